This design comes from an exercise in tuning for small area and a short achievable clock period on the open sky130 flow, not from production work.
At most, simulation tests tie the RTL to the original design; equivalence was not proved.
Runs are listed by start time; runs that overlapped did not see each other's results, and the first one shown may already differ from the original design.
The series may have gaps, and a smaller design here may also do less where the tests do not look.
No functional check of the RTL was part of runs 4 to 7, 14, 17 to 19, 21, 25, 26 and 33.
Power figures rest on the tool's default switching activity, not on a simulated workload.

==> flow/design.v <==
module Register_simple #(
     parameter WIDTH=8)
    (
	  input  clk, reset,
	  input	[WIDTH-1:0] DATA,
	  output reg [WIDTH-1:0] OUT
    );
always@(posedge clk) begin
	if(reset == 1'b1)
		OUT<={WIDTH{1'b0}};
	else	
		OUT<=DATA;
end
endmodule	 
module Register_sync_rw #(
     parameter WIDTH=8)
    (
	  input  clk, reset,we,
	  input	[WIDTH-1:0] DATA,
	  output reg [WIDTH-1:0] OUT
    );
always@(negedge clk) begin
	if (reset == 1'b1)
		OUT<={WIDTH{1'b0}};
	else if(we==1'b1)	
		OUT<=DATA;
end
endmodule	 
module Register_file #(parameter WIDTH=32)
    (
	  input clk, write_enable, reset,
	  input [3:0] Source_select_0, Source_select_1, Destination_select,
	  input	[WIDTH-1:0] DATA, Reg_15,
	  output wire [WIDTH-1:0] out_0, out_1
    );
wire [WIDTH-1:0] Reg_Out [14:0];
wire [15:0] Reg_enable;
genvar i;
generate
    for (i = 0 ; i < 15 ; i = i + 1) begin : registers
        Register_sync_rw #(WIDTH) Reg (.clk(clk),.reset(reset),.we(Reg_enable[i]& write_enable),.DATA(DATA),.OUT(Reg_Out[i]));
    end
endgenerate
Decoder_4to16 dec (.IN(Destination_select),.OUT(Reg_enable));
Mux_16to1 #(WIDTH) mux_0 (.select(Source_select_0),
	.input_0 (Reg_Out[0]),
	.input_1 (Reg_Out[1]),
	.input_2 (Reg_Out[2]),
	.input_3 (Reg_Out[3]),
	.input_4 (Reg_Out[4]),
	.input_5 (Reg_Out[5]),
	.input_6 (Reg_Out[6]),
	.input_7 (Reg_Out[7]),
	.input_8 (Reg_Out[8]),
	.input_9 (Reg_Out[9]),
	.input_10(Reg_Out[10]),
	.input_11(Reg_Out[11]),
	.input_12(Reg_Out[12]),
	.input_13(Reg_Out[13]),
	.input_14(Reg_Out[14]),
	.input_15(Reg_15),
	.output_value(out_0)
    );
Mux_16to1 #(WIDTH) mux_1 (.select(Source_select_1),
	.input_0 (Reg_Out[0]),
	.input_1 (Reg_Out[1]),
	.input_2 (Reg_Out[2]),
	.input_3 (Reg_Out[3]),
	.input_4 (Reg_Out[4]),
	.input_5 (Reg_Out[5]),
	.input_6 (Reg_Out[6]),
	.input_7 (Reg_Out[7]),
	.input_8 (Reg_Out[8]),
	.input_9 (Reg_Out[9]),
	.input_10(Reg_Out[10]),
	.input_11(Reg_Out[11]),
	.input_12(Reg_Out[12]),
	.input_13(Reg_Out[13]),
	.input_14(Reg_Out[14]),
	.input_15(Reg_15),
	.output_value(out_1)
    );
endmodule
module Decoder_4to16
    (
	  input [3:0] IN,
      output reg [15:0] OUT
    );
always @(*) begin
	case(IN)
		4'h0:OUT=16'h0001;
		4'h1:OUT=16'h0002;
		4'h2:OUT=16'h0004;
		4'h3:OUT=16'h0008;
		4'h4:OUT=16'h0010;
		4'h5:OUT=16'h0020;
		4'h6:OUT=16'h0040;
		4'h7:OUT=16'h0080;
		4'h8:OUT=16'h0100;
		4'h9:OUT=16'h0200;
		4'ha:OUT=16'h0400;
		4'hb:OUT=16'h0800;
		4'hc:OUT=16'h1000;
		4'hd:OUT=16'h2000;
		4'he:OUT=16'h4000;
		4'hf:OUT=16'h8000;
	endcase
end
endmodule
module Mux_16to1 #(parameter WIDTH=4)
    (
	  input [3:0] select,
	  input [WIDTH-1:0] input_0, input_1, input_2, input_3, input_4, input_5, input_6, input_7, input_8, input_9, input_10, input_11, input_12, input_13, input_14, input_15,
      output reg [WIDTH-1:0] output_value
    );
always@(*) begin
	case(select)
		4'b0000:output_value = input_0;
		4'b0001:output_value = input_1;
		4'b0010:output_value = input_2;
		4'b0011:output_value = input_3;
		4'b0100:output_value = input_4;
		4'b0101:output_value = input_5;
		4'b0110:output_value = input_6;
		4'b0111:output_value = input_7;
		4'b1000:output_value = input_8;
		4'b1001:output_value = input_9;
		4'b1010:output_value = input_10;
		4'b1011:output_value = input_11;
		4'b1100:output_value = input_12;
		4'b1101:output_value = input_13;
		4'b1110:output_value = input_14;
		4'b1111:output_value = input_15;
		default: output_value = {WIDTH{1'b0}};
	endcase
end
endmodule
module Mux_2to1 #(parameter WIDTH=4)
    (
	  input select,
	  input [WIDTH-1:0] input_0, input_1,
      output [WIDTH-1:0] output_value
    );
assign output_value = select ? input_1 : input_0;
endmodule
module ConstGen  #(parameter W=8, value=4) (output wire [(W -1) : 0] out);
	assign out = value;
endmodule 
module Adder #(parameter WIDTH=32)
    (
	  input	[WIDTH-1:0] DATA_A,
	  input	[WIDTH-1:0] DATA_B,
	  output [WIDTH-1:0] OUT
    );
assign OUT = DATA_A + DATA_B;
endmodule	 
module Extender(
input [23:0] A,
input [1:0] select,
output reg [31:0] Q
);
always @(*)
begin
	case(select)
	0: Q = {24'b0,A[7:0]};
	1: Q = {20'b0,A[11:0]};
	2: Q = {{6{A[23]}}, A, 2'b0};
	default: Q = 0;
	endcase
end
endmodule
module shifter #(
     parameter WIDTH=8)
    (
	  input [1:0]  control,
	  input [4:0]  shamt,
	  input signed [WIDTH-1:0] DATA,
	  output reg signed [WIDTH-1:0] OUT
    );
parameter LSL=2'b00,
		  LSR=2'b01,
		  ASR=2'b10,
		  RR=2'b11;
always@(*) begin
	case(control)
	LSL: OUT = DATA << shamt;
	LSR: OUT = DATA >> shamt;
	ASR: OUT = DATA >>> shamt;
	RR: OUT = {DATA, DATA} >> shamt;
	endcase
end
endmodule	 
module ALU #(parameter WIDTH=8)
    (
	  input [3:0] control,
	  input CI,
	  input [WIDTH-1:0] DATA_A,
	  input [WIDTH-1:0] DATA_B,
      output reg [WIDTH-1:0] OUT,
	  output reg CO,
	  output reg OVF,
	  output N, Z
    );
parameter AND=4'b0000,
		  EXOR=4'b0001,
		  SubtractionAB=4'b0010,
		  SubtractionBA=4'b0011,
		  Addition=4'b0100,
		  Addition_Carry=4'b0101,
		  SubtractionAB_Carry=4'b0110,
		  SubtractionBA_Carry=4'b0111,
		  ORR=4'b1100,
		  Move=4'b1101,
		  Bit_Clear=4'b1110,
		  Move_Not=4'b1111;
assign N = OUT[WIDTH-1];
assign Z = ~(|OUT);
always@(*) begin
	case(control)
		AND:begin
			OUT = DATA_A & DATA_B;
			CO = 1'b0;
			OVF = 1'b0;
		end
		EXOR:begin
			OUT = DATA_A ^ DATA_B;
			CO = 1'b0;
			OVF = 1'b0;
		end
		SubtractionAB:begin
			OUT = DATA_A - DATA_B;
			CO = ~N;  
			OVF = (DATA_A[WIDTH-1] & ~DATA_B[WIDTH-1] & ~OUT[WIDTH-1]) | (~DATA_A[WIDTH-1] & DATA_B[WIDTH-1] & OUT[WIDTH-1]);
		end
		SubtractionBA:begin
			OUT = DATA_B - DATA_A;
			CO = ~N;  
			OVF = (DATA_B[WIDTH-1] & ~DATA_A[WIDTH-1] & ~OUT[WIDTH-1]) | (~DATA_B[WIDTH-1] & DATA_A[WIDTH-1] & OUT[WIDTH-1]);
		end
		Addition:begin
			{CO,OUT} = DATA_A + DATA_B;
			OVF = (DATA_A[WIDTH-1] & DATA_B[WIDTH-1] & ~OUT[WIDTH-1]) | (~DATA_A[WIDTH-1] & ~DATA_B[WIDTH-1] & OUT[WIDTH-1]);
		end
		Addition_Carry:begin
			{CO,OUT} = DATA_A + DATA_B + CI;
			OVF = (DATA_A[WIDTH-1] & DATA_B[WIDTH-1] & ~OUT[WIDTH-1]) | (~DATA_A[WIDTH-1] & ~DATA_B[WIDTH-1] & OUT[WIDTH-1]);
		end
		SubtractionAB_Carry:begin
			OUT = DATA_A - DATA_B + CI - 1;
			CO = ~N;  
			OVF = (DATA_A[WIDTH-1] & ~DATA_B[WIDTH-1] & ~OUT[WIDTH-1]) | (~DATA_A[WIDTH-1] & DATA_B[WIDTH-1] & OUT[WIDTH-1]);
		end
		SubtractionBA_Carry:begin
			OUT = DATA_B - DATA_A + CI - 1;
			CO = ~N;  
			OVF = (DATA_B[WIDTH-1] & ~DATA_A[WIDTH-1] & ~OUT[WIDTH-1]) | (~DATA_B[WIDTH-1] & DATA_A[WIDTH-1] & OUT[WIDTH-1]);
		end
		ORR:begin
			OUT = DATA_A | DATA_B;
			CO = 1'b0;
			OVF = 1'b0;
		end
		Move:begin
			OUT = DATA_B;
			CO = 1'b0;
			OVF = 1'b0;
		end
		Bit_Clear:begin
			OUT = DATA_A ^ ~DATA_B;
			CO = 1'b0;
			OVF = 1'b0;
		end
		Move_Not:begin
			OUT = ~DATA_B;
			CO = 1'b0;
			OVF = 1'b0;
		end
		default:begin
		OUT = {WIDTH{1'b0}};
		CO = 1'b0;
		OVF = 1'b0;
		end
	endcase
end
endmodule	 
module ConditionCheck(
	input [3:0] Cond,
	input [3:0] Flags,			 
	output reg CondEx);
always @(*)
begin
	case(Cond)
	4'b0000: 
	begin
		CondEx = Flags[2];
	end
	4'b0001: 
	begin
		CondEx = ~Flags[2];
	end
	4'b0010: 
	begin
		CondEx = Flags[1];
	end
	4'b0011: 
	begin
		CondEx = ~Flags[1];
	end
	4'b0100: 
	begin
		CondEx = Flags[3];
	end
	4'b0101: 
	begin
		CondEx = ~Flags[3];
	end
	4'b0110: 
	begin
		CondEx = Flags[0];
	end
	4'b0111: 
	begin
		CondEx = ~Flags[0];
	end
	4'b1000: 
	begin
		CondEx = (~Flags[2]) & Flags[1];
	end
	4'b1001: 
	begin
		CondEx = Flags[2] | (~Flags[1]);
	end
	4'b1010: 
	begin
		CondEx = ~(Flags[3] ^ Flags[0]);
	end
	4'b1011: 
	begin
		CondEx = Flags[3] ^ Flags[0];
	end
	4'b1100: 
	begin
		CondEx = (~Flags[2]) & (~(Flags[3] ^ Flags[0]));
	end
	4'b1101: 
	begin
		CondEx = Flags[2] | (Flags[3] ^ Flags[0]);
	end
	default: CondEx = 1'b1;			 
	endcase
end	
endmodule 
module ConditionalLogic(
	input [3:0] Cond,
	input [3:0] ALUFlags,
	input [1:0] FlagW,
	input PCS, Branch,
	input RegW, MemW,
	input clk, reset,
	output PCWrite, RegWrite, MemWrite,
	output ALU_CI);
wire [1:0] FlagWrite;
reg [3:0] Flags;
wire CondEx;
ConditionCheck conditionCheck(
	.Cond(Cond),
	.Flags(Flags),			
	.CondEx(CondEx));
assign FlagWrite[1] = FlagW[1] & CondEx;
assign FlagWrite[0] = FlagW[0] & CondEx;
assign PCWrite = (PCS & CondEx) | (Branch & CondEx);
assign RegWrite = RegW & CondEx;
assign MemWrite = MemW & CondEx;
assign ALU_CI = Flags[1];			 
always @ (posedge clk)
begin
	if(reset)
	begin
		Flags <= 4'b0000;
	end
	else
	begin
	if(FlagWrite[1])
	begin
		Flags[3:2] <= ALUFlags[3:2];
	end
	if(FlagWrite[0])
	begin
		Flags[1:0] <= ALUFlags[1:0];
	end
	end
end		
endmodule 
module PCLogic( 
	input [3:0] Rd, 
	input Branch, RegW, 
	output PCSrc);
	assign PCSrc = ((Rd == 15) & RegW);
endmodule 
module ALUDecoder(
	input [4:0] Funct,
	input ALUOp, Branch,
	output reg [1:0] FlagW,
	output reg [3:0] ALUControl);
parameter AND=4'b0000,
		  EXOR=4'b0001,
		  SubtractionAB=4'b0010,
		  SubtractionBA=4'b0011,
		  Addition=4'b0100,
		  Addition_Carry=4'b0101,
		  SubtractionAB_Carry=4'b0110,
		  SubtractionBA_Carry=4'b0111,
		  ORR=4'b1100,
		  Move=4'b1101,
		  Bit_Clear=4'b1110,
		  Move_Not=4'b1111;
always @(Funct, ALUOp, Branch)	
begin
	case(ALUOp)
	0:
	begin
		FlagW = 2'b00;
		case(Branch)
		0: ALUControl = Addition;
		1: ALUControl = Move;
		endcase			
	end
	1:
	begin
		case(Funct[4:1])
		4'b0100:
		begin
			FlagW = Funct[0] ? 2'b11 : 2'b00;
			ALUControl = Addition;
		end
		4'b0010:
		begin
			FlagW = Funct[0] ? 2'b11 : 2'b00;
			ALUControl = SubtractionAB;
		end
		4'b0000:
		begin
			FlagW = Funct[0] ? 2'b10 : 2'b00;
			ALUControl = AND;
		end
		4'b1100:
		begin
			FlagW = Funct[0] ? 2'b10 : 2'b00;
			ALUControl = ORR;
		end
		4'b1101:
		begin
			FlagW = Funct[0] ? 2'b10 : 2'b00;
			ALUControl = Move;
		end
		4'b1010:
		begin
			FlagW = 2'b11;
			ALUControl = SubtractionAB;
		end
		default:
		begin
			FlagW = 2'b00;
			ALUControl = Move;
		end
		endcase
	end
	endcase
end
endmodule 
module MainDecoder(
	input [1:0] Op, 
	input [5:0] Funct,			
	input [4:0] shamt5,
	input [1:0] sh,
	input L,
	input [23:0] bx_inst,
	output reg RegW, MemtoReg, ALUSrc, WriteSrc, 
	output wire ALUOp, Branch, MemW,
	output reg [1:0] ImmSrc, 
	output reg [2:0] RegSrc,     
	output reg [4:0] shamt,
	output reg [1:0] shiftControl);
assign ALUOp = (Op == 2'b00) & (~( bx_inst == 24'b000100101111111111110001));
assign Branch = (Op == 2'b10) | (( bx_inst == 24'b000100101111111111110001) & (Op == 2'b00));
assign MemW = (Op == 2'b01) & (Funct[0] == 1'b0);			 
always @(*)
begin
	case(Op)
	2'b00:
	begin
		if( bx_inst == 24'b000100101111111111110001)
		begin
			RegSrc[1] =1'b0;		 
			RegSrc[2] = 1'b0;
			RegSrc[0] = 1'b0;
			RegW = 1'b0;
			WriteSrc = 1'b0;
			MemtoReg = 1'b0;		 
			ALUSrc = 1'b0;
			shamt = 0;				 
			shiftControl = 0;		 
			ImmSrc = 2'b00;
		end
		else
		begin
			RegSrc = 3'b000;		 
			WriteSrc = 1'b0;		 
			shamt = shamt5;
			shiftControl = sh;
			MemtoReg = 1'b0;
			if(Funct[4:1] == 4'b1010)
			begin
				RegW = 1'b0;
			end
			else
			begin
				RegW = 1'b1;
			end
			case(Funct[5])
			0:
			begin
				ImmSrc = 2'b00;
				ALUSrc = 1'b0; 		 
			end
			1:
			begin
				ImmSrc = 2'b00;		 
				ALUSrc = 1'b1;			 
			end
			endcase
		end
	end
	2'b01:
	begin
		ALUSrc = 1'b1; 		 
		ImmSrc = 2'b01;		 
		shamt = 0;				 
		shiftControl = 0;		 
		RegSrc[0] = 1'b0;		 
		WriteSrc = 1'b0;		 
		case(Funct[0])
		0:
		begin
			RegSrc[1] =1'b1;		 
			RegSrc[2] = 1'b0;
			RegW = 1'b0;
			MemtoReg = 1'b0;
		end
		1:
		begin
			RegSrc[2] =1'b0;		 
			RegSrc[1] = 1'b0;
			RegW = 1'b1;
			MemtoReg = 1'b1;
		end
		endcase
	end
	2'b10:
	begin
		ImmSrc = 2'b10;				 
		case(L)
		0:
		begin
			RegSrc = 3'b000;
			RegW = 1'b0;
			WriteSrc = 1'b0;
			ALUSrc = 1'b1;
			shamt = 0;				 
			shiftControl = 0;		 
			MemtoReg = 1'b0;		 
		end
		1:
		begin
			RegSrc[2] =1'b1;		 
			RegSrc[1:0] = 2'b00;
			WriteSrc = 1'b1;		 
			ALUSrc = 1'b1;			 
			shamt = 0;				 
			shiftControl = 0;		 
			RegW = 1'b1;			
			MemtoReg = 1'b0;		 
		end
		endcase
	end
	default:
	begin
		RegSrc =3'b000;
		RegW = 1'b0;
		WriteSrc = 1'b0;
		MemtoReg = 1'b0;		
		ALUSrc = 1'b0;
		shamt = 0;				
		shiftControl = 0;		
		ImmSrc = 2'b00;
	end
	endcase
end	
endmodule 
module Decoder_control(
	input [1:0] Op, 
	input [5:0] Funct, 
	input [3:0] Rd,
	input [4:0] shamt5,
	input [1:0] sh,
	input L, 
	input [23:0] bx_inst, 
	output wire [1:0] FlagW,
	output PCSrc, RegW, MemW,
	output MemtoReg, ALUSrc, WriteSrc,
	output [1:0] ImmSrc,
	output [2:0] RegSrc,	
	output [3:0] ALUControl,
	output [4:0] shamt,
	output [1:0] shiftControl,
	output BranchD);
wire ALUOp, Branch;
assign BranchD = Branch;
ALUDecoder ALUdecoder(
	.Funct(Funct[4:0]),
	.ALUOp(ALUOp), .Branch(Branch),
	.FlagW(FlagW),
	.ALUControl(ALUControl));
PCLogic pclogic( 
	.Rd(Rd), 
	.Branch(Branch), .RegW(RegW), 
	.PCSrc(PCSrc));
MainDecoder mainDecoder(
	.Op(Op), 
	.Funct(Funct),			
	.shamt5(shamt5),
	.sh(sh),
	.L(L),
	.bx_inst(bx_inst),
	.RegW(RegW), .MemtoReg(MemtoReg), .ALUSrc(ALUSrc), .WriteSrc(WriteSrc), 
	.ALUOp(ALUOp), .Branch(Branch), .MemW(MemW),
	.ImmSrc(ImmSrc), 
	.RegSrc(RegSrc),    
	.shamt(shamt),
	.shiftControl(shiftControl));
endmodule 
module datapath(
	clk,
	ALU_CI,
	PCSrcW,
	WriteSrcW,
	RegSrcW,
	RESET,
	MemWriteM,
	RegWriteW,
	ALUSrcE,
	MemtoRegW,
	ALUControlE,
	ImmSrcD,
	RegSrc,
	shamt,
	ShiftCont,
	ALU_CO,
	ALU_OVF,
	ALU_N,
	ALU_Z,
	ALUOutW,
	Instruction,
	PC_out,
	RD1_out,
	RD2_out,
	ReadDataW,
	InstrF,
	ReadDataM,
	DataAdrM,
	WriteDataM
);
input wire	clk;
input wire	ALU_CI;
input wire	PCSrcW;
input wire	WriteSrcW;
input wire	RegSrcW;
input wire	RESET;
input wire	MemWriteM;
input wire	RegWriteW;
input wire	ALUSrcE;
input wire	MemtoRegW;
input wire	[3:0] ALUControlE;
input wire	[1:0] ImmSrcD;
input wire	[1:0] RegSrc;
input wire	[4:0] shamt;
input wire	[1:0] ShiftCont;
output wire	ALU_CO;
output wire	ALU_OVF;
output wire	ALU_N;
output wire	ALU_Z;
output wire	[31:0] ALUOutW;
output wire	[31:0] Instruction;
output wire	[31:0] PC_out;
output wire	[31:0] RD1_out;
output wire	[31:0] RD2_out;
output wire	[31:0] ReadDataW;
input wire	[31:0] InstrF;
input wire	[31:0] ReadDataM;
output wire	[31:0] DataAdrM;
output wire	[31:0] WriteDataM;
wire	[31:0] Instr;
wire	[31:0] SYNTHESIZED_WIRE_0;
wire	[31:0] SYNTHESIZED_WIRE_1;
wire	[31:0] SYNTHESIZED_WIRE_2;
wire	[31:0] SYNTHESIZED_WIRE_3;
wire	[31:0] SYNTHESIZED_WIRE_4;
wire	[31:0] SYNTHESIZED_WIRE_36;
wire	[31:0] SYNTHESIZED_WIRE_37;
wire	SYNTHESIZED_WIRE_7;
wire	[31:0] SYNTHESIZED_WIRE_8;
wire	[3:0] SYNTHESIZED_WIRE_9;
wire	[3:0] SYNTHESIZED_WIRE_11;
wire	[3:0] SYNTHESIZED_WIRE_12;
wire	[31:0] SYNTHESIZED_WIRE_38;
wire	[31:0] SYNTHESIZED_WIRE_39;
wire	[31:0] SYNTHESIZED_WIRE_16;
wire	[31:0] SYNTHESIZED_WIRE_17;
wire	[31:0] SYNTHESIZED_WIRE_18;
wire	[31:0] SYNTHESIZED_WIRE_19;
wire	[31:0] SYNTHESIZED_WIRE_40;
wire	[31:0] SYNTHESIZED_WIRE_21;
wire	[31:0] SYNTHESIZED_WIRE_22;
wire	[31:0] SYNTHESIZED_WIRE_23;
wire	[3:0] SYNTHESIZED_WIRE_24;
wire	[3:0] SYNTHESIZED_WIRE_26;
wire	[3:0] SYNTHESIZED_WIRE_27;
wire	[31:0] SYNTHESIZED_WIRE_28;
wire	[3:0] SYNTHESIZED_WIRE_29;
wire	[31:0] SYNTHESIZED_WIRE_32;
wire	[31:0] SYNTHESIZED_WIRE_34;
wire	[3:0] SYNTHESIZED_WIRE_35;
assign	ALUOutW = SYNTHESIZED_WIRE_22;
assign	PC_out = SYNTHESIZED_WIRE_38;
assign	RD1_out = SYNTHESIZED_WIRE_18;
assign	RD2_out = SYNTHESIZED_WIRE_39;
assign	ReadDataW = SYNTHESIZED_WIRE_23;
Register_simple	b2v_decode_regInst(
	.clk(clk),
	.reset(RESET),
	.DATA(SYNTHESIZED_WIRE_0),
	.OUT(Instr));
	defparam	b2v_decode_regInst.WIDTH = 32;
Register_simple	b2v_execute_regExtImm(
	.clk(clk),
	.reset(RESET),
	.DATA(SYNTHESIZED_WIRE_1),
	.OUT(SYNTHESIZED_WIRE_16));
	defparam	b2v_execute_regExtImm.WIDTH = 32;
Register_simple	b2v_execute_regRD1(
	.clk(clk),
	.reset(RESET),
	.DATA(SYNTHESIZED_WIRE_2),
	.OUT(SYNTHESIZED_WIRE_18));
	defparam	b2v_execute_regRD1.WIDTH = 32;
Register_simple	b2v_execute_regRD2(
	.clk(clk),
	.reset(RESET),
	.DATA(SYNTHESIZED_WIRE_3),
	.OUT(SYNTHESIZED_WIRE_39));
	defparam	b2v_execute_regRD2.WIDTH = 32;
Register_simple	b2v_execute_regWA3E(
	.clk(clk),
	.reset(RESET),
	.DATA(Instr[15:12]),
	.OUT(SYNTHESIZED_WIRE_29));
	defparam	b2v_execute_regWA3E.WIDTH = 4;
Register_simple	b2v_FetchReg(
	.clk(clk),
	.reset(RESET),
	.DATA(SYNTHESIZED_WIRE_4),
	.OUT(SYNTHESIZED_WIRE_38));
	defparam	b2v_FetchReg.WIDTH = 32;
Mux_2to1	b2v_inst(
	.select(PCSrcW),
	.input_0(SYNTHESIZED_WIRE_36),
	.input_1(SYNTHESIZED_WIRE_37),
	.output_value(SYNTHESIZED_WIRE_4));
	defparam	b2v_inst.WIDTH = 32;
Register_file	b2v_inst1(
	.clk(clk),
	.write_enable(RegWriteW),
	.reset(RESET),
	.DATA(SYNTHESIZED_WIRE_8),
	.Destination_select(SYNTHESIZED_WIRE_9),
	.Reg_15(SYNTHESIZED_WIRE_36),
	.Source_select_0(SYNTHESIZED_WIRE_11),
	.Source_select_1(SYNTHESIZED_WIRE_12),
	.out_0(SYNTHESIZED_WIRE_2),
	.out_1(SYNTHESIZED_WIRE_3));
	defparam	b2v_inst1.WIDTH = 32;
ConstGen	b2v_inst10(
	.out(SYNTHESIZED_WIRE_32));
	defparam	b2v_inst10.value = 4;
	defparam	b2v_inst10.W = 32;
Mux_2to1	b2v_inst11(
	.select(WriteSrcW),
	.input_0(SYNTHESIZED_WIRE_37),
	.input_1(SYNTHESIZED_WIRE_38),
	.output_value(SYNTHESIZED_WIRE_8));
	defparam	b2v_inst11.WIDTH = 32;
Mux_2to1	b2v_inst13(
	.select(ALUSrcE),
	.input_0(SYNTHESIZED_WIRE_39),
	.input_1(SYNTHESIZED_WIRE_16),
	.output_value(SYNTHESIZED_WIRE_17));
	defparam	b2v_inst13.WIDTH = 32;
shifter	b2v_inst14(
	.control(ShiftCont),
	.DATA(SYNTHESIZED_WIRE_17),
	.shamt(shamt),
	.OUT(SYNTHESIZED_WIRE_19));
	defparam	b2v_inst14.WIDTH = 32;
ALU	b2v_inst15(
	.CI(ALU_CI),
	.control(ALUControlE),
	.DATA_A(SYNTHESIZED_WIRE_18),
	.DATA_B(SYNTHESIZED_WIRE_19),
	.CO(ALU_CO),
	.OVF(ALU_OVF),
	.N(ALU_N),
	.Z(ALU_Z),
	.OUT(SYNTHESIZED_WIRE_28));
	defparam	b2v_inst15.WIDTH = 32;
assign	DataAdrM = SYNTHESIZED_WIRE_40;
assign	WriteDataM = SYNTHESIZED_WIRE_21;
assign	SYNTHESIZED_WIRE_34 = ReadDataM;
Mux_2to1	b2v_inst18(
	.select(MemtoRegW),
	.input_0(SYNTHESIZED_WIRE_22),
	.input_1(SYNTHESIZED_WIRE_23),
	.output_value(SYNTHESIZED_WIRE_37));
	defparam	b2v_inst18.WIDTH = 32;
Mux_2to1	b2v_inst2(
	.select(RegSrc[0]),
	.input_0(Instr[19:16]),
	.input_1(SYNTHESIZED_WIRE_24),
	.output_value(SYNTHESIZED_WIRE_11));
	defparam	b2v_inst2.WIDTH = 4;
ConstGen	b2v_inst3(
	.out(SYNTHESIZED_WIRE_24));
	defparam	b2v_inst3.value = 15;
	defparam	b2v_inst3.W = 4;
Mux_2to1	b2v_inst4(
	.select(RegSrc[1]),
	.input_0(Instr[3:0]),
	.input_1(Instr[15:12]),
	.output_value(SYNTHESIZED_WIRE_12));
	defparam	b2v_inst4.WIDTH = 4;
assign	SYNTHESIZED_WIRE_0 = InstrF;
Mux_2to1	b2v_inst6(
	.select(RegSrcW),
	.input_0(SYNTHESIZED_WIRE_26),
	.input_1(SYNTHESIZED_WIRE_27),
	.output_value(SYNTHESIZED_WIRE_9));
	defparam	b2v_inst6.WIDTH = 4;
ConstGen	b2v_inst7(
	.out(SYNTHESIZED_WIRE_27));
	defparam	b2v_inst7.value = 14;
	defparam	b2v_inst7.W = 4;
Extender	b2v_inst8(
	.A(Instr[23:0]),
	.select(ImmSrcD),
	.Q(SYNTHESIZED_WIRE_1));
assign	SYNTHESIZED_WIRE_7 =  ~clk;
Register_simple	b2v_memory_regALUResultE(
	.clk(clk),
	.reset(RESET),
	.DATA(SYNTHESIZED_WIRE_28),
	.OUT(SYNTHESIZED_WIRE_40));
	defparam	b2v_memory_regALUResultE.WIDTH = 32;
Register_simple	b2v_memory_regWAEM(
	.clk(clk),
	.reset(RESET),
	.DATA(SYNTHESIZED_WIRE_29),
	.OUT(SYNTHESIZED_WIRE_35));
	defparam	b2v_memory_regWAEM.WIDTH = 4;
Register_simple	b2v_memory_regWriteDataE(
	.clk(clk),
	.reset(RESET),
	.DATA(SYNTHESIZED_WIRE_39),
	.OUT(SYNTHESIZED_WIRE_21));
	defparam	b2v_memory_regWriteDataE.WIDTH = 32;
Adder	b2v_PCPlus4(
	.DATA_A(SYNTHESIZED_WIRE_38),
	.DATA_B(SYNTHESIZED_WIRE_32),
	.OUT(SYNTHESIZED_WIRE_36));
	defparam	b2v_PCPlus4.WIDTH = 32;
Register_simple	b2v_writeback_regALUOutM(
	.clk(clk),
	.reset(RESET),
	.DATA(SYNTHESIZED_WIRE_40),
	.OUT(SYNTHESIZED_WIRE_22));
	defparam	b2v_writeback_regALUOutM.WIDTH = 32;
Register_simple	b2v_writeback_regReadDataW(
	.clk(clk),
	.reset(RESET),
	.DATA(SYNTHESIZED_WIRE_34),
	.OUT(SYNTHESIZED_WIRE_23));
	defparam	b2v_writeback_regReadDataW.WIDTH = 32;
Register_simple	b2v_writeback_regWA3W(
	.clk(clk),
	.reset(RESET),
	.DATA(SYNTHESIZED_WIRE_35),
	.OUT(SYNTHESIZED_WIRE_26));
	defparam	b2v_writeback_regWA3W.WIDTH = 4;
assign	Instruction = Instr;
endmodule
module topmodule (
	input clk, rst,
	output [31:0] PC_out, RD1, RD2,
	output wire [31:0] Inst,
	output REGWr,
	output [3:0] ALUCnt,
	output [31:0] ALUOutW, ReadDataW,
	input [31:0] InstrF,
	output [31:0] DataAdrM, WriteDataM,
	output MemWriteM,
	input [31:0] ReadDataM);
wire [31:0] Instruction;
assign Inst = Instruction;
assign REGWr = RegWriteW;
assign ALUCnt = ALUControlE;
wire ALU_CI;	
wire WriteSrcD, WriteSrcE, WriteSrcM, WriteSrcW;
wire [1:0] ImmSrcD;
wire [2:0] RegSrc;
wire [1:0] RegSrcD;	
wire [3:0] ALUControlD, ALUControlE;
wire [4:0] shamtD, shamtE;
wire [1:0] shiftControlD, shiftControlE;
wire RegSrcD2;
wire ALU_N, ALU_Z, ALU_CO, ALU_OVF;
wire [3:0] ALUFlags;
wire [1:0] FlagWriteD, FlagWriteE; 
wire PCSrcD, BranchD, RegWriteD, MemWriteD, ALUSrcD, MemtoRegD;
wire ALUSrcE, PCSrcE, BranchE, RegWriteE, MemWriteE, MemtoRegE, RegSrcE;
wire RegWriteE_cond, MemWriteE_cond, PCSrcE_cond;
wire [3:0] Cond, CondE;
wire PCSrcM, RegWriteM, MemtoRegM, RegSrcM;
wire PCSrcW, RegWriteW, MemtoRegW, RegSrcW;
assign ALUFlags = {ALU_N, ALU_Z, ALU_CO, ALU_OVF};
assign Cond = Instruction[31:28];
assign RegSrcD = RegSrc[1:0];
assign RegSrcD2 = RegSrc[2];
datapath datapath(
	.clk(clk),
	.RESET(rst),
	.MemWriteM(MemWriteM),
	.PCSrcW(PCSrcW),
	.ALUSrcE(ALUSrcE),
	.MemtoRegW(MemtoRegW),
	.RegWriteW(RegWriteW),
	.WriteSrcW(WriteSrcW),
	.RegSrcW(RegSrcW),
	.ALU_CI(ALU_CI),
	.ALUControlE(ALUControlE),
	.ImmSrcD(ImmSrcD),
	.RegSrc(RegSrcD),
	.shamt(shamtE),
	.ShiftCont(shiftControlE),
	.ALU_CO(ALU_CO),
	.ALU_OVF(ALU_OVF),
	.ALU_N(ALU_N),
	.ALU_Z(ALU_Z),
	.Instruction(Instruction),
	.PC_out(PC_out), 
	.RD1_out(RD1), 
	.RD2_out(RD2),
	.ALUOutW(ALUOutW),
	.ReadDataW(ReadDataW),
	.InstrF(InstrF),
	.ReadDataM(ReadDataM),
	.DataAdrM(DataAdrM),
	.WriteDataM(WriteDataM));
ConditionalLogic conditionalLogic(
	.Cond(CondE),
	.ALUFlags(ALUFlags),
	.FlagW(FlagWriteE),
	.PCS(PCSrcE), .Branch(BranchE), 		
	.RegW(RegWriteE), .MemW(MemWriteE),
	.clk(clk), .reset(rst),
	.RegWrite(RegWriteE_cond), .MemWrite(MemWriteE_cond),
	.PCWrite(PCSrcE_cond),
	.ALU_CI(ALU_CI));
Decoder_control decoder_control(
	.Op(Instruction[27:26]), 
	.Funct(Instruction[25:20]), 
	.Rd(Instruction[15:12]),
	.shamt5(Instruction[11:7]),
	.sh(Instruction[6:5]),
	.L(Instruction[24]), 
	.bx_inst(Instruction[27:4]), 
	.FlagW(FlagWriteD),
	.PCSrc(PCSrcD), .RegW(RegWriteD), .MemW(MemWriteD),
	.MemtoReg(MemtoRegD), .ALUSrc(ALUSrcD), .WriteSrc(WriteSrcD),
	.ImmSrc(ImmSrcD),
	.RegSrc(RegSrc),	
	.ALUControl(ALUControlD),
	.shamt(shamtD),
	.shiftControl(shiftControlD),
	.BranchD(BranchD));
Register_simple #(.WIDTH(1)) execute_PCSrc
    (
	  .clk(clk), .reset(rst),
	  .DATA(PCSrcD),
	  .OUT(PCSrcE)
    );
Register_simple  #(.WIDTH(1)) execute_BranchD
    (
	  .clk(clk), .reset(rst),
	  .DATA(BranchD),
	  .OUT(BranchE)
    );
Register_simple  #(.WIDTH(1)) execute_RegWriteD
    (
	  .clk(clk), .reset(rst),
	  .DATA(RegWriteD),
	  .OUT(RegWriteE)
    );
Register_simple  #(.WIDTH(1)) execute_MemWriteD
    (
	  .clk(clk), .reset(rst),
	  .DATA(MemWriteD),
	  .OUT(MemWriteE)
    );
Register_simple  #(.WIDTH(1)) execute_MemtoRegD
    (
	  .clk(clk), .reset(rst),
	  .DATA(MemtoRegD),
	  .OUT(MemtoRegE)
    );
Register_simple  #(.WIDTH(4)) execute_ALUControlD
    (
	  .clk(clk), .reset(rst),
	  .DATA(ALUControlD),
	  .OUT(ALUControlE)
    );	 
Register_simple  #(.WIDTH(1)) execute_ALUSrcD
    (
	  .clk(clk), .reset(rst),
	  .DATA(ALUSrcD),
	  .OUT(ALUSrcE)
    );	
Register_simple  #(.WIDTH(2)) execute_FlagWriteD
    (
	  .clk(clk), .reset(rst),
	  .DATA(FlagWriteD),
	  .OUT(FlagWriteE)
    );	
Register_simple  #(.WIDTH(4)) execute_Cond   
    (
	  .clk(clk), .reset(rst),
	  .DATA(Cond),
	  .OUT(CondE)
    ); 
Register_simple  #(.WIDTH(1)) execute_RegSrcD2
    (
	  .clk(clk), .reset(rst),
	  .DATA(RegSrcD2),
	  .OUT(RegSrcE)
    );	 
Register_simple  #(.WIDTH(5)) execute_shamtD
    (
	  .clk(clk), .reset(rst),
	  .DATA(shamtD),
	  .OUT(shamtE)
    );	
Register_simple  #(.WIDTH(2)) execute_shiftControlD
    (
	  .clk(clk), .reset(rst),
	  .DATA(shiftControlD),
	  .OUT(shiftControlE)
    );	
Register_simple  #(.WIDTH(1)) execute_WriteSrcD
    (
	  .clk(clk), .reset(rst),
	  .DATA(WriteSrcD),
	  .OUT(WriteSrcE)
    );		 
Register_simple  #(.WIDTH(1)) memory_PCSrcE_cond
    (
	  .clk(clk), .reset(rst),
	  .DATA(PCSrcE_cond),
	  .OUT(PCSrcM)
    );	
Register_simple  #(.WIDTH(1)) memory_RegWriteE_cond
    (
	  .clk(clk), .reset(rst),
	  .DATA(RegWriteE_cond),
	  .OUT(RegWriteM)
    );	
Register_simple  #(.WIDTH(1)) memory_MemWriteE_cond
    (
	  .clk(clk), .reset(rst),
	  .DATA(MemWriteE_cond),
	  .OUT(MemWriteM)
    );		 
Register_simple  #(.WIDTH(1)) memory_MemtoRegE
    (
	  .clk(clk), .reset(rst),
	  .DATA(MemtoRegE),
	  .OUT(MemtoRegM)
    );
Register_simple  #(.WIDTH(1)) memory_WriteSrcE
    (
	  .clk(clk), .reset(rst),
	  .DATA(WriteSrcE),
	  .OUT(WriteSrcM)
    );
Register_simple  #(.WIDTH(1)) memory_RegSrcE
    (
	  .clk(clk), .reset(rst),
	  .DATA(RegSrcE),
	  .OUT(RegSrcM)
    );
Register_simple  #(.WIDTH(1)) writeback_PCSrcM
    (
	  .clk(clk), .reset(rst),
	  .DATA(PCSrcM),
	  .OUT(PCSrcW)
    );
Register_simple  #(.WIDTH(1)) writeback_RegWriteM
    (
	  .clk(clk), .reset(rst),
	  .DATA(RegWriteM),
	  .OUT(RegWriteW)
    );
Register_simple  #(.WIDTH(1)) writeback_MemtoRegM
    (
	  .clk(clk), .reset(rst),
	  .DATA(MemtoRegM),
	  .OUT(MemtoRegW)
    );	
Register_simple  #(.WIDTH(1)) writeback_WriteSrcM
    (
	  .clk(clk), .reset(rst),
	  .DATA(WriteSrcM),
	  .OUT(WriteSrcW)
    );
Register_simple  #(.WIDTH(1)) writeback_RegSrcM   
    (
	  .clk(clk), .reset(rst),
	  .DATA(RegSrcM),
	  .OUT(RegSrcW)
    );
endmodule 
==> flow/run.sh <==
#!/bin/bash
# synth_recipe.tcl (not shown) runs the flow's synth.tcl, then flattens the netlist and writes it again
# the make line also repeats each setting of config.mk as NAME=value (left out here)
make -C /OpenROAD-flow-scripts/flow DESIGN_CONFIG=/design/flow/config.mk WORK_HOME=/design/flow/orfs CLKGATE_MAP_FILE= SYNTH_SCRIPT=/design/flow/synth_recipe.tcl finish
==> flow/config.mk <==
export PLATFORM = sky130hd
export DESIGN_NAME = topmodule
export DESIGN_NICKNAME = topmodule
export VERILOG_FILES = /design/flow/design.v
export SDC_FILE = /design/flow/constraint.sdc
export NUM_CORES = 8
export LEC_CHECK = 0
export CAP_MARGIN = 20
export CORE_MARGIN = 2
export CORE_UTILIZATION = 40
export SLEW_MARGIN = 20
==> flow/constraint.sdc <==
create_clock -name core_clock -period 10.0 [get_ports {clk}]
set_input_delay 2.0000 -clock core_clock [delete_from_list [all_inputs] [get_ports {clk}]]
set_output_delay 2.0000 -clock core_clock [all_outputs]
set_load 0.01 [all_outputs]
==> flow_metrics.tcl, run 1 <==
set metrics [dict create \
    syn_inst 6966 \
    via_count 63903 \
    portBuffers 327 \
    synth_area_leader_cell "dfxtp_1" \
    ys_ff_latch 814 \
    gp_congestion 1.08 \
    io_pins 328 \
    drtIter0Drc 11205 \
    rows 134 \
    slew_headroom_pct 14.4 \
    synth-async-reset-ratio_pct 0 \
    numClockSinks 814 \
    viasPerCell 6.74 \
    crit_arrival_ns 9.64 \
    route.detailed.drc 0 \
    syn_area_um2 53600 \
    first_global_vias 59357 \
    syn_area_per_cell_um2 7.70 \
    root_buffer "clkbuf_16" \
    critPathCaptureType "flip-flop" \
    start_util_pct 40.2 \
    max_cap_viol_count 0 \
    ant_nets 0 \
    tightest_slew_ns 1.28 \
    fmax_mhz 111 \
    cp_num_buf_inv 2 \
    peakVddDrop_mv 0.134 \
    cts_htree_levels 3 \
    worstSetupPathType "flip-flop to flip-flop" \
    fin_crit_sh_pct 90.1 \
    antenna_found_initial 28 \
    status "finished clean" \
    synth_area_leaders "dfxtp_1, nand2_1, a21oi_1, a22oi_1, mux4_2" \
    setup.worst_path.start_class "flip-flop" \
    tns_ns 0 \
    postCtsHoldBufs 0 \
    yosysWarnings 16 \
    cts_resized 0 \
    crit_slowest_cell "ha_1" \
    clock_path_buffers 3 \
    synth_top_area_share_pct 30.4 \
    path_cells "buf_12, mux2_2, mux4_2, o221ai_1, nor2_1, o211ai_1, and3_1, inv_1, ha_1, nor2b_1, nor4_1, nand3_1, a2111oi_4, nor2_1, o22ai_1, xnor2_1, nor4b_2, nand2_1, xnor2_1, a2111oi_2, nand4_1, o41ai_2" \
    final_cell_mix "nand2_1, dfxtp_1, a21oi_1" \
    fin_total_pwr_mw 11.3 \
    core_area_um2 133000 \
    insertion_delay_ns 0.76 \
    drive_gt1_share_pct 11.2 \
    power.density_nw_per_um2 175 \
    drv_slew 0 \
    final_common_cell "nand2_1" \
    fin_skew_ns 0.0568 \
    wire_per_inst_um 34.1 \
    cts.clk_slew.worst_paths_ns 0.06 \
    post-cts-setup-buffers 0 \
    nets 7837 \
    cts_buffers 92 \
    syn-num-nets 7175 \
    ys.flop_type "dfxtp_1" \
    hold_viol 0 \
    syn_to_final_growth_pct 20.8 \
    cpPeakStageDelay_ns 0.85 \
    die_w_um 370 \
    setup_viol 0 \
    grt_max_degree 131 \
    critPathRequiredTime_ns 10.63 \
    rsz0062_at_grt "no" \
    wirelength_mm 323 \
    critPathMaxFanout 81 \
    gr-total-overflow 0 \
    fillCellCount 13205 \
    dr.pass1.iters 10 \
    critPathTopFamily "compound AO/OA/AOI/OAI gates" \
    hold_path_class "flip-flop to flip-flop" \
    cts_tree "done" \
    layout_min_cycle_time_ns 9.01 \
    die_height_um 370 \
    seq_area_frac_synth_pct 30.4 \
    synth_cell_types 121 \
    grt_pass1_wl_mm 448 \
    p_leak_nw 24.3 \
    grt_usage_pct 45.3 \
    dieArea_um2 137000 \
    hpwl_mm 223 \
    holdWs_ns 0.433 \
    synth_edf_count 0 \
]
final timing paths:
path                                                        from                                     end  slack [ns]  cells after the start
worst max-delay path            execute_shamtD.OUT[2]$_SDFF_PP0_  conditionalLogic.Flags[2]$_SDFFE_PP0P_        0.99                     22
worst min-delay path            execute_RegWriteD.OUT$_SDFF_PP0_    memory_RegWriteE_cond.OUT$_SDFF_PP0_        0.43                      1
worst max register to register  execute_shamtD.OUT[2]$_SDFF_PP0_  conditionalLogic.Flags[2]$_SDFFE_PP0P_        0.99                     22
worst min register to register  execute_RegWriteD.OUT$_SDFF_PP0_    memory_RegWriteE_cond.OUT$_SDFF_PP0_        0.43                      1
logic make-up after synthesis:
group	Yosys count	share of synthesized area [%]
adders and majority gates	143	3.38
DFF	814	30.4
buffers and inverters	694	5.45
and+or+nand+nor	2831	24.5
xor gates and xnor gates	159	2.61
muxes	312	8.08
AOI/OAI and AO/OA	2013	25.6
worst reg2reg max path, cell delays in order (launching register included):
cell and delay (ns):
dfxtp_4 0.72, buf_12 0.51, mux2_2 0.41, mux4_2 0.46
o221ai_1 0.56, nor2_1 0.09, o211ai_1 0.18, and3_1 0.42
inv_1 0.13, ha_1 0.85, nor2b_1 0.21, nor4_1 0.56
nand3_1 0.29, a2111oi_4 0.59, nor2_1 0.18, o22ai_1 0.72
xnor2_1 0.36, nor4b_2 0.37, nand2_1 0.10, xnor2_1 0.16
a2111oi_2 0.46, nand4_1 0.22, o41ai_2 0.36
power breakdown:
group          internal (mW)  switching [mW]
clock network           2.34            2.10
logic                   1.12            2.23
registers               3.34           0.179
total                   6.79            4.51
Yosys cell counts, types with 110 or more instances:
cell      number
ha_1         140
xnor2_1      128
nand2_1     1252
clkbuf_1     454
nor2_1       499
nor3_1       221
nand3_1      175
a211oi_1     116
dfxtp_1      814
inv_1        120
mux2i_1      110
nor2b_1      204
a21oi_1      731
mux2_2       117
a22oi_1      355
nand4_1      116
o21ai_0      144
per-layer routing:
metal	routed length, um	track usage [%]
met2	131000	64.9
met5	174	0.140
met3	45100	16.2
met4	27300	31.1
met1	120000	56.5
layout make-up:
cell class | count | area (um2) | area share (%)
sequential | 814 | 16300 | 25.2
clock inverter | 540 | 2500 | 3.85
multi-input combinational | 5458 | 34800 | 53.8
clock buffer | 112 | 2530 | 3.91
inverter | 123 | 462 | 0.713
antenna | 5 | 12.5 | 0.0193
timing repair buffer | 659 | 5900 | 9.11
tap | 1768 | 2210 | 3.42
registers in the layout, summed over array words and instances (netlist names), 5 cells and up:
signal and flops:
datapath.b2v_inst1.registers.Reg.OUT 480, datapath.b2v_memory_regALUResultE.OUT 32, datapath.b2v_writeback_regReadDataW.OUT 32, datapath.b2v_execute_regExtImm.OUT 26, datapath.b2v_execute_regRD2.OUT 32, execute_shamtD.OUT 5
datapath.b2v_execute_regRD1.OUT 32, datapath.b2v_FetchReg.OUT 32, datapath.b2v_memory_regWriteDataE.OUT 32, datapath.b2v_writeback_regALUOutM.OUT 32, datapath.b2v_decode_regInst.OUT 32
stage by stage:
| stage | util [%] | cells | instance area, um2 | setup WS (ns) |
|---|---|---|---|---|
| 2_1_floorplan | - | 6966 | 53600 | 2.01 |
| 3_3_place_gp | 44.8 | 8821 | 59700 | 1.18 |
| 3_5_place_dp | 44.8 | 8822 | 59700 | 1.08 |
| 4_1_cts | 48.6 | 9473 | 64700 | 1.06 |
| 5_1_grt | 48.6 | 9474 | 64800 | 0.610 |
| 6_report | 48.6 | 9479 | 64800 | 0.991 |
==> run 2: changes to the inputs <==
==> flow/design.v (replaced) <==
module topmodule (
	input clk, rst,
	output [31:0] PC_out, RD1, RD2,
	output wire [31:0] Inst,
	output REGWr,
	output [3:0] ALUCnt,
	output [31:0] ALUOutW, ReadDataW,
	input [31:0] InstrF,
	output [31:0] DataAdrM, WriteDataM,
	output MemWriteM,
	input [31:0] ReadDataM);
reg [31:0] pcF;                        
reg [31:0] instD;                      
reg [31:0] rd1E, rd2E, srcbE;          
reg [3:0]  alucE, condE, waE;          
reg [1:0]  flagwE;
reg        regwE, memwE, memtoregE, pcsE, blE;
reg [31:0] aluM, wdataM;               
reg [3:0]  waM;
reg        regwM, memwM, memtoregM, pcsM, blM;
reg [31:0] aluW, rdataW;               
reg        regwW, memtoregW, pcsW;
reg [3:0]  flags;                      
wire [479:0] rf;                       
assign PC_out     = pcF;
assign Inst       = instD;
assign RD1        = rd1E;
assign RD2        = rd2E;
assign ALUCnt     = alucE;
assign DataAdrM   = aluM;
assign WriteDataM = wdataM;
assign MemWriteM  = memwM;
assign ALUOutW    = aluW;
assign ReadDataW  = rdataW;
assign REGWr      = regwW;
wire [31:0] pc4     = {pcF[31:2] + 30'd1, pcF[1:0]};
wire [31:0] resultW = memtoregW ? rdataW : aluW;
wire [31:0] pcnext  = pcsW ? resultW : pc4;
always @(posedge clk) begin
	pcF   <= rst ? 32'd0 : pcnext;
	instD <= rst ? 32'd0 : InstrF;
end
wire [1:0] op    = instD[27:26];
wire [3:0] cmd   = instD[24:21];
wire       sbit  = instD[20];
wire [3:0] rn    = instD[19:16];
wire [3:0] rd    = instD[15:12];
wire [3:0] rm    = instD[3:0];
wire isBX  = (instD[27:4] == 24'h12FFF1);
wire isDP  = (op == 2'b00) & ~isBX;
wire isMem = (op == 2'b01);
wire isSTR = isMem & ~instD[20];
wire isLDR = isMem &  instD[20];
wire isBr  = (op == 2'b10);
wire isBL  = isBr & instD[24];
wire isCMP = (cmd == 4'b1010);
wire regwD = (isDP & ~isCMP) | isLDR | isBL;
wire pcsD  = ((rd == 4'd15) & regwD) | isBr | isBX;
reg [3:0] alucD;
reg [1:0] flagwD;
always @* begin
	if (isDP) begin
		case (cmd)
		4'b0100: begin alucD = 4'b0100; flagwD = sbit ? 2'b11 : 2'b00; end
		4'b0010: begin alucD = 4'b0010; flagwD = sbit ? 2'b11 : 2'b00; end
		4'b0000: begin alucD = 4'b0000; flagwD = sbit ? 2'b10 : 2'b00; end
		4'b1100: begin alucD = 4'b1100; flagwD = sbit ? 2'b10 : 2'b00; end
		4'b1101: begin alucD = 4'b1101; flagwD = sbit ? 2'b10 : 2'b00; end
		4'b1010: begin alucD = 4'b0010; flagwD = 2'b11; end
		default: begin alucD = 4'b1101; flagwD = 2'b00; end
		endcase
	end else begin
		alucD  = (isBr | isBX) ? 4'b1101 : 4'b0100;
		flagwD = 2'b00;
	end
end
wire [3:0] ra2 = isSTR ? rd : rm;
wire [15:0] sel1, sel2;
genvar gi;
generate
	for (gi = 0; gi < 16; gi = gi + 1) begin : g_sel
		assign sel1[gi] = ~rst & (rn  == gi);
		assign sel2[gi] = ~rst & (ra2 == gi);
	end
endgenerate
reg [31:0] rv1, rv2;
integer i;
always @* begin
	rv1 = {32{sel1[15]}} & pc4;
	rv2 = {32{sel2[15]}} & pc4;
	for (i = 0; i < 15; i = i + 1) begin
		rv1 = rv1 | ({32{sel1[i]}} & rf[i*32 +: 32]);
		rv2 = rv2 | ({32{sel2[i]}} & rf[i*32 +: 32]);
	end
end
reg [31:0] extimm;
always @* begin
	if (isMem)     extimm = {20'd0, instD[11:0]};
	else if (isBr) extimm = {{6{instD[23]}}, instD[23:0], 2'b00};
	else           extimm = {24'd0, instD[7:0]};
end
wire        alusrcD = isDP ? instD[25] : (isMem | isBr);
wire [4:0]  shamt   = isDP ? instD[11:7] : 5'd0;
wire [1:0]  sh      = isDP ? instD[6:5]  : 2'd0;
wire [31:0] srcb    = alusrcD ? extimm : rv2;
wire signed [31:0] srcb_s = srcb;
reg [31:0] shifted;
always @* begin
	case (sh)
	2'b00: shifted = srcb << shamt;
	2'b01: shifted = srcb >> shamt;
	2'b10: shifted = srcb_s >>> shamt;
	default: shifted = ({srcb, srcb} >> shamt);
	endcase
end
always @(posedge clk) begin
	rd1E  <= rv1;
	rd2E  <= rv2;
	srcbE <= shifted;
	waE   <= isBL ? 4'd14 : rd;
	blE   <= isBL;
	memtoregE <= isLDR;
	if (rst) begin
		alucE <= 4'd0; condE <= 4'd0; flagwE <= 2'd0;
		regwE <= 1'b0; memwE <= 1'b0; pcsE <= 1'b0;
	end else begin
		alucE <= alucD; condE <= instD[31:28]; flagwE <= flagwD;
		regwE <= regwD; memwE <= isSTR; pcsE <= pcsD;
	end
end
wire        isSub = alucE[1];
wire [31:0] bx    = isSub ? ~srcbE : srcbE;
wire [32:0] sum   = {1'b0, rd1E} + {1'b0, bx} + {32'd0, isSub};
reg  [31:0] aluout;
always @* begin
	case (alucE)
	4'b0100, 4'b0010: aluout = sum[31:0];
	4'b1100:          aluout = rd1E | srcbE;
	4'b1101:          aluout = srcbE;
	default:          aluout = rd1E & srcbE;
	endcase
end
wire fN = aluout[31];
wire fZ = (aluout == 32'd0);
wire fC = isSub ? ~sum[31] : sum[32];
wire fV = (rd1E[31] == bx[31]) & (sum[31] != rd1E[31]);
reg condex;
always @* begin
	case (condE)
	4'b0000: condex = flags[2];
	4'b0001: condex = ~flags[2];
	4'b0010: condex = flags[1];
	4'b0011: condex = ~flags[1];
	4'b0100: condex = flags[3];
	4'b0101: condex = ~flags[3];
	4'b0110: condex = flags[0];
	4'b0111: condex = ~flags[0];
	4'b1000: condex = ~flags[2] & flags[1];
	4'b1001: condex = flags[2] | ~flags[1];
	4'b1010: condex = ~(flags[3] ^ flags[0]);
	4'b1011: condex = flags[3] ^ flags[0];
	4'b1100: condex = ~flags[2] & ~(flags[3] ^ flags[0]);
	4'b1101: condex = flags[2] | (flags[3] ^ flags[0]);
	default: condex = 1'b1;
	endcase
end
always @(posedge clk) begin
	if (rst) flags <= 4'd0;
	else begin
		if (flagwE[1] & condex) flags[3:2] <= {fN, fZ};
		if (flagwE[0] & condex) flags[1:0] <= {fC, fV};
	end
end
always @(posedge clk) begin
	wdataM    <= rd2E;
	waM       <= waE;
	blM       <= blE;
	memtoregM <= memtoregE;
	if (rst) begin
		aluM <= 32'd0; regwM <= 1'b0; memwM <= 1'b0; pcsM <= 1'b0;
	end else begin
		aluM  <= aluout;
		regwM <= regwE & condex;
		memwM <= memwE & condex;
		pcsM  <= pcsE & condex;
	end
end
wire [31:0] wd   = blM ? pcnext : (memtoregM ? ReadDataM : aluM);
wire [31:0] wdr  = wd & {32{~rst}};
generate
	for (gi = 0; gi < 15; gi = gi + 1) begin : g_rf
		wire wen = rst | (regwM & (waM == gi));
		reg [31:0] r;
		always @(posedge clk)
			if (wen) r <= wdr;
		assign rf[gi*32 +: 32] = r;
	end
endgenerate
always @(posedge clk) begin
	memtoregW <= memtoregM;
	if (rst) begin
		aluW <= 32'd0; rdataW <= 32'd0; regwW <= 1'b0; pcsW <= 1'b0;
	end else begin
		aluW <= aluM; rdataW <= ReadDataM; regwW <= regwM; pcsW <= pcsM;
	end
end
endmodule
==> run 2 against run 1 <==
  * Still clean on timing, DRC and antenna
  * Setup slack better by 2.2 ns
  * Worst hold slack worse by 0.11 ns
  * Global-route usage down 8.1 points
  * Core utilization up 0.56 points
  * Critical path type unchanged
  * Largest cell class is now flip-flops and latches
  * Largest power group is now registers
==> flow_metrics.tcl, run 2 <==
set metrics [dict create \
    die_height_um 320 \
    ys_top_cells_by_count "edfxtp_1, dfxtp_1, nand2_1, a22oi_1, nor2_1" \
    use_met1_pct 48.6 \
    peakVddDrop_mv 0.130 \
    setup_viol 0 \
    synth_area_leader_cell "edfxtp_1" \
    worstSetupPathType "flip-flop to flip-flop" \
    rows 115 \
    clkPwrFrac_pct 37.2 \
    cts_buffers 88 \
    ys.flop_type "edfxtp_1" \
    synth_cell_types 105 \
    syn-num-nets 3870 \
    numClockSinks 803 \
    tightest_slew_ns 1.22 \
    start_util_pct 40.5 \
    stdcell_count 5417 \
    pwr-share-seq_pct 42.9 \
    crit_slowest_cell "a221oi_1" \
    gr-total-overflow 0 \
    core_area_um2 98600 \
    dpl.cell_count 5247 \
    cpPeakStageDelay_ns 0.85 \
    drive_gt1_share_pct 11.0 \
    pre_cts_slack_ns 3.12 \
    syn_area_um2 39900 \
    setup.worst_path.start_class "flip-flop" \
    fin_total_pwr_mw 9.57 \
    p_int_mw 6.62 \
    top_register "g_rf.r" \
    post-cts-setup-buffers 0 \
    yosysWarnings 1 \
    dieArea_um2 102000 \
    die_w_um 320 \
    r2r_slack_ns 3.23 \
    yosysMostFrequentCell "edfxtp_1" \
    hpwl_mm 133 \
    fmax_mhz 148 \
    status "finished clean" \
    cts_htree_levels 3 \
    ant_nets 0 \
    clock_path_buffers 3 \
    root_buffer "clkbuf_16" \
    fin_crit_sh_pct 67.8 \
    cts.clk_slew.worst_paths_ns 0.07 \
    synth_area_leaders "edfxtp_1, dfxtp_1, mux2i_1, a22oi_1, nand2_1" \
    final_cell_mix "edfxtp_1, clkdlybuf4s50_1, dfxtp_1" \
    wire_per_inst_um 36.2 \
    hold_path_class "flip-flop to flip-flop" \
    syn_inst 3768 \
    slew_headroom_pct 18.4 \
    cts_resized 0 \
    final_common_cell "edfxtp_1" \
    comb_power_share_pct 19.9 \
    synth_top_area_share_pct 36.1 \
    cts_tree "done" \
    antenna_found_initial 18 \
    fin_util_pct 49.1 \
    critPathRequiredTime_ns 10.60 \
    postCtsHoldBufs 0 \
    ys_ff_latch 803 \
    critPathCaptureType "flip-flop" \
    crit_arrival_ns 7.37 \
    viasPerCell 6.86 \
    layout_min_cycle_time_ns 6.78 \
    via_count 37155 \
    largest_register_ffs 480 \
    fillCellCount 8921 \
    syn_to_final_growth_pct 21.5 \
    rsz0062_at_grt "no" \
    first_global_vias 34885 \
    path_cells "inv_1, ha_1, nand2b_1, buf_4, mux2_4, nand2_2, nor2_2, buf_4, nand2_1, a31oi_2, o22ai_1, a221oi_1, mux2i_1, o22ai_1, a21oi_1, a21oi_1" \
    grtUsageMet3_pct 11.2 \
    insertion_delay_ns 0.69 \
    max_cap_viol_count 0 \
    switching_share_pct 30.8 \
    p_leak_nw 17.7 \
    grt_pass1_wl_mm 271 \
    grt_usage_pct 37.2 \
    dr.pass1.iters 9 \
    io_pins 328 \
    switchingPower_mw 2.94 \
    critPathMaxFanout 45 \
    portBuffers 327 \
    tns_ns 0 \
    synth_edf_count 480 \
    cp_num_buf_inv 3 \
    gp_congestion 1.03 \
    drv_slew 0 \
    fin_skew_ns 0.0448 \
    use_met2_pct 53.8 \
    seq_area_frac_synth_pct 52.4 \
    critPathTopFamily "compound AO/OA/AOI/OAI gates" \
    busiest_layer "met2" \
    syn_area_per_cell_um2 10.6 \
    grt_max_degree 71 \
    nets 4156 \
    power.density_nw_per_um2 198 \
    fin_ws_ns 3.23 \
    wirelength_mm 196 \
    hold_viol 0 \
    drtIter0Drc 6539 \
    synth-async-reset-ratio_pct 0 \
    route.detailed.drc 0 \
]
==> run 2: cell types whose count changed after synthesis, moves of 104 or more <==
| cell | before | now |
|---|---|---|
| nand2_1 | 1252 | 319 |
| clkbuf_1 | 454 | 185 |
| nor3_1 | 221 | 55 |
| a21oi_1 | 731 | 184 |
| ha_1 | 140 | 35 |
| edfxtp_1 | 0 | 480 |
| mux2_2 | 117 | 13 |
| a22oi_1 | 355 | 226 |
| nor2_1 | 499 | 222 |
| dfxtp_1 | 814 | 323 |
==> run 2: routing by layer <==
metal	up-vias	routed length, um
met3	739	27900
li1	15285	-
met1	17974	72800
met5	-	71
met2	3147	80900
met4	10	14400
==> run 2: logic make-up (layout without fill, tap and decap cells) <==
family	after synthesis	count (layout)	share of synthesized area [%]
XOR/XNOR	84	84	1.84
AO/OA/AOI/OAI	1230	1230	22.4
other	0	3	0
adder cells (fa/ha/maj)	36	36	1.15
flip-flops	803	803	52.4
buffers and inverters	323	682	3.51
AND/OR/NAND/NOR	1095	1095	13.6
multiplexers	197	197	5.14
==> run 2: worst paths after layout <==
check                                           from  cells past startpoint                to
worst max-delay path            instD[27]$_SDFF_PP0_                     16  srcbE[3]$_DFF_P_
worst min-delay path               waE[2]$_SDFF_PP1_                      0    waM[2]$_DFF_P_
worst min register to register     waE[2]$_SDFF_PP1_                      0    waM[2]$_DFF_P_
worst max register to register  instD[27]$_SDFF_PP0_                     16  srcbE[3]$_DFF_P_
==> run 2: metrics by stage <==
stage                     hold WS [ns]  instance area [um2]
after floorplan                  0.310                39900
after global placement           0.310                45200
after detailed placement         0.312                45200
after CTS                        0.325                48300
after global routing             0.329                48400
final                            0.324                48400
==> run 2: power groups by stage <==
stage	combinational (mW)	sequential, mW	clock, mW
after floorplan	0.983	4.07	0
after global placement	1.82	4.16	0
after detailed placement	1.82	4.16	0
after CTS	1.82	4.10	3.58
after global routing	1.98	4.12	3.72
final	1.90	4.11	3.56
==> run 2: final cells by class <==
type,count,area [um2],area share (%)
flip-flops and latches,803,20900,43.1
multi-input cells,2642,18100,37.3
repair buffers,488,4550,9.39
clock buffers,118,2490,5.14
well taps,1287,1610,3.32
clock inverters,45,688,1.42
inverters,31,116,0.240
diodes,3,7.51,0.0155
==> run 3: changes to the inputs <==
--- a/flow/design.v
+++ b/flow/design.v
@@ -23,2 +23,3 @@
 reg [3:0]  flags;                      
+reg [15:0] sel1, sel2;                 
 wire [479:0] rf;                       
@@ -38,2 +39,5 @@
 wire [31:0] pcnext  = pcsW ? resultW : pc4;
+wire        strF = (InstrF[27:26] == 2'b01) & ~InstrF[20];
+wire [3:0]  ra1F = InstrF[19:16];
+wire [3:0]  ra2F = strF ? InstrF[15:12] : InstrF[3:0];
 always @(posedge clk) begin
@@ -41,2 +45,4 @@
 	instD <= rst ? 32'd0 : InstrF;
+	sel1  <= rst ? 16'd1 : (16'd1 << ra1F);
+	sel2  <= rst ? 16'd1 : (16'd1 << ra2F);
 end
@@ -76,11 +82,3 @@
 end
-wire [3:0] ra2 = isSTR ? rd : rm;
-wire [15:0] sel1, sel2;
 genvar gi;
-generate
-	for (gi = 0; gi < 16; gi = gi + 1) begin : g_sel
-		assign sel1[gi] = ~rst & (rn  == gi);
-		assign sel2[gi] = ~rst & (ra2 == gi);
-	end
-endgenerate
 reg [31:0] rv1, rv2;
@@ -105,15 +103,17 @@
 wire [31:0] srcb    = alusrcD ? extimm : rv2;
-wire signed [31:0] srcb_s = srcb;
-reg [31:0] shifted;
-always @* begin
-	case (sh)
-	2'b00: shifted = srcb << shamt;
-	2'b01: shifted = srcb >> shamt;
-	2'b10: shifted = srcb_s >>> shamt;
-	default: shifted = ({srcb, srcb} >> shamt);
-	endcase
-end
-always @(posedge clk) begin
-	rd1E  <= rv1;
-	rd2E  <= rv2;
+wire        lsl  = (sh == 2'b00);
+wire [4:0]  amt  = lsl ? (5'd0 - shamt) : shamt;
+wire [31:0] r0   = amt[0] ? {srcb[0],    srcb[31:1]} : srcb;
+wire [31:0] r1   = amt[1] ? {r0[1:0],   r0[31:2]}   : r0;
+wire [31:0] r2   = amt[2] ? {r1[3:0],   r1[31:4]}   : r1;
+wire [31:0] r3   = amt[3] ? {r2[7:0],   r2[31:8]}   : r2;
+wire [31:0] r4   = amt[4] ? {r3[15:0],  r3[31:16]}  : r3;
+wire [31:0] mr   = {32{1'b1}} >> shamt;    
+wire [31:0] ml   = {32{1'b1}} << shamt;    
+wire [31:0] keep = (sh == 2'b11) ? {32{1'b1}} : (lsl ? ml : mr);
+wire        fill = (sh == 2'b10) & srcb[31];
+wire [31:0] shifted = (r4 & keep) | ({32{fill}} & ~keep);
+always @(posedge clk) begin
+	rd1E  <= rst ? 32'd0 : rv1;
+	rd2E  <= rst ? 32'd0 : rv2;
 	srcbE <= shifted;
==> run 3 against run 2 <==
  * Still clean
  * Routed wire length is 17% lower
  * Final cell count is 6.8% lower
  * Die area is 4.6% lower
  * Synthesized area is 4.7% lower
  * First-iteration DRC count is 28% lower
  * Core utilization is 0.42 points lower
  * Critical path type unchanged
  * Largest cell class unchanged
  * Largest power group unchanged
==> flow_metrics.tcl, run 3 <==
set metrics [dict create \
    status "finished clean" \
    setup_viol 0 \
    layout_min_cycle_time_ns 5.21 \
    hold_path_class "flip-flop to flip-flop" \
    gr-total-overflow 0 \
    via_count 32782 \
    numClockSinks 835 \
    comb_power_share_pct 18.7 \
    clkPwrFrac_pct 36.0 \
    grt_max_degree 80 \
    crit_arrival_ns 5.82 \
    clock_path_buffers 3 \
    start_util_pct 40.2 \
    p_int_mw 6.67 \
    yosysMostFrequentCell "edfxtp_1" \
    critPathMaxFanout 44 \
    rsz0062_at_grt "no" \
    tightest_slew_ns 1.14 \
    syn-num-nets 3527 \
    tns_ns 0 \
    ff2ff_path_depth 17 \
    p_leak_nw 16.5 \
    gp_congestion 1.00 \
    critPathRequiredTime_ns 10.61 \
    hpwl_mm 106 \
    viasPerCell 6.50 \
    power.density_nw_per_um2 205 \
    syn_area_per_cell_um2 11.1 \
    syn_inst 3421 \
    cts_htree_levels 3 \
    synth_edf_count 480 \
    final_cell_mix "edfxtp_1, dfxtp_1, a22oi_1" \
    synthAdderAreaFrac_pct 1.34 \
    die_w_um 312 \
    cts_buffers 84 \
    pre_cts_slack_ns 4.95 \
    root_buffer "clkbuf_16" \
    path_cells "inv_1, ha_1, and4b_1, nand3_1, nor2_1, nor2b_1, nand2_1, ha_1, mux2_2, mux2i_1, nor3_1, nor2_1, a22oi_1, mux2i_1, a21oi_1, mux2i_1, mux2i_1" \
    synth_area_leader_cell "edfxtp_1" \
    max_cap_viol_count 0 \
    switchingPower_mw 2.80 \
    fin_util_pct 48.7 \
    dr.pass1.iters 10 \
    insertion_delay_ns 0.67 \
    top_register "g_rf.r" \
    synthSimpleGateAreaFrac_pct 12.9 \
    peakVddDrop_mv 0.136 \
    synth_area_leaders "edfxtp_1, dfxtp_1, a22oi_1, mux2i_1, nor2b_1" \
    fmax_mhz 192 \
    die_height_um 312 \
    final_common_cell "edfxtp_1" \
    postCtsHoldBufs 0 \
    first_global_vias 31107 \
    portBuffers 327 \
    cpMostUsedCell "mux2i_1" \
    post-cts-setup-buffers 0 \
    ant_nets 0 \
    ys_top_cells_by_count "edfxtp_1, dfxtp_1, a22oi_1, nor2_1, nand2_1" \
    hold_viol 0 \
    rows 113 \
    fillCellCount 8494 \
    drive_gt1_share_pct 8.63 \
    route.detailed.drc 0 \
    fin_ws_ns 4.79 \
    worstSetupPathType "flip-flop to flip-flop" \
    pwr-share-seq_pct 45.3 \
    largest_register_ffs 480 \
    nets 3815 \
    critPathCaptureType "flip-flop" \
    setup.worst_path.start_class "flip-flop" \
    yosys-mux-area-fraction_pct 3.98 \
    holdWs_ns 0.329 \
    crit_slowest_cell "mux2_2" \
    synth_xor_area_share_pct 1.94 \
    syn_area_um2 38000 \
    ys.flop_type "edfxtp_1" \
    wirelength_mm 163 \
    slew_headroom_pct 23.2 \
    fin_skew_ns 0.0261 \
    cts_tree "done" \
    yosysWarnings 1 \
    fin_crit_sh_pct 52.1 \
    drtIter0Drc 4700 \
    antenna_found_initial 4 \
    io_pins 328 \
    dieArea_um2 97500 \
    worstHoldPathCells 0 \
    synth_cell_types 97 \
    synth-async-reset-ratio_pct 0 \
    seq_area_frac_synth_pct 56.6 \
    grt_pass1_wl_mm 228 \
    cts.clk_slew.worst_paths_ns 0.06 \
    cpPeakStageDelay_ns 0.87 \
    drv_slew 0 \
    grt_usage_pct 32.3 \
    syn_to_final_growth_pct 21.2 \
    wire_per_inst_um 32.3 \
    core_area_um2 94600 \
    ys_ff_latch 835 \
    synth_compound_area_share_pct 20.3 \
    synth_top_area_share_pct 37.9 \
    synth_top_family_by_area "compound AO/OA/AOI/OAI gates" \
    switching_share_pct 29.6 \
    cts_resized 0 \
]
## run 3: cell types whose count changed in the layout (fill, tap and decap cells not counted), sizes merged, moves of 39 or more
cell,delta
a22oi,+103
a21oi,-69
o22ai,-45
nand2,-98
o21ai,-41
mux2i,-39
## run 3: path summary, 6_finish.rpt
| path | end | slack, ns | startpoint |
|---|---|---|---|
| min | blM$_DFF_P_ | 0.33 | blE$_DFF_P_ |
| max reg2reg | srcbE[11]$_DFF_P_ | 4.79 | instD[26]$_SDFF_PP0_ |
| max | srcbE[11]$_DFF_P_ | 4.79 | instD[26]$_SDFF_PP0_ |
| min reg2reg | blM$_DFF_P_ | 0.33 | blE$_DFF_P_ |
## run 3: kinds of logic after synthesis
kind of cell               after synthesis
AOI/OAI and AO/OA                     1050
xor gates and xnor gates                84
adders and majority gates               40
buffers and inverters                  285
DFF                                    835
muxes                                  148
and+or+nand+nor                        979
## run 3: per-stage QoR
stage | cells | cell area, um2 | power [mW]
after floorplan | 3421 | 38000 | 5.24
after global placement | 4886 | 43000 | 6.07
after detailed placement | 4887 | 43000 | 6.07
after CTS | 5041 | 46000 | 9.44
after global routing | 5043 | 46100 | 9.76
final | 5046 | 46100 | 9.47
## run 3: power groups by stage
stage          sequential (mW)  combinational, mW  clock [mW]
2_1_floorplan             4.26              0.984           0
3_3_place_gp              4.35               1.71           0
3_5_place_dp              4.35               1.71           0
4_1_cts                   4.28               1.72        3.44
5_1_grt                   4.31               1.88        3.58
6_report                  4.29               1.77        3.41
## run 3: worst max-delay path, delay by kind of cell, from the launching register on
| kind | cells | cell delay [ns] |
|---|---|---|
| flops | 1 | 0.37 |
| buf+inv | 1 | 0.08 |
| simple gates | 7 | 1.71 |
| compound gates | 2 | 0.72 |
| fa+ha+maj | 2 | 0.75 |
| mux | 5 | 1.51 |
## run 3: layer usage
metal | share of wire [%] | up-vias | track usage, %
li1 | - | 13899 | -
met1 | 37 | 15875 | 40.8
met2 | 44 | 2446 | 49.8
met3 | 12 | 560 | 8.94
met4 | 6.5 | 2 | 18.3
met5 | 0.0080 | - | 0
## run 3: final cells by class
class / instances / area (um2) / share of cell area (%)
diodes: 4 / 10.0 / 0.0217
flip-flops and latches: 835 / 21500 / 46.7
clock inverters: 51 / 653 / 1.42
inverters: 35 / 131 / 0.285
well taps: 1265 / 1580 / 3.43
clock buffers: 103 / 2340 / 5.07
repair buffers: 452 / 4240 / 9.20
multi-input cells: 2301 / 15600 / 33.9
==> run 4: changes to the inputs <==
--- a/flow/design.v
+++ b/flow/design.v
@@ -24,2 +24,5 @@
 reg [15:0] sel1, sel2;                 
+reg [4:0]  amtD, shamtD;               
+reg [1:0]  shD;                        
+reg        alusrcD, subD;              
 wire [479:0] rf;                       
@@ -39,10 +42,21 @@
 wire [31:0] pcnext  = pcsW ? resultW : pc4;
-wire        strF = (InstrF[27:26] == 2'b01) & ~InstrF[20];
-wire [3:0]  ra1F = InstrF[19:16];
-wire [3:0]  ra2F = strF ? InstrF[15:12] : InstrF[3:0];
-always @(posedge clk) begin
-	pcF   <= rst ? 32'd0 : pcnext;
-	instD <= rst ? 32'd0 : InstrF;
-	sel1  <= rst ? 16'd1 : (16'd1 << ra1F);
-	sel2  <= rst ? 16'd1 : (16'd1 << ra2F);
+wire [31:0] instF = rst ? 32'd0 : InstrF;
+wire        strF  = (instF[27:26] == 2'b01) & ~instF[20];
+wire [3:0]  ra1F  = instF[19:16];
+wire [3:0]  ra2F  = strF ? instF[15:12] : instF[3:0];
+wire        bxF   = (instF[27:4] == 24'h12FFF1);
+wire        dpF   = (instF[27:26] == 2'b00) & ~bxF;
+wire [4:0]  shamtF = dpF ? instF[11:7] : 5'd0;
+wire [1:0]  shF    = dpF ? instF[6:5]  : 2'd0;
+wire        subF   = dpF & (instF[23:21] == 3'b010);    
+always @(posedge clk) begin
+	pcF     <= rst ? 32'd0 : pcnext;
+	instD   <= instF;
+	sel1    <= 16'd1 << ra1F;
+	sel2    <= 16'd1 << ra2F;
+	shamtD  <= shamtF;
+	shD     <= shF;
+	amtD    <= (shF == 2'b00) ? (5'd0 - shamtF) : shamtF;
+	alusrcD <= dpF ? instF[25] : (instF[27:26] == 2'b01) | (instF[27:26] == 2'b10);
+	subD    <= subF;
 end
@@ -99,9 +113,9 @@
 end
-wire        alusrcD = isDP ? instD[25] : (isMem | isBr);
-wire [4:0]  shamt   = isDP ? instD[11:7] : 5'd0;
-wire [1:0]  sh      = isDP ? instD[6:5]  : 2'd0;
 wire [31:0] srcb    = alusrcD ? extimm : rv2;
+wire [31:0] srcx = srcb ^ {32{subD}};
+wire [4:0]  amt  = amtD;
+wire [4:0]  shamt = shamtD;
+wire [1:0]  sh   = shD;
 wire        lsl  = (sh == 2'b00);
-wire [4:0]  amt  = lsl ? (5'd0 - shamt) : shamt;
-wire [31:0] r0   = amt[0] ? {srcb[0],    srcb[31:1]} : srcb;
+wire [31:0] r0   = amt[0] ? {srcx[0],    srcx[31:1]} : srcx;
 wire [31:0] r1   = amt[1] ? {r0[1:0],   r0[31:2]}   : r0;
@@ -113,3 +127,3 @@
 wire [31:0] keep = (sh == 2'b11) ? {32{1'b1}} : (lsl ? ml : mr);
-wire        fill = (sh == 2'b10) & srcb[31];
+wire        fill = ((sh == 2'b10) & srcb[31]) ^ subD;
 wire [31:0] shifted = (r4 & keep) | ({32{fill}} & ~keep);
@@ -131,3 +145,3 @@
 wire        isSub = alucE[1];
-wire [31:0] bx    = isSub ? ~srcbE : srcbE;
+wire [31:0] bx    = srcbE;                  
 wire [32:0] sum   = {1'b0, rd1E} + {1'b0, bx} + {32'd0, isSub};
==> run 4 against run 3 <==
  * Largest cell class unchanged
  * Highest routed layer unchanged
  * Still clean on timing, DRC and antenna
  * Sequential share of layout area decreased by 0.87 points
  * Synthesized cell count is 4.6% higher
  * Routed wire length increased by 5.0%
  * Via count increased by 3.1%
==> flow_metrics.tcl, run 4 <==
set metrics [dict create \
    wire_per_inst_um 32.7 \
    die_w_um 318 \
    final_cell_mix "edfxtp_1, dfxtp_1, a22oi_1" \
    switchingPower_mw 3.06 \
    dr.pass1.iters 10 \
    clock_path_buffers 3 \
    power-top-group "registers" \
    fin_ws_ns 4.94 \
    clkPwrFrac_pct 35.6 \
    grt_max_degree 196 \
    cp_num_buf_inv 1 \
    synth-async-reset-ratio_pct 0 \
    cts_buffers 92 \
    cts.clk_slew.worst_paths_ns 0.07 \
    largest_register_ffs 480 \
    crit_slowest_cell "a221oi_1" \
    root_buffer "clkbuf_16" \
    fin_total_pwr_mw 9.95 \
    pwr-share-seq_pct 43.8 \
    critPathTopFamily "compound AO/OA/AOI/OAI gates" \
    syn_inst 3578 \
    critPathRequiredTime_ns 10.48 \
    worstReg2RegEnd "srcbE[14]$_DFF_P_" \
    final_common_cell "edfxtp_1" \
    hold_path_class "flip-flop to flip-flop" \
    antenna_found_initial 9 \
    crit_arrival_ns 5.54 \
    ys_top_cells_by_count "edfxtp_1, dfxtp_1, a22oi_1, nor2_1, nand2_1" \
    hold_start "waE[3]$_SDFF_PP1_" \
    critPathMaxFanout 32 \
    gr-total-overflow 0 \
    rsz0062_at_grt "no" \
    syn-num-nets 3714 \
    first_global_vias 32023 \
    io_pins 328 \
    crit-reg2reg-launch "sel2[11]$_SDFF_PN0_" \
    worstSetupPathType "flip-flop to flip-flop" \
    setup.worst_path.start_class "flip-flop" \
    r2r_slack_ns 4.94 \
    grt_usage_pct 32.6 \
    ys.flop_type "edfxtp_1" \
    ant_nets 0 \
    fin_crit_sh_pct 50.6 \
    synth_edf_count 480 \
    pre_cts_slack_ns 5.27 \
    hpwl_mm 112 \
    synth_area_leaders "edfxtp_1, dfxtp_1, a22oi_1, mux2i_1, nor2b_1" \
    synth_top_area_share_pct 36.5 \
    gp_congestion 0.985 \
    powerClk_mw 3.54 \
    p_leak_nw 17.1 \
    yosysWarnings 1 \
    core_area_um2 98100 \
    critPathCaptureType "flip-flop" \
    syn_area_um2 39500 \
    portBuffers 327 \
    viasPerCell 6.46 \
    min_to "waM[3]$_DFF_P_" \
    ff2ff_path_depth 12 \
    comb_power_share_pct 20.7 \
    pg_comb_mw 2.06 \
    max_cap_viol_count 0 \
    post-cts-setup-buffers 0 \
    fillCellCount 8869 \
    wirelength_mm 171 \
    p_int_mw 6.89 \
    path_cells "buf_4, a222oi_1, nand3_1, o21ai_0, o211ai_1, mux2i_1, mux2i_1, xnor2_1, nor2_1, a21oi_1, mux2_2, a221oi_1" \
    ys_ff_latch 848 \
    cts_htree_levels 3 \
    rows 115 \
    worstHoldPathCells 0 \
    power.density_nw_per_um2 209 \
    insertion_delay_ns 0.70 \
    synth_area_leader_cell "edfxtp_1" \
    drtIter0Drc 5340 \
    switching_share_pct 30.8 \
    postCtsHoldBufs 0 \
    fmax_mhz 198 \
    start_util_pct 40.3 \
    cpMostUsedCell "mux2i_1" \
    setup_viol 0 \
    via_count 33787 \
    nets 4003 \
    layout_min_cycle_time_ns 5.06 \
    hold_viol 0 \
    holdWs_ns 0.326 \
    status "finished clean" \
    dieArea_um2 101000 \
    cpPeakStageDelay_ns 1.02 \
    numClockSinks 848 \
    peakVddDrop_mv 0.150 \
    synth_cell_types 92 \
    route.detailed.drc 0 \
    syn_area_per_cell_um2 11.0 \
    syn_to_final_growth_pct 20.3 \
    top_register "g_rf.r" \
    slew_headroom_pct 14.7 \
    yosysMostFrequentCell "edfxtp_1" \
    drv_slew 0 \
    die_height_um 318 \
    pg_seq_mw 4.35 \
    cts_resized 0 \
    seq_area_frac_synth_pct 55.1 \
    fin_util_pct 48.4 \
    fin_skew_ns 0.0330 \
    drive_gt1_share_pct 9.06 \
    tns_ns 0 \
    grt_pass1_wl_mm 239 \
    cts_tree "done" \
    tightest_slew_ns 1.27 \
]
## run 4: cell types whose count changed in the layout (fill, tap and decap cells not counted), sizes merged, moves of 23 or more
cell / previous run / this run
inv: 35 / 107
xnor2: 26 / 68
mux2: 5 / 30
ha: 39 / 68
xor2: 58 / 30
a22oi: 329 / 352
## run 4: how the worst max path moves through the flow
stage,slack [ns],start,cells after the start,to
final,4.94,sel2[11]$_SDFF_PN0_,12,srcbE[14]$_DFF_P_
after global routing,5.09,alucE[1]$_SDFF_PP0_,14,flags[2]$_SDFFE_PP0P_
after CTS,5.25,sel2[6]$_SDFF_PP0_,12,srcbE[14]$_DFF_P_
after detailed placement,5.27,sel2[11]$_SDFF_PN0_,12,srcbE[14]$_DFF_P_
after global placement,5.25,sel2[11]$_SDFF_PN0_,12,srcbE[14]$_DFF_P_
after floorplan,5.50,rst,6,g_rf[0].r[0]$_DFFE_PP_
## run 4: cell families (layout without fill, tap and decap cells)
| family | Yosys count | in the layout | synth area share (%) |
|---|---|---|---|
| adders and majority gates | 77 | 77 | 2.43 |
| xor gates and xnor gates | 98 | 98 | 2.17 |
| other | 0 | 3 | 0 |
| and+or+nand+nor | 973 | 973 | 12.4 |
| AOI/OAI and AO/OA | 1045 | 1045 | 19.3 |
| muxes | 181 | 181 | 5.16 |
| DFF | 848 | 848 | 55.1 |
| buffers and inverters | 356 | 719 | 3.42 |
## run 4: final cells by class
type	count	area, um2	area share (%)
Clock inverter	44	533	1.12
Inverter	104	390	0.821
Timing Repair Buffer	447	4190	8.82
Sequential cell	848	21800	45.8
Antenna cell	3	7.51	0.0158
Clock buffer	124	2600	5.47
Tap cell	1287	1610	3.39
Multi-Input combinational cell	2374	16400	34.5
## run 4: routing by layer
metal	global-route usage [%]	part of all wire (%)	vias up
met3	9.65	12	548
met4	16.6	5.9	8
met5	0	0.029	-
met1	41.3	38	16307
li1	-	-	14356
met2	50.6	44	2568
## run 4: worst register-to-register path, delay by kind of cell (launching register included)
family,cells,cell delay (ns)
AND/OR/NAND/NOR,2,0.24
multiplexers,3,0.88
XOR/XNOR,1,0.20
AO/OA/AOI/OAI,5,2.91
flip-flops,1,0.30
buffers and inverters,1,0.33
## run 4: stage by stage
stage / instances / instance area [um2]
3_3_place_gp: 5060 / 44400
6_report: 5231 / 47500
2_1_floorplan: 3578 / 39500
4_1_cts: 5228 / 47500
5_1_grt: 5228 / 47500
3_5_place_dp: 5060 / 44400
==> run 5: changes to the inputs <==
--- a/flow/config.mk
+++ b/flow/config.mk
@@ -10,2 +10,3 @@
 export CORE_UTILIZATION = 40
+export SETUP_SLACK_MARGIN = 5
 export SLEW_MARGIN = 20
==> run 5 against run 4 <==
  * Critical endpoint unchanged
  * Die area stayed put
  * Power stayed put
  * Critical path depth unchanged
  * Core utilization stayed put
  * Sequential cell count unchanged
  * Worst hold slack unchanged
  * Still clean on timing, DRC and antenna
  * Non-clock buffer count unchanged
  * Highest routed layer unchanged
  * Synthesized cell count unchanged
  * Global-route usage did not move
  * Clock power about the same
==> flow_metrics.tcl, run 5 <==
set metrics [dict create \
    status "finished clean" \
    tns_ns 0 \
    hold_viol 0 \
    synth_top_area_share_pct 36.5 \
    nets 4003 \
    clkPwrFrac_pct 35.6 \
    clock_path_buffers 3 \
    layout_min_cycle_time_ns 5.06 \
    yosysWarnings 1 \
    synth_compound_area_share_pct 19.3 \
    dpl.cell_count 5060 \
    rows 115 \
    synthAdderAreaFrac_pct 2.43 \
    ys_ff_latch 848 \
    switchingPower_mw 3.06 \
    hold_path_class "flip-flop to flip-flop" \
    synth_edf_count 480 \
    post-cts-setup-buffers 0 \
    fillCellCount 8869 \
    ys_top_cells_by_count "edfxtp_1, dfxtp_1, a22oi_1, nor2_1, nand2_1" \
    cts_tree "done" \
    top_register "g_rf.r" \
    tightest_slew_ns 1.27 \
    crit_arrival_ns 5.54 \
    p_leak_nw 17.1 \
    syn-num-nets 3714 \
    drtIter0Drc 5340 \
    setup_viol 0 \
    cts_buffers 92 \
    largest_register_ffs 480 \
    drive_gt1_share_pct 9.06 \
    holdWs_ns 0.326 \
    cts_htree_levels 3 \
    syn_area_per_cell_um2 11.0 \
    pwr-share-seq_pct 43.8 \
    grt_max_degree 196 \
    fin_skew_ns 0.0330 \
    ys.flop_type "edfxtp_1" \
    drv_slew 0 \
    cts_resized 0 \
    fin_crit_sh_pct 50.6 \
    die_height_um 318 \
    synthSimpleGateAreaFrac_pct 12.4 \
    start_util_pct 40.3 \
    slew_headroom_pct 14.7 \
    critPathMaxFanout 32 \
    dr.pass1.iters 10 \
    synth_top_family_by_area "compound AO/OA/AOI/OAI gates" \
    seq_area_frac_synth_pct 55.1 \
    route.detailed.drc 0 \
    io_pins 328 \
    dieArea_um2 101000 \
    wire_per_inst_um 32.7 \
    final_cell_mix "edfxtp_1, dfxtp_1, a22oi_1" \
    fin_util_pct 48.4 \
    power.density_nw_per_um2 209 \
    max_cap_viol_count 0 \
    crit_slowest_cell "a221oi_1" \
    core_area_um2 98100 \
    worstSetupPathType "flip-flop to flip-flop" \
    hpwl_mm 112 \
    first_global_vias 32023 \
    gp_congestion 0.985 \
    root_buffer "clkbuf_16" \
    postCtsHoldBufs 0 \
    critPathRequiredTime_ns 10.48 \
    synth_area_leader_cell "edfxtp_1" \
    comb_power_share_pct 20.7 \
    numClockSinks 848 \
    cpPeakStageDelay_ns 1.02 \
    via_count 33787 \
    stdcell_count 5231 \
    die_w_um 318 \
    syn_to_final_growth_pct 20.3 \
    p_int_mw 6.89 \
    grt_pass1_wl_mm 239 \
    synth_cell_types 92 \
    final_common_cell "edfxtp_1" \
    gr-total-overflow 0 \
    rsz0062_at_grt "no" \
    viasPerCell 6.46 \
    fmax_mhz 198 \
    synth-async-reset-ratio_pct 0 \
    yosys-mux-area-fraction_pct 5.16 \
    portBuffers 327 \
    critPathCaptureType "flip-flop" \
    path_cells "buf_4, a222oi_1, nand3_1, o21ai_0, o211ai_1, mux2i_1, mux2i_1, xnor2_1, nor2_1, a21oi_1, mux2_2, a221oi_1" \
    fin_total_pwr_mw 9.95 \
    synth_xor_area_share_pct 2.17 \
    cpMostUsedCell "mux2i_1" \
    yosysMostFrequentCell "edfxtp_1" \
    setup.worst_path.start_class "flip-flop" \
    cts.clk_slew.worst_paths_ns 0.07 \
    syn_area_um2 39500 \
    ant_nets 0 \
    switching_share_pct 30.8 \
    peakVddDrop_mv 0.150 \
    antenna_found_initial 9 \
    wirelength_mm 171 \
    syn_inst 3578 \
    grt_usage_pct 32.6 \
    insertion_delay_ns 0.70 \
    synth_area_leaders "edfxtp_1, dfxtp_1, a22oi_1, mux2i_1, nor2b_1" \
]
[run 5: cell counts after synthesis]
Identical to the previous run, type by type.
[run 5: metrics by stage]
stage / cell area, um2 / worst slack, ns
6_report: 47500 / 4.94
5_1_grt: 47500 / 5.09
4_1_cts: 47500 / 5.25
3_5_place_dp: 44400 / 5.27
3_3_place_gp: 44400 / 5.25
2_1_floorplan: 39500 / 5.50
[run 5: worst max-delay path: cells and delay by family, from the launching register on]
kind	cells	cell delay, ns
and+or+nand+nor	2	0.24
buffers and inverters	1	0.33
DFF	1	0.30
muxes	3	0.88
xor gates and xnor gates	1	0.20
AOI/OAI and AO/OA	5	2.86
[run 5: power by group through the flow]
stage               Sequential, mW  Combinational (mW)  Clock (mW)
finish                        4.35                2.06        3.54
CTS                           4.35                2.01        3.57
floorplan                     4.32                1.13           0
global route                  4.38                2.17        3.71
global placement              4.42                2.00           0
detailed placement            4.42                2.00           0
[run 5: cell families after synthesis]
family | Yosys count
muxes | 181
buffers and inverters | 356
and+or+nand+nor | 973
DFF | 848
AOI/OAI and AO/OA | 1045
adders and majority gates | 77
xor gates and xnor gates | 98
[run 5: per-layer routing]
metal  wire [um]  track usage (%)  up-vias
li1            -                -    14356
met4       10100             16.6        8
met1       64200             41.3    16307
met5          50                0        -
met2       75600             50.6     2568
met3       21000             9.65      548
[run 5: area by class of cell]
class | count | area [um2] | share of cell area [%]
sequential | 848 | 21800 | 45.8
timing repair buffer | 447 | 4190 | 8.82
inverter | 104 | 390 | 0.821
clock buffer | 124 | 2600 | 5.47
tap | 1287 | 1610 | 3.39
antenna | 3 | 7.51 | 0.0158
clock inverter | 44 | 533 | 1.12
multi-input combinational | 2374 | 16400 | 34.5
[run 5: worst paths after layout]
kind                             from                end  slack [ns]  depth (start not counted)
setup / recovery  sel2[11]$_SDFF_PN0_  srcbE[14]$_DFF_P_        4.94                         12
setup reg to reg  sel2[11]$_SDFF_PN0_  srcbE[14]$_DFF_P_        4.94                         12
hold reg to reg     waE[3]$_SDFF_PP1_     waM[3]$_DFF_P_        0.33                          0
hold / removal      waE[3]$_SDFF_PP1_     waM[3]$_DFF_P_        0.33                          0
==> run 6: changes to the inputs <==
--- a/flow/config.mk
+++ b/flow/config.mk
@@ -9,4 +9,4 @@
 export CORE_MARGIN = 2
-export CORE_UTILIZATION = 40
-export SETUP_SLACK_MARGIN = 5
+export CORE_UTILIZATION = 50
+export CTS_BUF_LIST = sky130_fd_sc_hd__clkbuf_4 sky130_fd_sc_hd__clkbuf_8
 export SLEW_MARGIN = 20
==> run 6 against run 5 <==
  * Still clean
  * Core utilization up 11 points
  * Count of clock-buffer cells in the layout up 74
  * Clock skew up 0.021 ns
  * Global-route usage up 9.3 points
  * Setup slack better by 0.27 ns
  * First-iteration DRC count up 15%
  * Critical path depth down 1
  * Worst hold slack better by 0.0050 ns
  * Register-to-register slack better by 0.27 ns
  * Power down 3.5%
  * Final cell count down 3.3%
==> flow_metrics.tcl, run 6 <==
set metrics [dict create \
    status "finished clean" \
    insertion_delay_ns 0.84 \
    hpwl_mm 117 \
    ys_ff_latch 848 \
    synth_area_leader_cell "edfxtp_1" \
    rsz0062_at_grt "no" \
    pre_cts_slack_ns 5.24 \
    route.detailed.drc 0 \
    p_leak_nw 17.0 \
    yosysMostFrequentCell "edfxtp_1" \
    final_common_cell "edfxtp_1" \
    cts_tree "done" \
    start_util_pct 50.3 \
    power.density_nw_per_um2 204 \
    cts.clk_slew.worst_paths_ns 0.06 \
    syn_area_um2 39500 \
    synth_top_family_by_area "compound AO/OA/AOI/OAI gates" \
    synth_top_area_share_pct 36.5 \
    drtIter0Drc 6116 \
    hold_viol 0 \
    syn_to_final_growth_pct 18.9 \
    fin_crit_sh_pct 47.9 \
    largest_register_ffs 480 \
    wirelength_mm 176 \
    io_pins 328 \
    ys_top_cells_by_count "edfxtp_1, dfxtp_1, a22oi_1, nor2_1, nand2_1" \
    viasPerCell 6.91 \
    synth-async-reset-ratio_pct 0 \
    synth_compound_area_share_pct 19.3 \
    fmax_mhz 209 \
    critPathCaptureType "flip-flop" \
    fin_area_um2 47000 \
    cpPeakStageDelay_ns 0.94 \
    gp_congestion 1.01 \
    tightest_slew_ns 1.21 \
    die_w_um 285 \
    yosysWarnings 1 \
    path_cells "ha_1, and4_1, nand2_1, xnor2_1, a211oi_2, mux4_2, xnor2_1, mux2_2, mux4_2, or3_1, o311ai_1" \
    grt_usage_pct 41.9 \
    syn_inst 3578 \
    cts_htree_levels 4 \
    hold_path_class "flip-flop to flip-flop" \
    layout_min_cycle_time_ns 4.79 \
    max_cap_viol_count 0 \
    holdWs_ns 0.331 \
    fin_skew_ns 0.0541 \
    setup.worst_path.start_class "flip-flop" \
    peakVddDrop_mv 0.138 \
    postCtsHoldBufs 0 \
    ys.flop_type "edfxtp_1" \
    syn-num-nets 3714 \
    critPathRequiredTime_ns 10.72 \
    synth_edf_count 480 \
    cts_buffers 142 \
    drv_slew 0 \
    tns_ns 0 \
    numClockSinks 848 \
    place_area_um2 44000 \
    synthSimpleGateAreaFrac_pct 12.4 \
    die_height_um 285 \
    fin_ws_ns 5.21 \
    final_cell_mix "edfxtp_1, dfxtp_1, a22oi_1" \
    critPathMaxFanout 8 \
    first_global_vias 33404 \
    dieArea_um2 81300 \
    drive_gt1_share_pct 11.0 \
    dr.pass1.iters 9 \
    wire_per_inst_um 34.8 \
    syn_area_per_cell_um2 11.0 \
    crit_slowest_cell "xnor2_1" \
    grt_pass1_wl_mm 244 \
    root_buffer "clkbuf_8" \
    portBuffers 327 \
    top_register "g_rf.r" \
    synth_cell_types 92 \
    seq_area_frac_synth_pct 55.1 \
    slew_headroom_pct 19.1 \
    antenna_found_initial 12 \
    worstSetupPathType "flip-flop to flip-flop" \
    synth_xor_area_share_pct 2.17 \
    setup_viol 0 \
    core_area_um2 78600 \
    fin_total_pwr_mw 9.60 \
    cts_resized 0 \
    yosys-mux-area-fraction_pct 5.16 \
    via_count 34969 \
    nets 4033 \
    ant_nets 0 \
    synth_area_leaders "edfxtp_1, dfxtp_1, a22oi_1, mux2i_1, nor2b_1" \
    clock_path_buffers 3 \
    post-cts-setup-buffers 0 \
    rows 103 \
    gr-total-overflow 0 \
    grt_max_degree 96 \
    crit_arrival_ns 5.51 \
    synthAdderAreaFrac_pct 2.43 \
]
-- run 6: cell counts after synthesis --
Identical to the previous run, type by type.
-- run 6: per-layer routing --
layer | vias up | routed length [um] | track usage, %
li1 | 14442 | - | -
met1 | 16846 | 64300 | 54.6
met2 | 2987 | 74800 | 61.7
met3 | 684 | 25600 | 14.0
met4 | 10 | 11100 | 22.7
met5 | - | 72 | 0
-- run 6: critical path, delay by kind of cell (launching register included) --
family / cells / cell delay, ns
multiplexers: 3 / 1.50
adder cells (fa/ha/maj): 1 / 0.30
AND/OR/NAND/NOR: 3 / 0.73
XOR/XNOR: 2 / 1.14
flip-flops: 1 / 0.49
AO/OA/AOI/OAI: 2 / 0.53
-- run 6: logic make-up after synthesis --
| group | Yosys count |
|---|---|
| compound gates | 1045 |
| simple gates | 973 |
| mux | 181 |
| xor+xnor | 98 |
| fa+ha+maj | 77 |
| flops | 848 |
| buf+inv | 356 |
-- run 6: power by group --
part	internal [mW]	leakage [nW]	switching, mW
logic	0.774	7.53	1.28
clock network	1.67	1.53	1.48
registers	4.06	7.98	0.334
total	6.51	17.0	3.10
-- run 6: layout make-up --
type | count | area [um2]
Fill cell | 6504 | 31600
Sequential cell | 848 | 21800
Multi-Input combinational cell | 2374 | 16600
Timing Repair Buffer | 427 | 4040
Clock buffer | 198 | 2420
Tap cell | 1050 | 1310
Clock inverter | 53 | 449
Inverter | 104 | 390
Antenna cell | 6 | 15.0
-- run 6: final timing paths --
path                                   startpoint                end  slack (ns)  cells after the start
worst min-delay path                  blE$_DFF_P_        blM$_DFF_P_        0.33                      0
worst max-delay path            pcF[2]$_SDFF_PP0_  srcbE[30]$_DFF_P_        5.21                     11
worst max register to register  pcF[2]$_SDFF_PP0_  srcbE[30]$_DFF_P_        5.21                     11
worst min register to register        blE$_DFF_P_        blM$_DFF_P_        0.33                      0
-- run 6: through the flow --
stage	cells	util (%)
finish	5060	59.8
global route	5055	59.8
CTS	5054	59.7
detailed placement	4803	56.0
global placement	4797	55.9
floorplan	3578	-
==> run 7: changes to the inputs <==
==> flow/flow/run.sh (new file) <==
#!/bin/bash
set -euo pipefail
cd "$(dirname "$0")/.."
bash standard.sh \
  "BUFFER_PORTS_ARGS=-buffer_cell sky130_fd_sc_hd__buf_2" \
  MATCH_CELL_FOOTPRINT=0 \
  SETUP_SLACK_MARGIN=${MARGIN:-6} \
  finish > flow_make.log 2>&1
==> flow/standard.sh (new file) <==
#!/bin/bash
# synth_recipe.tcl (not shown) runs the flow's synth.tcl, then flattens the netlist and writes it again
# the make line also repeats each setting of config.mk as NAME=value (left out here)
make -C /OpenROAD-flow-scripts/flow DESIGN_CONFIG=/design/flow/config.mk WORK_HOME=/design/flow/orfs CLKGATE_MAP_FILE= SYNTH_SCRIPT=/design/flow/synth_recipe.tcl "${@:-finish}"
--- a/flow/config.mk
+++ b/flow/config.mk
@@ -10,3 +10,2 @@
 export CORE_UTILIZATION = 50
-export CTS_BUF_LIST = sky130_fd_sc_hd__clkbuf_4 sky130_fd_sc_hd__clkbuf_8
 export SLEW_MARGIN = 20
removed: flow/run.sh
==> run 7 against run 6 <==
  * Still clean
  * Final cell count shrank 1.2%
  * Combinational power is essentially flat
  * Sequential cell count is the same
  * Critical endpoint is now srcbE[16]$_DFF_P_
==> flow_metrics.tcl, run 7 <==
set metrics [dict create \
    numClockSinks 848 \
    pg_comb_mw 2.07 \
    max_cap_viol_count 0 \
    wire_per_inst_um 35.0 \
    setup_viol 0 \
    drv_slew 0 \
    fin_area_um2 46200 \
    gr-total-overflow 0 \
    portBuffers 327 \
    top_register "g_rf.r" \
    via_count 34717 \
    peakVddDrop_mv 0.201 \
    yosys-mux-area-fraction_pct 5.16 \
    worstReg2RegEnd "srcbE[16]$_DFF_P_" \
    synth_area_leader_cell "edfxtp_1" \
    switching_share_pct 31.4 \
    insertion_delay_ns 0.69 \
    r2r_slack_ns 5.89 \
    fillCellCount 6661 \
    root_buffer "clkbuf_16" \
    ant_nets 0 \
    dr.pass1.iters 9 \
    stdcell_count 4997 \
    drive_gt1_share_pct 19.5 \
    pg_seq_mw 4.35 \
    io_pins 328 \
    drtIter0Drc 5641 \
    tightest_slew_ns 1.19 \
    core_area_um2 78600 \
    critPathLaunch "sel2[7]$_SDFF_PP0_" \
    critPathMaxFanout 32 \
    crit-reg2reg-launch "sel2[7]$_SDFF_PP0_" \
    hpwl_mm 116 \
    gp_congestion 0.981 \
    syn_area_per_cell_um2 11.0 \
    worstSetupPathType "flip-flop to flip-flop" \
    synth_area_leaders "edfxtp_1, dfxtp_1, a22oi_1, mux2i_1, nor2b_1" \
    clock_path_buffers 3 \
    syn_inst 3578 \
    ff2ff_path_depth 12 \
    cts_buffers 89 \
    holdWs_ns 0.328 \
    p_int_mw 6.79 \
    cts_htree_levels 3 \
    switchingPower_mw 3.11 \
    yosysWarnings 1 \
    synthAdderAreaFrac_pct 2.43 \
    p_leak_nw 17.7 \
    synthSimpleGateAreaFrac_pct 12.4 \
    start_util_pct 50.3 \
    largest_register_ffs 480 \
    seq_area_frac_synth_pct 55.1 \
    critPathCaptureType "flip-flop" \
    clkPwrFrac_pct 35.1 \
    hold_path_class "flip-flop to flip-flop" \
    dieArea_um2 81300 \
    final_common_cell "edfxtp_1" \
    pwr-share-seq_pct 44.0 \
    first_global_vias 32631 \
    rows 103 \
    rsz0062_at_grt "yes" \
    yosysMostFrequentCell "edfxtp_1" \
    synth_top_area_share_pct 36.5 \
    nets 4001 \
    hold_start "waE[1]$_SDFF_PP1_" \
    worstHoldPathCells 0 \
    tns_ns 0 \
    ys_ff_latch 848 \
    comb_power_share_pct 20.9 \
    synth_edf_count 480 \
    synth_top_family_by_area "compound AO/OA/AOI/OAI gates" \
    fin_skew_ns 0.0388 \
    synth-async-reset-ratio_pct 0 \
    route.detailed.drc 0 \
    place_area_um2 42400 \
    power.density_nw_per_um2 214 \
    die_w_um 285 \
    status "finished clean" \
    fin_crit_sh_pct 41.1 \
    syn_to_final_growth_pct 17.0 \
    antenna_found_initial 8 \
    fmax_mhz 243 \
    power-top-group "registers" \
    syn_area_um2 39500 \
    critPathRequiredTime_ns 10.53 \
    slew_headroom_pct 20.5 \
    viasPerCell 6.95 \
    synth_cell_types 92 \
    cts.clk_slew.worst_paths_ns 0.06 \
    powerClk_mw 3.48 \
    min_to "waM[1]$_DFF_P_" \
    ys.flop_type "edfxtp_1" \
    wirelength_mm 175 \
    crit_arrival_ns 4.65 \
    hold_viol 0 \
    layout_min_cycle_time_ns 4.11 \
    cts_tree "done" \
    synth_compound_area_share_pct 19.3 \
    grt_max_degree 86 \
    synth_xor_area_share_pct 2.17 \
    fin_total_pwr_mw 9.90 \
    syn-num-nets 3714 \
    final_cell_mix "edfxtp_1, a22oi_1, dfxtp_1" \
    grt_pass1_wl_mm 243 \
    dpl.cell_count 4803 \
    die_height_um 285 \
    setup.worst_path.start_class "flip-flop" \
    ys_top_cells_by_count "edfxtp_1, dfxtp_1, a22oi_1, nor2_1, nand2_1" \
    grt_usage_pct 41.7 \
]
[run 7: cell count changes in the layout (fill, tap and decap cells not counted), sizes merged]
cell,previous run,this run
clkbuf,198,127
buf,101,447
clkinv,38,24
diode,6,10
bufinv,3,8
inv,114,107
clkdlybuf4s50,326,0
[run 7: through the flow]
step / utilization (%) / setup WS, ns
6_report: 58.8 / 5.89
5_1_grt: 58.8 / 5.93
4_1_cts: 58.3 / 5.99
3_5_place_dp: 53.9 / 4.87
3_3_place_gp: 53.9 / 4.90
2_1_floorplan: - / 6.01
[run 7: worst max path at each step]
stage	endpoint	cells past startpoint
2_1_floorplan	amtD[3]$_DFF_P_	13
3_3_place_gp	srcbE[14]$_DFF_P_	10
3_5_place_dp	srcbE[14]$_DFF_P_	10
4_1_cts	srcbE[14]$_DFF_P_	11
5_1_grt	srcbE[7]$_DFF_P_	13
6_report	srcbE[16]$_DFF_P_	12
[run 7: worst max-delay path, stage by stage (launching register included)]
cell       delay [ns]
dfxtp_1          0.30
buf_4            0.36
a222oi_1         0.46
nand3_1          0.12
nor2_1           0.73
a2bb2oi_1        0.24
nand3_1          0.09
o21ai_0          0.37
xnor2_1          0.21
a211o_1          0.37
a21oi_2          0.19
mux2i_1          0.13
mux2i_2          0.36
[run 7: final cells by class]
class	count	area [um2]	area share, %
Sequential cell	848	21800	47.2
Multi-Input combinational cell	2374	17000	36.7
Timing Repair Buffer	448	2590	5.61
Clock buffer	126	2560	5.55
Tap cell	1050	1310	2.84
Clock inverter	37	537	1.16
Inverter	104	390	0.844
Antenna cell	10	25.0	0.0541
[run 7: per-layer routing]
| metal | vias to the layer above | routed length (um) | share of wire (%) | GRT usage [%] |
|---|---|---|---|---|
| li1 | 14347 | - | - | - |
| met4 | 6 | 10500 | 6.0 | 20.8 |
| met5 | - | 35 | 0.020 | 0 |
| met3 | 623 | 23400 | 13 | 11.2 |
| met2 | 2826 | 74900 | 43 | 61.9 |
| met1 | 16915 | 66100 | 38 | 56.5 |
[run 7: logic make-up (layout without fill, tap and decap cells)]
family / Yosys count / count (layout)
and+or+nand+nor: 973 / 973
adders and majority gates: 77 / 77
DFF: 848 / 848
muxes: 181 / 181
buffers and inverters: 356 / 715
AOI/OAI and AO/OA: 1045 / 1045
other: 0 / 10
xor gates and xnor gates: 98 / 98
[run 7: what timing repair did]
item | 4_1_cts | 5_1_grt
buffers inserted | 10 | 10
setup endpoints to repair | 37 | 91
endpoints found under the hold margin | 0 | 0
hold buffers | 0 | 0
resized for setup | 67 | 60
pin swaps | 10 | 17
==> run 8: changes to the inputs <==
--- a/flow/design.v
+++ b/flow/design.v
@@ -22,3 +22,5 @@
 reg        regwW, memtoregW, pcsW;
-reg [3:0]  flags;                      
+reg [3:0]  flagr;                      
+reg        nzp, cvp;                   
+reg        cM, vM;                     
 reg [15:0] sel1, sel2;                 
@@ -42,3 +44,3 @@
 wire [31:0] pcnext  = pcsW ? resultW : pc4;
-wire [31:0] instF = rst ? 32'd0 : InstrF;
+wire [31:0] instF = InstrF;
 wire        strF  = (instF[27:26] == 2'b01) & ~instF[20];
@@ -53,10 +55,10 @@
 	pcF     <= rst ? 32'd0 : pcnext;
-	instD   <= instF;
-	sel1    <= 16'd1 << ra1F;
-	sel2    <= 16'd1 << ra2F;
-	shamtD  <= shamtF;
-	shD     <= shF;
-	amtD    <= (shF == 2'b00) ? (5'd0 - shamtF) : shamtF;
-	alusrcD <= dpF ? instF[25] : (instF[27:26] == 2'b01) | (instF[27:26] == 2'b10);
-	subD    <= subF;
+	instD   <= rst ? 32'd0 : instF;
+	sel1    <= rst ? 16'd1 : (16'd1 << ra1F);
+	sel2    <= rst ? 16'd1 : (16'd1 << ra2F);
+	shamtD  <= rst ? 5'd0 : shamtF;
+	shD     <= rst ? 2'd0 : shF;
+	amtD    <= rst ? 5'd0 : ((shF == 2'b00) ? (5'd0 - shamtF) : shamtF);
+	alusrcD <= ~rst & (dpF ? instF[25] : (instF[27:26] == 2'b01) | (instF[27:26] == 2'b10));
+	subD    <= ~rst & subF;
 end
@@ -156,6 +158,8 @@
 end
-wire fN = aluout[31];
-wire fZ = (aluout == 32'd0);
 wire fC = isSub ? ~sum[31] : sum[32];
 wire fV = (rd1E[31] == bx[31]) & (sum[31] != rd1E[31]);
+wire [3:0] flags = {nzp ? aluM[31] : flagr[3],
+                    nzp ? (aluM == 32'd0) : flagr[2],
+                    cvp ? cM : flagr[1],
+                    cvp ? vM : flagr[0]};
 reg condex;
@@ -181,6 +185,10 @@
 always @(posedge clk) begin
-	if (rst) flags <= 4'd0;
-	else begin
-		if (flagwE[1] & condex) flags[3:2] <= {fN, fZ};
-		if (flagwE[0] & condex) flags[1:0] <= {fC, fV};
+	cM <= fC;
+	vM <= fV;
+	if (rst) begin
+		flagr <= 4'd0; nzp <= 1'b0; cvp <= 1'b0;
+	end else begin
+		flagr <= flags;
+		nzp   <= flagwE[1] & condex;
+		cvp   <= flagwE[0] & condex;
 	end
--- a/flow/flow/run.sh
+++ b/flow/flow/run.sh
@@ -6,3 +6,4 @@
   MATCH_CELL_FOOTPRINT=0 \
-  SETUP_SLACK_MARGIN=${MARGIN:-6} \
+  SETUP_SLACK_MARGIN=7 \
+  "CTS_ARGS=-sink_clustering_enable -repair_clock_nets -dont_use_dummy_load -sink_clustering_size 30 -sink_clustering_max_diameter 100" \
   finish > flow_make.log 2>&1
==> run 8 against run 7 <==
  * Still clean on timing, DRC and antenna
  * Fmax grew 13%
  * Setup slack gained 0.49 ns
  * Sequential share of layout area shrank 3.3 points
  * Highest routed layer is now met4
==> flow_metrics.tcl, run 8 <==
set metrics [dict create \
    wirelength_mm 189 \
    ys_top_cells_by_count "edfxtp_1, dfxtp_1, a22oi_1, nor2_1, nand2_1" \
    root_buffer "clkbuf_16" \
    max_cap_viol_count 0 \
    switchingPower_mw 2.47 \
    nets 4292 \
    final_cell_mix "edfxtp_1, a22oi_1, buf_4" \
    rows 103 \
    cpPeakStageDelay_ns 0.45 \
    hold_viol 0 \
    synth_top_area_share_pct 36.0 \
    wire_per_inst_um 36.3 \
    cp_num_buf_inv 1 \
    ant_nets 0 \
    hpwl_mm 119 \
    critPathLaunch "sel2[7]$_SDFF_PP0_" \
    fin_area_um2 51300 \
    stdcell_count 5208 \
    cts_buffers 38 \
    drv_slew 0 \
    first_global_vias 34736 \
    dieArea_um2 82300 \
    use_met1_pct 57.2 \
    synth_cell_types 89 \
    comb_power_share_pct 24.1 \
    holdWs_ns 0.334 \
    start_util_pct 50.5 \
    grtUsageMet3_pct 13.1 \
    rsz0062_at_grt "yes" \
    switching_share_pct 31.0 \
    cts_htree_levels 2 \
    io_pins 328 \
    setup_viol 0 \
    status "finished clean" \
    critPathTopFamily "compound AO/OA/AOI/OAI gates" \
    syn_to_final_growth_pct 28.2 \
    via_count 37342 \
    dpl.cell_count 4861 \
    top_register "g_rf.r" \
    syn_area_um2 40000 \
    crit-reg2reg-launch "sel2[7]$_SDFF_PP0_" \
    numClockSinks 852 \
    setup.worst_path.start_class "flip-flop" \
    drtIter0Drc 6200 \
    insertion_delay_ns 0.66 \
    p_leak_nw 19.0 \
    r2r_slack_ns 6.37 \
    crit_slowest_cell "a311oi_2" \
    critPathCaptureType "flip-flop" \
    worstReg2RegEnd "srcbE[12]$_DFF_P_" \
    final_common_cell "edfxtp_1" \
    slew_headroom_pct 19.8 \
    route.detailed.drc 0 \
    fin_util_pct 64.8 \
    syn-num-nets 3791 \
    peakVddDrop_mv 0.190 \
    critPathCapture "srcbE[12]$_DFF_P_" \
    clkPwrFrac_pct 22.3 \
    critPathMaxFanout 16 \
    layout_min_cycle_time_ns 3.63 \
    crit_arrival_ns 4.09 \
    die_w_um 287 \
    fin_total_pwr_mw 7.96 \
    synth_area_leader_cell "edfxtp_1" \
    hold_path_class "flip-flop to flip-flop" \
    seq_area_frac_synth_pct 54.7 \
    ff2ff_path_depth 11 \
    syn_area_per_cell_um2 10.9 \
    portBuffers 327 \
    core_area_um2 79100 \
    yosysMostFrequentCell "edfxtp_1" \
    p_int_mw 5.49 \
    antenna_found_initial 5 \
    ys.flop_type "edfxtp_1" \
    grt_pass1_wl_mm 258 \
    pwr-share-seq_pct 53.6 \
    syn_inst 3655 \
    grt_usage_pct 43.9 \
    multi_input_area_um2 19100 \
    use_met2_pct 66.3 \
    synth_area_leaders "edfxtp_1, dfxtp_1, a22oi_1, mux2i_1, nor2_1" \
    viasPerCell 7.17 \
    cts.clk_slew.worst_paths_ns 0.11 \
    grt_max_degree 87 \
    worstHoldPathCells 0 \
    seq_area_um2 22500 \
    tightest_slew_ns 1.20 \
    fin_ws_ns 6.37 \
    worstSetupPathType "flip-flop to flip-flop" \
    cts_tree "done" \
    gr-total-overflow 0 \
    path_cells "clkbuf_16, a22oi_1, nand4_1, a311oi_2, o211ai_1, o21ai_2, o22ai_2, xnor2_2, mux2_4, mux4_2, mux2_2" \
    fin_skew_ns 0.126 \
    fin_crit_sh_pct 36.3 \
    gp_congestion 1.08 \
    drive_gt1_share_pct 33.0 \
    clock_path_buffers 3 \
    synth-async-reset-ratio_pct 0 \
    busiest_layer "met2" \
    largest_register_ffs 480 \
    place_area_um2 43500 \
    fillCellCount 6014 \
    fmax_mhz 276 \
    dr.pass1.iters 9 \
    yosysWarnings 1 \
    synth_edf_count 480 \
    cp.depth 11 \
    power.density_nw_per_um2 155 \
    critPathRequiredTime_ns 10.46 \
    pre_cts_slack_ns 5.45 \
    tns_ns 0 \
    ys_ff_latch 852 \
    die_height_um 287 \
]
run 8: cell count changes in the layout (fill, tap and decap cells not counted), moves of 31 or more:
cell,change
buf_12,+51
clkbuf_16,-45
a211oi_1,-42
buf_2,-239
dfxtp_2,+108
o21ai_0,-31
a211oi_4,+35
buf_6,+259
dfxtp_1,-229
buf_4,+187
dfxtp_4,+125
run 8: cells by family after synthesis:
kind of cell | count (synthesis) | share of synthesized area [%]
buffers and inverters | 358 | 3.39
AOI/OAI and AO/OA | 1093 | 20.0
and+or+nand+nor | 1043 | 13.1
xor gates and xnor gates | 83 | 1.82
adders and majority gates | 74 | 2.33
muxes | 152 | 4.64
DFF | 852 | 54.7
run 8: worst min-delay path by stage:
stage                         from            endpoint
2_1_floorplan          blE$_DFF_P_         blM$_DFF_P_
3_3_place_gp     waE[1]$_SDFF_PP1_      waM[1]$_DFF_P_
3_5_place_dp     waE[3]$_SDFF_PP1_      waM[3]$_DFF_P_
4_1_cts                blE$_DFF_P_         blM$_DFF_P_
5_1_grt        rd2E[30]$_SDFF_PP0_  wdataM[30]$_DFF_P_
6_report       rd2E[30]$_SDFF_PP0_  wdataM[30]$_DFF_P_
run 8: cell type report:
type                            instances  area share [%]
Antenna cell                            4          0.0195
Timing Repair Buffer                  719            13.7
Clock buffer                           38            1.85
Sequential cell                       852            43.9
Multi-Input combinational cell       2445            37.2
Inverter                              100           0.761
Tap cell                             1050            2.56
run 8: per-layer routing:
layer / routed length [um] / share of wire [%]
met4: 13000 / 6.9
met5: 0 / 0
met3: 27400 / 15
met1: 66500 / 35
met2: 82200 / 43
run 8: timing repair:
| action | 4_1_cts | 5_1_grt |
|---|---|---|
| pin swaps | 90 | 84 |
| setup endpoints to repair | 1275 | 598 |
| gates resized for setup | 908 | 165 |
| hold buffers | 0 | 0 |
| gates cloned | 7 | 4 |
| setup buffers | 219 | 74 |
run 8: power groups by stage:
stage | combinational [mW] | clock, mW | sequential [mW]
after CTS | 1.74 | 1.77 | 4.25
after global placement | 1.42 | 0 | 4.33
final | 1.92 | 1.77 | 4.27
after global routing | 2.00 | 1.90 | 4.28
after detailed placement | 1.44 | 0 | 4.33
after floorplan | 0.869 | 0 | 4.25
==> run 9: changes to the inputs <==
==> flow/flow/run.sh (replaced) <==
#!/bin/bash
set -euo pipefail
cd "$(dirname "$0")/.."
bash standard.sh \
  "BUFFER_PORTS_ARGS=-buffer_cell sky130_fd_sc_hd__buf_2" \
  MATCH_CELL_FOOTPRINT=0 \
  SETUP_SLACK_MARGIN=6 \
  finish > flow_make.log 2>&1
==> run 9 against run 8 <==
  * Synthesized area unchanged
  * Clock skew is 0.080 ns lower
  * Final cell count shrank 2.7%
  * Die area unchanged
  * Largest power group unchanged
  * Largest cell class unchanged
  * Worst hold slack improved by 0.0016 ns
  * Cell area decreased by 9.2%
  * Highest routed layer is now met5
  * Synthesized cell count is the same
==> flow_metrics.tcl, run 9 <==
set metrics [dict create \
    status "finished clean" \
    drv_slew 0 \
    root_buffer "clkbuf_16" \
    dieArea_um2 82300 \
    hold_path_class "flip-flop to flip-flop" \
    synth_area_leader_cell "edfxtp_1" \
    ff2ff_path_depth 12 \
    start_util_pct 50.5 \
    top_register "g_rf.r" \
    ys.flop_type "edfxtp_1" \
    synth_area_leaders "edfxtp_1, dfxtp_1, a22oi_1, mux2i_1, nor2_1" \
    largest_register_ffs 480 \
    synthAdderAreaFrac_pct 2.33 \
    path_cells "buf_4, buf_4, a222oi_1, nand3_1, a311oi_1, o211ai_1, o21ai_2, a211oi_2, xnor2_1, mux2_2, mux4_2, mux2_2" \
    crit_slowest_cell "mux4_2" \
    synth_compound_area_share_pct 20.0 \
    drtIter0Drc 5723 \
    wire_per_inst_um 35.4 \
    setup.worst_path.start_class "flip-flop" \
    syn_area_um2 40000 \
    fin_skew_ns 0.0463 \
    worstReg2RegEnd "srcbE[28]$_DFF_P_" \
    setup_viol 0 \
    dr.pass1.iters 9 \
    fin_area_um2 46600 \
    hpwl_mm 119 \
    grt_pass1_wl_mm 247 \
    yosys-mux-area-fraction_pct 4.64 \
    layout_min_cycle_time_ns 3.97 \
    antenna_found_initial 10 \
    tns_ns 0 \
    die_height_um 287 \
    gp_congestion 1.06 \
    critPathMaxFanout 18 \
    fillCellCount 6560 \
    viasPerCell 7.07 \
    min_to "memtoregM$_DFF_P_" \
    fin_total_pwr_mw 9.16 \
    synth_xor_area_share_pct 1.82 \
    hold_viol 0 \
    synth_cell_types 89 \
    yosysMostFrequentCell "edfxtp_1" \
    cts_tree "done" \
    synth-async-reset-ratio_pct 0 \
    power.density_nw_per_um2 197 \
    syn-num-nets 3791 \
    pre_cts_slack_ns 5.58 \
    stdcell_count 5067 \
    final_cell_mix "edfxtp_1, dfxtp_1, a22oi_1" \
    crit_arrival_ns 4.52 \
    critPathCaptureType "flip-flop" \
    peakVddDrop_mv 0.181 \
    cts_htree_levels 3 \
    r2r_slack_ns 6.03 \
    grt_usage_pct 42.0 \
    route.detailed.drc 0 \
    rsz0062_at_grt "yes" \
    synth_top_area_share_pct 36.0 \
    insertion_delay_ns 0.68 \
    die_w_um 287 \
    slew_headroom_pct 19.8 \
    syn_area_per_cell_um2 10.9 \
    drive_gt1_share_pct 19.1 \
    yosysWarnings 1 \
    critPathRequiredTime_ns 10.55 \
    cpPeakStageDelay_ns 0.49 \
    fin_crit_sh_pct 39.7 \
    cts.clk_slew.worst_paths_ns 0.07 \
    io_pins 328 \
    portBuffers 327 \
    numClockSinks 852 \
    nets 4080 \
    clock_path_buffers 3 \
    synth_edf_count 480 \
    ys_top_cells_by_count "edfxtp_1, dfxtp_1, a22oi_1, nor2_1, nand2_1" \
    worstHoldPathCells 0 \
    fin_ws_ns 6.03 \
    synth_top_family_by_area "compound AO/OA/AOI/OAI gates" \
    wirelength_mm 179 \
    holdWs_ns 0.336 \
    seq_area_um2 21900 \
    fin_util_pct 58.9 \
    hold_start "memtoregE$_DFF_P_" \
    core_area_um2 79100 \
    syn_inst 3655 \
    fmax_mhz 252 \
    max_cap_viol_count 0 \
    multi_input_area_um2 17400 \
    worstSetupPathType "flip-flop to flip-flop" \
    synthSimpleGateAreaFrac_pct 13.1 \
    final_common_cell "edfxtp_1" \
    ant_nets 0 \
    ys_ff_latch 852 \
    tightest_slew_ns 1.20 \
    syn_to_final_growth_pct 16.4 \
    dpl.cell_count 4889 \
    p_leak_nw 17.6 \
    place_area_um2 43100 \
    via_count 35832 \
    rows 103 \
    grt_max_degree 198 \
    seq_area_frac_synth_pct 54.7 \
    first_global_vias 33210 \
    postCtsHoldBufs 0 \
    crit-reg2reg-launch "sel2[1]$_SDFF_PP0_" \
    gr-total-overflow 0 \
    cts_buffers 88 \
]
## run 9: changes by cell type in the layout (fill, tap and decap cells not counted), moves of 16 or more
cell / before / now
a211oi_1: 63 / 89
a211oi_4: 37 / 7
buf_12: 51 / 1
buf_2: 87 / 326
buf_4: 298 / 123
buf_6: 268 / 3
clkbuf_1: 0 / 18
clkbuf_16: 49 / 90
clkbuf_8: 0 / 16
dfxtp_1: 113 / 354
dfxtp_2: 129 / 18
dfxtp_4: 130 / 0
o21ai_0: 86 / 107
## run 9: how the worst max path moves through the flow
stage	from	end	slack, ns	cells past startpoint
after CTS	pcF[2]$_SDFF_PP0_	srcbE[22]$_DFF_P_	6.00	10
after detailed placement	pcF[5]$_SDFF_PP0_	srcbE[3]$_DFF_P_	5.58	11
after floorplan	rst	g_rf[3].r[0]$_DFFE_PP_	5.96	4
after global placement	pcF[5]$_SDFF_PP0_	g_rf[0].r[21]$_DFFE_PP_	5.23	6
after global routing	sel2[1]$_SDFF_PP0_	srcbE[12]$_DFF_P_	5.96	12
final	sel2[1]$_SDFF_PP0_	srcbE[28]$_DFF_P_	6.03	12
## run 9: worst max-delay path, delay by kind of cell (launching register included)
family,cells,cell delay (ns)
xor gates and xnor gates,1,0.18
AOI/OAI and AO/OA,5,1.55
and+or+nand+nor,1,0.16
DFF,1,0.30
buffers and inverters,2,0.55
muxes,3,1.08
## run 9: final cells by class
| type | instances | area share [%] |
|---|---|---|
| sequential | 852 | 47.0 |
| multi-input combinational | 2445 | 37.3 |
| timing repair buffer | 457 | 5.73 |
| clock buffer | 122 | 5.39 |
| tap | 1050 | 2.82 |
| clock inverter | 40 | 0.981 |
| inverter | 100 | 0.806 |
| antenna | 1 | 0.00537 |
## run 9: logic make-up (layout without fill, tap and decap cells)
family | after synthesis | count (layout)
multiplexers | 152 | 152
XOR/XNOR | 83 | 83
AO/OA/AOI/OAI | 1093 | 1093
other | 0 | 1
flip-flops | 852 | 852
adder cells (fa/ha/maj) | 74 | 74
AND/OR/NAND/NOR | 1043 | 1043
buffers and inverters | 358 | 719
## run 9: layer usage
metal	track usage [%]	wire, um
met5	0	38
met3	12.7	25200
met2	61.4	75900
met4	22.2	11100
met1	56.3	66800
## run 9: power by group
part	internal (mW)	switching, mW	leakage [nW]
combinational	0.521	0.974	8.14
clock	1.93	1.46	1.44
sequential	4.02	0.263	8.01
## run 9: what timing repair did
item                                    4_1_cts  5_1_grt
gates resized for setup                      29       50
endpoints found under the setup margin       53       47
pin swaps                                     2        4
setup buffers                                 5       10
==> run 10: changes to the inputs <==
--- a/flow/flow/run.sh
+++ b/flow/flow/run.sh
@@ -6,3 +6,4 @@
   MATCH_CELL_FOOTPRINT=0 \
-  SETUP_SLACK_MARGIN=6 \
+  SETUP_SLACK_MARGIN=6.2 \
+  "CTS_ARGS=-sink_clustering_enable -repair_clock_nets -dont_use_dummy_load -sink_clustering_size 20 -sink_clustering_max_diameter 60" \
   finish > flow_make.log 2>&1
==> run 10 against run 9 <==
  * Still clean on timing, DRC and antenna
  * Cell area shrank 1.4%
  * Die area unchanged
  * Count of clock-buffer cells in the layout shrank 55
  * Critical path depth up 1
  * Fmax grew 2.9%
  * Register-to-register slack better by 0.11 ns
  * Critical endpoint is now srcbE[5]$_DFF_P_
  * Largest power group unchanged
==> flow_metrics.tcl, run 10 <==
set metrics [dict create \
    tightest_slew_ns 1.26 \
    fillCellCount 6682 \
    ys.flop_type "edfxtp_1" \
    root_buffer "clkbuf_16" \
    worstHoldPathCells 0 \
    cts_htree_levels 3 \
    synth_top_area_share_pct 36.0 \
    stdcell_count 5008 \
    peakVddDrop_mv 0.179 \
    seq_area_frac_synth_pct 54.7 \
    cts_tree "done" \
    via_count 35660 \
    fin_crit_sh_pct 38.6 \
    synth-async-reset-ratio_pct 0 \
    io_pins 328 \
    worstSetupPathType "flip-flop to flip-flop" \
    p_int_mw 5.75 \
    synth_area_leader_cell "edfxtp_1" \
    drv_slew 0 \
    slew_headroom_pct 15.3 \
    switchingPower_mw 2.43 \
    insertion_delay_ns 0.65 \
    first_global_vias 33532 \
    setup.worst_path.start_class "flip-flop" \
    clkPwrFrac_pct 28.9 \
    route.detailed.drc 0 \
    dr.pass1.iters 9 \
    numClockSinks 852 \
    ff2ff_path_depth 13 \
    ys_top_cells_by_count "edfxtp_1, dfxtp_1, a22oi_1, nor2_1, nand2_1" \
    hpwl_mm 120 \
    die_w_um 287 \
    rsz0062_at_grt "yes" \
    antenna_found_initial 11 \
    synth_edf_count 480 \
    grt_usage_pct 42.1 \
    dieArea_um2 82300 \
    drtIter0Drc 5836 \
    holdWs_ns 0.332 \
    hold_start "blE$_DFF_P_" \
    layout_min_cycle_time_ns 3.86 \
    hold_path_class "flip-flop to flip-flop" \
    final_cell_mix "edfxtp_1, dfxtp_1, a22oi_1" \
    synth_cell_types 89 \
    tns_ns 0 \
    rows 103 \
    start_util_pct 50.5 \
    setup_viol 0 \
    grt_pass1_wl_mm 247 \
    synth_area_leaders "edfxtp_1, dfxtp_1, a22oi_1, mux2i_1, nor2_1" \
    hold_viol 0 \
    p_leak_nw 17.3 \
    fin_util_pct 58.1 \
    critPathRequiredTime_ns 10.39 \
    viasPerCell 7.12 \
    syn_inst 3655 \
    top_register "g_rf.r" \
    switching_share_pct 29.7 \
    nets 4093 \
    critPathCaptureType "flip-flop" \
    max_cap_viol_count 0 \
    dpl.cell_count 4894 \
    gp_congestion 1.04 \
    syn-num-nets 3791 \
    largest_register_ffs 480 \
    crit-reg2reg-launch "sel2[14]$_SDFF_PP0_" \
    cts_buffers 67 \
    crit_arrival_ns 4.25 \
    cts.clk_slew.worst_paths_ns 0.08 \
    gr-total-overflow 0 \
    power.density_nw_per_um2 178 \
    die_height_um 287 \
    fmax_mhz 259 \
    wire_per_inst_um 35.7 \
    fin_skew_ns 0.0955 \
    syn_area_per_cell_um2 10.9 \
    pwr-share-seq_pct 52.4 \
    clock_path_buffers 3 \
    postCtsHoldBufs 0 \
    ant_nets 0 \
    drive_gt1_share_pct 19.6 \
    final_common_cell "edfxtp_1" \
    yosysWarnings 1 \
    grt_max_degree 186 \
    syn_area_um2 40000 \
    status "finished clean" \
    ys_ff_latch 852 \
    critPathLaunch "sel2[14]$_SDFF_PP0_" \
    fin_total_pwr_mw 8.17 \
    yosysMostFrequentCell "edfxtp_1" \
    wirelength_mm 179 \
    comb_power_share_pct 18.7 \
    syn_to_final_growth_pct 14.8 \
    portBuffers 327 \
    critPathMaxFanout 19 \
    core_area_um2 79100 \
]
run 10: routing by layer:
layer  share of wire (%)  vias to the layer above  track usage (%)
met5               0.020                        -                0
met4                 6.3                        6             22.9
met3                  14                      649             13.8
met2                  43                     2916             61.8
met1                  37                    17376             55.1
li1                    -                    14713                -
run 10: timing repair:
action,CTS,global route
gates resized for setup,73,91
pin swaps,12,18
setup endpoints to repair,93,62
endpoints found under the hold margin,0,0
buffers inserted,28,16
run 10: per-stage QoR:
| stage | area (um2) | setup WS [ns] |
|---|---|---|
| 3_5_place_dp | 43200 | 5.48 |
| 3_3_place_gp | 43000 | 4.88 |
| 2_1_floorplan | 40000 | 5.96 |
| 5_1_grt | 45900 | 6.07 |
| 4_1_cts | 45400 | 6.16 |
| 6_report | 45900 | 6.14 |
run 10: logic make-up (layout without fill, tap and decap cells):
kind of cell / count (synthesis) / in the layout / share of synthesized area [%]
multiplexers: 152 / 152 / 4.64
AND/OR/NAND/NOR: 1043 / 1043 / 13.1
AO/OA/AOI/OAI: 1093 / 1093 / 20.0
other: 0 / 3 / 0
buffers and inverters: 358 / 658 / 3.39
flip-flops: 852 / 852 / 54.7
XOR/XNOR: 83 / 83 / 1.82
adder cells (fa/ha/maj): 74 / 74 / 2.33
run 10: final timing paths:
path	endpoint	slack, ns
min	blM$_DFF_P_	0.33
max reg2reg	srcbE[5]$_DFF_P_	6.14
min reg2reg	blM$_DFF_P_	0.33
max	srcbE[5]$_DFF_P_	6.14
run 10: power groups by stage:
stage	Sequential, mW	Clock [mW]	Combinational (mW)
finish	4.28	2.37	1.53
global route	4.29	2.49	1.60
floorplan	4.25	0	0.818
global placement	4.34	0	1.38
detailed placement	4.34	0	1.41
CTS	4.27	2.38	1.44
run 10: area by class of cell:
cell class | instances | area (um2) | area share, %
sequential | 852 | 21900 | 47.7
clock buffer | 67 | 1680 | 3.65
tap | 1050 | 1310 | 2.86
timing repair buffer | 491 | 3020 | 6.57
multi-input combinational | 2445 | 17700 | 38.4
antenna | 3 | 7.51 | 0.0163
inverter | 100 | 375 | 0.817
run 10: critical path: stages, from the launching register on:
cell	delay, ns
dfxtp_1	0.31
buf_4	0.22
buf_6	0.26
a222oi_1	0.32
nand3_1	0.29
o21ai_2	0.28
nand3_1	0.27
mux2i_1	0.39
a211oi_4	0.18
buf_4	0.18
xnor2_1	0.11
mux4_2	0.50
nand2_1	0.10
a31oi_1	0.14
==> run 11: changes to the inputs <==
==> flow/flow/run.sh (replaced) <==
#!/bin/bash
set -euo pipefail
cd "$(dirname "$0")/.."
bash standard.sh \
  "BUFFER_PORTS_ARGS=-buffer_cell sky130_fd_sc_hd__buf_2" \
  MATCH_CELL_FOOTPRINT=0 \
  SETUP_SLACK_MARGIN=6.3 \
  "CTS_ARGS=-sink_clustering_enable -repair_clock_nets -dont_use_dummy_load -sink_clustering_size 25 -sink_clustering_max_diameter 70" \
  finish > flow_make.log 2>&1
==> run 11 against run 10 <==
  * Critical path depth down 3
  * Routed wire length is 2.2% higher
  * First-iteration DRC count rose by 3.1%
  * Sequential cell count is the same
  * Die area did not move
==> flow_metrics.tcl, run 11 <==
set metrics [dict create \
    antenna_found_initial 10 \
    tns_ns 0 \
    ys.flop_type "edfxtp_1" \
    hpwl_mm 122 \
    via_count 35760 \
    io_pins 328 \
    p_int_mw 5.44 \
    crit-reg2reg-launch "sel2[1]$_SDFF_PP0_" \
    clock_path_buffers 3 \
    hold_viol 0 \
    die_w_um 287 \
    cp.depth 10 \
    final_common_cell "edfxtp_1" \
    fin_crit_sh_pct 38.1 \
    crit_slowest_cell "a222oi_1" \
    setup_viol 0 \
    p_leak_nw 17.2 \
    use_met1_pct 55.9 \
    setup.worst_path.start_class "flip-flop" \
    seq_area_frac_synth_pct 54.7 \
    switchingPower_mw 2.39 \
    dr.pass1.iters 9 \
    cpPeakStageDelay_ns 0.93 \
    syn_area_per_cell_um2 10.9 \
    synth_area_leaders "edfxtp_1, dfxtp_1, a22oi_1, mux2i_1, nor2_1" \
    critPathCaptureType "flip-flop" \
    top_register "g_rf.r" \
    largest_register_ffs 480 \
    busiest_layer "met2" \
    root_buffer "clkbuf_16" \
    pwr-share-seq_pct 54.7 \
    synth_area_leader_cell "edfxtp_1" \
    first_global_vias 33352 \
    cts_htree_levels 2 \
    ys_top_cells_by_count "edfxtp_1, dfxtp_1, a22oi_1, nor2_1, nand2_1" \
    critPathTopFamily "compound AO/OA/AOI/OAI gates" \
    syn_area_um2 40000 \
    path_cells "buf_12, a222oi_1, o2111a_2, nand3_4, o32ai_4, a211oi_4, xnor2_1, mux2_2, mux4_2, mux2_2" \
    comb_power_share_pct 20.0 \
    hold_start "memtoregE$_DFF_P_" \
    numClockSinks 852 \
    drv_slew 0 \
    syn_inst 3655 \
    rows 103 \
    wire_per_inst_um 36.4 \
    fin_ws_ns 6.19 \
    power.density_nw_per_um2 170 \
    synth_top_area_share_pct 36.0 \
    slew_headroom_pct 20.0 \
    dpl.cell_count 4883 \
    grt_usage_pct 42.9 \
    max_cap_viol_count 0 \
    final_cell_mix "edfxtp_1, dfxtp_1, a22oi_1" \
    ff2ff_path_depth 10 \
    switching_share_pct 30.5 \
    die_height_um 287 \
    postCtsHoldBufs 0 \
    route.detailed.drc 0 \
    cpMostUsedCell "mux2_2" \
    drtIter0Drc 6014 \
    cts_tree "done" \
    insertion_delay_ns 0.68 \
    syn-num-nets 3791 \
    yosysWarnings 1 \
    cp_num_buf_inv 1 \
    start_util_pct 50.5 \
    r2r_slack_ns 6.19 \
    wirelength_mm 183 \
    tightest_slew_ns 1.19 \
    holdWs_ns 0.329 \
    crit_arrival_ns 4.27 \
    clkPwrFrac_pct 25.3 \
    hold_path_class "flip-flop to flip-flop" \
    synth_edf_count 480 \
    worstSetupPathType "flip-flop to flip-flop" \
    fmax_mhz 262 \
    use_met2_pct 63.6 \
    worstReg2RegEnd "srcbE[12]$_DFF_P_" \
    critPathRequiredTime_ns 10.46 \
    grt_pass1_wl_mm 251 \
    grtUsageMet3_pct 13.4 \
    portBuffers 327 \
    yosysMostFrequentCell "edfxtp_1" \
    status "finished clean" \
    viasPerCell 7.14 \
    layout_min_cycle_time_ns 3.81 \
    syn_to_final_growth_pct 15.0 \
    critPathMaxFanout 32 \
    synth-async-reset-ratio_pct 0 \
    peakVddDrop_mv 0.199 \
    grt_max_degree 92 \
    cts_buffers 49 \
    dieArea_um2 82300 \
    stdcell_count 5010 \
    fin_skew_ns 0.119 \
    gp_congestion 1.03 \
    cts.clk_slew.worst_paths_ns 0.10 \
    ys_ff_latch 852 \
    rsz0062_at_grt "yes" \
    fin_total_pwr_mw 7.83 \
    synth_cell_types 89 \
    ant_nets 0 \
    critPathLaunch "sel2[1]$_SDFF_PP0_" \
    drive_gt1_share_pct 20.3 \
    core_area_um2 79100 \
    critPathCapture "srcbE[12]$_DFF_P_" \
    pre_cts_slack_ns 5.09 \
    gr-total-overflow 0 \
    nets 4092 \
]
==> run 11: per-stage QoR <==
step | area (um2) | util [%]
2_1_floorplan | 40000 | -
3_3_place_gp | 43000 | 54.3
3_5_place_dp | 43000 | 54.3
4_1_cts | 45300 | 57.2
5_1_grt | 46000 | 58.1
6_report | 46000 | 58.1
==> run 11: cell families after synthesis <==
family                   Yosys count  synth area share [%]
adder cells (fa/ha/maj)           74                  2.33
flip-flops                       852                  54.7
XOR/XNOR                          83                  1.82
multiplexers                     152                  4.64
buffers and inverters            358                  3.39
AND/OR/NAND/NOR                 1043                  13.1
AO/OA/AOI/OAI                   1093                  20.0
==> run 11: worst register-to-register path: stages, from the launching register on <==
cell and delay [ns]:
dfxtp_1 0.34, buf_12 0.20, a222oi_1 0.99, o2111a_2 0.40, nand3_4 0.16, o32ai_4 0.21
a211oi_4 0.10, xnor2_1 0.16, mux2_2 0.30, mux4_2 0.48, mux2_2 0.27
==> run 11: final cells by class <==
type | count | area, um2
Inverter | 100 | 375
Clock buffer | 49 | 1230
Timing Repair Buffer | 508 | 3310
Sequential cell | 852 | 21900
Multi-Input combinational cell | 2445 | 17800
Antenna cell | 6 | 15.0
Tap cell | 1050 | 1310
Fill cell | 6713 | 33100
==> run 11: how the worst min path moves through the flow <==
stage | slack (ns) | cells past startpoint | to
after floorplan | 0.31 | 0 | blM$_DFF_P_
after global placement | 0.32 | 0 | memtoregM$_DFF_P_
after detailed placement | 0.31 | 0 | waM[3]$_DFF_P_
after CTS | 0.33 | 0 | memtoregM$_DFF_P_
after global routing | 0.33 | 0 | memtoregM$_DFF_P_
final | 0.33 | 0 | memtoregM$_DFF_P_
==> run 11: timing repair <==
action,4_1_cts,5_1_grt
gates resized for setup,153,108
gates cloned,1,2
pin swaps,32,41
hold endpoints to repair,0,0
setup endpoints to repair,233,103
setup buffers,44,24
==> run 11: routing by layer <==
metal,part of all wire [%],vias up
met5,0.042,-
met4,6.9,12
met3,14,683
met2,43,2877
met1,37,17484
li1,-,14704
==> run 11: power by group through the flow <==
| stage | Sequential [mW] | Clock [mW] | Combinational, mW |
|---|---|---|---|
| 2_1_floorplan | 4.25 | 0 | 0.818 |
| 3_3_place_gp | 4.34 | 0 | 1.38 |
| 3_5_place_dp | 4.35 | 0 | 1.41 |
| 4_1_cts | 4.27 | 1.99 | 1.47 |
| 5_1_grt | 4.30 | 2.11 | 1.64 |
| 6_report | 4.28 | 1.98 | 1.57 |
==> run 12: changes to the inputs <==
--- a/flow/design.v
+++ b/flow/design.v
@@ -26,2 +26,3 @@
 reg [15:0] sel1, sel2;                 
+reg [14:0] valid;                      
 reg [4:0]  amtD, shamtD;               
@@ -45,2 +46,4 @@
 wire [31:0] instF = InstrF;
+wire [14:0] wevec;
+wire [14:0] vnext = valid | wevec;
 wire        strF  = (instF[27:26] == 2'b01) & ~instF[20];
@@ -56,4 +59,5 @@
 	instD   <= rst ? 32'd0 : instF;
-	sel1    <= rst ? 16'd1 : (16'd1 << ra1F);
-	sel2    <= rst ? 16'd1 : (16'd1 << ra2F);
+	sel1    <= rst ? 16'd0 : ((16'd1 << ra1F) & {1'b1, vnext});
+	sel2    <= rst ? 16'd0 : ((16'd1 << ra2F) & {1'b1, vnext});
+	valid   <= rst ? 15'd0 : vnext;
 	shamtD  <= rst ? 5'd0 : shamtF;
@@ -210,9 +214,9 @@
 wire [31:0] wd   = blM ? pcnext : (memtoregM ? ReadDataM : aluM);
-wire [31:0] wdr  = wd & {32{~rst}};
 generate
 	for (gi = 0; gi < 15; gi = gi + 1) begin : g_rf
-		wire wen = rst | (regwM & (waM == gi));
+		wire wen = regwM & (waM == gi);
+		assign wevec[gi] = wen;
 		reg [31:0] r;
 		always @(posedge clk)
-			if (wen) r <= wdr;
+			if (wen) r <= wd;
 		assign rf[gi*32 +: 32] = r;
==> flow/flow/run.sh (replaced) <==
#!/bin/bash
set -euo pipefail
cd "$(dirname "$0")/.."
bash standard.sh \
  "BUFFER_PORTS_ARGS=-buffer_cell sky130_fd_sc_hd__buf_2" \
  MATCH_CELL_FOOTPRINT=0 \
  SETUP_SLACK_MARGIN=6.2 \
  "CTS_ARGS=-sink_clustering_enable -repair_clock_nets -dont_use_dummy_load -sink_clustering_size 20 -sink_clustering_max_diameter 60" \
  finish > flow_make.log 2>&1
==> run 12 against run 11 <==
  * Highest routed layer unchanged
  * Via count is 0.35% higher
  * Largest cell class unchanged
  * Global-route usage fell by 2.5 points
  * Sequential cell count increased by 15
  * Setup slack lost 0.013 ns
==> flow_metrics.tcl, run 12 <==
set metrics [dict create \
    status "finished clean" \
    route.detailed.drc 0 \
    fin_crit_sh_pct 38.2 \
    synth_cell_types 109 \
    power.density_nw_per_um2 151 \
    powerClk_mw 2.51 \
    r2r_slack_ns 6.18 \
    synth_top_area_share_pct 35.0 \
    largest_register_ffs 480 \
    grt_usage_pct 40.4 \
    hold_viol 0 \
    yosysMostFrequentCell "edfxtp_1" \
    start_util_pct 50.3 \
    dr.pass1.iters 10 \
    wirelength_mm 177 \
    fin_skew_ns 0.0971 \
    worstReg2RegEnd "srcbE[16]$_DFF_P_" \
    grt_pass1_wl_mm 246 \
    switching_share_pct 24.4 \
    setup.worst_path.start_class "flip-flop" \
    synth_edf_count 480 \
    tightest_slew_ns 1.24 \
    critPathCapture "srcbE[16]$_DFF_P_" \
    crit-reg2reg-launch "sel2[8]$_SDFF_PP0_" \
    top_register "g_rf.r" \
    peakVddDrop_mv 0.152 \
    ff2ff_path_depth 11 \
    fin_ws_ns 6.18 \
    core_area_um2 81800 \
    critPathMaxFanout 32 \
    seq_area_frac_synth_pct 53.8 \
    cts_htree_levels 3 \
    drv_slew 0 \
    critPathLaunch "sel2[8]$_SDFF_PP0_" \
    p_leak_nw 16.9 \
    switchingPower_mw 1.71 \
    crit_arrival_ns 4.34 \
    dieArea_um2 84700 \
    numClockSinks 867 \
    nets 4176 \
    cts.clk_slew.worst_paths_ns 0.08 \
    final_cell_mix "edfxtp_1, dfxtp_1, a22oi_1" \
    viasPerCell 7.02 \
    cts_buffers 73 \
    cts_tree "done" \
    ys.flop_type "edfxtp_1" \
    worstSetupPathType "flip-flop to flip-flop" \
    io_pins 328 \
    hold_path_class "flip-flop to flip-flop" \
    gr-total-overflow 0 \
    ant_nets 0 \
    pg_comb_mw 0.612 \
    synth_area_leaders "edfxtp_1, dfxtp_1, a22oi_1, mux2i_1, nor2_1" \
    layout_min_cycle_time_ns 3.82 \
    slew_headroom_pct 17.1 \
    yosysWarnings 1 \
    critPathCaptureType "flip-flop" \
    hpwl_mm 116 \
    final_common_cell "edfxtp_1" \
    drive_gt1_share_pct 17.5 \
    rows 105 \
    antenna_found_initial 11 \
    clkPwrFrac_pct 35.7 \
    wire_per_inst_um 34.6 \
    synth_area_leader_cell "edfxtp_1" \
    root_buffer "clkbuf_16" \
    first_global_vias 32806 \
    gp_congestion 0.985 \
    die_height_um 291 \
    pwr-share-seq_pct 55.6 \
    holdWs_ns 0.281 \
    setup_viol 0 \
    clock_path_buffers 3 \
    ys_ff_latch 867 \
    pre_cts_slack_ns 5.45 \
    syn_area_per_cell_um2 10.9 \
    grt_max_degree 181 \
    syn_inst 3787 \
    max_cap_viol_count 0 \
    via_count 35885 \
    die_w_um 291 \
    comb_power_share_pct 8.7 \
    fmax_mhz 262 \
    syn_area_um2 41200 \
    rsz0062_at_grt "yes" \
    postCtsHoldBufs 0 \
    power-top-group "registers" \
    ys_top_cells_by_count "edfxtp_1, dfxtp_1, a22oi_1, nor2_1, nand2_1" \
    portBuffers 327 \
    drtIter0Drc 5655 \
    fillCellCount 7184 \
    pg_seq_mw 3.91 \
    insertion_delay_ns 0.66 \
    p_int_mw 5.32 \
    syn_to_final_growth_pct 12.8 \
    synth-async-reset-ratio_pct 0 \
    critPathRequiredTime_ns 10.51 \
    syn-num-nets 3923 \
    tns_ns 0 \
]
run 12: stage by stage:
| stage | area (um2) | total power [mW] | std cells | utilization (%) |
|---|---|---|---|---|
| floorplan | 41200 | 4.31 | 3787 | - |
| global placement | 43900 | 4.57 | 5013 | 53.7 |
| detailed placement | 43900 | 4.57 | 5013 | 53.7 |
| CTS | 45900 | 7.03 | 5088 | 56.1 |
| global route | 46500 | 7.22 | 5110 | 56.8 |
| finish | 46500 | 7.03 | 5114 | 56.8 |
run 12: how the worst min path moves through the flow:
| stage | startpoint | to | slack [ns] | cells after the start |
|---|---|---|---|---|
| 2_1_floorplan | blE$_DFF_P_ | blM$_DFF_P_ | 0.31 | 0 |
| 3_3_place_gp | waE[2]$_SDFF_PP1_ | waM[2]$_DFF_P_ | 0.31 | 0 |
| 3_5_place_dp | waE[0]$_SDFF_PP0_ | waM[0]$_DFF_P_ | 0.31 | 0 |
| 4_1_cts | waE[2]$_SDFF_PP1_ | waM[2]$_DFF_P_ | 0.28 | 0 |
| 5_1_grt | waE[2]$_SDFF_PP1_ | waM[2]$_DFF_P_ | 0.30 | 0 |
| 6_report | waE[2]$_SDFF_PP1_ | waM[2]$_DFF_P_ | 0.28 | 0 |
run 12: cell type report:
type,instances,area (um2),area share (%)
tap,1070,1340,2.88
antenna,6,15.0,0.0323
timing repair buffer,440,2560,5.50
multi-input combinational,2562,18200,39.1
inverter,96,364,0.784
sequential,867,22200,47.7
clock buffer,73,1830,3.93
run 12: kinds of logic (layout without fill, tap and decap cells):
group	count (synthesis)	after routing	share of synthesized area [%]
simple gates	1157	1157	14.5
compound gates	1084	1084	19.3
flops	867	867	53.8
buf+inv	358	609	3.49
mux	171	171	4.96
fa+ha+maj	76	76	2.31
xor+xnor	74	74	1.59
other cells	0	6	0
run 12: repair_timing:
| action | CTS | global route |
|---|---|---|
| buffers inserted | 2 | 20 |
| pin swaps | 1 | 16 |
| resized for setup | 33 | 65 |
| setup endpoints to repair | 32 | 36 |
run 12: per-layer routing:
metal,track usage [%],wire length [um],vias to the layer above
li1,-,-,15053
met1,54.3,67600,17536
met2,60.6,76500,2710
met3,10.7,22300,576
met4,19.6,10600,10
met5,0,57,-
run 12: critical path: stages (launching register included):
cell and delay (ns):
dfxtp_1 0.31, buf_4 0.34, a222oi_1 0.47, nand3_1 0.27
a311oi_1 0.45, nand3_2 0.24, a221oi_4 0.39, mux2i_4 0.18
mux2i_4 0.21, mux2_1 0.36, a221oi_1 0.25, mux2_2 0.21
==> run 13: changes to the inputs <==
==> flow/flow/run.sh (replaced) <==
#!/bin/bash
set -euo pipefail
cd "$(dirname "$0")/.."
bash standard.sh \
  "BUFFER_PORTS_ARGS=-buffer_cell sky130_fd_sc_hd__buf_2" \
  MATCH_CELL_FOOTPRINT=0 \
  SETUP_SLACK_MARGIN=6.6 \
  "CTS_ARGS=-sink_clustering_enable -repair_clock_nets -dont_use_dummy_load -sink_clustering_size 25 -sink_clustering_max_diameter 70" \
  finish > flow_make.log 2>&1
==> run 13 against run 12 <==
  * Critical path type unchanged
  * Sequential share of layout area fell by 1.5 points
  * Synthesized cell count did not move
  * Setup slack improved by 0.28 ns
  * Largest cell class unchanged
  * First-iteration DRC count rose by 17%
  * Still clean
  * Clock power fell by about 20%
  * Critical path depth rose by 1
  * Non-clock buffer count rose by 120
==> flow_metrics.tcl, run 13 <==
set metrics [dict create \
    fin_skew_ns 0.0987 \
    cts_htree_levels 2 \
    path_cells "buf_6, a22oi_1, nand4_1, o21ai_1, o41a_1, buf_12, a31oi_1, xnor2_1, mux2i_2, mux2_4, mux4_2, mux2_2" \
    die_w_um 291 \
    die_height_um 291 \
    tns_ns 0 \
    wirelength_mm 184 \
    via_count 36736 \
    wire_per_inst_um 35.3 \
    status "finished clean" \
    fin_crit_sh_pct 35.4 \
    max_cap_viol_count 0 \
    ys_top_cells_by_count "edfxtp_1, dfxtp_1, a22oi_1, nor2_1, nand2_1" \
    syn-num-nets 3923 \
    route.detailed.drc 0 \
    cts_tree "done" \
    synth_top_area_share_pct 35.0 \
    yosysWarnings 1 \
    layout_min_cycle_time_ns 3.54 \
    antenna_found_initial 9 \
    p_leak_nw 17.6 \
    drv_slew 0 \
    postCtsHoldBufs 0 \
    yosysMostFrequentCell "edfxtp_1" \
    portBuffers 327 \
    rsz0062_at_grt "yes" \
    hold_path_class "flip-flop to flip-flop" \
    critPathTopFamily "multiplexers" \
    ant_nets 0 \
    final_common_cell "edfxtp_1" \
    synth_edf_count 480 \
    cpPeakStageDelay_ns 0.48 \
    seq_area_frac_synth_pct 53.8 \
    stdcell_count 5205 \
    cts_buffers 48 \
    cts.clk_slew.worst_paths_ns 0.09 \
    hpwl_mm 115 \
    numClockSinks 867 \
    gr-total-overflow 0 \
    root_buffer "clkbuf_16" \
    critPathMaxFanout 32 \
    syn_inst 3787 \
    fin_total_pwr_mw 6.56 \
    crit_arrival_ns 4.01 \
    hold_viol 0 \
    dr.pass1.iters 8 \
    io_pins 328 \
    syn_area_um2 41200 \
    tightest_slew_ns 1.23 \
    top_register "g_rf.r" \
    rows 105 \
    gp_congestion 1.02 \
    largest_register_ffs 480 \
    worstSetupPathType "flip-flop to flip-flop" \
    ys.flop_type "edfxtp_1" \
    grt_max_degree 182 \
    syn_area_per_cell_um2 10.9 \
    clock_path_buffers 3 \
    peakVddDrop_mv 0.139 \
    critPathCaptureType "flip-flop" \
    insertion_delay_ns 0.66 \
    syn_to_final_growth_pct 17.0 \
    viasPerCell 7.06 \
    fmax_mhz 283 \
    cp_num_buf_inv 2 \
    synth_cell_types 109 \
    critPathRequiredTime_ns 10.47 \
    setup_viol 0 \
    slew_headroom_pct 17.4 \
    setup.worst_path.start_class "flip-flop" \
    first_global_vias 33396 \
    ys_ff_latch 867 \
    power.density_nw_per_um2 136 \
    core_area_um2 81800 \
    synth_area_leader_cell "edfxtp_1" \
    crit_slowest_cell "mux4_2" \
    dieArea_um2 84700 \
    drive_gt1_share_pct 23.5 \
    dpl.cell_count 5016 \
    drtIter0Drc 6618 \
    final_cell_mix "edfxtp_1, a22oi_1, buf_2" \
    grt_usage_pct 40.4 \
    grt_pass1_wl_mm 246 \
    start_util_pct 50.3 \
    synth_area_leaders "edfxtp_1, dfxtp_1, a22oi_1, mux2i_1, nor2_1" \
    synth-async-reset-ratio_pct 0 \
    nets 4271 \
]
run 13: cell counts after synthesis:
Identical to the previous run, type by type.
run 13: repair_timing:
| action | in CTS | in global routing |
|---|---|---|
| resized for setup | 231 | 183 |
| endpoints found under the setup margin | 140 | 66 |
| pin swaps | 45 | 97 |
| cloned | 2 | 11 |
| setup buffers | 47 | 79 |
run 13: worst paths after layout:
kind / start / endpoint / slack (ns) / cells past startpoint
worst min register to register: waE[0]$_SDFF_PP0_ / waM[0]$_DFF_P_ / 0.26 / 0
worst max-delay path: sel2[3]$_SDFF_PP0_ / srcbE[7]$_DFF_P_ / 6.46 / 12
worst max register to register: sel2[3]$_SDFF_PP0_ / srcbE[7]$_DFF_P_ / 6.46 / 12
worst min-delay path: waE[0]$_SDFF_PP0_ / waM[0]$_DFF_P_ / 0.26 / 0
run 13: routing by layer:
layer  vias up  share of wire, %  global-route usage, %  routed length (um)
met5         -             0.015                      0                  27
li1      15254                 -                      -                   -
met3       643                14                   11.3               25400
met1     17844                36                   53.2               66800
met4         4               6.4                   19.3               11700
met2      2991                43                   61.5               79700
run 13: kinds of logic after synthesis:
| logic type | count (synthesis) | share of synthesized area [%] |
|---|---|---|
| AOI/OAI and AO/OA | 1084 | 19.3 |
| xor gates and xnor gates | 74 | 1.59 |
| adders and majority gates | 76 | 2.31 |
| buffers and inverters | 358 | 3.49 |
| DFF | 867 | 53.8 |
| muxes | 171 | 4.96 |
| and+or+nand+nor | 1157 | 14.5 |
run 13: through the flow:
stage	util (%)	cell area, um2	hold slack [ns]	setup WS [ns]
2_1_floorplan	-	41200	0.310	6.56
3_3_place_gp	53.7	43900	0.311	5.76
3_5_place_dp	53.7	44000	0.312	5.69
4_1_cts	56.7	46400	0.260	6.55
5_1_grt	58.9	48200	0.248	6.43
6_report	58.9	48200	0.258	6.46
run 13: where the power goes:
group	switching, mW	internal, mW	total (mW)
clock	1.14	0.853	2.00
combinational	0.423	0.236	0.659
sequential	0.0838	3.82	3.90
total	1.65	4.91	6.56
run 13: layout make-up:
class	instances	area [um2]
sequential	867	22300
timing repair buffer	560	4020
clock buffer	48	1200
tap	1070	1340
multi-input combinational	2562	19000
inverter	96	367
fill	6920	33700
antenna	2	5.00
==> run 14: changes to the inputs <==
--- a/flow/design.v
+++ b/flow/design.v
@@ -21,3 +21,3 @@
 reg [31:0] aluW, rdataW;               
-reg        regwW, memtoregW, pcsW;
+reg        regwW, memtoregW, pcsW, blW;
 reg [3:0]  flagr;                      
@@ -25,3 +25,5 @@
 reg        cM, vM;                     
-reg [15:0] sel1, sel2;                 
+reg [15:0] sel1;                       
+reg [31:0] pre2;                       
+reg        hit2, r15s2;                
 reg [14:0] valid;                      
@@ -45,2 +47,3 @@
 wire [31:0] pcnext  = pcsW ? resultW : pc4;
+wire [31:0] wdW     = blW ? pcF : resultW;    
 wire [31:0] instF = InstrF;
@@ -60,3 +63,5 @@
 	sel1    <= rst ? 16'd0 : ((16'd1 << ra1F) & {1'b1, vnext});
-	sel2    <= rst ? 16'd0 : ((16'd1 << ra2F) & {1'b1, vnext});
+	pre2    <= rst ? 32'd0 : pre2F;
+	hit2    <= ~rst & (|(oh2F[14:0] & wevec));
+	r15s2   <= ~rst & oh2F[15];
 	valid   <= rst ? 15'd0 : vnext;
@@ -67,2 +72,10 @@
 	subD    <= ~rst & subF;
+end
+wire [15:0] oh2F = 16'd1 << ra2F;
+reg  [31:0] pre2F;
+integer k;
+always @* begin
+	pre2F = 32'd0;
+	for (k = 0; k < 15; k = k + 1)
+		pre2F = pre2F | ({32{oh2F[k] & valid[k] & ~wevec[k]}} & rf[k*32 +: 32]);
 end
@@ -107,6 +120,5 @@
 	rv1 = {32{sel1[15]}} & pc4;
-	rv2 = {32{sel2[15]}} & pc4;
+	rv2 = ({32{r15s2}} & pc4) | ({32{hit2}} & wdW) | pre2;
 	for (i = 0; i < 15; i = i + 1) begin
 		rv1 = rv1 | ({32{sel1[i]}} & rf[i*32 +: 32]);
-		rv2 = rv2 | ({32{sel2[i]}} & rf[i*32 +: 32]);
 	end
@@ -228,4 +240,6 @@
 		aluW <= 32'd0; rdataW <= 32'd0; regwW <= 1'b0; pcsW <= 1'b0;
+		blW  <= 1'b0;
 	end else begin
 		aluW <= aluM; rdataW <= ReadDataM; regwW <= regwM; pcsW <= pcsM;
+		blW  <= blM;
 	end
--- a/flow/flow/run.sh
+++ b/flow/flow/run.sh
@@ -6,3 +6,3 @@
   MATCH_CELL_FOOTPRINT=0 \
-  SETUP_SLACK_MARGIN=6.6 \
+  SETUP_SLACK_MARGIN=6.4 \
   "CTS_ARGS=-sink_clustering_enable -repair_clock_nets -dont_use_dummy_load -sink_clustering_size 25 -sink_clustering_max_diameter 70" \
==> run 14 against run 13 <==
  * Still clean on timing, DRC and antenna
  * Global-route usage is 0.093 points higher
  * Routed wire length up 0.95%
  * Non-clock buffer count grew 41
  * Clock skew is 0.015 ns lower
  * Power increased by 2.5%
  * Final cell count rose by 0.31%
  * Fmax is 6.2% lower
  * Sequential share of layout area down 0.51 points
  * Sequential power increased by 2%
  * Die area up 0.81%
  * Count of clock-buffer cells in the layout increased by 2
  * Synthesized cell count is 0.24% lower
  * Critical path type is now input pin to flip-flop
  * Highest routed layer unchanged
==> flow_metrics.tcl, run 14 <==
set metrics [dict create \
    via_count 36711 \
    syn_area_per_cell_um2 11.0 \
    tns_ns 0 \
    grt_max_degree 146 \
    seq_area_frac_synth_pct 54.3 \
    synth_edf_count 480 \
    cts_htree_levels 2 \
    fin_ws_ns 6.23 \
    use_met2_pct 60.4 \
    setup.worst_path.start_class "input pin" \
    critPathRequiredTime_ns 10.56 \
    route.detailed.drc 0 \
    nets 4286 \
    critPathMaxFanout 8 \
    syn_area_um2 41500 \
    grt_pass1_wl_mm 248 \
    worstSetupPathType "input pin to flip-flop" \
    synth_area_leaders "edfxtp_1, dfxtp_1, a22oi_1, mux2i_1, nor2_1" \
    final_cell_mix "edfxtp_1, dfxtp_1, buf_2" \
    synth_xor_area_share_pct 2.04 \
    status "finished clean" \
    syn_inst 3778 \
    ys_ff_latch 886 \
    hpwl_mm 113 \
    synthAdderAreaFrac_pct 2.34 \
    grt_usage_pct 40.5 \
    synthSimpleGateAreaFrac_pct 12.9 \
    synth_top_family_by_area "compound AO/OA/AOI/OAI gates" \
    gr-total-overflow 0 \
    peakVddDrop_mv 0.131 \
    drtIter0Drc 6089 \
    critPathTopFamily "buffers and inverters" \
    crit_slowest_cell "mux2i_4" \
    cp_num_buf_inv 6 \
    clkPwrFrac_pct 30.5 \
    drv_slew 0 \
    switching_share_pct 25.1 \
    ys_top_cells_by_count "edfxtp_1, dfxtp_1, nor2_1, a22oi_1, clkbuf_1" \
    yosysMostFrequentCell "edfxtp_1" \
    syn-num-nets 3914 \
    die_height_um 292 \
    wire_per_inst_um 35.5 \
    critPathCaptureType "flip-flop" \
    ant_nets 0 \
    path_cells "buf_8, inv_8, ha_4, nand2b_4, mux2i_4, buf_6, nand2b_4, nor4b_4, buf_4, buf_12, buf_12, a22o_1, a221oi_2, a31oi_1" \
    fmax_mhz 265 \
    portBuffers 327 \
    switchingPower_mw 1.68 \
    synth-async-reset-ratio_pct 0 \
    post-cts-setup-buffers 49 \
    top_register "g_rf.r" \
    pwr-share-seq_pct 59.0 \
    syn_to_final_growth_pct 19.2 \
    rsz0062_at_grt "yes" \
    dieArea_um2 85400 \
    p_int_mw 5.04 \
    io_pins 328 \
    die_w_um 292 \
    cts_buffers 50 \
    slew_headroom_pct 20.6 \
    antenna_found_initial 7 \
    largest_register_ffs 480 \
    clock_path_buffers 3 \
    cpPeakStageDelay_ns 0.35 \
    synth_compound_area_share_pct 20.2 \
    synth_area_leader_cell "edfxtp_1" \
    crit_arrival_ns 4.33 \
    p_leak_nw 17.9 \
    comb_power_share_pct 10.5 \
    gp_congestion 1.03 \
    cts.clk_slew.worst_paths_ns 0.09 \
    yosys-mux-area-fraction_pct 4.66 \
    busiest_layer "met2" \
    yosysWarnings 1 \
    pre_cts_slack_ns 4.99 \
    grtUsageMet3_pct 10.3 \
    synth_top_area_share_pct 34.7 \
    start_util_pct 50.6 \
    wirelength_mm 185 \
    insertion_delay_ns 0.66 \
    first_global_vias 33195 \
    hold_viol 0 \
    dr.pass1.iters 9 \
    power.density_nw_per_um2 136 \
    viasPerCell 7.03 \
    use_met1_pct 53.8 \
    hold_path_class "flip-flop to flip-flop" \
    cts_tree "done" \
    drive_gt1_share_pct 24.0 \
    rows 105 \
    core_area_um2 82100 \
    numClockSinks 886 \
    final_common_cell "edfxtp_1" \
    cts_resized 272 \
    max_cap_viol_count 0 \
    tightest_slew_ns 1.18 \
    setup_viol 0 \
    layout_min_cycle_time_ns 3.77 \
    ys.flop_type "edfxtp_1" \
    synth_cell_types 97 \
    postCtsHoldBufs 0 \
    fin_crit_sh_pct 37.7 \
    fin_skew_ns 0.0832 \
    root_buffer "clkbuf_16" \
]
-- run 14: changes by cell type after synthesis, moves of 19 or more --
| cell | before | now |
|---|---|---|
| a22oi_1 | 344 | 257 |
| clkbuf_1 | 182 | 234 |
| a22o_1 | 42 | 85 |
| nand3_1 | 107 | 69 |
| a221oi_1 | 55 | 91 |
| nand2_1 | 223 | 187 |
| a31oi_1 | 38 | 68 |
| xnor2_1 | 47 | 75 |
| nor2_1 | 304 | 279 |
| nand4_1 | 73 | 51 |
| buf_2 | 37 | 16 |
| a211oi_1 | 78 | 97 |
| dfxtp_1 | 387 | 406 |
-- run 14: layer usage --
metal / wire, um / vias to the layer above
met1: 68100 / 17736
li1: - / 15281
met4: 14100 / 6
met2: 78100 / 2975
met5: 28 / -
met3: 25000 / 713
-- run 14: layout make-up --
class	count	area (um2)
inverter	110	429
clock buffer	50	1250
multi-input combinational	2501	19300
timing repair buffer	601	4510
antenna	3	7.51
sequential	886	22700
fill	6848	32600
tap	1070	1340
-- run 14: worst paths after layout --
| kind | startpoint | to | slack, ns | depth (start not counted) |
|---|---|---|---|---|
| max | InstrF[27] | pre2[26]$_SDFF_PP0_ | 6.23 | 14 |
| min | blE$_DFF_P_ | blM$_DFF_P_ | 0.33 | 0 |
| max reg2reg | pcF[9]$_SDFF_PP0_ | srcbE[24]$_DFF_P_ | 6.29 | 12 |
| min reg2reg | blE$_DFF_P_ | blM$_DFF_P_ | 0.33 | 0 |
-- run 14: stage by stage --
step / area, um2 / instances / util (%) / power (mW) / hold slack [ns]
2_1_floorplan: 41800 / 3778 / - / 4.40 / 0.310
3_3_place_gp: 44500 / 4991 / 54.2 / 4.66 / 0.311
3_5_place_dp: 44500 / 4993 / 54.3 / 4.66 / 0.312
4_1_cts: 47700 / 5103 / 58.0 / 6.67 / 0.332
5_1_grt: 49500 / 5219 / 60.3 / 6.90 / 0.338
6_report: 49500 / 5221 / 60.3 / 6.72 / 0.331
-- run 14: power by group through the flow --
stage / Clock, mW / Sequential [mW] / Combinational [mW]
2_1_floorplan: 0 / 4.02 / 0.380
3_3_place_gp: 0 / 4.05 / 0.611
3_5_place_dp: 0 / 4.05 / 0.616
4_1_cts: 2.06 / 3.96 / 0.646
5_1_grt: 2.19 / 3.97 / 0.746
6_report: 2.05 / 3.96 / 0.708
-- run 14: cell families (layout without fill, tap and decap cells) --
kind of cell | after synthesis | after routing
compound gates | 1127 | 1127
simple gates | 1037 | 1038
flops | 886 | 886
buf+inv | 392 | 761
mux | 162 | 162
xor+xnor | 96 | 96
fa+ha+maj | 78 | 78
other cells | 0 | 3
==> run 15: changes to the inputs <==
--- a/flow/design.v
+++ b/flow/design.v
@@ -21,3 +21,3 @@
 reg [31:0] aluW, rdataW;               
-reg        regwW, memtoregW, pcsW, blW;
+reg        regwW, memtoregW, pcsW;
 reg [3:0]  flagr;                      
@@ -25,5 +25,3 @@
 reg        cM, vM;                     
-reg [15:0] sel1;                       
-reg [31:0] pre2;                       
-reg        hit2, r15s2;                
+reg [15:0] sel1, sel2;                 
 reg [14:0] valid;                      
@@ -47,3 +45,2 @@
 wire [31:0] pcnext  = pcsW ? resultW : pc4;
-wire [31:0] wdW     = blW ? pcF : resultW;    
 wire [31:0] instF = InstrF;
@@ -63,5 +60,3 @@
 	sel1    <= rst ? 16'd0 : ((16'd1 << ra1F) & {1'b1, vnext});
-	pre2    <= rst ? 32'd0 : pre2F;
-	hit2    <= ~rst & (|(oh2F[14:0] & wevec));
-	r15s2   <= ~rst & oh2F[15];
+	sel2    <= rst ? 16'd0 : ((16'd1 << ra2F) & {1'b1, vnext});
 	valid   <= rst ? 15'd0 : vnext;
@@ -72,10 +67,2 @@
 	subD    <= ~rst & subF;
-end
-wire [15:0] oh2F = 16'd1 << ra2F;
-reg  [31:0] pre2F;
-integer k;
-always @* begin
-	pre2F = 32'd0;
-	for (k = 0; k < 15; k = k + 1)
-		pre2F = pre2F | ({32{oh2F[k] & valid[k] & ~wevec[k]}} & rf[k*32 +: 32]);
 end
@@ -120,5 +107,6 @@
 	rv1 = {32{sel1[15]}} & pc4;
-	rv2 = ({32{r15s2}} & pc4) | ({32{hit2}} & wdW) | pre2;
+	rv2 = {32{sel2[15]}} & pc4;
 	for (i = 0; i < 15; i = i + 1) begin
 		rv1 = rv1 | ({32{sel1[i]}} & rf[i*32 +: 32]);
+		rv2 = rv2 | ({32{sel2[i]}} & rf[i*32 +: 32]);
 	end
@@ -240,6 +228,4 @@
 		aluW <= 32'd0; rdataW <= 32'd0; regwW <= 1'b0; pcsW <= 1'b0;
-		blW  <= 1'b0;
 	end else begin
 		aluW <= aluM; rdataW <= ReadDataM; regwW <= regwM; pcsW <= pcsM;
-		blW  <= blM;
 	end
==> run 15 against run 14 <==
  * Critical endpoint is now srcbE[0]$_DFF_P_
  * Global-route usage decreased by 0.29 points
  * Die area decreased by 0.80%
  * Clock skew increased by 0.016 ns
==> flow_metrics.tcl, run 15 <==
set metrics [dict create \
    status "finished clean" \
    critPathMaxFanout 32 \
    synth_area_leaders "edfxtp_1, dfxtp_1, a22oi_1, mux2i_1, nor2_1" \
    rsz0062_at_grt "yes" \
    first_global_vias 32897 \
    switching_share_pct 25.1 \
    drive_gt1_share_pct 20.1 \
    core_area_um2 81800 \
    gr-total-overflow 0 \
    power.density_nw_per_um2 140 \
    start_util_pct 50.3 \
    setup.worst_path.start_class "flip-flop" \
    dr.pass1.iters 9 \
    syn_inst 3787 \
    fin_util_pct 57.3 \
    numClockSinks 867 \
    hold_path_class "flip-flop to flip-flop" \
    drtIter0Drc 5532 \
    fin_ws_ns 6.39 \
    postCtsHoldBufs 0 \
    synth_area_leader_cell "edfxtp_1" \
    pre_cts_slack_ns 5.61 \
    syn-num-nets 3923 \
    critPathCaptureType "flip-flop" \
    yosysMostFrequentCell "edfxtp_1" \
    dieArea_um2 84700 \
    fin_crit_sh_pct 36.1 \
    cts.clk_slew.worst_paths_ns 0.08 \
    comb_power_share_pct 9.6 \
    stdcell_count 5138 \
    syn_to_final_growth_pct 13.9 \
    peakVddDrop_mv 0.166 \
    synth_top_area_share_pct 35.0 \
    hold_viol 0 \
    slew_headroom_pct 23.2 \
    ys_ff_latch 867 \
    die_height_um 291 \
    largest_register_ffs 480 \
    gp_congestion 1.00 \
    ff2ff_path_depth 11 \
    min_to "wdataM[10]$_DFF_P_" \
    final_common_cell "edfxtp_1" \
    worstSetupPathType "flip-flop to flip-flop" \
    met3_length_mm 22.8 \
    worstReg2RegEnd "srcbE[0]$_DFF_P_" \
    tightest_slew_ns 1.15 \
    max_cap_viol_count 0 \
    viasPerCell 6.99 \
    syn_area_per_cell_um2 10.9 \
    insertion_delay_ns 0.68 \
    nets 4204 \
    die_w_um 291 \
    holdWs_ns 0.321 \
    clock_path_buffers 3 \
    hpwl_mm 118 \
    grt_pass1_wl_mm 245 \
    p_int_mw 4.93 \
    switchingPower_mw 1.65 \
    grt_max_degree 73 \
    met1Wirelength_mm 68.1 \
    critPathRequiredTime_ns 10.56 \
    crit_arrival_ns 4.17 \
    final_cell_mix "edfxtp_1, dfxtp_1, a22oi_1" \
    cts_buffers 50 \
    root_buffer "clkbuf_16" \
    p_leak_nw 17.1 \
    dpl.cell_count 5016 \
    r2r_slack_ns 6.39 \
    ant_nets 0 \
    route.detailed.drc 0 \
    ys.flop_type "edfxtp_1" \
    topRoutingLayerUsed "met5" \
    synth_edf_count 480 \
    ys_top_cells_by_count "edfxtp_1, dfxtp_1, a22oi_1, nor2_1, nand2_1" \
    via_count 35906 \
    cts_tree "done" \
    tns_ns 0 \
    clkPwrFrac_pct 31.0 \
    fin_skew_ns 0.0994 \
    wirelength_mm 179 \
    yosysWarnings 1 \
    drv_slew 0 \
    worstHoldPathCells 0 \
    pwr-share-seq_pct 59.4 \
    top_register "g_rf.r" \
    antenna_found_initial 7 \
    syn_area_um2 41200 \
    portBuffers 327 \
    rows 105 \
    grt_usage_pct 40.2 \
    crit-reg2reg-launch "sel2[3]$_SDFF_PP0_" \
    wire_per_inst_um 34.8 \
    synth-async-reset-ratio_pct 0 \
    fmax_mhz 277 \
    synth_cell_types 109 \
    setup_viol 0 \
    cts_htree_levels 2 \
    seq_area_frac_synth_pct 53.8 \
    layout_min_cycle_time_ns 3.61 \
    wl_met2_mm 77.5 \
    io_pins 328 \
    hold_start "rd2E[10]$_SDFF_PP0_" \
]
[run 15: cell count changes in the layout (fill, tap and decap cells not counted), sizes merged, moves of 18 or more]
cell    delta
o21ai     +18
a22oi     +88
a31oi     -30
nand4     +22
a22o      -43
nand2     +36
a221oi    -38
nand3     +41
buf       -90
a211oi    -20
nor2      +25
dfxtp     -19
xnor2     -28
[run 15: cell families after synthesis]
family,synth area share [%]
XOR/XNOR,1.59
flip-flops,53.8
adder cells (fa/ha/maj),2.31
buffers and inverters,3.49
AND/OR/NAND/NOR,14.5
multiplexers,4.96
AO/OA/AOI/OAI,19.3
[run 15: how the worst max path moves through the flow]
stage,startpoint,to,slack (ns),cells after the start
final,sel2[3]$_SDFF_PP0_,srcbE[0]$_DFF_P_,6.39,11
after global routing,amtD[0]$_SDFF_PP0_,srcbE[0]$_DFF_P_,6.27,12
after CTS,amtD[0]$_SDFF_PP0_,srcbE[0]$_DFF_P_,6.29,12
after detailed placement,pcF[11]$_SDFF_PP0_,srcbE[4]$_DFF_P_,5.61,10
after global placement,pcF[11]$_SDFF_PP0_,srcbE[4]$_DFF_P_,5.64,10
after floorplan,InstrF[20],amtD[4]$_SDFF_PP0_,6.48,11
[run 15: layer usage]
layer / GRT usage, % / vias up
met2: 60.4 / 2702
met3: 11.0 / 526
met4: 19.3 / 8
met5: 0 / -
met1: 53.7 / 17549
li1: - / 15121
[run 15: power groups by stage]
stage	Combinational (mW)	Sequential, mW	Clock (mW)
finish	0.633	3.90	2.04
detailed placement	0.586	3.98	0
global placement	0.582	3.98	0
floorplan	0.369	3.95	0
CTS	0.598	3.90	2.05
global route	0.673	3.91	2.16
[run 15: what timing repair did]
item	4_1_cts	5_1_grt
gates cloned	0	3
pin swaps	14	43
endpoints found under the setup margin	45	114
setup buffers	29	38
resized for setup	110	143
[run 15: critical path, stage by stage, from the launching register on]
cell      delay (ns)
dfxtp_1         0.32
buf_6           0.24
a222oi_1        0.40
nand3_1         0.16
nor2_2          0.52
nand3_1         0.15
o211ai_1        0.26
a221oi_1        0.18
o32a_1          0.37
mux2_2          0.29
a221oi_1        0.35
mux2_2          0.22
[run 15: through the flow]
step,instance area [um2],total power [mW]
final,46900,6.58
after global routing,46900,6.74
after CTS,45900,6.55
after detailed placement,43900,4.57
after global placement,43900,4.57
after floorplan,41200,4.31
[run 15: cell type report]
class | count | area [um2]
sequential | 867 | 22200
fill | 7131 | 35000
tap | 1070 | 1340
antenna | 2 | 5.00
timing repair buffer | 491 | 3120
multi-input combinational | 2562 | 18600
inverter | 96 | 372
clock buffer | 50 | 1250
==> run 16: changes to the inputs <==
--- a/flow/flow/run.sh
+++ b/flow/flow/run.sh
@@ -4,3 +4,3 @@
 bash standard.sh \
-  "BUFFER_PORTS_ARGS=-buffer_cell sky130_fd_sc_hd__buf_2" \
+  "BUFFER_PORTS_ARGS=-buffer_cell sky130_fd_sc_hd__buf_1" \
   MATCH_CELL_FOOTPRINT=0 \
--- a/flow/config.mk
+++ b/flow/config.mk
@@ -7,5 +7,5 @@
 export LEC_CHECK = 0
-export CAP_MARGIN = 20
+export CAP_MARGIN = 25
 export CORE_MARGIN = 2
 export CORE_UTILIZATION = 50
-export SLEW_MARGIN = 20
+export SLEW_MARGIN = 25
==> run 16 against run 15 <==
  * Core utilization down 1.1 points
  * Routed wire length down 1.5%
  * Die area unchanged
  * Fmax down 1.6%
  * Still clean on timing, DRC and antenna
  * Register-to-register slack worse by 0.06 ns
  * Via count about the same
  * Final cell count down 0.68%
  * Global-route usage down 0.15 points
  * Largest cell class unchanged
  * Setup slack worse by 0.057 ns
  * Sequential cell count unchanged
==> flow_metrics.tcl, run 16 <==
set metrics [dict create \
    synth_top_area_share_pct 35.0 \
    cts_buffers 50 \
    fin_crit_sh_pct 36.7 \
    portBuffers 327 \
    ys_ff_latch 867 \
    largest_register_ffs 480 \
    tightest_slew_ns 1.15 \
    synth_area_leader_cell "edfxtp_1" \
    gp_congestion 1.04 \
    status "finished clean" \
    critPathMaxFanout 32 \
    syn-num-nets 3923 \
    fin_skew_ns 0.0965 \
    worstReg2RegEnd "srcbE[23]$_DFF_P_" \
    top_register "g_rf.r" \
    die_w_um 291 \
    yosysWarnings 1 \
    synth_top_family_by_area "compound AO/OA/AOI/OAI gates" \
    hpwl_mm 115 \
    grt_max_degree 153 \
    gr-total-overflow 0 \
    viasPerCell 7.04 \
    synth_edf_count 480 \
    drive_gt1_share_pct 11.2 \
    setup.worst_path.start_class "flip-flop" \
    root_buffer "clkbuf_16" \
    wirelength_mm 176 \
    synthSimpleGateAreaFrac_pct 14.5 \
    critPathRequiredTime_ns 10.52 \
    ff2ff_path_depth 11 \
    insertion_delay_ns 0.68 \
    r2r_slack_ns 6.33 \
    seq_share_pct 48.3 \
    synth_xor_area_share_pct 1.59 \
    peakVddDrop_mv 0.123 \
    synth_compound_area_share_pct 19.3 \
    seq_area_um2 22200 \
    start_util_pct 50.3 \
    synthAdderAreaFrac_pct 2.31 \
    rsz0062_at_grt "yes" \
    hold_viol 0 \
    largest_class "flip-flops and latches" \
    syn_area_per_cell_um2 10.9 \
    taps 1070 \
    ys_top_cells_by_count "edfxtp_1, dfxtp_1, a22oi_1, nor2_1, nand2_1" \
    syn_area_um2 41200 \
    syn_inst 3787 \
    grt_pass1_wl_mm 244 \
    rows 105 \
    dieArea_um2 84700 \
    hold_path_class "flip-flop to flip-flop" \
    synth_cell_types 109 \
    buffers_excl_clock 456 \
    slew_headroom_pct 23.1 \
    yosysMostFrequentCell "edfxtp_1" \
    via_count 35902 \
    inverters 96 \
    seq_area_frac_synth_pct 53.8 \
    wire_per_inst_um 34.5 \
    fin_util_pct 56.2 \
    core_area_um2 81800 \
    crit_arrival_ns 4.19 \
    multi_input_area_um2 18500 \
    multi_input_cells 2562 \
    critPathLaunch "sel2[4]$_SDFF_PP0_" \
    crit-reg2reg-launch "sel2[4]$_SDFF_PP0_" \
    drtIter0Drc 6242 \
    numClockSinks 867 \
    critPathCapture "srcbE[23]$_DFF_P_" \
    max_cap_viol_count 0 \
    clock_area_share_pct 2.72 \
    antenna_found_initial 5 \
    drv_slew 0 \
    ant_nets 0 \
    nets 4169 \
    layout_min_cycle_time_ns 3.67 \
    synth-async-reset-ratio_pct 0 \
    final_common_cell "edfxtp_1" \
    yosys-mux-area-fraction_pct 4.96 \
    p_leak_nw 15.5 \
    setup_viol 0 \
    fmax_mhz 272 \
    cts_tree "done" \
    route.detailed.drc 0 \
    tns_ns 0 \
    seq_cell_count 867 \
    nClkBuffers 50 \
    buffer_area_share_pct 5.14 \
    synth_area_leaders "edfxtp_1, dfxtp_1, a22oi_1, mux2i_1, nor2_1" \
    postCtsHoldBufs 0 \
    clock_path_buffers 3 \
    worstSetupPathType "flip-flop to flip-flop" \
    die_height_um 291 \
    io_pins 328 \
    grt_usage_pct 40.0 \
    ys.flop_type "edfxtp_1" \
    multi_input_area_share_pct 40.2 \
    cts.clk_slew.worst_paths_ns 0.10 \
    dr.pass1.iters 9 \
    cts_htree_levels 2 \
    critPathCaptureType "flip-flop" \
    power.density_nw_per_um2 142 \
    diodes 2 \
    fillCellCount 7223 \
    final_cell_mix "edfxtp_1, dfxtp_1, a22oi_1" \
    first_global_vias 32694 \
    syn_to_final_growth_pct 11.8 \
]
run 16: worst min path at each step:
| stage | startpoint | end | depth (start not counted) |
|---|---|---|---|
| floorplan | blE$_DFF_P_ | blM$_DFF_P_ | 0 |
| global placement | waE[1]$_SDFF_PP1_ | waM[1]$_DFF_P_ | 0 |
| detailed placement | waE[0]$_SDFF_PP0_ | waM[0]$_DFF_P_ | 0 |
| CTS | waE[1]$_SDFF_PP1_ | waM[1]$_DFF_P_ | 0 |
| global route | waE[1]$_SDFF_PP1_ | waM[1]$_DFF_P_ | 0 |
| finish | waE[1]$_SDFF_PP1_ | waM[1]$_DFF_P_ | 0 |
run 16: timing repair:
| action | 4_1_cts | 5_1_grt |
|---|---|---|
| resized for setup | 84 | 133 |
| pin swaps | 14 | 32 |
| setup buffers | 21 | 14 |
| setup endpoints to repair | 55 | 60 |
run 16: power by group:
part	total [mW]	internal (mW)	switching [mW]
Sequential	3.91	3.82	0.0868
Clock	2.02	0.885	1.13
Combinational	0.611	0.205	0.405
run 16: cells by family after synthesis:
| kind of cell | after synthesis |
|---|---|
| DFF | 867 |
| and+or+nand+nor | 1157 |
| AOI/OAI and AO/OA | 1084 |
| adders and majority gates | 76 |
| muxes | 171 |
| xor gates and xnor gates | 74 |
| buffers and inverters | 358 |
run 16: metal layers:
metal | up-vias | global-route usage (%) | share of wire (%)
met5 | - | 0 | 0.041
met4 | 6 | 20.6 | 6.3
met1 | 17567 | 53.5 | 38
met3 | 603 | 10.3 | 13
met2 | 2678 | 60.2 | 43
li1 | 15048 | - | -
run 16: critical path, cell delays in order, from the launching register on:
cell,delay (ns)
dfxtp_1,0.32
buf_6,0.26
a222oi_1,0.37
nand3_1,0.27
o21ai_0,0.26
o41a_1,0.40
a31oi_1,0.15
xnor2_1,0.25
mux2i_1,0.15
mux2_2,0.34
mux4_2,0.48
mux2_2,0.27
run 16: per-stage QoR:
| step | setup slack (ns) | cell area (um2) | hold slack, ns | total power, mW | std cells |
|---|---|---|---|---|---|
| 6_report | 6.33 | 46000 | 0.330 | 6.53 | 5103 |
| 5_1_grt | 6.33 | 46000 | 0.335 | 6.71 | 5101 |
| 4_1_cts | 6.36 | 45400 | 0.331 | 6.52 | 5087 |
| 3_5_place_dp | 5.74 | 43600 | 0.312 | 4.56 | 5016 |
| 3_3_place_gp | 5.50 | 43500 | 0.311 | 4.56 | 5016 |
| 2_1_floorplan | 6.48 | 41200 | 0.310 | 4.31 | 3787 |
==> run 17: changes to the inputs <==
--- a/flow/design.v
+++ b/flow/design.v
@@ -29,3 +29,3 @@
 reg [1:0]  shD;                        
-reg        alusrcD, subD;              
+reg        immD, subD;                 
 wire [479:0] rf;                       
@@ -65,3 +65,3 @@
 	amtD    <= rst ? 5'd0 : ((shF == 2'b00) ? (5'd0 - shamtF) : shamtF);
-	alusrcD <= ~rst & (dpF ? instF[25] : (instF[27:26] == 2'b01) | (instF[27:26] == 2'b10));
+	immD    <= ~rst & dpF & instF[25];
 	subD    <= ~rst & subF;
@@ -113,9 +113,5 @@
 end
-reg [31:0] extimm;
-always @* begin
-	if (isMem)     extimm = {20'd0, instD[11:0]};
-	else if (isBr) extimm = {{6{instD[23]}}, instD[23:0], 2'b00};
-	else           extimm = {24'd0, instD[7:0]};
-end
-wire [31:0] srcb    = alusrcD ? extimm : rv2;
+wire        memBr  = isMem | isBr;
+wire [31:0] extMB  = isMem ? {20'd0, instD[11:0]} : {{6{instD[23]}}, instD[23:0], 2'b00};
+wire [31:0] srcb = immD ? {24'd0, instD[7:0]} : rv2;
 wire [31:0] srcx = srcb ^ {32{subD}};
@@ -130,7 +126,13 @@
 wire [31:0] r4   = amt[4] ? {r3[15:0],  r3[31:16]}  : r3;
-wire [31:0] mr   = {32{1'b1}} >> shamt;    
-wire [31:0] ml   = {32{1'b1}} << shamt;    
-wire [31:0] keep = (sh == 2'b11) ? {32{1'b1}} : (lsl ? ml : mr);
-wire        fill = ((sh == 2'b10) & srcb[31]) ^ subD;
-wire [31:0] shifted = (r4 & keep) | ({32{fill}} & ~keep);
+wire [31:0] ml   = {32{1'b1}} << shamt;
+wire [31:0] mr;
+generate
+	for (gi = 0; gi < 32; gi = gi + 1) begin : g_mr
+		assign mr[gi] = ml[31 - gi];
+	end
+endgenerate
+wire [31:0] keep = memBr ? 32'd0 : ((sh == 2'b11) ? {32{1'b1}} : (lsl ? ml : mr));
+wire        fill = (sh == 2'b10) ? srcx[31] : subD;    
+wire [31:0] fillv = memBr ? extMB : {32{fill}};
+wire [31:0] shifted = (r4 & keep) | (fillv & ~keep);
 always @(posedge clk) begin
@@ -152,13 +154,23 @@
 wire [31:0] bx    = srcbE;                  
-wire [32:0] sum   = {1'b0, rd1E} + {1'b0, bx} + {32'd0, isSub};
-reg  [31:0] aluout;
-always @* begin
-	case (alucE)
-	4'b0100, 4'b0010: aluout = sum[31:0];
-	4'b1100:          aluout = rd1E | srcbE;
-	4'b1101:          aluout = srcbE;
-	default:          aluout = rd1E & srcbE;
-	endcase
-end
-wire fC = isSub ? ~sum[31] : sum[32];
+wire [31:0] ag = rd1E & bx, ap = rd1E ^ bx;
+reg  [31:0] G, P;
+integer d, j, b;
+always @* begin
+	G = {ag[31:1], ag[0] | (ap[0] & isSub)};
+	P = ap;
+	for (d = 1; d < 32; d = d * 2)
+		for (b = 0; b < 32; b = b + 1)
+			if (b & d) begin
+				j = (b & ~(d - 1)) - 1;        
+				G[b] = G[b] | (P[b] & G[j]);
+				P[b] = P[b] & P[j];
+			end
+end
+wire [32:0] carry = {G, isSub};
+wire [31:0] sum   = ap ^ carry[31:0];
+wire opArith = ~alucE[3] & (alucE[2] | alucE[1]);
+wire opOrr   = alucE[3] & ~alucE[0];
+wire opMov   = alucE[3] &  alucE[0];
+wire [31:0] aluout = opArith ? sum : ((ag & {32{~opMov}}) | (ap & {32{opOrr}}) | (bx & {32{opMov}}));
+wire fC = isSub ? ~sum[31] : carry[32];
 wire fV = (rd1E[31] == bx[31]) & (sum[31] != rd1E[31]);
--- a/flow/flow/run.sh
+++ b/flow/flow/run.sh
@@ -4,3 +4,3 @@
 bash standard.sh \
-  "BUFFER_PORTS_ARGS=-buffer_cell sky130_fd_sc_hd__buf_1" \
+  "BUFFER_PORTS_ARGS=-buffer_cell sky130_fd_sc_hd__buf_2" \
   MATCH_CELL_FOOTPRINT=0 \
--- a/flow/config.mk
+++ b/flow/config.mk
@@ -7,5 +7,5 @@
 export LEC_CHECK = 0
-export CAP_MARGIN = 25
+export CAP_MARGIN = 20
 export CORE_MARGIN = 2
 export CORE_UTILIZATION = 50
-export SLEW_MARGIN = 25
+export SLEW_MARGIN = 20
==> run 17 against run 16 <==
  * Setup slack got worse by 0.057 ns
  * Count of clock-buffer cells in the layout is the same
  * Clock power is essentially flat
  * Cell area fell by 1.3%
  * Clock skew up 0.034 ns
  * Global-route usage rose by 2.1 points
  * Die area decreased by 4.1%
  * Non-clock buffer count is 50 higher
  * Sequential cell count unchanged
  * Worst hold slack better by 0.0058 ns
  * Power is 0.60% higher
  * Synthesized cell count fell by 5.7%
  * Critical path type unchanged
==> flow_metrics.tcl, run 17 <==
set metrics [dict create \
    status "finished clean" \
    antenna_found_initial 13 \
    dieArea_um2 81200 \
    final_common_cell "edfxtp_1" \
    grtUsageMet3_pct 14.5 \
    wire_per_inst_um 36.3 \
    pwr-share-seq_pct 59.8 \
    fin_crit_sh_pct 37.3 \
    via_count 35015 \
    gp_congestion 1.03 \
    worstReg2RegEnd "srcbE[28]$_DFF_P_" \
    hold_viol 0 \
    cts_tree "done" \
    crit-reg2reg-launch "sel2[2]$_SDFF_PP0_" \
    drive_gt1_share_pct 21.5 \
    setup_viol 0 \
    route.detailed.drc 0 \
    cpPeakStageDelay_ns 0.49 \
    crit_arrival_ns 4.23 \
    stdcell_count 4917 \
    top_register "g_rf.r" \
    use_met1_pct 55.2 \
    grt_pass1_wl_mm 244 \
    final_cell_mix "edfxtp_1, dfxtp_1, a22oi_1" \
    critPathCaptureType "flip-flop" \
    largest_register_ffs 480 \
    worstSetupPathType "flip-flop to flip-flop" \
    worstHoldPathCells 0 \
    hold_start "memtoregE$_DFF_P_" \
    peakVddDrop_mv 0.196 \
    insertion_delay_ns 0.68 \
    io_pins 328 \
    grt_usage_pct 42.1 \
    layout_min_cycle_time_ns 3.73 \
    max_cap_viol_count 0 \
    cpMostUsedCell "mux2i_1" \
    comb_power_share_pct 9.6 \
    yosysWarnings 1 \
    grt_max_degree 119 \
    cts_buffers 50 \
    core_area_um2 78600 \
    dr.pass1.iters 10 \
    crit_slowest_cell "mux4_2" \
    fmax_mhz 268 \
    critPathTopFamily "multiplexers" \
    die_w_um 285 \
    setup.worst_path.start_class "flip-flop" \
    ys_top_cells_by_count "edfxtp_1, dfxtp_1, a22oi_1, nor2_1, clkbuf_1" \
    power.density_nw_per_um2 145 \
    r2r_slack_ns 6.27 \
    fillCellCount 6641 \
    synth_cell_types 87 \
    p_leak_nw 16.5 \
    rows 103 \
    tns_ns 0 \
    syn-num-nets 3681 \
    synth_top_area_share_pct 36.5 \
    start_util_pct 50.2 \
    viasPerCell 7.12 \
    use_met2_pct 62.3 \
    drv_slew 0 \
    path_cells "buf_8, a22o_1, a221oi_1, nand4_1, nor3b_4, mux2i_1, o2111a_1, and2_4, mux4_2, mux2_4, mux2i_1" \
    clock_path_buffers 3 \
    yosysMostFrequentCell "edfxtp_1" \
    ys_ff_latch 867 \
    switchingPower_mw 1.64 \
    switching_share_pct 25.0 \
    hold_path_class "flip-flop to flip-flop" \
    ff2ff_path_depth 11 \
    syn_area_um2 39500 \
    rsz0062_at_grt "yes" \
    slew_headroom_pct 19.8 \
    ant_nets 0 \
    busiest_layer "met2" \
    p_int_mw 4.93 \
    dpl.cell_count 4787 \
    nets 3976 \
    cts.clk_slew.worst_paths_ns 0.09 \
    seq_area_frac_synth_pct 56.1 \
    critPathMaxFanout 25 \
    gr-total-overflow 0 \
    synth_area_leaders "edfxtp_1, dfxtp_1, a22oi_1, nor2_1, nor2b_1" \
    critPathRequiredTime_ns 10.50 \
    ys.flop_type "edfxtp_1" \
    drtIter0Drc 5802 \
    syn_to_final_growth_pct 15.0 \
    critPathLaunch "sel2[2]$_SDFF_PP0_" \
    first_global_vias 32534 \
    cp_num_buf_inv 1 \
    numClockSinks 867 \
    root_buffer "clkbuf_16" \
    die_height_um 285 \
    fin_skew_ns 0.130 \
    portBuffers 327 \
    synth_area_leader_cell "edfxtp_1" \
    hpwl_mm 117 \
    syn_area_per_cell_um2 11.1 \
    clkPwrFrac_pct 30.5 \
    wirelength_mm 178 \
    synth_edf_count 480 \
    min_to "memtoregM$_DFF_P_" \
    syn_inst 3572 \
    tightest_slew_ns 1.20 \
    cts_htree_levels 2 \
    synth-async-reset-ratio_pct 0 \
]
## run 17: metal layers
layer  vias to the layer above  part of all wire [%]
li1                      14392                     -
met4                        12                   6.4
met2                      2987                    42
met5                         -                 0.045
met3                       674                    15
met1                     16950                    36
## run 17: area by class of cell
| type | instances | area (um2) | share of cell area [%] |
|---|---|---|---|
| Timing Repair Buffer | 506 | 3200 | 7.06 |
| Antenna cell | 2 | 5.00 | 0.0110 |
| Tap cell | 1050 | 1310 | 2.89 |
| Inverter | 42 | 158 | 0.347 |
| Multi-Input combinational cell | 2400 | 17200 | 37.9 |
| Clock buffer | 50 | 1250 | 2.76 |
| Sequential cell | 867 | 22300 | 49.1 |
## run 17: how the worst max path moves through the flow
| stage | end | cells after the start |
|---|---|---|
| 2_1_floorplan | srcbE[26]$_DFF_P_ | 13 |
| 3_3_place_gp | srcbE[25]$_DFF_P_ | 11 |
| 3_5_place_dp | srcbE[25]$_DFF_P_ | 11 |
| 4_1_cts | srcbE[26]$_DFF_P_ | 11 |
| 5_1_grt | srcbE[26]$_DFF_P_ | 12 |
| 6_report | srcbE[28]$_DFF_P_ | 11 |
## run 17: what timing repair did
| item | CTS | global route |
|---|---|---|
| pin swaps | 21 | 54 |
| hold buffers | 0 | 0 |
| setup endpoints to repair | 133 | 61 |
| buffers inserted | 37 | 39 |
| gates resized for setup | 122 | 140 |
| endpoints found under the hold margin | 0 | 0 |
| cloned | 0 | 2 |
## run 17: cells by family after synthesis
logic type               synth area share [%]
multiplexers                             4.07
adder cells (fa/ha/maj)                  1.50
flip-flops                               56.1
XOR/XNOR                                 1.82
AND/OR/NAND/NOR                          13.9
buffers and inverters                    2.99
AO/OA/AOI/OAI                            19.6
## run 17: metrics by stage
stage	power, mW	hold slack (ns)	instance area [um2]	worst slack [ns]	util (%)
6_report	6.57	0.336	45400	6.27	57.8
5_1_grt	6.73	0.342	45400	6.24	57.8
4_1_cts	6.54	0.333	44400	6.29	56.5
3_5_place_dp	4.60	0.314	42400	5.56	53.9
3_3_place_gp	4.59	0.315	42400	5.56	53.9
2_1_floorplan	4.31	0.310	39500	6.38	-
## run 17: power by group through the flow
| stage | clock network (mW) | registers [mW] | logic, mW |
|---|---|---|---|
| 2_1_floorplan | 0 | 3.98 | 0.334 |
| 3_3_place_gp | 0 | 4.02 | 0.571 |
| 3_5_place_dp | 0 | 4.02 | 0.581 |
| 4_1_cts | 2.01 | 3.93 | 0.592 |
| 5_1_grt | 2.13 | 3.94 | 0.664 |
| 6_report | 2.01 | 3.93 | 0.632 |
==> run 18: changes to the inputs <==
--- a/flow/flow/run.sh
+++ b/flow/flow/run.sh
@@ -4,3 +4,3 @@
 bash standard.sh \
-  "BUFFER_PORTS_ARGS=-buffer_cell sky130_fd_sc_hd__buf_2" \
+  "BUFFER_PORTS_ARGS=-buffer_cell sky130_fd_sc_hd__buf_1" \
   MATCH_CELL_FOOTPRINT=0 \
--- a/flow/config.mk
+++ b/flow/config.mk
@@ -7,5 +7,5 @@
 export LEC_CHECK = 0
-export CAP_MARGIN = 20
+export CAP_MARGIN = 25
 export CORE_MARGIN = 2
 export CORE_UTILIZATION = 50
-export SLEW_MARGIN = 20
+export SLEW_MARGIN = 25
==> run 18 against run 17 <==
  * Sequential cell count unchanged
  * Highest routed layer unchanged
  * Die area unchanged
  * First-iteration DRC count decreased by 3.4%
  * Count of clock-buffer cells in the layout decreased by 1
  * Sequential power about the same
  * Cell area decreased by 0.92%
  * Core utilization decreased by 0.53 points
  * Synthesized area unchanged
  * Critical path type unchanged
  * Final cell count unchanged
  * Routed wire length increased by 1.8%
==> flow_metrics.tcl, run 18 <==
set metrics [dict create \
    synth-async-reset-ratio_pct 0 \
    synth_area_leaders "edfxtp_1, dfxtp_1, a22oi_1, nor2_1, nor2b_1" \
    io_pins 328 \
    holdWs_ns 0.333 \
    yosysMostFrequentCell "edfxtp_1" \
    fin_skew_ns 0.0987 \
    cpPeakStageDelay_ns 0.66 \
    via_count 35450 \
    worstReg2RegEnd "srcbE[28]$_DFF_P_" \
    peakVddDrop_mv 0.198 \
    wirelength_mm 181 \
    critPathCaptureType "flip-flop" \
    largest_register_ffs 480 \
    max_cap_viol_count 0 \
    portBuffers 327 \
    drv_slew 0 \
    ys.flop_type "edfxtp_1" \
    tightest_slew_ns 1.14 \
    rsz0062_at_grt "yes" \
    fillCellCount 6714 \
    fin_util_pct 57.2 \
    crit-reg2reg-launch "sel2[2]$_SDFF_PP0_" \
    fin_area_um2 45000 \
    worstHoldPathCells 0 \
    final_cell_mix "edfxtp_1, dfxtp_1, a22oi_1" \
    ff2ff_path_depth 10 \
    r2r_slack_ns 6.24 \
    syn_area_per_cell_um2 11.1 \
    place_area_um2 42000 \
    seq_area_frac_synth_pct 56.1 \
    dpl.cell_count 4782 \
    die_w_um 285 \
    hold_viol 0 \
    min_to "blM$_DFF_P_" \
    layout_min_cycle_time_ns 3.76 \
    crit_arrival_ns 4.26 \
    route.detailed.drc 0 \
    ant_nets 0 \
    cts_htree_levels 2 \
    power.density_nw_per_um2 146 \
    critPathMaxFanout 32 \
    syn_to_final_growth_pct 13.9 \
    final_common_cell "edfxtp_1" \
    p_leak_nw 15.2 \
    tns_ns 0 \
    synth_cell_types 87 \
    grt_pass1_wl_mm 249 \
    cts_tree "done" \
    fin_total_pwr_mw 6.56 \
    syn_inst 3572 \
    synth_area_leader_cell "edfxtp_1" \
    numClockSinks 867 \
    die_height_um 285 \
    worstSetupPathType "flip-flop to flip-flop" \
    status "finished clean" \
    gr-total-overflow 0 \
    stdcell_count 4917 \
    core_area_um2 78600 \
    clock_path_buffers 3 \
    fin_crit_sh_pct 37.6 \
    drive_gt1_share_pct 12.8 \
    hold_start "blE$_DFF_P_" \
    yosysWarnings 1 \
    crit_slowest_cell "nor2_1" \
    rows 103 \
    synth_edf_count 480 \
    pwr-share-seq_pct 60.0 \
    syn_area_um2 39500 \
    insertion_delay_ns 0.67 \
    slew_headroom_pct 23.8 \
    switchingPower_mw 1.67 \
    antenna_found_initial 16 \
    syn-num-nets 3681 \
    hpwl_mm 119 \
    dieArea_um2 81200 \
    nets 3973 \
    ys_top_cells_by_count "edfxtp_1, dfxtp_1, a22oi_1, nor2_1, clkbuf_1" \
    grt_max_degree 173 \
    synth_top_area_share_pct 36.5 \
    ys_ff_latch 867 \
    p_int_mw 4.90 \
    wire_per_inst_um 36.9 \
    comb_power_share_pct 9.5 \
    fin_ws_ns 6.24 \
    critPathRequiredTime_ns 10.50 \
    cts_buffers 49 \
    setup_viol 0 \
    dr.pass1.iters 10 \
    setup.worst_path.start_class "flip-flop" \
    first_global_vias 32837 \
    viasPerCell 7.21 \
    cts.clk_slew.worst_paths_ns 0.10 \
    path_cells "buf_4, a222oi_1, nand3_1, nor2_1, nand4_1, a32oi_1, xnor2_1, mux4_2, mux2_4, mux2i_1" \
    drtIter0Drc 5603 \
    start_util_pct 50.2 \
    hold_path_class "flip-flop to flip-flop" \
    gp_congestion 1.03 \
    grt_usage_pct 42.8 \
    fmax_mhz 266 \
    root_buffer "clkbuf_16" \
    pre_cts_slack_ns 5.44 \
    switching_share_pct 25.4 \
    clkPwrFrac_pct 30.5 \
    top_register "g_rf.r" \
]
-- run 18: metal layers --
metal	global-route usage (%)	vias to the layer above	routed length, um
met4	21.1	10	11500
li1	-	14390	-
met3	15.0	701	26400
met5	0	-	197
met1	56.0	17343	66400
met2	63.3	3006	77000
-- run 18: worst max-delay path by stage --
stage | startpoint | end | slack, ns
6_report | sel2[2]$_SDFF_PP0_ | srcbE[28]$_DFF_P_ | 6.24
5_1_grt | pcF[6]$_SDFF_PP0_ | srcbE[26]$_DFF_P_ | 6.26
4_1_cts | pcF[3]$_SDFF_PP0_ | srcbE[26]$_DFF_P_ | 6.34
3_5_place_dp | pcF[10]$_SDFF_PP0_ | srcbE[11]$_DFF_P_ | 5.44
3_3_place_gp | pcF[10]$_SDFF_PP0_ | srcbE[27]$_DFF_P_ | 5.52
2_1_floorplan | pcF[2]$_SDFF_PP0_ | srcbE[26]$_DFF_P_ | 6.38
-- run 18: what timing repair did --
| item | CTS | global route |
|---|---|---|
| gates cloned | 4 | 2 |
| hold buffers | 0 | 0 |
| resized for setup | 149 | 99 |
| pin swaps | 32 | 34 |
| buffers inserted | 54 | 20 |
| setup endpoints to repair | 139 | 39 |
-- run 18: critical path: cells and delay by family (launching register included) --
family                    cells  cell delay [ns]
and+or+nand+nor               3             1.01
xor gates and xnor gates      1             0.17
AOI/OAI and AO/OA             2             0.85
DFF                           1             0.31
muxes                         3             0.91
buffers and inverters         1             0.29
-- run 18: kinds of logic after synthesis --
group	synth area share, %
adders and majority gates	1.50
buffers and inverters	2.99
DFF	56.1
muxes	4.07
and+or+nand+nor	13.9
AOI/OAI and AO/OA	19.6
xor gates and xnor gates	1.82
-- run 18: power by group through the flow --
stage | Sequential, mW | Combinational, mW | Clock [mW]
floorplan | 3.98 | 0.334 | 0
global placement | 4.02 | 0.565 | 0
detailed placement | 4.02 | 0.574 | 0
CTS | 3.94 | 0.587 | 2.00
global route | 3.94 | 0.651 | 2.13
finish | 3.94 | 0.621 | 2.01
-- run 18: cell type report --
class	instances	area, um2	share of cell area (%)
Antenna cell	5	12.5	0.0278
Clock buffer	49	1230	2.73
Inverter	42	161	0.359
Multi-Input combinational cell	2400	17100	38.1
Sequential cell	867	22300	49.5
Tap cell	1050	1310	2.92
Timing Repair Buffer	503	2860	6.35
Timing Repair inverter	1	5.00	0.0111
==> run 19: changes to the inputs <==
--- a/flow/config.mk
+++ b/flow/config.mk
@@ -10,2 +10,3 @@
 export CORE_UTILIZATION = 50
+export PLACE_DENSITY = 0.7
 export SLEW_MARGIN = 25
==> run 19 against run 18 <==
  * Count of clock-buffer cells in the layout increased by 1
  * Sequential cell count unchanged
  * Still clean
  * Worst hold slack got worse by 0.021 ns
  * Sequential power about the same
  * Combinational power decreased by 2%
  * First-iteration DRC count increased by 11%
  * Global-route usage decreased by 3.4 points
  * Critical path type unchanged
  * Critical path depth increased by 2
==> flow_metrics.tcl, run 19 <==
set metrics [dict create \
    ys_top_cells_by_count "edfxtp_1, dfxtp_1, a22oi_1, nor2_1, clkbuf_1" \
    r2r_slack_ns 6.31 \
    synth_edf_count 480 \
    tns_ns 0 \
    critPathCaptureType "flip-flop" \
    drv_slew 0 \
    hold_viol 0 \
    postCtsHoldBufs 0 \
    numClockSinks 867 \
    cts.clk_slew.worst_paths_ns 0.09 \
    ys.flop_type "edfxtp_1" \
    fin_area_um2 44700 \
    insertion_delay_ns 0.67 \
    seq_area_frac_synth_pct 56.1 \
    max_cap_viol_count 0 \
    tightest_slew_ns 1.18 \
    final_cell_mix "edfxtp_1, dfxtp_1, a22oi_1" \
    root_buffer "clkbuf_16" \
    critPathRequiredTime_ns 10.48 \
    antenna_found_initial 9 \
    synth_cell_types 87 \
    setup.worst_path.start_class "flip-flop" \
    core_area_um2 78600 \
    cts_tree "done" \
    cts_htree_levels 2 \
    syn_area_per_cell_um2 11.1 \
    synth_area_leaders "edfxtp_1, dfxtp_1, a22oi_1, nor2_1, nor2b_1" \
    rows 103 \
    die_w_um 285 \
    synthAdderAreaFrac_pct 1.50 \
    syn_to_final_growth_pct 13.1 \
    syn-num-nets 3681 \
    wire_per_inst_um 34.1 \
    wirelength_mm 167 \
    grt_max_degree 184 \
    ys_ff_latch 867 \
    viasPerCell 7.09 \
    nets 3956 \
    synth_top_family_by_area "compound AO/OA/AOI/OAI gates" \
    crit-reg2reg-launch "pcF[3]$_SDFF_PP0_" \
    dr.pass1.iters 11 \
    final_common_cell "edfxtp_1" \
    synth_area_leader_cell "edfxtp_1" \
    crit_arrival_ns 4.17 \
    gr-total-overflow 0 \
    cts_buffers 50 \
    critPathLaunch "pcF[3]$_SDFF_PP0_" \
    ant_nets 0 \
    critPathMaxFanout 7 \
    hpwl_mm 109 \
    grt_usage_pct 39.4 \
    drtIter0Drc 6207 \
    power.density_nw_per_um2 147 \
    die_height_um 285 \
    slew_headroom_pct 21.6 \
    synth-async-reset-ratio_pct 0 \
    place_area_um2 42000 \
    dieArea_um2 81200 \
    synth_compound_area_share_pct 19.6 \
    setup_viol 0 \
    via_count 34756 \
    fin_crit_sh_pct 36.9 \
    layout_min_cycle_time_ns 3.69 \
    fillCellCount 6755 \
    top_register "g_rf.r" \
    holdWs_ns 0.312 \
    fmax_mhz 271 \
    rsz0062_at_grt "yes" \
    p_leak_nw 15.1 \
    yosysMostFrequentCell "edfxtp_1" \
    drive_gt1_share_pct 11.9 \
    largest_register_ffs 480 \
    portBuffers 327 \
    worstSetupPathType "flip-flop to flip-flop" \
    synthSimpleGateAreaFrac_pct 13.9 \
    syn_inst 3572 \
    fin_skew_ns 0.0826 \
    status "finished clean" \
    yosysWarnings 1 \
    synth_top_area_share_pct 36.5 \
    peakVddDrop_mv 0.135 \
    clock_path_buffers 3 \
    start_util_pct 50.2 \
    hold_path_class "flip-flop to flip-flop" \
    first_global_vias 31767 \
    io_pins 328 \
    route.detailed.drc 0 \
    syn_area_um2 39500 \
    yosys-mux-area-fraction_pct 4.07 \
    grt_pass1_wl_mm 231 \
    synth_xor_area_share_pct 1.82 \
    hold_start "waE[1]$_SDFF_PP1_" \
    gp_congestion 1.03 \
]
-- run 19: cell counts after synthesis --
No cell type changed its count.
-- run 19: where the power goes --
part | internal (mW) | switching (mW)
clock network | 0.885 | 1.13
registers | 3.84 | 0.0930
logic | 0.192 | 0.414
-- run 19: worst max-delay path: stages, from the launching register on --
cell and delay, ns:
dfxtp_4 0.37, ha_4 0.15, nand4_4 0.13, buf_4 0.19, nor4_4 0.39, xor2_4 0.20
a211o_1 0.33, a222oi_1 0.71, xnor2_2 0.26, and2_1 0.23, a211oi_2 0.21, o211ai_1 0.12
and3_1 0.23
-- run 19: cell families (layout without fill, tap and decap cells) --
logic type / Yosys count / in the layout
xor gates and xnor gates: 82 / 82
other: 0 / 6
and+or+nand+nor: 1071 / 1071
muxes: 137 / 137
buffers and inverters: 305 / 578
adders and majority gates: 44 / 44
DFF: 867 / 867
AOI/OAI and AO/OA: 1066 / 1066
-- run 19: cell type report --
class | instances | area, um2 | share of cell area (%)
multi-input cells | 2400 | 17100 | 38.3
flip-flops and latches | 867 | 22300 | 49.8
clock buffers | 50 | 1250 | 2.80
diodes | 6 | 15.0 | 0.0336
inverters | 42 | 158 | 0.353
repair buffers | 486 | 2600 | 5.81
well taps | 1050 | 1310 | 2.94
-- run 19: final timing paths --
kind / cells after the start / endpoint
worst min register to register: 0 / waM[1]$_DFF_P_
worst max-delay path: 12 / srcbE[7]$_DFF_P_
worst min-delay path: 0 / waM[1]$_DFF_P_
worst max register to register: 12 / srcbE[7]$_DFF_P_
-- run 19: through the flow --
stage                     power [mW]  setup slack, ns  instances  util (%)
after global placement          4.57             5.62       4781      53.3
after global routing            6.71             6.24       4895      56.8
final                           6.56             6.31       4901      56.8
after floorplan                 4.31             6.38       3572         -
after detailed placement        4.57             5.56       4782      53.4
after CTS                       6.53             6.39       4865      55.9
-- run 19: repair_timing --
item                       in CTS  in global routing
pin swaps                      21                 29
gates resized for setup       128                 81
gates cloned                    0                  2
setup buffers                  33                 27
setup endpoints to repair      66                 57
-- run 19: per-layer routing --
metal  global-route usage, %  vias up  wire length, um
met3                    13.0      720            25400
met5                       0        -               35
met1                    50.4    16626            58500
li1                        -    14356                -
met4                    22.1        6            11900
met2                    58.9     3048            71200
==> run 20: changes to the inputs <==
--- a/flow/design.v
+++ b/flow/design.v
@@ -29,3 +29,3 @@
 reg [1:0]  shD;                        
-reg        immD, subD;                 
+reg        alusrcD, subD;              
 wire [479:0] rf;                       
@@ -65,3 +65,3 @@
 	amtD    <= rst ? 5'd0 : ((shF == 2'b00) ? (5'd0 - shamtF) : shamtF);
-	immD    <= ~rst & dpF & instF[25];
+	alusrcD <= ~rst & (dpF ? instF[25] : (instF[27:26] == 2'b01) | (instF[27:26] == 2'b10));
 	subD    <= ~rst & subF;
@@ -113,5 +113,9 @@
 end
-wire        memBr  = isMem | isBr;
-wire [31:0] extMB  = isMem ? {20'd0, instD[11:0]} : {{6{instD[23]}}, instD[23:0], 2'b00};
-wire [31:0] srcb = immD ? {24'd0, instD[7:0]} : rv2;
+reg [31:0] extimm;
+always @* begin
+	if (isMem)     extimm = {20'd0, instD[11:0]};
+	else if (isBr) extimm = {{6{instD[23]}}, instD[23:0], 2'b00};
+	else           extimm = {24'd0, instD[7:0]};
+end
+wire [31:0] srcb    = alusrcD ? extimm : rv2;
 wire [31:0] srcx = srcb ^ {32{subD}};
@@ -126,13 +130,7 @@
 wire [31:0] r4   = amt[4] ? {r3[15:0],  r3[31:16]}  : r3;
-wire [31:0] ml   = {32{1'b1}} << shamt;
-wire [31:0] mr;
-generate
-	for (gi = 0; gi < 32; gi = gi + 1) begin : g_mr
-		assign mr[gi] = ml[31 - gi];
-	end
-endgenerate
-wire [31:0] keep = memBr ? 32'd0 : ((sh == 2'b11) ? {32{1'b1}} : (lsl ? ml : mr));
-wire        fill = (sh == 2'b10) ? srcx[31] : subD;    
-wire [31:0] fillv = memBr ? extMB : {32{fill}};
-wire [31:0] shifted = (r4 & keep) | (fillv & ~keep);
+wire [31:0] mr   = {32{1'b1}} >> shamt;    
+wire [31:0] ml   = {32{1'b1}} << shamt;    
+wire [31:0] keep = (sh == 2'b11) ? {32{1'b1}} : (lsl ? ml : mr);
+wire        fill = ((sh == 2'b10) & srcb[31]) ^ subD;
+wire [31:0] shifted = (r4 & keep) | ({32{fill}} & ~keep);
 always @(posedge clk) begin
--- a/flow/config.mk
+++ b/flow/config.mk
@@ -10,3 +10,2 @@
 export CORE_UTILIZATION = 50
-export PLACE_DENSITY = 0.7
 export SLEW_MARGIN = 25
==> run 20 against run 19 <==
  * Final cell count shrank 2.6%
  * Count of clock-buffer cells in the layout rose by 3
  * Setup slack improved by 0.079 ns
  * Register-to-register slack improved by 0.08 ns
  * Routed wire length grew 2.1%
  * Combinational power is 1% higher
  * Worst hold slack improved by 0.0093 ns
  * Sequential cell count stayed put
  * Core utilization up 0.21 points
  * Synthesized cell count fell by 3.2%
  * First-iteration DRC count decreased by 13%
==> flow_metrics.tcl, run 20 <==
set metrics [dict create \
    path_cells "ha_4, nand4_4, or4_4, or4_4, a31oi_4, o31ai_4, xnor2_2, o211a_1, mux2_4, mux2_4, mux2i_1, mux2i_1" \
    wirelength_mm 171 \
    worstSetupPathType "flip-flop to flip-flop" \
    hold_viol 0 \
    ys_ff_latch 867 \
    grt_max_degree 164 \
    core_area_um2 77300 \
    via_count 33696 \
    critPathTopFamily "simple AND/OR/NAND/NOR gates" \
    gr-total-overflow 0 \
    min_to "wdataM[7]$_DFF_P_" \
    first_global_vias 31706 \
    synth_top_area_share_pct 37.0 \
    portBuffers 327 \
    wire_per_inst_um 35.7 \
    start_util_pct 50.3 \
    die_w_um 283 \
    ys.flop_type "edfxtp_1" \
    layout_min_cycle_time_ns 3.61 \
    syn_to_final_growth_pct 13.3 \
    setup.worst_path.start_class "flip-flop" \
    fin_skew_ns 0.0980 \
    antenna_found_initial 10 \
    drtIter0Drc 5381 \
    hold_path_class "flip-flop to flip-flop" \
    synth_area_leader_cell "edfxtp_1" \
    ys_top_cells_by_count "edfxtp_1, dfxtp_1, a22oi_1, nor2_1, clkbuf_1" \
    synth_edf_count 480 \
    die_height_um 283 \
    cts.clk_slew.worst_paths_ns 0.10 \
    rsz0062_at_grt "yes" \
    io_pins 328 \
    synth_area_leaders "edfxtp_1, dfxtp_1, a22oi_1, mux2i_1, nor2_1" \
    numClockSinks 867 \
    drive_gt1_share_pct 11.9 \
    hold_start "rd2E[7]$_SDFF_PP0_" \
    synth_cell_types 86 \
    fin_total_pwr_mw 6.62 \
    worstHoldPathCells 0 \
    viasPerCell 7.06 \
    peakVddDrop_mv 0.164 \
    tns_ns 0 \
    cp_num_buf_inv 0 \
    setup_viol 0 \
    syn_area_per_cell_um2 11.3 \
    route.detailed.drc 0 \
    crit-reg2reg-launch "pcF[2]$_SDFF_PP0_" \
    yosysWarnings 1 \
    top_register "g_rf.r" \
    final_cell_mix "edfxtp_1, a22oi_1, dfxtp_1" \
    syn-num-nets 3564 \
    dieArea_um2 80100 \
    clock_path_buffers 3 \
    cts_tree "done" \
    busiest_layer "met2" \
    yosysMostFrequentCell "edfxtp_1" \
    seq_area_frac_synth_pct 56.9 \
    grt_pass1_wl_mm 234 \
    final_common_cell "edfxtp_1" \
    worstReg2RegEnd "srcbE[19]$_DFF_P_" \
    postCtsHoldBufs 0 \
    tightest_slew_ns 1.23 \
    crit_arrival_ns 4.08 \
    max_cap_viol_count 0 \
    critPathCaptureType "flip-flop" \
    use_met2_pct 61.2 \
    largest_register_ffs 480 \
    cts_buffers 53 \
    status "finished clean" \
    grt_usage_pct 40.5 \
    drv_slew 0 \
    rows 102 \
    r2r_slack_ns 6.39 \
    power.density_nw_per_um2 150 \
    cts_htree_levels 2 \
    dr.pass1.iters 7 \
    insertion_delay_ns 0.68 \
    nets 3844 \
    holdWs_ns 0.321 \
    fmax_mhz 277 \
    crit_slowest_cell "or4_4" \
    fin_crit_sh_pct 36.1 \
    critPathRequiredTime_ns 10.47 \
    critPathMaxFanout 5 \
    ff2ff_path_depth 12 \
    use_met1_pct 54.2 \
    p_leak_nw 14.9 \
    ant_nets 0 \
    syn_inst 3456 \
    syn_area_um2 38900 \
    cpPeakStageDelay_ns 0.57 \
    hpwl_mm 109 \
    synth-async-reset-ratio_pct 0 \
    gp_congestion 1.02 \
    slew_headroom_pct 17.9 \
    grtUsageMet3_pct 9.65 \
    root_buffer "clkbuf_16" \
]
run 20: where the power goes:
| group | leakage (nW) | internal, mW | total [mW] | switching (mW) |
|---|---|---|---|---|
| Combinational | 6.70 | 0.206 | 0.613 | 0.406 |
| Clock | 0.653 | 0.935 | 2.09 | 1.16 |
| Sequential | 7.60 | 3.83 | 3.92 | 0.0874 |
run 20: worst max-delay path by stage:
| stage | start | endpoint | slack [ns] | cells past startpoint |
|---|---|---|---|---|
| after floorplan | InstrF[16] | amtD[4]$_SDFF_PP0_ | 6.33 | 11 |
| after global placement | InstrF[16] | amtD[4]$_SDFF_PP0_ | 5.77 | 12 |
| after detailed placement | InstrF[16] | amtD[4]$_SDFF_PP0_ | 5.76 | 12 |
| after CTS | sel2[1]$_SDFF_PP0_ | srcbE[25]$_DFF_P_ | 6.34 | 12 |
| after global routing | alucE[1]$_SDFF_PP0_ | aluM[16]$_SDFF_PP0_ | 6.32 | 13 |
| final | pcF[2]$_SDFF_PP0_ | srcbE[19]$_DFF_P_ | 6.39 | 12 |
run 20: cells by family after synthesis:
| kind of cell | Yosys count | share of synthesized area, % |
|---|---|---|
| AOI/OAI and AO/OA | 1000 | 18.5 |
| xor gates and xnor gates | 91 | 2.05 |
| adders and majority gates | 50 | 1.67 |
| buffers and inverters | 293 | 2.93 |
| DFF | 867 | 56.9 |
| muxes | 173 | 5.08 |
| and+or+nand+nor | 982 | 12.9 |
run 20: layout make-up:
class	instances	area, um2
diodes	1	2.50
clock buffers	53	1330
fillers	6702	33200
inverters	38	150
multi-input cells	2299	16500
flip-flops and latches	867	22300
well taps	1040	1300
repair buffers	477	2590
run 20: stage by stage:
step	instances	area, um2	util (%)	setup WS (ns)
after floorplan	3456	39000	-	6.33
after global placement	4655	41300	53.4	5.77
after detailed placement	4655	41300	53.4	5.76
after CTS	4734	43300	55.9	6.34
after global routing	4774	44100	57.0	6.32
final	4775	44100	57.0	6.39
run 20: timing repair:
item                                    CTS  global route
resized for setup                       102           128
gates cloned                              2             5
endpoints found under the setup margin   56            46
buffers inserted                         24            35
pin swaps                                14            37
run 20: layer usage:
layer / vias up / wire (um)
met5: - / 47
met4: 6 / 11200
met3: 625 / 21700
met2: 2773 / 73900
met1: 16401 / 63700
li1: 13891 / -
==> run 21: changes to the inputs <==
--- a/flow/design.v
+++ b/flow/design.v
@@ -29,3 +29,3 @@
 reg [1:0]  shD;                        
-reg        alusrcD, subD;              
+reg        alusrcD;                    
 wire [479:0] rf;                       
@@ -55,3 +55,2 @@
 wire [1:0]  shF    = dpF ? instF[6:5]  : 2'd0;
-wire        subF   = dpF & (instF[23:21] == 3'b010);    
 always @(posedge clk) begin
@@ -66,3 +65,2 @@
 	alusrcD <= ~rst & (dpF ? instF[25] : (instF[27:26] == 2'b01) | (instF[27:26] == 2'b10));
-	subD    <= ~rst & subF;
 end
@@ -120,3 +118,3 @@
 wire [31:0] srcb    = alusrcD ? extimm : rv2;
-wire [31:0] srcx = srcb ^ {32{subD}};
+wire [31:0] srcx = srcb;
 wire [4:0]  amt  = amtD;
@@ -133,3 +131,3 @@
 wire [31:0] keep = (sh == 2'b11) ? {32{1'b1}} : (lsl ? ml : mr);
-wire        fill = ((sh == 2'b10) & srcb[31]) ^ subD;
+wire        fill = (sh == 2'b10) & srcb[31];
 wire [31:0] shifted = (r4 & keep) | ({32{fill}} & ~keep);
@@ -151,3 +149,3 @@
 wire        isSub = alucE[1];
-wire [31:0] bx    = srcbE;                  
+wire [31:0] bx    = srcbE ^ {32{isSub}};
 wire [31:0] ag = rd1E & bx, ap = rd1E ^ bx;
--- a/flow/config.mk
+++ b/flow/config.mk
@@ -10,2 +10,3 @@
 export CORE_UTILIZATION = 50
+export PLACE_DENSITY = 0.7
 export SLEW_MARGIN = 25
==> run 21 against run 20 <==
  * Die area decreased by 0.34%
  * Power decreased by 2.1%
  * Combinational power increased by 2%
  * Sequential cell count decreased by 1
==> flow_metrics.tcl, run 21 <==
set metrics [dict create \
    cts_buffers 47 \
    path_cells "ha_2, and4_1, nand4_1, xnor2_1, a2111o_1, a32oi_2, mux4_2, a222oi_1, mux2i_1, a21oi_1" \
    hold_start "waE[0]$_SDFF_PP0_" \
    synth_area_leader_cell "edfxtp_1" \
    power.density_nw_per_um2 149 \
    gp_congestion 1.02 \
    ff2ff_path_depth 10 \
    cts_htree_levels 2 \
    synth_compound_area_share_pct 18.7 \
    grt_max_degree 77 \
    drv_slew 0 \
    die_w_um 283 \
    synth-async-reset-ratio_pct 0 \
    worstSetupPathType "flip-flop to flip-flop" \
    worstReg2RegEnd "srcbE[5]$_DFF_P_" \
    layout_min_cycle_time_ns 3.75 \
    ys_top_cells_by_count "edfxtp_1, dfxtp_1, a22oi_1, nor2_1, clkbuf_1" \
    grt_usage_pct 37.9 \
    core_area_um2 77100 \
    setup_viol 0 \
    cpPeakStageDelay_ns 0.55 \
    use_met2_pct 56.6 \
    synth_cell_types 85 \
    cp_num_buf_inv 0 \
    seq_area_frac_synth_pct 57.1 \
    synthSimpleGateAreaFrac_pct 12.7 \
    wire_per_inst_um 33.4 \
    root_buffer "clkbuf_16" \
    drive_gt1_share_pct 10.8 \
    clkPwrFrac_pct 30.0 \
    comb_power_share_pct 9.6 \
    critPathMaxFanout 5 \
    synth_top_area_share_pct 37.1 \
    switchingPower_mw 1.61 \
    syn_to_final_growth_pct 11.9 \
    ys_ff_latch 866 \
    die_height_um 283 \
    busiest_layer "met2" \
    clock_path_buffers 3 \
    cts_tree "done" \
    syn_area_um2 38800 \
    yosysMostFrequentCell "edfxtp_1" \
    drtIter0Drc 5693 \
    fin_area_um2 43400 \
    place_area_um2 41200 \
    final_cell_mix "edfxtp_1, dfxtp_1, a22oi_1" \
    critPathCaptureType "flip-flop" \
    dpl.cell_count 4605 \
    viasPerCell 7.05 \
    largest_register_ffs 480 \
    dieArea_um2 79900 \
    p_int_mw 4.88 \
    ant_nets 0 \
    peakVddDrop_mv 0.0919 \
    critPathTopFamily "compound AO/OA/AOI/OAI gates" \
    switching_share_pct 24.8 \
    insertion_delay_ns 0.65 \
    fin_crit_sh_pct 37.5 \
    ys.flop_type "edfxtp_1" \
    via_count 33102 \
    numClockSinks 866 \
    fillCellCount 6575 \
    rsz0062_at_grt "yes" \
    syn_area_per_cell_um2 11.4 \
    synth_xor_area_share_pct 1.74 \
    start_util_pct 50.3 \
    tightest_slew_ns 1.06 \
    yosysWarnings 1 \
    pre_cts_slack_ns 5.48 \
    min_to "waM[0]$_DFF_P_" \
    postCtsHoldBufs 0 \
    fin_skew_ns 0.0986 \
    route.detailed.drc 0 \
    p_leak_nw 14.5 \
    cts.clk_slew.worst_paths_ns 0.10 \
    fin_util_pct 56.3 \
    r2r_slack_ns 6.25 \
    critPathRequiredTime_ns 10.54 \
    crit-reg2reg-launch "pcF[3]$_SDFF_PP0_" \
    hold_viol 0 \
    slew_headroom_pct 28.6 \
    synthAdderAreaFrac_pct 1.57 \
    top_register "g_rf.r" \
    portBuffers 327 \
    synth_top_family_by_area "compound AO/OA/AOI/OAI gates" \
    dr.pass1.iters 9 \
    tns_ns 0 \
    fin_ws_ns 6.25 \
    crit_arrival_ns 4.28 \
    hold_path_class "flip-flop to flip-flop" \
    use_met1_pct 46.7 \
    rows 102 \
    grt_pass1_wl_mm 217 \
    fmax_mhz 267 \
    status "finished clean" \
    hpwl_mm 101 \
    syn_inst 3397 \
    syn-num-nets 3504 \
    wirelength_mm 157 \
    worstHoldPathCells 0 \
    gr-total-overflow 0 \
    pwr-share-seq_pct 60.3 \
    first_global_vias 30468 \
    grtUsageMet3_pct 12.5 \
    io_pins 328 \
    stdcell_count 4697 \
    max_cap_viol_count 0 \
    synth_area_leaders "edfxtp_1, dfxtp_1, a22oi_1, mux2i_1, nor2b_1" \
    antenna_found_initial 5 \
    synth_edf_count 480 \
    final_common_cell "edfxtp_1" \
    nets 3763 \
    crit_slowest_cell "a2111o_1" \
    yosys-mux-area-fraction_pct 5.31 \
    setup.worst_path.start_class "flip-flop" \
]
[run 21: final cells by class]
class | instances | area, um2 | share of cell area, %
Sequential cell | 866 | 22200 | 51.1
Multi-Input combinational cell | 2238 | 16200 | 37.4
Timing Repair Buffer | 457 | 2320 | 5.34
Tap cell | 1040 | 1300 | 3.00
Clock buffer | 47 | 1180 | 2.71
Inverter | 45 | 179 | 0.412
Antenna cell | 3 | 7.51 | 0.0173
Timing Repair inverter | 1 | 5.00 | 0.0115
[run 21: kinds of logic after synthesis]
| family | after synthesis |
|---|---|
| XOR/XNOR | 77 |
| AND/OR/NAND/NOR | 955 |
| AO/OA/AOI/OAI | 1000 |
| buffers and inverters | 293 |
| multiplexers | 159 |
| flip-flops | 866 |
| adder cells (fa/ha/maj) | 47 |
[run 21: power by group through the flow]
| stage | logic, mW | clock network [mW] | registers, mW |
|---|---|---|---|
| after floorplan | 0.356 | 0 | 3.96 |
| after global placement | 0.572 | 0 | 3.99 |
| after detailed placement | 0.580 | 0 | 3.99 |
| after CTS | 0.585 | 1.95 | 3.91 |
| after global routing | 0.652 | 2.06 | 3.91 |
| final | 0.625 | 1.95 | 3.91 |
[run 21: repair_timing]
item,CTS,global route
pin swaps,5,15
resized for setup,45,74
buffers inserted,8,31
cloned,0,2
endpoints found under the setup margin,167,50
[run 21: per-stage QoR]
| stage | power (mW) | hold slack, ns |
|---|---|---|
| floorplan | 4.32 | 0.310 |
| global placement | 4.56 | 0.311 |
| detailed placement | 4.57 | 0.312 |
| CTS | 6.44 | 0.309 |
| global route | 6.63 | 0.312 |
| finish | 6.48 | 0.306 |
[run 21: how the worst max path moves through the flow]
stage | startpoint | cells past startpoint | endpoint | slack, ns
floorplan | InstrF[16] | 11 | amtD[4]$_SDFF_PP0_ | 6.33
global placement | rst | 6 | aluM[15]$_SDFF_PP0_ | 5.48
detailed placement | rst | 6 | aluM[15]$_SDFF_PP0_ | 5.48
CTS | alucE[1]$_SDFF_PP0_ | 13 | aluM[17]$_SDFF_PP0_ | 6.35
global route | pcF[3]$_SDFF_PP0_ | 10 | srcbE[19]$_DFF_P_ | 6.34
finish | pcF[3]$_SDFF_PP0_ | 10 | srcbE[5]$_DFF_P_ | 6.25
[run 21: per-layer routing]
metal / vias up / routed length [um]
li1: 13707 / -
met1: 15822 / 53500
met2: 2836 / 67100
met3: 735 / 23000
met4: 2 / 13500
met5: - / 13
==> run 22: changes to the inputs <==
--- a/flow/design.v
+++ b/flow/design.v
@@ -27,3 +27,3 @@
 reg [14:0] valid;                      
-reg [4:0]  amtD, shamtD;               
+reg [4:0]  amtD;                       
 reg [1:0]  shD;                        
@@ -61,3 +61,2 @@
 	valid   <= rst ? 15'd0 : vnext;
-	shamtD  <= rst ? 5'd0 : shamtF;
 	shD     <= rst ? 2'd0 : shF;
@@ -120,3 +119,2 @@
 wire [4:0]  amt  = amtD;
-wire [4:0]  shamt = shamtD;
 wire [1:0]  sh   = shD;
@@ -128,5 +126,4 @@
 wire [31:0] r4   = amt[4] ? {r3[15:0],  r3[31:16]}  : r3;
-wire [31:0] mr   = {32{1'b1}} >> shamt;    
-wire [31:0] ml   = {32{1'b1}} << shamt;    
-wire [31:0] keep = (sh == 2'b11) ? {32{1'b1}} : (lsl ? ml : mr);
+wire [31:0] mr   = {32{1'b1}} >> amt;
+wire [31:0] keep = (sh == 2'b11) ? {32{1'b1}} : (lsl ? (~mr | {32{amt == 5'd0}}) : mr);
 wire        fill = (sh == 2'b10) & srcb[31];
==> run 22 against run 21 <==
  * Fmax rose by 0.66%
  * Critical endpoint is now srcbE[21]$_DFF_P_
  * Setup slack better by 0.025 ns
  * First-iteration DRC count is 1.1% lower
==> flow_metrics.tcl, run 22 <==
set metrics [dict create \
    status "finished clean" \
    largest_register_ffs 480 \
    synth_area_leader_cell "edfxtp_1" \
    setup_viol 0 \
    ant_nets 0 \
    fin_skew_ns 0.0988 \
    postCtsHoldBufs 0 \
    ys_ff_latch 862 \
    power.density_nw_per_um2 152 \
    setup.worst_path.start_class "flip-flop" \
    yosysWarnings 1 \
    start_util_pct 50.6 \
    p_leak_nw 14.6 \
    ys_top_cells_by_count "edfxtp_1, dfxtp_1, a22oi_1, nor2_1, nand2_1" \
    fin_util_pct 56.2 \
    wirelength_mm 157 \
    tns_ns 0 \
    holdWs_ns 0.316 \
    critPathCaptureType "flip-flop" \
    final_cell_mix "edfxtp_1, dfxtp_1, a22oi_1" \
    slew_headroom_pct 18.1 \
    fin_crit_sh_pct 37.2 \
    dpl.cell_count 4616 \
    grt_usage_pct 38.2 \
    core_area_um2 76100 \
    grt_max_degree 86 \
    synth_edf_count 480 \
    drv_slew 0 \
    layout_min_cycle_time_ns 3.72 \
    seq_area_frac_synth_pct 57.3 \
    root_buffer "clkbuf_16" \
    place_area_um2 41000 \
    via_count 33157 \
    antenna_found_initial 7 \
    tightest_slew_ns 1.22 \
    fin_ws_ns 6.28 \
    syn-num-nets 3512 \
    synth_cell_types 90 \
    nets 3760 \
    syn_area_um2 38500 \
    route.detailed.drc 0 \
    clock_path_buffers 3 \
    io_pins 328 \
    wire_per_inst_um 33.4 \
    die_w_um 281 \
    syn_to_final_growth_pct 11.0 \
    cts_htree_levels 2 \
    numClockSinks 862 \
    first_global_vias 30312 \
    viasPerCell 7.08 \
    syn_inst 3405 \
    synth_area_leaders "edfxtp_1, dfxtp_1, a22oi_1, mux2i_1, nor2_1" \
    stdcell_count 4684 \
    critPathMaxFanout 32 \
    synth_top_area_share_pct 37.5 \
    dieArea_um2 79200 \
    syn_area_per_cell_um2 11.3 \
    max_cap_viol_count 0 \
    peakVddDrop_mv 0.108 \
    hold_path_class "flip-flop to flip-flop" \
    cts.clk_slew.worst_paths_ns 0.09 \
    fin_area_um2 42700 \
    top_register "g_rf.r" \
    worstSetupPathType "flip-flop to flip-flop" \
    crit_arrival_ns 4.20 \
    gp_congestion 1.07 \
    dr.pass1.iters 10 \
    rsz0062_at_grt "yes" \
    final_common_cell "edfxtp_1" \
    insertion_delay_ns 0.66 \
    yosysMostFrequentCell "edfxtp_1" \
    hpwl_mm 101 \
    die_height_um 281 \
    synth-async-reset-ratio_pct 0 \
    gr-total-overflow 0 \
    critPathRequiredTime_ns 10.47 \
    grt_pass1_wl_mm 218 \
    cts_tree "done" \
    drtIter0Drc 5628 \
    fin_total_pwr_mw 6.50 \
    portBuffers 327 \
    cts_buffers 46 \
    ys.flop_type "edfxtp_1" \
    fmax_mhz 269 \
    drive_gt1_share_pct 9.09 \
    rows 101 \
    pre_cts_slack_ns 5.47 \
    hold_viol 0 \
]
-- run 22: changes by cell type after synthesis, sizes merged, moves of 10 or more --
cell	delta
a21oi	+12
nor2	+13
mux4	-26
o221ai	+10
nand2	+16
xnor2	+10
nand3	+15
o21ai	-11
buf	+30
xor2	+11
clkbuf	-36
-- run 22: cells by family (layout without fill, tap and decap cells) --
group,after synthesis,after routing,synth area share [%]
xor gates and xnor gates,98,98,2.23
buffers and inverters,279,525,2.80
adders and majority gates,41,41,1.43
DFF,862,862,57.3
and+or+nand+nor,967,967,13.0
muxes,125,125,3.63
AOI/OAI and AO/OA,1033,1033,19.6
other,0,3,0
-- run 22: final cells by class --
type                    count  area [um2]
multi-input cells        2264       15900
diodes                      3        7.51
inverters                  37         143
well taps                1030        1290
clock buffers              46        1150
fillers                  6452       33300
repair buffers            442        2180
flip-flops and latches    862       22100
-- run 22: final timing paths --
kind | from | end | slack, ns | cells past startpoint
worst max-delay path | sel2[5]$_SDFF_PP0_ | srcbE[21]$_DFF_P_ | 6.28 | 11
worst min-delay path | waE[0]$_SDFF_PP0_ | waM[0]$_DFF_P_ | 0.32 | 0
worst max register to register | sel2[5]$_SDFF_PP0_ | srcbE[21]$_DFF_P_ | 6.28 | 11
worst min register to register | waE[0]$_SDFF_PP0_ | waM[0]$_DFF_P_ | 0.32 | 0
-- run 22: where the power goes --
part	switching, mW	leakage, nW	internal (mW)
logic	0.466	6.50	0.210
clock network	1.11	0.567	0.819
registers	0.0689	7.54	3.82
total	1.65	14.6	4.85
-- run 22: routing by layer --
layer / wire length (um) / track usage, % / vias up / part of all wire, %
met2: 66300 / 56.7 / 2986 / 42
met4: 11800 / 22.4 / 0 / 7.5
met5: 0 / 0 / - / 0
met1: 54600 / 48.5 / 15754 / 35
li1: - / - / 13689 / -
met3: 23900 / 13.0 / 728 / 15
-- run 22: what timing repair did --
action	4_1_cts	5_1_grt
endpoints found under the hold margin	0	0
setup buffers	13	6
endpoints found under the setup margin	154	44
pin swaps	6	6
gates resized for setup	35	63
-- run 22: worst max-delay path, stage by stage, from the launching register on --
cell and delay [ns]:
dfxtp_1 0.31, buf_4 0.32, a222oi_1 0.45, nand3_1 0.18, o31ai_2 0.51, nand3_2 0.33
o21ai_2 0.33, mux2i_1 0.19, mux2i_1 0.35, mux2i_1 0.19, a211oi_1 0.25, a21oi_1 0.07
==> run 23: changes to the inputs <==
==> flow/flow/run.sh (replaced) <==
#!/bin/bash
set -euo pipefail
cd "$(dirname "$0")/.."
bash standard.sh \
  "BUFFER_PORTS_ARGS=-buffer_cell sky130_fd_sc_hd__buf_1" \
  MATCH_CELL_FOOTPRINT=0 \
  SETUP_SLACK_MARGIN=6.4 \
  "CTS_ARGS=-sink_clustering_enable -repair_clock_nets -dont_use_dummy_load -sink_clustering_size 15 -sink_clustering_max_diameter 50 -buf_list sky130_fd_sc_hd__clkbuf_8" \
  finish > flow_make.log 2>&1
==> run 23 against run 22 <==
  * Final cell count rose by 1.0%
  * Core utilization rose by 0.092 points
  * Sequential share of layout area fell by 0.079 points
  * Worst hold slack got worse by 0.0019 ns
  * Cell area rose by 0.16%
  * Critical endpoint is now srcbE[7]$_DFF_P_
  * Highest routed layer is now met5
==> flow_metrics.tcl, run 23 <==
set metrics [dict create \
    status "finished clean" \
    insertion_delay_ns 0.76 \
    synth_top_family_by_area "compound AO/OA/AOI/OAI gates" \
    ys_ff_latch 862 \
    syn_inst 3405 \
    largest_register_ffs 480 \
    wire_per_inst_um 33.1 \
    via_count 33212 \
    synth_area_leader_cell "edfxtp_1" \
    ys_top_cells_by_count "edfxtp_1, dfxtp_1, a22oi_1, nor2_1, nand2_1" \
    root_buffer "clkbuf_8" \
    yosysWarnings 1 \
    dr.pass1.iters 9 \
    fillCellCount 6469 \
    tns_ns 0 \
    synth_edf_count 480 \
    syn-num-nets 3512 \
    fin_ws_ns 6.38 \
    core_area_um2 76100 \
    io_pins 328 \
    gr-total-overflow 0 \
    ys.flop_type "edfxtp_1" \
    die_w_um 281 \
    synth_area_leaders "edfxtp_1, dfxtp_1, a22oi_1, mux2i_1, nor2_1" \
    rsz0062_at_grt "yes" \
    top_register "g_rf.r" \
    viasPerCell 7.02 \
    worstSetupPathType "flip-flop to flip-flop" \
    critPathRequiredTime_ns 10.56 \
    power.density_nw_per_um2 152 \
    switching_share_pct 26.0 \
    drv_slew 0 \
    grt_usage_pct 38.3 \
    switchingPower_mw 1.69 \
    wirelength_mm 157 \
    tightest_slew_ns 1.13 \
    cts_buffers 86 \
    cts.clk_slew.worst_paths_ns 0.10 \
    peakVddDrop_mv 0.107 \
    crit_arrival_ns 4.18 \
    fin_crit_sh_pct 36.2 \
    antenna_found_initial 7 \
    synth-async-reset-ratio_pct 0 \
    gp_congestion 1.07 \
    synthAdderAreaFrac_pct 1.43 \
    synth_xor_area_share_pct 2.23 \
    drive_gt1_share_pct 10.2 \
    hold_viol 0 \
    first_global_vias 30529 \
    grt_max_degree 86 \
    portBuffers 327 \
    drtIter0Drc 5354 \
    synth_compound_area_share_pct 19.6 \
    synthSimpleGateAreaFrac_pct 13.0 \
    synth_cell_types 90 \
    nets 3804 \
    die_height_um 281 \
    start_util_pct 50.6 \
    fin_total_pwr_mw 6.49 \
    syn_to_final_growth_pct 11.2 \
    clock_path_buffers 3 \
    r2r_slack_ns 6.38 \
    critPathCaptureType "flip-flop" \
    dieArea_um2 79200 \
    pre_cts_slack_ns 5.47 \
    cts_tree "done" \
    grt_pass1_wl_mm 218 \
    p_leak_nw 14.7 \
    slew_headroom_pct 24.5 \
    route.detailed.drc 0 \
    max_cap_viol_count 0 \
    clkPwrFrac_pct 29.5 \
    layout_min_cycle_time_ns 3.62 \
    setup.worst_path.start_class "flip-flop" \
    numClockSinks 862 \
    fmax_mhz 276 \
    final_common_cell "edfxtp_1" \
    hpwl_mm 101 \
    comb_power_share_pct 10.5 \
    syn_area_per_cell_um2 11.3 \
    fin_skew_ns 0.112 \
    syn_area_um2 38500 \
    postCtsHoldBufs 0 \
    critPathMaxFanout 32 \
    final_cell_mix "edfxtp_1, dfxtp_1, a22oi_1" \
    rows 101 \
    pwr-share-seq_pct 60.0 \
    setup_viol 0 \
    synth_top_area_share_pct 37.5 \
    cts_htree_levels 3 \
    yosys-mux-area-fraction_pct 3.63 \
    ant_nets 0 \
    p_int_mw 4.80 \
    yosysMostFrequentCell "edfxtp_1" \
    hold_path_class "flip-flop to flip-flop" \
    seq_area_frac_synth_pct 57.3 \
]
## run 23: cell counts after synthesis
Identical to the previous run, type by type.
## run 23: what timing repair did
item / in CTS / in global routing
gates cloned: 0 / 0
pin swaps: 5 / 8
resized for setup: 38 / 62
setup buffers: 11 / 11
endpoints found under the setup margin: 151 / 140
## run 23: power groups by stage
stage | Sequential, mW | Clock (mW) | Combinational (mW)
3_3_place_gp | 3.97 | 0 | 0.634
6_report | 3.89 | 1.92 | 0.679
5_1_grt | 3.90 | 2.03 | 0.712
2_1_floorplan | 3.95 | 0 | 0.387
4_1_cts | 3.89 | 1.91 | 0.644
3_5_place_dp | 3.97 | 0 | 0.638
## run 23: final cells by class
cell class	instances	area, um2	share of cell area [%]
Antenna cell	7	17.5	0.0409
Clock buffer	86	1180	2.77
Inverter	37	143	0.333
Multi-Input combinational cell	2264	15900	37.1
Sequential cell	862	22100	51.6
Tap cell	1030	1290	3.01
Timing Repair Buffer	446	2210	5.16
## run 23: worst paths after layout
| kind | from | end | cells after the start |
|---|---|---|---|
| max | sel2[3]$_SDFF_PP0_ | srcbE[7]$_DFF_P_ | 11 |
| min | waE[3]$_SDFF_PP1_ | waM[3]$_DFF_P_ | 0 |
| max reg2reg | sel2[3]$_SDFF_PP0_ | srcbE[7]$_DFF_P_ | 11 |
| min reg2reg | waE[3]$_SDFF_PP1_ | waM[3]$_DFF_P_ | 0 |
## run 23: layer usage
layer | track usage (%) | up-vias | wire length [um] | share of wire (%)
met4 | 23.5 | 2 | 11600 | 7.4
met3 | 13.7 | 705 | 23600 | 15
met5 | 0 | - | 22 | 0.014
li1 | - | 13761 | - | -
met1 | 48.1 | 15845 | 54900 | 35
met2 | 56.5 | 2899 | 66400 | 42
## run 23: critical path, cell delays in order (launching register included)
cell	delay, ns
dfxtp_1	0.31
buf_4	0.31
a222oi_1	0.43
nand3_1	0.11
nor2_1	0.50
a31oi_1	0.27
mux2i_2	0.33
nor2_1	0.09
or3_1	0.43
o21ai_2	0.20
nor2_1	0.07
or3_1	0.37
## run 23: through the flow
step,instance area [um2],utilization (%),instances,hold slack (ns)
floorplan,38500,-,3405,0.310
global placement,40900,53.8,4616,0.310
detailed placement,41000,53.8,4616,0.314
CTS,42400,55.7,4713,0.315
global route,42800,56.2,4729,0.325
finish,42800,56.3,4732,0.314
==> run 24: changes to the inputs <==
==> flow/flow/run.sh (replaced) <==
#!/bin/bash
set -euo pipefail
cd "$(dirname "$0")/.."
bash standard.sh \
  "BUFFER_PORTS_ARGS=-buffer_cell sky130_fd_sc_hd__buf_1" \
  MATCH_CELL_FOOTPRINT=0 \
  SETUP_SLACK_MARGIN=6.4 \
  "CTS_ARGS=-sink_clustering_enable -repair_clock_nets -dont_use_dummy_load -sink_clustering_size 18 -sink_clustering_max_diameter 60 -buf_list sky130_fd_sc_hd__clkbuf_8" \
  finish > flow_make.log 2>&1
==> run 24 against run 23 <==
  * Still clean
  * Register-to-register slack gained 0.03 ns
  * Routed wire length is essentially flat
  * Die area is the same
  * Sequential share of layout area grew 0.35 points
  * Combinational power is essentially flat
  * Critical path depth is the same
  * Synthesized cell count is the same
  * Highest routed layer unchanged
==> flow_metrics.tcl, run 24 <==
set metrics [dict create \
    status "finished clean" \
    cpPeakStageDelay_ns 0.45 \
    nets 3778 \
    route.detailed.drc 0 \
    ff2ff_path_depth 11 \
    dieArea_um2 79200 \
    synth_area_leaders "edfxtp_1, dfxtp_1, a22oi_1, mux2i_1, nor2_1" \
    path_cells "buf_4, a222oi_1, nand3_2, nor4_2, o2bb2ai_1, mux2i_2, nor3_1, or3_1, o21ai_2, nor2_1, or3_1" \
    tightest_slew_ns 1.13 \
    drive_gt1_share_pct 9.89 \
    synth-async-reset-ratio_pct 0 \
    synth_area_leader_cell "edfxtp_1" \
    final_cell_mix "edfxtp_1, dfxtp_1, a22oi_1" \
    crit_slowest_cell "or3_1" \
    syn_to_final_growth_pct 10.5 \
    gp_congestion 1.07 \
    r2r_slack_ns 6.41 \
    first_global_vias 30467 \
    min_to "wdataM[14]$_DFF_P_" \
    syn_area_per_cell_um2 11.3 \
    cpMostUsedCell "or3_1" \
    p_leak_nw 14.5 \
    cts_tree "done" \
    max_cap_viol_count 0 \
    wirelength_mm 156 \
    grtUsageMet3_pct 12.9 \
    worstHoldPathCells 0 \
    root_buffer "clkbuf_8" \
    yosysMostFrequentCell "edfxtp_1" \
    worstReg2RegEnd "srcbE[7]$_DFF_P_" \
    busiest_layer "met2" \
    top_register "g_rf.r" \
    wire_per_inst_um 33.3 \
    ys_top_cells_by_count "edfxtp_1, dfxtp_1, a22oi_1, nor2_1, nand2_1" \
    gr-total-overflow 0 \
    largest_register_ffs 480 \
    drtIter0Drc 5459 \
    cts_htree_levels 2 \
    layout_min_cycle_time_ns 3.59 \
    hpwl_mm 101 \
    slew_headroom_pct 24.3 \
    tns_ns 0 \
    fin_skew_ns 0.144 \
    hold_start "rd2E[14]$_SDFF_PP0_" \
    cts.clk_slew.worst_paths_ns 0.11 \
    ys_ff_latch 862 \
    fin_total_pwr_mw 6.20 \
    numClockSinks 862 \
    start_util_pct 50.6 \
    critPathCaptureType "flip-flop" \
    syn_inst 3405 \
    rsz0062_at_grt "yes" \
    viasPerCell 7.04 \
    synth_top_area_share_pct 37.5 \
    crit-reg2reg-launch "sel2[9]$_SDFF_PP0_" \
    cts_buffers 60 \
    clock_path_buffers 3 \
    seq_area_frac_synth_pct 57.3 \
    insertion_delay_ns 0.81 \
    postCtsHoldBufs 0 \
    yosysWarnings 1 \
    rows 101 \
    critPathMaxFanout 30 \
    setup_viol 0 \
    setup.worst_path.start_class "flip-flop" \
    portBuffers 327 \
    syn_area_um2 38500 \
    core_area_um2 76100 \
    grt_usage_pct 38.2 \
    synth_edf_count 480 \
    grt_pass1_wl_mm 218 \
    die_w_um 281 \
    hold_viol 0 \
    use_met1_pct 48.4 \
    grt_max_degree 86 \
    critPathRequiredTime_ns 10.59 \
    io_pins 328 \
    ant_nets 0 \
    syn-num-nets 3512 \
    peakVddDrop_mv 0.0998 \
    via_count 33107 \
    worstSetupPathType "flip-flop to flip-flop" \
    antenna_found_initial 9 \
    power.density_nw_per_um2 146 \
    fmax_mhz 278 \
    ys.flop_type "edfxtp_1" \
    dr.pass1.iters 7 \
    hold_path_class "flip-flop to flip-flop" \
    use_met2_pct 56.1 \
    drv_slew 0 \
    final_common_cell "edfxtp_1" \
    crit_arrival_ns 4.18 \
    synth_cell_types 90 \
    fin_crit_sh_pct 35.9 \
    die_height_um 281 \
]
==> run 24: where the power goes <==
| group | leakage [nW] | internal, mW | switching [mW] | total (mW) |
|---|---|---|---|---|
| registers | 7.54 | 3.82 | 0.0694 | 3.89 |
| logic | 6.53 | 0.213 | 0.468 | 0.681 |
| clock network | 0.431 | 0.534 | 1.10 | 1.63 |
| total | 14.5 | 4.57 | 1.63 | 6.20 |
==> run 24: area by class of cell <==
type,count,area (um2)
fillers,6488,33500
flip-flops and latches,862,22100
multi-input cells,2264,15900
repair buffers,446,2260
well taps,1030,1290
clock buffers,60,826
inverters,37,143
diodes,4,10.0
==> run 24: cell families after synthesis <==
family                   count (synthesis)  share of synthesized area, %
AO/OA/AOI/OAI                         1033                          19.6
XOR/XNOR                                98                          2.23
adder cells (fa/ha/maj)                 41                          1.43
buffers and inverters                  279                          2.80
flip-flops                             862                          57.3
multiplexers                           125                          3.63
AND/OR/NAND/NOR                        967                          13.0
==> run 24: layer usage <==
| layer | vias to the layer above | wire [um] |
|---|---|---|
| met5 | - | 290 |
| met4 | 10 | 12100 |
| met3 | 725 | 23900 |
| met2 | 2922 | 66100 |
| met1 | 15739 | 54100 |
| li1 | 13711 | - |
==> run 24: stage by stage <==
step	cell area [um2]	std cells	setup slack (ns)	hold slack, ns	utilization [%]
floorplan	38500	3405	6.51	0.310	-
global placement	40900	4616	5.47	0.310	53.8
detailed placement	41000	4616	5.47	0.314	53.8
CTS	42100	4689	6.31	0.331	55.3
global route	42500	4702	6.38	0.345	55.9
finish	42500	4703	6.41	0.316	55.9
==> run 24: how the worst max path moves through the flow <==
stage | startpoint | slack (ns) | to
floorplan | alucE[1]$_SDFF_PP0_ | 6.51 | cM$_DFF_P_
global placement | rst | 5.47 | aluM[30]$_SDFF_PP0_
detailed placement | rst | 5.47 | aluM[30]$_SDFF_PP0_
CTS | sel2[0]$_SDFF_PP0_ | 6.31 | srcbE[9]$_DFF_P_
global route | pcF[12]$_SDFF_PP0_ | 6.38 | PC_out[12]
finish | sel2[9]$_SDFF_PP0_ | 6.41 | srcbE[7]$_DFF_P_
==> run 24: repair_timing <==
item                       in CTS  in global routing
gates resized for setup        47                 76
setup endpoints to repair     150                129
cloned                          0                  1
setup buffers                  13                  8
pin swaps                       6                 13
==> run 24: critical path: cells and delay by family, from the launching register on <==
family,cells,cell delay (ns)
mux,1,0.35
flops,1,0.36
compound gates,3,0.83
simple gates,6,1.49
buf+inv,1,0.34
==> run 25: changes to the inputs <==
--- a/flow/design.v
+++ b/flow/design.v
@@ -26,2 +26,3 @@
 reg [15:0] sel1, sel2;                 
+reg [15:0] sel2h;                      
 reg [14:0] valid;                      
@@ -42,2 +43,3 @@
 assign REGWr      = regwW;
+genvar gi;
 wire [31:0] pc4     = {pcF[31:2] + 30'd1, pcF[1:0]};
@@ -51,2 +53,8 @@
 wire [3:0]  ra2F  = strF ? instF[15:12] : instF[3:0];
+wire [15:0] oh2F;
+generate
+	for (gi = 0; gi < 16; gi = gi + 1) begin : g_oh2
+		assign oh2F[gi] = strF ? (instF[15:12] == gi) : (instF[3:0] == gi);
+	end
+endgenerate
 wire        bxF   = (instF[27:4] == 24'h12FFF1);
@@ -60,2 +68,3 @@
 	sel2    <= rst ? 16'd0 : ((16'd1 << ra2F) & {1'b1, vnext});
+	sel2h   <= rst ? 16'd0 : (oh2F & {1'b1, vnext});
 	valid   <= rst ? 15'd0 : vnext;
@@ -99,3 +108,2 @@
 end
-genvar gi;
 reg [31:0] rv1, rv2;
@@ -104,6 +112,6 @@
 	rv1 = {32{sel1[15]}} & pc4;
-	rv2 = {32{sel2[15]}} & pc4;
+	rv2 = {{16{sel2h[15]}}, {16{sel2[15]}}} & pc4;
 	for (i = 0; i < 15; i = i + 1) begin
 		rv1 = rv1 | ({32{sel1[i]}} & rf[i*32 +: 32]);
-		rv2 = rv2 | ({32{sel2[i]}} & rf[i*32 +: 32]);
+		rv2 = rv2 | ({{16{sel2h[i]}}, {16{sel2[i]}}} & rf[i*32 +: 32]);
 	end
==> flow/flow/run.sh (replaced) <==
#!/bin/bash
set -euo pipefail
cd "$(dirname "$0")/.."
bash standard.sh \
  "BUFFER_PORTS_ARGS=-buffer_cell sky130_fd_sc_hd__buf_1" \
  MATCH_CELL_FOOTPRINT=0 \
  SETUP_SLACK_MARGIN=6.4 \
  "CTS_ARGS=-sink_clustering_enable -repair_clock_nets -dont_use_dummy_load -sink_clustering_size 15 -sink_clustering_max_diameter 50 -buf_list sky130_fd_sc_hd__clkbuf_8" \
  finish > flow_make.log 2>&1
==> run 25 against run 24 <==
  * Register-to-register slack worse by 0.07 ns
  * Final cell count up 2.6%
  * Count of clock-buffer cells in the layout up 32
  * Sequential power up 2%
  * Largest cell class unchanged
  * Synthesized cell count up 2.6%
  * Core utilization up 0.38 points
  * Non-clock buffer count up 16
  * Routed wire length up 5.1%
  * Combinational power down 6.0%
  * Fmax down 2.0%
  * Still clean
==> flow_metrics.tcl, run 25 <==
set metrics [dict create \
    final_cell_mix "edfxtp_1, dfxtp_1, a22oi_1" \
    rsz0062_at_grt "yes" \
    top_register "g_rf.r" \
    hpwl_mm 108 \
    cts_buffers 92 \
    slew_headroom_pct 24.5 \
    cts.clk_slew.worst_paths_ns 0.10 \
    root_buffer "clkbuf_8" \
    first_global_vias 32171 \
    drtIter0Drc 6452 \
    synth_area_leaders "edfxtp_1, dfxtp_1, a22oi_1, nor2b_1, nor2_1" \
    pre_cts_slack_ns 5.51 \
    dieArea_um2 81000 \
    synth_cell_types 93 \
    postCtsHoldBufs 0 \
    syn-num-nets 3602 \
    setup_viol 0 \
    ys_ff_latch 878 \
    fin_skew_ns 0.0959 \
    route.detailed.drc 0 \
    synth_edf_count 480 \
    start_util_pct 50.6 \
    antenna_found_initial 6 \
    nets 3891 \
    status "finished clean" \
    layout_min_cycle_time_ns 3.67 \
    rows 102 \
    gp_congestion 1.02 \
    portBuffers 327 \
    syn_area_per_cell_um2 11.3 \
    grt_max_degree 186 \
    clock_path_buffers 3 \
    drive_gt1_share_pct 11.3 \
    synth_top_family_by_area "compound AO/OA/AOI/OAI gates" \
    fmax_mhz 273 \
    peakVddDrop_mv 0.0907 \
    ys.flop_type "edfxtp_1" \
    io_pins 328 \
    seq_area_frac_synth_pct 56.9 \
    stdcell_count 4827 \
    wire_per_inst_um 34.1 \
    critPathCaptureType "flip-flop" \
    yosys-mux-area-fraction_pct 4.42 \
    hold_viol 0 \
    fin_total_pwr_mw 6.58 \
    synth_top_area_share_pct 36.6 \
    crit_arrival_ns 4.24 \
    grt_usage_pct 39.4 \
    syn_area_um2 39400 \
    setup.worst_path.start_class "flip-flop" \
    ant_nets 0 \
    syn_to_final_growth_pct 11.1 \
    wirelength_mm 165 \
    yosysWarnings 1 \
    die_w_um 285 \
    numClockSinks 878 \
    synthSimpleGateAreaFrac_pct 13.0 \
    synth_compound_area_share_pct 19.5 \
    tightest_slew_ns 1.13 \
    gr-total-overflow 0 \
    synth-async-reset-ratio_pct 0 \
    fin_crit_sh_pct 36.7 \
    fillCellCount 6649 \
    grt_pass1_wl_mm 230 \
    dpl.cell_count 4711 \
    ys_top_cells_by_count "edfxtp_1, dfxtp_1, a22oi_1, nor2_1, clkbuf_1" \
    via_count 34253 \
    drv_slew 0 \
    worstSetupPathType "flip-flop to flip-flop" \
    hold_path_class "flip-flop to flip-flop" \
    dr.pass1.iters 9 \
    power.density_nw_per_um2 150 \
    core_area_um2 77700 \
    max_cap_viol_count 0 \
    synth_area_leader_cell "edfxtp_1" \
    largest_register_ffs 480 \
    fin_ws_ns 6.33 \
    synthAdderAreaFrac_pct 1.40 \
    critPathRequiredTime_ns 10.57 \
    cts_tree "done" \
    place_area_um2 41900 \
    viasPerCell 7.10 \
    cts_htree_levels 3 \
    syn_inst 3495 \
    synth_xor_area_share_pct 1.82 \
    insertion_delay_ns 0.76 \
    fin_area_um2 43700 \
    die_height_um 285 \
    yosysMostFrequentCell "edfxtp_1" \
    tns_ns 0 \
    final_common_cell "edfxtp_1" \
    critPathMaxFanout 16 \
    p_leak_nw 15.0 \
]
run 25: cell types whose count changed in the layout (fill, tap and decap cells not counted), moves of 13 or more:
| cell | previous run | this run |
|---|---|---|
| xnor2_1 | 41 | 20 |
| buf_4 | 101 | 128 |
| nor3_1 | 41 | 56 |
| o21ai_0 | 69 | 85 |
| and3_1 | 24 | 38 |
| clkbuf_8 | 60 | 92 |
| mux2_2 | 17 | 30 |
| nor2_1 | 224 | 209 |
| mux4_2 | 9 | 23 |
| dfxtp_1 | 353 | 376 |
| dfxtp_2 | 29 | 15 |
run 25: power by group:
part / switching, mW / internal, mW / leakage [nW]
Sequential: 0.0737 / 3.88 / 7.67
Combinational: 0.435 / 0.206 / 6.67
Clock: 1.17 / 0.814 / 0.661
run 25: logic make-up after synthesis:
family | count (synthesis)
AOI/OAI and AO/OA | 1054
buffers and inverters | 305
and+or+nand+nor | 995
adders and majority gates | 41
xor gates and xnor gates | 82
DFF | 878
muxes | 140
run 25: timing repair:
item | 4_1_cts | 5_1_grt
pin swaps | 4 | 8
endpoints found under the setup margin | 150 | 57
setup buffers | 7 | 11
resized for setup | 50 | 60
run 25: final cells by class:
cell class / instances / area (um2) / share of cell area (%)
antenna: 5 / 12.5 / 0.0286
clock buffer: 92 / 1270 / 2.89
inverter: 38 / 143 / 0.326
multi-input combinational: 2312 / 16300 / 37.3
sequential: 878 / 22400 / 51.3
tap: 1040 / 1300 / 2.97
timing repair buffer: 462 / 2280 / 5.22
run 25: final timing paths:
path              cells after the start  slack [ns]           startpoint           endpoint
hold reg to reg                       0        0.30    memtoregE$_DFF_P_  memtoregM$_DFF_P_
setup reg to reg                     10        6.33  sel2h[6]$_SDFF_PP0_  srcbE[29]$_DFF_P_
setup / recovery                     10        6.33  sel2h[6]$_SDFF_PP0_  srcbE[29]$_DFF_P_
hold / removal                        0        0.30    memtoregE$_DFF_P_  memtoregM$_DFF_P_
run 25: metal layers:
layer / share of wire, % / track usage [%]
met1: 34 / 49.8
met4: 7.9 / 25.7
met5: 0.012 / 0
met3: 16 / 12.9
met2: 42 / 57.7
run 25: critical path, stage by stage (launching register included):
cell and delay (ns):
dfxtp_1 0.32, buf_4 0.25, a222oi_1 0.38, nand3_1 0.20, o31ai_1 0.56, a31oi_1 0.22
a21oi_2 0.24, o211ai_1 0.21, mux2_2 0.35, mux4_2 0.46, mux2_4 0.26
run 25: per-stage QoR:
step           hold WS [ns]  utilization (%)
5_1_grt               0.298             56.3
3_5_place_dp          0.314             53.8
3_3_place_gp          0.312             53.8
2_1_floorplan         0.310                -
4_1_cts               0.299             55.8
6_report              0.302             56.3
==> run 26: changes to the inputs <==
--- a/flow/design.v
+++ b/flow/design.v
@@ -26,3 +26,2 @@
 reg [15:0] sel1, sel2;                 
-reg [15:0] sel2h;                      
 reg [14:0] valid;                      
@@ -30,3 +29,3 @@
 reg [1:0]  shD;                        
-reg        alusrcD;                    
+reg        immD;                       
 wire [479:0] rf;                       
@@ -43,3 +42,2 @@
 assign REGWr      = regwW;
-genvar gi;
 wire [31:0] pc4     = {pcF[31:2] + 30'd1, pcF[1:0]};
@@ -53,8 +51,2 @@
 wire [3:0]  ra2F  = strF ? instF[15:12] : instF[3:0];
-wire [15:0] oh2F;
-generate
-	for (gi = 0; gi < 16; gi = gi + 1) begin : g_oh2
-		assign oh2F[gi] = strF ? (instF[15:12] == gi) : (instF[3:0] == gi);
-	end
-endgenerate
 wire        bxF   = (instF[27:4] == 24'h12FFF1);
@@ -68,3 +60,2 @@
 	sel2    <= rst ? 16'd0 : ((16'd1 << ra2F) & {1'b1, vnext});
-	sel2h   <= rst ? 16'd0 : (oh2F & {1'b1, vnext});
 	valid   <= rst ? 15'd0 : vnext;
@@ -72,3 +63,3 @@
 	amtD    <= rst ? 5'd0 : ((shF == 2'b00) ? (5'd0 - shamtF) : shamtF);
-	alusrcD <= ~rst & (dpF ? instF[25] : (instF[27:26] == 2'b01) | (instF[27:26] == 2'b10));
+	immD    <= ~rst & dpF & instF[25];
 end
@@ -108,2 +99,3 @@
 end
+genvar gi;
 reg [31:0] rv1, rv2;
@@ -112,15 +104,11 @@
 	rv1 = {32{sel1[15]}} & pc4;
-	rv2 = {{16{sel2h[15]}}, {16{sel2[15]}}} & pc4;
+	rv2 = {32{sel2[15]}} & pc4;
 	for (i = 0; i < 15; i = i + 1) begin
 		rv1 = rv1 | ({32{sel1[i]}} & rf[i*32 +: 32]);
-		rv2 = rv2 | ({{16{sel2h[i]}}, {16{sel2[i]}}} & rf[i*32 +: 32]);
-	end
-end
-reg [31:0] extimm;
-always @* begin
-	if (isMem)     extimm = {20'd0, instD[11:0]};
-	else if (isBr) extimm = {{6{instD[23]}}, instD[23:0], 2'b00};
-	else           extimm = {24'd0, instD[7:0]};
-end
-wire [31:0] srcb    = alusrcD ? extimm : rv2;
+		rv2 = rv2 | ({32{sel2[i]}} & rf[i*32 +: 32]);
+	end
+end
+wire        memBr  = isMem | isBr;
+wire [31:0] extMB  = isMem ? {20'd0, instD[11:0]} : {{6{instD[23]}}, instD[23:0], 2'b00};
+wire [31:0] srcb = immD ? {24'd0, instD[7:0]} : rv2;
 wire [31:0] srcx = srcb;
@@ -135,5 +123,6 @@
 wire [31:0] mr   = {32{1'b1}} >> amt;
-wire [31:0] keep = (sh == 2'b11) ? {32{1'b1}} : (lsl ? (~mr | {32{amt == 5'd0}}) : mr);
+wire [31:0] keep = memBr ? 32'd0 : ((sh == 2'b11) ? {32{1'b1}} : (lsl ? (~mr | {32{amt == 5'd0}}) : mr));
 wire        fill = (sh == 2'b10) & srcb[31];
-wire [31:0] shifted = (r4 & keep) | ({32{fill}} & ~keep);
+wire [31:0] fillv = memBr ? extMB : {32{fill}};
+wire [31:0] shifted = (r4 & keep) | (fillv & ~keep);
 always @(posedge clk) begin
==> run 26 against run 25 <==
  * Still clean
  * Global-route usage is 0.72 points lower
  * Register-to-register slack gained 0.03 ns
  * Power shrank 0.35%
  * Critical path type unchanged
  * Highest routed layer unchanged
==> flow_metrics.tcl, run 26 <==
set metrics [dict create \
    power.density_nw_per_um2 153 \
    ant_nets 0 \
    max_cap_viol_count 0 \
    synth_cell_types 83 \
    route.detailed.drc 0 \
    grt_pass1_wl_mm 218 \
    syn_area_per_cell_um2 11.4 \
    syn-num-nets 3479 \
    synthAdderAreaFrac_pct 1.47 \
    pwr-share-seq_pct 59.7 \
    fin_ws_ns 6.36 \
    syn_inst 3371 \
    io_pins 328 \
    setup_viol 0 \
    crit-reg2reg-launch "sel2[1]$_SDFF_PP0_" \
    ys.flop_type "edfxtp_1" \
    fin_skew_ns 0.108 \
    numClockSinks 862 \
    syn_area_um2 38300 \
    insertion_delay_ns 0.76 \
    antenna_found_initial 9 \
    switchingPower_mw 1.70 \
    cpMostUsedCell "nor2_1" \
    largest_register_ffs 480 \
    top_register "g_rf.r" \
    pre_cts_slack_ns 5.66 \
    yosys-mux-area-fraction_pct 4.01 \
    root_buffer "clkbuf_8" \
    comb_power_share_pct 9.9 \
    cts_htree_levels 3 \
    slew_headroom_pct 24.2 \
    synth_compound_area_share_pct 19.2 \
    critPathMaxFanout 32 \
    wirelength_mm 158 \
    gr-total-overflow 0 \
    critPathRequiredTime_ns 10.63 \
    ys_top_cells_by_count "edfxtp_1, dfxtp_1, a22oi_1, nor2_1, clkbuf_1" \
    ys_ff_latch 862 \
    core_area_um2 75900 \
    synth_edf_count 480 \
    setup.worst_path.start_class "flip-flop" \
    crit_slowest_cell "nor3_1" \
    postCtsHoldBufs 0 \
    wire_per_inst_um 33.4 \
    synth_top_family_by_area "compound AO/OA/AOI/OAI gates" \
    final_cell_mix "edfxtp_1, dfxtp_1, a22oi_1" \
    start_util_pct 50.4 \
    crit_arrival_ns 4.27 \
    synth_top_area_share_pct 37.6 \
    fin_area_um2 42900 \
    seq_area_um2 22100 \
    drtIter0Drc 6119 \
    syn_to_final_growth_pct 12.1 \
    multi_input_area_um2 15700 \
    final_common_cell "edfxtp_1" \
    rsz0062_at_grt "yes" \
    tightest_slew_ns 1.13 \
    gp_congestion 0.987 \
    grt_usage_pct 38.6 \
    synth_area_leaders "edfxtp_1, dfxtp_1, a22oi_1, mux2i_1, nor2_1" \
    peakVddDrop_mv 0.0962 \
    nets 3806 \
    first_global_vias 30643 \
    clkPwrFrac_pct 30.4 \
    path_cells "buf_4, a22oi_1, nand4_1, nor3_2, o211a_4, nor3_1, nor2_1, a21oi_1, nor2_1, a211oi_1" \
    grt_max_degree 87 \
    yosysWarnings 1 \
    dr.pass1.iters 10 \
    synth-async-reset-ratio_pct 0 \
    portBuffers 327 \
    viasPerCell 7.03 \
    clock_path_buffers 3 \
    seq_area_frac_synth_pct 57.6 \
    fin_total_pwr_mw 6.56 \
    die_w_um 281 \
    place_area_um2 40800 \
    fillCellCount 6408 \
    cts_buffers 93 \
    yosysMostFrequentCell "edfxtp_1" \
    cpPeakStageDelay_ns 0.62 \
    die_height_um 281 \
    hold_start "memtoregE$_DFF_P_" \
    critPathCaptureType "flip-flop" \
    fmax_mhz 275 \
    status "finished clean" \
    hold_path_class "flip-flop to flip-flop" \
    hpwl_mm 100 \
    rows 101 \
    drv_slew 0 \
    worstSetupPathType "flip-flop to flip-flop" \
    synthSimpleGateAreaFrac_pct 13.0 \
    hold_viol 0 \
    switching_share_pct 25.9 \
    p_int_mw 4.86 \
    cts.clk_slew.worst_paths_ns 0.09 \
    p_leak_nw 14.8 \
    via_count 33224 \
    fin_crit_sh_pct 36.4 \
    synth_area_leader_cell "edfxtp_1" \
    layout_min_cycle_time_ns 3.64 \
    tns_ns 0 \
    dieArea_um2 78800 \
    critPathLaunch "sel2[1]$_SDFF_PP0_" \
    synth_xor_area_share_pct 2.04 \
    drive_gt1_share_pct 11.0 \
    cts_tree "done" \
]
-- run 26: routing by layer --
layer | wire length, um | track usage [%] | up-vias
met5 | 20 | 0 | -
met4 | 11100 | 21.7 | 4
met3 | 24500 | 14.2 | 701
li1 | - | - | 13698
met1 | 55400 | 48.7 | 15806
met2 | 67000 | 57.4 | 3015
-- run 26: kinds of logic (layout without fill, tap and decap cells) --
group,after synthesis,in the layout
multiplexers,131,131
flip-flops,862,862
other,0,2
AND/OR/NAND/NOR,963,963
XOR/XNOR,87,87
adder cells (fa/ha/maj),42,42
buffers and inverters,272,597
AO/OA/AOI/OAI,1014,1014
-- run 26: power by group through the flow --
stage | sequential, mW | combinational (mW) | clock (mW)
after global routing | 3.92 | 0.682 | 2.12
after CTS | 3.91 | 0.621 | 1.99
after floorplan | 3.96 | 0.371 | 0
final | 3.92 | 0.648 | 1.99
after global placement | 3.99 | 0.611 | 0
after detailed placement | 3.99 | 0.614 | 0
-- run 26: area by class of cell --
class                   count  share of cell area, %
flip-flops and latches    862                   51.5
inverters                  36                  0.323
well taps                1030                   3.00
repair buffers            467                   5.60
repair inverters            1                 0.0117
clock buffers              93                   2.98
diodes                      2                 0.0117
multi-input cells        2237                   36.6
-- run 26: critical path: cells and delay by family, from the launching register on --
family / cells / cell delay [ns]
simple gates: 5 / 1.51
compound gates: 4 / 1.08
flops: 1 / 0.32
buf+inv: 1 / 0.59
-- run 26: per-stage QoR --
step                      hold slack [ns]  util (%)  cells
after floorplan                     0.310         -   3371
after global placement              0.311      53.7   4593
after detailed placement            0.312      53.8   4593
after CTS                           0.277      55.9   4701
after global routing                0.274      56.5   4727
final                               0.280      56.5   4728
-- run 26: worst paths after layout --
kind	endpoint	slack, ns	cells past startpoint
min	memtoregM$_DFF_P_	0.28	0
max reg2reg	srcbE[7]$_DFF_P_	6.36	10
min reg2reg	memtoregM$_DFF_P_	0.28	0
max	srcbE[7]$_DFF_P_	6.36	10
-- run 26: what timing repair did --
item | in CTS | in global routing
cloned | 2 | 1
resized for setup | 46 | 66
pin swaps | 6 | 15
buffers inserted | 13 | 23
endpoints found under the setup margin | 145 | 45
==> run 27: changes to the inputs <==
--- a/flow/design.v
+++ b/flow/design.v
@@ -29,3 +29,3 @@
 reg [1:0]  shD;                        
-reg        immD;                       
+reg        alusrcD;                    
 wire [479:0] rf;                       
@@ -63,3 +63,3 @@
 	amtD    <= rst ? 5'd0 : ((shF == 2'b00) ? (5'd0 - shamtF) : shamtF);
-	immD    <= ~rst & dpF & instF[25];
+	alusrcD <= ~rst & (dpF ? instF[25] : (instF[27:26] == 2'b01) | (instF[27:26] == 2'b10));
 end
@@ -110,5 +110,9 @@
 end
-wire        memBr  = isMem | isBr;
-wire [31:0] extMB  = isMem ? {20'd0, instD[11:0]} : {{6{instD[23]}}, instD[23:0], 2'b00};
-wire [31:0] srcb = immD ? {24'd0, instD[7:0]} : rv2;
+reg [31:0] extimm;
+always @* begin
+	if (isMem)     extimm = {20'd0, instD[11:0]};
+	else if (isBr) extimm = {{6{instD[23]}}, instD[23:0], 2'b00};
+	else           extimm = {24'd0, instD[7:0]};
+end
+wire [31:0] srcb    = alusrcD ? extimm : rv2;
 wire [31:0] srcx = srcb;
@@ -123,6 +127,5 @@
 wire [31:0] mr   = {32{1'b1}} >> amt;
-wire [31:0] keep = memBr ? 32'd0 : ((sh == 2'b11) ? {32{1'b1}} : (lsl ? (~mr | {32{amt == 5'd0}}) : mr));
+wire [31:0] keep = (sh == 2'b11) ? {32{1'b1}} : (lsl ? (~mr | {32{amt == 5'd0}}) : mr);
 wire        fill = (sh == 2'b10) & srcb[31];
-wire [31:0] fillv = memBr ? extMB : {32{fill}};
-wire [31:0] shifted = (r4 & keep) | (fillv & ~keep);
+wire [31:0] shifted = (r4 & keep) | ({32{fill}} & ~keep);
 always @(posedge clk) begin
--- a/flow/config.mk
+++ b/flow/config.mk
@@ -9,4 +9,4 @@
 export CORE_MARGIN = 2
-export CORE_UTILIZATION = 50
-export PLACE_DENSITY = 0.7
+export CORE_UTILIZATION = 55
+export PLACE_DENSITY = 0.75
 export SLEW_MARGIN = 25
==> run 27 against run 26 <==
  * Combinational power grew 5.1%
  * Routed wire length shrank 2.3%
  * Clock power shrank 4%
  * Fmax is essentially flat
  * Final cell count shrank 2.0%
  * Non-clock buffer count shrank 20
  * Register-to-register slack is essentially flat
  * Largest power group unchanged
  * Die area shrank 8.5%
  * First-iteration DRC count grew 0.65%
==> flow_metrics.tcl, run 27 <==
set metrics [dict create \
    crit_arrival_ns 4.31 \
    die_height_um 269 \
    synth_area_leaders "edfxtp_1, dfxtp_1, a22oi_1, mux2i_1, nor2_1" \
    largest_register_ffs 480 \
    cts_tree "done" \
    hold_start "waE[2]$_SDFF_PP1_" \
    power.density_nw_per_um2 152 \
    io_pins 328 \
    route.detailed.drc 0 \
    synth_area_leader_cell "edfxtp_1" \
    clkPwrFrac_pct 29.4 \
    cts.clk_slew.worst_paths_ns 0.09 \
    start_util_pct 55.8 \
    slew_headroom_pct 21.0 \
    cts_htree_levels 3 \
    syn-num-nets 3512 \
    r2r_slack_ns 6.36 \
    clock_path_buffers 3 \
    core_area_um2 68900 \
    die_w_um 269 \
    grt_max_degree 149 \
    portBuffers 327 \
    synth_cell_types 90 \
    cts_buffers 86 \
    ys.flop_type "edfxtp_1" \
    layout_min_cycle_time_ns 3.64 \
    first_global_vias 30748 \
    ff2ff_path_depth 11 \
    worstHoldPathCells 0 \
    gp_congestion 1.03 \
    min_to "waM[2]$_DFF_P_" \
    dieArea_um2 72100 \
    ant_nets 0 \
    grt_usage_pct 41.3 \
    syn_area_per_cell_um2 11.3 \
    hpwl_mm 97.7 \
    setup_viol 0 \
    crit-reg2reg-launch "sel2[15]$_SDFF_PP0_" \
    hold_path_class "flip-flop to flip-flop" \
    worstSetupPathType "flip-flop to flip-flop" \
    max_cap_viol_count 0 \
    syn_to_final_growth_pct 11.1 \
    switching_share_pct 26.0 \
    final_common_cell "edfxtp_1" \
    via_count 33441 \
    fin_crit_sh_pct 36.4 \
    holdWs_ns 0.299 \
    rows 96 \
    final_cell_mix "edfxtp_1, dfxtp_1, a22oi_1" \
    gr-total-overflow 0 \
    drtIter0Drc 6159 \
    fmax_mhz 275 \
    rsz0062_at_grt "yes" \
    p_leak_nw 14.7 \
    viasPerCell 7.21 \
    nets 3805 \
    top_register "g_rf.r" \
    comb_power_share_pct 10.5 \
    status "finished clean" \
    critPathRequiredTime_ns 10.67 \
    hold_viol 0 \
    fin_area_um2 42800 \
    drv_slew 0 \
    seq_area_frac_synth_pct 57.3 \
    critPathCaptureType "flip-flop" \
    root_buffer "clkbuf_8" \
    yosysMostFrequentCell "edfxtp_1" \
    p_int_mw 4.80 \
    switchingPower_mw 1.68 \
    synth-async-reset-ratio_pct 0 \
    synth_edf_count 480 \
    yosysWarnings 1 \
    setup.worst_path.start_class "flip-flop" \
    ys_top_cells_by_count "edfxtp_1, dfxtp_1, a22oi_1, nor2_1, nand2_1" \
    syn_area_um2 38500 \
    grt_pass1_wl_mm 214 \
    tightest_slew_ns 1.18 \
    numClockSinks 862 \
    synth_top_area_share_pct 37.5 \
    insertion_delay_ns 0.76 \
    peakVddDrop_mv 0.0851 \
    wire_per_inst_um 33.3 \
    ys_ff_latch 862 \
    wirelength_mm 154 \
    fin_skew_ns 0.107 \
    worstReg2RegEnd "srcbE[9]$_DFF_P_" \
    place_area_um2 40800 \
    antenna_found_initial 8 \
    critPathMaxFanout 47 \
    tns_ns 0 \
    pwr-share-seq_pct 60.1 \
    drive_gt1_share_pct 10.2 \
    dr.pass1.iters 12 \
    syn_inst 3405 \
    postCtsHoldBufs 0 \
]
## run 27: worst max path at each step
stage | start | end | slack [ns] | cells past startpoint
5_1_grt | sel2[8]$_SDFF_PP0_ | srcbE[4]$_DFF_P_ | 6.33 | 13
3_3_place_gp | rst | nzp$_SDFF_PP0_ | 5.53 | 5
6_report | sel2[15]$_SDFF_PP0_ | srcbE[9]$_DFF_P_ | 6.36 | 11
4_1_cts | pcF[15]$_SDFF_PP0_ | srcbE[11]$_DFF_P_ | 6.39 | 10
2_1_floorplan | alucE[1]$_SDFF_PP0_ | cM$_DFF_P_ | 6.51 | 13
3_5_place_dp | rst | memwM$_SDFF_PP0_ | 5.53 | 5
## run 27: power by group through the flow
stage          logic (mW)  clock network (mW)  registers [mW]
6_report            0.681                1.91            3.90
5_1_grt             0.713                2.03            3.90
4_1_cts             0.641                1.90            3.89
3_5_place_dp        0.633                   0            3.97
3_3_place_gp        0.624                   0            3.97
2_1_floorplan       0.387                   0            3.95
## run 27: kinds of logic after synthesis
group | Yosys count | share of synthesized area (%)
mux | 125 | 3.63
fa+ha+maj | 41 | 1.43
flops | 862 | 57.3
xor+xnor | 98 | 2.23
buf+inv | 279 | 2.80
simple gates | 967 | 13.0
compound gates | 1033 | 19.6
## run 27: layout make-up
type                       instances  area (um2)
fill                            5571       26200
antenna                            8        20.0
tap                              931        1160
inverter                          37         143
multi-input combinational       2264       15900
sequential                       862       22100
clock buffer                      86        1180
timing repair buffer             447        2270
## run 27: timing repair
item	4_1_cts	5_1_grt
setup endpoints to repair	141	60
pin swaps	5	9
resized for setup	48	55
gates cloned	0	2
setup buffers	10	12
## run 27: layer usage
| metal | track usage [%] | vias to the layer above | share of wire, % |
|---|---|---|---|
| met3 | 15.9 | 753 | 16 |
| met4 | 27.5 | 2 | 7.8 |
| met2 | 59.8 | 3133 | 42 |
| met5 | 0 | - | 0.069 |
| li1 | - | 13769 | - |
| met1 | 51.5 | 15784 | 34 |
## run 27: through the flow
step	setup WS (ns)	power [mW]	instances	util [%]
floorplan	6.51	4.34	3405	-
global placement	5.53	4.60	4514	59.1
detailed placement	5.53	4.61	4517	59.2
CTS	6.39	6.43	4613	61.4
global route	6.33	6.64	4628	62.0
finish	6.36	6.49	4635	62.0
## run 27: critical path, cell delays in order (launching register included)
cell and delay [ns]:
dfxtp_2 0.33, buf_4 0.53, inv_1 0.33, nor4_1 0.29
nand4_1 0.15, nand3_1 0.39, mux2i_1 0.17, o211ai_1 0.45
mux2i_2 0.22, or3_1 0.40, o31ai_1 0.08, a211o_1 0.13
==> run 28: changes to the inputs <==
==> flow/flow/run.sh (replaced) <==
#!/bin/bash
set -euo pipefail
cd "$(dirname "$0")/.."
bash standard.sh \
  "BUFFER_PORTS_ARGS=-buffer_cell sky130_fd_sc_hd__buf_1" \
  MATCH_CELL_FOOTPRINT=0 \
  SETUP_SLACK_MARGIN=6.85 \
  "CTS_ARGS=-sink_clustering_enable -repair_clock_nets -dont_use_dummy_load -sink_clustering_size 18 -sink_clustering_max_diameter 60 -buf_list sky130_fd_sc_hd__clkbuf_8" \
  finish > flow_make.log 2>&1
--- a/flow/config.mk
+++ b/flow/config.mk
@@ -9,4 +9,4 @@
 export CORE_MARGIN = 2
-export CORE_UTILIZATION = 55
-export PLACE_DENSITY = 0.75
+export CORE_UTILIZATION = 50
+export PLACE_DENSITY = 0.7
 export SLEW_MARGIN = 25
==> run 28 against run 27 <==
  * Count of clock-buffer cells in the layout is 28 lower
  * Fmax increased by 6.0%
  * First-iteration DRC count down 3.2%
  * Sequential power hardly changed
  * Global-route usage grew 0.19 points
  * Still clean on timing, DRC and antenna
  * Core utilization grew 1.3 points
  * Power down 2.3%
  * Setup slack gained 0.20 ns
  * Clock skew is 0.029 ns higher
  * Critical endpoint is now srcbE[7]$_DFF_P_
  * Via count grew 6.1%
  * Die area up 9.8%
==> flow_metrics.tcl, run 28 <==
set metrics [dict create \
    status "finished clean" \
    drive_gt1_share_pct 30.8 \
    hold_path_class "flip-flop to flip-flop" \
    final_cell_mix "edfxtp_1, a22oi_1, buf_4" \
    start_util_pct 50.6 \
    ys_top_cells_by_count "edfxtp_1, dfxtp_1, a22oi_1, nor2_1, nand2_1" \
    cts_tree "done" \
    largest_register_ffs 480 \
    cts.clk_slew.worst_paths_ns 0.11 \
    hold_viol 0 \
    synth_area_leaders "edfxtp_1, dfxtp_1, a22oi_1, mux2i_1, nor2_1" \
    numClockSinks 862 \
    synth_cell_types 90 \
    dr.pass1.iters 10 \
    seq_area_frac_synth_pct 57.3 \
    synth_top_area_share_pct 37.5 \
    fin_ws_ns 6.57 \
    gr-total-overflow 0 \
    route.detailed.drc 0 \
    critPathCapture "srcbE[7]$_DFF_P_" \
    power.density_nw_per_um2 131 \
    stdcell_count 4954 \
    hold_start "blE$_DFF_P_" \
    yosysWarnings 1 \
    fin_skew_ns 0.137 \
    dpl.cell_count 4618 \
    tns_ns 0 \
    setup.worst_path.start_class "flip-flop" \
    clock_path_buffers 3 \
    cts_buffers 58 \
    hpwl_mm 100 \
    crit_arrival_ns 4.03 \
    dieArea_um2 79200 \
    die_w_um 281 \
    critPathMaxFanout 7 \
    final_common_cell "edfxtp_1" \
    wirelength_mm 172 \
    cpPeakStageDelay_ns 0.56 \
    synth_edf_count 480 \
    path_cells "buf_12, a222oi_1, and3_1, nand4_1, a311oi_4, buf_4, and2_4, o41ai_4, o22ai_2, o31ai_1, or3_1" \
    slew_headroom_pct 21.6 \
    root_buffer "clkbuf_8" \
    yosysMostFrequentCell "edfxtp_1" \
    antenna_found_initial 10 \
    worstReg2RegEnd "srcbE[7]$_DFF_P_" \
    max_cap_viol_count 0 \
    gp_congestion 1.04 \
    fmax_mhz 291 \
    r2r_slack_ns 6.57 \
    grt_max_degree 82 \
    pre_cts_slack_ns 5.51 \
    syn_area_um2 38500 \
    first_global_vias 32929 \
    ant_nets 0 \
    syn_to_final_growth_pct 25.3 \
    wire_per_inst_um 34.8 \
    syn_area_per_cell_um2 11.3 \
    top_register "g_rf.r" \
    peakVddDrop_mv 0.117 \
    io_pins 328 \
    rows 101 \
    rsz0062_at_grt "yes" \
    nets 4030 \
    ff2ff_path_depth 11 \
    insertion_delay_ns 0.82 \
    synth-async-reset-ratio_pct 0 \
    portBuffers 327 \
    layout_min_cycle_time_ns 3.43 \
    drv_slew 0 \
    grt_pass1_wl_mm 236 \
    synth_area_leader_cell "edfxtp_1" \
    crit_slowest_cell "a311oi_4" \
    fin_crit_sh_pct 34.3 \
    setup_viol 0 \
    grt_usage_pct 41.5 \
    tightest_slew_ns 1.17 \
    drtIter0Drc 5962 \
    cts_htree_levels 2 \
    critPathCaptureType "flip-flop" \
    syn_inst 3405 \
    postCtsHoldBufs 0 \
    viasPerCell 7.16 \
    critPathLaunch "sel2[1]$_SDFF_PP0_" \
    die_height_um 281 \
    worstSetupPathType "flip-flop to flip-flop" \
    syn-num-nets 3512 \
    ys.flop_type "edfxtp_1" \
    ys_ff_latch 862 \
    fin_util_pct 63.4 \
    p_leak_nw 17.6 \
    crit-reg2reg-launch "sel2[1]$_SDFF_PP0_" \
    critPathRequiredTime_ns 10.59 \
    via_count 35490 \
    core_area_um2 76100 \
]
-- run 28: where the power goes --
group          internal, mW  total, mW  switching [mW]
logic                 0.328      0.859           0.531
registers              3.80       3.87          0.0714
clock network         0.518       1.60            1.08
total                  4.65       6.34            1.69
-- run 28: final cells by class --
class / count / area [um2]
fillers: 5607 / 27900
multi-input cells: 2265 / 16700
diodes: 3 / 7.51
flip-flops and latches: 862 / 22700
well taps: 1030 / 1290
inverters: 37 / 146
repair inverters: 1 / 7.51
clock buffers: 58 / 798
repair buffers: 698 / 6520
-- run 28: through the flow --
| stage | hold WS (ns) | cell area, um2 | power, mW |
|---|---|---|---|
| global placement | 0.310 | 41000 | 4.60 |
| detailed placement | 0.312 | 41000 | 4.60 |
| global route | 0.341 | 48200 | 6.48 |
| CTS | 0.328 | 46800 | 6.23 |
| floorplan | 0.310 | 38500 | 4.34 |
| finish | 0.329 | 48200 | 6.34 |
-- run 28: cell families (layout without fill, tap and decap cells) --
logic type	Yosys count	in the layout	share of synthesized area, %
and+or+nand+nor	967	968	13.0
other	0	3	0
adders and majority gates	41	41	1.43
DFF	862	862	57.3
muxes	125	125	3.63
xor gates and xnor gates	98	98	2.23
AOI/OAI and AO/OA	1033	1033	19.6
buffers and inverters	279	794	2.80
-- run 28: routing by layer --
metal	vias up	wire length [um]	part of all wire [%]	GRT usage, %
li1	14207	-	-	-
met1	16939	56300	33	50.3
met2	3416	74000	43	62.8
met3	924	26600	15	13.5
met4	4	15400	8.9	29.1
met5	-	26	0.015	0.0611
-- run 28: worst min path at each step --
| stage | to | slack (ns) | cells after the start |
|---|---|---|---|
| 6_report | blM$_DFF_P_ | 0.33 | 0 |
| 5_1_grt | memtoregM$_DFF_P_ | 0.34 | 0 |
| 3_3_place_gp | memtoregM$_DFF_P_ | 0.31 | 0 |
| 2_1_floorplan | blM$_DFF_P_ | 0.31 | 0 |
| 4_1_cts | blM$_DFF_P_ | 0.33 | 0 |
| 3_5_place_dp | blM$_DFF_P_ | 0.31 | 0 |
-- run 28: critical path, delay by kind of cell (launching register included) --
family                 cells  cell delay [ns]
DFF                        1             0.35
AOI/OAI and AO/OA          5             1.29
buffers and inverters      2             0.34
and+or+nand+nor            4             1.30
-- run 28: repair_timing --
action                                  in CTS  in global routing
endpoints found under the setup margin     506                364
pin swaps                                   35                 66
buffers inserted                           186                 72
cloned                                      13                  4
resized for setup                         1313                157
==> run 29: changes to the inputs <==
--- a/flow/flow/run.sh
+++ b/flow/flow/run.sh
@@ -6,3 +6,3 @@
   MATCH_CELL_FOOTPRINT=0 \
-  SETUP_SLACK_MARGIN=6.85 \
+  SETUP_SLACK_MARGIN=6.7 \
   "CTS_ARGS=-sink_clustering_enable -repair_clock_nets -dont_use_dummy_load -sink_clustering_size 18 -sink_clustering_max_diameter 60 -buf_list sky130_fd_sc_hd__clkbuf_8" \
==> run 29 against run 28 <==
  * Critical path depth is 7 lower
  * Cell area decreased by 8.4%
  * Die area unchanged
  * Setup slack better by 0.011 ns
  * Final cell count shrank 3.4%
  * Power shrank 0.25%
  * Largest cell class unchanged
  * Largest power group unchanged
==> flow_metrics.tcl, run 29 <==
set metrics [dict create \
    synth_top_area_share_pct 37.5 \
    path_cells "clkbuf_4, buf_12, nand2b_1, nor3_1" \
    met3_length_mm 24.8 \
    met1Wirelength_mm 54.3 \
    first_global_vias 31198 \
    synth_area_leader_cell "edfxtp_1" \
    ys.flop_type "edfxtp_1" \
    slew_headroom_pct 27.5 \
    wire_per_inst_um 33.4 \
    holdWs_ns 0.311 \
    synth-async-reset-ratio_pct 0 \
    worstHoldPathCells 0 \
    route.detailed.drc 0 \
    insertion_delay_ns 0.73 \
    die_w_um 281 \
    core_area_um2 76100 \
    synth_area_leaders "edfxtp_1, dfxtp_1, a22oi_1, mux2i_1, nor2_1" \
    power.density_nw_per_um2 143 \
    drv_slew 0 \
    peakVddDrop_mv 0.0894 \
    wirelength_mm 160 \
    wl_met2_mm 68.3 \
    grt_max_degree 146 \
    grt_usage_pct 38.9 \
    syn-num-nets 3512 \
    hpwl_mm 101 \
    seq_area_um2 22300 \
    max_cap_viol_count 0 \
    ys_top_cells_by_count "edfxtp_1, dfxtp_1, a22oi_1, nor2_1, nand2_1" \
    fin_skew_ns 0.123 \
    hold_start "rd2E[25]$_SDFF_PP0_" \
    fillCellCount 6383 \
    ant_nets 0 \
    final_cell_mix "edfxtp_1, a22oi_1, buf_1" \
    start_util_pct 50.6 \
    postCtsHoldBufs 0 \
    top_register "g_rf.r" \
    topRoutingLayerUsed "met5" \
    root_buffer "clkbuf_8" \
    rows 101 \
    synth_edf_count 480 \
    dieArea_um2 79200 \
    portBuffers 327 \
    critPathRequiredTime_ns 10.54 \
    r2r_slack_ns 6.66 \
    final_common_cell "edfxtp_1" \
    synth_cell_types 90 \
    hold_path_class "flip-flop to flip-flop" \
    seq_area_frac_synth_pct 57.3 \
    rsz0062_at_grt "yes" \
    critPathCaptureType "flip-flop" \
    tightest_slew_ns 1.08 \
    setup.worst_path.start_class "input pin" \
    gr-total-overflow 0 \
    nets 3863 \
    die_height_um 281 \
    viasPerCell 7.09 \
    worstSetupPathType "input pin to flip-flop" \
    yosysWarnings 1 \
    multi_input_area_um2 16300 \
    setup_viol 0 \
    clock_path_buffers 3 \
    largest_register_ffs 480 \
    syn_inst 3405 \
    numClockSinks 862 \
    status "finished clean" \
    dr.pass1.iters 10 \
    layout_min_cycle_time_ns 3.42 \
    syn_area_um2 38500 \
    fin_crit_sh_pct 34.2 \
    crit_arrival_ns 3.96 \
    cts_buffers 68 \
    antenna_found_initial 7 \
    cp_num_buf_inv 2 \
    yosysMostFrequentCell "edfxtp_1" \
    min_to "wdataM[25]$_DFF_P_" \
    ys_ff_latch 862 \
    drtIter0Drc 6464 \
    hold_viol 0 \
    critPathMaxFanout 145 \
    io_pins 328 \
    crit_slowest_cell "nor3_1" \
    fmax_mhz 292 \
    drive_gt1_share_pct 16.8 \
    cts_tree "done" \
    worstReg2RegEnd "srcbE[27]$_DFF_P_" \
    cts.clk_slew.worst_paths_ns 0.11 \
    crit-reg2reg-launch "sel2[4]$_SDFF_PP0_" \
    tns_ns 0 \
    ff2ff_path_depth 11 \
    via_count 33921 \
    p_leak_nw 15.4 \
    critPathTopFamily "simple AND/OR/NAND/NOR gates" \
    syn_area_per_cell_um2 11.3 \
    cpPeakStageDelay_ns 0.61 \
    gp_congestion 1.01 \
    syn_to_final_growth_pct 14.8 \
    cts_htree_levels 3 \
    grt_pass1_wl_mm 221 \
]
[run 29: final cells by class]
cell class | instances | share of cell area (%)
Antenna cell | 3 | 0.0170
Clock buffer | 68 | 2.12
Inverter | 37 | 0.331
Multi-Input combinational cell | 2265 | 36.8
Sequential cell | 862 | 50.6
Tap cell | 1030 | 2.92
Timing Repair Buffer | 522 | 7.23
[run 29: cell families (layout without fill, tap and decap cells)]
kind of cell | after synthesis | after routing | share of synthesized area [%]
compound gates | 1033 | 1033 | 19.6
simple gates | 967 | 968 | 13.0
flops | 862 | 862 | 57.3
buf+inv | 279 | 627 | 2.80
mux | 125 | 125 | 3.63
xor+xnor | 98 | 98 | 2.23
fa+ha+maj | 41 | 41 | 1.43
other cells | 0 | 3 | 0
[run 29: what timing repair did]
action | CTS | global route
endpoints found under the hold margin | 0 | 0
cloned | 4 | 2
pin swaps | 25 | 42
setup endpoints to repair | 304 | 65
buffers inserted | 65 | 31
gates resized for setup | 346 | 108
[run 29: how the worst max path moves through the flow]
stage,start,cells past startpoint,slack [ns],end
2_1_floorplan,alucE[1]$_SDFF_PP0_,13,6.67,cM$_DFF_P_
3_3_place_gp,alucE[1]$_SDFF_PP0_,12,5.81,cM$_DFF_P_
3_5_place_dp,alucE[1]$_SDFF_PP0_,12,5.75,cM$_DFF_P_
4_1_cts,alucE[1]$_SDFF_PP0_,2,6.67,ALUCnt[1]
5_1_grt,sel2[13]$_SDFF_PP0_,13,6.59,srcbE[4]$_DFF_P_
6_report,rst,4,6.58,sel2[13]$_SDFF_PP0_
[run 29: stage by stage]
stage               worst slack [ns]  power, mW  instance area, um2  cells  util, %
detailed placement              5.75       4.60               40900   4612     53.8
global placement                5.81       4.60               40900   4611     53.8
finish                          6.58       6.32               44200   4787     58.1
global route                    6.59       6.47               44200   4785     58.0
floorplan                       6.67       4.34               38500   3405        -
CTS                             6.67       6.27               43400   4749     57.0
[run 29: power breakdown]
part           total [mW]  internal (mW)  switching (mW)
sequential           3.89           3.82          0.0778
combinational       0.708          0.236           0.472
clock                1.72          0.611            1.11
total                6.32           4.66            1.66
[run 29: layer usage]
metal / track usage [%] / up-vias
met5: 0 / -
met4: 24.1 / 10
met3: 13.5 / 751
met2: 58.2 / 3107
met1: 48.5 / 16174
li1: - / 13879
==> run 30: changes to the inputs <==
--- a/flow/flow/run.sh
+++ b/flow/flow/run.sh
@@ -6,3 +6,3 @@
   MATCH_CELL_FOOTPRINT=0 \
-  SETUP_SLACK_MARGIN=6.7 \
+  SETUP_SLACK_MARGIN=6.55 \
   "CTS_ARGS=-sink_clustering_enable -repair_clock_nets -dont_use_dummy_load -sink_clustering_size 18 -sink_clustering_max_diameter 60 -buf_list sky130_fd_sc_hd__clkbuf_8" \
==> run 30 against run 29 <==
  * Core utilization down 0.96 points
  * Sequential share of layout area up 0.51 points
  * Fmax down 1.0%
  * Via count down 0.95%
  * Routed wire length down 0.79%
  * Largest power group unchanged
  * Synthesized area unchanged
  * Sequential cell count unchanged
  * First-iteration DRC count down 15%
  * Critical path type is now flip-flop to flip-flop
  * Die area unchanged
==> flow_metrics.tcl, run 30 <==
set metrics [dict create \
    grt_usage_pct 38.6 \
    synth_cell_types 90 \
    die_w_um 281 \
    cts.clk_slew.worst_paths_ns 0.11 \
    yosys-mux-area-fraction_pct 3.63 \
    max_cap_viol_count 0 \
    final_common_cell "edfxtp_1" \
    power.density_nw_per_um2 144 \
    tns_ns 0 \
    setup_viol 0 \
    rows 101 \
    switching_share_pct 26.6 \
    dr.pass1.iters 10 \
    start_util_pct 50.6 \
    drtIter0Drc 5500 \
    syn_to_final_growth_pct 12.9 \
    use_met1_pct 48.6 \
    largest_register_ffs 480 \
    syn_area_um2 38500 \
    hold_viol 0 \
    clock_path_buffers 3 \
    critPathCaptureType "flip-flop" \
    via_count 33600 \
    hold_start "rd2E[14]$_SDFF_PP0_" \
    fin_skew_ns 0.140 \
    use_met2_pct 56.3 \
    topRoutingLayerUsed "met5" \
    setup.worst_path.start_class "flip-flop" \
    ff2ff_path_depth 13 \
    fin_ws_ns 6.54 \
    stdcell_count 4736 \
    numClockSinks 862 \
    synth_top_area_share_pct 37.5 \
    syn-num-nets 3512 \
    synth-async-reset-ratio_pct 0 \
    grt_pass1_wl_mm 220 \
    root_buffer "clkbuf_8" \
    wl_met2_mm 66.6 \
    slew_headroom_pct 23.5 \
    critPathMaxFanout 24 \
    synth_edf_count 480 \
    rsz0062_at_grt "yes" \
    die_height_um 281 \
    syn_inst 3405 \
    min_to "wdataM[14]$_DFF_P_" \
    cts_buffers 60 \
    top_register "g_rf.r" \
    gp_congestion 1.07 \
    yosysWarnings 1 \
    viasPerCell 7.09 \
    grt_max_degree 86 \
    first_global_vias 30690 \
    io_pins 328 \
    ys_ff_latch 862 \
    synth_area_leader_cell "edfxtp_1" \
    grtUsageMet3_pct 13.3 \
    syn_area_per_cell_um2 11.3 \
    clkPwrFrac_pct 26.2 \
    gr-total-overflow 0 \
    core_area_um2 76100 \
    portBuffers 327 \
    hpwl_mm 101 \
    crit_arrival_ns 4.06 \
    drv_slew 0 \
    status "finished clean" \
    layout_min_cycle_time_ns 3.46 \
    dpl.cell_count 4616 \
    yosysMostFrequentCell "edfxtp_1" \
    ant_nets 0 \
    synth_compound_area_share_pct 19.6 \
    postCtsHoldBufs 0 \
    nets 3809 \
    synth_xor_area_share_pct 2.23 \
    switchingPower_mw 1.66 \
    crit-reg2reg-launch "sel2[0]$_SDFF_PP0_" \
    p_int_mw 4.58 \
    r2r_slack_ns 6.54 \
    antenna_found_initial 6 \
    pwr-share-seq_pct 62.4 \
    critPathRequiredTime_ns 10.60 \
    worstSetupPathType "flip-flop to flip-flop" \
    peakVddDrop_mv 0.102 \
    fin_crit_sh_pct 34.6 \
    wirelength_mm 158 \
    worstHoldPathCells 0 \
    fmax_mhz 289 \
    wire_per_inst_um 33.5 \
    hold_path_class "flip-flop to flip-flop" \
    synth_top_family_by_area "compound AO/OA/AOI/OAI gates" \
    cts_htree_levels 2 \
    ys_top_cells_by_count "edfxtp_1, dfxtp_1, a22oi_1, nor2_1, nand2_1" \
    ys.flop_type "edfxtp_1" \
    synth_area_leaders "edfxtp_1, dfxtp_1, a22oi_1, mux2i_1, nor2_1" \
    synthAdderAreaFrac_pct 1.43 \
    drive_gt1_share_pct 13.6 \
    tightest_slew_ns 1.14 \
    cts_tree "done" \
    met1Wirelength_mm 55.2 \
    p_leak_nw 14.9 \
    insertion_delay_ns 0.82 \
    final_cell_mix "edfxtp_1, a22oi_1, dfxtp_1" \
    route.detailed.drc 0 \
    worstReg2RegEnd "srcbE[27]$_DFF_P_" \
    dieArea_um2 79200 \
    synthSimpleGateAreaFrac_pct 13.0 \
    comb_power_share_pct 11.4 \
    pre_cts_slack_ns 5.47 \
    busiest_layer "met2" \
    seq_area_frac_synth_pct 57.3 \
    met3_length_mm 23.6 \
]
[run 30: power by group through the flow]
stage / registers (mW) / logic, mW / clock network (mW)
final: 3.89 / 0.711 / 1.64
after global routing: 3.90 / 0.743 / 1.74
after detailed placement: 3.97 / 0.638 / 0
after CTS: 3.89 / 0.658 / 1.63
after global placement: 3.97 / 0.634 / 0
after floorplan: 3.95 / 0.387 / 0
[run 30: worst max-delay path by stage]
stage / start / end / slack, ns / cells after the start
floorplan: alucE[1]$_SDFF_PP0_ / cM$_DFF_P_ / 6.51 / 13
finish: sel2[0]$_SDFF_PP0_ / srcbE[27]$_DFF_P_ / 6.54 / 13
CTS: sel2[10]$_SDFF_PP0_ / srcbE[9]$_DFF_P_ / 6.42 / 11
global placement: rst / aluM[30]$_SDFF_PP0_ / 5.47 / 4
detailed placement: rst / aluM[30]$_SDFF_PP0_ / 5.47 / 4
global route: alucE[1]$_SDFF_PP0_ / aluM[31]$_SDFF_PP0_ / 6.51 / 13
[run 30: metrics by stage]
step                      hold WS (ns)  power (mW)  area [um2]  utilization, %
final                            0.320        6.24       43400            57.1
after global routing             0.332        6.38       43400            57.1
after CTS                        0.331        6.18       42500            55.9
after detailed placement         0.314        4.61       41000            53.8
after global placement           0.310        4.60       40900            53.8
after floorplan                  0.310        4.34       38500               -
[run 30: layout make-up]
| class | count | area (um2) |
|---|---|---|
| Inverter | 37 | 143 |
| Tap cell | 1030 | 1290 |
| Clock buffer | 60 | 826 |
| Timing Repair Buffer | 477 | 2660 |
| Fill cell | 6372 | 32600 |
| Antenna cell | 6 | 15.0 |
| Sequential cell | 862 | 22200 |
| Multi-Input combinational cell | 2264 | 16300 |
[run 30: cells by family after synthesis]
group                    Yosys count
AO/OA/AOI/OAI                   1033
AND/OR/NAND/NOR                  967
flip-flops                       862
buffers and inverters            279
multiplexers                     125
XOR/XNOR                          98
adder cells (fa/ha/maj)           41
[run 30: what timing repair did]
action	in CTS	in global routing
buffers inserted	25	23
pin swaps	10	35
cloned	3	2
setup endpoints to repair	255	87
gates resized for setup	155	131
[run 30: critical path: stages (launching register included)]
cell and delay (ns):
dfxtp_1 0.33, buf_4 0.20, buf_8 0.23, a22o_1 0.24
a221oi_1 0.22, nand4_1 0.12, buf_4 0.19, or3_1 0.48
a32oi_1 0.27, o41ai_2 0.14, o22ai_1 0.31, mux2_2 0.23
nor2_1 0.04, a211o_1 0.24
==> run 31: changes to the inputs <==
==> flow/flow/run.sh (replaced) <==
#!/bin/bash
set -euo pipefail
cd "$(dirname "$0")/.."
bash standard.sh \
  "BUFFER_PORTS_ARGS=-buffer_cell sky130_fd_sc_hd__buf_1" \
  MATCH_CELL_FOOTPRINT=0 \
  SETUP_SLACK_MARGIN=6.55 \
  "CTS_ARGS=-sink_clustering_enable -repair_clock_nets -dont_use_dummy_load -sink_clustering_size 15 -sink_clustering_max_diameter 50 -buf_list sky130_fd_sc_hd__clkbuf_8" \
  finish > flow_make.log 2>&1
==> run 31 against run 30 <==
  * Still clean on timing, DRC and antenna
  * Clock skew fell by 0.025 ns
  * Register-to-register slack worse by 0.06 ns
  * Cell area increased by 0.28%
  * Final cell count up 0.44%
  * Synthesized cell count stayed put
  * Combinational power decreased by 0.8%
  * Synthesized area unchanged
  * Setup slack worse by 0.059 ns
  * Routed wire length hardly changed
  * Power rose by 4.3%
  * First-iteration DRC count is 3.9% higher
  * Core utilization rose by 0.16 points
  * Critical endpoint is now srcbE[24]$_DFF_P_
==> flow_metrics.tcl, run 31 <==
set metrics [dict create \
    synthAdderAreaFrac_pct 1.43 \
    seq_area_frac_synth_pct 57.3 \
    critPathLaunch "sel2[3]$_SDFF_PP0_" \
    dr.pass1.iters 8 \
    peakVddDrop_mv 0.107 \
    fin_total_pwr_mw 6.51 \
    status "finished clean" \
    gp_congestion 1.07 \
    syn_area_um2 38500 \
    ys_top_cells_by_count "edfxtp_1, dfxtp_1, a22oi_1, nor2_1, nand2_1" \
    grt_max_degree 86 \
    ys_ff_latch 862 \
    synthSimpleGateAreaFrac_pct 13.0 \
    first_global_vias 30792 \
    multi_input_area_um2 16200 \
    top_register "g_rf.r" \
    rows 101 \
    p_leak_nw 15.0 \
    crit_arrival_ns 4.09 \
    fin_ws_ns 6.48 \
    die_height_um 281 \
    tightest_slew_ns 1.07 \
    cts.clk_slew.worst_paths_ns 0.10 \
    synth_compound_area_share_pct 19.6 \
    gr-total-overflow 0 \
    fmax_mhz 284 \
    synth_area_leader_cell "edfxtp_1" \
    fin_util_pct 57.3 \
    cts_tree "done" \
    portBuffers 327 \
    wire_per_inst_um 33.3 \
    worstReg2RegEnd "srcbE[24]$_DFF_P_" \
    hold_viol 0 \
    syn_area_per_cell_um2 11.3 \
    cts_htree_levels 3 \
    fin_area_um2 43600 \
    seq_area_um2 22100 \
    hold_start "waE[3]$_SDFF_PP1_" \
    final_cell_mix "edfxtp_1, a22oi_1, dfxtp_1" \
    dpl.cell_count 4616 \
    yosysWarnings 1 \
    stdcell_count 4757 \
    place_area_um2 41000 \
    ant_nets 0 \
    worstSetupPathType "flip-flop to flip-flop" \
    crit-reg2reg-launch "sel2[3]$_SDFF_PP0_" \
    grt_pass1_wl_mm 220 \
    ff2ff_path_depth 11 \
    synth_cell_types 90 \
    route.detailed.drc 0 \
    critPathCaptureType "flip-flop" \
    synth_edf_count 480 \
    io_pins 328 \
    layout_min_cycle_time_ns 3.52 \
    dieArea_um2 79200 \
    synth_xor_area_share_pct 2.23 \
    largest_register_ffs 480 \
    wirelength_mm 159 \
    antenna_found_initial 5 \
    syn_inst 3405 \
    syn_to_final_growth_pct 13.2 \
    postCtsHoldBufs 0 \
    start_util_pct 50.6 \
    root_buffer "clkbuf_8" \
    critPathRequiredTime_ns 10.58 \
    grt_usage_pct 38.7 \
    die_w_um 281 \
    synth-async-reset-ratio_pct 0 \
    via_count 33555 \
    yosys-mux-area-fraction_pct 3.63 \
    hold_path_class "flip-flop to flip-flop" \
    r2r_slack_ns 6.48 \
    drive_gt1_share_pct 12.9 \
    fin_crit_sh_pct 35.2 \
    pre_cts_slack_ns 5.47 \
    syn-num-nets 3512 \
    setup.worst_path.start_class "flip-flop" \
    nets 3831 \
    tns_ns 0 \
    holdWs_ns 0.317 \
    cts_buffers 86 \
    viasPerCell 7.05 \
    synth_top_area_share_pct 37.5 \
    synth_top_family_by_area "compound AO/OA/AOI/OAI gates" \
    slew_headroom_pct 28.0 \
    clock_path_buffers 3 \
    core_area_um2 76100 \
    drv_slew 0 \
    critPathCapture "srcbE[24]$_DFF_P_" \
    fillCellCount 6379 \
    synth_area_leaders "edfxtp_1, dfxtp_1, a22oi_1, mux2i_1, nor2_1" \
    hpwl_mm 101 \
    ys.flop_type "edfxtp_1" \
    rsz0062_at_grt "yes" \
    final_common_cell "edfxtp_1" \
    critPathMaxFanout 32 \
    power.density_nw_per_um2 150 \
    yosysMostFrequentCell "edfxtp_1" \
    max_cap_viol_count 0 \
    fin_skew_ns 0.115 \
    numClockSinks 862 \
    drtIter0Drc 5715 \
    insertion_delay_ns 0.78 \
    setup_viol 0 \
]
-- run 31: logic make-up (layout without fill, tap and decap cells) --
logic type      after synthesis  after routing
compound gates             1033           1033
simple gates                967            967
flops                       862            862
fa+ha+maj                    41             41
buf+inv                     279            596
mux                         125            125
other cells                   0              5
xor+xnor                     98             98
-- run 31: power breakdown --
group          switching (mW)  internal [mW]
clock                    1.15          0.763
combinational           0.478          0.227
sequential             0.0722           3.82
total                    1.70           4.81
-- run 31: layout make-up --
cell class | instances | share of cell area (%)
antenna | 5 | 0.0287
tap | 1030 | 2.96
multi-input combinational | 2264 | 37.1
inverter | 37 | 0.327
timing repair buffer | 473 | 6.06
clock buffer | 86 | 2.72
sequential | 862 | 50.8
-- run 31: routing by layer --
layer | wire, um | vias up | track usage, % | share of wire (%)
met5 | 120 | - | 0 | 0.076
met4 | 12300 | 4 | 24.4 | 7.8
met3 | 24000 | 765 | 13.3 | 15
met2 | 67000 | 3087 | 57.3 | 42
met1 | 55200 | 15888 | 48.5 | 35
li1 | - | 13811 | - | -
-- run 31: how the worst min path moves through the flow --
stage                        end  cells after the start
6_report          waM[3]$_DFF_P_                      0
5_1_grt        memtoregM$_DFF_P_                      0
4_1_cts           waM[3]$_DFF_P_                      0
3_5_place_dp      waM[0]$_DFF_P_                      0
3_3_place_gp      waM[0]$_DFF_P_                      0
2_1_floorplan        blM$_DFF_P_                      0
-- run 31: repair_timing --
item                                    in CTS  in global routing
pin swaps                                    9                 28
buffers inserted                            26                 18
cloned                                       4                  1
resized for setup                          118                101
endpoints found under the setup margin     238                119
-- run 31: worst max-delay path: stages, from the launching register on --
cell and delay [ns]:
dfxtp_1 0.32, buf_4 0.56, a22oi_1 0.22, nand2_1 0.25, nor4_2 0.09, o2bb2ai_1 0.45
mux2i_4 0.17, buf_4 0.17, mux4_2 0.54, o32ai_1 0.14, nor3_1 0.09, a211oi_1 0.34
==> run 32: changes to the inputs <==
==> flow/flow/run.sh (replaced) <==
#!/bin/bash
set -euo pipefail
cd "$(dirname "$0")/.."
bash standard.sh \
  "BUFFER_PORTS_ARGS=-buffer_cell sky130_fd_sc_hd__buf_1" \
  MATCH_CELL_FOOTPRINT=0 \
  SETUP_SLACK_MARGIN=6.55 \
  "CTS_ARGS=-sink_clustering_enable -repair_clock_nets -dont_use_dummy_load -sink_clustering_size 18 -sink_clustering_max_diameter 60 -buf_list sky130_fd_sc_hd__clkbuf_8 -root_buf sky130_fd_sc_hd__clkbuf_16" \
  finish > flow_make.log 2>&1
==> run 32 against run 31 <==
  * Non-clock buffer count decreased by 5
  * Synthesized cell count unchanged
  * Sequential share of layout area is 0.41 points higher
  * Cell area decreased by 0.93%
  * Die area stayed put
  * First-iteration DRC count fell by 2.9%
  * Count of clock-buffer cells in the layout shrank 26
  * Routed wire length decreased by 0.54%
  * Via count is 0.92% lower
  * Critical path depth grew 2
==> flow_metrics.tcl, run 32 <==
set metrics [dict create \
    worstSetupPathType "flip-flop to flip-flop" \
    syn-num-nets 3512 \
    cpPeakStageDelay_ns 0.48 \
    synth_cell_types 90 \
    gp_congestion 1.07 \
    use_met1_pct 48.2 \
    viasPerCell 7.04 \
    seq_area_frac_synth_pct 57.3 \
    synth_edf_count 480 \
    cts_tree "done" \
    dr.pass1.iters 7 \
    fin_ws_ns 6.51 \
    first_global_vias 30568 \
    syn_area_per_cell_um2 11.3 \
    path_cells "buf_4, buf_6, a22o_1, a221oi_1, nand4_1, buf_4, or3_1, a22oi_2, o211ai_1, mux2i_2, or3_1, o31ai_1, a211o_1" \
    ys.flop_type "edfxtp_1" \
    ys_top_cells_by_count "edfxtp_1, dfxtp_1, a22oi_1, nor2_1, nand2_1" \
    fin_skew_ns 0.106 \
    tightest_slew_ns 1.16 \
    start_util_pct 50.6 \
    largest_register_ffs 480 \
    holdWs_ns 0.330 \
    cts_htree_levels 2 \
    portBuffers 327 \
    synth_area_leaders "edfxtp_1, dfxtp_1, a22oi_1, mux2i_1, nor2_1" \
    root_buffer "clkbuf_16" \
    hold_viol 0 \
    die_w_um 281 \
    ff2ff_path_depth 13 \
    fin_total_pwr_mw 6.29 \
    synth_top_area_share_pct 37.5 \
    pre_cts_slack_ns 5.47 \
    setup_viol 0 \
    syn_to_final_growth_pct 12.1 \
    switchingPower_mw 1.66 \
    insertion_delay_ns 0.67 \
    gr-total-overflow 0 \
    core_area_um2 76100 \
    slew_headroom_pct 22.4 \
    grt_usage_pct 38.4 \
    layout_min_cycle_time_ns 3.49 \
    rsz0062_at_grt "yes" \
    clock_path_buffers 3 \
    drtIter0Drc 5550 \
    setup.worst_path.start_class "flip-flop" \
    grt_pass1_wl_mm 219 \
    multi_input_area_um2 16200 \
    final_common_cell "edfxtp_1" \
    drive_gt1_share_pct 11.7 \
    power.density_nw_per_um2 146 \
    antenna_found_initial 5 \
    io_pins 328 \
    route.detailed.drc 0 \
    dpl.cell_count 4616 \
    final_cell_mix "edfxtp_1, dfxtp_1, a22oi_1" \
    hold_path_class "flip-flop to flip-flop" \
    dieArea_um2 79200 \
    ys_ff_latch 862 \
    ant_nets 0 \
    place_area_um2 41000 \
    yosysMostFrequentCell "edfxtp_1" \
    synth_area_leader_cell "edfxtp_1" \
    peakVddDrop_mv 0.0916 \
    comb_power_share_pct 11.1 \
    clkPwrFrac_pct 27.0 \
    fmax_mhz 287 \
    drv_slew 0 \
    rows 101 \
    fillCellCount 6414 \
    cts_buffers 60 \
    grtUsageMet3_pct 14.0 \
    fin_area_um2 43200 \
    wire_per_inst_um 33.4 \
    critPathCaptureType "flip-flop" \
    stdcell_count 4724 \
    p_leak_nw 14.8 \
    max_cap_viol_count 0 \
    pwr-share-seq_pct 61.9 \
    fin_crit_sh_pct 34.9 \
    fin_util_pct 56.7 \
    crit_slowest_cell "or3_1" \
    die_height_um 281 \
    synth-async-reset-ratio_pct 0 \
    use_met2_pct 56.4 \
    tns_ns 0 \
    top_register "g_rf.r" \
    hpwl_mm 101 \
    crit_arrival_ns 3.97 \
    postCtsHoldBufs 0 \
    busiest_layer "met2" \
    cts.clk_slew.worst_paths_ns 0.11 \
    seq_area_um2 22100 \
    switching_share_pct 26.3 \
    worstHoldPathCells 0 \
    via_count 33245 \
    status "finished clean" \
    nets 3800 \
    p_int_mw 4.63 \
    yosysWarnings 1 \
    grt_max_degree 86 \
    critPathMaxFanout 24 \
    syn_area_um2 38500 \
    numClockSinks 862 \
    syn_inst 3405 \
    wirelength_mm 158 \
    critPathRequiredTime_ns 10.48 \
]
-- run 32: changes by cell type in the layout (fill, tap and decap cells not counted), moves of 4 or more --
cell,delta
dfxtp_4,-5
clkbuf_8,-31
dfxtp_1,+14
buf_1,+4
xor2_2,-5
xor2_1,+5
dfxtp_2,-9
-- run 32: kinds of logic after synthesis --
group / Yosys count / share of synthesized area [%]
buf+inv: 279 / 2.80
mux: 125 / 3.63
compound gates: 1033 / 19.6
xor+xnor: 98 / 2.23
flops: 862 / 57.3
fa+ha+maj: 41 / 1.43
simple gates: 967 / 13.0
-- run 32: cell type report --
type	count	area share, %
repair buffers	468	5.93
well taps	1030	2.99
multi-input cells	2264	37.5
clock buffers	60	2.04
diodes	3	0.0174
inverters	37	0.331
flip-flops and latches	862	51.2
-- run 32: metal layers --
metal,up-vias,routed length (um)
met5,-,18
met4,2,12300
met3,748,24400
met2,2965,66200
met1,15782,54700
li1,13748,-
-- run 32: repair_timing --
action,4_1_cts,5_1_grt
setup buffers,18,23
pin swaps,10,28
resized for setup,86,113
cloned,1,2
endpoints found under the hold margin,0,0
endpoints found under the setup margin,233,161
-- run 32: worst paths after layout --
path,startpoint,to,slack [ns]
setup / recovery,sel2[0]$_SDFF_PP0_,srcbE[9]$_DFF_P_,6.51
hold / removal,memtoregE$_DFF_P_,memtoregM$_DFF_P_,0.33
setup reg to reg,sel2[0]$_SDFF_PP0_,srcbE[9]$_DFF_P_,6.51
hold reg to reg,memtoregE$_DFF_P_,memtoregM$_DFF_P_,0.33
-- run 32: power groups by stage --
stage	combinational, mW	clock, mW	sequential (mW)
2_1_floorplan	0.387	0	3.95
3_3_place_gp	0.634	0	3.97
3_5_place_dp	0.638	0	3.97
4_1_cts	0.650	1.68	3.89
5_1_grt	0.732	1.80	3.90
6_report	0.699	1.70	3.89
-- run 32: worst max-delay path, delay by kind of cell, from the launching register on --
kind,cells,cell delay [ns]
AO/OA/AOI/OAI,6,1.16
multiplexers,1,0.39
buffers and inverters,3,0.63
flip-flops,1,0.33
AND/OR/NAND/NOR,3,0.79
==> run 33: changes to the inputs <==
--- a/flow/design.v
+++ b/flow/design.v
@@ -26,2 +26,4 @@
 reg [15:0] sel1, sel2;                 
+reg [15:0] sel2h;                      
+reg        subLo, subHi;               
 reg [14:0] valid;                      
@@ -42,2 +44,3 @@
 assign REGWr      = regwW;
+genvar gi;
 wire [31:0] pc4     = {pcF[31:2] + 30'd1, pcF[1:0]};
@@ -51,2 +54,8 @@
 wire [3:0]  ra2F  = strF ? instF[15:12] : instF[3:0];
+wire [15:0] oh2F;
+generate
+	for (gi = 0; gi < 16; gi = gi + 1) begin : g_oh2
+		assign oh2F[gi] = strF ? (instF[15:12] == gi) : (instF[3:0] == gi);
+	end
+endgenerate
 wire        bxF   = (instF[27:4] == 24'h12FFF1);
@@ -60,2 +69,3 @@
 	sel2    <= rst ? 16'd0 : ((16'd1 << ra2F) & {1'b1, vnext});
+	sel2h   <= rst ? 16'd0 : (oh2F & {1'b1, vnext});
 	valid   <= rst ? 15'd0 : vnext;
@@ -99,3 +109,2 @@
 end
-genvar gi;
 reg [31:0] rv1, rv2;
@@ -104,6 +113,6 @@
 	rv1 = {32{sel1[15]}} & pc4;
-	rv2 = {32{sel2[15]}} & pc4;
+	rv2 = {{16{sel2h[15]}}, {16{sel2[15]}}} & pc4;
 	for (i = 0; i < 15; i = i + 1) begin
 		rv1 = rv1 | ({32{sel1[i]}} & rf[i*32 +: 32]);
-		rv2 = rv2 | ({32{sel2[i]}} & rf[i*32 +: 32]);
+		rv2 = rv2 | ({{16{sel2h[i]}}, {16{sel2[i]}}} & rf[i*32 +: 32]);
 	end
@@ -144,5 +153,7 @@
 	end
+	subLo <= ~rst & isDP & (instD[23:21] == 3'b010);
+	subHi <= ~rst & isDP & ~instD[23] & instD[22] & ~instD[21];
 end
 wire        isSub = alucE[1];
-wire [31:0] bx    = srcbE ^ {32{isSub}};
+wire [31:0] bx    = srcbE ^ {{16{subHi}}, {16{subLo}}};
 wire [31:0] ag = rd1E & bx, ap = rd1E ^ bx;
==> flow/flow/run.sh (replaced) <==
#!/bin/bash
set -euo pipefail
cd "$(dirname "$0")/.."
bash standard.sh \
  "BUFFER_PORTS_ARGS=-buffer_cell sky130_fd_sc_hd__buf_1" \
  MATCH_CELL_FOOTPRINT=0 \
  SETUP_SLACK_MARGIN=6.55 \
  "CTS_ARGS=-sink_clustering_enable -repair_clock_nets -dont_use_dummy_load -sink_clustering_size 18 -sink_clustering_max_diameter 60 -buf_list sky130_fd_sc_hd__clkbuf_8" \
  finish > flow_make.log 2>&1
==> run 33 against run 32 <==
  * Sequential cell count is 18 higher
  * Clock skew is 0.0049 ns higher
  * Critical path type unchanged
  * Largest cell class unchanged
  * Final cell count is 0.85% higher
==> flow_metrics.tcl, run 33 <==
set metrics [dict create \
    io_pins 328 \
    synth_top_area_share_pct 36.9 \
    core_area_um2 77500 \
    slew_headroom_pct 28.6 \
    power.density_nw_per_um2 146 \
    synth_area_leader_cell "edfxtp_1" \
    fin_crit_sh_pct 35.6 \
    fillCellCount 6566 \
    synth_area_leaders "edfxtp_1, dfxtp_1, a22oi_1, mux2i_1, nor2b_1" \
    status "finished clean" \
    path_cells "buf_4, a222oi_1, nand4_1, nor3_1, buf_4, o221ai_2, mux2_4, mux2_2, mux4_2, mux2_2" \
    critPathCaptureType "flip-flop" \
    synth_cell_types 91 \
    tns_ns 0 \
    syn_area_um2 39100 \
    fin_area_um2 43700 \
    layout_min_cycle_time_ns 3.56 \
    p_leak_nw 15.1 \
    final_common_cell "edfxtp_1" \
    cp_num_buf_inv 2 \
    crit_slowest_cell "mux4_2" \
    via_count 33643 \
    syn-num-nets 3538 \
    largest_register_ffs 480 \
    hpwl_mm 104 \
    dr.pass1.iters 19 \
    postCtsHoldBufs 0 \
    peakVddDrop_mv 0.0877 \
    yosysMostFrequentCell "edfxtp_1" \
    rows 102 \
    dieArea_um2 80500 \
    insertion_delay_ns 0.79 \
    crit_arrival_ns 4.15 \
    portBuffers 327 \
    yosysWarnings 1 \
    synth_edf_count 480 \
    cpPeakStageDelay_ns 0.46 \
    wire_per_inst_um 33.8 \
    cts_tree "done" \
    cts_htree_levels 3 \
    route.detailed.drc 0 \
    ant_nets 0 \
    start_util_pct 50.5 \
    tightest_slew_ns 1.06 \
    ys.flop_type "edfxtp_1" \
    nets 3828 \
    numClockSinks 880 \
    fmax_mhz 281 \
    viasPerCell 7.06 \
    ys_top_cells_by_count "edfxtp_1, dfxtp_1, a22oi_1, clkbuf_1, nor2_1" \
    critPathRequiredTime_ns 10.59 \
    r2r_slack_ns 6.44 \
    gp_congestion 1.04 \
    synth-async-reset-ratio_pct 0 \
    drtIter0Drc 6642 \
    die_w_um 284 \
    clock_path_buffers 3 \
    setup_viol 0 \
    drive_gt1_share_pct 13.2 \
    gr-total-overflow 0 \
    syn_area_per_cell_um2 11.4 \
    place_area_um2 41600 \
    first_global_vias 31517 \
    hold_viol 0 \
    hold_path_class "flip-flop to flip-flop" \
    cts_buffers 70 \
    die_height_um 284 \
    antenna_found_initial 3 \
    grt_max_degree 80 \
    ys_ff_latch 880 \
    cts.clk_slew.worst_paths_ns 0.11 \
    critPathTopFamily "multiplexers" \
    final_cell_mix "edfxtp_1, a22oi_1, dfxtp_1" \
    rsz0062_at_grt "yes" \
    worstSetupPathType "flip-flop to flip-flop" \
    root_buffer "clkbuf_8" \
    syn_to_final_growth_pct 11.7 \
    drv_slew 0 \
    grt_usage_pct 38.6 \
    fin_skew_ns 0.111 \
    seq_area_frac_synth_pct 57.3 \
    syn_inst 3430 \
    critPathMaxFanout 16 \
    wirelength_mm 161 \
    setup.worst_path.start_class "flip-flop" \
    top_register "g_rf.r" \
    max_cap_viol_count 0 \
    grt_pass1_wl_mm 225 \
]
[run 33: per-stage QoR]
step	cells	hold slack, ns	power, mW	setup slack, ns	utilization [%]
floorplan	3430	0.310	4.38	6.56	-
global placement	4641	0.310	4.62	5.54	53.6
detailed placement	4642	0.313	4.62	5.53	53.7
CTS	4743	0.312	6.32	6.50	55.8
global route	4759	0.317	6.53	6.43	56.3
finish	4764	0.319	6.37	6.44	56.4
[run 33: where the power goes]
part	internal (mW)	leakage (nW)	total [mW]	switching [mW]
clock	0.628	0.503	1.77	1.14
sequential	3.88	7.71	3.95	0.0694
combinational	0.209	6.92	0.646	0.437
total	4.72	15.1	6.37	1.65
[run 33: cells by family (layout without fill, tap and decap cells)]
| group | after synthesis | in the layout | synth area share (%) |
|---|---|---|---|
| AO/OA/AOI/OAI | 1036 | 1036 | 19.3 |
| AND/OR/NAND/NOR | 941 | 942 | 12.5 |
| flip-flops | 880 | 880 | 57.3 |
| buffers and inverters | 305 | 592 | 3.02 |
| multiplexers | 141 | 141 | 4.55 |
| XOR/XNOR | 85 | 85 | 1.92 |
| adder cells (fa/ha/maj) | 42 | 42 | 1.46 |
| other | 0 | 6 | 0 |
[run 33: cell type report]
type / instances / area [um2] / share of cell area, %
Sequential cell: 880 / 22600 / 51.6
Multi-Input combinational cell: 2246 / 16200 / 37.1
Timing Repair Buffer: 480 / 2480 / 5.69
Tap cell: 1040 / 1300 / 2.98
Clock buffer: 70 / 963 / 2.21
Inverter: 42 / 158 / 0.361
Antenna cell: 6 / 15.0 / 0.0344
[run 33: what timing repair did]
action | in CTS | in global routing
endpoints found under the setup margin | 227 | 82
gates resized for setup | 122 | 79
gates cloned | 3 | 0
buffers inserted | 28 | 15
pin swaps | 16 | 13
[run 33: worst paths after layout]
kind | start | endpoint | depth (start not counted)
min | waE[1]$_SDFF_PP1_ | waM[1]$_DFF_P_ | 0
max | sel2h[4]$_SDFF_PP0_ | srcbE[22]$_DFF_P_ | 10
max reg2reg | sel2h[4]$_SDFF_PP0_ | srcbE[22]$_DFF_P_ | 10
min reg2reg | waE[1]$_SDFF_PP1_ | waM[1]$_DFF_P_ | 0
[run 33: layer usage]
layer  GRT usage, %  part of all wire [%]
met5              0                     0
met3           13.7                    15
met1           47.1                    34
met4           25.3                   8.2
met2           57.9                    43
==> run 34: changes to the inputs <==
--- a/flow/design.v
+++ b/flow/design.v
@@ -26,4 +26,2 @@
 reg [15:0] sel1, sel2;                 
-reg [15:0] sel2h;                      
-reg        subLo, subHi;               
 reg [14:0] valid;                      
@@ -44,3 +42,2 @@
 assign REGWr      = regwW;
-genvar gi;
 wire [31:0] pc4     = {pcF[31:2] + 30'd1, pcF[1:0]};
@@ -54,8 +51,2 @@
 wire [3:0]  ra2F  = strF ? instF[15:12] : instF[3:0];
-wire [15:0] oh2F;
-generate
-	for (gi = 0; gi < 16; gi = gi + 1) begin : g_oh2
-		assign oh2F[gi] = strF ? (instF[15:12] == gi) : (instF[3:0] == gi);
-	end
-endgenerate
 wire        bxF   = (instF[27:4] == 24'h12FFF1);
@@ -69,3 +60,2 @@
 	sel2    <= rst ? 16'd0 : ((16'd1 << ra2F) & {1'b1, vnext});
-	sel2h   <= rst ? 16'd0 : (oh2F & {1'b1, vnext});
 	valid   <= rst ? 15'd0 : vnext;
@@ -109,2 +99,3 @@
 end
+genvar gi;
 reg [31:0] rv1, rv2;
@@ -113,6 +104,6 @@
 	rv1 = {32{sel1[15]}} & pc4;
-	rv2 = {{16{sel2h[15]}}, {16{sel2[15]}}} & pc4;
+	rv2 = {32{sel2[15]}} & pc4;
 	for (i = 0; i < 15; i = i + 1) begin
 		rv1 = rv1 | ({32{sel1[i]}} & rf[i*32 +: 32]);
-		rv2 = rv2 | ({{16{sel2h[i]}}, {16{sel2[i]}}} & rf[i*32 +: 32]);
+		rv2 = rv2 | ({32{sel2[i]}} & rf[i*32 +: 32]);
 	end
@@ -153,7 +144,5 @@
 	end
-	subLo <= ~rst & isDP & (instD[23:21] == 3'b010);
-	subHi <= ~rst & isDP & ~instD[23] & instD[22] & ~instD[21];
 end
 wire        isSub = alucE[1];
-wire [31:0] bx    = srcbE ^ {{16{subHi}}, {16{subLo}}};
+wire [31:0] bx    = srcbE ^ {32{isSub}};
 wire [31:0] ag = rd1E & bx, ap = rd1E ^ bx;
==> flow/flow/run.sh (replaced) <==
#!/bin/bash
set -euo pipefail
cd "$(dirname "$0")/.."
bash standard.sh \
  "BUFFER_PORTS_ARGS=-buffer_cell sky130_fd_sc_hd__buf_1" \
  MATCH_CELL_FOOTPRINT=0 \
  SETUP_SLACK_MARGIN=6.55 \
  "CTS_ARGS=-sink_clustering_enable -repair_clock_nets -dont_use_dummy_load -sink_clustering_size 15 -sink_clustering_max_diameter 50 -buf_list sky130_fd_sc_hd__clkbuf_8" \
  finish > flow_make.log 2>&1
--- a/flow/config.mk
+++ b/flow/config.mk
@@ -10,2 +10,3 @@
 export CORE_UTILIZATION = 50
+export GPL_ROUTABILITY_DRIVEN = 0
 export PLACE_DENSITY = 0.7
==> run 34 against run 33 <==
  * Synthesized area down 1.6%
  * Combinational power up 7.0%
  * Critical endpoint is now RD2[7]
  * Fmax up 2.1%
  * Worst hold slack better by 0.0026 ns
  * Routed wire length down 1.9%
  * Largest cell class unchanged
  * Critical path depth down 9
  * Final cell count down 0.38%
  * Still clean on timing, DRC and antenna
  * Register-to-register slack better by 0.09 ns
  * Count of clock-buffer cells in the layout up 15
  * Sequential power down 1%
  * First-iteration DRC count up 5.8%
  * Largest power group unchanged
==> flow_metrics.tcl, run 34 <==
set metrics [dict create \
    status "finished clean" \
    die_height_um 281 \
    cts_htree_levels 3 \
    rows 101 \
    drv_slew 0 \
    peakVddDrop_mv 0.108 \
    fmax_mhz 287 \
    seq_area_frac_synth_pct 57.3 \
    via_count 33987 \
    setup_viol 0 \
    postCtsHoldBufs 0 \
    synth_area_leaders "edfxtp_1, dfxtp_1, a22oi_1, mux2i_1, nor2_1" \
    hold_path_class "flip-flop to flip-flop" \
    die_w_um 281 \
    worstSetupPathType "flip-flop to output pin" \
    crit_slowest_cell "dfxtp_1" \
    core_area_um2 76100 \
    layout_min_cycle_time_ns 3.49 \
    grt_usage_pct 38.5 \
    root_buffer "clkbuf_8" \
    syn_inst 3405 \
    synth_edf_count 480 \
    route.detailed.drc 0 \
    critPathRequiredTime_ns 8.00 \
    numClockSinks 862 \
    nets 3822 \
    dr.pass1.iters 12 \
    fin_util_pct 56.8 \
    synth-async-reset-ratio_pct 0 \
    clock_path_buffers 3 \
    grt_pass1_wl_mm 219 \
    largest_register_ffs 480 \
    syn_area_per_cell_um2 11.3 \
    syn_area_um2 38500 \
    ant_nets 0 \
    synth_cell_types 90 \
    cts_tree "done" \
    grtUsageMet3_pct 15.3 \
    use_met2_pct 56.1 \
    syn_to_final_growth_pct 12.3 \
    critPathMaxFanout 2 \
    p_leak_nw 14.9 \
    dieArea_um2 79200 \
    critPathTopFamily "flip-flops" \
    ff2ff_path_depth 11 \
    worstHoldPathCells 0 \
    max_cap_viol_count 0 \
    fin_crit_sh_pct 34.9 \
    portBuffers 327 \
    syn-num-nets 3512 \
    setup.worst_path.start_class "flip-flop" \
    start_util_pct 50.6 \
    antenna_found_initial 9 \
    final_cell_mix "edfxtp_1, a22oi_1, dfxtp_1" \
    io_pins 328 \
    tightest_slew_ns 1.23 \
    cp_num_buf_inv 1 \
    ys.flop_type "edfxtp_1" \
    grt_max_degree 84 \
    drive_gt1_share_pct 12.4 \
    drtIter0Drc 7028 \
    busiest_layer "met2" \
    gr-total-overflow 0 \
    power.density_nw_per_um2 150 \
    cpPeakStageDelay_ns 0.50 \
    yosysWarnings 1 \
    final_common_cell "edfxtp_1" \
    fillCellCount 6390 \
    viasPerCell 7.16 \
    wirelength_mm 158 \
    synth_area_leader_cell "edfxtp_1" \
    use_met1_pct 46.5 \
    ys_ff_latch 862 \
    ys_top_cells_by_count "edfxtp_1, dfxtp_1, a22oi_1, nor2_1, nand2_1" \
    slew_headroom_pct 17.7 \
    tns_ns 0 \
    path_cells "clkbuf_4" \
    rsz0062_at_grt "yes" \
    top_register "g_rf.r" \
    yosysMostFrequentCell "edfxtp_1" \
    synth_top_area_share_pct 37.5 \
    first_global_vias 31666 \
    hold_viol 0 \
    cts_buffers 85 \
    critPathCaptureType "output pin" \
    insertion_delay_ns 0.77 \
    wire_per_inst_um 33.3 \
    fin_total_pwr_mw 6.50 \
    hpwl_mm 98.1 \
    cts.clk_slew.worst_paths_ns 0.09 \
    fin_skew_ns 0.103 \
    crit_arrival_ns 1.49 \
    cp.depth 1 \
]
## run 34: cell count changes after synthesis, moves of 9 or more
cell | previous run | this run
a21o_1 | 9 | 18
a22oi_1 | 355 | 341
o21ai_0 | 92 | 75
and3_1 | 38 | 24
buf_2 | 5 | 15
buf_1 | 24 | 44
clkbuf_1 | 226 | 180
nor2_1 | 225 | 242
mux4_2 | 27 | 9
dfxtp_1 | 400 | 382
## run 34: layout make-up
| type | instances | area, um2 | area share (%) |
|---|---|---|---|
| sequential | 862 | 22200 | 51.3 |
| tap | 1030 | 1290 | 2.98 |
| inverter | 37 | 139 | 0.321 |
| timing repair buffer | 465 | 2480 | 5.75 |
| antenna | 3 | 7.51 | 0.0174 |
| multi-input combinational | 2264 | 16000 | 36.9 |
| clock buffer | 85 | 1170 | 2.71 |
## run 34: cell families (layout without fill, tap and decap cells)
logic type / Yosys count / count (layout) / share of synthesized area [%]
compound gates: 1033 / 1033 / 19.6
simple gates: 967 / 967 / 13.0
flops: 862 / 862 / 57.3
buf+inv: 279 / 587 / 2.80
mux: 125 / 125 / 3.63
xor+xnor: 98 / 98 / 2.23
fa+ha+maj: 41 / 41 / 1.43
other cells: 0 / 3 / 0
## run 34: final timing paths
kind	startpoint	endpoint	slack, ns
min	memtoregE$_DFF_P_	memtoregM$_DFF_P_	0.32
max	rd2E[7]$_SDFF_PP0_	RD2[7]	6.51
max reg2reg	sel2[5]$_SDFF_PP0_	srcbE[7]$_DFF_P_	6.53
min reg2reg	memtoregE$_DFF_P_	memtoregM$_DFF_P_	0.32
## run 34: repair_timing
item,4_1_cts,5_1_grt
pin swaps,8,17
setup buffers,23,15
gates resized for setup,108,93
gates cloned,3,1
setup endpoints to repair,191,67
endpoints found under the hold margin,0,0
## run 34: power by group
part	switching, mW	total, mW	internal [mW]
Clock	1.16	1.91	0.755
Sequential	0.0734	3.90	3.82
Combinational	0.471	0.691	0.220
Total	1.70	6.50	4.80
## run 34: routing by layer
metal / up-vias / part of all wire, %
met5: - / 0.11
met4: 10 / 8.2
met3: 860 / 16
met2: 3323 / 42
met1: 16004 / 33
li1: 13790 / -
## run 34: per-stage QoR
step / hold slack, ns / cells / area (um2) / setup slack [ns]
6_report: 0.321 / 4746 / 43200 / 6.51
5_1_grt: 0.326 / 4745 / 43200 / 6.47
4_1_cts: 0.320 / 4727 / 42700 / 6.53
3_5_place_dp: 0.314 / 4616 / 40900 / 5.93
3_3_place_gp: 0.310 / 4616 / 40900 / 5.98
2_1_floorplan: 0.310 / 3405 / 38500 / 6.51
==> run 35: changes to the inputs <==
--- a/flow/flow/run.sh
+++ b/flow/flow/run.sh
@@ -6,3 +6,3 @@
   MATCH_CELL_FOOTPRINT=0 \
-  SETUP_SLACK_MARGIN=6.55 \
+  SETUP_SLACK_MARGIN=6.62 \
   "CTS_ARGS=-sink_clustering_enable -repair_clock_nets -dont_use_dummy_load -sink_clustering_size 15 -sink_clustering_max_diameter 50 -buf_list sky130_fd_sc_hd__clkbuf_8" \
==> run 35 against run 34 <==
  * Synthesized area unchanged
  * Still clean on timing, DRC and antenna
  * Final cell count increased by 0.38%
  * Worst hold slack got worse by 0.016 ns
  * Via count increased by 0.13%
  * Setup slack got worse by 0.097 ns
==> flow_metrics.tcl, run 35 <==
set metrics [dict create \
    synth_area_leader_cell "edfxtp_1" \
    pwr-share-seq_pct 60.3 \
    cts_buffers 82 \
    fmax_mhz 279 \
    status "finished clean" \
    cts_htree_levels 3 \
    route.detailed.drc 0 \
    numClockSinks 862 \
    worstSetupPathType "flip-flop to flip-flop" \
    drive_gt1_share_pct 14.7 \
    root_buffer "clkbuf_8" \
    dieArea_um2 79200 \
    layout_min_cycle_time_ns 3.58 \
    cts_tree "done" \
    setup.worst_path.start_class "flip-flop" \
    ff2ff_path_depth 11 \
    switchingPower_mw 1.70 \
    ys.flop_type "edfxtp_1" \
    hold_path_class "flip-flop to flip-flop" \
    grt_max_degree 152 \
    drv_slew 0 \
    power.density_nw_per_um2 148 \
    fin_util_pct 57.6 \
    nets 3839 \
    ant_nets 0 \
    fin_crit_sh_pct 35.8 \
    insertion_delay_ns 0.74 \
    wire_per_inst_um 33.2 \
    holdWs_ns 0.305 \
    synth_area_leaders "edfxtp_1, dfxtp_1, a22oi_1, mux2i_1, nor2_1" \
    die_w_um 281 \
    syn_to_final_growth_pct 13.8 \
    die_height_um 281 \
    critPathCaptureType "flip-flop" \
    rsz0062_at_grt "yes" \
    tightest_slew_ns 1.22 \
    p_int_mw 4.78 \
    first_global_vias 31400 \
    largest_register_ffs 480 \
    path_cells "buf_12, clkinvlp_4, nor2_2, nand2_1, nor2_1, a221oi_2, a22oi_1, mux2i_2, or3_1, o31ai_1, a211o_1" \
    viasPerCell 7.14 \
    stdcell_count 4764 \
    synth_edf_count 480 \
    p_leak_nw 15.1 \
    grt_pass1_wl_mm 218 \
    clkPwrFrac_pct 29.0 \
    worstHoldPathCells 0 \
    syn_inst 3405 \
    seq_area_frac_synth_pct 57.3 \
    setup_viol 0 \
    rows 101 \
    io_pins 328 \
    final_common_cell "edfxtp_1" \
    syn_area_um2 38500 \
    top_register "g_rf.r" \
    syn-num-nets 3512 \
    wirelength_mm 158 \
    cpPeakStageDelay_ns 0.64 \
    tns_ns 0 \
    crit_arrival_ns 4.28 \
    critPathMaxFanout 19 \
    portBuffers 327 \
    ys_top_cells_by_count "edfxtp_1, dfxtp_1, a22oi_1, nor2_1, nand2_1" \
    max_cap_viol_count 0 \
    yosysMostFrequentCell "edfxtp_1" \
    synth_top_area_share_pct 37.5 \
    ys_ff_latch 862 \
    crit_slowest_cell "nor2_2" \
    cts.clk_slew.worst_paths_ns 0.10 \
    postCtsHoldBufs 0 \
    syn_area_per_cell_um2 11.3 \
    fillCellCount 6289 \
    synth_cell_types 90 \
    start_util_pct 50.6 \
    switching_share_pct 26.3 \
    dr.pass1.iters 20 \
    final_cell_mix "edfxtp_1, a22oi_1, buf_1" \
    dpl.cell_count 4615 \
    hpwl_mm 99.5 \
    clock_path_buffers 3 \
    yosysWarnings 1 \
    antenna_found_initial 6 \
    comb_power_share_pct 10.7 \
    slew_headroom_pct 18.6 \
    hold_viol 0 \
    fin_skew_ns 0.0791 \
    critPathRequiredTime_ns 10.69 \
    gr-total-overflow 0 \
    grt_usage_pct 38.3 \
    peakVddDrop_mv 0.0832 \
    synth-async-reset-ratio_pct 0 \
    drtIter0Drc 7072 \
    core_area_um2 76100 \
    via_count 34032 \
]
[run 35: critical path, delay by kind of cell (launching register included)]
family                 cells  cell delay (ns)
AND/OR/NAND/NOR            4             1.86
AO/OA/AOI/OAI              4             0.65
flip-flops                 1             0.43
buffers and inverters      2             0.38
multiplexers               1             0.21
[run 35: final cells by class]
type / count / area (um2) / share of cell area [%]
inverters: 37 / 143 / 0.326
diodes: 4 / 10.0 / 0.0229
well taps: 1030 / 1290 / 2.94
clock buffers: 82 / 1130 / 2.58
repair buffers: 484 / 2770 / 6.32
flip-flops and latches: 862 / 22300 / 50.8
multi-input cells: 2265 / 16200 / 37.0
[run 35: through the flow]
step	power (mW)	area, um2	setup slack [ns]
after floorplan	4.34	38500	6.59
after global placement	4.59	40900	5.89
after detailed placement	4.60	40900	5.72
after CTS	6.40	42800	6.52
after global routing	6.64	43800	6.27
final	6.48	43800	6.42
[run 35: path summary, 6_finish.rpt]
check	startpoint	endpoint	slack, ns
worst max-delay path	alusrcD$_DFF_P_	srcbE[9]$_DFF_P_	6.42
worst min register to register	blE$_DFF_P_	blM$_DFF_P_	0.31
worst max register to register	alusrcD$_DFF_P_	srcbE[9]$_DFF_P_	6.42
worst min-delay path	blE$_DFF_P_	blM$_DFF_P_	0.31
[run 35: cell families (layout without fill, tap and decap cells)]
logic type	count (synthesis)	in the layout	share of synthesized area (%)
xor gates and xnor gates	98	98	2.23
adders and majority gates	41	41	1.43
muxes	125	125	3.63
other	0	4	0
DFF	862	862	57.3
buffers and inverters	279	603	2.80
AOI/OAI and AO/OA	1033	1033	19.6
and+or+nand+nor	967	968	13.0
[run 35: per-layer routing]
layer / up-vias / GRT usage (%) / part of all wire [%]
met2: 3287 / 56.2 / 42
met5: - / 2.56 / 0.21
met4: 10 / 26.7 / 8.9
met1: 15958 / 45.9 / 33
met3: 944 / 15.0 / 16
li1: 13833 / - / -
[run 35: power groups by stage]
stage               Clock (mW)  Combinational (mW)  Sequential [mW]
finish                    1.88               0.695             3.91
global route              2.01               0.726             3.91
floorplan                    0               0.387             3.95
global placement             0               0.604             3.98
CTS                       1.87               0.634             3.90
detailed placement           0               0.614             3.98
[run 35: repair_timing]
item,4_1_cts,5_1_grt
setup endpoints to repair,217,99
setup buffers,18,37
cloned,4,4
pin swaps,10,37
resized for setup,165,143
==> run 36: changes to the inputs <==
==> flow/flow/run.sh (replaced) <==
#!/bin/bash
set -euo pipefail
cd "$(dirname "$0")/.."
bash standard.sh \
  "BUFFER_PORTS_ARGS=-buffer_cell sky130_fd_sc_hd__buf_1" \
  MATCH_CELL_FOOTPRINT=0 \
  SETUP_SLACK_MARGIN=6.62 \
  "CTS_ARGS=-sink_clustering_enable -repair_clock_nets -dont_use_dummy_load -sink_clustering_size 18 -sink_clustering_max_diameter 60 -buf_list sky130_fd_sc_hd__clkbuf_8" \
  finish > flow_make.log 2>&1
--- a/flow/config.mk
+++ b/flow/config.mk
@@ -10,3 +10,2 @@
 export CORE_UTILIZATION = 50
-export GPL_ROUTABILITY_DRIVEN = 0
 export PLACE_DENSITY = 0.7
==> run 36 against run 35 <==
  * Combinational power is essentially flat
  * Routed wire length is 1.3% lower
  * Global-route usage fell by 0.33 points
  * Count of clock-buffer cells in the layout is 24 lower
  * Clock skew increased by 0.013 ns
  * Sequential cell count unchanged
  * Non-clock buffer count is 4 lower
  * Register-to-register slack better by 0.16 ns
  * Largest cell class unchanged
  * Largest power group unchanged
==> flow_metrics.tcl, run 36 <==
set metrics [dict create \
    cp.depth 12 \
    layout_min_cycle_time_ns 3.42 \
    gp_congestion 1.05 \
    synth_cell_types 90 \
    tns_ns 0 \
    syn_inst 3405 \
    grt_max_degree 90 \
    largest_register_ffs 480 \
    syn_area_per_cell_um2 11.3 \
    antenna_found_initial 7 \
    grt_usage_pct 37.9 \
    cts_htree_levels 2 \
    core_area_um2 76100 \
    slew_headroom_pct 21.9 \
    worstSetupPathType "flip-flop to flip-flop" \
    synth_area_leaders "edfxtp_1, dfxtp_1, a22oi_1, mux2i_1, nor2_1" \
    first_global_vias 31001 \
    postCtsHoldBufs 0 \
    holdWs_ns 0.308 \
    drtIter0Drc 6122 \
    critPathCaptureType "flip-flop" \
    fin_crit_sh_pct 34.2 \
    seq_area_um2 22300 \
    fmax_mhz 293 \
    cp_num_buf_inv 2 \
    portBuffers 327 \
    crit_arrival_ns 4.01 \
    fillCellCount 6385 \
    critPathMaxFanout 24 \
    nets 3810 \
    viasPerCell 7.08 \
    die_height_um 281 \
    critPathTopFamily "compound AO/OA/AOI/OAI gates" \
    crit_slowest_cell "o31ai_2" \
    cts_buffers 58 \
    insertion_delay_ns 0.77 \
    peakVddDrop_mv 0.0814 \
    synth_edf_count 480 \
    gr-total-overflow 0 \
    dieArea_um2 79200 \
    ff2ff_path_depth 12 \
    numClockSinks 862 \
    syn-num-nets 3512 \
    status "finished clean" \
    route.detailed.drc 0 \
    setup_viol 0 \
    rows 101 \
    fin_skew_ns 0.0916 \
    synth_area_leader_cell "edfxtp_1" \
    ys.flop_type "edfxtp_1" \
    syn_to_final_growth_pct 12.5 \
    cts.clk_slew.worst_paths_ns 0.11 \
    critPathRequiredTime_ns 10.59 \
    fin_util_pct 56.9 \
    p_leak_nw 14.9 \
    tightest_slew_ns 1.16 \
    seq_area_frac_synth_pct 57.3 \
    synth_top_area_share_pct 37.5 \
    ant_nets 0 \
    dr.pass1.iters 9 \
    power.density_nw_per_um2 143 \
    hold_path_class "flip-flop to flip-flop" \
    start_util_pct 50.6 \
    final_common_cell "edfxtp_1" \
    multi_input_area_um2 16100 \
    final_cell_mix "edfxtp_1, a22oi_1, buf_1" \
    yosysMostFrequentCell "edfxtp_1" \
    pre_cts_slack_ns 5.69 \
    drv_slew 0 \
    ys_top_cells_by_count "edfxtp_1, dfxtp_1, a22oi_1, nor2_1, nand2_1" \
    syn_area_um2 38500 \
    setup.worst_path.start_class "flip-flop" \
    drive_gt1_share_pct 14.4 \
    wirelength_mm 156 \
    hpwl_mm 99.1 \
    synth-async-reset-ratio_pct 0 \
    cts_tree "done" \
    yosysWarnings 1 \
    die_w_um 281 \
    io_pins 328 \
    path_cells "buf_4, buf_6, a222oi_1, nand3_1, o31ai_2, nand3_2, o21ai_2, nor2_1, a211o_1, mux2i_1, nor2_1, or3_1" \
    cpPeakStageDelay_ns 0.42 \
    clock_path_buffers 3 \
    fin_ws_ns 6.58 \
    worstHoldPathCells 0 \
    via_count 33531 \
    cpMostUsedCell "nor2_1" \
    root_buffer "clkbuf_8" \
    ys_ff_latch 862 \
    wire_per_inst_um 33.0 \
    grt_pass1_wl_mm 216 \
    hold_viol 0 \
    max_cap_viol_count 0 \
    top_register "g_rf.r" \
    rsz0062_at_grt "yes" \
]
[run 36: cell type report]
type	count	area share [%]
antenna	4	0.0231
clock buffer	58	1.84
inverter	37	0.321
multi-input combinational	2264	37.1
sequential	862	51.5
tap	1030	2.98
timing repair buffer	480	6.19
[run 36: cells by family after synthesis]
| group | after synthesis | share of synthesized area [%] |
|---|---|---|
| compound gates | 1033 | 19.6 |
| xor+xnor | 98 | 2.23 |
| mux | 125 | 3.63 |
| buf+inv | 279 | 2.80 |
| flops | 862 | 57.3 |
| fa+ha+maj | 41 | 1.43 |
| simple gates | 967 | 13.0 |
[run 36: where the power goes]
group	switching (mW)	internal, mW	total, mW
sequential	0.0782	3.82	3.90
clock	1.09	0.517	1.60
combinational	0.467	0.228	0.695
total	1.63	4.56	6.19
[run 36: path summary, 6_finish.rpt]
kind | end | startpoint | slack [ns]
max | srcbE[4]$_DFF_P_ | sel2[13]$_SDFF_PP0_ | 6.58
min | memtoregM$_DFF_P_ | memtoregE$_DFF_P_ | 0.31
max reg2reg | srcbE[4]$_DFF_P_ | sel2[13]$_SDFF_PP0_ | 6.58
min reg2reg | memtoregM$_DFF_P_ | memtoregE$_DFF_P_ | 0.31
[run 36: what timing repair did]
action,CTS,global route
setup buffers,29,23
setup endpoints to repair,268,84
resized for setup,228,108
cloned,4,0
pin swaps,13,16
[run 36: stage by stage]
step           total power, mW  cell area, um2  instances
2_1_floorplan             4.34           38500       3405
3_3_place_gp              4.59           40900       4617
3_5_place_dp              4.60           40900       4617
4_1_cts                   6.13           42700       4708
5_1_grt                   6.33           43300       4732
6_report                  6.19           43300       4735
[run 36: layer usage]
metal  GRT usage (%)  share of wire, %  vias to the layer above
met3            12.0                16                      772
met1            47.2                34                    15846
li1                -                 -                    13776
met2            56.3                42                     3131
met4            26.1               8.4                        6
met5            1.04             0.085                        -
==> run 37: changes to the inputs <==
--- a/flow/config.mk
+++ b/flow/config.mk
@@ -10,3 +10,3 @@
 export CORE_UTILIZATION = 50
-export PLACE_DENSITY = 0.7
+export PLACE_DENSITY = 0.75
 export SLEW_MARGIN = 25
==> run 37 against run 36 <==
  * Setup slack improved by 0.0096 ns
  * Register-to-register slack barely moved
  * Cell area rose by 0.31%
  * Still clean
  * Synthesized area did not move
  * Non-clock buffer count fell by 7
==> flow_metrics.tcl, run 37 <==
set metrics [dict create \
    synthSimpleGateAreaFrac_pct 13.0 \
    gp_congestion 1.07 \
    synth_compound_area_share_pct 19.6 \
    hold_viol 0 \
    stdcell_count 4733 \
    fin_skew_ns 0.0772 \
    final_cell_mix "edfxtp_1, a22oi_1, dfxtp_1" \
    ant_nets 0 \
    fin_util_pct 57.1 \
    comb_power_share_pct 11.2 \
    setup.worst_path.start_class "flip-flop" \
    fin_crit_sh_pct 34.1 \
    fin_area_um2 43400 \
    antenna_found_initial 3 \
    grt_max_degree 151 \
    synth_area_leader_cell "edfxtp_1" \
    via_count 33501 \
    drive_gt1_share_pct 13.6 \
    final_common_cell "edfxtp_1" \
    place_area_um2 40900 \
    busiest_layer "met2" \
    syn-num-nets 3512 \
    yosys-mux-area-fraction_pct 3.63 \
    p_leak_nw 14.9 \
    start_util_pct 50.6 \
    tightest_slew_ns 1.22 \
    syn_to_final_growth_pct 12.8 \
    worstSetupPathType "flip-flop to flip-flop" \
    crit-reg2reg-launch "sel2[8]$_SDFF_PP0_" \
    synth_area_leaders "edfxtp_1, dfxtp_1, a22oi_1, mux2i_1, nor2_1" \
    critPathCapture "srcbE[4]$_DFF_P_" \
    first_global_vias 30945 \
    crit_arrival_ns 3.97 \
    power.density_nw_per_um2 145 \
    multi_input_area_um2 16200 \
    cts_buffers 66 \
    peakVddDrop_mv 0.0876 \
    hpwl_mm 97.7 \
    tns_ns 0 \
    dr.pass1.iters 14 \
    yosysMostFrequentCell "edfxtp_1" \
    grt_pass1_wl_mm 216 \
    rsz0062_at_grt "yes" \
    cts_tree "done" \
    dieArea_um2 79200 \
    ff2ff_path_depth 12 \
    status "finished clean" \
    switchingPower_mw 1.66 \
    route.detailed.drc 0 \
    powerClk_mw 1.69 \
    portBuffers 327 \
    postCtsHoldBufs 0 \
    worstReg2RegEnd "srcbE[4]$_DFF_P_" \
    drtIter0Drc 6659 \
    drv_slew 0 \
    synth_edf_count 480 \
    layout_min_cycle_time_ns 3.41 \
    yosysWarnings 1 \
    grtUsageMet3_pct 13.9 \
    cts.clk_slew.worst_paths_ns 0.11 \
    power-top-group "registers" \
    clock_path_buffers 3 \
    critPathLaunch "sel2[8]$_SDFF_PP0_" \
    rows 101 \
    die_w_um 281 \
    r2r_slack_ns 6.59 \
    syn_area_um2 38500 \
    ys.flop_type "edfxtp_1" \
    synthAdderAreaFrac_pct 1.43 \
    gr-total-overflow 0 \
    synth_xor_area_share_pct 2.23 \
    top_register "g_rf.r" \
    synth_top_area_share_pct 37.5 \
    syn_inst 3405 \
    ys_top_cells_by_count "edfxtp_1, dfxtp_1, a22oi_1, nor2_1, nand2_1" \
    pg_comb_mw 0.709 \
    fmax_mhz 293 \
    switching_share_pct 26.3 \
    use_met2_pct 54.3 \
    viasPerCell 7.08 \
    fillCellCount 6289 \
    synth_cell_types 90 \
    root_buffer "clkbuf_8" \
    seq_area_um2 22200 \
    io_pins 328 \
    numClockSinks 862 \
    fin_ws_ns 6.59 \
    grt_usage_pct 37.6 \
    wire_per_inst_um 32.5 \
    ys_ff_latch 862 \
    synth_top_family_by_area "compound AO/OA/AOI/OAI gates" \
    core_area_um2 76100 \
    seq_area_frac_synth_pct 57.3 \
    syn_area_per_cell_um2 11.3 \
    critPathRequiredTime_ns 10.56 \
    largest_register_ffs 480 \
    critPathCaptureType "flip-flop" \
    pre_cts_slack_ns 5.72 \
    cts_htree_levels 3 \
    use_met1_pct 46.1 \
    nets 3811 \
    pg_seq_mw 3.90 \
    insertion_delay_ns 0.72 \
    setup_viol 0 \
    hold_path_class "flip-flop to flip-flop" \
    pwr-share-seq_pct 61.9 \
    p_int_mw 4.65 \
    die_height_um 281 \
    dpl.cell_count 4608 \
    clkPwrFrac_pct 26.9 \
    critPathMaxFanout 23 \
    synth-async-reset-ratio_pct 0 \
    slew_headroom_pct 17.9 \
    wirelength_mm 154 \
    max_cap_viol_count 0 \
]
## run 37: changes by cell type in the layout (fill, tap and decap cells not counted), moves of 4 or more
cell | previous run | this run
buf_1 | 290 | 299
dfxtp_2 | 59 | 43
xor2_2 | 4 | 14
clkbuf_2 | 29 | 22
xor2_1 | 52 | 42
clkbuf_8 | 59 | 67
nor3_4 | 5 | 9
a21oi_1 | 124 | 120
dfxtp_4 | 44 | 24
dfxtp_1 | 279 | 315
nor3_2 | 9 | 5
buf_4 | 125 | 119
## run 37: timing repair
item,4_1_cts,5_1_grt
pin swaps,11,39
setup buffers,30,24
endpoints found under the setup margin,233,71
cloned,4,0
resized for setup,161,126
## run 37: logic make-up (layout without fill, tap and decap cells)
| logic type | count (synthesis) | after routing |
|---|---|---|
| flops | 862 | 862 |
| simple gates | 967 | 967 |
| buf+inv | 279 | 576 |
| compound gates | 1033 | 1033 |
| xor+xnor | 98 | 98 |
| mux | 125 | 125 |
| other cells | 0 | 1 |
| fa+ha+maj | 41 | 41 |
## run 37: worst min path at each step
stage                      startpoint  cells after the start              to  slack [ns]
finish              waE[2]$_SDFF_PP1_                      0  waM[2]$_DFF_P_        0.33
CTS                 waE[2]$_SDFF_PP1_                      0  waM[2]$_DFF_P_        0.33
global placement    waE[2]$_SDFF_PP1_                      0  waM[2]$_DFF_P_        0.31
global route        waE[2]$_SDFF_PP1_                      0  waM[2]$_DFF_P_        0.33
detailed placement  waE[0]$_SDFF_PP0_                      0  waM[0]$_DFF_P_        0.31
floorplan                 blE$_DFF_P_                      0     blM$_DFF_P_        0.31
## run 37: routing by layer
layer / vias up / wire length, um
li1: 13747 / -
met1: 15635 / 51200
met2: 3265 / 63500
met3: 852 / 25000
met4: 2 / 14300
met5: - / 45
## run 37: final cells by class
type	count	area share [%]
timing repair buffer	473	6.07
sequential	862	51.1
antenna	1	0.00576
tap	1030	2.97
multi-input combinational	2264	37.4
clock buffer	66	2.09
inverter	37	0.320
## run 37: worst max-delay path, cell delays in order (launching register included)
cell and delay, ns:
dfxtp_1 0.30, buf_4 0.19, buf_6 0.24, a222oi_1 0.35, and3_1 0.21, nand4_1 0.20, a311oi_4 0.48, o21ai_1 0.17
o21a_1 0.22, o221ai_2 0.22, o21ai_1 0.12, and3_1 0.21, or3_1 0.33
## run 37: per-stage QoR
step | hold WS [ns] | power, mW
finish | 0.330 | 6.30
global route | 0.330 | 6.46
CTS | 0.327 | 6.23
detailed placement | 0.312 | 4.60
global placement | 0.311 | 4.60
floorplan | 0.310 | 4.34
==> run 38: changes to the inputs <==
--- a/flow/config.mk
+++ b/flow/config.mk
@@ -10,3 +10,3 @@
 export CORE_UTILIZATION = 50
-export PLACE_DENSITY = 0.75
+export PLACE_DENSITY = 0.7
 export SLEW_MARGIN = 25
==> run 38 against run 37 <==
  * Non-clock buffer count up 7
  * Setup slack worse by 0.0096 ns
  * Synthesized cell count unchanged
  * Largest cell class unchanged
  * Largest power group unchanged
==> flow_metrics.tcl, run 38 <==
set metrics [dict create \
    status "finished clean" \
    crit_arrival_ns 4.01 \
    numClockSinks 862 \
    wire_per_inst_um 33.0 \
    critPathTopFamily "compound AO/OA/AOI/OAI gates" \
    drv_slew 0 \
    first_global_vias 31001 \
    fin_total_pwr_mw 6.19 \
    dpl.cell_count 4617 \
    grt_max_degree 90 \
    grt_pass1_wl_mm 216 \
    seq_area_frac_synth_pct 57.3 \
    antenna_found_initial 7 \
    postCtsHoldBufs 0 \
    critPathCaptureType "flip-flop" \
    drtIter0Drc 6122 \
    gr-total-overflow 0 \
    largest_register_ffs 480 \
    dr.pass1.iters 9 \
    root_buffer "clkbuf_8" \
    io_pins 328 \
    r2r_slack_ns 6.58 \
    syn_to_final_growth_pct 12.5 \
    fin_skew_ns 0.0916 \
    synth_top_area_share_pct 37.5 \
    fin_ws_ns 6.58 \
    ys_ff_latch 862 \
    viasPerCell 7.08 \
    via_count 33531 \
    start_util_pct 50.6 \
    synth_edf_count 480 \
    crit_slowest_cell "o31ai_2" \
    synth_area_leader_cell "edfxtp_1" \
    yosysWarnings 1 \
    hpwl_mm 99.1 \
    layout_min_cycle_time_ns 3.42 \
    p_leak_nw 14.9 \
    clock_path_buffers 3 \
    yosysMostFrequentCell "edfxtp_1" \
    synth_area_leaders "edfxtp_1, dfxtp_1, a22oi_1, mux2i_1, nor2_1" \
    cts.clk_slew.worst_paths_ns 0.11 \
    tns_ns 0 \
    final_common_cell "edfxtp_1" \
    syn-num-nets 3512 \
    cts_buffers 58 \
    tightest_slew_ns 1.16 \
    slew_headroom_pct 21.9 \
    insertion_delay_ns 0.77 \
    syn_inst 3405 \
    synth-async-reset-ratio_pct 0 \
    drive_gt1_share_pct 14.4 \
    syn_area_um2 38500 \
    cts_tree "done" \
    dieArea_um2 79200 \
    fmax_mhz 293 \
    setup.worst_path.start_class "flip-flop" \
    wirelength_mm 156 \
    rows 101 \
    ys_top_cells_by_count "edfxtp_1, dfxtp_1, a22oi_1, nor2_1, nand2_1" \
    cp_num_buf_inv 2 \
    portBuffers 327 \
    holdWs_ns 0.308 \
    peakVddDrop_mv 0.0814 \
    setup_viol 0 \
    seq_area_um2 22300 \
    nets 3810 \
    gp_congestion 1.05 \
    max_cap_viol_count 0 \
    cpPeakStageDelay_ns 0.42 \
    path_cells "buf_4, buf_6, a222oi_1, nand3_1, o31ai_2, nand3_2, o21ai_2, nor2_1, a211o_1, mux2i_1, nor2_1, or3_1" \
    hold_path_class "flip-flop to flip-flop" \
    synth_cell_types 90 \
    multi_input_area_um2 16100 \
    syn_area_per_cell_um2 11.3 \
    cpMostUsedCell "nor2_1" \
    die_height_um 281 \
    critPathRequiredTime_ns 10.59 \
    rsz0062_at_grt "yes" \
    cts_htree_levels 2 \
    pre_cts_slack_ns 5.69 \
    grt_usage_pct 37.9 \
    die_w_um 281 \
    final_cell_mix "edfxtp_1, a22oi_1, buf_1" \
    ys.flop_type "edfxtp_1" \
    ant_nets 0 \
    worstSetupPathType "flip-flop to flip-flop" \
    core_area_um2 76100 \
    fin_crit_sh_pct 34.2 \
    top_register "g_rf.r" \
    stdcell_count 4735 \
    fillCellCount 6385 \
    critPathMaxFanout 24 \
    route.detailed.drc 0 \
    power.density_nw_per_um2 143 \
    hold_viol 0 \
]
## run 38: area by class of cell
class                   count  share of cell area (%)
diodes                      4                  0.0231
clock buffers              58                    1.84
inverters                  37                   0.321
multi-input cells        2264                    37.1
flip-flops and latches    862                    51.5
well taps                1030                    2.98
repair buffers            480                    6.19
## run 38: power by group
part,total (mW),leakage [nW],internal [mW],switching [mW]
clock,1.60,0.417,0.517,1.09
sequential,3.90,7.59,3.82,0.0782
combinational,0.695,6.89,0.228,0.467
## run 38: timing repair
| item | 4_1_cts | 5_1_grt |
|---|---|---|
| endpoints found under the setup margin | 268 | 84 |
| gates resized for setup | 228 | 108 |
| pin swaps | 13 | 16 |
| gates cloned | 4 | 0 |
| setup buffers | 29 | 23 |
## run 38: routing by layer
metal,up-vias,share of wire [%],GRT usage [%]
met1,15846,34,47.2
met3,772,16,12.0
li1,13776,-,-
met2,3131,42,56.3
met5,-,0.085,1.04
met4,6,8.4,26.1
## run 38: per-stage QoR
stage          area (um2)  utilization [%]
3_3_place_gp        40900             53.8
2_1_floorplan       38500                -
3_5_place_dp        40900             53.8
5_1_grt             43300             56.9
4_1_cts             42700             56.1
6_report            43300             56.9
## run 38: logic make-up after synthesis
family,Yosys count,share of synthesized area [%]
compound gates,1033,19.6
mux,125,3.63
flops,862,57.3
fa+ha+maj,41,1.43
buf+inv,279,2.80
simple gates,967,13.0
xor+xnor,98,2.23
## run 38: final timing paths
check	startpoint	to	cells after the start
worst max-delay path	sel2[13]$_SDFF_PP0_	srcbE[4]$_DFF_P_	12
worst min-delay path	memtoregE$_DFF_P_	memtoregM$_DFF_P_	0
worst max register to register	sel2[13]$_SDFF_PP0_	srcbE[4]$_DFF_P_	12
worst min register to register	memtoregE$_DFF_P_	memtoregM$_DFF_P_	0
==> run 39: changes to the inputs <==
--- a/flow/flow/run.sh
+++ b/flow/flow/run.sh
@@ -3,3 +3,6 @@
 cd "$(dirname "$0")/.."
+export OWN_ABC_SCRIPT="$PWD/flow/abc_map.script"
+export FLOW_SYNTH_TCL="$PWD/synth_recipe.tcl"
 bash standard.sh \
+  "SYNTH_SCRIPT=$PWD/flow/synth.tcl" \
   "BUFFER_PORTS_ARGS=-buffer_cell sky130_fd_sc_hd__buf_1" \
==> flow/flow/abc_map.script (new file) <==
&get -n
&st
&syn2
&dch
&nf
&st
&syn2
&dch
&nf
&put
==> flow/flow/synth.tcl (new file) <==
# The standard flow's synthesis (synth_recipe.tcl, which sources ORFS's synth.tcl), with
# only the ABC mapping script replaced by flow/abc_map.script.
proc abc {args} {
  set i [lsearch -exact $args -script]
  if {$i >= 0} { lset args [expr {$i + 1}] $::env(OWN_ABC_SCRIPT) }
  yosys abc {*}$args
}
source $::env(FLOW_SYNTH_TCL)
==> run 39 against run 38 <==
  * Still clean on timing, DRC and antenna
  * Register-to-register slack got worse by 1.4 ns
  * Setup slack got worse by 1.4 ns
  * Core utilization increased by 2.8 points
  * Cell area is 3.1% lower
  * Critical endpoint is now aluM[28]$_SDFF_PP0_
  * Largest cell class unchanged
  * Highest routed layer unchanged
==> flow_metrics.tcl, run 39 <==
set metrics [dict create \
    seq_area_frac_synth_pct 62.0 \
    critPathTopFamily "compound AO/OA/AOI/OAI gates" \
    max_cap_viol_count 0 \
    tightest_slew_ns 1.19 \
    yosysMostFrequentCell "edfxtp_1" \
    rows 97 \
    fin_util_pct 59.7 \
    synth_xor_area_share_pct 2.14 \
    cts_htree_levels 3 \
    critPathMaxFanout 7 \
    synth_cell_types 57 \
    layout_min_cycle_time_ns 4.84 \
    syn_to_final_growth_pct 17.8 \
    numClockSinks 862 \
    synth_top_area_share_pct 40.5 \
    synth_area_leaders "edfxtp_1, dfxtp_1, a222oi_1, a22oi_1, nor2_1" \
    drtIter0Drc 6617 \
    via_count 31225 \
    setup_viol 0 \
    die_w_um 271 \
    dr.pass1.iters 11 \
    synthAdderAreaFrac_pct 1.55 \
    critPathRequiredTime_ns 10.59 \
    grt_max_degree 84 \
    cts.clk_slew.worst_paths_ns 0.10 \
    hpwl_mm 83.5 \
    drv_slew 0 \
    dieArea_um2 73400 \
    wirelength_mm 145 \
    fin_crit_sh_pct 48.4 \
    syn_inst 2939 \
    largest_register_ffs 480 \
    wire_per_inst_um 32.9 \
    core_area_um2 70300 \
    setup.worst_path.start_class "flip-flop" \
    hold_viol 0 \
    first_global_vias 30139 \
    portBuffers 327 \
    synth_compound_area_share_pct 18.2 \
    drive_gt1_share_pct 16.9 \
    seq_area_um2 22200 \
    final_common_cell "edfxtp_1" \
    status "finished clean" \
    crit_arrival_ns 5.44 \
    critPathCaptureType "flip-flop" \
    cts_buffers 66 \
    start_util_pct 50.7 \
    gp_congestion 0.951 \
    die_height_um 271 \
    multi_input_area_um2 14900 \
    clock_path_buffers 3 \
    synth_area_leader_cell "edfxtp_1" \
    synth_top_family_by_area "compound AO/OA/AOI/OAI gates" \
    ys_ff_latch 862 \
    power.density_nw_per_um2 150 \
    postCtsHoldBufs 0 \
    syn-num-nets 3046 \
    antenna_found_initial 7 \
    syn_area_um2 35600 \
    cpPeakStageDelay_ns 0.46 \
    fmax_mhz 206 \
    grt_usage_pct 38.3 \
    fillCellCount 5632 \
    crit_slowest_cell "dfxtp_4" \
    syn_area_per_cell_um2 12.1 \
    final_cell_mix "edfxtp_1, buf_1, dfxtp_1" \
    ant_nets 0 \
    tns_ns 0 \
    ys.flop_type "edfxtp_1" \
    peakVddDrop_mv 0.116 \
    ys_top_cells_by_count "edfxtp_1, dfxtp_1, nor2_1, nand2_1, a222oi_1" \
    hold_path_class "flip-flop to flip-flop" \
    top_register "g_rf.r" \
    synth_edf_count 480 \
    io_pins 328 \
    nets 3588 \
    cts_tree "done" \
    yosysWarnings 1 \
    route.detailed.drc 0 \
    p_leak_nw 14.3 \
    path_cells "xor2_4, ha_4, nor2b_1, o21ai_1, a21oi_2, o21ai_2, a21boi_2, o211ai_1, a21boi_2, o311a_1, o21a_1, o311ai_4, a21o_1, a311oi_2, o21a_2, o311a_4, o211ai_1, buf_4, buf_4, nand2_4, xnor2_2, a2111oi_2" \
    slew_headroom_pct 20.5 \
    grt_pass1_wl_mm 205 \
    root_buffer "clkbuf_8" \
    yosys-mux-area-fraction_pct 3.60 \
    rsz0062_at_grt "yes" \
    fin_skew_ns 0.0809 \
    synthSimpleGateAreaFrac_pct 12.2 \
    cp_num_buf_inv 2 \
    viasPerCell 7.06 \
    synth-async-reset-ratio_pct 0 \
    worstSetupPathType "flip-flop to flip-flop" \
    insertion_delay_ns 0.73 \
    gr-total-overflow 0 \
]
run 39: cell types whose count changed after synthesis, moves of 31 or more:
| cell | change |
|---|---|
| buf_1 | -44 |
| a22oi_1 | -204 |
| clkbuf_1 | -180 |
| o221ai_1 | -31 |
| o21a_1 | -35 |
| nand2_1 | +33 |
| inv_1 | -35 |
| o21ai_0 | +51 |
| a222oi_1 | +131 |
run 39: worst paths after layout:
path	startpoint	depth (start not counted)	end	slack, ns
setup / recovery	alucE[1]$_SDFF_PP0_	22	aluM[28]$_SDFF_PP0_	5.16
hold reg to reg	rd2E[16]$_SDFF_PP0_	0	wdataM[16]$_DFF_P_	0.33
hold / removal	rd2E[16]$_SDFF_PP0_	0	wdataM[16]$_DFF_P_	0.33
setup reg to reg	alucE[1]$_SDFF_PP0_	22	aluM[28]$_SDFF_PP0_	5.16
run 39: metrics by stage:
stage	power [mW]	hold WS, ns	setup slack, ns	instance area, um2	std cells
floorplan	4.33	0.310	5.45	35800	2939
global placement	4.56	0.316	4.78	38900	4277
detailed placement	4.58	0.315	4.62	38900	4278
CTS	6.24	0.318	5.22	41100	4389
global route	6.47	0.329	4.98	41900	4420
finish	6.30	0.326	5.16	41900	4421
run 39: power by group:
part / internal, mW / total, mW / switching (mW)
sequential: 3.85 / 3.93 / 0.0822
combinational: 0.231 / 0.669 / 0.438
clock: 0.595 / 1.70 / 1.10
total: 4.67 / 6.30 / 1.62
run 39: routing by layer:
layer	global-route usage, %	up-vias	part of all wire, %
li1	-	12766	-
met1	48.8	14803	34
met2	56.5	2923	42
met3	11.6	727	16
met4	25.6	6	8.5
met5	0	-	0.030
run 39: cells by family after synthesis:
logic type / after synthesis
AOI/OAI and AO/OA: 889
adders and majority gates: 41
buffers and inverters: 29
DFF: 862
muxes: 122
xor gates and xnor gates: 87
and+or+nand+nor: 909
run 39: area by class of cell:
cell class	count	area share, %
tap	940	2.80
clock buffer	66	2.17
timing repair buffer	476	6.09
antenna	2	0.0119
multi-input combinational	2048	35.6
sequential	862	53.0
inverter	27	0.260
run 39: what timing repair did:
action	CTS	global route
pin swaps	72	79
resized for setup	247	155
endpoints found under the setup margin	310	174
buffers inserted	45	28
==> run 40: changes to the inputs <==
==> flow/flow/abc_map.script (replaced) <==
&get -n
&st
&syn2
&dch
&nf
&st
&syn2
&dch
&nf
&st
&syn2
&dch
&nf
&put
==> run 40 against run 39 <==
  * Still clean on timing, DRC and antenna
  * Clock skew is 0.038 ns higher
  * Via count down 0.21%
  * Non-clock buffer count rose by 32
  * Critical path depth rose by 5
  * Core utilization rose by 0.31 points
  * Global-route usage is 0.093 points lower
  * Synthesized cell count fell by 0.27%
  * Fmax decreased by 18%
  * Power shrank 2.7%
  * First-iteration DRC count fell by 0.39%
  * Setup slack worse by 1.1 ns
  * Largest cell class unchanged
  * Highest routed layer is now met4
==> flow_metrics.tcl, run 40 <==
set metrics [dict create \
    grt_usage_pct 38.2 \
    critPathRequiredTime_ns 10.59 \
    max_cap_viol_count 0 \
    p_leak_nw 14.5 \
    synth-async-reset-ratio_pct 0 \
    route.detailed.drc 0 \
    ys_ff_latch 862 \
    slew_headroom_pct 23.7 \
    pre_cts_slack_ns 3.75 \
    crit-reg2reg-launch "alucE[1]$_SDFF_PP0_" \
    worstReg2RegEnd "aluM[31]$_SDFF_PP0_" \
    start_util_pct 50.6 \
    gr-total-overflow 0 \
    peakVddDrop_mv 0.134 \
    hold_path_class "flip-flop to flip-flop" \
    synth_cell_types 53 \
    cts_resized 324 \
    numClockSinks 862 \
    drive_gt1_share_pct 18.3 \
    gp_congestion 1.01 \
    hpwl_mm 86.5 \
    r2r_slack_ns 4.06 \
    cpPeakStageDelay_ns 0.40 \
    clock_path_buffers 3 \
    rows 97 \
    fin_crit_sh_pct 59.4 \
    ant_nets 0 \
    crit_arrival_ns 6.53 \
    die_height_um 270 \
    fin_util_pct 60.0 \
    power.density_nw_per_um2 146 \
    pwr-share-seq_pct 63.6 \
    synth_top_family_by_area "compound AO/OA/AOI/OAI gates" \
    dieArea_um2 73200 \
    viasPerCell 7.02 \
    antenna_found_initial 7 \
    post-cts-setup-buffers 64 \
    rsz0062_at_grt "yes" \
    cts.clk_slew.worst_paths_ns 0.11 \
    yosysWarnings 1 \
    fin_ws_ns 4.06 \
    switchingPower_mw 1.55 \
    yosys-mux-area-fraction_pct 3.58 \
    first_global_vias 30135 \
    status "finished clean" \
    nets 3608 \
    fmax_mhz 168 \
    critPathCaptureType "flip-flop" \
    wire_per_inst_um 32.8 \
    seq_area_frac_synth_pct 62.1 \
    synth_area_leaders "edfxtp_1, dfxtp_1, a222oi_1, mux2i_1, nor2_1" \
    io_pins 328 \
    core_area_um2 70100 \
    cts_tree "done" \
    grt_pass1_wl_mm 205 \
    hold_viol 0 \
    setup.worst_path.start_class "flip-flop" \
    dr.pass1.iters 13 \
    critPathLaunch "alucE[1]$_SDFF_PP0_" \
    drtIter0Drc 6591 \
    critPathMaxFanout 6 \
    worstHoldPathCells 0 \
    setup_viol 0 \
    synth_compound_area_share_pct 17.9 \
    ff2ff_path_depth 27 \
    tns_ns 0 \
    final_cell_mix "edfxtp_1, buf_1, dfxtp_1" \
    layout_min_cycle_time_ns 5.94 \
    final_common_cell "edfxtp_1" \
    postCtsHoldBufs 0 \
    top_register "g_rf.r" \
    insertion_delay_ns 0.74 \
    syn_area_per_cell_um2 12.1 \
    p_int_mw 4.58 \
    grt_max_degree 81 \
    wirelength_mm 145 \
    ys.flop_type "edfxtp_1" \
    largest_register_ffs 480 \
    root_buffer "clkbuf_8" \
    portBuffers 327 \
    hold_start "rd2E[23]$_SDFF_PP0_" \
    synthAdderAreaFrac_pct 1.55 \
    cp_num_buf_inv 1 \
    cts_buffers 61 \
    worstSetupPathType "flip-flop to flip-flop" \
    syn_inst 2931 \
    fin_total_pwr_mw 6.13 \
    synth_area_leader_cell "edfxtp_1" \
    drv_slew 0 \
    tightest_slew_ns 1.14 \
    switching_share_pct 25.3 \
    comb_power_share_pct 10.0 \
    synth_edf_count 480 \
    min_to "wdataM[23]$_DFF_P_" \
    synth_xor_area_share_pct 1.95 \
    synth_top_area_share_pct 40.6 \
    fin_skew_ns 0.119 \
    syn_to_final_growth_pct 18.5 \
    cpMostUsedCell "o21a_1" \
    die_w_um 270 \
    yosysMostFrequentCell "edfxtp_1" \
    crit_slowest_cell "dfxtp_4" \
    syn-num-nets 3038 \
    clkPwrFrac_pct 26.4 \
    syn_area_um2 35500 \
    synthSimpleGateAreaFrac_pct 12.5 \
    ys_top_cells_by_count "edfxtp_1, dfxtp_1, nor2_1, nand2_1, a222oi_1" \
    via_count 31159 \
    critPathTopFamily "compound AO/OA/AOI/OAI gates" \
    cts_htree_levels 2 \
]
run 40: cell types whose count changed after synthesis, moves of 13 or more:
cell / change
a211oi_1: +15
o21ai_0: +15
a22oi_1: -18
nor3_1: +13
nor2b_1: -13
mux2i_1: +16
a21oi_1: -30
run 40: routing by layer:
| layer | up-vias | part of all wire (%) | global-route usage (%) |
|---|---|---|---|
| li1 | 12804 | - | - |
| met1 | 14831 | 34 | 48.2 |
| met2 | 2795 | 42 | 56.4 |
| met3 | 729 | 16 | 12.7 |
| met4 | 0 | 8.0 | 24.8 |
| met5 | - | 0 | 0 |
run 40: power groups by stage:
stage / clock network, mW / registers, mW / logic [mW]
2_1_floorplan: 0 / 3.99 / 0.291
3_3_place_gp: 0 / 3.98 / 0.511
3_5_place_dp: 0 / 3.98 / 0.524
4_1_cts: 1.61 / 3.89 / 0.567
5_1_grt: 1.74 / 3.90 / 0.657
6_report: 1.61 / 3.90 / 0.615
run 40: worst max-delay path by stage:
stage | end | slack, ns | depth (start not counted)
global placement | aluM[31]$_SDFF_PP0_ | 3.99 | 28
finish | aluM[31]$_SDFF_PP0_ | 4.06 | 27
detailed placement | aluM[31]$_SDFF_PP0_ | 3.75 | 28
floorplan | aluM[31]$_SDFF_PP0_ | 4.63 | 28
CTS | aluM[31]$_SDFF_PP0_ | 4.36 | 28
global route | aluM[31]$_SDFF_PP0_ | 3.76 | 27
run 40: worst register-to-register path, stage by stage, from the launching register on:
cell	delay [ns]
dfxtp_4	0.40
buf_6	0.14
xor2_2	0.17
ha_1	0.36
a21o_1	0.22
o21ai_2	0.21
a21boi_2	0.09
o211ai_1	0.26
a21boi_2	0.11
o21a_1	0.22
o21a_1	0.20
o21a_1	0.19
o21a_1	0.19
o21a_1	0.19
o211ai_1	0.28
a21oi_2	0.11
o21a_2	0.25
o21a_1	0.19
o21a_1	0.22
o311a_1	0.39
o2111ai_2	0.26
a21boi_2	0.10
o21ai_2	0.21
a21boi_2	0.10
o21ai_2	0.13
nand2b_1	0.15
xnor2_2	0.20
a211oi_2	0.28
run 40: final cells by class:
class | count | area (um2)
fill | 5756 | 28100
timing repair buffer | 508 | 2870
antenna | 1 | 2.50
sequential | 862 | 22300
inverter | 37 | 143
multi-input combinational | 2031 | 14700
tap | 940 | 1180
clock buffer | 61 | 840
run 40: per-stage QoR:
stage	cells	cell area [um2]	hold WS, ns
2_1_floorplan	2931	35700	0.310
3_3_place_gp	4278	38800	0.314
3_5_place_dp	4280	38900	0.312
4_1_cts	4406	41200	0.290
5_1_grt	4440	42100	0.292
6_report	4440	42100	0.281
==> run 41: changes to the inputs <==
==> flow/flow/abc_map.script (replaced) <==
&get -n
&st
&dch
&nf
&st
&syn2
&if -g -K 6
&synch2
&nf
&st
&syn2
&if -g -K 6
&synch2
&nf
&st
&syn2
&if -g -K 6
&synch2
&nf
&st
&syn2
&if -g -K 6
&synch2
&nf
&st
&syn2
&if -g -K 6
&synch2
&nf
&put
==> run 41 against run 40 <==
  * Still clean on timing, DRC and antenna
  * Global-route usage rose by 2.1 points
  * Synthesized cell count is 8.0% higher
  * Worst hold slack better by 0.036 ns
  * Count of clock-buffer cells in the layout rose by 8
  * Sequential power about the same
  * Fmax is 72% higher
  * Clock skew shrank 0.022 ns
  * Setup slack improved by 2.5 ns
  * Power rose by 3.9%
  * Critical path type unchanged
  * Largest cell class unchanged
  * Largest power group unchanged
==> flow_metrics.tcl, run 41 <==
set metrics [dict create \
    fmax_mhz 290 \
    drv_slew 0 \
    synth_area_leader_cell "edfxtp_1" \
    tightest_slew_ns 1.15 \
    hold_path_class "flip-flop to flip-flop" \
    status "finished clean" \
    path_cells "buf_4, a222oi_1, nand3_1, nor3_4, buf_12, or3b_4, a221o_1, o221a_1, mux2i_2, mux2i_1, a211o_1" \
    critPathCaptureType "flip-flop" \
    numClockSinks 862 \
    switching_share_pct 26.5 \
    setup_viol 0 \
    start_util_pct 50.4 \
    insertion_delay_ns 0.76 \
    fin_area_um2 43800 \
    fin_total_pwr_mw 6.36 \
    clock_path_buffers 3 \
    cpPeakStageDelay_ns 0.41 \
    wirelength_mm 162 \
    cp_num_buf_inv 2 \
    worstReg2RegEnd "srcbE[9]$_DFF_P_" \
    comb_power_share_pct 11.0 \
    synth-async-reset-ratio_pct 0 \
    postCtsHoldBufs 0 \
    critPathRequiredTime_ns 10.59 \
    hpwl_mm 98.4 \
    cts.clk_slew.worst_paths_ns 0.10 \
    critPathTopFamily "compound AO/OA/AOI/OAI gates" \
    syn_to_final_growth_pct 17.1 \
    rsz0062_at_grt "yes" \
    switchingPower_mw 1.69 \
    cts_tree "done" \
    cts_buffers 69 \
    slew_headroom_pct 23.5 \
    tns_ns 0 \
    layout_min_cycle_time_ns 3.45 \
    wire_per_inst_um 34.4 \
    hold_start "rd2E[11]$_SDFF_PP0_" \
    grt_max_degree 77 \
    via_count 34150 \
    crit_slowest_cell "or3b_4" \
    max_cap_viol_count 0 \
    ys.flop_type "edfxtp_1" \
    final_common_cell "edfxtp_1" \
    core_area_um2 74200 \
    largest_register_ffs 480 \
    grt_pass1_wl_mm 224 \
    synth_cell_types 69 \
    ff2ff_path_depth 11 \
    nets 3849 \
    worstHoldPathCells 0 \
    syn-num-nets 3272 \
    clkPwrFrac_pct 27.4 \
    drive_gt1_share_pct 14.7 \
    crit_arrival_ns 4.04 \
    setup.worst_path.start_class "flip-flop" \
    first_global_vias 31519 \
    place_area_um2 40600 \
    root_buffer "clkbuf_8" \
    viasPerCell 7.25 \
    crit-reg2reg-launch "sel2[13]$_SDFF_PP0_" \
    r2r_slack_ns 6.55 \
    critPathMaxFanout 32 \
    syn_inst 3165 \
    route.detailed.drc 0 \
    power.density_nw_per_um2 145 \
    syn_area_um2 37400 \
    drtIter0Drc 6456 \
    fillCellCount 6057 \
    synth_edf_count 480 \
    die_w_um 277 \
    worstSetupPathType "flip-flop to flip-flop" \
    antenna_found_initial 13 \
    ys_ff_latch 862 \
    synth_top_area_share_pct 38.5 \
    synth_area_leaders "edfxtp_1, dfxtp_1, a22oi_1, mux2i_1, nor2_1" \
    top_register "g_rf.r" \
    dieArea_um2 77000 \
    hold_viol 0 \
    fin_skew_ns 0.0971 \
    ys_top_cells_by_count "edfxtp_1, dfxtp_1, a22oi_1, nor2_1, nand2_1" \
    grt_usage_pct 40.3 \
    seq_area_frac_synth_pct 59.0 \
    stdcell_count 4713 \
    pwr-share-seq_pct 61.6 \
    gp_congestion 1.08 \
    yosysMostFrequentCell "edfxtp_1" \
    rows 100 \
    cts_htree_levels 3 \
    multi_input_area_um2 16100 \
    die_height_um 277 \
    dr.pass1.iters 14 \
    seq_area_um2 22300 \
    portBuffers 327 \
    io_pins 328 \
    p_leak_nw 15.0 \
    peakVddDrop_mv 0.0773 \
    min_to "wdataM[11]$_DFF_P_" \
    final_cell_mix "edfxtp_1, a22oi_1, buf_1" \
    yosysWarnings 1 \
    gr-total-overflow 0 \
    dpl.cell_count 4536 \
    ant_nets 0 \
    p_int_mw 4.67 \
    fin_crit_sh_pct 34.5 \
    syn_area_per_cell_um2 11.8 \
]
==> run 41: changes by cell type after synthesis, sizes merged, moves of 28 or more <==
cell    change
a22oi     +222
a211oi     -32
o221ai     +28
o21a       +28
nand3      +39
a222oi    -129
nand2      -32
o21ai      -59
==> run 41: worst max-delay path by stage <==
stage	slack (ns)	to	cells after the start	start
after floorplan	6.62	sel1[8]$_SDFF_PP0_	4	waM[2]$_DFF_P_
after global placement	5.52	sel1[8]$_SDFF_PP0_	6	rst
after detailed placement	5.50	sel1[8]$_SDFF_PP0_	6	rst
after CTS	6.51	srcbE[4]$_DFF_P_	13	sel2[7]$_SDFF_PP0_
after global routing	6.43	srcbE[4]$_DFF_P_	12	sel2[13]$_SDFF_PP0_
final	6.55	srcbE[9]$_DFF_P_	11	sel2[13]$_SDFF_PP0_
==> run 41: layer usage <==
layer	track usage, %	up-vias	part of all wire (%)
li1	-	13832	-
met1	49.4	16005	33
met2	59.1	3388	41
met3	15.4	909	17
met4	26.8	16	8.6
met5	0	-	0.074
==> run 41: logic make-up (layout without fill, tap and decap cells) <==
family	Yosys count	in the layout	synth area share, %
XOR/XNOR	98	98	2.30
adder cells (fa/ha/maj)	41	41	1.47
other	0	4	0
AO/OA/AOI/OAI	1033	1033	20.1
multiplexers	125	125	3.70
flip-flops	862	862	59.0
buffers and inverters	39	614	0.412
AND/OR/NAND/NOR	967	967	13.0
==> run 41: final cells by class <==
cell class / count / share of cell area, %
flip-flops and latches: 862 / 50.9
inverters: 37 / 0.351
repair buffers: 504 / 6.85
diodes: 4 / 0.0229
repair inverters: 4 / 0.0571
clock buffers: 69 / 2.17
well taps: 969 / 2.77
multi-input cells: 2264 / 36.9
==> run 41: power by group through the flow <==
stage                     logic, mW  registers [mW]  clock network [mW]
after global routing          0.730            3.92                1.85
after detailed placement      0.591            4.00                   0
after CTS                     0.627            3.91                1.73
final                         0.701            3.92                1.74
after floorplan               0.337            3.98                   0
after global placement        0.584            4.00                   0
==> run 41: metrics by stage <==
stage	hold slack, ns	setup WS, ns	util, %
6_report	0.317	6.55	59.0
5_1_grt	0.316	6.43	59.0
4_1_cts	0.316	6.51	57.4
3_5_place_dp	0.312	5.50	54.7
3_3_place_gp	0.311	5.52	54.7
2_1_floorplan	0.310	6.62	-
==> run 41: what timing repair did <==
| item | 4_1_cts | 5_1_grt |
|---|---|---|
| gates resized for setup | 204 | 175 |
| endpoints found under the setup margin | 508 | 186 |
| pin swaps | 14 | 46 |
| buffers inserted | 42 | 50 |
| cloned | 9 | 0 |
==> run 42: changes to the inputs <==
==> flow/flow/abc_map.script (replaced) <==
&get -n
&st
&dch
&nf
&st
&syn2
&if -g -K 6
&synch2
&nf
&st
&syn2
&if -g -K 6
&synch2
&nf
&put
==> run 42 against run 41 <==
  * Non-clock buffer count down 41
  * Sequential cell count did not move
  * Largest cell class unchanged
  * Routed wire length decreased by 3.7%
  * Power is 3.1% lower
  * Register-to-register slack lost 0.03 ns
  * First-iteration DRC count decreased by 9.4%
  * Global-route usage fell by 1.1 points
  * Sequential share of layout area grew 1.3 points
  * Critical endpoint is now srcbE[17]$_DFF_P_
  * Core utilization is 0.60 points lower
  * Synthesized cell count decreased by 2.0%
==> flow_metrics.tcl, run 42 <==
set metrics [dict create \
    antenna_found_initial 12 \
    gp_congestion 1.01 \
    crit_arrival_ns 4.02 \
    switching_share_pct 25.4 \
    root_buffer "clkbuf_8" \
    dieArea_um2 76400 \
    fillCellCount 6073 \
    fmax_mhz 287 \
    cts_tree "done" \
    rows 99 \
    peakVddDrop_mv 0.0976 \
    rsz0062_at_grt "yes" \
    setup.worst_path.start_class "flip-flop" \
    grt_max_degree 161 \
    crit-reg2reg-launch "sel2[10]$_SDFF_PP0_" \
    critPathRequiredTime_ns 10.53 \
    hold_start "rd2E[20]$_SDFF_PP0_" \
    drv_slew 0 \
    grt_pass1_wl_mm 217 \
    fin_total_pwr_mw 6.17 \
    clock_path_buffers 3 \
    start_util_pct 50.7 \
    synth_cell_types 68 \
    critPathTopFamily "multiplexers" \
    tns_ns 0 \
    pwr-share-seq_pct 62.7 \
    fin_skew_ns 0.120 \
    hold_viol 0 \
    core_area_um2 73200 \
    pg_seq_mw 3.87 \
    synth_edf_count 480 \
    tightest_slew_ns 1.25 \
    viasPerCell 7.14 \
    path_cells "buf_4, a222oi_1, nand3_1, o21ai_4, o211ai_1, mux4_2, mux2_1, mux2_1, mux2i_1, mux2i_1" \
    power-top-group "registers" \
    wire_per_inst_um 34.0 \
    syn-num-nets 3210 \
    yosysWarnings 1 \
    postCtsHoldBufs 0 \
    holdWs_ns 0.312 \
    hold_path_class "flip-flop to flip-flop" \
    min_to "wdataM[20]$_DFF_P_" \
    powerClk_mw 1.72 \
    io_pins 328 \
    setup_viol 0 \
    hpwl_mm 95.1 \
    final_common_cell "edfxtp_1" \
    syn_area_um2 37100 \
    slew_headroom_pct 15.9 \
    clkPwrFrac_pct 27.9 \
    pg_comb_mw 0.577 \
    worstHoldPathCells 0 \
    top_register "g_rf.r" \
    syn_area_per_cell_um2 12.0 \
    status "finished clean" \
    cts.clk_slew.worst_paths_ns 0.11 \
    die_height_um 276 \
    yosysMostFrequentCell "edfxtp_1" \
    worstReg2RegEnd "srcbE[17]$_DFF_P_" \
    fin_crit_sh_pct 34.8 \
    synth-async-reset-ratio_pct 0 \
    max_cap_viol_count 0 \
    cts_buffers 68 \
    cpPeakStageDelay_ns 0.54 \
    worstSetupPathType "flip-flop to flip-flop" \
    multi_input_area_um2 15600 \
    drtIter0Drc 5852 \
    dr.pass1.iters 8 \
    ant_nets 0 \
    wirelength_mm 156 \
    largest_register_ffs 480 \
    synth_area_leaders "edfxtp_1, dfxtp_1, a22oi_1, mux2i_1, nor2_1" \
    seq_area_um2 22300 \
    switchingPower_mw 1.56 \
    syn_inst 3103 \
    cts_htree_levels 3 \
    critPathMaxFanout 32 \
    drive_gt1_share_pct 12.6 \
    gr-total-overflow 0 \
    final_cell_mix "edfxtp_1, a22oi_1, buf_1" \
    cp_num_buf_inv 1 \
    via_count 32809 \
    layout_min_cycle_time_ns 3.48 \
    synth_area_leader_cell "edfxtp_1" \
    nets 3743 \
    route.detailed.drc 0 \
    insertion_delay_ns 0.76 \
    first_global_vias 30606 \
    p_int_mw 4.60 \
    r2r_slack_ns 6.52 \
    portBuffers 327 \
    ys_ff_latch 862 \
    die_w_um 276 \
    ys_top_cells_by_count "edfxtp_1, dfxtp_1, a22oi_1, nor2_1, nand2_1" \
    ff2ff_path_depth 10 \
    comb_power_share_pct 9.4 \
    syn_to_final_growth_pct 15.3 \
    seq_area_frac_synth_pct 59.5 \
    crit_slowest_cell "mux4_2" \
    grt_usage_pct 39.2 \
    synth_top_area_share_pct 38.9 \
    critPathCaptureType "flip-flop" \
    ys.flop_type "edfxtp_1" \
    p_leak_nw 14.6 \
    power.density_nw_per_um2 144 \
    numClockSinks 862 \
]
[run 42: cell families (layout without fill, tap and decap cells)]
group | count (synthesis) | in the layout | synth area share [%]
buffers and inverters | 38 | 569 | 0.405
xor gates and xnor gates | 101 | 101 | 2.39
and+or+nand+nor | 910 | 910 | 12.3
muxes | 148 | 148 | 4.32
AOI/OAI and AO/OA | 1003 | 1003 | 19.6
adders and majority gates | 41 | 41 | 1.48
DFF | 862 | 862 | 59.5
other | 0 | 1 | 0
[run 42: worst max path at each step]
stage / startpoint / to / slack, ns / cells past startpoint
final: sel2[10]$_SDFF_PP0_ / srcbE[17]$_DFF_P_ / 6.52 / 10
after global routing: pcF[4]$_SDFF_PP0_ / srcbE[17]$_DFF_P_ / 6.50 / 10
after CTS: alusrcD$_DFF_P_ / srcbE[28]$_DFF_P_ / 6.59 / 10
after detailed placement: pcF[2]$_SDFF_PP0_ / srcbE[24]$_DFF_P_ / 6.02 / 11
after global placement: pcF[2]$_SDFF_PP0_ / srcbE[2]$_DFF_P_ / 5.99 / 11
after floorplan: waM[2]$_DFF_P_ / sel1[8]$_SDFF_PP0_ / 6.62 / 4
[run 42: worst reg2reg max path, stage by stage, from the launching register on]
cell,delay (ns)
dfxtp_1,0.33
buf_4,0.34
a222oi_1,0.39
nand3_1,0.20
o21ai_4,0.30
o211ai_1,0.21
mux4_2,0.54
mux2_1,0.35
mux2_1,0.34
mux2i_1,0.17
mux2i_1,0.12
[run 42: final cells by class]
type / instances / share of cell area [%]
diodes: 1 / 0.00585
clock buffers: 68 / 2.19
inverters: 36 / 0.351
multi-input cells: 2203 / 36.4
flip-flops and latches: 862 / 52.2
well taps: 959 / 2.81
repair buffers: 463 / 6.02
repair inverters: 2 / 0.0234
[run 42: repair_timing]
item,in CTS,in global routing
gates cloned,5,2
resized for setup,214,128
pin swaps,7,24
buffers inserted,27,29
endpoints found under the setup margin,402,155
[run 42: metrics by stage]
stage	util [%]	cells	instance area (um2)	setup slack, ns
after floorplan	-	3103	37100	6.62
after global placement	54.9	4460	40200	5.99
after detailed placement	55.0	4461	40200	6.02
after CTS	57.4	4561	42100	6.59
after global routing	58.4	4594	42800	6.50
final	58.4	4594	42800	6.52
[run 42: routing by layer]
metal  part of all wire [%]  global-route usage, %  vias to the layer above
met5                   0.10                  0.500                        -
met4                    7.7                   24.1                       18
met3                     17                   16.9                      766
met2                     42                   57.1                     3004
met1                     34                   48.1                    15503
li1                       -                      -                    13518
==> run 43: changes to the inputs <==
==> flow/flow/run.sh (replaced) <==
#!/bin/bash
set -euo pipefail
cd "$(dirname "$0")/.."
bash standard.sh \
  "BUFFER_PORTS_ARGS=-buffer_cell sky130_fd_sc_hd__buf_1" \
  MATCH_CELL_FOOTPRINT=0 \
  SETUP_SLACK_MARGIN=6.68 \
  "CTS_ARGS=-sink_clustering_enable -repair_clock_nets -dont_use_dummy_load -sink_clustering_size 18 -sink_clustering_max_diameter 60 -buf_list sky130_fd_sc_hd__clkbuf_8" \
  finish > flow_make.log 2>&1
removed: flow/flow/abc_map.script
removed: flow/flow/synth.tcl
==> run 43 against run 42 <==
  * Critical path type is now input pin to flip-flop
  * Sequential cell count stayed put
  * Global-route usage decreased by 0.43 points
  * Combinational power grew 22%
  * Highest routed layer unchanged
  * Critical path depth down 6
  * Sequential share of layout area decreased by 1.8 points
  * Fmax up 2.3%
  * Core utilization down 0.31 points
  * Largest power group unchanged
==> flow_metrics.tcl, run 43 <==
set metrics [dict create \
    tns_ns 0 \
    synth_cell_types 90 \
    fin_skew_ns 0.122 \
    synth_edf_count 480 \
    tightest_slew_ns 1.13 \
    stdcell_count 4795 \
    viasPerCell 7.05 \
    insertion_delay_ns 0.72 \
    final_cell_mix "edfxtp_1, a22oi_1, buf_1" \
    core_area_um2 76100 \
    ys_top_cells_by_count "edfxtp_1, dfxtp_1, a22oi_1, nor2_1, nand2_1" \
    dpl.cell_count 4612 \
    yosysMostFrequentCell "edfxtp_1" \
    worstReg2RegEnd "srcbE[7]$_DFF_P_" \
    ant_nets 0 \
    syn_area_um2 38500 \
    gr-total-overflow 0 \
    r2r_slack_ns 6.62 \
    power.density_nw_per_um2 143 \
    hold_start "rd2E[25]$_SDFF_PP0_" \
    die_height_um 281 \
    start_util_pct 50.6 \
    ys.flop_type "edfxtp_1" \
    crit_arrival_ns 3.95 \
    hpwl_mm 101 \
    fin_util_pct 58.1 \
    drv_slew 0 \
    route.detailed.drc 0 \
    synth_top_family_by_area "compound AO/OA/AOI/OAI gates" \
    portBuffers 327 \
    top_register "g_rf.r" \
    holdWs_ns 0.318 \
    synth_compound_area_share_pct 19.6 \
    cts_tree "done" \
    numClockSinks 862 \
    ff2ff_path_depth 12 \
    hold_path_class "flip-flop to flip-flop" \
    via_count 33805 \
    seq_area_frac_synth_pct 57.3 \
    fin_crit_sh_pct 34.0 \
    grt_pass1_wl_mm 221 \
    die_w_um 281 \
    synthAdderAreaFrac_pct 1.43 \
    yosysWarnings 1 \
    syn-num-nets 3512 \
    dr.pass1.iters 13 \
    first_global_vias 31166 \
    crit-reg2reg-launch "sel2[14]$_SDFF_PP0_" \
    synth_xor_area_share_pct 2.23 \
    peakVddDrop_mv 0.0991 \
    synth_top_area_share_pct 37.5 \
    setup_viol 0 \
    largest_register_ffs 480 \
    min_to "wdataM[25]$_DFF_P_" \
    wire_per_inst_um 33.5 \
    gp_congestion 1.01 \
    cts.clk_slew.worst_paths_ns 0.11 \
    antenna_found_initial 7 \
    io_pins 328 \
    final_common_cell "edfxtp_1" \
    critPathCaptureType "flip-flop" \
    synth_area_leaders "edfxtp_1, dfxtp_1, a22oi_1, mux2i_1, nor2_1" \
    grt_usage_pct 38.8 \
    pre_cts_slack_ns 5.75 \
    ys_ff_latch 862 \
    max_cap_viol_count 0 \
    clock_path_buffers 3 \
    worstSetupPathType "input pin to flip-flop" \
    rows 101 \
    drive_gt1_share_pct 16.7 \
    fmax_mhz 294 \
    worstHoldPathCells 0 \
    grt_max_degree 146 \
    synthSimpleGateAreaFrac_pct 13.0 \
    syn_to_final_growth_pct 14.9 \
    status "finished clean" \
    syn_inst 3405 \
    p_leak_nw 15.4 \
    nets 3871 \
    postCtsHoldBufs 0 \
    critPathMaxFanout 145 \
    synth-async-reset-ratio_pct 0 \
    root_buffer "clkbuf_8" \
    slew_headroom_pct 24.4 \
    rsz0062_at_grt "yes" \
    hold_viol 0 \
    syn_area_per_cell_um2 11.3 \
    drtIter0Drc 6391 \
    yosys-mux-area-fraction_pct 3.63 \
    cts_buffers 68 \
    critPathRequiredTime_ns 10.55 \
    cts_htree_levels 3 \
    layout_min_cycle_time_ns 3.40 \
    dieArea_um2 79200 \
    synth_area_leader_cell "edfxtp_1" \
    setup.worst_path.start_class "input pin" \
    fin_ws_ns 6.60 \
    wirelength_mm 161 \
]
run 43: cell count changes after synthesis, sizes merged, moves of 11 or more:
cell / change
clkbuf: +180
buf: +60
inv: +35
clkinv: -34
a21oi: +31
o21ai: -18
nand2: +17
a22oi: -15
mux2i: -15
a211oi: -13
o211ai: -12
o221ai: +11
run 43: per-stage QoR:
stage | cell area (um2) | total power [mW]
finish | 44200 | 6.32
floorplan | 38500 | 4.34
global route | 44200 | 6.47
detailed placement | 40900 | 4.60
global placement | 40900 | 4.60
CTS | 43200 | 6.26
run 43: worst max-delay path by stage:
stage / startpoint / endpoint / slack (ns) / depth (start not counted)
2_1_floorplan: alucE[1]$_SDFF_PP0_ / cM$_DFF_P_ / 6.67 / 13
3_3_place_gp: alucE[1]$_SDFF_PP0_ / cM$_DFF_P_ / 5.81 / 12
3_5_place_dp: alucE[1]$_SDFF_PP0_ / cM$_DFF_P_ / 5.75 / 12
4_1_cts: alucE[1]$_SDFF_PP0_ / ALUCnt[1] / 6.66 / 2
5_1_grt: pcF[3]$_SDFF_PP0_ / srcbE[11]$_DFF_P_ / 6.51 / 11
6_report: rst / sel2[13]$_SDFF_PP0_ / 6.60 / 4
run 43: timing repair:
| action | 4_1_cts | 5_1_grt |
|---|---|---|
| resized for setup | 292 | 125 |
| gates cloned | 4 | 4 |
| pin swaps | 22 | 53 |
| setup buffers | 55 | 48 |
| setup endpoints to repair | 275 | 70 |
run 43: routing by layer:
| layer | part of all wire, % | global-route usage [%] |
|---|---|---|
| met5 | 0.12 | 0 |
| met4 | 7.7 | 24.0 |
| met2 | 43 | 58.1 |
| met3 | 16 | 13.7 |
| met1 | 34 | 48.1 |
run 43: worst max-delay path, stage by stage:
cell and delay [ns]:
clkbuf_4 0.40, buf_12 0.39, nand2b_1 0.37, nor3_1 0.58
run 43: cell type report:
cell class                 count  area, um2
multi-input combinational   2265      16300
fill                        6351      31900
antenna                        3       7.51
timing repair buffer         530       3260
inverter                      37        146
tap                         1030       1290
sequential                   862      22300
clock buffer                  68        936
run 43: where the power goes:
group | switching [mW] | internal [mW] | total, mW
Sequential | 0.0784 | 3.82 | 3.90
Combinational | 0.469 | 0.234 | 0.703
Clock | 1.11 | 0.611 | 1.72
Total | 1.66 | 4.66 | 6.32
run 43: cells by family (layout without fill, tap and decap cells):
logic type,count (synthesis),in the layout
AO/OA/AOI/OAI,1033,1033
buffers and inverters,279,635
XOR/XNOR,98,98
adder cells (fa/ha/maj),41,41
flip-flops,862,862
multiplexers,125,125
AND/OR/NAND/NOR,967,968
other,0,3
==> run 44: changes to the inputs <==
--- a/flow/flow/run.sh
+++ b/flow/flow/run.sh
@@ -6,3 +6,3 @@
   MATCH_CELL_FOOTPRINT=0 \
-  SETUP_SLACK_MARGIN=6.68 \
+  SETUP_SLACK_MARGIN=6.62 \
   "CTS_ARGS=-sink_clustering_enable -repair_clock_nets -dont_use_dummy_load -sink_clustering_size 18 -sink_clustering_max_diameter 60 -buf_list sky130_fd_sc_hd__clkbuf_8" \
--- a/flow/config.mk
+++ b/flow/config.mk
@@ -10,3 +10,3 @@
 export CORE_UTILIZATION = 50
-export PLACE_DENSITY = 0.7
+export PLACE_DENSITY = 0.65
 export SLEW_MARGIN = 25
==> run 44 against run 43 <==
  * Still clean on timing, DRC and antenna
  * Setup slack got worse by 0.046 ns
  * Sequential share of layout area is 0.21 points higher
  * Combinational power is 1% higher
==> flow_metrics.tcl, run 44 <==
set metrics [dict create \
    fin_skew_ns 0.109 \
    drive_gt1_share_pct 14.4 \
    fin_area_um2 43900 \
    numClockSinks 862 \
    hpwl_mm 103 \
    largest_register_ffs 480 \
    hold_start "blE$_DFF_P_" \
    path_cells "buf_12, a222oi_1, nand3_1, nor3_4, or3b_4, a221oi_2, nand2_2, o221ai_2, o21ai_2, and3_1, or3_1" \
    slew_headroom_pct 24.2 \
    io_pins 328 \
    synth_area_leader_cell "edfxtp_1" \
    fin_crit_sh_pct 34.5 \
    syn_inst 3405 \
    layout_min_cycle_time_ns 3.45 \
    insertion_delay_ns 0.73 \
    ys.flop_type "edfxtp_1" \
    seq_area_frac_synth_pct 57.3 \
    tightest_slew_ns 1.13 \
    root_buffer "clkbuf_8" \
    first_global_vias 30676 \
    peakVddDrop_mv 0.0689 \
    crit_arrival_ns 3.95 \
    critPathLaunch "sel2[7]$_SDFF_PP0_" \
    start_util_pct 50.6 \
    critPathTopFamily "simple AND/OR/NAND/NOR gates" \
    fillCellCount 6424 \
    crit-reg2reg-launch "sel2[7]$_SDFF_PP0_" \
    hold_path_class "flip-flop to flip-flop" \
    final_cell_mix "edfxtp_1, a22oi_1, dfxtp_1" \
    syn_to_final_growth_pct 14.0 \
    syn_area_um2 38500 \
    cts.clk_slew.worst_paths_ns 0.09 \
    dr.pass1.iters 12 \
    setup_viol 0 \
    synth-async-reset-ratio_pct 0 \
    fmax_mhz 290 \
    final_common_cell "edfxtp_1" \
    syn_area_per_cell_um2 11.3 \
    critPathRequiredTime_ns 10.50 \
    place_area_um2 41000 \
    grt_usage_pct 39.6 \
    viasPerCell 7.03 \
    top_register "g_rf.r" \
    ys_ff_latch 862 \
    worstSetupPathType "flip-flop to flip-flop" \
    hold_viol 0 \
    critPathCaptureType "flip-flop" \
    critPathMaxFanout 32 \
    cts_tree "done" \
    die_height_um 281 \
    antenna_found_initial 4 \
    cp_num_buf_inv 1 \
    syn-num-nets 3512 \
    ant_nets 0 \
    drtIter0Drc 6145 \
    synth_edf_count 480 \
    yosysMostFrequentCell "edfxtp_1" \
    gr-total-overflow 0 \
    gp_congestion 1.01 \
    cpPeakStageDelay_ns 0.46 \
    fin_total_pwr_mw 6.36 \
    via_count 33460 \
    max_cap_viol_count 0 \
    power.density_nw_per_um2 145 \
    cts_htree_levels 3 \
    p_leak_nw 15.0 \
    tns_ns 0 \
    nets 3836 \
    portBuffers 327 \
    synth_top_area_share_pct 37.5 \
    route.detailed.drc 0 \
    rsz0062_at_grt "yes" \
    status "finished clean" \
    clock_path_buffers 3 \
    dieArea_um2 79200 \
    crit_slowest_cell "or3b_4" \
    drv_slew 0 \
    cts_buffers 70 \
    core_area_um2 76100 \
    rows 101 \
    grt_pass1_wl_mm 224 \
    wire_per_inst_um 34.5 \
    ys_top_cells_by_count "edfxtp_1, dfxtp_1, a22oi_1, nor2_1, nand2_1" \
    synth_cell_types 90 \
    holdWs_ns 0.315 \
    setup.worst_path.start_class "flip-flop" \
    synth_area_leaders "edfxtp_1, dfxtp_1, a22oi_1, mux2i_1, nor2_1" \
    grt_max_degree 154 \
    yosysWarnings 1 \
    die_w_um 281 \
    wirelength_mm 164 \
    postCtsHoldBufs 0 \
]
-- run 44: cell counts after synthesis --
Identical to the previous run, type by type.
-- run 44: path summary, 6_finish.rpt --
path	end	slack (ns)	cells past startpoint
setup / recovery	srcbE[4]$_DFF_P_	6.55	11
hold / removal	blM$_DFF_P_	0.32	0
setup reg to reg	srcbE[4]$_DFF_P_	6.55	11
hold reg to reg	blM$_DFF_P_	0.32	0
-- run 44: area by class of cell --
type | instances | area, um2 | area share (%)
clock buffer | 70 | 963 | 2.20
inverter | 37 | 139 | 0.317
timing repair buffer | 493 | 2980 | 6.80
sequential | 862 | 22200 | 50.7
tap | 1030 | 1290 | 2.94
antenna | 2 | 5.00 | 0.0114
multi-input combinational | 2265 | 16300 | 37.1
-- run 44: per-layer routing --
layer | GRT usage (%) | share of wire, % | up-vias | wire length [um]
met5 | 0 | 0.0079 | - | 13
li1 | - | - | 13817 | -
met2 | 59.2 | 43 | 2872 | 69900
met4 | 22.6 | 7.2 | 2 | 11800
met3 | 11.2 | 14 | 684 | 23600
met1 | 51.9 | 36 | 16085 | 58800
-- run 44: per-stage QoR --
stage | util [%] | cells | worst slack [ns]
after floorplan | - | 3405 | 6.59
after global placement | 53.8 | 4618 | 5.95
after detailed placement | 53.8 | 4618 | 5.86
after CTS | 56.3 | 4716 | 6.54
after global routing | 57.6 | 4758 | 6.49
final | 57.7 | 4759 | 6.55
-- run 44: what timing repair did --
| item | CTS | global route |
|---|---|---|
| buffers inserted | 23 | 34 |
| setup endpoints to repair | 194 | 75 |
| pin swaps | 15 | 39 |
| cloned | 5 | 7 |
| gates resized for setup | 199 | 127 |
-- run 44: logic make-up after synthesis --
| group | Yosys count | synth area share [%] |
|---|---|---|
| AO/OA/AOI/OAI | 1033 | 19.6 |
| XOR/XNOR | 98 | 2.23 |
| adder cells (fa/ha/maj) | 41 | 1.43 |
| buffers and inverters | 279 | 2.80 |
| flip-flops | 862 | 57.3 |
| multiplexers | 125 | 3.63 |
| AND/OR/NAND/NOR | 967 | 13.0 |
-- run 44: where the power goes --
group          total (mW)  internal (mW)  leakage (nW)  switching, mW
clock                1.75          0.628         0.503           1.13
combinational       0.713          0.234          6.95          0.479
sequential           3.89           3.82          7.57         0.0726
==> run 45: changes to the inputs <==
--- a/flow/config.mk
+++ b/flow/config.mk
@@ -7,6 +7,6 @@
 export LEC_CHECK = 0
-export CAP_MARGIN = 25
+export CAP_MARGIN = 22
 export CORE_MARGIN = 2
 export CORE_UTILIZATION = 50
-export PLACE_DENSITY = 0.65
-export SLEW_MARGIN = 25
+export PLACE_DENSITY = 0.7
+export SLEW_MARGIN = 22
==> run 45 against run 44 <==
  * Power fell by 2.8%
  * Global-route usage fell by 1.7 points
  * Largest cell class unchanged
  * Cell area fell by 1.1%
  * Sequential power barely moved
  * Critical path depth did not move
  * Still clean on timing, DRC and antenna
  * Sequential cell count did not move
  * Routed wire length fell by 4.6%
==> flow_metrics.tcl, run 45 <==
set metrics [dict create \
    cts.clk_slew.worst_paths_ns 0.11 \
    cts_tree "done" \
    use_met1_pct 46.9 \
    synth_top_area_share_pct 37.5 \
    critPathMaxFanout 32 \
    die_height_um 281 \
    syn_area_um2 38500 \
    grt_usage_pct 37.9 \
    hold_start "waE[1]$_SDFF_PP1_" \
    fin_skew_ns 0.0789 \
    holdWs_ns 0.328 \
    root_buffer "clkbuf_8" \
    top_register "g_rf.r" \
    fin_ws_ns 6.59 \
    io_pins 328 \
    cts_buffers 57 \
    antenna_found_initial 6 \
    fillCellCount 6398 \
    hold_viol 0 \
    clock_path_buffers 3 \
    gr-total-overflow 0 \
    drv_slew 0 \
    grtUsageMet3_pct 12.2 \
    crit_slowest_cell "or3_1" \
    dr.pass1.iters 22 \
    path_cells "buf_6, a222oi_1, and3_1, nand4_1, or3_1, a32oi_1, o41ai_4, o22ai_1, mux2i_1, a22oi_1, nand2_1" \
    pwr-share-seq_pct 63.0 \
    pre_cts_slack_ns 5.69 \
    slew_headroom_pct 19.0 \
    synth-async-reset-ratio_pct 0 \
    peakVddDrop_mv 0.0695 \
    viasPerCell 7.06 \
    start_util_pct 50.6 \
    ys_top_cells_by_count "edfxtp_1, dfxtp_1, a22oi_1, nor2_1, nand2_1" \
    setup.worst_path.start_class "flip-flop" \
    grt_pass1_wl_mm 216 \
    busiest_layer "met2" \
    max_cap_viol_count 0 \
    hpwl_mm 99.2 \
    cp_num_buf_inv 1 \
    wire_per_inst_um 33.1 \
    drtIter0Drc 6102 \
    syn_inst 3405 \
    nets 3807 \
    comb_power_share_pct 11.2 \
    route.detailed.drc 0 \
    tns_ns 0 \
    critPathCaptureType "flip-flop" \
    cpPeakStageDelay_ns 0.50 \
    p_int_mw 4.55 \
    crit-reg2reg-launch "sel2[6]$_SDFF_PP0_" \
    largest_register_ffs 480 \
    core_area_um2 76100 \
    via_count 33412 \
    fmax_mhz 293 \
    syn_to_final_growth_pct 12.7 \
    layout_min_cycle_time_ns 3.41 \
    critPathTopFamily "compound AO/OA/AOI/OAI gates" \
    critPathRequiredTime_ns 10.62 \
    hold_path_class "flip-flop to flip-flop" \
    yosysWarnings 1 \
    yosysMostFrequentCell "edfxtp_1" \
    switchingPower_mw 1.63 \
    first_global_vias 30937 \
    critPathLaunch "sel2[6]$_SDFF_PP0_" \
    ys_ff_latch 862 \
    status "finished clean" \
    ys.flop_type "edfxtp_1" \
    rsz0062_at_grt "yes" \
    final_common_cell "edfxtp_1" \
    switching_share_pct 26.3 \
    p_leak_nw 14.9 \
    synth_cell_types 90 \
    dpl.cell_count 4617 \
    r2r_slack_ns 6.59 \
    seq_area_frac_synth_pct 57.3 \
    drive_gt1_share_pct 14.3 \
    wirelength_mm 156 \
    die_w_um 281 \
    final_cell_mix "edfxtp_1, a22oi_1, buf_1" \
    ant_nets 0 \
    cts_htree_levels 2 \
    use_met2_pct 56.6 \
    setup_viol 0 \
    synth_area_leader_cell "edfxtp_1" \
    tightest_slew_ns 1.21 \
    fin_crit_sh_pct 34.1 \
    fin_util_pct 57.0 \
    syn_area_per_cell_um2 11.3 \
    synth_area_leaders "edfxtp_1, dfxtp_1, a22oi_1, mux2i_1, nor2_1" \
    dieArea_um2 79200 \
    power.density_nw_per_um2 143 \
    rows 101 \
    portBuffers 327 \
    numClockSinks 862 \
    gp_congestion 1.05 \
    insertion_delay_ns 0.78 \
    clkPwrFrac_pct 25.7 \
    syn-num-nets 3512 \
    worstSetupPathType "flip-flop to flip-flop" \
    stdcell_count 4731 \
    crit_arrival_ns 4.03 \
    synth_edf_count 480 \
    grt_max_degree 90 \
]
[run 45: final cells by class]
class,instances,area (um2),share of cell area [%]
inverters,37,139,0.320
flip-flops and latches,862,22300,51.4
multi-input cells,2265,16100,37.2
clock buffers,57,785,1.81
well taps,1030,1290,2.97
diodes,3,7.51,0.0173
repair buffers,477,2720,6.28
[run 45: power by group through the flow]
stage | registers, mW | clock network [mW] | logic (mW)
final | 3.90 | 1.59 | 0.695
after global routing | 3.90 | 1.70 | 0.727
after CTS | 3.89 | 1.58 | 0.649
after detailed placement | 3.98 | 0 | 0.620
after global placement | 3.98 | 0 | 0.615
after floorplan | 3.95 | 0 | 0.387
[run 45: kinds of logic after synthesis]
logic type,Yosys count,share of synthesized area [%]
DFF,862,57.3
AOI/OAI and AO/OA,1033,19.6
and+or+nand+nor,967,13.0
muxes,125,3.63
buffers and inverters,279,2.80
xor gates and xnor gates,98,2.23
adders and majority gates,41,1.43
[run 45: per-stage QoR]
stage,power [mW],instance area [um2]
6_report,6.18,43400
5_1_grt,6.32,43400
4_1_cts,6.12,42600
3_5_place_dp,4.60,40900
3_3_place_gp,4.59,40900
2_1_floorplan,4.34,38500
[run 45: timing repair]
item	CTS	global route
resized for setup	218	127
endpoints found under the setup margin	294	84
hold buffers	0	0
setup buffers	28	18
cloned	4	3
pin swaps	11	25
[run 45: worst paths after layout]
check,cells past startpoint,to
worst max register to register,11,srcbE[31]$_DFF_P_
worst min-delay path,0,waM[1]$_DFF_P_
worst max-delay path,11,srcbE[31]$_DFF_P_
worst min register to register,0,waM[1]$_DFF_P_
[run 45: layer usage]
layer  up-vias  share of wire (%)
li1      13767                  -
met1     15754                 34
met2      3101                 42
met3       784                 15
met4         6                8.9
met5         -              0.022
==> run 46: changes to the inputs <==
==> flow/flow/run.sh (replaced) <==
#!/bin/bash
set -euo pipefail
cd "$(dirname "$0")/.."
bash standard.sh \
  "BUFFER_PORTS_ARGS=-buffer_cell sky130_fd_sc_hd__buf_1" \
  MATCH_CELL_FOOTPRINT=0 \
  SETUP_SLACK_MARGIN=6.62 \
  "CTS_ARGS=-sink_clustering_enable -repair_clock_nets -dont_use_dummy_load -sink_clustering_size 16 -sink_clustering_max_diameter 55 -buf_list sky130_fd_sc_hd__clkbuf_8" \
  finish > flow_make.log 2>&1
--- a/flow/config.mk
+++ b/flow/config.mk
@@ -7,3 +7,3 @@
 export LEC_CHECK = 0
-export CAP_MARGIN = 22
+export CAP_MARGIN = 25
 export CORE_MARGIN = 2
@@ -11,2 +11,2 @@
 export PLACE_DENSITY = 0.7
-export SLEW_MARGIN = 22
+export SLEW_MARGIN = 25
==> run 46 against run 45 <==
  * Clock skew rose by 0.023 ns
  * Setup slack improved by 0.015 ns
  * Fmax rose by 0.44%
  * Power rose by 2.6%
  * First-iteration DRC count rose by 2.5%
  * Sequential cell count did not move
  * Synthesized area did not move
  * Global-route usage rose by 0.14 points
  * Synthesized cell count did not move
  * Worst hold slack barely moved
  * Clock power rose by about 10%
  * Non-clock buffer count fell by 4
  * Largest power group unchanged
==> flow_metrics.tcl, run 46 <==
set metrics [dict create \
    rsz0062_at_grt "yes" \
    postCtsHoldBufs 0 \
    yosysWarnings 1 \
    setup_viol 0 \
    fin_skew_ns 0.102 \
    drv_slew 0 \
    rows 101 \
    clock_path_buffers 3 \
    synth_area_leaders "edfxtp_1, dfxtp_1, a22oi_1, mux2i_1, nor2_1" \
    seq_area_frac_synth_pct 57.3 \
    start_util_pct 50.6 \
    synth_edf_count 480 \
    grt_usage_pct 38.1 \
    fin_util_pct 57.1 \
    max_cap_viol_count 0 \
    r2r_slack_ns 6.62 \
    via_count 33599 \
    syn_inst 3405 \
    hold_path_class "flip-flop to flip-flop" \
    syn-num-nets 3512 \
    root_buffer "clkbuf_8" \
    cpPeakStageDelay_ns 0.46 \
    grt_pass1_wl_mm 217 \
    portBuffers 327 \
    crit_slowest_cell "dfxtp_4" \
    top_register "g_rf.r" \
    layout_min_cycle_time_ns 3.39 \
    ant_nets 0 \
    crit-reg2reg-launch "sel2[2]$_SDFF_PP0_" \
    ys_ff_latch 862 \
    antenna_found_initial 7 \
    die_w_um 281 \
    wire_per_inst_um 33.1 \
    drtIter0Drc 6254 \
    fin_crit_sh_pct 33.9 \
    tightest_slew_ns 1.20 \
    final_cell_mix "edfxtp_1, a22oi_1, dfxtp_1" \
    cts.clk_slew.worst_paths_ns 0.10 \
    synth_top_area_share_pct 37.5 \
    path_cells "buf_1" \
    fmax_mhz 295 \
    worstHoldPathCells 0 \
    synth_area_leader_cell "edfxtp_1" \
    worstSetupPathType "flip-flop to output pin" \
    dieArea_um2 79200 \
    largest_register_ffs 480 \
    ys_top_cells_by_count "edfxtp_1, dfxtp_1, a22oi_1, nor2_1, nand2_1" \
    p_leak_nw 14.9 \
    core_area_um2 76100 \
    crit_arrival_ns 1.39 \
    critPathMaxFanout 5 \
    viasPerCell 7.09 \
    dr.pass1.iters 11 \
    syn_to_final_growth_pct 12.8 \
    syn_area_um2 38500 \
    peakVddDrop_mv 0.0806 \
    min_to "waM[1]$_DFF_P_" \
    cp_num_buf_inv 1 \
    worstReg2RegEnd "srcbE[15]$_DFF_P_" \
    grt_max_degree 90 \
    gp_congestion 1.05 \
    drive_gt1_share_pct 13.3 \
    cts_htree_levels 3 \
    first_global_vias 31055 \
    wirelength_mm 157 \
    final_common_cell "edfxtp_1" \
    yosysMostFrequentCell "edfxtp_1" \
    ff2ff_path_depth 11 \
    gr-total-overflow 0 \
    ys.flop_type "edfxtp_1" \
    die_height_um 281 \
    syn_area_per_cell_um2 11.3 \
    hpwl_mm 99.1 \
    status "finished clean" \
    setup.worst_path.start_class "flip-flop" \
    critPathCaptureType "output pin" \
    numClockSinks 862 \
    cts_buffers 71 \
    io_pins 328 \
    critPathRequiredTime_ns 8.00 \
    synth-async-reset-ratio_pct 0 \
    hold_start "waE[1]$_SDFF_PP1_" \
    route.detailed.drc 0 \
    cp.depth 1 \
    slew_headroom_pct 19.5 \
    synth_cell_types 90 \
    power.density_nw_per_um2 146 \
    tns_ns 0 \
    cts_tree "done" \
    nets 3817 \
    insertion_delay_ns 0.73 \
    hold_viol 0 \
    critPathTopFamily "flip-flops" \
]
-- run 46: cell counts after synthesis --
No cell type changed its count.
-- run 46: routing by layer --
layer | GRT usage, % | up-vias | wire length (um)
li1 | - | 13776 | -
met4 | 26.1 | 6 | 13000
met5 | 1.04 | - | 130
met2 | 56.6 | 3194 | 66300
met1 | 47.3 | 15855 | 52400
met3 | 12.1 | 768 | 24900
-- run 46: area by class of cell --
class	instances	area [um2]
Fill cell	6372	32700
Inverter	37	139
Sequential cell	862	22200
Clock buffer	71	977
Multi-Input combinational cell	2265	16200
Antenna cell	3	7.51
Timing Repair Buffer	473	2610
Tap cell	1030	1290
-- run 46: through the flow --
step	cell area (um2)	cells	hold WS [ns]	worst slack (ns)	power, mW
floorplan	38500	3405	0.310	6.59	4.34
global placement	40900	4617	0.311	5.82	4.59
detailed placement	40900	4617	0.314	5.69	4.60
CTS	42600	4711	0.325	6.60	6.28
global route	43400	4740	0.335	6.51	6.50
finish	43400	4741	0.327	6.61	6.35
-- run 46: how the worst max path moves through the flow --
stage	from	to	slack, ns
floorplan	alucE[1]$_SDFF_PP0_	cM$_DFF_P_	6.59
CTS	aluM[26]$_SDFF_PP0_	DataAdrM[26]	6.60
finish	alucE[1]$_SDFF_PP0_	ALUCnt[1]	6.61
global route	sel2[8]$_SDFF_PP0_	srcbE[4]$_DFF_P_	6.51
global placement	alucE[1]$_SDFF_PP0_	cM$_DFF_P_	5.82
detailed placement	pcF[2]$_SDFF_PP0_	srcbE[9]$_DFF_P_	5.69
-- run 46: timing repair --
action                                  CTS  global route
endpoints found under the setup margin  246            59
pin swaps                                 9            29
gates cloned                              4             3
gates resized for setup                 167            99
setup buffers                            19            24
-- run 46: cells by family after synthesis --
family	Yosys count	synth area share, %
adder cells (fa/ha/maj)	41	1.43
multiplexers	125	3.63
flip-flops	862	57.3
AO/OA/AOI/OAI	1033	19.6
AND/OR/NAND/NOR	967	13.0
buffers and inverters	279	2.80
XOR/XNOR	98	2.23
-- run 46: power by group --
group | total (mW) | leakage (nW) | internal [mW] | switching, mW
logic | 0.689 | 6.85 | 0.228 | 0.461
clock network | 1.75 | 0.510 | 0.637 | 1.12
registers | 3.90 | 7.57 | 3.82 | 0.0838
==> run 47: changes to the inputs <==
--- a/flow/flow/run.sh
+++ b/flow/flow/run.sh
@@ -6,3 +6,3 @@
   MATCH_CELL_FOOTPRINT=0 \
-  SETUP_SLACK_MARGIN=6.62 \
+  SETUP_SLACK_MARGIN=6.66 \
   "CTS_ARGS=-sink_clustering_enable -repair_clock_nets -dont_use_dummy_load -sink_clustering_size 16 -sink_clustering_max_diameter 55 -buf_list sky130_fd_sc_hd__clkbuf_8" \
==> run 47 against run 46 <==
  * Still clean on timing, DRC and antenna
  * Synthesized area stayed put
  * Clock power is 6% higher
  * Register-to-register slack hardly changed
  * Setup slack better by 0.017 ns
  * First-iteration DRC count is 0.67% higher
  * Critical path depth is 11 higher
  * Cell area is 1.9% higher
  * Power is 1.8% higher
  * Largest cell class unchanged
==> flow_metrics.tcl, run 47 <==
set metrics [dict create \
    ant_nets 0 \
    final_cell_mix "edfxtp_1, a22oi_1, dfxtp_1" \
    critPathRequiredTime_ns 10.53 \
    wirelength_mm 161 \
    fillCellCount 6293 \
    switching_share_pct 26.3 \
    critPathCaptureType "flip-flop" \
    first_global_vias 30878 \
    pre_cts_slack_ns 5.70 \
    grt_usage_pct 38.9 \
    hold_path_class "flip-flop to flip-flop" \
    clock_path_buffers 3 \
    hold_viol 0 \
    yosysMostFrequentCell "edfxtp_1" \
    route.detailed.drc 0 \
    tns_ns 0 \
    power.density_nw_per_um2 146 \
    cts.clk_slew.worst_paths_ns 0.07 \
    gr-total-overflow 0 \
    grtUsageMet3_pct 14.2 \
    max_cap_viol_count 0 \
    antenna_found_initial 9 \
    drtIter0Drc 6296 \
    layout_min_cycle_time_ns 3.38 \
    final_common_cell "edfxtp_1" \
    synth_top_area_share_pct 37.5 \
    fmax_mhz 296 \
    numClockSinks 862 \
    setup.worst_path.start_class "flip-flop" \
    rsz0062_at_grt "yes" \
    use_met1_pct 48.1 \
    topRoutingLayerUsed "met5" \
    via_count 33787 \
    top_register "g_rf.r" \
    comb_power_share_pct 11.1 \
    clkPwrFrac_pct 28.6 \
    postCtsHoldBufs 0 \
    dr.pass1.iters 14 \
    rows 101 \
    core_area_um2 76100 \
    largest_register_ffs 480 \
    fin_skew_ns 0.118 \
    switchingPower_mw 1.70 \
    worstSetupPathType "flip-flop to flip-flop" \
    ys.flop_type "edfxtp_1" \
    fin_crit_sh_pct 33.8 \
    place_area_um2 41000 \
    crit_arrival_ns 3.91 \
    synth-async-reset-ratio_pct 0 \
    grt_pass1_wl_mm 220 \
    syn_inst 3405 \
    drv_slew 0 \
    p_leak_nw 15.3 \
    hpwl_mm 101 \
    io_pins 328 \
    syn-num-nets 3512 \
    met1Wirelength_mm 54.3 \
    seq_area_frac_synth_pct 57.3 \
    portBuffers 327 \
    fin_ws_ns 6.62 \
    peakVddDrop_mv 0.0889 \
    start_util_pct 50.6 \
    insertion_delay_ns 0.76 \
    met3_length_mm 25.7 \
    status "finished clean" \
    cts_tree "done" \
    nets 3868 \
    cts_buffers 79 \
    synth_area_leaders "edfxtp_1, dfxtp_1, a22oi_1, mux2i_1, nor2_1" \
    synth_cell_types 90 \
    tightest_slew_ns 1.06 \
    synth_area_leader_cell "edfxtp_1" \
    ys_top_cells_by_count "edfxtp_1, dfxtp_1, a22oi_1, nor2_1, nand2_1" \
    die_height_um 281 \
    cts_htree_levels 3 \
    syn_area_per_cell_um2 11.3 \
    use_met2_pct 57.9 \
    synth_edf_count 480 \
    pwr-share-seq_pct 60.3 \
    root_buffer "clkbuf_8" \
    dieArea_um2 79200 \
    die_w_um 281 \
    critPathMaxFanout 19 \
    fin_area_um2 44200 \
    setup_viol 0 \
    slew_headroom_pct 28.9 \
    busiest_layer "met2" \
    gp_congestion 1.04 \
    wire_per_inst_um 33.5 \
    syn_area_um2 38500 \
    drive_gt1_share_pct 15.8 \
    p_int_mw 4.76 \
    grt_max_degree 98 \
    yosysWarnings 1 \
    wl_met2_mm 67.8 \
    syn_to_final_growth_pct 14.9 \
    viasPerCell 7.05 \
    ys_ff_latch 862 \
]
-- run 47: changes by cell type in the layout (fill, tap and decap cells not counted), sizes merged --
| cell | before | now |
|---|---|---|
| buf | 445 | 479 |
| diode | 3 | 2 |
| nand4 | 73 | 72 |
| clkbuf | 99 | 117 |
| clkinvlp | 0 | 1 |
| inv | 35 | 34 |
-- run 47: cell families after synthesis --
group                    after synthesis  synth area share, %
multiplexers                         125                 3.63
XOR/XNOR                              98                 2.23
AND/OR/NAND/NOR                      967                 13.0
flip-flops                           862                 57.3
AO/OA/AOI/OAI                       1033                 19.6
adder cells (fa/ha/maj)               41                 1.43
buffers and inverters                279                 2.80
-- run 47: cell type report --
type / count / area [um2] / share of cell area (%)
Antenna cell: 2 / 5.00 / 0.0113
Timing Repair Buffer: 517 / 3180 / 7.18
Multi-Input combinational cell: 2264 / 16300 / 36.8
Sequential cell: 862 / 22200 / 50.3
Clock buffer: 79 / 1090 / 2.46
Inverter: 37 / 143 / 0.322
Tap cell: 1030 / 1290 / 2.91
-- run 47: stage by stage --
step	power (mW)	hold slack (ns)	util (%)	cells
after global routing	6.60	0.331	58.1	4790
after CTS	6.39	0.321	56.8	4745
final	6.46	0.328	58.1	4791
after floorplan	4.34	0.310	-	3405
after global placement	4.60	0.312	53.8	4617
after detailed placement	4.61	0.312	53.8	4617
-- run 47: worst max-delay path, cell delays in order (launching register included) --
cell and delay, ns:
dfxtp_1 0.32, buf_4 0.22, buf_6 0.24, a22oi_1 0.20, nand2_1 0.11, o31ai_2 0.50, nand3_1 0.32, o21ai_2 0.33
mux2i_1 0.24, mux2i_1 0.26, mux2i_1 0.13, a211oi_1 0.24, a21oi_1 0.07
-- run 47: path summary, 6_finish.rpt --
check	from	endpoint	cells past startpoint	slack [ns]
setup / recovery	sel2[3]$_SDFF_PP0_	srcbE[21]$_DFF_P_	12	6.62
hold / removal	blE$_DFF_P_	blM$_DFF_P_	0	0.33
setup reg to reg	sel2[3]$_SDFF_PP0_	srcbE[21]$_DFF_P_	12	6.62
hold reg to reg	blE$_DFF_P_	blM$_DFF_P_	0	0.33
-- run 47: repair_timing --
item                       4_1_cts  5_1_grt
cloned                           5        5
pin swaps                       19       50
setup endpoints to repair      220       68
resized for setup              223      125
buffers inserted                44       39
-- run 47: power groups by stage --
stage	combinational, mW	sequential [mW]	clock, mW
finish	0.719	3.89	1.85
global route	0.750	3.89	1.96
CTS	0.666	3.89	1.84
detailed placement	0.635	3.97	0
global placement	0.629	3.98	0
floorplan	0.387	3.95	0

==> static timing again, ports no longer ideal <==
The flow's constraints put no driver on any port. The routed layouts listed below were extracted and timed again, unchanged, in two steps. Step 1 (the two cells are an assumption about what drives the block):
set clk [get_ports {clk}]
set_driving_cell -lib_cell sky130_fd_sc_hd__clkbuf_16 $clk
set_driving_cell -lib_cell sky130_fd_sc_hd__buf_2 [delete_from_list [all_inputs] $clk]
Step 2 times the ports against the registers' clock, not the clock port: input delays grow and output delays shrink by t, the midpoint of the rising clock arrivals with the driver on. a / b / c = no drivers / after step 1 / after step 2; a / b = the first two.
run	shift t [ns]	setup WS [ns]	clock arrival spread, ns	worst slew at a driven data input, ns	pins driven straight from the clock port
run 2	0.736	3.225 / 3.225 / 2.745	0.047 / 0.047	0.09	1
run 3	0.738	4.790 / 4.790 / 4.790	0.026 / 0.026	0.09	1
run 4	0.748	4.942 / 4.942 / 4.942	0.034 / 0.034	0.07	1
run 5	0.748	4.942 / 4.942 / 4.942	0.034 / 0.034	0.07	1
run 6	0.887	5.209 / 5.209 / 5.142	0.054 / 0.054	0.08	1
run 7	0.736	5.885 / 5.885 / 5.467	0.041 / 0.041	0.06	1
run 8	0.668	6.375 / 6.375 / 6.184	0.125 / 0.126	0.22	1
run 9	0.731	6.027 / 6.027 / 5.667	0.046 / 0.046	0.07	1
run 10	0.679	6.138 / 6.138 / 5.570	0.096 / 0.096	0.07	1
run 11	0.691	6.190 / 6.190 / 5.605	0.119 / 0.120	0.08	1
run 12	0.685	6.177 / 6.177 / 5.854	0.102 / 0.103	0.07	1
run 13	0.682	6.460 / 6.460 / 6.047	0.100 / 0.099	0.07	1
run 14	0.681	6.227 / 6.236 / 5.555	0.084 / 0.084	0.09	1
run 15	0.700	6.386 / 6.386 / 5.869	0.100 / 0.101	0.07	1
run 16	0.694	6.328 / 6.328 / 5.904	0.097 / 0.097	0.06	1
run 17	0.695	6.272 / 6.272 / 5.885	0.130 / 0.131	0.06	1
run 18	0.696	6.245 / 6.245 / 5.903	0.099 / 0.098	0.06	1
run 19	0.690	6.308 / 6.308 / 5.939	0.083 / 0.082	0.04	1
run 20	0.701	6.387 / 6.387 / 5.858	0.102 / 0.102	0.07	1
run 21	0.674	6.254 / 6.254 / 5.924	0.111 / 0.112	0.05	1
run 22	0.679	6.278 / 6.278 / 5.939	0.101 / 0.101	0.11	1
run 23	0.774	6.377 / 6.345 / 5.853	0.112 / 0.112	0.08	1
run 24	0.805	6.407 / 6.367 / 5.877	0.144 / 0.144	0.07	1
run 25	0.774	6.333 / 6.313 / 5.826	0.096 / 0.096	0.05	1
run 26	0.773	6.361 / 6.354 / 5.823	0.117 / 0.118	0.07	1
run 27	0.757	6.363 / 6.342 / 5.858	0.107 / 0.108	0.14	1
run 28	0.820	6.567 / 6.567 / 6.089	0.137 / 0.137	0.14	1
run 29	0.733	6.578 / 6.621 / 5.888	0.123 / 0.122	0.05	1
run 30	0.820	6.542 / 6.491 / 5.925	0.141 / 0.141	0.07	1
run 31	0.781	6.483 / 6.470 / 6.030	0.116 / 0.115	0.12	1
run 32	0.683	6.512 / 6.460 / 5.994	0.107 / 0.106	0.10	1
run 33	0.798	6.441 / 6.441 / 5.890	0.111 / 0.112	0.05	1
run 34	0.779	6.515 / 6.451 / 5.933	0.104 / 0.104	0.11	1
run 35	0.766	6.418 / 6.418 / 6.133	0.079 / 0.079	0.06	1
run 36	0.791	6.582 / 6.540 / 6.001	0.094 / 0.093	0.06	1
run 37	0.750	6.592 / 6.542 / 5.967	0.077 / 0.077	0.05	1
run 38	0.791	6.582 / 6.540 / 6.001	0.094 / 0.093	0.06	1
run 39	0.748	5.156 / 5.156 / 5.156	0.082 / 0.082	0.05	1
run 40	0.751	4.061 / 4.061 / 4.061	0.142 / 0.142	0.04	1
run 41	0.782	6.549 / 6.478 / 5.916	0.100 / 0.100	0.10	1
run 42	0.765	6.516 / 6.516 / 5.938	0.120 / 0.121	0.05	1
run 43	0.731	6.596 / 6.620 / 5.907	0.123 / 0.122	0.05	1
run 44	0.737	6.549 / 6.541 / 6.019	0.109 / 0.110	0.16	1
run 45	0.802	6.591 / 6.544 / 5.881	0.079 / 0.079	0.06	1
run 46	0.742	6.606 / 6.545 / 5.948	0.109 / 0.108	0.05	1
run 47	0.767	6.623 / 6.577 / 5.967	0.118 / 0.118	0.08	1
After both steps setup and hold are still met in every run listed. The setup slack of run 45, which loses most, moves by -0.047 ns with the drivers and by -0.710 ns with both steps.
